Background: an optimization exercise with open tools, aiming at small area. Do not read the settings as production practice.
At most, simulation tests tie the RTL to the original design; equivalence was not proved.
Order is by start time. A run may have started before the one above it ended, and the first run may already hold edits.
Not every run is shown, and edits may drop behaviour that the tests do not exercise.
For runs 5 to 10 and 19, only the layout was checked, not whether the RTL still works.
Power figures rest on the tool's default switching activity, not on a simulated workload.

[design/flow/config.mk]
export PLATFORM = sky130hd
export DESIGN_NAME = sap1_top
export DESIGN_NICKNAME = sap1_top
export VERILOG_FILES = /design/flow/design.v
export SDC_FILE = /design/flow/constraint.sdc
export NUM_CORES = 4
export LEC_CHECK = 0
export CAP_MARGIN = 20
export CORE_MARGIN = 2
export CORE_UTILIZATION = 40
export SLEW_MARGIN = 20
[design/flow/constraint.sdc]
create_clock -name core_clock -period 15.0 [get_ports {clk}]
set_input_delay 3.0000 -clock core_clock [delete_from_list [all_inputs] [get_ports {clk}]]
set_output_delay 3.0000 -clock core_clock [all_outputs]
set_load 0.01 [all_outputs]
[design/flow/design.v]
`timescale 1ns / 10ps
module sap1_top (
    input wire clk,   
    input wire btnC,   
    input wire btnR,   
    input wire btnL,   
    input wire [15:0] sw,   
    output wire sclk,   
    output wire mosi,   
    output wire cs_n,   
    output wire [6:0] seg,   
    output wire [3:0] an,   
    output wire [15:0] led   
);
  wire sap1_clk;
  wire [15:0] sw_stable;
  wire sys_reset;
  wire [3:0] opcode;
  wire halt;
  wire [7:0] bus;
  wire [3:0] pc_out, mar_out, operand;
  wire [7:0] ir_out, a_out, b_out;
  wire [15:0] acc_out, acc_reg_out;
  wire hlt, pc_inc, pc_en, mar_load, mem_en, ir_load, ir_en;
  wire a_load, a_en, b_load, alu_sub, alu_en, acc_load, acc_reg_load, acc_reg_en, sng_en;
  wire [2:0] state;
  wire overflow, underflow;
  wire [7:0] pc_bus_out, ir_bus_out, a_bus_out, alu_bus_out, ram_bus_out;
  assign halt = hlt;
  wire bus_conflict = (pc_en + ir_en + a_en + alu_en + mem_en + acc_reg_en) > 1;
  reg [9:0] reset_sync;
  always @(posedge clk) begin
    reset_sync <= {reset_sync[8:0], btnC};
  end
  assign sys_reset = |reset_sync;
  reg sap1_clk_d;
  always @(posedge clk) begin
    if (sys_reset) sap1_clk_d <= 0;
    else sap1_clk_d <= sap1_clk;
  end
  wire sap1_pe = sap1_clk & ~sap1_clk_d;
  wire sap1_ne = ~sap1_clk & sap1_clk_d;
  localparam [2:0] IDLE = 3'd0, SELECT_PROG = 3'd1, INPUT_A = 3'd2, INPUT_B = 3'd3, WRITE_RAM = 3'd4, EXECUTE = 3'd5, WRITE_WAIT = 3'd6;
  reg [2:0] input_state;
  reg [2:0] selected_prog;
  reg [7:0] input_A, input_B;
  reg [3:0] write_addr;
  reg write_en;
  reg [3:0] song_number;
  reg write_done_internal;
  wire write_done = write_done_internal;
  reg [2:0] write_counter;
  reg write_busy;
  reg [15:0] btnR_shift, btnL_shift;
  reg btnR_stable, btnL_stable;
  reg btnR_rising_fast_reg, btnL_rising_fast_reg;
  always @(posedge clk) begin
    if (sys_reset) begin
      btnR_shift <= 16'h0000;
      btnR_stable <= 0;
      btnR_rising_fast_reg <= 0;
      btnL_shift <= 16'h0000;
      btnL_stable <= 0;
      btnL_rising_fast_reg <= 0;
    end else begin
      btnR_shift <= {btnR_shift[14:0], btnR};
      if (btnR_shift == 16'hFFFF) btnR_stable <= 1;
      else if (btnR_shift == 16'h0000) btnR_stable <= 0;
      btnR_rising_fast_reg <= btnR_stable & ~btnR_rising_fast_reg;
      btnL_shift <= {btnL_shift[14:0], btnL};
      if (btnL_shift == 16'hFFFF) btnL_stable <= 1;
      else if (btnL_shift == 16'h0000) btnL_stable <= 0;
      btnL_rising_fast_reg <= btnL_stable & ~btnL_rising_fast_reg;
    end
  end
  wire btnR_rising_fast = btnR_stable & ~btnR_rising_fast_reg;
  wire btnL_rising_fast = btnL_stable & ~btnL_rising_fast_reg;
  reg btnR_latched, btnL_latched;
  reg [1:0] btnR_sync, btnL_sync;
  always @(posedge clk) begin
    if (sys_reset) begin
      btnR_latched <= 0;
      btnL_latched <= 0;
    end else begin
      if (btnR_rising_fast) btnR_latched <= 1;
      else if (btnR_sync[1]) btnR_latched <= 0;
      if (btnL_rising_fast) btnL_latched <= 1;
      else if (btnL_sync[1]) btnL_latched <= 0;
    end
  end
  always @(posedge clk) begin
    if (sys_reset) begin
      btnR_sync <= 2'b00;
      btnL_sync <= 2'b00;
    end else if (sap1_pe) begin
      btnR_sync <= {btnR_sync[0], btnR_latched};
      btnL_sync <= {btnL_sync[0], btnL_latched};
    end
  end
  wire btnR_rising = btnR_sync[1] & ~btnR_sync[0];
  wire btnL_rising = btnL_sync[1] & ~btnL_sync[0];
  always @(posedge clk) begin
    if (sys_reset) begin
      input_state <= IDLE;
      selected_prog <= 0;
      input_A <= 0;
      input_B <= 0;
      write_addr <= 0;
      write_en <= 0;
      song_number <= 0;
      write_done_internal <= 0;
      write_counter <= 0;
      write_busy <= 0;
    end else if (sap1_pe) begin
      case (input_state)
        IDLE: begin
          if (btnR_rising) begin
            input_state <= SELECT_PROG;
          end
        end
        SELECT_PROG: begin
          if (btnR_rising) begin
            if (sw_stable[13]) begin
              selected_prog <= 3'b100;
              song_number <= sw_stable[5:2];
              input_state <= WRITE_RAM;
              write_busy <= 1;
              write_counter <= 0;
              write_en <= 1;
              write_addr <= 0;
            end else begin
              selected_prog <= (sw_stable[15:14] == 2'b10) ? 3'b010 : 3'b001;
              input_state <= INPUT_A;
            end
          end
          if (btnL_rising) input_state <= IDLE;
        end
        INPUT_A: begin
          if (btnR_rising) begin
            input_A <= sw_stable[7:0];
            input_state <= INPUT_B;
          end
          if (btnL_rising) input_state <= SELECT_PROG;
        end
        INPUT_B: begin
          if (btnR_rising) begin
            input_B <= sw_stable[7:0];
            input_state <= WRITE_RAM;
            write_busy <= 1;
            write_counter <= 0;
            write_en <= 1;
            write_addr <= 0;
          end
          if (btnL_rising) input_state <= INPUT_A;
        end
        WRITE_RAM: begin
          if (write_busy) begin
            if (selected_prog == 3'b100) begin  
              if (write_counter == 0) begin
                write_addr <= 0;
                write_en <= 1;
                input_state <= WRITE_WAIT;
                write_counter <= 1;
              end else if (write_counter == 1) begin
                write_addr <= 1;
                write_en <= 1;
                input_state <= WRITE_WAIT;
                write_counter <= 2;
              end else begin
                write_en <= 0;
                write_busy <= 0;
                write_done_internal <= 1;
                input_state <= EXECUTE;
                write_counter <= 0;
              end
            end else begin  
              if (write_counter == 0) begin
                write_addr <= 0;
                write_en <= 1;
                input_state <= WRITE_WAIT;
                write_counter <= 1;
              end else if (write_counter == 1) begin
                write_addr <= 1;
                write_en <= 1;
                input_state <= WRITE_WAIT;
                write_counter <= 2;
              end else if (write_counter == 2) begin
                write_addr <= 2;
                write_en <= 1;
                input_state <= WRITE_WAIT;
                write_counter <= 3;
              end else if (write_counter == 3) begin
                write_addr <= 3;
                write_en <= 1;
                input_state <= WRITE_WAIT;
                write_counter <= 4;
              end else if (write_counter == 4) begin
                write_addr <= 4;
                write_en <= 1;
                input_state <= WRITE_WAIT;
                write_counter <= 5;
              end else if (write_counter == 5) begin
                write_addr <= 14;
                write_en <= 1;
                input_state <= WRITE_WAIT;
                write_counter <= 6;
              end else if (write_counter == 6) begin
                write_addr <= 15;
                write_en <= 1;
                input_state <= WRITE_WAIT;
                write_counter <= 7;
              end else begin
                write_en <= 0;
                write_busy <= 0;
                write_done_internal <= 1;
                input_state <= EXECUTE;
                write_counter <= 0;
              end
            end
          end
        end
        WRITE_WAIT: begin
          write_en <= 0;
          input_state <= WRITE_RAM;
        end
        EXECUTE: begin
          if (halt) begin
          end else if (btnL_rising) begin
            input_state <= IDLE;
            write_done_internal <= 0;
            write_en <= 0;
            write_busy <= 0;
            write_counter <= 0;
          end
        end
        default: begin
          input_state <= IDLE;
          write_done_internal <= 0;
          write_en <= 0;
          write_busy <= 0;
          write_counter <= 0;
        end
      endcase
    end
  end
  reg [2:0] spi_clk_sync;
  reg clk_prev;
  reg [1:0] spi_delay;
  wire spi_sending;
  always @(posedge clk) begin
    if (sys_reset) begin
      spi_clk_sync <= 3'b000;
      clk_prev <= 0;
      spi_delay <= 2'b00;
    end else begin
      spi_clk_sync <= {spi_clk_sync[1:0], sap1_clk};
      clk_prev <= spi_clk_sync[2];
      spi_delay <= {spi_delay[0], spi_clk_sync[2] && !clk_prev};
    end
  end
  wire spi_start = spi_delay[1] && (input_state == EXECUTE) && !halt && !spi_sending;
  reg [39:0] spi_data_latched;
  always @(posedge clk) begin
    if (sys_reset) begin
      spi_data_latched <= 40'b0;
    end else if (spi_delay[1]) begin
      spi_data_latched <= {
        a_out,                            
        b_out,                            
        acc_out[7:0],                     
        sng_en, overflow, underflow, 1'b0, pc_out[3:0],   
        1'b0, operand[3:0], state[2:0]    
      };
    end
  end
  assign bus = mem_en ? ram_bus_out :
               pc_en ? pc_bus_out :
               ir_en ? ir_bus_out :
               a_en ? a_bus_out :
               alu_en ? alu_bus_out : 8'b0;
  assign led = {
    bus_conflict,
    ir_load,
    opcode[1:0],
    write_done,
    btnR_rising,
    acc_load,
    a_load,
    b_load,
    write_en,
    halt,
    sap1_clk,
    input_state[1:0]
  };
  program_counter pc_inst (
      .clk(clk),
      .ce(sap1_pe),
      .reset(sys_reset),
      .hlt(halt),
      .pc_inc(pc_inc),
      .pc_en(pc_en),
      .pc_out(pc_out),
      .pc_bus_out(pc_bus_out)
  );
  mar mar_inst (
      .clk(clk),
      .ce(sap1_pe),
      .reset(sys_reset),
      .mar_load(mar_load),
      .bus(bus[3:0]),
      .mar_out(mar_out)
  );
  ram ram_inst (
      .clk(clk),
      .ce(sap1_pe),
      .reset(sys_reset),
      .write_en(write_en),
      .write_addr(write_addr),
      .selected_prog(selected_prog),
      .input_A(input_A),
      .input_B(input_B),
      .song_number(song_number),
      .addr(mar_out),
      .mem_en(mem_en),
      .ram_bus_out(ram_bus_out)
  );
  instruction_reg ir_inst (
      .clk(clk),
      .ce(sap1_pe),
      .reset(sys_reset),
      .ir_load(ir_load),
      .ir_en(ir_en),
      .bus(bus),
      .opcode(opcode),
      .operand(operand),
      .ir_out(ir_out),
      .ir_bus_out(ir_bus_out)
  );
  controller controller_inst (
      .clk(clk),
      .ce(sap1_ne),
      .rst(sys_reset),
      .opcode(opcode),
      .operand(operand),
      .execute(input_state == EXECUTE),
      .out({
        sng_en,         
        hlt,            
        pc_inc,         
        pc_en,          
        mar_load,       
        mem_en,         
        ir_load,        
        ir_en,          
        a_load,         
        a_en,           
        b_load,         
        alu_sub,        
        alu_en,         
        acc_load,       
        acc_reg_load,   
        acc_reg_en      
      }),
      .state(state)
  );
  reg_a reg_a_inst (
      .clk(clk),
      .ce(sap1_pe),
      .reset(sys_reset),
      .a_load(a_load),
      .a_en(a_en),
      .bus(bus),
      .a_out(a_out),
      .a_bus_out(a_bus_out)
  );
  reg_b reg_b_inst (
      .clk(clk),
      .ce(sap1_pe),
      .reset(sys_reset),
      .b_load(b_load),
      .bus(bus),
      .b_out(b_out)
  );
  ALU alu_inst (
      .clk(clk),
      .ce(sap1_pe),
      .reset(sys_reset),
      .a(a_out),
      .b(b_out),
      .sub(alu_sub),
      .en(alu_en),
      .load(acc_load),
      .acc_out(acc_out),
      .overflow(overflow),
      .underflow(underflow),
      .alu_bus_out(alu_bus_out)
  );
  acc_register acc_reg_inst (
      .clk(clk),
      .ce(sap1_pe),
      .reset(sys_reset),
      .acc_reg_load(acc_reg_load),
      .acc_reg_en(acc_reg_en),
      .acc_in(acc_out),
      .acc_reg_out(acc_reg_out)
  );
  spi_master spi_inst (
      .clk(clk),
      .reset(sys_reset),
      .start(spi_start),
      .data_in(spi_data_latched),
      .sclk(sclk),
      .mosi(mosi),
      .cs_n(cs_n),
      .sending(spi_sending)
  );
  clk_divider clk_div_inst (
      .clk(clk),
      .clk_reset(sys_reset),
      .btnL(btnL_rising),
      .halt(halt),
      .sap1_clk(sap1_clk)
  );
  switch_debouncer sw_debounce_inst (
      .clk(clk),
      .reset(sys_reset),
      .sw(sw),
      .sw_stable(sw_stable)
  );
  seven_segment_display seg_display_inst (
      .clk(clk),
      .reset(sys_reset),
      .halt(halt),
      .opcode(opcode),
      .input_state(input_state),
      .overflow(overflow),
      .underflow(underflow),
      .acc_out(acc_out[15:0]),   
      .seg(seg),
      .an(an)
  );
endmodule
module controller (
    input wire clk,
    input wire ce,
    input wire rst,
    input wire [3:0] opcode,
    input wire [3:0] operand,
    input wire execute,
    output wire [15:0] out,
    output reg [2:0] state
);
    localparam SIG_SNG_EN      = 15;
    localparam SIG_HLT         = 14;
    localparam SIG_PC_INC      = 13;
    localparam SIG_PC_EN       = 12;
    localparam SIG_MEM_LOAD    = 11;
    localparam SIG_MEM_EN      = 10;
    localparam SIG_IR_LOAD     = 9;
    localparam SIG_IR_EN       = 8;
    localparam SIG_A_LOAD      = 7;
    localparam SIG_A_EN        = 6;
    localparam SIG_B_LOAD      = 5;
    localparam SIG_ADDER_SUB   = 4;
    localparam SIG_ADDER_EN    = 3;
    localparam SIG_ACC_LOAD    = 2;
    localparam SIG_ACC_REG_LOAD = 1;
    localparam SIG_ACC_REG_EN   = 0;
    localparam OP_LDA = 4'h0;   
    localparam OP_ADD = 4'h1;   
    localparam OP_SUB = 4'h2;   
    localparam OP_SNG = 4'h3;   
    localparam OP_OUT = 4'hE;   
    localparam OP_HLT = 4'hF;   
    reg [15:0] ctrl_word;
    always @(posedge clk) begin
        if (rst) begin
            state <= 0;
        end else if (ce && execute && !ctrl_word[SIG_HLT]) begin   
            if (state == 5) state <= 0;
            else state <= state + 1;
        end
    end
    always @(*) begin
        ctrl_word = 16'b0;
        if (execute) begin
            case (state)
                0: begin
                    ctrl_word[SIG_PC_EN] = 1;
                    ctrl_word[SIG_MEM_LOAD] = 1;
                end
                1: begin
                    ctrl_word[SIG_PC_INC] = 1;
                end
                2: begin
                    ctrl_word[SIG_MEM_EN] = 1;
                    ctrl_word[SIG_IR_LOAD] = 1;
                end
                3: begin
                    case (opcode)
                        OP_LDA: begin
                            ctrl_word[SIG_IR_EN] = 1;
                            ctrl_word[SIG_MEM_LOAD] = 1;
                        end
                        OP_ADD: begin
                            ctrl_word[SIG_IR_EN] = 1;
                            ctrl_word[SIG_MEM_LOAD] = 1;
                        end
                        OP_SUB: begin
                            ctrl_word[SIG_IR_EN] = 1;
                            ctrl_word[SIG_MEM_LOAD] = 1;
                        end
                        OP_SNG: begin
                            ctrl_word[SIG_SNG_EN] = 1;
                        end
                        OP_OUT: begin
                            ctrl_word[SIG_ADDER_EN] = 1;   
                        end
                        OP_HLT: begin
                            ctrl_word[SIG_HLT] = 1;
                        end
                    endcase
                end
                4: begin
                    case (opcode)
                        OP_LDA: begin
                            ctrl_word[SIG_MEM_EN] = 1;
                            ctrl_word[SIG_A_LOAD] = 1;
                        end
                        OP_ADD: begin
                            ctrl_word[SIG_MEM_EN] = 1;
                            ctrl_word[SIG_B_LOAD] = 1;
                        end
                        OP_SUB: begin
                            ctrl_word[SIG_MEM_EN] = 1;
                            ctrl_word[SIG_B_LOAD] = 1;
                        end
                    endcase
                end
                5: begin
                    case (opcode)
                        OP_ADD: begin
                            ctrl_word[SIG_ADDER_EN] = 1;
                            ctrl_word[SIG_ACC_LOAD] = 1;
                        end
                        OP_SUB: begin
                            ctrl_word[SIG_ADDER_SUB] = 1;
                            ctrl_word[SIG_ADDER_EN] = 1;
                            ctrl_word[SIG_ACC_LOAD] = 1;
                        end
                    endcase
                end
            endcase
        end
    end
    assign out = ctrl_word;
endmodule
module acc_register (
    input wire clk,
    input wire ce,
    input wire reset,
    input wire acc_reg_load,
    input wire acc_reg_en,
    input wire [15:0] acc_in,   
    output reg [15:0] acc_reg_out   
);
    always @(posedge clk) begin
        if (reset) begin
            acc_reg_out <= 16'h0000;
        end else if (ce && acc_reg_load) begin
            acc_reg_out <= acc_in;
        end
    end
endmodule
module clk_divider (
    input wire clk,
    input wire clk_reset,
    input wire btnL,
    input wire halt,
    output reg sap1_clk
);
    reg [3:0] clk_counter;
    reg sap1_clk_raw;
    always @(posedge clk) begin
        if (clk_reset) begin
            clk_counter <= 0;
            sap1_clk_raw <= 0;
            sap1_clk <= 0;
        end else if (!halt) begin
            clk_counter <= clk_counter + 1;
            if (clk_counter == 4'd15) begin
                clk_counter <= 0;
                sap1_clk_raw <= ~sap1_clk_raw;
                sap1_clk <= sap1_clk_raw;
            end
        end
    end
endmodule
module switch_debouncer (
    input wire clk,
    input wire reset,
    input wire [15:0] sw,
    output reg [15:0] sw_stable
);
    reg [4:0] debounce_counter[15:0];
    reg [15:0] sw_sync, sw_prev;
    integer i;
    always @(posedge clk) begin
        if (reset) begin
            for (i = 0; i < 16; i = i + 1) begin
                debounce_counter[i] <= 0;
                sw_sync[i] <= 0;
                sw_prev[i] <= 0;
                sw_stable[i] <= 0;
            end
        end else begin
            for (i = 0; i < 16; i = i + 1) begin
                sw_sync[i] <= sw[i];
                if (sw_sync[i] != sw_prev[i]) begin
                    debounce_counter[i] <= 0;
                end else if (debounce_counter[i] < 5'd20) begin
                    debounce_counter[i] <= debounce_counter[i] + 1;
                end else begin
                    sw_stable[i] <= sw_sync[i];
                end
                sw_prev[i] <= sw_sync[i];
            end
        end
    end
endmodule
module seven_segment_display (
    input wire clk,
    input wire reset,
    input wire halt,
    input wire [3:0] opcode,
    input wire [2:0] input_state,
    input wire overflow,
    input wire underflow,
    input wire [15:0] acc_out,   
    output reg [6:0] seg,
    output reg [3:0] an
);
    localparam [6:0] SEG_0 = 7'b0111111;
    localparam [6:0] SEG_1 = 7'b0000110;
    localparam [6:0] SEG_2 = 7'b1011011;
    localparam [6:0] SEG_3 = 7'b1001111;
    localparam [6:0] SEG_4 = 7'b1100110;
    localparam [6:0] SEG_5 = 7'b1101101;
    localparam [6:0] SEG_6 = 7'b1111101;
    localparam [6:0] SEG_7 = 7'b0000111;
    localparam [6:0] SEG_8 = 7'b1111111;
    localparam [6:0] SEG_9 = 7'b1101111;
    localparam [6:0] SEG_A = 7'b1110111;
    localparam [6:0] SEG_B = 7'b1111100;
    localparam [6:0] SEG_C = 7'b0111001;
    localparam [6:0] SEG_D = 7'b1011110;
    localparam [6:0] SEG_E = 7'b1111001;
    localparam [6:0] SEG_F = 7'b1110001;
    localparam [6:0] SEG_I = 7'b0110000;
    localparam [6:0] SEG_L = 7'b0111000;
    localparam [6:0] SEG_S = 7'b1101101;
    localparam [6:0] SEG_X = 7'b1110110;
    localparam [6:0] SEG_O = 7'b0111111;
    localparam [6:0] SEG_U = 7'b0111110;
    localparam [6:0] SEG_N = 7'b1010100;
    localparam [6:0] SEG_R = 7'b1010000;
    localparam [6:0] SEG_MINUS = 7'b1000000;
    localparam [6:0] SEG_OFF = 7'b0000000;
    localparam [2:0] IDLE = 3'd0, SELECT_PROG = 3'd1, INPUT_A = 3'd2, INPUT_B = 3'd3, EXECUTE = 3'd5;
    reg [3:0] seg_counter;
    reg [1:0] digit_select;
    reg [6:0] digit0, digit1, digit2, digit3;
    always @(posedge clk) begin
        if (reset) begin
            seg_counter <= 0;
            digit_select <= 0;
        end else begin
            seg_counter <= seg_counter + 1;
            if (seg_counter == 0) begin
                digit_select <= digit_select + 1;
            end
        end
    end
    function [6:0] digit_to_7seg;
        input [3:0] digit;
        begin
            case (digit)
                4'h0: digit_to_7seg = SEG_0;
                4'h1: digit_to_7seg = SEG_1;
                4'h2: digit_to_7seg = SEG_2;
                4'h3: digit_to_7seg = SEG_3;
                4'h4: digit_to_7seg = SEG_4;
                4'h5: digit_to_7seg = SEG_5;
                4'h6: digit_to_7seg = SEG_6;
                4'h7: digit_to_7seg = SEG_7;
                4'h8: digit_to_7seg = SEG_8;
                4'h9: digit_to_7seg = SEG_9;
                4'hA: digit_to_7seg = SEG_A;
                4'hB: digit_to_7seg = SEG_B;
                4'hC: digit_to_7seg = SEG_C;
                4'hD: digit_to_7seg = SEG_D;
                4'hE: digit_to_7seg = SEG_E;
                4'hF: digit_to_7seg = SEG_F;
                default: digit_to_7seg = SEG_OFF;
            endcase
        end
    endfunction
    wire [15:0] q_1000 = acc_out / 1000;
    wire [15:0] q_100 = acc_out / 100;
    wire [15:0] q_10 = acc_out / 10;
    wire [15:0] r_100_10 = (acc_out / 100) % 10;
    wire [15:0] r_10_10 = (acc_out / 10) % 10;
    wire [15:0] r_10 = acc_out % 10;
    wire [3:0] dig_1000 = q_1000[3:0];
    wire [3:0] dig_q100 = q_100[3:0];
    wire [3:0] dig_q10 = q_10[3:0];
    wire [3:0] dig_r100 = r_100_10[3:0];
    wire [3:0] dig_r10 = r_10_10[3:0];
    wire [3:0] dig_r1 = r_10[3:0];
    wire [3:0] dig_low = acc_out[3:0];
    always @(*) begin
        if (reset) begin
            digit0 = SEG_OFF;
            digit1 = SEG_OFF;
            digit2 = SEG_OFF;
            digit3 = SEG_OFF;
        end else if (halt && (overflow || underflow)) begin
            if (overflow) begin
                digit3 = SEG_O;       
                digit2 = SEG_F;       
                digit1 = SEG_L;       
                digit0 = SEG_O;       
            end else begin
                digit3 = SEG_MINUS;   
                digit2 = digit_to_7seg(dig_q100);           
                digit1 = digit_to_7seg(dig_r10);     
                digit0 = digit_to_7seg(dig_r1);            
            end
        end else if (halt) begin
            if (acc_out >= 1000) begin
                digit3 = digit_to_7seg(dig_1000);
                digit2 = digit_to_7seg(dig_r100);
                digit1 = digit_to_7seg(dig_r10);
                digit0 = digit_to_7seg(dig_r1);
            end else if (acc_out >= 100) begin
                digit3 = SEG_OFF;
                digit2 = digit_to_7seg(dig_q100);
                digit1 = digit_to_7seg(dig_r10);
                digit0 = digit_to_7seg(dig_r1);
            end else if (acc_out >= 10) begin
                digit3 = SEG_OFF;
                digit2 = SEG_OFF;
                digit1 = digit_to_7seg(dig_q10);
                digit0 = digit_to_7seg(dig_r1);
            end else begin
                digit3 = SEG_OFF;
                digit2 = SEG_OFF;
                digit1 = SEG_OFF;
                digit0 = digit_to_7seg(dig_low);
            end
        end else begin
            case (input_state)
                IDLE: begin
                    digit3 = SEG_I;
                    digit2 = SEG_D;
                    digit1 = SEG_L;
                    digit0 = SEG_E;
                end
                SELECT_PROG: begin
                    digit3 = SEG_S;
                    digit2 = SEG_E;
                    digit1 = SEG_L;
                    digit0 = SEG_OFF;
                end
                INPUT_A: begin
                    digit3 = SEG_OFF;
                    digit2 = SEG_OFF;
                    digit1 = SEG_OFF;
                    digit0 = SEG_A;
                end
                INPUT_B: begin
                    digit3 = SEG_OFF;
                    digit2 = SEG_OFF;
                    digit1 = SEG_OFF;
                    digit0 = SEG_B;
                end
                EXECUTE: begin
                    digit3 = SEG_E;
                    digit2 = SEG_X;
                    digit1 = SEG_E;
                    digit0 = SEG_C;
                end
                default: begin
                    digit0 = SEG_OFF;
                    digit1 = SEG_OFF;
                    digit2 = SEG_OFF;
                    digit3 = SEG_OFF;
                end
            endcase
        end
    end
    always @(posedge clk) begin
        case (digit_select)
            2'b00: begin
                an <= 4'b1110;
                seg <= ~digit0;
            end
            2'b01: begin
                an <= 4'b1101;
                seg <= ~digit1;
            end
            2'b10: begin
                an <= 4'b1011;
                seg <= ~digit2;
            end
            2'b11: begin
                an <= 4'b0111;
                seg <= ~digit3;
            end
            default: begin
                an <= 4'b1111;
                seg <= ~SEG_OFF;
            end
        endcase
    end
endmodule
module program_counter (
    input wire clk,
    input wire ce,
    input wire reset,
    input wire hlt,
    input wire pc_inc,
    input wire pc_en,
    output reg [3:0] pc_out,
    output wire [7:0] pc_bus_out
);
    always @(posedge clk) begin
        if (reset) begin
            pc_out <= 0;
        end else if (ce && !hlt && pc_inc) begin
            pc_out <= pc_out + 1;
            if (pc_out >= 4'd15) begin
                pc_out <= 4'd15;   
            end
        end
    end
    assign pc_bus_out = pc_en ? {4'b0, pc_out} : 8'b0;
endmodule
module mar (
    input wire clk,
    input wire ce,
    input wire reset,
    input wire mar_load,
    input wire [3:0] bus,
    output reg [3:0] mar_out
);
    always @(posedge clk) begin
        if (reset) mar_out <= 0;
        else if (ce && mar_load) mar_out <= bus;
    end
endmodule
module ram (
    input wire clk,
    input wire ce,
    input wire reset,
    input wire write_en,
    input wire [3:0] write_addr,
    input wire [2:0] selected_prog,
    input wire [7:0] input_A,
    input wire [7:0] input_B,
    input wire [3:0] song_number,
    input wire [3:0] addr,
    input wire mem_en,
    output reg [7:0] ram_bus_out
);
    reg [7:0] mem[0:15];
    integer i;
    always @(posedge clk) begin
        if (reset) begin
            for (i = 0; i < 16; i = i + 1) mem[i] <= 8'h00;
        end else if (ce && write_en) begin
            if (selected_prog == 3'b100) begin  
                case (write_addr)
                    0: mem[0] <= {4'h3, song_number};
                    1: mem[1] <= 8'hF0;
                endcase
            end else begin  
                case (write_addr)
                    0: mem[0] <= 8'h0F;  
                    1: mem[1] <= (selected_prog == 3'b001) ? 8'h1E : 8'h2E;  
                    2: mem[2] <= 8'hE0;  
                    3: mem[3] <= 8'h30;  
                    4: mem[4] <= 8'hF0;  
                    14: mem[14] <= input_B;   
                    15: mem[15] <= input_A;   
                endcase
            end
        end
    end
    always @(*) begin
        ram_bus_out = mem_en ? mem[addr] : 8'b0;
    end
endmodule
module instruction_reg (
    input wire clk,
    input wire ce,
    input wire reset,
    input wire ir_load,
    input wire ir_en,
    input wire [7:0] bus,
    output reg [3:0] opcode,
    output reg [3:0] operand,
    output wire [7:0] ir_out,
    output wire [7:0] ir_bus_out
);
    always @(posedge clk) begin
        if (reset) begin
            opcode <= 0;
            operand <= 0;
        end else if (ce && ir_load) begin
            opcode <= bus[7:4];
            operand <= bus[3:0];
        end
    end
    assign ir_out = {opcode, operand};
    assign ir_bus_out = ir_en ? ir_out : 8'b0;
endmodule
module reg_a (
    input wire clk,
    input wire ce,
    input wire reset,
    input wire a_load,
    input wire a_en,
    input wire [7:0] bus,
    output reg [7:0] a_out,
    output wire [7:0] a_bus_out
);
    always @(posedge clk) begin
        if (reset) a_out <= 0;
        else if (ce && a_load) a_out <= bus;
    end
    assign a_bus_out = a_en ? a_out : 8'b0;
endmodule
module reg_b (
    input wire clk,
    input wire ce,
    input wire reset,
    input wire b_load,
    input wire [7:0] bus,
    output reg [7:0] b_out
);
    always @(posedge clk) begin
        if (reset) b_out <= 0;
        else if (ce && b_load) b_out <= bus;
    end
endmodule
module ALU (
    input wire clk,
    input wire ce,
    input wire reset,
    input wire [7:0] a,
    input wire [7:0] b,
    input wire sub,
    input wire en,
    input wire load,
    output reg [15:0] acc_out,   
    output reg overflow,
    output reg underflow,
    output wire [7:0] alu_bus_out
);
    wire [15:0] sum = a + b;   
    wire signed [15:0] signed_diff = $signed({8'b0, a}) - $signed({8'b0, b});
    wire diff_underflow = (sub && signed_diff < 0);
    wire sum_overflow = (sum > 9999);   
    always @(posedge clk) begin
        if (reset) begin
            acc_out <= 0;
            overflow <= 0;
            underflow <= 0;
        end else if (ce && load) begin
            if (sub) begin
                if (diff_underflow) begin
                    acc_out <= (-signed_diff);   
                    underflow <= 1;
                    overflow <= 0;
                end else begin
                    acc_out <= signed_diff;
                    underflow <= 0;
                    overflow <= 0;
                end
            end else begin   
                if (sum_overflow) begin
                    acc_out <= 16'h270F;   
                    overflow <= 1;
                    underflow <= 0;
                end else begin
                    acc_out <= sum;   
                    overflow <= 0;
                    underflow <= 0;
                end
            end
        end
    end
    assign alu_bus_out = en ? acc_out[7:0] : 8'b0;
endmodule
module spi_master (
    input wire clk,
    input wire reset,
    input wire start,
    input wire [39:0] data_in,
    output reg mosi,
    output reg sclk,
    output reg cs_n,
    output reg sending
);
    parameter CLK_DIV = 2;
    reg clk_count;
    reg [39:0] shift_reg;
    reg [5:0] bit_count;
    always @(posedge clk) begin
        if (reset) begin
            mosi <= 0;
            sclk <= 0;
            cs_n <= 1;
            clk_count <= 0;
            shift_reg <= 0;
            bit_count <= 0;
            sending <= 0;
        end else if (!sending) begin
            if (start) begin
                shift_reg <= data_in;
                bit_count <= 6'd40;
                sending <= 1;
                cs_n <= 0;
                clk_count <= 0;
            end
        end else begin
            if (clk_count < CLK_DIV - 1) begin
                clk_count <= clk_count + 1;
            end else begin
                clk_count <= 0;
                sclk <= ~sclk;
                if (!sclk) begin
                    mosi <= shift_reg[39];
                    shift_reg <= {shift_reg[38:0], 1'b0};
                    bit_count <= bit_count - 1;
                    if (bit_count == 0) begin
                        sending <= 0;
                        cs_n <= 1;
                    end
                end
            end
        end
    end
endmodule
[design/flow/run.sh]
#!/bin/bash
# synth_recipe.tcl (not shown) runs the flow's synth.tcl, then flattens the netlist and writes it again
# the make line also repeats each setting of config.mk as NAME=value (left out here)
make -C /OpenROAD-flow-scripts/flow DESIGN_CONFIG=/design/flow/config.mk WORK_HOME=/design/flow/orfs CLKGATE_MAP_FILE= SYNTH_SCRIPT=/design/flow/synth_recipe.tcl finish
==> results of run 1 <==
## cell families after synthesis
| family | count (synthesis) | share of synthesized area |
|---|---|---|
| AND/OR/NAND/NOR | 1073 | 0.2249 |
| AO/OA/AOI/OAI | 750 | 0.2241 |
| flip-flops | 375 | 0.3243 |
| buffers and inverters | 280 | 0.05216 |
| multiplexers | 180 | 0.08065 |
| adder cells (fa/ha/maj) | 110 | 0.06027 |
| XOR/XNOR | 87 | 0.03351 |
| other | 1 | 0.0001620 |
## layer usage
metal	vias up	share of wire	GRT usage
met4	0	0.027	0.06564
met3	100	0.050	0.02853
met5	-	0	0
li1	10150	-	-
met2	542	0.46	0.3324
met1	9797	0.46	0.2659
## through the flow
| step | instance area [sq um] | worst slack, ps | utilization |
|---|---|---|---|
| 6_report | 25180 | 4928 | 0.4382 |
| 3_3_place_gp | 23890 | 5324 | 0.4156 |
| 3_5_place_dp | 23890 | 5113 | 0.4156 |
| 5_1_grt | 25180 | 4330 | 0.4382 |
| 4_1_cts | 25180 | 5087 | 0.4382 |
| 2_1_floorplan | 23150 | 6673 | - |
## worst max path at each step
stage | startpoint | to | cells after the start
CTS | alu_inst.acc_out[14]$_SDFFE_PN0P_ | seg_display_inst.seg[0]$_DFF_P_ | 30
global placement | alu_inst.acc_out[14]$_SDFFE_PN0P_ | seg_display_inst.seg[0]$_DFF_P_ | 30
detailed placement | alu_inst.acc_out[14]$_SDFFE_PN0P_ | seg_display_inst.seg[0]$_DFF_P_ | 30
finish | alu_inst.acc_out[14]$_SDFFE_PN0P_ | seg_display_inst.seg[0]$_DFF_P_ | 30
global route | alu_inst.acc_out[14]$_SDFFE_PN0P_ | seg_display_inst.seg[0]$_DFF_P_ | 30
floorplan | alu_inst.acc_out[14]$_SDFFE_PN0P_ | seg_display_inst.seg[0]$_DFF_P_ | 36
## cell type report
class / count / area [sq um]
fillers: 5711 / 32290
clock inverters: 13 / 158.9
inverters: 101 / 381.6
multi-input cells: 2202 / 14450
clock buffers: 58 / 1139
well taps: 765 / 957.2
flip-flops and latches: 375 / 7511
repair buffers: 63 / 590.6
## cells in the final DEF, fill, tap and decap left out, drive strengths merged, types with 13 or more instances in the layout
master	synthesis	routed
xnor2	61	61
a211oi	102	102
o211ai	30	30
nor2b	31	31
inv	100	103
mux2	14	14
nand2b	25	25
o21a	17	17
a311oi	20	20
xor2	25	25
o31ai	21	21
nor4	29	29
nand2	197	197
nand3	75	75
nor2	426	426
o22ai	14	14
buf	56	21
clkbuf	123	58
nand4	39	39
and2	86	86
and3	28	28
mux2i	165	165
o21ai	145	145
a21o	13	13
or3	15	15
dfxtp	375	375
a31oi	50	50
clkdlybuf4s50	0	42
a21oi	185	185
ha	105	105
nor3	59	59
==> flow_summary.yaml, run 1 <==
critical_path:
  cp_common_cell: "ha_1"
  worst-path-max-fanout: 74
  reg2reg_depth: 30
  end_kind: "register"
  cp.arrival_ps: 10520
  r2r_start: "alu_inst.acc_out[14]$_SDFFE_PN0P_"
  ff2ff_setup_slack_ps: 4930
  cp_top_family: "compound AO/OA/AOI/OAI gates"
  cpPeakStageDelay_ps: 570
  path_class: "register to register"
  crit_buf_inv: 4
  required_ps: 15450
  worst_path_max_delay_cell: "buf_4"
  r2r-end: "seg_display_inst.seg[0]$_DFF_P_"
  start_kind: "register"
detailed_routing:
  drc: 0
  via_per_inst: 5.756
  first_pass_iters: 5
  wire_per_inst_um: 17.09
  ant_nets: 0
  vias: 20590
  first_iter_violations: 1446
  drt_wl_total_um: 61120
yosys:
  synth.top_cells.by_area: "dfxtp_1, mux2i_1, nor2_1, ha_1, a21oi_1"
  yosys.area.top_type: "dfxtp_1"
  synthArstFlopShare: 0
  yosysMostFrequentCell: "nor2_1"
  avgSynthCellArea_sq_um: 8.105
  yosysSeqAreaShare: 0.3243
  ys.flop_type: "dfxtp_1"
  netlist_instances: 2856
  syn-cell-area_sq_um: 23150
  ys_types: 123
  synth_seq_cells: 375
  synthTopCellsByCount: "nor2_1, dfxtp_1, nand2_1, a21oi_1, mux2i_1"
  synth_edf_count: 0
  yosys_warnings: 16
  synth_top_area_share: 0.3243
sta:
  clock_skew_ps: 24.47
  hold_violations: 0
  max-slew-margin-rel: 0.3541
  setup_tns_ps: 0
  period_needed_ps: 10070
  post-route-period-util: 0.6715
  maxSlewViolCount: 0
  fmax_mhz: 99.28
  rsz0062_at_grt: "false"
  holdWs_ps: 353.4
  tightest_slew_ps: 968.8
  setup_viol: 0
clock_network:
  clockRootBuffer: "clkbuf_16"
  ctsResizeCount: 0
  clock_latency_ps: 570
  hold_buffers: 0
  cts_setup_buffers: 0
  cts.sinks: 375
  cts_buffers: 40
  tritoncts: "yes"
  cts_buffer_depth: 3
  htree_num_levels: 2
  cts.clk_slew.worst_paths_ps: 60
layout:
  final_nets: 2911
  drive_gt1_frac: 0.06508
  layout.cells.non_filler: 3577
  largest_register_ff_count: 55
  syn2layout_area_growth_pct: 8.800
  diodes: 0
status:
  status: "complete, no violations"
grt:
  grt_max_degree: 196
  antenna_found_initial: 0
  grt_pass1_wl_um: 100400
  grt_pass1_vias: 19600
  grt_usage: 0.2000
  grt_overflow: 0
placed_design:
  portBuffers: 42
  post-place-cells: 3506
  dp_hpwl_um: 43780
  place_congestion: 0.8980
die:
  top_level_ports: 50
  die_y_um: 244.6
  start_util: 0.4027
  die_x_um: 244.6
  core_region_area_sq_um: 57480
  rows: 88
  dieArea_sq_um: 59810
hold_path:
  holdPathEnd: "reset_sync[9]$_DFF_P_"
  worstHoldStart: "reset_sync[8]$_DFF_P_"
  hold_depth: 0
  min_path_type: "register to register"
job:
  drv_cap: 0
Power of run 1 is not shown: the default activity estimate is doubtful for this run.
==> inputs of run 2 (changes only) <==
==> design/flow/design.v (replaced) <==
`timescale 1ns / 10ps
module sap1_top (
    input  wire        clk,
    input  wire        btnC,
    input  wire        btnR,
    input  wire        btnL,
    input  wire [15:0] sw,
    output wire        sclk,
    output wire        mosi,
    output wire        cs_n,
    output reg  [6:0]  seg,
    output wire [3:0]  an,
    output wire [15:0] led
);
  localparam [2:0] IDLE = 3'd0, SELECT_PROG = 3'd1, INPUT_A = 3'd2, INPUT_B = 3'd3,
                   WRITE_RAM = 3'd4, EXECUTE = 3'd5, WRITE_WAIT = 3'd6;
  reg [3:0] rcnt;
  always @(posedge clk)
    if (btnC) rcnt <= 4'd10;
    else if (rcnt != 4'd0) rcnt <= rcnt - 4'd1;
  wire rst = (rcnt != 4'd0);
  reg [5:0] q;
  reg       run;
  always @(posedge clk)
    if (rst) begin
      q   <= 6'd0;
      run <= 1'b0;
    end else begin
      q <= q + 6'd1;
      if (q[4:0] == 5'd31) run <= 1'b1;
    end
  wire       halt;
  wire       tick     = run & ~halt;
  wire       pe       = tick & (q[4:0] == 5'd0);
  wire       ne       = tick & (q[4:0] == 5'd16);
  wire       spi_evt  = tick & (q[4:0] == 5'd5);
  wire       sap1_clk = tick & ~q[4];
  reg       rl, ll;
  reg [3:0] rr, lr;
  reg       rs, ls, rf, lf, rlat, llat;
  reg [1:0] rsy, lsy;
  always @(posedge clk)
    if (rst) begin
      rl <= 1'b0; rr <= 4'd15; rs <= 1'b0; rf <= 1'b0; rlat <= 1'b0; rsy <= 2'b00;
      ll <= 1'b0; lr <= 4'd15; ls <= 1'b0; lf <= 1'b0; llat <= 1'b0; lsy <= 2'b00;
    end else begin
      rl <= btnR;
      rr <= (btnR != rl) ? 4'd0 : ((rr == 4'd15) ? 4'd15 : rr + 4'd1);
      if (rr == 4'd15) rs <= rl;
      rf <= rs & ~rf;
      if (rs & ~rf) rlat <= 1'b1;
      else if (rsy[1]) rlat <= 1'b0;
      if (pe) rsy <= {rsy[0], rlat};
      ll <= btnL;
      lr <= (btnL != ll) ? 4'd0 : ((lr == 4'd15) ? 4'd15 : lr + 4'd1);
      if (lr == 4'd15) ls <= ll;
      lf <= ls & ~lf;
      if (ls & ~lf) llat <= 1'b1;
      else if (lsy[1]) llat <= 1'b0;
      if (pe) lsy <= {lsy[0], llat};
    end
  wire bR = rsy[1] & ~rsy[0];
  wire bL = lsy[1] & ~lsy[0];
  wire [15:0] sst;
  genvar gi;
  generate
    for (gi = 0; gi < 16; gi = gi + 1) begin : g_sw
      if (gi < 8 || gi > 12) begin : g_used
        reg       sy, st;
        reg [4:0] c;
        always @(posedge clk)
          if (rst) begin
            sy <= 1'b0;
            c  <= 5'd1;
            st <= 1'b0;
          end else begin
            sy <= sw[gi];
            c  <= (sw[gi] != sy) ? 5'd0 : ((c == 5'd21) ? 5'd21 : c + 5'd1);
            if (c == 5'd21) st <= sy;
          end
        assign sst[gi] = st;
      end else begin : g_unused
        assign sst[gi] = 1'b0;
      end
    end
  endgenerate
  reg [2:0] ist;
  reg [2:0] wc;
  reg       wen;
  reg       psng, psub;
  reg [3:0] song;
  reg [7:0] inA, inB, m15;
  wire      ex = (ist == EXECUTE);
  always @(posedge clk)
    if (rst) begin
      ist <= IDLE; wc <= 3'd0; wen <= 1'b0; psng <= 1'b0; psub <= 1'b0;
      song <= 4'd0; inA <= 8'd0; inB <= 8'd0; m15 <= 8'd0;
    end else if (pe) begin
      case (ist)
        IDLE: if (bR) ist <= SELECT_PROG;
        SELECT_PROG: begin
          if (bR) begin
            if (sst[13]) begin
              psng <= 1'b1;
              song <= sst[5:2];
              ist  <= WRITE_RAM;
              wen  <= 1'b1;
              wc   <= 3'd0;
            end else begin
              psng <= 1'b0;
              psub <= (sst[15:14] == 2'b10);
              ist  <= INPUT_A;
            end
          end
          if (bL) ist <= IDLE;
        end
        INPUT_A: begin
          if (bR) begin
            inA <= sst[7:0];
            ist <= INPUT_B;
          end
          if (bL) ist <= SELECT_PROG;
        end
        INPUT_B: begin
          if (bR) begin
            ist <= WRITE_RAM;
            wen <= 1'b1;
            wc  <= 3'd0;
            if (!bL) begin
              inB <= sst[7:0];
              m15 <= inA;
            end
          end
          if (bL) ist <= INPUT_A;
        end
        WRITE_RAM: begin
          if (wc == (psng ? 3'd2 : 3'd7)) begin
            wen <= 1'b0;
            ist <= EXECUTE;
            wc  <= 3'd0;
          end else begin
            wen <= 1'b1;
            ist <= WRITE_WAIT;
            wc  <= wc + 3'd1;
          end
        end
        WRITE_WAIT: begin
          wen <= 1'b0;
          ist <= WRITE_RAM;
        end
        EXECUTE: begin
          if (!halt && bL) begin
            ist <= IDLE;
            wen <= 1'b0;
            wc  <= 3'd0;
          end
        end
        default: begin
          ist <= IDLE;
          wen <= 1'b0;
          wc  <= 3'd0;
        end
      endcase
    end
  reg [2:0] cst;    
  reg [2:0] pc;
  reg [2:0] opc;    
  reg [3:0] opr;
  reg [7:0] ra, rb;
  reg [8:0] acc;
  reg       udf;
  wire op_lda = ~opc[2] & (opc[1:0] == 2'd0);
  wire op_add = ~opc[2] & (opc[1:0] == 2'd1);
  wire op_sub = ~opc[2] & (opc[1:0] == 2'd2);
  wire op_sng = ~opc[2] & (opc[1:0] == 2'd3);
  wire op_hlt =  opc[2] & (opc[1:0] == 2'd3);
  wire op_as  = op_add | op_sub;
  assign halt = ex & (cst == 3'd3) & op_hlt;
  wire ir_load  = ex & (cst == 3'd2);
  wire a_load   = ex & (cst == 3'd4) & op_lda;
  wire b_load   = ex & (cst == 3'd4) & op_as;
  wire acc_load = ex & (cst == 3'd5) & op_as;
  wire sng_en   = ex & (cst == 3'd3) & op_sng;
  reg [7:0] ins;
  always @(*) begin
    case (pc)
      3'd1:    ins = psng ? {4'h3, song} : 8'h0F;
      3'd2:    ins = psng ? 8'hF0 : (psub ? 8'h2E : 8'h1E);
      3'd3:    ins = 8'hE0;
      3'd4:    ins = 8'h30;
      default: ins = 8'hF0;
    endcase
  end
  wire [8:0] sum = {1'b0, ra} + {1'b0, rb};
  wire [8:0] dif = {1'b0, ra} - {1'b0, rb};
  wire [7:0] mag = dif[8] ? (~dif[7:0] + 8'd1) : dif[7:0];
  always @(posedge clk)
    if (rst) cst <= 3'd0;
    else if (ne && ex) cst <= (cst == 3'd5) ? 3'd0 : cst + 3'd1;
  always @(posedge clk)
    if (rst) begin
      pc <= 3'd0; opc <= 3'd0; opr <= 4'd0; ra <= 8'd0; rb <= 8'd0;
      acc <= 9'd0; udf <= 1'b0;
    end else if (pe && ex) begin
      case (cst)
        3'd1: pc <= pc + 3'd1;
        3'd2: begin
          opc <= {ins[7], ins[5:4]};
          opr <= ins[3:0];
        end
        3'd4: begin
          if (op_lda) ra <= m15;
          if (op_as) rb <= inB;
        end
        3'd5: begin
          if (op_as) begin
            if (op_sub) begin
              acc <= {1'b0, mag};
              udf <= dif[8];
            end else begin
              acc <= sum;
              udf <= 1'b0;
            end
          end
        end
        default: ;
      endcase
    end
  reg [5:0]  bc;     
  reg        sck;
  reg [35:0] snap;
  wire       sending = ~&bc;
  wire [39:0] word = {snap[35:20], snap[19:12], snap[11], 1'b0, snap[10], 1'b0,
                      1'b0, snap[9:7], 1'b0, snap[6:0]};
  always @(posedge clk)
    if (rst) begin
      bc   <= 6'd63;
      sck  <= 1'b0;
      snap <= 36'd0;
    end else begin
      if (!sending) begin
        if (spi_evt && ex) bc <= 6'd40;
        if (q[4:2] == 3'b011)
          snap <= {ra, rb, acc[7:0], sng_en, udf, pc, opr, cst};
      end else if (q[0]) begin
        sck <= ~sck;
        if (!sck) bc <= bc - 6'd1;
      end
    end
  assign sclk = sck;
  assign cs_n = ~sending;
  assign mosi = (bc < 6'd40) ? word[bc] : 1'b0;
  localparam [6:0] SEG_I = 7'b0110000, SEG_D = 7'b1011110, SEG_L = 7'b0111000,
                   SEG_E = 7'b1111001, SEG_S = 7'b1101101, SEG_A = 7'b1110111,
                   SEG_B = 7'b1111100, SEG_X = 7'b1110110, SEG_C = 7'b0111001,
                   SEG_MINUS = 7'b1000000, SEG_OFF = 7'b0000000;
  function [6:0] seg7;
    input [3:0] d;
    begin
      case (d)
        4'h0: seg7 = 7'b0111111;
        4'h1: seg7 = 7'b0000110;
        4'h2: seg7 = 7'b1011011;
        4'h3: seg7 = 7'b1001111;
        4'h4: seg7 = 7'b1100110;
        4'h5: seg7 = 7'b1101101;
        4'h6: seg7 = 7'b1111101;
        4'h7: seg7 = 7'b0000111;
        4'h8: seg7 = 7'b1111111;
        default: seg7 = 7'b1101111;
      endcase
    end
  endfunction
  function [10:0] bcd9;
    input [8:0] b;
    reg [19:0] s;
    integer i;
    begin
      s = {11'd0, b};
      for (i = 0; i < 9; i = i + 1) begin
        if (s[12:9] >= 4'd5) s[12:9] = s[12:9] + 4'd3;
        if (s[16:13] >= 4'd5) s[16:13] = s[16:13] + 4'd3;
        s = s << 1;
      end
      bcd9 = s[19:9];
    end
  endfunction
  wire [10:0] bcd = bcd9(acc);
  wire [3:0]  d_h = {1'b0, bcd[10:8]};
  wire [3:0]  d_t = bcd[7:4];
  wire [3:0]  d_u = bcd[3:0];
  wire        ge100 = (d_h != 4'd0);
  wire        ge10  = ge100 | (d_t != 4'd0);
  wire [1:0] ds = q[5:4] + {1'b0, |q[3:0]};
  reg  [1:0] dsp;
  reg  [6:0] dig;
  always @(*) begin
    if (rst) dig = SEG_OFF;
    else if (halt) begin
      case (ds)
        2'd0: dig = seg7(d_u);
        2'd1: dig = (udf | ge10) ? seg7(d_t) : SEG_OFF;
        2'd2: dig = (udf | ge100) ? seg7(d_h) : SEG_OFF;
        default: dig = udf ? SEG_MINUS : SEG_OFF;
      endcase
    end else begin
      case (ist)
        IDLE:        dig = (ds == 2'd3) ? SEG_I : (ds == 2'd2) ? SEG_D : (ds == 2'd1) ? SEG_L : SEG_E;
        SELECT_PROG: dig = (ds == 2'd3) ? SEG_S : (ds == 2'd2) ? SEG_E : (ds == 2'd1) ? SEG_L : SEG_OFF;
        INPUT_A:     dig = (ds == 2'd0) ? SEG_A : SEG_OFF;
        INPUT_B:     dig = (ds == 2'd0) ? SEG_B : SEG_OFF;
        EXECUTE:     dig = (ds == 2'd3) ? SEG_E : (ds == 2'd2) ? SEG_X : (ds == 2'd1) ? SEG_E : SEG_C;
        default:     dig = SEG_OFF;
      endcase
    end
  end
  always @(posedge clk) begin
    dsp <= ds;
    seg <= ~dig;
  end
  assign an = ~(4'b0001 << dsp);
  assign led = {2'b00, 1'b0, ir_load, opc[1:0], ex, bR, acc_load, a_load, b_load,
                wen, halt, sap1_clk, ist[1:0]};
endmodule
==> run 2 against run 1 <==
Still clean on timing, DRC and antenna. Non-clock buffer count decreased by 12. Die area fell by 43%. Global-route usage shrank 4.2 points. Final cell count is 45% lower. Wire length is 56% lower. Worst setup slack improved by 2100 ps. Sequential cell count decreased by 139. Fmax increased by 26%. Clock skew decreased by 15 ps. Critical path type unchanged. Largest cell class unchanged.
==> flow_summary.yaml, run 2 <==
die:
  top_level_ports: 50
  rows: 66
  dieArea_sq_um: 33990
  die_y_um: 184.4
  core_region_area_sq_um: 32290
  die_x_um: 184.4
  start_util: 0.4030
sta:
  rsz0062_at_grt: "false"
  hold_violations: 0
  holdWs_ps: 450.3
  tightest_slew_ps: 832.7
  setup_tns_ps: 0
  setup_viol: 0
  setup_ws_ps: 7025
  max-slew-margin-rel: 0.4406
  post-route-period-util: 0.5317
  fmax_mhz: 125.4
  maxSlewViolCount: 0
  period_needed_ps: 7975
  clock_skew_ps: 9.941
clock_network:
  tritoncts: "yes"
  clockRootBuffer: "clkbuf_16"
  cts_setup_buffers: 0
  ctsResizeCount: 0
  cts.sinks: 236
  htree_num_levels: 1
  cts_buffers: 26
  cts.clk_slew.worst_paths_ps: 60
  clock_latency_ps: 520
  cts_buffer_depth: 3
  hold_buffers: 0
critical_path:
  path_class: "register to register"
  cp_common_cell: "ha_1"
  worst_path_max_delay_cell: "dfxtp_1"
  cpPeakStageDelay_ps: 580
  worst-path-max-fanout: 11
  required_ps: 15410
  end_kind: "register"
  r2r_start: "acc[7]$_SDFFE_PP0P_"
  cp-startpoint: "acc[7]$_SDFFE_PP0P_"
  cp.arrival_ps: 8390
  start_kind: "register"
layout:
  regMostFlops: "g_sw.g_used.c"
  layout_commonest_cell: "dfxtp_1"
  n_fill_cell: 3165
  largest_register_ff_count: 55
  layout_common_cells: "dfxtp_1, nand2_1, nor2_1, a21oi_1, ha_1"
  final_nets: 1636
  final_area_sq_um: 14530
  syn2layout_area_growth_pct: 11.66
  drive_gt1_frac: 0.07393
  diodes: 0
  fin_util: 0.4501
detailed_routing:
  vias: 10120
  first_pass_iters: 5
  ant_nets: 0
  drc: 0
  via_per_inst: 5.100
  first_iter_violations: 553
  drt_wl_total_um: 27190
  wire_per_inst_um: 13.71
placed_design:
  dp_slack_ps: 7109
  place_congestion: 0.8353
  place_area_sq_um: 13660
  dp_hpwl_um: 19260
  portBuffers: 41
yosys:
  synthTopCellsByCount: "dfxtp_1, nand2_1, nor2_1, a21oi_1, ha_1"
  yosys.area.top_type: "dfxtp_1"
  synthArstFlopShare: 0
  synth_edf_count: 0
  avgSynthCellArea_sq_um: 8.500
  synth.top_cells.by_area: "dfxtp_1, ha_1, nand2_1, nor2_1, mux2i_1"
  synth_seq_cells: 236
  synth_top_area_share: 0.3630
  netlist_instances: 1531
  yosysMostFrequentCell: "dfxtp_1"
  yosys_warnings: 1
  ys.flop_type: "dfxtp_1"
  ys_types: 101
  syn-cell-area_sq_um: 13010
  yosysSeqAreaShare: 0.3630
job:
  drv_cap: 0
grt:
  grt_max_degree: 63
  grt_pass1_wl_um: 45340
  grt_pass1_vias: 9386
  antenna_found_initial: 0
  grt_usage: 0.1583
  grt_overflow: 0
pwr:
  power_density_nw_per_um2: 91.56
  peakVddDrop_uv: 85.86
  power_leakage_nw: 5.402
hold_path:
  worstHoldStart: "snap[26]$_SDFFE_PP0P_"
  min_path_type: "register to register"
status:
  status: "complete, no violations"
[run 2: cell type report]
| cell class | instances | area [sq um] | area share |
|---|---|---|---|
| multi-input combinational | 1135 | 7612 | 0.5239 |
| timing repair buffer | 51 | 485.5 | 0.03341 |
| sequential | 236 | 4725 | 0.3251 |
| clock inverter | 7 | 97.59 | 0.006716 |
| clock buffer | 37 | 773.2 | 0.05321 |
| tap | 442 | 553.0 | 0.03806 |
| inverter | 76 | 285.3 | 0.01963 |
[run 2: cell families after synthesis]
| group | synth area share |
|---|---|
| buffers and inverters | 0.05394 |
| AO/OA/AOI/OAI | 0.1647 |
| AND/OR/NAND/NOR | 0.2022 |
| multiplexers | 0.06970 |
| other | 0.0002882 |
| flip-flops | 0.3630 |
| XOR/XNOR | 0.05846 |
| adder cells (fa/ha/maj) | 0.08768 |
[run 2: worst paths after layout]
path	endpoint	slack (ps)	cells past startpoint
setup / recovery	seg[0]$_DFF_P_	7020	34
hold / removal	snap[26]$_SDFFE_PP0P_	450	2
setup reg to reg	seg[0]$_DFF_P_	7020	34
hold reg to reg	snap[26]$_SDFFE_PP0P_	450	2
[run 2: report_power, final]
group          leakage, nW  total [mW]  switching [mW]  internal [mW]
combinational         3.07      0.0488          0.0290         0.0198
sequential            1.90       0.639         0.00526          0.634
clock                0.427       0.643           0.251          0.391
total                 5.40        1.33           0.286           1.05
[run 2: metal layers]
| layer | part of all wire | GRT usage |
|---|---|---|
| met5 | 0 | 0 |
| met4 | 0.013 | 0.03264 |
| met3 | 0.034 | 0.02292 |
| met2 | 0.47 | 0.2740 |
| met1 | 0.49 | 0.2092 |
[run 2: worst max-delay path: cells and delay by family, from the launching register on]
| family | cells | cell delay (ps) |
|---|---|---|
| flip-flops | 1 | 580 |
| XOR/XNOR | 3 | 820 |
| AO/OA/AOI/OAI | 12 | 2920 |
| adder cells (fa/ha/maj) | 6 | 1740 |
| AND/OR/NAND/NOR | 9 | 1400 |
| buffers and inverters | 4 | 400 |
[run 2: per-stage QoR]
step / power, mW / cells
3_5_place_dp: 0.7024 / 1940
3_3_place_gp: 0.7010 / 1940
6_report: 1.331 / 1984
2_1_floorplan: 0.6834 / 1533
4_1_cts: 1.347 / 1984
5_1_grt: 1.378 / 1984
==> inputs of run 3 (changes only) <==
--- a/design/flow/config.mk
+++ b/design/flow/config.mk
@@ -5,7 +5,11 @@
 export SDC_FILE = /design/flow/constraint.sdc
 export NUM_CORES = 4
 export LEC_CHECK = 0
+export ABC_AREA = 1
 export CAP_MARGIN = 20
 export CORE_MARGIN = 2
 export CORE_UTILIZATION = 40
+export CTS_BUF_LIST = sky130_fd_sc_hd__clkbuf_2 sky130_fd_sc_hd__clkbuf_4
+export CTS_CLUSTER_SIZE = 30
+export GPL_TIMING_DRIVEN = 0
 export SLEW_MARGIN = 20
==> run 3 against run 2 <==
Still clean on timing, DRC and antenna. Combinational power rose by 35%. Clock power fell by 19%. Critical path depth decreased by 24. Worst setup slack improved by 910 ps. Utilization is 1.2 points higher. Wire length rose by 12%. First-iteration DRC count up 7.4%. Global-route usage increased by 2.7 points. Synthesized area decreased by 3.1%. Design area fell by 2.1%. Total power decreased by 7.5%. Via count increased by 11%. Critical endpoint is now led[3].
==> flow_summary.yaml, run 3 <==
detailed_routing:
  via_per_inst: 4.990
  first_pass_iters: 5
  first_iter_violations: 594
  drt_wl_total_um: 30480
  wire_per_inst_um: 13.49
  vias: 11280
  ant_nets: 0
  drc: 0
critical_path:
  start_kind: "register"
  crit_chain: "clkbuf_1 -> inv_1 -> nor2_1 -> inv_1 -> nor2_1 -> inv_1 -> nor4_1 -> buf_2 -> buf_4 -> clkdlybuf4s50_1"
  crit_buf_inv: 7
  cp_common_cell: "inv_1"
  cp_top_family: "buffers and inverters"
  cp.arrival_ps: 4060
  end_kind: "primary output"
  worst-path-max-fanout: 10
  cpPeakStageDelay_ps: 650
  path_class: "register to primary output"
  required_ps: 12000
  worst_path_max_delay_cell: "nor4_1"
sta:
  max-slew-margin-rel: 0.3755
  tightest_slew_ps: 929.6
  maxSlewViolCount: 0
  clock_skew_ps: 43.85
  fmax_mhz: 141.6
  period_needed_ps: 7061
  setup_tns_ps: 0
  setup_viol: 0
  hold_violations: 0
  rsz0062_at_grt: "false"
  post-route-period-util: 0.4707
layout:
  largest_register_ff_count: 55
  fin_util: 0.4616
  layout_commonest_cell: "inv_1"
  drive_gt1_frac: 0.1014
  regArea_sq_um: 4725
  n_fill_cell: 3124
  final_nets: 1938
  syn2layout_area_growth_pct: 12.89
  layout_common_cells: "inv_1, dfxtp_1, nand2_1, nor2_1, o21ai_0"
  regMostFlops: "g_sw.g_used.c"
  multiInputGateArea_sq_um: 6650
yosys:
  ys.flop_type: "dfxtp_1"
  synth_seq_cells: 236
  synthTopCellsByCount: "inv_1, dfxtp_1, nand2_1, nor2_1, o21ai_0"
  yosysMostFrequentCell: "inv_1"
  yosys_warnings: 1
  syn-cell-area_sq_um: 12600
  yosys.area.top_type: "dfxtp_1"
  netlist_instances: 1723
  ys_types: 54
  avgSynthCellArea_sq_um: 7.315
  synth.top_cells.by_area: "dfxtp_1, ha_1, inv_1, nand2_1, o21ai_0"
  yosysSeqAreaShare: 0.3748
  synthArstFlopShare: 0
  synth_top_area_share: 0.3748
  synth_edf_count: 0
die:
  dieArea_sq_um: 32950
  start_util: 0.4088
  rows: 64
  core_region_area_sq_um: 30830
  top_level_ports: 50
  die_y_um: 181.5
  die_x_um: 181.5
grt:
  grt_pass1_vias: 10560
  grt_pass1_wl_um: 50550
  grt_max_degree: 17
  grt_usage: 0.1855
  grt_overflow: 0
  antenna_found_initial: 1
clock_network:
  hold_buffers: 0
  tritoncts: "yes"
  cts.sinks: 236
  cts_buffers: 60
  clock_latency_ps: 720
  htree_num_levels: 2
  clockRootBuffer: "clkbuf_4"
  ctsResizeCount: 0
  cts_buffer_depth: 3
  cts_setup_buffers: 0
  cts.clk_slew.worst_paths_ps: 70
placed_design:
  dp_hpwl_um: 22870
  place_congestion: 0.8847
  portBuffers: 41
pwr:
  power_leakage_nw: 6.405
  fin_total_pwr_mw: 1.231
  peakVddDrop_uv: 55.63
  power_density_nw_per_um2: 86.51
status:
  status: "complete, no violations"
job:
  drv_cap: 0
hold_path:
  min_path_type: "register to register"
run 3: cell count changes after synthesis, sizes merged, moves of 18 or more:
| cell | previous run | this run |
|---|---|---|
| mux2i | 65 | 0 |
| nor2 | 171 | 222 |
| nand2 | 181 | 266 |
| and3 | 23 | 2 |
| nand2b | 29 | 0 |
| clkbuf | 59 | 41 |
| xnor2 | 37 | 6 |
| inv | 75 | 248 |
| nand3 | 58 | 96 |
| o21ai | 56 | 178 |
| a21o | 27 | 0 |
run 3: metal layers:
metal  wire length [um]  vias to the layer above  track usage
met5                  0                        -            0
met1              14400                     5171       0.2395
met2              14090                      231       0.3171
met4                463                        0      0.04976
met3               1522                       42      0.03510
li1                   -                     5834            -
run 3: kinds of logic after synthesis:
kind of cell               Yosys count  share of synthesized area
and+or+nand+nor                    665                     0.2376
buffers and inverters              313                    0.09817
other                                1                  0.0002975
adders and majority gates           90                    0.09053
AOI/OAI and AO/OA                  374                     0.1669
DFF                                236                     0.3748
xor gates and xnor gates            44                    0.03167
run 3: area by class of cell:
type | instances | share of cell area
Tap cell | 396 | 0.03482
Clock buffer | 90 | 0.04748
Buffer | 62 | 0.02075
Clock inverter | 7 | 0.002374
Inverter | 251 | 0.06621
Antenna cell | 1 | 0.0001759
Timing Repair Buffer | 41 | 0.02884
Sequential cell | 236 | 0.3320
Multi-Input combinational cell | 1176 | 0.4673
run 3: where the power goes:
group          leakage, nW  switching (mW)  total, mW  internal (mW)
sequential            1.90         0.00692      0.643          0.636
clock                0.422           0.254      0.522          0.269
combinational         4.08          0.0415     0.0659         0.0244
total                 6.40           0.302       1.23          0.929
run 3: worst paths after layout:
check	startpoint	to	slack, ps	depth (start not counted)
min	rf$_SDFF_PP0_	rf$_SDFF_PP0_	420	1
max	ist[0]$_SDFFE_PP0P_	led[3]	7940	10
min reg2reg	rf$_SDFF_PP0_	rf$_SDFF_PP0_	420	1
max reg2reg	acc[7]$_SDFFE_PP0P_	seg[4]$_DFF_P_	9260	44
run 3: stage by stage:
step                      hold WS (ps)  setup slack [ps]  cells  cell area (sq um)
after CTS                        420.4              7904   2259              14230
after global routing             445.0              7538   2260              14230
after global placement           399.1              8572   2162              13520
after floorplan                  384.1             10030   1725              12610
after detailed placement         409.8              8711   2162              13520
final                            417.5              7939   2260              14230
==> inputs of run 4 (changes only) <==
--- a/design/flow/config.mk
+++ b/design/flow/config.mk
@@ -9,7 +9,5 @@
 export CAP_MARGIN = 20
 export CORE_MARGIN = 2
 export CORE_UTILIZATION = 40
-export CTS_BUF_LIST = sky130_fd_sc_hd__clkbuf_2 sky130_fd_sc_hd__clkbuf_4
-export CTS_CLUSTER_SIZE = 30
-export GPL_TIMING_DRIVEN = 0
+export CTS_BUF_LIST = sky130_fd_sc_hd__clkbuf_4
 export SLEW_MARGIN = 20
==> run 4 against run 3 <==
Via count shrank 3.4%. Largest power group unchanged. Synthesized cell count is the same. Clock power grew 3%. Register-to-register slack gained 180 ps. Die area is the same. Critical endpoint is now mosi. Clock skew grew 17 ps. Still clean. Worst setup slack gained 210 ps. Sequential share of layout area grew 0.41 points. Utilization shrank 0.57 points. Synthesized area is the same. Global-route usage shrank 1.5 points.
==> flow_summary.yaml, run 4 <==
layout:
  regMostFlops: "g_sw.g_used.c"
  final_nets: 1892
  largest_register_ff_count: 55
  layout_common_cells: "inv_1, dfxtp_1, nand2_1, nor2_1, o21ai_0"
  layout_commonest_cell: "inv_1"
  drive_gt1_frac: 0.1019
  fin_util: 0.4559
  n_fill_cell: 3116
  syn2layout_area_growth_pct: 11.50
grt:
  grt_pass1_wl_um: 47290
  grt_overflow: 0
  antenna_found_initial: 1
  grt_usage: 0.1700
  grt_pass1_vias: 10440
  grt_max_degree: 77
critical_path:
  cp-startpoint: "bc[0]$_SDFFE_PP1P_"
  reg2reg_depth: 47
  worst-path-max-fanout: 21
  path_class: "register to primary output"
  cp.arrival_ps: 3850
  required_ps: 12000
  start_kind: "register"
  end_kind: "primary output"
  r2r_start: "acc[7]$_SDFFE_PP0P_"
detailed_routing:
  via_per_inst: 4.921
  drt_wl_total_um: 27640
  wire_per_inst_um: 12.49
  drc: 0
  first_pass_iters: 6
  first_iter_violations: 523
  ant_nets: 0
  vias: 10890
pwr:
  power_leakage_nw: 6.314
  power_density_nw_per_um2: 88.11
  peakVddDrop_uv: 70.41
clock_network:
  cts_setup_buffers: 0
  cts_buffers: 68
  clockRootBuffer: "clkbuf_4"
  clock_latency_ps: 660
  cts_buffer_depth: 3
  cts.sinks: 236
  htree_num_levels: 3
  cts.clk_slew.worst_paths_ps: 60
  ctsResizeCount: 0
  hold_buffers: 0
  tritoncts: "yes"
yosys:
  synthArstFlopShare: 0
  ys_types: 54
  synth.top_cells.by_area: "dfxtp_1, ha_1, inv_1, nand2_1, o21ai_0"
  synth_top_area_share: 0.3748
  avgSynthCellArea_sq_um: 7.315
  yosysMostFrequentCell: "inv_1"
  yosysSeqAreaShare: 0.3748
  yosys_warnings: 1
  synth_edf_count: 0
  synthTopCellsByCount: "inv_1, dfxtp_1, nand2_1, nor2_1, o21ai_0"
  yosys.area.top_type: "dfxtp_1"
  netlist_instances: 1723
  synth_seq_cells: 236
  ys.flop_type: "dfxtp_1"
  syn-cell-area_sq_um: 12600
sta:
  setup_ws_ps: 8150
  maxSlewViolCount: 0
  setup_tns_ps: 0
  clock_skew_ps: 60.62
  hold_violations: 0
  holdWs_ps: 411.5
  setup_viol: 0
  fmax_mhz: 146.0
  post-route-period-util: 0.4566
  max-slew-margin-rel: 0.3702
  rsz0062_at_grt: "false"
  tightest_slew_ps: 942.4
  period_needed_ps: 6850
die:
  top_level_ports: 50
  core_region_area_sq_um: 30830
  rows: 64
  start_util: 0.4088
  dieArea_sq_um: 32950
  die_y_um: 181.5
  die_x_um: 181.5
job:
  drv_cap: 0
hold_path:
  min_path_type: "register to register"
  hold_depth: 1
  worstHoldStart: "lf$_SDFF_PP0_"
status:
  status: "complete, no violations"
placed_design:
  portBuffers: 41
  dp_hpwl_um: 19670
  place_congestion: 0.8428
  dp_slack_ps: 8854
## run 4: path summary, 6_finish.rpt
kind,to,slack (ps)
max,mosi,8150
min,lf$_SDFF_PP0_,410
max reg2reg,seg[4]$_DFF_P_,9440
min reg2reg,lf$_SDFF_PP0_,410
## run 4: critical path: stages (launching register included)
cell	delay, ps
dfxtp_1	780
clkinv_1	650
a21oi_1	270
o21ai_0	110
a221oi_1	280
a211o_1	150
nand2_1	50
a22oi_1	280
clkdlybuf4s50_1	610
## run 4: report_power, final
group / switching, mW / internal (mW) / leakage, nW
Clock: 0.269 / 0.267 / 0.434
Sequential: 0.00720 / 0.636 / 1.90
Combinational: 0.0357 / 0.0232 / 3.98
Total: 0.312 / 0.927 / 6.31
## run 4: final cells by class
class / count / area (sq um) / area share
clock inverter: 18 / 90.09 / 0.006410
inverter: 251 / 942.2 / 0.06703
sequential: 236 / 4725 / 0.3362
multi-input combinational: 1176 / 6684 / 0.4756
tap: 396 / 495.5 / 0.03525
clock buffer: 86 / 645.6 / 0.04594
timing repair buffer: 49 / 470.5 / 0.03347
antenna: 1 / 2.502 / 0.0001780
## run 4: through the flow
stage | cell area, sq um | instances | total power [mW]
3_3_place_gp | 13310 | 2108 | 0.7153
4_1_cts | 14050 | 2212 | 1.264
6_report | 14050 | 2213 | 1.238
3_5_place_dp | 13320 | 2108 | 0.7166
2_1_floorplan | 12610 | 1725 | 0.6970
5_1_grt | 14050 | 2213 | 1.305
## run 4: metal layers
metal  share of wire  global-route usage  routed length, um
met1            0.48              0.2146              13190
met2            0.46              0.2841              12640
met3           0.041             0.03510               1136
met4           0.024             0.06797                669
met5               0                   0                  0
## run 4: logic make-up after synthesis
group | after synthesis | synth area share
AO/OA/AOI/OAI | 374 | 0.1669
other | 1 | 0.0002975
buffers and inverters | 313 | 0.09817
AND/OR/NAND/NOR | 665 | 0.2376
XOR/XNOR | 44 | 0.03167
flip-flops | 236 | 0.3748
adder cells (fa/ha/maj) | 90 | 0.09053
==> inputs of run 5 (changes only) <==
--- a/design/flow/design.v
+++ b/design/flow/design.v
@@ -16,8 +16,8 @@
                    WRITE_RAM = 3'd4, EXECUTE = 3'd5, WRITE_WAIT = 3'd6;
   reg [3:0] rcnt;
   always @(posedge clk)
-    if (btnC) rcnt <= 4'd10;
-    else if (rcnt != 4'd0) rcnt <= rcnt - 4'd1;
+    if (btnC) rcnt <= 4'b0111;
+    else rcnt <= {rcnt[2:0], rcnt[3] & rcnt[2]};
   wire rst = (rcnt != 4'd0);
   reg [5:0] q;
   reg       run;
@@ -68,15 +68,16 @@
       if (gi < 8 || gi > 12) begin : g_used
         reg       sy, st;
         reg [4:0] c;
+        wire      fb = (c[0] + c[2] + c[4]) == 2'd2;
         always @(posedge clk)
           if (rst) begin
             sy <= 1'b0;
-            c  <= 5'd1;
+            c  <= 5'b10110;
             st <= 1'b0;
           end else begin
             sy <= sw[gi];
-            c  <= (sw[gi] != sy) ? 5'd0 : ((c == 5'd21) ? 5'd21 : c + 5'd1);
-            if (c == 5'd21) st <= sy;
+            c  <= (sw[gi] != sy) ? 5'b01011 : {c[3:0], fb};
+            if (c == 5'd0) st <= sy;
           end
         assign sst[gi] = st;
       end else begin : g_unused
@@ -91,57 +92,43 @@
   reg [3:0] song;
   reg [7:0] inA, inB, m15;
   wire      ex = (ist == EXECUTE);
+  wire      wr_last = (wc == (psng ? 3'd2 : 3'd7));
   always @(posedge clk)
     if (rst) begin
-      ist <= IDLE; wc <= 3'd0; wen <= 1'b0; psng <= 1'b0; psub <= 1'b0;
-      song <= 4'd0; inA <= 8'd0; inB <= 8'd0; m15 <= 8'd0;
+      ist <= IDLE;
+      wen <= 1'b0;
     end else if (pe) begin
       case (ist)
         IDLE: if (bR) ist <= SELECT_PROG;
         SELECT_PROG: begin
           if (bR) begin
             if (sst[13]) begin
-              psng <= 1'b1;
-              song <= sst[5:2];
               ist  <= WRITE_RAM;
               wen  <= 1'b1;
-              wc   <= 3'd0;
             end else begin
-              psng <= 1'b0;
-              psub <= (sst[15:14] == 2'b10);
               ist  <= INPUT_A;
             end
           end
           if (bL) ist <= IDLE;
         end
         INPUT_A: begin
-          if (bR) begin
-            inA <= sst[7:0];
-            ist <= INPUT_B;
-          end
+          if (bR) ist <= INPUT_B;
           if (bL) ist <= SELECT_PROG;
         end
         INPUT_B: begin
           if (bR) begin
             ist <= WRITE_RAM;
             wen <= 1'b1;
-            wc  <= 3'd0;
-            if (!bL) begin
-              inB <= sst[7:0];
-              m15 <= inA;
-            end
           end
           if (bL) ist <= INPUT_A;
         end
         WRITE_RAM: begin
-          if (wc == (psng ? 3'd2 : 3'd7)) begin
+          if (wr_last) begin
             wen <= 1'b0;
             ist <= EXECUTE;
-            wc  <= 3'd0;
           end else begin
             wen <= 1'b1;
             ist <= WRITE_WAIT;
-            wc  <= wc + 3'd1;
           end
         end
         WRITE_WAIT: begin
@@ -152,16 +139,29 @@
           if (!halt && bL) begin
             ist <= IDLE;
             wen <= 1'b0;
-            wc  <= 3'd0;
           end
         end
         default: begin
           ist <= IDLE;
           wen <= 1'b0;
-          wc  <= 3'd0;
         end
       endcase
     end
+  always @(posedge clk)
+    if (pe) begin
+      if (ist == SELECT_PROG && bR) begin
+        psng <= sst[13];
+        if (sst[13]) song <= sst[5:2];
+        else psub <= (sst[15:14] == 2'b10);
+      end
+      if (ist == INPUT_A && bR) inA <= sst[7:0];
+      if (ist == INPUT_B && bR && !bL) begin
+        inB <= sst[7:0];
+        m15 <= inA;
+      end
+      if (ist == WRITE_RAM) wc <= wc + 3'd1;
+      else if (ist != WRITE_WAIT) wc <= 3'd0;
+    end
   reg [2:0] cst;    
   reg [2:0] pc;
   reg [2:0] opc;    
@@ -191,9 +191,10 @@
       default: ins = 8'hF0;
     endcase
   end
-  wire [8:0] sum = {1'b0, ra} + {1'b0, rb};
-  wire [8:0] dif = {1'b0, ra} - {1'b0, rb};
-  wire [7:0] mag = dif[8] ? (~dif[7:0] + 8'd1) : dif[7:0];
+  wire [7:0] bx  = rb ^ {8{op_sub}};
+  wire [8:0] sum = {1'b0, ra} + {1'b0, bx} + {8'd0, op_sub};
+  wire       neg = op_sub & ~sum[8];
+  wire [7:0] mag = neg ? (~sum[7:0] + 8'd1) : sum[7:0];
   always @(posedge clk)
     if (rst) cst <= 3'd0;
     else if (ne && ex) cst <= (cst == 3'd5) ? 3'd0 : cst + 3'd1;
@@ -214,13 +215,8 @@
         end
         3'd5: begin
           if (op_as) begin
-            if (op_sub) begin
-              acc <= {1'b0, mag};
-              udf <= dif[8];
-            end else begin
-              acc <= sum;
-              udf <= 1'b0;
-            end
+            acc <= {~op_sub & sum[8], mag};
+            udf <= neg;
           end
         end
         default: ;
@@ -233,15 +229,15 @@
   wire [39:0] word = {snap[35:20], snap[19:12], snap[11], 1'b0, snap[10], 1'b0,
                       1'b0, snap[9:7], 1'b0, snap[6:0]};
   always @(posedge clk)
+    if (!sending && q[4:2] == 3'b011)
+      snap <= {ra, rb, acc[7:0], sng_en, udf, pc, opr, cst};
+  always @(posedge clk)
     if (rst) begin
       bc   <= 6'd63;
       sck  <= 1'b0;
-      snap <= 36'd0;
     end else begin
       if (!sending) begin
         if (spi_evt && ex) bc <= 6'd40;
-        if (q[4:2] == 3'b011)
-          snap <= {ra, rb, acc[7:0], sng_en, udf, pc, opr, cst};
       end else if (q[0]) begin
         sck <= ~sck;
         if (!sck) bc <= bc - 6'd1;
@@ -271,6 +267,19 @@
       endcase
     end
   endfunction
+  function [3:0] add3;
+    input [3:0] d;
+    begin
+      case (d)
+        4'd5: add3 = 4'd8;
+        4'd6: add3 = 4'd9;
+        4'd7: add3 = 4'd10;
+        4'd8: add3 = 4'd11;
+        4'd9: add3 = 4'd12;
+        default: add3 = d;
+      endcase
+    end
+  endfunction
   function [10:0] bcd9;
     input [8:0] b;
     reg [19:0] s;
@@ -278,42 +287,36 @@
     begin
       s = {11'd0, b};
       for (i = 0; i < 9; i = i + 1) begin
-        if (s[12:9] >= 4'd5) s[12:9] = s[12:9] + 4'd3;
-        if (s[16:13] >= 4'd5) s[16:13] = s[16:13] + 4'd3;
+        s[12:9] = add3(s[12:9]);
+        s[16:13] = add3(s[16:13]);
         s = s << 1;
       end
       bcd9 = s[19:9];
     end
   endfunction
   wire [10:0] bcd = bcd9(acc);
-  wire [3:0]  d_h = {1'b0, bcd[10:8]};
-  wire [3:0]  d_t = bcd[7:4];
-  wire [3:0]  d_u = bcd[3:0];
-  wire        ge100 = (d_h != 4'd0);
-  wire        ge10  = ge100 | (d_t != 4'd0);
+  wire        ge100 = (bcd[10:8] != 3'd0);
+  wire        ge10  = ge100 | (bcd[7:4] != 4'd0);
   wire [1:0] ds = q[5:4] + {1'b0, |q[3:0]};
   reg  [1:0] dsp;
-  reg  [6:0] dig;
+  wire [3:0] nib = ds[1] ? {1'b0, bcd[10:8]} : ds[0] ? bcd[7:4] : bcd[3:0];
+  wire [6:0] num = seg7(nib);
+  wire       shown = (ds == 2'd0) | ((ds == 2'd1) & (udf | ge10)) | ((ds == 2'd2) & (udf | ge100));
+  reg  [6:0] txt;
   always @(*) begin
-    if (rst) dig = SEG_OFF;
-    else if (halt) begin
-      case (ds)
-        2'd0: dig = seg7(d_u);
-        2'd1: dig = (udf | ge10) ? seg7(d_t) : SEG_OFF;
-        2'd2: dig = (udf | ge100) ? seg7(d_h) : SEG_OFF;
-        default: dig = udf ? SEG_MINUS : SEG_OFF;
-      endcase
-    end else begin
-      case (ist)
-        IDLE:        dig = (ds == 2'd3) ? SEG_I : (ds == 2'd2) ? SEG_D : (ds == 2'd1) ? SEG_L : SEG_E;
-        SELECT_PROG: dig = (ds == 2'd3) ? SEG_S : (ds == 2'd2) ? SEG_E : (ds == 2'd1) ? SEG_L : SEG_OFF;
-        INPUT_A:     dig = (ds == 2'd0) ? SEG_A : SEG_OFF;
-        INPUT_B:     dig = (ds == 2'd0) ? SEG_B : SEG_OFF;
-        EXECUTE:     dig = (ds == 2'd3) ? SEG_E : (ds == 2'd2) ? SEG_X : (ds == 2'd1) ? SEG_E : SEG_C;
-        default:     dig = SEG_OFF;
-      endcase
-    end
+    case (ist)
+      IDLE:        txt = (ds == 2'd3) ? SEG_I : (ds == 2'd2) ? SEG_D : (ds == 2'd1) ? SEG_L : SEG_E;
+      SELECT_PROG: txt = (ds == 2'd3) ? SEG_S : (ds == 2'd2) ? SEG_E : (ds == 2'd1) ? SEG_L : SEG_OFF;
+      INPUT_A:     txt = (ds == 2'd0) ? SEG_A : SEG_OFF;
+      INPUT_B:     txt = (ds == 2'd0) ? SEG_B : SEG_OFF;
+      EXECUTE:     txt = (ds == 2'd3) ? SEG_E : (ds == 2'd2) ? SEG_X : (ds == 2'd1) ? SEG_E : SEG_C;
+      default:     txt = SEG_OFF;
+    endcase
   end
+  wire [6:0] dig = rst ? SEG_OFF :
+                   ~halt ? txt :
+                   shown ? num :
+                   ((ds == 2'd3) & udf) ? SEG_MINUS : SEG_OFF;
   always @(posedge clk) begin
     dsp <= ds;
     seg <= ~dig;
--- a/design/flow/config.mk
+++ b/design/flow/config.mk
@@ -9,5 +9,7 @@
 export CAP_MARGIN = 20
 export CORE_MARGIN = 2
 export CORE_UTILIZATION = 40
-export CTS_BUF_LIST = sky130_fd_sc_hd__clkbuf_4
+export CTS_BUF_LIST = sky130_fd_sc_hd__clkbuf_8
+export CTS_CLUSTER_DIAMETER = 60
+export CTS_CLUSTER_SIZE = 12
 export SLEW_MARGIN = 20
==> run 5 against run 4 <==
Largest cell class is now registers. Worst setup slack improved by 150 ps. Clock skew decreased by 33 ps. Fmax increased by 2.2%. Synthesized cell count decreased by 24%. Via count decreased by 25%. Design area decreased by 14%.
==> flow_summary.yaml, run 5 <==
clock_network:
  htree_num_levels: 1
  cts_setup_buffers: 0
  hold_buffers: 0
  ctsResizeCount: 0
  cts.sinks: 236
  cts.clk_slew.worst_paths_ps: 80
  clockRootBuffer: "clkbuf_8"
  cts_buffer_depth: 3
  cts_buffers: 24
  clock_latency_ps: 550
  tritoncts: "yes"
die:
  core_region_area_sq_um: 26880
  dieArea_sq_um: 28700
  die_x_um: 169.4
  die_y_um: 169.4
  top_level_ports: 50
  start_util: 0.4072
  rows: 60
sta:
  fmax_mhz: 149.2
  hold_violations: 0
  period_needed_ps: 6703
  maxSlewViolCount: 0
  rsz0062_at_grt: "false"
  setup_tns_ps: 0
  post-route-period-util: 0.4469
  setup_viol: 0
  max-slew-margin-rel: 0.3410
  tightest_slew_ps: 980.9
  clock_skew_ps: 27.20
detailed_routing:
  drt_wl_total_um: 21740
  wire_per_inst_um: 12.79
  vias: 8184
  ant_nets: 0
  via_per_inst: 4.814
  drc: 0
  first_pass_iters: 6
  first_iter_violations: 528
critical_path:
  ff2ff_setup_slack_ps: 11550
  path_class: "register to primary output"
  start_kind: "register"
  r2r_start: "opc[1]$_SDFFE_PP0P_"
  required_ps: 12000
  worst-path-max-fanout: 21
  reg2reg_depth: 17
  cp.arrival_ps: 3700
  r2r-end: "acc[3]$_SDFFE_PP0P_"
  end_kind: "primary output"
yosys:
  yosysSeqAreaShare: 0.4948
  ys.flop_type: "dfxtp_1"
  avgSynthCellArea_sq_um: 8.323
  syn-cell-area_sq_um: 10940
  yosysMostFrequentCell: "nand2_1"
  yosys.area.top_type: "dfxtp_1"
  synthTopCellsByCount: "nand2_1, dfxtp_1, nor2_1, inv_1, o21ai_0"
  yosys_warnings: 1
  synth.top_cells.by_area: "dfxtp_1, edfxtp_1, nand2_1, nor2_1, inv_1"
  ys_types: 54
  synthArstFlopShare: 0
  synth_edf_count: 69
  netlist_instances: 1315
  synth_seq_cells: 236
  synth_top_area_share: 0.3055
hold_path:
  min_path_type: "register to register"
  holdPathEnd: "m15[4]$_DFFE_PP_"
  hold_depth: 0
  worstHoldStart: "inA[4]$_DFFE_PP_"
layout:
  final_nets: 1411
  syn2layout_area_growth_pct: 9.946
  largest_register_ff_count: 55
  drive_gt1_frac: 0.07358
  regMostFlops: "g_sw.g_used.c"
  diodes: 0
  layout_common_cells: "nand2_1, inv_1, dfxtp_1, nor2_1, o21ai_0"
  layout_commonest_cell: "nand2_1"
  final_area_sq_um: 12030
placed_design:
  portBuffers: 41
  dp_hpwl_um: 15250
  place_congestion: 0.8407
  place_area_sq_um: 11600
job:
  drv_cap: 0
status:
  status: "complete, no violations"
grt:
  grt_overflow: 0
  grt_usage: 0.1571
  antenna_found_initial: 0
  grt_max_degree: 91
  grt_pass1_wl_um: 37470
  grt_pass1_vias: 7800
==> run 5: cell types whose count changed after synthesis, sizes merged, moves of 18 or more <==
cell	previous run	this run
inv	248	170
o21ai	178	106
dfxtp	236	167
edfxtp	0	69
nor2	222	170
ha	88	37
a21oi	120	76
nand3	96	53
xor2	37	15
clkbuf	41	23
==> run 5: area by class of cell <==
cell class	count	area, sq um
Multi-Input combinational cell	863	4669
Tap cell	341	426.7
Inverter	171	641.9
Timing Repair Buffer	46	447.9
Clock buffer	26	357.8
Clock inverter	17	73.82
Fill cell	2699	14840
Sequential cell	236	5415
==> run 5: cells by family (layout without fill, tap and decap cells) <==
family	Yosys count	in the layout	share of synthesized area
AND/OR/NAND/NOR	556	556	0.2210
buffers and inverters	218	260	0.08151
XOR/XNOR	25	25	0.02001
AO/OA/AOI/OAI	230	230	0.1181
flip-flops	236	236	0.4948
adder cells (fa/ha/maj)	49	49	0.06425
other	1	3	0.0003426
==> run 5: worst max-delay path by stage <==
stage / startpoint / to / slack (ps) / cells after the start
6_report: bc[0]$_SDFFE_PP1P_ / mosi / 8300 / 9
3_3_place_gp: bc[0]$_SDFFE_PP1P_ / mosi / 8960 / 9
2_1_floorplan: bc[2]$_SDFFE_PP1P_ / snap[0]$_DFFE_PP_ / 9880 / 6
4_1_cts: bc[0]$_SDFFE_PP1P_ / mosi / 8310 / 9
5_1_grt: bc[0]$_SDFFE_PP1P_ / mosi / 7960 / 9
3_5_place_dp: bc[0]$_SDFFE_PP1P_ / mosi / 8910 / 9
==> run 5: per-layer routing <==
layer / track usage / vias up / part of all wire
met5: 0 / - / 0
met4: 0.04496 / 0 / 0.022
met3: 0.01982 / 32 / 0.032
met2: 0.2625 / 99 / 0.46
met1: 0.2146 / 3722 / 0.49
li1: - / 4331 / -
==> run 5: stage by stage <==
stage                     worst slack (ps)  instances  hold slack (ps)    util
after global placement                8962       1657            401.2  0.4317
after global routing                  7960       1700            430.2  0.4477
after CTS                             8312       1700            419.7  0.4477
after floorplan                       9884       1317            400.3       -
final                                 8297       1700            409.6  0.4477
after detailed placement              8906       1657            404.5  0.4317
==> run 5: critical path, cell delays in order, from the launching register on <==
cell             delay [ps]
dfxtp_1                 800
clkinv_1                660
nor2_1                  240
o21ai_0                 100
a221oi_1                300
o21ai_0                 120
nand2_1                  70
nor2_1                   40
a21oi_1                 240
clkdlybuf4s50_1         600
Power of run 5 is not shown: the default activity estimate is doubtful for this run.
==> inputs of run 6 (changes only) <==
--- a/design/flow/config.mk
+++ b/design/flow/config.mk
@@ -9,7 +9,7 @@
 export CAP_MARGIN = 20
 export CORE_MARGIN = 2
 export CORE_UTILIZATION = 40
-export CTS_BUF_LIST = sky130_fd_sc_hd__clkbuf_8
-export CTS_CLUSTER_DIAMETER = 60
-export CTS_CLUSTER_SIZE = 12
+export CTS_BUF_LIST = sky130_fd_sc_hd__clkbuf_16
+export CTS_CLUSTER_DIAMETER = 80
+export CTS_CLUSTER_SIZE = 20
 export SLEW_MARGIN = 20
==> run 6 against run 5 <==
Critical endpoint unchanged. Die area is the same. Global-route usage is 0.065 points lower. Non-clock buffer count unchanged. First-iteration DRC count rose by 3.6%. Via count decreased by 0.44%. Final cell count is 0.94% lower. Wire length decreased by 0.40%. Utilization rose by 0.18 points. Still clean on timing, DRC and antenna. Synthesized cell count unchanged.
==> flow_summary.yaml, run 6 <==
status:
  status: "complete, no violations"
die:
  rows: 60
  die_x_um: 169.4
  die_y_um: 169.4
  core_region_area_sq_um: 26880
  start_util: 0.4072
  dieArea_sq_um: 28700
  top_level_ports: 50
yosys:
  yosys_warnings: 1
  synthArstFlopShare: 0
  yosysMostFrequentCell: "nand2_1"
  yosysSeqAreaShare: 0.4948
  ys_types: 54
  synthTopCellsByCount: "nand2_1, dfxtp_1, nor2_1, inv_1, o21ai_0"
  synth_seq_cells: 236
  synth.top_cells.by_area: "dfxtp_1, edfxtp_1, nand2_1, nor2_1, inv_1"
  synth_edf_count: 69
  ys.flop_type: "dfxtp_1"
  avgSynthCellArea_sq_um: 8.323
  yosys.area.top_type: "dfxtp_1"
  synth_top_area_share: 0.3055
  syn-cell-area_sq_um: 10940
  netlist_instances: 1315
critical_path:
  crit_buf_inv: 2
  reg2reg_depth: 17
  cpPeakStageDelay_ps: 800
  cp.arrival_ps: 3680
  end_kind: "primary output"
  path_class: "register to primary output"
  r2r_start: "opc[1]$_SDFFE_PP0P_"
  r2r-end: "acc[3]$_SDFFE_PP0P_"
  worst-path-max-fanout: 21
  crit_chain: "clkinv_1 -> nor2_1 -> o21ai_0 -> a221oi_1 -> o21ai_0 -> nand2_1 -> nor2_1 -> a21oi_1 -> clkdlybuf4s50_1"
  cp_top_family: "buffers and inverters"
  required_ps: 12000
  ff2ff_setup_slack_ps: 11490
  worst_path_max_delay_cell: "dfxtp_1"
  start_kind: "register"
sta:
  holdWs_ps: 420.8
  max-slew-margin-rel: 0.3216
  rsz0062_at_grt: "false"
  fmax_mhz: 149.7
  setup_tns_ps: 0
  maxSlewViolCount: 0
  clock_skew_ps: 25.42
  period_needed_ps: 6681
  tightest_slew_ps: 1010
  post-route-period-util: 0.4454
  setup_viol: 0
  setup_ws_ps: 8319
  hold_violations: 0
hold_path:
  worstHoldStart: "inA[3]$_DFFE_PP_"
  hold_depth: 0
  min_path_type: "register to register"
  holdPathEnd: "m15[3]$_DFFE_PP_"
layout:
  layout_commonest_cell: "nand2_1"
  syn2layout_area_growth_pct: 10.39
  layout_common_cells: "nand2_1, dfxtp_1, inv_1, nor2_1, o21ai_0"
  largest_register_ff_count: 55
  final_nets: 1403
  n_fill_cell: 2674
  regMostFlops: "g_sw.g_used.c"
  layout.cells.non_filler: 1684
  diodes: 0
  drive_gt1_frac: 0.06850
clock_network:
  ctsResizeCount: 0
  cts_setup_buffers: 0
  cts.sinks: 236
  cts_buffer_depth: 3
  tritoncts: "yes"
  clockRootBuffer: "clkbuf_16"
  clock_latency_ps: 500
  htree_num_levels: 1
  cts.clk_slew.worst_paths_ps: 90
  hold_buffers: 0
  cts_buffers: 16
placed_design:
  post-place-cells: 1657
  dp_slack_ps: 8906
  portBuffers: 41
  place_congestion: 0.8407
  dp_hpwl_um: 15250
detailed_routing:
  wl_met1_um: 10680
  drt_wl_total_um: 21650
  wire_per_inst_um: 12.86
  ant_nets: 0
  via_per_inst: 4.838
  wl_met2_um: 9918
  first_pass_iters: 5
  drc: 0
  vias: 8148
  first_iter_violations: 547
  route.met3.wl_um: 656
  routed.top_layer: "met4"
grt:
  grt_pass1_wl_um: 37310
  grt_max_degree: 91
  grt_pass1_vias: 7702
  antenna_found_initial: 0
  grt_overflow: 0
  grt_usage: 0.1565
job:
  drv_cap: 0
[run 6: cell counts after synthesis]
No cell type changed its count.
[run 6: how the worst max path moves through the flow]
stage	depth (start not counted)	to	startpoint
final	9	mosi	bc[0]$_SDFFE_PP1P_
after global routing	9	mosi	bc[0]$_SDFFE_PP1P_
after CTS	9	mosi	bc[0]$_SDFFE_PP1P_
after detailed placement	9	mosi	bc[0]$_SDFFE_PP1P_
after global placement	9	mosi	bc[0]$_SDFFE_PP1P_
after floorplan	6	snap[0]$_DFFE_PP_	bc[2]$_SDFFE_PP1P_
[run 6: cells by family (layout without fill, tap and decap cells)]
kind of cell / after synthesis / in the layout / share of synthesized area
AND/OR/NAND/NOR: 556 / 556 / 0.2210
flip-flops: 236 / 236 / 0.4948
AO/OA/AOI/OAI: 230 / 230 / 0.1181
buffers and inverters: 218 / 244 / 0.08151
adder cells (fa/ha/maj): 49 / 49 / 0.06425
XOR/XNOR: 25 / 25 / 0.02001
other: 1 / 3 / 0.0003426
[run 6: final cells by class]
type                    instances  area (sq um)  area share
inverters                     171         641.9     0.05313
repair buffers                 46         447.9     0.03708
well taps                     341         426.7     0.03531
flip-flops and latches        236          5415      0.4482
multi-input cells             863          4669      0.3865
clock buffers                  17         425.4     0.03521
clock inverters                10         55.05    0.004557
[run 6: stage by stage]
| step | util | area (sq um) |
|---|---|---|
| 6_report | 0.4495 | 12080 |
| 3_3_place_gp | 0.4317 | 11600 |
| 4_1_cts | 0.4495 | 12080 |
| 2_1_floorplan | - | 10950 |
| 5_1_grt | 0.4495 | 12080 |
| 3_5_place_dp | 0.4317 | 11600 |
[run 6: metal layers]
metal	up-vias	track usage
met3	28	0.02192
li1	4305	-
met1	3718	0.2162
met2	97	0.2602
met5	-	0
met4	0	0.03753
Power of run 6 is not shown: the default activity estimate is doubtful for this run.
==> inputs of run 7 (changes only) <==
--- a/design/flow/design.v
+++ b/design/flow/design.v
@@ -35,6 +35,7 @@
   wire       ne       = tick & (q[4:0] == 5'd16);
   wire       spi_evt  = tick & (q[4:0] == 5'd5);
   wire       sap1_clk = tick & ~q[4];
+  localparam [15:0] BT_FB = 16'd61583;
   reg       rl, ll;
   reg [3:0] rr, lr;
   reg       rs, ls, rf, lf, rlat, llat;
@@ -45,14 +46,14 @@
       ll <= 1'b0; lr <= 4'd15; ls <= 1'b0; lf <= 1'b0; llat <= 1'b0; lsy <= 2'b00;
     end else begin
       rl <= btnR;
-      rr <= (btnR != rl) ? 4'd0 : ((rr == 4'd15) ? 4'd15 : rr + 4'd1);
+      rr <= (btnR != rl) ? 4'b1110 : {rr[2:0], BT_FB[rr]};
       if (rr == 4'd15) rs <= rl;
       rf <= rs & ~rf;
       if (rs & ~rf) rlat <= 1'b1;
       else if (rsy[1]) rlat <= 1'b0;
       if (pe) rsy <= {rsy[0], rlat};
       ll <= btnL;
-      lr <= (btnL != ll) ? 4'd0 : ((lr == 4'd15) ? 4'd15 : lr + 4'd1);
+      lr <= (btnL != ll) ? 4'b1110 : {lr[2:0], BT_FB[lr]};
       if (lr == 4'd15) ls <= ll;
       lf <= ls & ~lf;
       if (ls & ~lf) llat <= 1'b1;
@@ -61,6 +62,7 @@
     end
   wire bR = rsy[1] & ~rsy[0];
   wire bL = lsy[1] & ~lsy[0];
+  localparam [15:0] SW_FB = 16'd35059;
   wire [15:0] sst;
   genvar gi;
   generate
@@ -68,16 +70,16 @@
       if (gi < 8 || gi > 12) begin : g_used
         reg       sy, st;
         reg [4:0] c;
-        wire      fb = (c[0] + c[2] + c[4]) == 2'd2;
+        wire      fb = SW_FB[{c[4], c[3], c[2], c[0]}];
         always @(posedge clk)
           if (rst) begin
             sy <= 1'b0;
-            c  <= 5'b10110;
+            c  <= 5'b00001;
             st <= 1'b0;
           end else begin
             sy <= sw[gi];
-            c  <= (sw[gi] != sy) ? 5'b01011 : {c[3:0], fb};
-            if (c == 5'd0) st <= sy;
+            c  <= (sw[gi] != sy) ? 5'b00000 : {c[3:0], fb};
+            if (&c) st <= sy;
           end
         assign sst[gi] = st;
       end else begin : g_unused
@@ -148,7 +150,10 @@
       endcase
     end
   always @(posedge clk)
-    if (pe) begin
+    if (cv) begin
+      inB      <= {cv_t[2:0], cv_u[3], cv_u[2:0], acc[8]};
+      m15[2:0] <= {cv_h[1:0], cv_t[3]};
+    end else if (pe) begin
       if (ist == SELECT_PROG && bR) begin
         psng <= sst[13];
         if (sst[13]) song <= sst[5:2];
@@ -195,6 +200,12 @@
   wire [8:0] sum = {1'b0, ra} + {1'b0, bx} + {8'd0, op_sub};
   wire       neg = op_sub & ~sum[8];
   wire [7:0] mag = neg ? (~sum[7:0] + 8'd1) : sum[7:0];
+  wire       pre_halt = ex & (cst == 3'd2) & op_hlt;
+  wire       cv  = pre_halt & ~q[4] & (q[3:0] != 4'd0) & (q[3:0] <= 4'd9);
+  wire       cv0 = (q[3:0] == 4'd1);
+  wire [3:0] cv_u = cv0 ? 4'd0 : add3(inB[3:0]);
+  wire [3:0] cv_t = cv0 ? 4'd0 : add3(inB[7:4]);
+  wire [2:0] cv_h = cv0 ? 3'd0 : m15[2:0];
   always @(posedge clk)
     if (rst) cst <= 3'd0;
     else if (ne && ex) cst <= (cst == 3'd5) ? 3'd0 : cst + 3'd1;
@@ -221,7 +232,7 @@
         end
         default: ;
       endcase
-    end
+    end else if (cv) acc <= {acc[7:0], 1'b0};
   reg [5:0]  bc;     
   reg        sck;
   reg [35:0] snap;
@@ -280,21 +291,7 @@
       endcase
     end
   endfunction
-  function [10:0] bcd9;
-    input [8:0] b;
-    reg [19:0] s;
-    integer i;
-    begin
-      s = {11'd0, b};
-      for (i = 0; i < 9; i = i + 1) begin
-        s[12:9] = add3(s[12:9]);
-        s[16:13] = add3(s[16:13]);
-        s = s << 1;
-      end
-      bcd9 = s[19:9];
-    end
-  endfunction
-  wire [10:0] bcd = bcd9(acc);
+  wire [10:0] bcd = {m15[2:0], inB};
   wire        ge100 = (bcd[10:8] != 3'd0);
   wire        ge10  = ge100 | (bcd[7:4] != 4'd0);
   wire [1:0] ds = q[5:4] + {1'b0, |q[3:0]};
--- a/design/flow/config.mk
+++ b/design/flow/config.mk
@@ -9,7 +9,7 @@
 export CAP_MARGIN = 20
 export CORE_MARGIN = 2
 export CORE_UTILIZATION = 40
-export CTS_BUF_LIST = sky130_fd_sc_hd__clkbuf_16
-export CTS_CLUSTER_DIAMETER = 80
-export CTS_CLUSTER_SIZE = 20
+export CTS_BUF_LIST = sky130_fd_sc_hd__clkbuf_8
+export CTS_CLUSTER_DIAMETER = 60
+export CTS_CLUSTER_SIZE = 12
 export SLEW_MARGIN = 20
==> run 7 against run 6 <==
Fmax grew 7.4%. Utilization shrank 0.28 points. Still clean. Critical path type unchanged. Count of clock-buffer cells in the layout is 11 higher. Via count down 3.7%. Wire length is 1.2% higher. Synthesized area down 4.0%. Global-route usage grew 0.16 points. Sequential share of layout area rose by 2.0 points.
==> flow_summary.yaml, run 7 <==
yosys:
  ys_types: 55
  synth.top_cells.by_area: "dfxtp_1, edfxtp_1, nand2_1, nor2_1, inv_1"
  ys.flop_type: "dfxtp_1"
  netlist_instances: 1233
  avgSynthCellArea_sq_um: 8.521
  synth_seq_cells: 236
  synth-compound-area-share: 0.1380
  synth_top_family_by_area: "simple AND/OR/NAND/NOR gates"
  syn-cell-area_sq_um: 10510
  synth-simple-area-share: 0.1919
  synth_edf_count: 69
  synthArstFlopShare: 0
  synthAdderAreaFrac: 0.04478
  synthMuxAreaShare: 0
  synthTopCellsByCount: "nand2_1, nor2_1, dfxtp_1, inv_1, o21ai_0"
  yosys.area.top_type: "dfxtp_1"
  yosysMostFrequentCell: "nand2_1"
  yosys_warnings: 1
  synth_top_area_share: 0.3182
  yosysSeqAreaShare: 0.5154
  synthXorXnorAreaFrac: 0.02251
layout:
  drive_gt1_frac: 0.05560
  final_area_sq_um: 11580
  layout_commonest_cell: "nand2_1"
  multiInputGateArea_sq_um: 4197
  diodes: 0
  largest_register_ff_count: 55
  n_fill_cell: 2579
  syn2layout_area_growth_pct: 10.18
  layout_common_cells: "nand2_1, inv_1, nor2_1, dfxtp_1, o21ai_0"
  final_nets: 1321
  regMostFlops: "g_sw.g_used.c"
  regArea_sq_um: 5415
  layout.cells.non_filler: 1612
sta:
  post-route-period-util: 0.4148
  fmax_mhz: 160.7
  max-slew-margin-rel: 0.3161
  setup_ws_ps: 8779
  setup_viol: 0
  hold_violations: 0
  maxSlewViolCount: 0
  rsz0062_at_grt: "false"
  period_needed_ps: 6221
  clock_skew_ps: 15.59
  setup_tns_ps: 0
  tightest_slew_ps: 1016
critical_path:
  r2r_start: "q[0]$_SDFF_PP0_"
  path_class: "register to primary output"
  cp.arrival_ps: 3220
  worst-path-max-fanout: 23
  end_kind: "primary output"
  cp-startpoint: "bc[0]$_SDFFE_PP1P_"
  required_ps: 12000
  start_kind: "register"
grt:
  grt_pass1_vias: 7410
  grt_pass1_wl_um: 36410
  grt_usage: 0.1580
  grt_max_degree: 43
  grt_overflow: 0
  antenna_found_initial: 0
detailed_routing:
  wire_per_inst_um: 13.59
  vias: 7850
  drt_wl_total_um: 21910
  first_iter_violations: 620
  ant_nets: 0
  drc: 0
  first_pass_iters: 5
  via_per_inst: 4.870
status:
  status: "complete, no violations"
clock_network:
  cts.clk_slew.worst_paths_ps: 90
  clock_latency_ps: 540
  hold_buffers: 0
  clockRootBuffer: "clkbuf_8"
  cts_buffer_depth: 3
  cts_setup_buffers: 0
  htree_num_levels: 1
  tritoncts: "yes"
  cts.sinks: 236
  ctsResizeCount: 0
  cts_buffers: 24
die:
  dieArea_sq_um: 27580
  die_x_um: 166.1
  die_y_um: 166.1
  rows: 59
  top_level_ports: 50
  core_region_area_sq_um: 25910
  start_util: 0.4055
placed_design:
  place_congestion: 0.8768
  place_area_sq_um: 11140
  portBuffers: 41
  post-place-cells: 1573
  dp_hpwl_um: 15740
  dp_slack_ps: 9397
hold_path:
  worstHoldStart: "inA[4]$_DFFE_PP_"
  min_path_type: "register to register"
job:
  drv_cap: 0
run 7: path summary, 6_finish.rpt:
kind                       to  slack (ps)  depth (start not counted)
max                      mosi        8780                          9
min          m15[4]$_DFFE_PP_         420                          0
max reg2reg    seg[5]$_DFF_P_       11380                         13
min reg2reg  m15[4]$_DFFE_PP_         420                          0
run 7: cell type report:
class	instances	area share
Tap cell	335	0.03621
Multi-Input combinational cell	782	0.3625
Sequential cell	236	0.4678
Clock buffer	28	0.03329
Clock inverter	11	0.004215
Timing Repair Buffer	46	0.03869
Inverter	174	0.05728
run 7: worst max-delay path, stage by stage (launching register included):
cell	delay, ps
dfxtp_1	740
inv_1	530
nor3_1	270
o21ai_0	100
o21ai_0	110
nand2_1	70
nand4_1	70
nand3_1	60
o21ai_0	130
clkdlybuf4s50_1	590
run 7: routing by layer:
| layer | up-vias | part of all wire | track usage |
|---|---|---|---|
| li1 | 4117 | - | - |
| met5 | - | 0 | 0 |
| met2 | 139 | 0.45 | 0.2576 |
| met1 | 3569 | 0.48 | 0.2192 |
| met4 | 0 | 0.020 | 0.04121 |
| met3 | 25 | 0.048 | 0.02598 |
run 7: per-stage QoR:
stage | utilization | hold slack, ps
floorplan | - | 400.3
global placement | 0.4300 | 403.5
detailed placement | 0.4300 | 404.5
CTS | 0.4468 | 425.9
global route | 0.4468 | 429.7
finish | 0.4468 | 424.5
run 7: logic make-up (layout without fill, tap and decap cells):
| family | Yosys count | after routing |
|---|---|---|
| other | 1 | 3 |
| AND/OR/NAND/NOR | 462 | 462 |
| flip-flops | 236 | 236 |
| XOR/XNOR | 27 | 27 |
| AO/OA/AOI/OAI | 253 | 253 |
| adder cells (fa/ha/maj) | 37 | 37 |
| buffers and inverters | 217 | 259 |
Power of run 7 is not shown: the default activity estimate is doubtful for this run.
==> inputs of run 8 (changes only) <==
--- a/design/flow/config.mk
+++ b/design/flow/config.mk
@@ -5,7 +5,7 @@
 export SDC_FILE = /design/flow/constraint.sdc
 export NUM_CORES = 4
 export LEC_CHECK = 0
-export ABC_AREA = 1
+export ABC_AREA = 0
 export CAP_MARGIN = 20
 export CORE_MARGIN = 2
 export CORE_UTILIZATION = 40
==> run 8 against run 7 <==
Still clean on timing, DRC and antenna. First-iteration DRC count decreased by 35%. Synthesized cell count fell by 14%. Critical path depth is 5 lower. Wire length is 1.3% higher. Worst setup slack worse by 120 ps. Via count fell by 5.4%. Hold slack got worse by 2.8 ps. Register-to-register slack lost 170 ps. Clock skew is 17 ps higher. Critical path type unchanged.
==> flow_summary.yaml, run 8 <==
detailed_routing:
  first_iter_violations: 403
  drt_wl_total_um: 22190
  first_pass_iters: 7
  ant_nets: 0
  vias: 7426
  wire_per_inst_um: 15.71
  drc: 0
  via_per_inst: 5.255
clock_network:
  clockRootBuffer: "clkbuf_8"
  ctsResizeCount: 0
  cts_setup_buffers: 0
  clock_latency_ps: 560
  cts_buffers: 24
  hold_buffers: 0
  cts.clk_slew.worst_paths_ps: 80
  cts_buffer_depth: 3
  htree_num_levels: 1
  cts.sinks: 236
  tritoncts: "yes"
yosys:
  yosysMostFrequentCell: "dfxtp_1"
  avgSynthCellArea_sq_um: 10.04
  ys_types: 72
  netlist_instances: 1057
  synthArstFlopShare: 0
  yosysSeqAreaShare: 0.5104
  yosys.area.top_type: "dfxtp_1"
  synth_edf_count: 69
  synth.top_cells.by_area: "dfxtp_1, edfxtp_1, ha_1, nor2_1, mux2i_1"
  yosys_warnings: 1
  ys.flop_type: "dfxtp_1"
  synth_top_area_share: 0.3151
  synth_seq_cells: 236
  synthTopCellsByCount: "dfxtp_1, nor2_1, edfxtp_1, o21ai_0"
  syn-cell-area_sq_um: 10610
layout:
  fin_util: 0.4447
  layout_common_cells: "dfxtp_1, nor2_1, edfxtp_1, o21ai_0"
  layout.cells.non_filler: 1413
  syn2layout_area_growth_pct: 9.210
  diodes: 0
  drive_gt1_frac: 0.06308
  n_fill_cell: 2529
  largest_register_ff_count: 55
  regMostFlops: "g_sw.g_used.c"
  layout_commonest_cell: "dfxtp_1"
  final_nets: 1123
job:
  drv_cap: 0
sta:
  maxSlewViolCount: 0
  hold_violations: 0
  clock_skew_ps: 32.26
  tightest_slew_ps: 1086
  rsz0062_at_grt: "false"
  period_needed_ps: 6342
  setup_viol: 0
  fmax_mhz: 157.7
  max-slew-margin-rel: 0.2760
  post-route-period-util: 0.4228
  setup_ws_ps: 8658
  setup_tns_ps: 0
critical_path:
  start_kind: "register"
  crit_chain: "nand3b_4 -> or4_4 -> nor3b_1 -> clkdlybuf4s50_1"
  cpPeakStageDelay_ps: 880
  required_ps: 12000
  worst-path-max-fanout: 26
  cp.arrival_ps: 3340
  end_kind: "primary output"
  cp_top_family: "simple AND/OR/NAND/NOR gates"
  path_class: "register to primary output"
  crit_buf_inv: 1
  worst_path_max_delay_cell: "dfxtp_1"
grt:
  grt_usage: 0.1603
  grt_pass1_vias: 7146
  grt_max_degree: 55
  antenna_found_initial: 0
  grt_pass1_wl_um: 36990
  grt_overflow: 0
die:
  top_level_ports: 50
  dieArea_sq_um: 27840
  rows: 59
  die_x_um: 166.9
  die_y_um: 166.9
  start_util: 0.4072
  core_region_area_sq_um: 26060
placed_design:
  dp_slack_ps: 9282
  post-place-cells: 1375
  place_congestion: 0.8231
  portBuffers: 41
  dp_hpwl_um: 15760
status:
  status: "complete, no violations"
hold_path:
  min_path_type: "register to register"
==> run 8: cell count changes after synthesis, moves of 19 or more <==
cell      delta
xor2_1      +20
nand3_1     -20
nand2_1    -124
inv_1      -126
o21ai_0     -50
clkbuf_1    +19
and2_1      +50
mux2i_1     +44
nor2_1      -54
==> run 8: per-layer routing <==
layer | GRT usage | vias up | share of wire
li1 | - | 3739 | -
met1 | 0.2205 | 3481 | 0.47
met2 | 0.2662 | 167 | 0.46
met3 | 0.02258 | 39 | 0.046
met4 | 0.04123 | 0 | 0.026
met5 | 0 | - | 0
==> run 8: through the flow <==
stage | hold WS, ps | instance area, sq um
after detailed placement | 404.5 | 11170
final | 421.7 | 11590
after floorplan | 400.3 | 10620
after CTS | 417.8 | 11590
after global routing | 425.7 | 11590
after global placement | 402.6 | 11170
==> run 8: cell families after synthesis <==
family                   after synthesis  share of synthesized area
flip-flops                           236                     0.5104
AO/OA/AOI/OAI                        204                     0.1218
other                                  1                  0.0003534
adder cells (fa/ha/maj)               37                    0.04434
XOR/XNOR                              40                    0.03302
multiplexers                          56                    0.06274
buffers and inverters                107                    0.04587
AND/OR/NAND/NOR                      376                     0.1815
==> run 8: cell type report <==
cell class                 count  area, sq um  area share
clock inverter                14        91.34    0.007882
multi-input combinational    716         4726      0.4078
inverter                      42        157.7     0.01361
sequential                   236         5415      0.4673
clock buffer                  24        330.3     0.02851
tap                          335        419.2     0.03617
timing repair buffer          46        447.9     0.03866
==> run 8: path summary, 6_finish.rpt <==
| check | start | end | slack (ps) | depth (start not counted) |
|---|---|---|---|---|
| max | ist[2]$_SDFFE_PP0P_ | led[5] | 8660 | 4 |
| max reg2reg | q[0]$_SDFF_PP0_ | seg[0]$_DFF_P_ | 11210 | 13 |
| min | inA[7]$_DFFE_PP_ | m15[7]$_DFFE_PP_ | 420 | 0 |
| min reg2reg | inA[7]$_DFFE_PP_ | m15[7]$_DFFE_PP_ | 420 | 0 |
==> run 8: worst reg2reg max path: stages (launching register included) <==
cell and delay, ps:
dfxtp_1 410, inv_1 180, ha_1 170, nand2_1 70, ha_1 190, xnor2_1 600, inv_1 340, o21ai_0 590
inv_1 200, ha_1 280, mux2i_1 130, nor2_1 50, o21ai_0 360, nand2_1 100
Power of run 8 is not shown: the default activity estimate is doubtful for this run.
==> inputs of run 9 (changes only) <==
--- a/design/flow/design.v
+++ b/design/flow/design.v
@@ -23,18 +23,18 @@
   reg       run;
   always @(posedge clk)
     if (rst) begin
-      q   <= 6'd0;
+      q   <= 6'd15;
       run <= 1'b0;
     end else begin
       q <= q + 6'd1;
-      if (q[4:0] == 5'd31) run <= 1'b1;
+      if (q[4:0] == 5'd14) run <= 1'b1;
     end
   wire       halt;
   wire       tick     = run & ~halt;
-  wire       pe       = tick & (q[4:0] == 5'd0);
-  wire       ne       = tick & (q[4:0] == 5'd16);
-  wire       spi_evt  = tick & (q[4:0] == 5'd5);
-  wire       sap1_clk = tick & ~q[4];
+  wire       pe       = tick & (q[4:0] == 5'd15);
+  wire       ne       = tick & (q[4:0] == 5'd31);
+  wire       spi_evt  = tick & (q[4:0] == 5'd20);
+  wire       sap1_clk = tick & (q[4] ^ (q[3:0] == 4'd15));
   localparam [15:0] BT_FB = 16'd61583;
   reg       rl, ll;
   reg [3:0] rr, lr;
@@ -201,8 +201,8 @@
   wire       neg = op_sub & ~sum[8];
   wire [7:0] mag = neg ? (~sum[7:0] + 8'd1) : sum[7:0];
   wire       pre_halt = ex & (cst == 3'd2) & op_hlt;
-  wire       cv  = pre_halt & ~q[4] & (q[3:0] != 4'd0) & (q[3:0] <= 4'd9);
-  wire       cv0 = (q[3:0] == 4'd1);
+  wire       cv  = pre_halt & q[4] & (~q[3] | (q[2:0] == 3'd0));
+  wire       cv0 = (q[3:0] == 4'd0);
   wire [3:0] cv_u = cv0 ? 4'd0 : add3(inB[3:0]);
   wire [3:0] cv_t = cv0 ? 4'd0 : add3(inB[7:4]);
   wire [2:0] cv_h = cv0 ? 3'd0 : m15[2:0];
@@ -240,7 +240,7 @@
   wire [39:0] word = {snap[35:20], snap[19:12], snap[11], 1'b0, snap[10], 1'b0,
                       1'b0, snap[9:7], 1'b0, snap[6:0]};
   always @(posedge clk)
-    if (!sending && q[4:2] == 3'b011)
+    if (!sending && q[4:2] == 3'b110)
       snap <= {ra, rb, acc[7:0], sng_en, udf, pc, opr, cst};
   always @(posedge clk)
     if (rst) begin
@@ -249,7 +249,7 @@
     end else begin
       if (!sending) begin
         if (spi_evt && ex) bc <= 6'd40;
-      end else if (q[0]) begin
+      end else if (!q[0]) begin
         sck <= ~sck;
         if (!sck) bc <= bc - 6'd1;
       end
@@ -294,7 +294,7 @@
   wire [10:0] bcd = {m15[2:0], inB};
   wire        ge100 = (bcd[10:8] != 3'd0);
   wire        ge10  = ge100 | (bcd[7:4] != 4'd0);
-  wire [1:0] ds = q[5:4] + {1'b0, |q[3:0]};
+  wire [1:0] ds = q[5:4];
   reg  [1:0] dsp;
   wire [3:0] nib = ds[1] ? {1'b0, bcd[10:8]} : ds[0] ? bcd[7:4] : bcd[3:0];
   wire [6:0] num = seg7(nib);
==> run 9 against run 8 <==
Sequential cell count unchanged. Utilization is 0.22 points higher. Synthesized cell count down 0.57%. Global-route usage is 0.45 points lower. Still clean on timing, DRC and antenna. Wire length shrank 2.5%. Critical endpoint is now mosi.
==> flow_summary.yaml, run 9 <==
status:
  status: "complete, no violations"
sta:
  max-slew-margin-rel: 0.3372
  hold_violations: 0
  setup_tns_ps: 0
  setup_ws_ps: 8623
  tightest_slew_ps: 994.2
  clock_skew_ps: 14.95
  setup_viol: 0
  period_needed_ps: 6377
  maxSlewViolCount: 0
  post-route-period-util: 0.4251
  rsz0062_at_grt: "false"
  fmax_mhz: 156.8
die:
  rows: 59
  start_util: 0.4057
  dieArea_sq_um: 27590
  die_y_um: 166.1
  core_region_area_sq_um: 25910
  top_level_ports: 50
  die_x_um: 166.1
detailed_routing:
  ant_nets: 0
  drt_wl_total_um: 21640
  via_per_inst: 5.146
  vias: 7308
  wire_per_inst_um: 15.24
  first_pass_iters: 5
  first_iter_violations: 303
  drc: 0
grt:
  grt_usage: 0.1559
  grt_pass1_wl_um: 35690
  antenna_found_initial: 0
  grt_max_degree: 88
  grt_pass1_vias: 6895
  grt_overflow: 0
layout:
  diodes: 0
  regMostFlops: "g_sw.g_used.c"
  syn2layout_area_growth_pct: 10.15
  final_nets: 1125
  layout_commonest_cell: "dfxtp_1"
  fin_util: 0.4469
  layout_common_cells: "dfxtp_1, nor2_1, nand2_1, edfxtp_1, o21ai_0"
  drive_gt1_frac: 0.07742
  largest_register_ff_count: 55
  final_area_sq_um: 11580
critical_path:
  start_kind: "register"
  cp-endpoint: "mosi"
  cp-startpoint: "bc[0]$_SDFFE_PP1P_"
  path_class: "register to primary output"
  ff2ff_setup_slack_ps: 11320
  cp.arrival_ps: 3380
  worst-path-max-fanout: 13
  r2r_start: "opc[1]$_SDFFE_PP0P_"
  r2r-end: "acc[6]$_SDFFE_PP0P_"
  end_kind: "primary output"
  required_ps: 12000
  reg2reg_depth: 10
placed_design:
  place_congestion: 0.8533
  dp_hpwl_um: 15370
  dp_slack_ps: 9153
  place_area_sq_um: 11090
  portBuffers: 41
clock_network:
  clock_latency_ps: 550
  cts_buffer_depth: 3
  ctsResizeCount: 0
  cts_buffers: 26
  cts.clk_slew.worst_paths_ps: 80
  cts_setup_buffers: 0
  hold_buffers: 0
  clockRootBuffer: "clkbuf_8"
  cts.sinks: 236
  htree_num_levels: 1
  tritoncts: "yes"
yosys:
  synthArstFlopShare: 0
  netlist_instances: 1051
  yosys_warnings: 1
  ys_types: 82
  synth.top_cells.by_area: "dfxtp_1, edfxtp_1, nor2_1, ha_1, mux2i_1"
  synth_edf_count: 69
  synthTopCellsByCount: "dfxtp_1, nor2_1, nand2_1, edfxtp_1, o21ai_0"
  avgSynthCellArea_sq_um: 10.00
  synth_seq_cells: 236
  yosys.area.top_type: "dfxtp_1"
  synth_top_area_share: 0.3180
  yosysMostFrequentCell: "dfxtp_1"
  yosysSeqAreaShare: 0.5151
  ys.flop_type: "dfxtp_1"
  syn-cell-area_sq_um: 10510
job:
  drv_cap: 0
hold_path:
  min_path_type: "register to register"
## run 9: cell count changes in the layout (fill, tap and decap cells not counted), moves of 4 or more
cell and delta:
nor3_1 -4, mux2i_1 -7, o31ai_1 -4, a22o_1 -7, nand2_1 +21, a311oi_1 -4, o21ai_0 +4
## run 9: how the worst min path moves through the flow
stage	to	start	cells past startpoint
floorplan	dsp[1]$_DFF_P_	q[5]$_SDFF_PP0_	0
global placement	m15[5]$_DFFE_PP_	inA[5]$_DFFE_PP_	0
global route	m15[5]$_DFFE_PP_	inA[5]$_DFFE_PP_	0
CTS	m15[3]$_DFFE_PP_	inA[3]$_DFFE_PP_	0
finish	m15[3]$_DFFE_PP_	inA[3]$_DFFE_PP_	0
detailed placement	m15[4]$_DFFE_PP_	inA[4]$_DFFE_PP_	0
## run 9: metal layers
metal	track usage	wire, um
met1	0.2186	10400
met2	0.2443	9638
met3	0.02836	982
met4	0.05104	624
met5	0	0
## run 9: worst max-delay path: stages (launching register included)
cell and delay [ps]:
dfxtp_1 770, mux4_2 580, nor2b_1 140, a311oi_1 270, nor3_1 90, a22oi_1 180
a2bb2oi_1 220, o21ai_0 100, clkdlybuf4s50_1 480
## run 9: cell families (layout without fill, tap and decap cells)
group,after synthesis,count (layout),share of synthesized area
AO/OA/AOI/OAI,199,199,0.1212
XOR/XNOR,41,41,0.03416
adder cells (fa/ha/maj),35,35,0.04237
buffers and inverters,99,131,0.04439
flip-flops,236,236,0.5151
multiplexers,48,48,0.05451
other,1,3,0.0003567
AND/OR/NAND/NOR,392,392,0.1879
## run 9: area by class of cell
type | instances | area, sq um
fill | 2452 | 14330
sequential | 236 | 5415
multi-input combinational | 718 | 4657
timing repair buffer | 44 | 432.9
tap | 335 | 419.2
clock buffer | 27 | 371.6
inverter | 44 | 167.7
clock inverter | 16 | 116.4
## run 9: per-stage QoR
stage,hold WS (ps),instances
6_report,416.8,1420
5_1_grt,428.0,1420
4_1_cts,420.3,1420
3_5_place_dp,410.7,1377
3_3_place_gp,408.7,1377
2_1_floorplan,384.5,1053
Power of run 9 is not shown: the default activity estimate is doubtful for this run.
==> inputs of run 10 (changes only) <==
--- a/design/flow/config.mk
+++ b/design/flow/config.mk
@@ -5,7 +5,7 @@
 export SDC_FILE = /design/flow/constraint.sdc
 export NUM_CORES = 4
 export LEC_CHECK = 0
-export ABC_AREA = 0
+export ABC_AREA = 1
 export CAP_MARGIN = 20
 export CORE_MARGIN = 2
 export CORE_UTILIZATION = 40
==> run 10 against run 9 <==
Design area up 0.46%. Synthesized cell count grew 18%. First-iteration DRC count is 50% higher. Critical path depth grew 4. Clock skew rose by 0.91 ps. Sequential share of layout area is 0.22 points lower. Highest routed layer unchanged.
==> flow_summary.yaml, run 10 <==
die:
  dieArea_sq_um: 27800
  die_y_um: 166.7
  top_level_ports: 50
  start_util: 0.4065
  core_region_area_sq_um: 26060
  rows: 59
  die_x_um: 166.7
clock_network:
  cts_buffer_depth: 3
  htree_num_levels: 1
  cts.sinks: 236
  clockRootBuffer: "clkbuf_8"
  tritoncts: "yes"
  cts.clk_slew.worst_paths_ps: 80
  cts_buffers: 24
  cts_setup_buffers: 0
  clock_latency_ps: 550
  hold_buffers: 0
  ctsResizeCount: 0
layout:
  layout_common_cells: "nand2_1, inv_1, nor2_1, dfxtp_1, o21ai_0"
  layout_commonest_cell: "nand2_1"
  regMostFlops: "g_sw.g_used.c"
  drive_gt1_frac: 0.06075
  final_nets: 1325
  n_fill_cell: 2558
  multiInputGateArea_sq_um: 4245
  layout.cells.non_filler: 1619
  largest_register_ff_count: 55
  regArea_sq_um: 5415
  syn2layout_area_growth_pct: 9.815
  fin_util: 0.4464
  diodes: 0
placed_design:
  dp_hpwl_um: 16350
  portBuffers: 41
  post-place-cells: 1579
  place_congestion: 0.8585
sta:
  clock_skew_ps: 15.86
  hold_violations: 0
  rsz0062_at_grt: "false"
  period_needed_ps: 6181
  holdWs_ps: 422.6
  setup_viol: 0
  post-route-period-util: 0.4121
  setup_tns_ps: 0
  maxSlewViolCount: 0
  max-slew-margin-rel: 0.4213
  tightest_slew_ps: 862.8
  fmax_mhz: 161.8
hold_path:
  holdPathEnd: "g_sw[13].g_used.c[2]$_SDFF_PP0_"
  hold_depth: 2
  worstHoldStart: "g_sw[13].g_used.c[1]$_SDFF_PP0_"
  min_path_type: "register to register"
detailed_routing:
  drc: 0
  first_iter_violations: 454
  vias: 8051
  wire_per_inst_um: 13.99
  drt_wl_total_um: 22650
  first_pass_iters: 5
  ant_nets: 0
  via_per_inst: 4.973
critical_path:
  path_class: "register to primary output"
  worst-path-max-fanout: 20
  start_kind: "register"
  r2r_start: "opc[1]$_SDFFE_PP0P_"
  cp.arrival_ps: 3180
  end_kind: "primary output"
  reg2reg_depth: 12
  required_ps: 12000
  r2r-end: "acc[4]$_SDFFE_PP0P_"
  ff2ff_setup_slack_ps: 11760
grt:
  grt_overflow: 0
  grt_usage: 0.1611
  antenna_found_initial: 0
  grt_pass1_vias: 7480
  grt_max_degree: 76
  grt_pass1_wl_um: 37030
yosys:
  synthTopCellsByCount: "nand2_1, inv_1, nor2_1, dfxtp_1, o21ai_0"
  ys.flop_type: "dfxtp_1"
  syn-cell-area_sq_um: 10590
  yosys.area.top_type: "dfxtp_1"
  yosys_warnings: 1
  synthArstFlopShare: 0
  synth.top_cells.by_area: "dfxtp_1, edfxtp_1, nand2_1, inv_1, nor2_1"
  yosysMostFrequentCell: "nand2_1"
  netlist_instances: 1241
  synth_edf_count: 69
  synth_seq_cells: 236
  avgSynthCellArea_sq_um: 8.537
  ys_types: 58
  yosysSeqAreaShare: 0.5112
  synth_top_area_share: 0.3156
status:
  status: "complete, no violations"
job:
  drv_cap: 0
## run 10: changes by cell type in the layout (fill, tap and decap cells not counted), moves of 20 or more
| cell | change |
|---|---|
| mux2i_1 | -37 |
| and2_1 | -50 |
| inv_1 | +136 |
| nor2_1 | +52 |
| nand2_1 | +110 |
| xor2_1 | -20 |
| o21ai_0 | +34 |
## run 10: how the worst max path moves through the flow
stage / start / end / cells past startpoint
floorplan: bc[0]$_SDFFE_PP1P_ / mosi / 10
global placement: bc[0]$_SDFFE_PP1P_ / mosi / 12
detailed placement: bc[0]$_SDFFE_PP1P_ / mosi / 12
CTS: bc[0]$_SDFFE_PP1P_ / mosi / 12
global route: bc[0]$_SDFFE_PP1P_ / mosi / 12
finish: bc[0]$_SDFFE_PP1P_ / mosi / 12
## run 10: cell type report
cell class | count | area share
Tap cell | 335 | 0.03603
Sequential cell | 236 | 0.4655
Inverter | 184 | 0.06044
Clock buffer | 26 | 0.03076
Multi-Input combinational cell | 780 | 0.3649
Clock inverter | 14 | 0.005162
Timing Repair Buffer | 44 | 0.03721
## run 10: cell families (layout without fill, tap and decap cells)
family,Yosys count,in the layout,share of synthesized area
AOI/OAI and AO/OA,248,248,0.1404
buffers and inverters,227,268,0.08988
and+or+nand+nor,468,468,0.1946
xor gates and xnor gates,26,26,0.02150
other,1,3,0.0003540
adders and majority gates,35,35,0.04205
DFF,236,236,0.5112
## run 10: through the flow
stage          setup slack (ps)  area [sq um]
2_1_floorplan             10570         10600
3_3_place_gp               9442         11220
3_5_place_dp               9404         11220
4_1_cts                    8794         11630
5_1_grt                    8551         11630
6_report                   8819         11630
## run 10: layer usage
metal / routed length, um / part of all wire / GRT usage / vias to the layer above
met5: 0 / 0 / 0 / -
met4: 537 / 0.024 / 0.04423 / 0
met3: 1067 / 0.047 / 0.02662 / 41
met2: 10040 / 0.44 / 0.2648 / 181
met1: 11000 / 0.49 / 0.2203 / 3693
li1: - / - / - / 4136
## run 10: critical path, cell delays in order (launching register included)
cell,delay [ps]
dfxtp_1,730
inv_1,470
o21ai_0,270
nand2_1,70
o21ai_0,70
nand2_1,70
nand3_1,60
o311ai_0,170
nand2_1,100
nand2_1,50
nand2_1,50
nand2_1,40
clkdlybuf4s50_1,470
Power of run 10 is not shown: the default activity estimate is doubtful for this run.
==> inputs of run 11 (changes only) <==
--- a/design/flow/design.v
+++ b/design/flow/design.v
@@ -94,6 +94,7 @@
   reg [3:0] song;
   reg [7:0] inA, inB, m15;
   wire      ex = (ist == EXECUTE);
+  wire      snap_ld;
   wire      wr_last = (wc == (psng ? 3'd2 : 3'd7));
   always @(posedge clk)
     if (rst) begin
@@ -153,17 +154,20 @@
     if (cv) begin
       inB      <= {cv_t[2:0], cv_u[3], cv_u[2:0], acc[8]};
       m15[2:0] <= {cv_h[1:0], cv_t[3]};
-    end else if (pe) begin
+    end else if (pe && ist == INPUT_B && bR && !bL) begin
+      inB <= sst[7:0];
+      m15 <= inA;
+    end
+  always @(posedge clk)
+    if (snap_ld) inA <= ra;
+    else if (pe && ist == INPUT_A && bR) inA <= sst[7:0];
+  always @(posedge clk)
+    if (pe) begin
       if (ist == SELECT_PROG && bR) begin
         psng <= sst[13];
         if (sst[13]) song <= sst[5:2];
         else psub <= (sst[15:14] == 2'b10);
       end
-      if (ist == INPUT_A && bR) inA <= sst[7:0];
-      if (ist == INPUT_B && bR && !bL) begin
-        inB <= sst[7:0];
-        m15 <= inA;
-      end
       if (ist == WRITE_RAM) wc <= wc + 3'd1;
       else if (ist != WRITE_WAIT) wc <= 3'd0;
     end
@@ -235,13 +239,14 @@
     end else if (cv) acc <= {acc[7:0], 1'b0};
   reg [5:0]  bc;     
   reg        sck;
-  reg [35:0] snap;
+  reg [27:0] snap;
   wire       sending = ~&bc;
-  wire [39:0] word = {snap[35:20], snap[19:12], snap[11], 1'b0, snap[10], 1'b0,
+  assign snap_ld = ~sending & (q[4:2] == 3'b110) & (ist != INPUT_B);
+  wire [39:0] word = {inA, snap[27:12], snap[11], 1'b0, snap[10], 1'b0,
                       1'b0, snap[9:7], 1'b0, snap[6:0]};
   always @(posedge clk)
-    if (!sending && q[4:2] == 3'b110)
-      snap <= {ra, rb, acc[7:0], sng_en, udf, pc, opr, cst};
+    if (snap_ld)
+      snap <= {rb, acc[7:0], sng_en, udf, pc, opr, cst};
   always @(posedge clk)
     if (rst) begin
       bc   <= 6'd63;
--- a/design/flow/config.mk
+++ b/design/flow/config.mk
@@ -5,7 +5,6 @@
 export SDC_FILE = /design/flow/constraint.sdc
 export NUM_CORES = 4
 export LEC_CHECK = 0
-export ABC_AREA = 1
 export CAP_MARGIN = 20
 export CORE_MARGIN = 2
 export CORE_UTILIZATION = 40
==> run 11 against run 10 <==
Critical path type unchanged. Fmax decreased by 10%. Critical path depth decreased by 7. Wire length decreased by 3.2%. Sequential share of layout area decreased by 0.75 points. Largest cell class unchanged. Synthesized cell count decreased by 14%. Clock skew increased by 2.6 ps. Die area decreased by 3.3%. Still clean on timing, DRC and antenna. Register-to-register slack got worse by 250 ps. Design area decreased by 2.9%.
==> flow_summary.yaml, run 11 <==
grt:
  grt_max_degree: 67
  antenna_found_initial: 0
  grt_overflow: 0
  grt_usage: 0.1680
  grt_pass1_vias: 7004
  grt_pass1_wl_um: 36260
yosys:
  synth_top_area_share: 0.3265
  synthAdderAreaFrac: 0.04350
  yosysSeqAreaShare: 0.5054
  syn-cell-area_sq_um: 10240
  ys_types: 69
  yosysMostFrequentCell: "dfxtp_1"
  synthXorXnorAreaFrac: 0.03397
  synth_seq_cells: 228
  synthMuxAreaShare: 0.05340
  yosys_warnings: 1
  ys.flop_type: "dfxtp_1"
  synth.top_cells.by_area: "dfxtp_1, edfxtp_1, ha_1, nand2_1, a21oi_1"
  synth_edf_count: 61
  synth_top_family_by_area: "simple AND/OR/NAND/NOR gates"
  yosys.area.top_type: "dfxtp_1"
  synthArstFlopShare: 0
  synth-simple-area-share: 0.2006
  synth-compound-area-share: 0.1180
  synthTopCellsByCount: "dfxtp_1, nand2_1, nor2_1, a21oi_1, o21ai_0"
  avgSynthCellArea_sq_um: 9.561
  netlist_instances: 1071
clock_network:
  cts_buffer_depth: 3
  clock_latency_ps: 550
  cts_buffers: 24
  cts.sinks: 228
  cts_setup_buffers: 0
  ctsResizeCount: 0
  cts.clk_slew.worst_paths_ps: 90
  clockRootBuffer: "clkbuf_8"
  hold_buffers: 0
  tritoncts: "yes"
  htree_num_levels: 1
detailed_routing:
  drc: 0
  wire_per_inst_um: 15.31
  vias: 7373
  first_pass_iters: 5
  drt_wl_total_um: 21920
  first_iter_violations: 484
  ant_nets: 0
  via_per_inst: 5.149
die:
  dieArea_sq_um: 26900
  die_y_um: 164
  die_x_um: 164
  core_region_area_sq_um: 25180
  start_util: 0.4066
  rows: 58
  top_level_ports: 50
layout:
  drive_gt1_frac: 0.06624
  syn2layout_area_growth_pct: 10.35
  final_nets: 1143
  regMostFlops: "g_sw.g_used.c"
  diodes: 0
  layout_commonest_cell: "dfxtp_1"
  fin_util: 0.4487
  layout_common_cells: "dfxtp_1, nand2_1, nor2_1, a21oi_1, o21ai_0"
  largest_register_ff_count: 55
sta:
  tightest_slew_ps: 844.1
  setup_tns_ps: 0
  clock_skew_ps: 18.42
  post-route-period-util: 0.4578
  holdWs_ps: 450.4
  max-slew-margin-rel: 0.4294
  setup_viol: 0
  maxSlewViolCount: 0
  fmax_mhz: 145.6
  period_needed_ps: 6867
  rsz0062_at_grt: "false"
  hold_violations: 0
job:
  drv_cap: 0
critical_path:
  worst-path-max-fanout: 26
  cp.arrival_ps: 3870
  r2r_start: "opc[1]$_SDFFE_PP0P_"
  required_ps: 12000
  end_kind: "primary output"
  path_class: "register to primary output"
  cp-endpoint: "led[5]"
  r2r-end: "acc[6]$_SDFFE_PP0P_"
  start_kind: "register"
  ff2ff_setup_slack_ps: 11510
  cp-startpoint: "ist[2]$_SDFFE_PP0P_"
  reg2reg_depth: 10
status:
  status: "complete, no violations"
hold_path:
  worstHoldStart: "opr[3]$_SDFFE_PP0P_"
  min_path_type: "register to register"
placed_design:
  dp_hpwl_um: 15710
  portBuffers: 41
  place_congestion: 0.8829
-- run 11: cell count changes in the layout (fill, tap and decap cells not counted), moves of 15 or more --
cell,before,now
nand2_1,188,110
inv_1,186,50
mux2i_1,0,31
and3_1,0,15
xor2_1,5,24
and2_1,0,50
o21ai_0,98,72
nor3_1,13,34
nor2_1,170,94
nand2b_1,0,18
-- run 11: stage by stage --
stage | worst slack, ps | cell area [sq um] | cells
floorplan | 10130 | 10250 | 1073
global placement | 8815 | 10840 | 1392
detailed placement | 8797 | 10840 | 1392
CTS | 8166 | 11300 | 1432
global route | 7875 | 11300 | 1432
finish | 8133 | 11300 | 1432
-- run 11: area by class of cell --
class	count	area, sq um
clock inverters	13	90.09
multi-input cells	743	4622
inverters	42	157.7
well taps	330	412.9
fillers	2443	13880
clock buffers	27	371.6
repair buffers	49	470.5
flip-flops and latches	228	5175
-- run 11: logic make-up after synthesis --
group                      after synthesis
other                                    1
buffers and inverters                  102
muxes                                   44
DFF                                    228
and+or+nand+nor                        417
AOI/OAI and AO/OA                      206
adders and majority gates               35
xor gates and xnor gates                38
-- run 11: worst min path at each step --
stage	end	slack, ps	depth (start not counted)
finish	snap[6]$_DFFE_PP_	450	0
global route	snap[6]$_DFFE_PP_	460	0
CTS	snap[6]$_DFFE_PP_	450	0
detailed placement	snap[6]$_DFFE_PP_	420	0
global placement	snap[6]$_DFFE_PP_	420	0
floorplan	dsp[0]$_DFF_P_	390	0
-- run 11: critical path, cell delays in order, from the launching register on --
cell	delay (ps)
dfxtp_1	810
nand3b_1	540
inv_1	400
nand3_1	200
nor3_2	690
clkdlybuf4s50_1	670
-- run 11: routing by layer --
| layer | global-route usage | wire length (um) | vias to the layer above |
|---|---|---|---|
| met4 | 0.04585 | 452 | 0 |
| met2 | 0.2786 | 9936 | 149 |
| met1 | 0.2270 | 10400 | 3440 |
| met5 | 0 | 0 | - |
| li1 | - | - | 3742 |
| met3 | 0.02879 | 1138 | 42 |
Power of run 11 is not shown: the default activity estimate is doubtful for this run.
==> inputs of run 12 (changes only) <==
==> design/flow/flow/run.sh (new file) <==
#!/bin/bash
# Standard layout, with the smallest buffer on the ports.
set -euo pipefail
bash standard.sh BUFFER_PORTS_ARGS="-buffer_cell sky130_fd_sc_hd__buf_1" finish > make_flow.log 2>&1
==> design/flow/standard.sh (new file) <==
#!/bin/bash
# synth_recipe.tcl (not shown) runs the flow's synth.tcl, then flattens the netlist and writes it again
# the make line also repeats each setting of config.mk as NAME=value (left out here)
make -C /OpenROAD-flow-scripts/flow DESIGN_CONFIG=/design/flow/config.mk WORK_HOME=/design/flow/orfs CLKGATE_MAP_FILE= SYNTH_SCRIPT=/design/flow/synth_recipe.tcl "${@:-finish}"
removed: design/flow/run.sh
==> run 12 against run 11 <==
Still clean on timing, DRC and antenna. Critical endpoint unchanged. Utilization fell by 1.1 points. Largest cell class unchanged. Design area shrank 2.6%. Non-clock buffer count stayed put.
==> flow_summary.yaml, run 12 <==
status:
  status: "complete, no violations"
placed_design:
  portBuffers: 41
  dp_slack_ps: 9224
  place_area_sq_um: 10580
  place_congestion: 0.8945
  dp_hpwl_um: 15790
clock_network:
  ctsResizeCount: 0
  clockRootBuffer: "clkbuf_8"
  hold_buffers: 0
  tritoncts: "yes"
  cts_buffers: 25
  cts_setup_buffers: 0
  cts.sinks: 228
  clock_latency_ps: 570
  htree_num_levels: 1
  cts_buffer_depth: 3
  cts.clk_slew.worst_paths_ps: 80
critical_path:
  cp-startpoint: "ist[2]$_SDFFE_PP0P_"
  end_kind: "primary output"
  worst-path-max-fanout: 26
  cp.arrival_ps: 3450
  path_class: "register to primary output"
  r2r_start: "opc[1]$_SDFFE_PP0P_"
  start_kind: "register"
  required_ps: 12000
grt:
  grt_pass1_vias: 6936
  grt_max_degree: 46
  grt_overflow: 0
  grt_usage: 0.1660
  grt_pass1_wl_um: 35650
  antenna_found_initial: 1
die:
  start_util: 0.4066
  core_region_area_sq_um: 25180
  die_y_um: 164
  dieArea_sq_um: 26900
  top_level_ports: 50
  rows: 58
  die_x_um: 164
yosys:
  synthArstFlopShare: 0
  synth.top_cells.by_area: "dfxtp_1, edfxtp_1, ha_1, nand2_1, a21oi_1"
  ys_types: 69
  yosys.area.top_type: "dfxtp_1"
  synthTopCellsByCount: "dfxtp_1, nand2_1, nor2_1, a21oi_1, o21ai_0"
  yosysMostFrequentCell: "dfxtp_1"
  netlist_instances: 1071
  yosys_warnings: 1
  synth_top_area_share: 0.3265
  synth_seq_cells: 228
  avgSynthCellArea_sq_um: 9.561
  syn-cell-area_sq_um: 10240
  synth_edf_count: 61
  ys.flop_type: "dfxtp_1"
  yosysSeqAreaShare: 0.5054
sta:
  fmax_mhz: 154.9
  setup_tns_ps: 0
  maxSlewViolCount: 0
  post-route-period-util: 0.4303
  setup_ws_ps: 8546
  max-slew-margin-rel: 0.3635
  clock_skew_ps: 16.09
  setup_viol: 0
  hold_violations: 0
  period_needed_ps: 6454
  rsz0062_at_grt: "false"
  tightest_slew_ps: 954.7
layout:
  layout_commonest_cell: "dfxtp_1"
  layout_common_cells: "dfxtp_1, nand2_1, nor2_1, a21oi_1, o21ai_0"
  diodes: 0
  n_fill_cell: 2477
  regMostFlops: "g_sw.g_used.c"
  final_nets: 1144
  fin_util: 0.4372
  syn2layout_area_growth_pct: 7.527
  largest_register_ff_count: 55
  drive_gt1_frac: 0.06890
  final_area_sq_um: 11010
detailed_routing:
  drt_wl_total_um: 22050
  wire_per_inst_um: 15.39
  drc: 0
  first_pass_iters: 4
  first_iter_violations: 392
  ant_nets: 0
  via_per_inst: 5.190
  vias: 7437
job:
  drv_cap: 0
hold_path:
  worstHoldStart: "opr[3]$_SDFFE_PP0P_"
  min_path_type: "register to register"
-- run 12: cell counts after synthesis --
No cell type changed its count.
-- run 12: path summary, 6_finish.rpt --
check / end / slack, ps / cells past startpoint
worst max-delay path: led[5] / 8550 / 5
worst min-delay path: snap[6]$_DFFE_PP_ / 440 / 0
worst max register to register: acc[6]$_SDFFE_PP0P_ / 11450 / 10
worst min register to register: snap[6]$_DFFE_PP_ / 440 / 0
-- run 12: cell type report --
class                      instances  area, sq um  share of cell area
timing repair buffer              49        214.0             0.01943
inverter                          42        157.7             0.01432
clock inverter                    16        85.08            0.007727
tap                              330        412.9             0.03750
clock buffer                      25        344.1             0.03125
multi-input combinational        743         4622              0.4198
sequential                       228         5175              0.4700
-- run 12: through the flow --
step,hold WS [ps],cells
after floorplan,386.1,1073
after global placement,420.3,1392
after detailed placement,423.1,1392
after global routing,453.3,1433
after CTS,439.5,1433
final,436.9,1433
-- run 12: cell families after synthesis --
group                    after synthesis  share of synthesized area
other                                  1                  0.0003662
buffers and inverters                102                    0.04472
XOR/XNOR                              38                    0.03397
adder cells (fa/ha/maj)               35                    0.04350
AO/OA/AOI/OAI                        206                     0.1180
multiplexers                          44                    0.05340
flip-flops                           228                     0.5054
AND/OR/NAND/NOR                      417                     0.2006
-- run 12: worst max-delay path, stage by stage, from the launching register on --
cell and delay, ps:
dfxtp_1 830, nand3b_1 560, inv_1 410, nand3_1 200, nor3_2 620, buf_1 250
-- run 12: layer usage --
| layer | vias up | share of wire | global-route usage |
|---|---|---|---|
| met5 | - | 0.00059 | 0 |
| met4 | 2 | 0.020 | 0.04545 |
| met3 | 33 | 0.053 | 0.03106 |
| met2 | 157 | 0.45 | 0.2701 |
| met1 | 3508 | 0.47 | 0.2271 |
| li1 | 3737 | - | - |
Power of run 12 is not shown: the default activity estimate is doubtful for this run.
==> inputs of run 13 (changes only) <==
==> design/flow/flow/run.sh (replaced) <==
#!/bin/bash
# Standard layout, with the smallest buffer on the ports and without the
# half/full adder extraction step of synthesis (abc maps the adders).
set -euo pipefail
bash standard.sh BUFFER_PORTS_ARGS="-buffer_cell sky130_fd_sc_hd__buf_1" ADDER_MAP_FILE= finish > make_flow.log 2>&1
==> run 13 against run 12 <==
Sequential cell count unchanged. Sequential share of layout area down 0.82 points. Critical endpoint is now led[2]. Clock skew up 4.5 ps. Worst setup slack better by 240 ps. Count of clock-buffer cells in the layout up 1. Highest routed layer is now met4. Still clean on timing, DRC and antenna. Critical path depth up 2.
==> flow_summary.yaml, run 13 <==
status:
  status: "complete, no violations"
die:
  die_x_um: 165.6
  die_y_um: 165.6
  start_util: 0.4042
  dieArea_sq_um: 27420
  rows: 59
  top_level_ports: 50
  core_region_area_sq_um: 25840
critical_path:
  crit_chain: "nor2b_1 -> nand2_1 -> inv_1 -> nand4_1 -> nand2_1 -> nor2_1 -> buf_1"
  r2r_start: "ist[1]$_SDFFE_PP0P_"
  cpPeakStageDelay_ps: 680
  start_kind: "register"
  reg2reg_depth: 11
  r2r-end: "acc[1]$_SDFFE_PP0P_"
  required_ps: 12000
  worst_path_max_delay_cell: "dfxtp_1"
  worst-path-max-fanout: 17
  end_kind: "primary output"
  cp.arrival_ps: 3210
  cp_common_cell: "nand2_1"
  path_class: "register to primary output"
  ff2ff_setup_slack_ps: 10540
yosys:
  synth.top_cells.by_area: "dfxtp_1, edfxtp_1, nor2_1, mux2i_1, a21oi_1"
  ys_types: 76
  yosysSeqAreaShare: 0.4955
  synth_top_area_share: 0.3201
  syn-cell-area_sq_um: 10440
  ys.flop_type: "dfxtp_1"
  yosys_warnings: 1
  netlist_instances: 1096
  yosysMostFrequentCell: "dfxtp_1"
  synth_seq_cells: 228
  synthArstFlopShare: 0
  yosys.area.top_type: "dfxtp_1"
  avgSynthCellArea_sq_um: 9.529
  synth_edf_count: 61
  synthTopCellsByCount: "dfxtp_1, nor2_1, nand2_1, a21oi_1, edfxtp_1"
detailed_routing:
  wire_per_inst_um: 15.98
  drt_wl_total_um: 23070
  vias: 7699
  drc: 0
  via_per_inst: 5.335
  ant_nets: 0
  first_pass_iters: 5
  first_iter_violations: 447
layout:
  layout_common_cells: "dfxtp_1, nor2_1, nand2_1, a21oi_1, edfxtp_1"
  layout_commonest_cell: "dfxtp_1"
  diodes: 0
  drive_gt1_frac: 0.07491
  final_nets: 1114
  largest_register_ff_count: 55
  syn2layout_area_growth_pct: 7.296
  fin_util: 0.4337
  regMostFlops: "g_sw.g_used.c"
grt:
  grt_overflow: 0
  grt_max_degree: 58
  antenna_found_initial: 0
  grt_usage: 0.1715
  grt_pass1_vias: 7244
  grt_pass1_wl_um: 37440
clock_network:
  htree_num_levels: 1
  cts_buffer_depth: 3
  cts.sinks: 228
  cts.clk_slew.worst_paths_ps: 80
  clock_latency_ps: 540
  clockRootBuffer: "clkbuf_8"
  cts_buffers: 24
  hold_buffers: 0
  tritoncts: "yes"
  ctsResizeCount: 0
  cts_setup_buffers: 0
sta:
  setup_tns_ps: 0
  rsz0062_at_grt: "false"
  clock_skew_ps: 20.58
  maxSlewViolCount: 0
  fmax_mhz: 161.0
  post-route-period-util: 0.4140
  hold_violations: 0
  period_needed_ps: 6210
  holdWs_ps: 437.7
  tightest_slew_ps: 1066
  setup_viol: 0
  max-slew-margin-rel: 0.2864
hold_path:
  min_path_type: "register to register"
  worstHoldStart: "opr[3]$_SDFFE_PP0P_"
  hold_depth: 0
  holdPathEnd: "snap[6]$_DFFE_PP_"
placed_design:
  portBuffers: 41
  place_congestion: 0.8069
  dp_hpwl_um: 16120
job:
  drv_cap: 0
## run 13: cell types whose count changed after synthesis, sizes merged, moves of 13 or more
| cell | previous run | this run |
|---|---|---|
| nor2 | 95 | 132 |
| nand2 | 110 | 75 |
| ha | 34 | 0 |
| xnor2 | 13 | 35 |
| o21ai | 74 | 59 |
| clkbuf | 33 | 46 |
## run 13: worst max-delay path by stage
stage | from | end | slack, ps | cells after the start
2_1_floorplan | bc[0]$_SDFFE_PP1P_ | mosi | 9980 | 5
3_3_place_gp | ist[0]$_SDFFE_PP0P_ | led[2] | 9450 | 7
3_5_place_dp | ist[0]$_SDFFE_PP0P_ | led[2] | 9380 | 7
4_1_cts | ist[0]$_SDFFE_PP0P_ | led[2] | 8800 | 7
5_1_grt | ist[0]$_SDFFE_PP0P_ | led[2] | 8500 | 7
6_report | ist[0]$_SDFFE_PP0P_ | led[2] | 8790 | 7
## run 13: layout make-up
| cell class | instances | area, sq um |
|---|---|---|
| Clock buffer | 26 | 357.8 |
| Clock inverter | 14 | 117.6 |
| Fill cell | 2579 | 14630 |
| Inverter | 32 | 120.1 |
| Multi-Input combinational cell | 761 | 4817 |
| Sequential cell | 228 | 5175 |
| Tap cell | 335 | 419.2 |
| Timing Repair Buffer | 47 | 198.9 |
## run 13: critical path, delay by kind of cell (launching register included)
| family | cells | cell delay (ps) |
|---|---|---|
| simple gates | 5 | 1530 |
| flops | 1 | 680 |
| buf+inv | 2 | 460 |
## run 13: metal layers
metal / global-route usage / routed length [um] / up-vias
met5: 0 / 0 / -
met4: 0.05329 / 565 / 0
met3: 0.02522 / 1125 / 34
met2: 0.2867 / 10890 / 156
met1: 0.2296 / 10480 / 3676
li1: - / - / 3833
## run 13: cell families after synthesis
group,after synthesis,synth area share
adders and majority gates,3,0.002875
DFF,228,0.4955
AOI/OAI and AO/OA,219,0.1349
xor gates and xnor gates,60,0.05355
buffers and inverters,109,0.04744
muxes,58,0.06637
other,1,0.0003591
and+or+nand+nor,418,0.1990
## run 13: through the flow
stage | worst slack (ps) | area [sq um] | std cells
floorplan | 9976 | 10450 | 1098
global placement | 9447 | 10730 | 1403
detailed placement | 9379 | 10730 | 1403
CTS | 8804 | 11210 | 1443
global route | 8498 | 11210 | 1443
finish | 8790 | 11210 | 1443
Power of run 13 is not shown: the default activity estimate is doubtful for this run.
==> inputs of run 14 (changes only) <==
--- a/design/flow/design.v
+++ b/design/flow/design.v
@@ -200,10 +200,20 @@
       default: ins = 8'hF0;
     endcase
   end
-  wire [7:0] bx  = rb ^ {8{op_sub}};
-  wire [8:0] sum = {1'b0, ra} + {1'b0, bx} + {8'd0, op_sub};
-  wire       neg = op_sub & ~sum[8];
-  wire [7:0] mag = neg ? (~sum[7:0] + 8'd1) : sum[7:0];
+  reg        cy;
+  wire       alu_w = q[4] & ~q[3];
+  wire       a_i   = ra[q[2:0]];
+  wire       b_i   = rb[q[2:0]];
+  wire       x_i   = udf ? b_i : a_i;
+  wire       y_i   = (udf ? a_i : b_i) ^ op_sub;
+  wire       s_i   = x_i ^ y_i ^ cy;
+  wire       c_o   = (x_i & y_i) | (x_i & cy) | (y_i & cy);
+  wire       lt_i  = (~a_i & b_i) | (~(a_i ^ b_i) & cy & (q[2:0] != 3'd0));
+  wire       alu_s = alu_w & (cst == 3'd5) & op_as;
+  always @(posedge clk)
+    if (pe && cst == 3'd5) cy <= op_sub;
+    else if (alu_w && cst == 3'd4) cy <= lt_i;
+    else if (alu_s) cy <= c_o;
   wire       pre_halt = ex & (cst == 3'd2) & op_hlt;
   wire       cv  = pre_halt & q[4] & (~q[3] | (q[2:0] == 3'd0));
   wire       cv0 = (q[3:0] == 4'd0);
@@ -228,15 +238,11 @@
           if (op_lda) ra <= m15;
           if (op_as) rb <= inB;
         end
-        3'd5: begin
-          if (op_as) begin
-            acc <= {~op_sub & sum[8], mag};
-            udf <= neg;
-          end
-        end
+        3'd5: if (op_as) udf <= op_sub & cy;
         default: ;
       endcase
-    end else if (cv) acc <= {acc[7:0], 1'b0};
+    end else if (alu_s) acc <= {~op_sub & c_o, s_i, acc[7:1]};
+    else if (cv) acc <= {acc[7:0], 1'b0};
   reg [5:0]  bc;     
   reg        sck;
   reg [27:0] snap;
==> design/flow/flow/run.sh (replaced) <==
#!/bin/bash
# Standard layout, with the smallest buffer on the ports.
set -euo pipefail
bash standard.sh BUFFER_PORTS_ARGS="-buffer_cell sky130_fd_sc_hd__buf_1" finish > make_flow.log 2>&1
==> run 14 against run 13 <==
Still clean on timing, DRC and antenna. Clock skew is essentially flat. Utilization is essentially flat. Critical endpoint unchanged. Critical path depth unchanged. Count of clock-buffer cells in the layout grew 1. Synthesized cell count is 7.5% lower. Synthesized area shrank 2.3%. Wire length shrank 7.0%. Sequential cell count up 1. Critical path type unchanged. Die area is 2.2% lower.
==> flow_summary.yaml, run 14 <==
clock_network:
  htree_num_levels: 1
  clock_latency_ps: 550
  clockRootBuffer: "clkbuf_8"
  cts_setup_buffers: 0
  cts_buffers: 26
  hold_buffers: 0
  cts_buffer_depth: 3
  cts.clk_slew.worst_paths_ps: 90
  cts.sinks: 229
  tritoncts: "yes"
  ctsResizeCount: 0
status:
  status: "complete, no violations"
placed_design:
  portBuffers: 41
  dp_hpwl_um: 14850
  place_congestion: 0.7998
detailed_routing:
  vias: 7097
  drt_wl_total_um: 21440
  ant_nets: 0
  first_pass_iters: 5
  via_per_inst: 5.184
  wire_per_inst_um: 15.66
  first_iter_violations: 492
  drc: 0
sta:
  maxSlewViolCount: 0
  setup_tns_ps: 0
  fmax_mhz: 165.4
  tightest_slew_ps: 822.7
  post-route-period-util: 0.4030
  clock_skew_ps: 20.97
  period_needed_ps: 6045
  setup_viol: 0
  max-slew-margin-rel: 0.4508
  hold_violations: 0
  rsz0062_at_grt: "false"
die:
  start_util: 0.4065
  core_region_area_sq_um: 25110
  rows: 58
  die_x_um: 163.7
  dieArea_sq_um: 26810
  top_level_ports: 50
  die_y_um: 163.7
yosys:
  avgSynthCellArea_sq_um: 10.07
  yosysSeqAreaShare: 0.5100
  ys_types: 69
  synthTopCellsByCount: "dfxtp_1, nor2_1, o21ai_0, nand2_1, a21oi_1"
  synth_seq_cells: 229
  syn-cell-area_sq_um: 10210
  synth_top_area_share: 0.3276
  netlist_instances: 1014
  ys.flop_type: "dfxtp_1"
  synth_edf_count: 62
  synth.top_cells.by_area: "dfxtp_1, edfxtp_1, mux2i_1, nor2_1, o21ai_0"
  yosys.area.top_type: "dfxtp_1"
  yosys_warnings: 1
  yosysMostFrequentCell: "dfxtp_1"
  synthArstFlopShare: 0
critical_path:
  worst-path-max-fanout: 12
  required_ps: 12000
  cp.arrival_ps: 3050
  path_class: "register to primary output"
  r2r_start: "ist[2]$_SDFFE_PP0P_"
  ff2ff_setup_slack_ps: 11620
  reg2reg_depth: 6
  end_kind: "primary output"
  cp-startpoint: "cst[0]$_SDFFE_PP0P_"
  start_kind: "register"
hold_path:
  min_path_type: "register to register"
  worstHoldStart: "llat$_SDFFE_PP0P_"
  hold_depth: 2
grt:
  grt_pass1_wl_um: 35010
  grt_max_degree: 61
  antenna_found_initial: 0
  grt_usage: 0.1627
  grt_use_met1: 0.2230
  grt_pass1_vias: 6806
  grt_use_met3: 0.02778
  grt_overflow: 0
  grt.busiest_layer: "met2"
  met2_usage: 0.2628
job:
  drv_cap: 0
layout:
  syn2layout_area_growth_pct: 6.645
  drive_gt1_frac: 0.08662
  final_nets: 1071
  layout_common_cells: "dfxtp_1, nor2_1, o21ai_0, nand2_1, a21oi_1"
  diodes: 0
  largest_register_ff_count: 55
  layout_commonest_cell: "dfxtp_1"
  regMostFlops: "g_sw.g_used.c"
[run 14: layer usage]
metal  wire length [um]  up-vias
met5                  0        -
met4                499        0
li1                   -     3582
met1              10130     3332
met3               1085       36
met2               9728      147
[run 14: cell families after synthesis]
group           count (synthesis)  share of synthesized area
simple gates                  343                     0.1689
flops                         229                     0.5100
compound gates                209                     0.1280
buf+inv                       115                    0.05811
mux                            66                    0.07981
fa+ha+maj                      28                    0.03506
xor+xnor                       23                    0.01974
other cells                     1                  0.0003674
[run 14: through the flow]
step	util	cell area, sq um	hold WS, ps	cells	worst slack [ps]
2_1_floorplan	-	10210	384.5	1016	10320
3_3_place_gp	0.4149	10420	410.7	1325	9535
3_5_place_dp	0.4149	10420	419.6	1325	9504
4_1_cts	0.4335	10880	437.2	1369	8895
5_1_grt	0.4335	10880	447.6	1369	8701
6_report	0.4335	10880	437.6	1369	8955
[run 14: final timing paths]
kind	to
max	led[2]
max reg2reg	pc[2]$_SDFFE_PP0P_
min	lsy[0]$_SDFFE_PP0P_
min reg2reg	lsy[0]$_SDFFE_PP0P_
[run 14: worst max-delay path: stages, from the launching register on]
cell     delay, ps
dfxtp_1        510
inv_1          190
nor2_1         140
ha_1           180
nand4_1        550
nor2_2         620
nor3b_1        160
buf_1          160
[run 14: layout make-up]
type	instances	area [sq um]
sequential	229	5205
fill	2454	14220
inverter	47	176.4
tap	330	412.9
clock inverter	17	93.84
timing repair buffer	47	198.9
clock buffer	27	371.6
multi-input combinational	672	4425
Power of run 14 is not shown: the default activity estimate is doubtful for this run.
==> inputs of run 15 (changes only) <==
==> design/flow/flow/run.sh (replaced) <==
#!/bin/bash
# Standard layout with two changes: synthesis maps the logic with an
# area-oriented abc script (flow/area.abc; registers are untouched), and the
# ports are buffered with the smallest buffer.
set -euo pipefail
export MY_ABC_SCRIPT="$PWD/flow/area.abc"
bash standard.sh SYNTH_SCRIPT="$PWD/flow/synth.tcl" \
  BUFFER_PORTS_ARGS="-buffer_cell sky130_fd_sc_hd__buf_1" finish > make_flow.log 2>&1
==> design/flow/flow/area.abc (new file) <==
&get -n
&st
&syn3
&dch -f
&put
amap
topo
dnsize -c
==> design/flow/flow/synth.tcl (new file) <==
proc synth {args} { yosys synth -nofsm -noshare {*}$args }
proc abc {args} {
  if {[info exists ::env(MY_ABC_SCRIPT)]} {
    set i [lsearch -exact $args -script]
    if {$i >= 0} { lset args [expr {$i + 1}] $::env(MY_ABC_SCRIPT) }
  }
  yosys abc {*}$args
}
source $::env(SCRIPTS_DIR)/synth.tcl
# left out here: clear keep_hierarchy, flatten, clean up, hide names made inside functions, write 1_2_yosys.v
==> run 15 against run 14 <==
Wire length shrank 0.30%. Hold slack lost 39 ps. Critical endpoint is now mosi. Final cell count grew 1.6%.
==> flow_summary.yaml, run 15 <==
critical_path:
  r2r_start: "ist[2]$_SDFFE_PP0P_"
  required_ps: 12000
  cp-startpoint: "bc[1]$_SDFFE_PP1P_"
  cp.arrival_ps: 3410
  end_kind: "primary output"
  worst_path_max_delay_cell: "dfxtp_1"
  reg2reg_depth: 10
  path_class: "register to primary output"
  crit_chain: "clkinv_1 -> o22ai_1 -> nor2_1 -> a311oi_1 -> a31oi_1 -> o32ai_1 -> a222oi_1 -> buf_1"
  cpPeakStageDelay_ps: 840
  ff2ff_setup_slack_ps: 10440
  r2r-end: "inB[1]$_DFFE_PP_"
  worst-path-max-fanout: 21
  start_kind: "register"
layout:
  layout_common_cells: "nor2_1, dfxtp_1, clkinv_1, a21oi_1, edfxtp_1"
  largest_register_ff_count: 55
  diodes: 0
  syn2layout_area_growth_pct: 9.888
  drive_gt1_frac: 0.03451
  regMostFlops: "g_sw.g_used.c"
  final_nets: 1107
  final_area_sq_um: 10340
  n_fill_cell: 2321
hold_path:
  worstHoldStart: "rf$_SDFF_PP0_"
  min_path_type: "register to register"
  holdPathEnd: "rf$_SDFF_PP0_"
  hold_depth: 1
sta:
  tightest_slew_ps: 1040
  rsz0062_at_grt: "false"
  maxSlewViolCount: 0
  fmax_mhz: 156.1
  max-slew-margin-rel: 0.3010
  period_needed_ps: 6407
  post-route-period-util: 0.4271
  setup_tns_ps: 0
  setup_viol: 0
  hold_violations: 0
  clock_skew_ps: 18.51
yosys:
  yosys.area.top_type: "dfxtp_1"
  yosys_warnings: 1
  synth_edf_count: 62
  synthTopCellsByCount: "dfxtp_1, nor2_1, clkinv_1, a21oi_1, edfxtp_1"
  ys.flop_type: "dfxtp_1"
  synthArstFlopShare: 0
  avgSynthCellArea_sq_um: 9.414
  synth_seq_cells: 229
  ys_types: 44
  syn-cell-area_sq_um: 9414
  netlist_instances: 1000
  yosysSeqAreaShare: 0.5529
  synth_top_area_share: 0.3551
  synth.top_cells.by_area: "dfxtp_1, edfxtp_1, nor2_1, clkinv_1, a21oi_1"
clock_network:
  tritoncts: "yes"
  clock_latency_ps: 530
  htree_num_levels: 1
  hold_buffers: 0
  cts_setup_buffers: 0
  cts.sinks: 229
  clockRootBuffer: "clkbuf_8"
  ctsResizeCount: 0
  cts.clk_slew.worst_paths_ps: 80
  cts_buffers: 23
  cts_buffer_depth: 3
placed_design:
  portBuffers: 41
  dp_hpwl_um: 14760
  place_area_sq_um: 9926
  place_congestion: 0.8831
grt:
  grt_max_degree: 67
  grt_pass1_wl_um: 35070
  grt_usage: 0.1751
  grt_pass1_vias: 6882
  antenna_found_initial: 0
  grt_overflow: 0
status:
  status: "complete, no violations"
detailed_routing:
  first_iter_violations: 495
  drc: 0
  vias: 7265
  wire_per_inst_um: 15.37
  via_per_inst: 5.223
  first_pass_iters: 5
  drt_wl_total_um: 21380
  ant_nets: 0
die:
  start_util: 0.4047
  die_y_um: 157.4
  dieArea_sq_um: 24780
  top_level_ports: 50
  die_x_um: 157.4
  core_region_area_sq_um: 23260
  rows: 56
job:
  drv_cap: 0
## run 15: cell count changes after synthesis, moves of 14 or more
cell	previous run	this run
o22ai_1	0	27
nand2_1	69	55
clkinv_1	0	112
o221ai_1	2	19
xor2_1	16	0
and2_1	48	0
nor2b_1	9	37
mux2i_1	42	0
clkbuf_1	30	0
a22oi_1	1	23
nor2_1	99	167
inv_1	47	0
## run 15: layer usage
metal	share of wire	GRT usage	vias to the layer above
met3	0.042	0.02478	38
met2	0.46	0.2855	163
li1	-	-	3688
met1	0.48	0.2449	3376
met4	0.024	0.04502	0
met5	0	0	-
## run 15: cell type report
cell class	count	area, sq um	share of cell area
sequential	229	5205	0.5031
inverter	112	420.4	0.04064
timing repair buffer	48	206.4	0.01996
multi-input combinational	645	3695	0.3572
clock inverter	13	75.07	0.007257
tap	319	399.1	0.03858
clock buffer	25	344.1	0.03326
## run 15: worst max-delay path by stage
stage	end	cells after the start
detailed placement	mosi	7
floorplan	llat$_SDFFE_PP0P_	4
global route	mosi	8
global placement	mosi	8
CTS	mosi	7
finish	mosi	8
## run 15: kinds of logic (layout without fill, tap and decap cells)
group	Yosys count	count (layout)	share of synthesized area
AND/OR/NAND/NOR	337	337	0.1602
AO/OA/AOI/OAI	277	277	0.1911
flip-flops	229	229	0.5529
buffers and inverters	128	198	0.05742
adder cells (fa/ha/maj)	28	28	0.03801
other	1	3	0.0003983
## run 15: critical path, delay by kind of cell, from the launching register on
kind / cells / cell delay, ps
DFF: 1 / 840
and+or+nand+nor: 1 / 60
buffers and inverters: 2 / 950
AOI/OAI and AO/OA: 5 / 1030
## run 15: per-stage QoR
step	setup slack, ps	std cells	utilization	hold WS [ps]
2_1_floorplan	8014	1002	-	378.6
3_3_place_gp	9214	1353	0.4267	389.5
3_5_place_dp	9247	1353	0.4267	389.4
4_1_cts	8615	1391	0.4447	401.1
5_1_grt	8295	1391	0.4447	417.7
6_report	8593	1391	0.4447	398.5
Power of run 15 is not shown: the default activity estimate is doubtful for this run.
==> inputs of run 16 (changes only) <==
==> design/flow/flow/run.sh (replaced) <==
#!/bin/bash
# Standard layout with three changes: synthesis maps the logic with an
# area-oriented abc script (flow/area.abc; registers are untouched), the
# ports are buffered with the smallest buffer, and the clock tree uses no
# dummy loads.
set -euo pipefail
export MY_ABC_SCRIPT="$PWD/flow/area.abc"
bash standard.sh SYNTH_SCRIPT="$PWD/flow/synth.tcl" \
  BUFFER_PORTS_ARGS="-buffer_cell sky130_fd_sc_hd__buf_1" \
  CTS_ARGS="-sink_clustering_enable -repair_clock_nets -buf_list sky130_fd_sc_hd__clkbuf_8 -sink_clustering_size 12 -sink_clustering_max_diameter 60 -dont_use_dummy_load" \
  finish > make_flow.log 2>&1
==> run 16 against run 15 <==
Worst setup slack gained 53 ps. Non-clock buffer count stayed put. Synthesized area stayed put. Count of clock-buffer cells in the layout down 2. Clock skew decreased by 4.9 ps. Synthesized cell count is the same. Highest routed layer unchanged.
==> flow_summary.yaml, run 16 <==
die:
  top_level_ports: 50
  dieArea_sq_um: 24780
  start_util: 0.4047
  core_region_area_sq_um: 23260
  die_y_um: 157.4
  rows: 56
  die_x_um: 157.4
grt:
  grt_max_degree: 67
  grt_overflow: 0
  grt_usage: 0.1750
  antenna_found_initial: 0
  grt_pass1_vias: 6848
  grt_pass1_wl_um: 34980
yosys:
  yosysSeqAreaShare: 0.5529
  synth_edf_count: 62
  synthTopCellsByCount: "dfxtp_1, nor2_1, clkinv_1, a21oi_1, edfxtp_1"
  synth_seq_cells: 229
  synthAdderAreaFrac: 0.03801
  yosys_warnings: 1
  synth_top_family_by_area: "compound AO/OA/AOI/OAI gates"
  synth-simple-area-share: 0.1602
  synth-compound-area-share: 0.1911
  ys.flop_type: "dfxtp_1"
  yosys.area.top_type: "dfxtp_1"
  synth.top_cells.by_area: "dfxtp_1, edfxtp_1, nor2_1, clkinv_1, a21oi_1"
  synthArstFlopShare: 0
  avgSynthCellArea_sq_um: 9.414
  syn-cell-area_sq_um: 9414
  ys_types: 44
  synth_top_area_share: 0.3551
  synthMuxAreaShare: 0
  synthXorXnorAreaFrac: 0
  netlist_instances: 1000
critical_path:
  worst_path_max_delay_cell: "nor2_1"
  crit_chain: "clkinv_1 -> nor2_1 -> clkinv_1 -> nor2_1 -> nand2_1 -> nor2_1 -> clkinv_1 -> nand2_1 -> nor2_1 -> buf_1"
  required_ps: 12000
  cp.arrival_ps: 3350
  path_class: "register to primary output"
  worst-path-max-fanout: 9
  cpPeakStageDelay_ps: 460
  crit_buf_inv: 4
  end_kind: "primary output"
  cp_top_family: "simple AND/OR/NAND/NOR gates"
  cp_common_cell: "nor2_1"
  start_kind: "register"
detailed_routing:
  first_pass_iters: 5
  vias: 7201
  wire_per_inst_um: 15.52
  drc: 0
  first_iter_violations: 519
  ant_nets: 0
  drt_wl_total_um: 21350
  via_per_inst: 5.233
sta:
  setup_tns_ps: 0
  rsz0062_at_grt: "false"
  maxSlewViolCount: 0
  hold_violations: 0
  period_needed_ps: 6354
  post-route-period-util: 0.4236
  clock_skew_ps: 13.64
  setup_ws_ps: 8646
  max-slew-margin-rel: 0.3313
  setup_viol: 0
  fmax_mhz: 157.4
  tightest_slew_ps: 994.8
  holdWs_ps: 397.3
status:
  status: "complete, no violations"
clock_network:
  cts_buffer_depth: 3
  cts_setup_buffers: 0
  ctsResizeCount: 0
  cts.sinks: 229
  tritoncts: "yes"
  cts.clk_slew.worst_paths_ps: 70
  clockRootBuffer: "clkbuf_8"
  clock_latency_ps: 530
  cts_buffers: 23
  htree_num_levels: 1
  hold_buffers: 0
layout:
  layout_common_cells: "nor2_1, dfxtp_1, clkinv_1, a21oi_1, edfxtp_1"
  layout.cells.non_filler: 1376
  syn2layout_area_growth_pct: 8.798
  largest_register_ff_count: 55
  final_nets: 1107
  drive_gt1_frac: 0.03217
  regMostFlops: "g_sw.g_used.c"
  diodes: 0
placed_design:
  dp_hpwl_um: 14760
  post-place-cells: 1353
  dp_slack_ps: 9247
  place_congestion: 0.8831
  portBuffers: 41
hold_path:
  min_path_type: "register to register"
job:
  drv_cap: 0
[run 16: cell counts after synthesis]
No cell type changed its count.
[run 16: cells by family after synthesis]
| family | Yosys count |
|---|---|
| buffers and inverters | 128 |
| other | 1 |
| AND/OR/NAND/NOR | 337 |
| adder cells (fa/ha/maj) | 28 |
| flip-flops | 229 |
| AO/OA/AOI/OAI | 277 |
[run 16: path summary, 6_finish.rpt]
path                            start          endpoint  slack, ps  cells past startpoint
setup reg to reg  ist[0]$_SDFFE_PP0P_  inB[1]$_DFFE_PP_      10390                     12
setup / recovery  ist[0]$_SDFFE_PP0P_            led[2]       8650                     10
hold reg to reg         rf$_SDFF_PP0_     rf$_SDFF_PP0_        400                      1
hold / removal          rf$_SDFF_PP0_     rf$_SDFF_PP0_        400                      1
[run 16: worst register-to-register path, stage by stage (launching register included)]
cell      delay, ps
dfxtp_1         450
clkinv_1        270
nor2_1          220
clkinv_1        160
nor2_1          360
nand2_1         150
nor2_1          460
clkinv_1        380
nand3_1         480
clkinv_1        380
nand2_1         250
nor4_2          140
or2_0           550
[run 16: final cells by class]
class / instances / area (sq um)
Sequential cell: 229 / 5205
Fill cell: 2322 / 13020
Multi-Input combinational cell: 645 / 3695
Timing Repair Buffer: 48 / 206.4
Tap cell: 319 / 399.1
Clock buffer: 23 / 316.6
Inverter: 112 / 420.4
[run 16: stage by stage]
step / instance area, sq um / util
after floorplan: 9422 / -
after detailed placement: 9926 / 0.4267
final: 10240 / 0.4403
after global placement: 9926 / 0.4267
after CTS: 10240 / 0.4403
after global routing: 10240 / 0.4403
[run 16: metal layers]
metal | vias to the layer above | routed length, um | track usage
met4 | 0 | 471 | 0.04156
met1 | 3319 | 10140 | 0.2441
met2 | 177 | 9746 | 0.2868
li1 | 3671 | - | -
met5 | - | 0 | 0
met3 | 34 | 996 | 0.02616
Power of run 16 is not shown: the default activity estimate is doubtful for this run.
==> inputs of run 17 (changes only) <==
--- a/design/flow/design.v
+++ b/design/flow/design.v
@@ -8,7 +8,7 @@
     output wire        sclk,
     output wire        mosi,
     output wire        cs_n,
-    output reg  [6:0]  seg,
+    output wire [6:0]  seg,
     output wire [3:0]  an,
     output wire [15:0] led
 );
@@ -305,30 +305,28 @@
   wire [10:0] bcd = {m15[2:0], inB};
   wire        ge100 = (bcd[10:8] != 3'd0);
   wire        ge10  = ge100 | (bcd[7:4] != 4'd0);
-  wire [1:0] ds = q[5:4];
   reg  [1:0] dsp;
-  wire [3:0] nib = ds[1] ? {1'b0, bcd[10:8]} : ds[0] ? bcd[7:4] : bcd[3:0];
+  reg  [2:0] mode;
+  always @(posedge clk) begin
+    dsp  <= q[5:4];
+    mode <= rst ? 3'd4 : halt ? 3'd7 : ist;
+  end
+  wire [3:0] nib = dsp[1] ? {1'b0, bcd[10:8]} : dsp[0] ? bcd[7:4] : bcd[3:0];
   wire [6:0] num = seg7(nib);
-  wire       shown = (ds == 2'd0) | ((ds == 2'd1) & (udf | ge10)) | ((ds == 2'd2) & (udf | ge100));
-  reg  [6:0] txt;
+  wire       shown = (dsp == 2'd0) | ((dsp == 2'd1) & (udf | ge10)) | ((dsp == 2'd2) & (udf | ge100));
+  reg  [6:0] dig;
   always @(*) begin
-    case (ist)
-      IDLE:        txt = (ds == 2'd3) ? SEG_I : (ds == 2'd2) ? SEG_D : (ds == 2'd1) ? SEG_L : SEG_E;
-      SELECT_PROG: txt = (ds == 2'd3) ? SEG_S : (ds == 2'd2) ? SEG_E : (ds == 2'd1) ? SEG_L : SEG_OFF;
-      INPUT_A:     txt = (ds == 2'd0) ? SEG_A : SEG_OFF;
-      INPUT_B:     txt = (ds == 2'd0) ? SEG_B : SEG_OFF;
-      EXECUTE:     txt = (ds == 2'd3) ? SEG_E : (ds == 2'd2) ? SEG_X : (ds == 2'd1) ? SEG_E : SEG_C;
-      default:     txt = SEG_OFF;
+    case (mode)
+      IDLE:        dig = (dsp == 2'd3) ? SEG_I : (dsp == 2'd2) ? SEG_D : (dsp == 2'd1) ? SEG_L : SEG_E;
+      SELECT_PROG: dig = (dsp == 2'd3) ? SEG_S : (dsp == 2'd2) ? SEG_E : (dsp == 2'd1) ? SEG_L : SEG_OFF;
+      INPUT_A:     dig = (dsp == 2'd0) ? SEG_A : SEG_OFF;
+      INPUT_B:     dig = (dsp == 2'd0) ? SEG_B : SEG_OFF;
+      EXECUTE:     dig = (dsp == 2'd3) ? SEG_E : (dsp == 2'd2) ? SEG_X : (dsp == 2'd1) ? SEG_E : SEG_C;
+      3'd7:        dig = shown ? num : ((dsp == 2'd3) & udf) ? SEG_MINUS : SEG_OFF;
+      default:     dig = SEG_OFF;
     endcase
   end
-  wire [6:0] dig = rst ? SEG_OFF :
-                   ~halt ? txt :
-                   shown ? num :
-                   ((ds == 2'd3) & udf) ? SEG_MINUS : SEG_OFF;
-  always @(posedge clk) begin
-    dsp <= ds;
-    seg <= ~dig;
-  end
+  assign seg = ~dig;
   assign an = ~(4'b0001 << dsp);
   assign led = {2'b00, 1'b0, ir_load, opc[1:0], ex, bR, acc_load, a_load, b_load,
                 wen, halt, sap1_clk, ist[1:0]};
==> design/flow/flow/run.sh (replaced) <==
#!/bin/bash
# Standard layout with these changes: synthesis maps the logic with an
# area-oriented abc script (flow/area.abc; registers are untouched), the
# ports are buffered with the smallest buffer, and the clock tree is built
# from mid-size buffers without dummy loads.
set -euo pipefail
export MY_ABC_SCRIPT="$PWD/flow/area.abc"
bash standard.sh SYNTH_SCRIPT="$PWD/flow/synth.tcl" \
  BUFFER_PORTS_ARGS="-buffer_cell sky130_fd_sc_hd__buf_1" \
  CTS_ARGS="-sink_clustering_enable -repair_clock_nets -buf_list sky130_fd_sc_hd__clkbuf_8 -sink_clustering_size 18 -sink_clustering_max_diameter 80 -dont_use_dummy_load" \
  finish > make_flow.log 2>&1
==> run 17 against run 16 <==
Final cell count down 1.3%. Sequential share of layout area hardly changed. Still clean. Synthesized cell count decreased by 0.30%. Die area fell by 0.62%. Critical path type unchanged.
==> flow_summary.yaml, run 17 <==
die:
  dieArea_sq_um: 24620
  die_x_um: 156.9
  die_y_um: 156.9
  core_region_area_sq_um: 22780
  start_util: 0.4107
  rows: 55
  top_level_ports: 50
sta:
  hold_violations: 0
  clock_skew_ps: 43.97
  maxSlewViolCount: 0
  tightest_slew_ps: 887.2
  fmax_mhz: 153.3
  period_needed_ps: 6525
  post-route-period-util: 0.4350
  setup_viol: 0
  setup_tns_ps: 0
  rsz0062_at_grt: "false"
  max-slew-margin-rel: 0.4040
  holdWs_ps: 408.3
clock_network:
  hold_buffers: 0
  tritoncts: "yes"
  clock_latency_ps: 530
  cts_buffer_depth: 3
  cts.clk_slew.worst_paths_ps: 110
  ctsResizeCount: 0
  cts_setup_buffers: 0
  clockRootBuffer: "clkbuf_8"
  cts.sinks: 225
  htree_num_levels: 1
  cts_buffers: 16
detailed_routing:
  ant_nets: 0
  vias: 7083
  wire_per_inst_um: 15.08
  routed.top_layer: "met4"
  via_per_inst: 5.216
  drc: 0
  wl_met1_um: 9997
  wl_met2_um: 9276
  first_pass_iters: 5
  first_iter_violations: 477
  drt_wl_total_um: 20480
  route.met3.wl_um: 852
grt:
  grt_overflow: 0
  grt_usage: 0.1683
  grt_pass1_vias: 6549
  grt_pass1_wl_um: 33440
  grt_max_degree: 56
  antenna_found_initial: 0
yosys:
  synthAdderAreaFrac: 0.03692
  ys_types: 49
  synth.top_cells.by_area: "dfxtp_1, edfxtp_1, nor2_1, clkinv_1, a21oi_1"
  ys.flop_type: "dfxtp_1"
  synth_seq_cells: 225
  yosysSeqAreaShare: 0.5479
  synthXorXnorAreaFrac: 0
  synth_top_area_share: 0.3488
  synth-simple-area-share: 0.1688
  synthArstFlopShare: 0
  avgSynthCellArea_sq_um: 9.382
  netlist_instances: 997
  syn-cell-area_sq_um: 9354
  synth_edf_count: 62
  yosys.area.top_type: "dfxtp_1"
  yosysMostFrequentCell: "nor2_1"
  synthTopCellsByCount: "nor2_1, dfxtp_1, clkinv_1, a21oi_1, edfxtp_1"
  synth-compound-area-share: 0.1882
  yosys_warnings: 1
  synth_top_family_by_area: "compound AO/OA/AOI/OAI gates"
  synthMuxAreaShare: 0
critical_path:
  worst-path-max-fanout: 21
  end_kind: "primary output"
  required_ps: 12000
  worst_path_max_delay_cell: "dfxtp_1"
  cp_common_cell: "o22ai_1"
  reg2reg_depth: 7
  start_kind: "register"
  crit_chain: "clkinv_1 -> o22ai_1 -> nor2_1 -> o32ai_1 -> o22ai_1 -> o21ai_0 -> o22ai_1 -> buf_1"
  cp.arrival_ps: 3530
  path_class: "register to primary output"
  cpPeakStageDelay_ps: 870
hold_path:
  min_path_type: "register to register"
  hold_depth: 1
layout:
  diodes: 0
  layout_common_cells: "nor2_1, dfxtp_1, clkinv_1, a21oi_1, edfxtp_1"
  layout_commonest_cell: "nor2_1"
  syn2layout_area_growth_pct: 7.718
  drive_gt1_frac: 0.02392
  layout.cells.non_filler: 1358
  final_area_sq_um: 10080
  final_nets: 1094
  largest_register_ff_count: 55
  regMostFlops: "g_sw.g_used.c"
placed_design:
  post-place-cells: 1342
  place_congestion: 0.8719
  dp_hpwl_um: 14380
  place_area_sq_um: 9844
  portBuffers: 41
job:
  drv_cap: 0
status:
  status: "complete, no violations"
## run 17: changes by cell type after synthesis, sizes merged, moves of 5 or more
| cell | before | now |
|---|---|---|
| a21oi | 68 | 77 |
| nor3 | 17 | 25 |
| o21ai | 61 | 50 |
| o221ai | 19 | 14 |
| o22ai | 27 | 17 |
## run 17: worst paths after layout
path                                           from               end  slack [ps]
worst min-delay path                  rf$_SDFF_PP0_     rf$_SDFF_PP0_         410
worst max-delay path             bc[1]$_SDFFE_PP1P_              mosi        8480
worst min register to register        rf$_SDFF_PP0_     rf$_SDFF_PP0_         410
worst max register to register  ist[0]$_SDFFE_PP0P_  inB[6]$_DFFE_PP_       10750
## run 17: final cells by class
class                   count  area [sq um]
fillers                  2268         12700
flip-flops and latches    225          5125
multi-input cells         646          3727
inverters                 112         420.4
well taps                 313         391.6
clock buffers              16         220.2
repair buffers             46         191.4
## run 17: cell families (layout without fill, tap and decap cells)
| family | count (synthesis) | in the layout |
|---|---|---|
| AOI/OAI and AO/OA | 268 | 268 |
| adders and majority gates | 27 | 27 |
| buffers and inverters | 128 | 174 |
| DFF | 225 | 225 |
| other | 1 | 3 |
| and+or+nand+nor | 348 | 348 |
## run 17: metal layers
metal  global-route usage  up-vias
met5                    0        -
met3              0.02285       25
li1                     -     3635
met2               0.2723      122
met4              0.04238        0
met1               0.2385     3301
## run 17: critical path: cells and delay by family, from the launching register on
kind | cells | cell delay, ps
simple gates | 1 | 80
buf+inv | 2 | 970
compound gates | 5 | 1120
flops | 1 | 870
## run 17: per-stage QoR
step                  util  worst slack [ps]
CTS                 0.4419              8453
finish              0.4424              8475
floorplan                -              8209
global placement    0.4322              9045
global route        0.4424              8167
detailed placement  0.4322              8988
Power of run 17 is not shown: the default activity estimate is doubtful for this run.
==> inputs of run 18 (changes only) <==
--- a/design/flow/flow/run.sh
+++ b/design/flow/flow/run.sh
@@ -7,5 +7,5 @@
 export MY_ABC_SCRIPT="$PWD/flow/area.abc"
 bash standard.sh SYNTH_SCRIPT="$PWD/flow/synth.tcl" \
   BUFFER_PORTS_ARGS="-buffer_cell sky130_fd_sc_hd__buf_1" \
-  CTS_ARGS="-sink_clustering_enable -repair_clock_nets -buf_list sky130_fd_sc_hd__clkbuf_8 -sink_clustering_size 18 -sink_clustering_max_diameter 80 -dont_use_dummy_load" \
+  CTS_ARGS="-sink_clustering_enable -repair_clock_nets -buf_list sky130_fd_sc_hd__clkbuf_8 -sink_clustering_size 12 -sink_clustering_max_diameter 60 -dont_use_dummy_load" ADDER_MAP_FILE= \
   finish > make_flow.log 2>&1
==> run 18 against run 17 <==
Still clean on timing, DRC and antenna. Non-clock buffer count rose by 2. First-iteration DRC count is 5.0% higher. Fmax grew 1.3%. Die area is 3.0% lower. Sequential cell count stayed put. Synthesized area is 3.1% lower. Via count is 0.34% lower.
==> flow_summary.yaml, run 18 <==
die:
  dieArea_sq_um: 23890
  core_region_area_sq_um: 22430
  die_x_um: 154.6
  start_util: 0.4042
  top_level_ports: 50
  die_y_um: 154.6
  rows: 55
clock_network:
  hold_buffers: 0
  tritoncts: "yes"
  cts.clk_slew.worst_paths_ps: 80
  cts.sinks: 225
  clock_latency_ps: 540
  clockRootBuffer: "clkbuf_8"
  cts_buffers: 23
  ctsResizeCount: 0
  cts_buffer_depth: 3
  htree_num_levels: 1
  cts_setup_buffers: 0
critical_path:
  path_class: "register to primary output"
  r2r-end: "m15[1]$_DFFE_PP_"
  cp_top_family: "buffers and inverters"
  worst_path_max_delay_cell: "dfxtp_1"
  end_kind: "primary output"
  cp.arrival_ps: 3440
  worst-path-max-fanout: 14
  cp.depth: 7
  cp-endpoint: "mosi"
  crit_chain: "clkinv_1 -> nand2_1 -> nor2_1 -> o41ai_1 -> o32ai_1 -> o32ai_1 -> buf_1"
  required_ps: 12000
  cpPeakStageDelay_ps: 730
  ff2ff_setup_slack_ps: 10690
  crit_buf_inv: 2
  reg2reg_depth: 8
  cp_common_cell: "o32ai_1"
  cp-startpoint: "bc[1]$_SDFFE_PP1P_"
  r2r_start: "ist[0]$_SDFFE_PP0P_"
  start_kind: "register"
yosys:
  synthTopCellsByCount: "nor2_1, dfxtp_1, clkinv_1, edfxtp_1, a21oi_1"
  synth.top_cells.by_area: "dfxtp_1, edfxtp_1, nor2_1, clkinv_1, a21oi_1"
  yosys_warnings: 1
  synth_edf_count: 62
  yosysSeqAreaShare: 0.5652
  yosys.area.top_type: "dfxtp_1"
  synth_top_area_share: 0.3599
  synth_seq_cells: 225
  yosysMostFrequentCell: "nor2_1"
  ys.flop_type: "dfxtp_1"
  avgSynthCellArea_sq_um: 9.077
  ys_types: 40
  syn-cell-area_sq_um: 9067
  netlist_instances: 999
  synthArstFlopShare: 0
layout:
  largest_register_ff_count: 55
  final_nets: 1078
  layout_commonest_cell: "nor2_1"
  layout.cells.non_filler: 1341
  n_fill_cell: 2235
  syn2layout_area_growth_pct: 8.528
  diodes: 0
  drive_gt1_frac: 0.03030
  layout_common_cells: "nor2_1, dfxtp_1, clkinv_1, edfxtp_1, a21oi_1"
  regMostFlops: "g_sw.g_used.c"
  fin_util: 0.4387
detailed_routing:
  first_pass_iters: 5
  first_iter_violations: 501
  wire_per_inst_um: 15.46
  drc: 0
  vias: 7059
  drt_wl_total_um: 20730
  ant_nets: 0
  via_per_inst: 5.264
placed_design:
  place_congestion: 0.8561
  portBuffers: 41
  dp_hpwl_um: 14660
  dp_slack_ps: 9023
  post-place-cells: 1318
grt:
  antenna_found_initial: 0
  grt_usage: 0.1751
  grt_max_degree: 64
  grt_pass1_vias: 6521
  grt_overflow: 0
  grt_pass1_wl_um: 33930
sta:
  maxSlewViolCount: 0
  rsz0062_at_grt: "false"
  setup_viol: 0
  period_needed_ps: 6444
  hold_violations: 0
  max-slew-margin-rel: 0.2932
  setup_ws_ps: 8556
  clock_skew_ps: 50.40
  tightest_slew_ps: 1054
  setup_tns_ps: 0
  post-route-period-util: 0.4296
  fmax_mhz: 155.2
hold_path:
  min_path_type: "register to register"
status:
  status: "complete, no violations"
job:
  drv_cap: 0
run 18: changes by cell type after synthesis, moves of 6 or more:
cell and change:
a211oi_1 +7, a21oi_1 -18, clkinv_1 +6, ha_1 -26, nand2_1 +6, nor2_1 +28
o221ai_1 -7, o22ai_1 +14
run 18: kinds of logic after synthesis:
| logic type | count (synthesis) | share of synthesized area |
|---|---|---|
| buf+inv | 134 | 0.06209 |
| other cells | 1 | 0.0004136 |
| flops | 225 | 0.5652 |
| simple gates | 377 | 0.1837 |
| compound gates | 262 | 0.1886 |
run 18: per-stage QoR:
step / hold slack [ps] / cell area, sq um
floorplan: 352.2 / 9075
global placement: 395.0 / 9524
detailed placement: 396.6 / 9524
CTS: 410.7 / 9841
global route: 421.3 / 9841
finish: 407.7 / 9841
run 18: how the worst min path moves through the flow:
stage | startpoint | endpoint | slack (ps) | cells after the start
floorplan | q[5]$_SDFF_PP0_ | dsp[1]$_DFF_P_ | 350 | 0
global placement | rf$_SDFF_PP0_ | rf$_SDFF_PP0_ | 390 | 1
detailed placement | q[5]$_SDFF_PP0_ | dsp[1]$_DFF_P_ | 400 | 0
CTS | lf$_SDFF_PP0_ | lf$_SDFF_PP0_ | 410 | 1
global route | q[5]$_SDFF_PP0_ | dsp[1]$_DFF_P_ | 420 | 0
finish | rf$_SDFF_PP0_ | rf$_SDFF_PP0_ | 410 | 1
run 18: area by class of cell:
cell class	count	area [sq um]	area share
flip-flops and latches	225	5125	0.5208
multi-input cells	642	3393	0.3448
inverters	118	442.9	0.04501
well taps	285	356.6	0.03624
clock buffers	23	316.6	0.03217
repair buffers	48	206.4	0.02098
run 18: per-layer routing:
layer / routed length [um] / GRT usage / vias to the layer above / share of wire
met5: 0 / 0 / - / 0
met4: 472 / 0.04497 / 0 / 0.023
met3: 1008 / 0.02914 / 39 / 0.049
met2: 9089 / 0.2749 / 167 / 0.44
met1: 10160 / 0.2519 / 3223 / 0.49
li1: - / - / 3630 / -
run 18: worst reg2reg max path: stages, from the launching register on:
cell      delay [ps]
dfxtp_1          470
clkinv_1         260
nor3_1           530
clkinv_1         380
nor3_1           640
o21ai_0          220
nor4_1           470
buf_4            270
or2_0            670
Power of run 18 is not shown: the default activity estimate is doubtful for this run.
==> inputs of run 19 (changes only) <==
--- a/design/flow/design.v
+++ b/design/flow/design.v
@@ -90,8 +90,8 @@
   reg [2:0] ist;
   reg [2:0] wc;
   reg       wen;
-  reg       psng, psub;
-  reg [3:0] song;
+  reg       psng;
+  reg [3:0] song;    
   reg [7:0] inA, inB, m15;
   wire      ex = (ist == EXECUTE);
   wire      snap_ld;
@@ -166,23 +166,25 @@
       if (ist == SELECT_PROG && bR) begin
         psng <= sst[13];
         if (sst[13]) song <= sst[5:2];
-        else psub <= (sst[15:14] == 2'b10);
+        else song[0] <= (sst[15:14] == 2'b10);
       end
       if (ist == WRITE_RAM) wc <= wc + 3'd1;
       else if (ist != WRITE_WAIT) wc <= 3'd0;
     end
   reg [2:0] cst;    
   reg [2:0] pc;
-  reg [2:0] opc;    
-  reg [3:0] opr;
+  reg       irk;
+  reg [3:0] irn;
+  wire [1:0] opc = irk ? 2'b11 : irn[1:0];                  
+  wire [3:0] opr = irk ? irn : {irn[3], irn[3], irn[3], irn[2]};   
   reg [7:0] ra, rb;
   reg [8:0] acc;
   reg       udf;
-  wire op_lda = ~opc[2] & (opc[1:0] == 2'd0);
-  wire op_add = ~opc[2] & (opc[1:0] == 2'd1);
-  wire op_sub = ~opc[2] & (opc[1:0] == 2'd2);
-  wire op_sng = ~opc[2] & (opc[1:0] == 2'd3);
-  wire op_hlt =  opc[2] & (opc[1:0] == 2'd3);
+  wire op_lda = ~irk & (irn[1:0] == 2'd0);
+  wire op_add = ~irk & (irn[1:0] == 2'd1);
+  wire op_sub = ~irk & (irn[1:0] == 2'd2) & irn[3];
+  wire op_sng = irk;
+  wire op_hlt = ~irk & (irn[1:0] == 2'd3);
   wire op_as  = op_add | op_sub;
   assign halt = ex & (cst == 3'd3) & op_hlt;
   wire ir_load  = ex & (cst == 3'd2);
@@ -190,14 +192,14 @@
   wire b_load   = ex & (cst == 3'd4) & op_as;
   wire acc_load = ex & (cst == 3'd5) & op_as;
   wire sng_en   = ex & (cst == 3'd3) & op_sng;
-  reg [7:0] ins;
+  reg [4:0] ins;
   always @(*) begin
     case (pc)
-      3'd1:    ins = psng ? {4'h3, song} : 8'h0F;
-      3'd2:    ins = psng ? 8'hF0 : (psub ? 8'h2E : 8'h1E);
-      3'd3:    ins = 8'hE0;
-      3'd4:    ins = 8'h30;
-      default: ins = 8'hF0;
+      3'd1:    ins = psng ? {1'b1, song} : 5'b01100;
+      3'd2:    ins = psng ? 5'b00011 : (song[0] ? 5'b01010 : 5'b01001);
+      3'd3:    ins = 5'b00010;
+      3'd4:    ins = 5'b10000;
+      default: ins = 5'b00011;
     endcase
   end
   reg        cy;
@@ -225,14 +227,14 @@
     else if (ne && ex) cst <= (cst == 3'd5) ? 3'd0 : cst + 3'd1;
   always @(posedge clk)
     if (rst) begin
-      pc <= 3'd0; opc <= 3'd0; opr <= 4'd0; ra <= 8'd0; rb <= 8'd0;
+      pc <= 3'd0; irk <= 1'b0; irn <= 4'd0; ra <= 8'd0; rb <= 8'd0;
       acc <= 9'd0; udf <= 1'b0;
     end else if (pe && ex) begin
       case (cst)
         3'd1: pc <= pc + 3'd1;
         3'd2: begin
-          opc <= {ins[7], ins[5:4]};
-          opr <= ins[3:0];
+          irk <= ins[4];
+          irn <= ins[3:0];
         end
         3'd4: begin
           if (op_lda) ra <= m15;
==> design/flow/flow/run.sh (replaced) <==
#!/bin/bash
# Standard layout with these changes: synthesis maps the logic with an
# area-oriented abc script (flow/area.abc) and without the adder-cell step
# (registers are untouched), the ports are buffered with the smallest
# buffer, and the clock tree is built from mid-size buffers without dummy
# loads.
set -euo pipefail
export MY_ABC_SCRIPT="$PWD/flow/area.abc"
bash standard.sh SYNTH_SCRIPT="$PWD/flow/synth.tcl" ADDER_MAP_FILE= \
  BUFFER_PORTS_ARGS="-buffer_cell sky130_fd_sc_hd__buf_1" \
  CTS_ARGS="-sink_clustering_enable -repair_clock_nets -buf_list sky130_fd_sc_hd__clkbuf_8 -sink_clustering_size 12 -sink_clustering_max_diameter 60 -dont_use_dummy_load" \
  finish > make_flow.log 2>&1
==> run 19 against run 18 <==
Worst setup slack better by 160 ps. Via count grew 1.0%. Critical endpoint unchanged. Critical path depth rose by 1. Largest cell class unchanged.
==> flow_summary.yaml, run 19 <==
status:
  status: "complete, no violations"
sta:
  max-slew-margin-rel: 0.4164
  maxSlewViolCount: 0
  setup_tns_ps: 0
  setup_viol: 0
  period_needed_ps: 6287
  clock_skew_ps: 47.79
  tightest_slew_ps: 875.4
  rsz0062_at_grt: "false"
  post-route-period-util: 0.4192
  hold_violations: 0
  holdWs_ps: 380.1
  fmax_mhz: 159.0
yosys:
  yosys.area.top_type: "dfxtp_1"
  synth.top_cells.by_area: "dfxtp_1, edfxtp_1, nor2_1, clkinv_1, a21oi_1"
  avgSynthCellArea_sq_um: 9.047
  synth-simple-area-share: 0.1802
  synth-compound-area-share: 0.1964
  synth_top_family_by_area: "compound AO/OA/AOI/OAI gates"
  yosysSeqAreaShare: 0.5599
  synthArstFlopShare: 0
  synth_top_area_share: 0.3570
  synthTopCellsByCount: "nor2_1, dfxtp_1, clkinv_1, a21oi_1, edfxtp_1"
  ys_types: 41
  synthXorXnorAreaFrac: 0
  synthMuxAreaShare: 0
  yosys_warnings: 1
  netlist_instances: 998
  synth_seq_cells: 222
  syn-cell-area_sq_um: 9029
  yosysMostFrequentCell: "nor2_1"
  ys.flop_type: "dfxtp_1"
  synthAdderAreaFrac: 0
  synth_edf_count: 61
clock_network:
  hold_buffers: 0
  tritoncts: "yes"
  clock_latency_ps: 540
  cts.clk_slew.worst_paths_ps: 90
  cts.sinks: 222
  clockRootBuffer: "clkbuf_8"
  ctsResizeCount: 0
  cts_setup_buffers: 0
  cts_buffers: 22
  htree_num_levels: 1
  cts_buffer_depth: 3
die:
  top_level_ports: 50
  die_y_um: 154.2
  rows: 54
  core_region_area_sq_um: 21960
  start_util: 0.4112
  dieArea_sq_um: 23790
  die_x_um: 154.2
critical_path:
  cp.arrival_ps: 3290
  worst_path_max_delay_cell: "dfxtp_1"
  cp.depth: 8
  cp_top_family: "compound AO/OA/AOI/OAI gates"
  end_kind: "primary output"
  worst-path-max-fanout: 15
  crit_chain: "clkinv_1 -> nand2_1 -> nor2_1 -> o41ai_1 -> o22ai_1 -> o22a_1 -> o21ai_0 -> buf_1"
  reg2reg_depth: 12
  crit_buf_inv: 2
  start_kind: "register"
  cpPeakStageDelay_ps: 710
  path_class: "register to primary output"
  required_ps: 12000
grt:
  grt_pass1_wl_um: 32950
  grt_max_degree: 75
  grt_overflow: 0
  antenna_found_initial: 0
  grt_pass1_vias: 6570
  grt_usage: 0.1680
layout:
  regMostFlops: "g_sw.g_used.c"
  layout_commonest_cell: "nor2_1"
  largest_register_ff_count: 55
  drive_gt1_frac: 0.02941
  final_nets: 1076
  syn2layout_area_growth_pct: 8.550
  diodes: 0
  layout_common_cells: "nor2_1, dfxtp_1, clkinv_1, a21oi_1, edfxtp_1"
  final_area_sq_um: 9801
placed_design:
  dp_hpwl_um: 14270
  place_area_sq_um: 9498
  place_congestion: 0.8212
  portBuffers: 41
detailed_routing:
  via_per_inst: 5.345
  vias: 7130
  drt_wl_total_um: 20160
  ant_nets: 0
  wire_per_inst_um: 15.11
  drc: 0
  first_pass_iters: 5
  first_iter_violations: 460
hold_path:
  hold_depth: 0
  min_path_type: "register to register"
job:
  drv_cap: 0
==> run 19: layer usage <==
metal / share of wire / GRT usage / vias to the layer above
met2: 0.45 / 0.2697 / 139
met4: 0.022 / 0.04361 / 0
met1: 0.49 / 0.2387 / 3322
li1: - / - / 3639
met3: 0.046 / 0.02466 / 30
met5: 0 / 0 / -
==> run 19: cell families (layout without fill, tap and decap cells) <==
kind of cell | count (synthesis) | after routing
and+or+nand+nor | 368 | 368
AOI/OAI and AO/OA | 269 | 269
DFF | 222 | 222
buffers and inverters | 138 | 192
other | 1 | 3
==> run 19: worst paths after layout <==
check	startpoint	end	slack, ps
max	bc[1]$_SDFFE_PP1P_	mosi	8710
min	q[5]$_SDFF_PP0_	dsp[1]$_DFF_P_	380
max reg2reg	ist[1]$_SDFFE_PP0P_	inB[1]$_DFFE_PP_	10800
min reg2reg	q[5]$_SDFF_PP0_	dsp[1]$_DFF_P_	380
==> run 19: layout make-up <==
cell class	count	area, sq um
fill	2128	12160
sequential	222	5055
multi-input combinational	640	3436
inverter	124	465.4
tap	280	350.3
clock buffer	22	302.8
timing repair buffer	46	191.4
==> run 19: per-stage QoR <==
step	std cells	util	worst slack [ps]
detailed placement	1312	0.4325	9227
global route	1334	0.4463	8464
finish	1334	0.4463	8713
global placement	1312	0.4325	9224
CTS	1334	0.4463	8652
floorplan	1000	-	8846
Power of run 19 is not shown: the default activity estimate is doubtful for this run.
==> inputs of run 20 (changes only) <==
--- a/design/flow/design.v
+++ b/design/flow/design.v
@@ -152,15 +152,14 @@
     end
   always @(posedge clk)
     if (cv) begin
-      inB      <= {cv_t[2:0], cv_u[3], cv_u[2:0], acc[8]};
+      inB      <= {cv_t[2:0], cv_u[3], cv_u[2:0], cv_b};
       m15[2:0] <= {cv_h[1:0], cv_t[3]};
     end else if (pe && ist == INPUT_B && bR && !bL) begin
       inB <= sst[7:0];
       m15 <= inA;
     end
   always @(posedge clk)
-    if (snap_ld) inA <= ra;
-    else if (pe && ist == INPUT_A && bR) inA <= sst[7:0];
+    if (pe && ist == INPUT_A && bR) inA <= sst[7:0];
   always @(posedge clk)
     if (pe) begin
       if (ist == SELECT_PROG && bR) begin
@@ -222,6 +221,8 @@
   wire [3:0] cv_u = cv0 ? 4'd0 : add3(inB[3:0]);
   wire [3:0] cv_t = cv0 ? 4'd0 : add3(inB[7:4]);
   wire [2:0] cv_h = cv0 ? 3'd0 : m15[2:0];
+  wire [7:0] acc_r = {acc[1], acc[2], acc[3], acc[4], acc[5], acc[6], acc[7], acc[8]};
+  wire       cv_b = q[3] ? acc[0] : acc_r[q[2:0]];
   always @(posedge clk)
     if (rst) cst <= 3'd0;
     else if (ne && ex) cst <= (cst == 3'd5) ? 3'd0 : cst + 3'd1;
@@ -243,18 +244,28 @@
         3'd5: if (op_as) udf <= op_sub & cy;
         default: ;
       endcase
-    end else if (alu_s) acc <= {~op_sub & c_o, s_i, acc[7:1]};
-    else if (cv) acc <= {acc[7:0], 1'b0};
+    end else if (alu_s) begin
+      acc[q[2:0]] <= s_i;
+      if (q[2:0] == 3'd7) acc[8] <= ~op_sub & c_o;
+    end
   reg [5:0]  bc;     
   reg        sck;
-  reg [27:0] snap;
+  reg [10:0] snap;
+  reg        fa, fb, fc;
   wire       sending = ~&bc;
-  assign snap_ld = ~sending & (q[4:2] == 3'b110) & (ist != INPUT_B);
-  wire [39:0] word = {inA, snap[27:12], snap[11], 1'b0, snap[10], 1'b0,
+  assign snap_ld = ~sending & (q[4:2] == 3'b110);
+  wire [39:0] word = {ra & {8{fa}}, rb & {8{fb}}, acc[7:0] & {8{fc}},
+                      snap[10], 1'b0, udf & fc, 1'b0,
                       1'b0, snap[9:7], 1'b0, snap[6:0]};
   always @(posedge clk)
     if (snap_ld)
-      snap <= {rb, acc[7:0], sng_en, udf, pc, opr, cst};
+      snap <= {sng_en, pc, opr, cst};
+  always @(posedge clk)
+    if (snap_ld) begin
+      fa <= |ra;
+      fb <= |rb;
+      fc <= |acc;
+    end
   always @(posedge clk)
     if (rst) begin
       bc   <= 6'd63;
==> run 20 against run 19 <==
Clock skew is 19 ps lower. Global-route usage is 0.80 points higher. Critical path depth is 2 lower. Hold slack worse by 4.1 ps. Critical endpoint is now led[6].
==> flow_summary.yaml, run 20 <==
detailed_routing:
  ant_nets: 0
  first_iter_violations: 434
  routed.top_layer: "met4"
  wire_per_inst_um: 15.09
  drc: 0
  wl_met2_um: 9112
  vias: 7093
  drt_wl_total_um: 19890
  via_per_inst: 5.382
  route.met3.wl_um: 1000
  wl_met1_um: 9498
  first_pass_iters: 5
critical_path:
  worst-path-max-fanout: 8
  crit_chain: "clkinv_1 -> nor3_1 -> clkinv_1 -> or3_1 -> nor3_1 -> buf_1"
  cp.arrival_ps: 3430
  cpPeakStageDelay_ps: 680
  r2r-end: "inB[7]$_DFFE_PP_"
  ff2ff_setup_slack_ps: 9670
  required_ps: 12000
  r2r_start: "q[0]$_SDFF_PP1_"
  reg2reg_depth: 13
  end_kind: "primary output"
  worst_path_max_delay_cell: "nor3_1"
  cp-startpoint: "ist[0]$_SDFFE_PP0P_"
  start_kind: "register"
  path_class: "register to primary output"
sta:
  rsz0062_at_grt: "false"
  hold_violations: 0
  clock_skew_ps: 28.86
  tightest_slew_ps: 828.2
  setup_viol: 0
  fmax_mhz: 155.4
  maxSlewViolCount: 0
  post-route-period-util: 0.4289
  setup_tns_ps: 0
  period_needed_ps: 6433
  max-slew-margin-rel: 0.4479
yosys:
  yosys.area.top_type: "dfxtp_1"
  netlist_instances: 986
  avgSynthCellArea_sq_um: 8.737
  syn-cell-area_sq_um: 8615
  synthArstFlopShare: 0
  ys.flop_type: "dfxtp_1"
  synth_edf_count: 47
  synth_top_area_share: 0.3741
  ys_types: 42
  synthMuxAreaShare: 0
  synth_top_family_by_area: "compound AO/OA/AOI/OAI gates"
  yosys_warnings: 1
  yosysMostFrequentCell: "nor2_1"
  synthXorXnorAreaFrac: 0
  synth_seq_cells: 208
  yosysSeqAreaShare: 0.5380
  synth.top_cells.by_area: "dfxtp_1, edfxtp_1, nor2_1, clkinv_1, a21oi_1"
  synthTopCellsByCount: "nor2_1, dfxtp_1, clkinv_1, a21oi_1, nand2_1"
  synthAdderAreaFrac: 0
  synth-compound-area-share: 0.2071
  synth-simple-area-share: 0.1856
layout:
  diodes: 0
  drive_gt1_frac: 0.02972
  syn2layout_area_growth_pct: 8.816
  regMostFlops: "g_sw.g_used.c"
  layout_common_cells: "nor2_1, dfxtp_1, clkinv_1, nand2_1, a21oi_1"
  final_nets: 1065
  layout_commonest_cell: "nor2_1"
  layout.cells.non_filler: 1318
  largest_register_ff_count: 55
clock_network:
  tritoncts: "yes"
  clock_latency_ps: 520
  cts.sinks: 208
  ctsResizeCount: 0
  cts_setup_buffers: 0
  cts_buffer_depth: 3
  cts.clk_slew.worst_paths_ps: 80
  htree_num_levels: 1
  cts_buffers: 22
  clockRootBuffer: "clkbuf_8"
  hold_buffers: 0
hold_path:
  worstHoldStart: "q[5]$_SDFF_PP0_"
  min_path_type: "register to register"
  holdPathEnd: "dsp[1]$_DFF_P_"
  hold_depth: 0
die:
  dieArea_sq_um: 22730
  die_y_um: 150.8
  die_x_um: 150.8
  core_region_area_sq_um: 21090
  start_util: 0.4085
  top_level_ports: 50
  rows: 53
grt:
  grt_max_degree: 58
  grt_usage: 0.1759
  grt_pass1_wl_um: 32210
  antenna_found_initial: 0
  grt_pass1_vias: 6427
  grt_overflow: 0
placed_design:
  post-place-cells: 1295
  portBuffers: 41
  place_congestion: 0.8855
  dp_hpwl_um: 14260
job:
  drv_cap: 0
status:
  status: "complete, no violations"
[run 20: metrics by stage]
step / utilization / hold WS (ps) / worst slack, ps / area [sq um]
after floorplan: - / 352.2 / 8053 / 8622
after global placement: 0.4299 / 365.2 / 9201 / 9066
after detailed placement: 0.4299 / 363.8 / 9202 / 9066
after CTS: 0.4443 / 377.8 / 8617 / 9369
after global routing: 0.4445 / 383.9 / 8340 / 9374
final: 0.4445 / 376.0 / 8567 / 9374
[run 20: critical path, delay by kind of cell, from the launching register on]
family        cells  cell delay, ps
buf+inv           3             920
simple gates      3            1520
flops             1             470
[run 20: kinds of logic after synthesis]
family,Yosys count
DFF,208
AOI/OAI and AO/OA,274
other,1
buffers and inverters,144
and+or+nand+nor,359
[run 20: worst max path at each step]
stage / end
3_5_place_dp: led[6]
6_report: led[6]
2_1_floorplan: ist[2]$_SDFFE_PP0P_
4_1_cts: led[6]
3_3_place_gp: led[2]
5_1_grt: led[6]
[run 20: area by class of cell]
| cell class | count | area, sq um |
|---|---|---|
| well taps | 275 | 344.1 |
| repair buffers | 47 | 196.4 |
| inverters | 130 | 488.0 |
| fillers | 2146 | 11710 |
| flip-flops and latches | 208 | 4634 |
| clock buffers | 22 | 302.8 |
| multi-input cells | 636 | 3408 |
[run 20: per-layer routing]
metal / up-vias / global-route usage
met1: 3289 / 0.2430
met5: - / 0
met2: 166 / 0.2877
li1: 3613 / -
met4: 0 / 0.04252
met3: 25 / 0.03091
Power of run 20 is not shown: the default activity estimate is doubtful for this run.
==> inputs of run 21 (changes only) <==
--- a/design/flow/flow/run.sh
+++ b/design/flow/flow/run.sh
@@ -8,5 +8,5 @@
 export MY_ABC_SCRIPT="$PWD/flow/area.abc"
 bash standard.sh SYNTH_SCRIPT="$PWD/flow/synth.tcl" ADDER_MAP_FILE= \
   BUFFER_PORTS_ARGS="-buffer_cell sky130_fd_sc_hd__buf_1" \
-  CTS_ARGS="-sink_clustering_enable -repair_clock_nets -buf_list sky130_fd_sc_hd__clkbuf_8 -sink_clustering_size 12 -sink_clustering_max_diameter 60 -dont_use_dummy_load" \
+  CTS_ARGS="-sink_clustering_enable -repair_clock_nets -buf_list sky130_fd_sc_hd__clkbuf_16 -sink_clustering_size 24 -sink_clustering_max_diameter 70 -dont_use_dummy_load" \
   finish > make_flow.log 2>&1
==> run 21 against run 20 <==
Still clean. Hold slack better by 1.5 ps. Non-clock buffer count unchanged. Sequential share of layout area down 0.25 points. Worst setup slack better by 98 ps. Clock skew up 7.4 ps. Sequential cell count unchanged. Global-route usage down 0.17 points. Synthesized cell count unchanged. Critical path depth unchanged. Synthesized area unchanged. Die area unchanged. Critical endpoint unchanged.
==> flow_summary.yaml, run 21 <==
status:
  status: "complete, no violations"
sta:
  max-slew-margin-rel: 0.4643
  clock_skew_ps: 36.26
  setup_viol: 0
  rsz0062_at_grt: "false"
  hold_violations: 0
  fmax_mhz: 157.9
  setup_tns_ps: 0
  post-route-period-util: 0.4223
  period_needed_ps: 6335
  maxSlewViolCount: 0
  tightest_slew_ps: 803.6
detailed_routing:
  drt_wl_total_um: 19750
  first_pass_iters: 6
  first_iter_violations: 366
  wire_per_inst_um: 15.08
  via_per_inst: 5.395
  ant_nets: 0
  vias: 7068
  drc: 0
yosys:
  synthXorXnorAreaFrac: 0
  ys.flop_type: "dfxtp_1"
  synth-compound-area-share: 0.2071
  yosys_warnings: 1
  synth-simple-area-share: 0.1856
  synth_edf_count: 47
  synthArstFlopShare: 0
  synth_top_area_share: 0.3741
  yosysSeqAreaShare: 0.5380
  synth_seq_cells: 208
  synthAdderAreaFrac: 0
  ys_types: 42
  syn-cell-area_sq_um: 8615
  yosysMostFrequentCell: "nor2_1"
  avgSynthCellArea_sq_um: 8.737
  synth.top_cells.by_area: "dfxtp_1, edfxtp_1, nor2_1, clkinv_1, a21oi_1"
  yosys.area.top_type: "dfxtp_1"
  synthMuxAreaShare: 0
  synthTopCellsByCount: "nor2_1, dfxtp_1, clkinv_1, a21oi_1, nand2_1"
  synth_top_family_by_area: "compound AO/OA/AOI/OAI gates"
  netlist_instances: 986
hold_path:
  min_path_type: "register to register"
  holdPathEnd: "dsp[1]$_DFF_P_"
  hold_depth: 0
  worstHoldStart: "q[5]$_SDFF_PP0_"
clock_network:
  cts_setup_buffers: 0
  htree_num_levels: 1
  cts.sinks: 208
  clock_latency_ps: 480
  cts_buffers: 14
  cts.clk_slew.worst_paths_ps: 80
  ctsResizeCount: 0
  cts_buffer_depth: 3
  hold_buffers: 0
  tritoncts: "yes"
  clockRootBuffer: "clkbuf_16"
die:
  top_level_ports: 50
  start_util: 0.4085
  die_x_um: 150.8
  dieArea_sq_um: 22730
  die_y_um: 150.8
  rows: 53
  core_region_area_sq_um: 21090
grt:
  grt_use_met3: 0.02606
  antenna_found_initial: 0
  grt_pass1_wl_um: 32000
  grt.busiest_layer: "met2"
  grt_usage: 0.1742
  grt_pass1_vias: 6320
  grt_max_degree: 58
  grt_overflow: 0
  met2_usage: 0.2855
  grt_use_met1: 0.2436
critical_path:
  path_class: "register to primary output"
  reg2reg_depth: 13
  cp.arrival_ps: 3340
  ff2ff_setup_slack_ps: 9660
  start_kind: "register"
  end_kind: "primary output"
  required_ps: 12000
  worst-path-max-fanout: 8
  r2r_start: "q[0]$_SDFF_PP1_"
  r2r-end: "inB[6]$_DFFE_PP_"
layout:
  drive_gt1_frac: 0.02222
  regMostFlops: "g_sw.g_used.c"
  largest_register_ff_count: 55
  final_nets: 1057
  n_fill_cell: 2143
  layout_commonest_cell: "nor2_1"
  syn2layout_area_growth_pct: 9.368
  diodes: 0
  layout_common_cells: "nor2_1, dfxtp_1, clkinv_1, nand2_1, a21oi_1"
placed_design:
  dp_hpwl_um: 14260
  portBuffers: 41
  place_congestion: 0.8855
job:
  drv_cap: 0
==> run 21: cell counts after synthesis <==
Identical to the previous run, type by type.
==> run 21: worst max-delay path by stage <==
stage                         from                   to  cells after the start
6_report       ist[0]$_SDFFE_PP0P_               led[6]                      6
5_1_grt        ist[0]$_SDFFE_PP0P_               led[6]                      6
4_1_cts        ist[0]$_SDFFE_PP0P_               led[6]                      6
3_5_place_dp   ist[0]$_SDFFE_PP0P_               led[6]                      6
3_3_place_gp       q[0]$_SDFF_PP1_               led[2]                     10
2_1_floorplan   rcnt[0]$_SDFF_PP1_  ist[2]$_SDFFE_PP0P_                      4
==> run 21: cells by family after synthesis <==
kind of cell,Yosys count
buf+inv,144
compound gates,274
flops,208
simple gates,359
other cells,1
==> run 21: per-stage QoR <==
step                hold slack [ps]  utilization  setup WS (ps)  area, sq um  cells
floorplan                     352.2            -           8053         8622    988
global placement              365.2       0.4299           9201         9066   1295
detailed placement            363.8       0.4299           9202         9066   1295
CTS                           375.2       0.4465           8664         9417   1309
global route                  381.3       0.4468           8396         9422   1310
finish                        377.5       0.4468           8665         9422   1310
==> run 21: cell type report <==
type / count / area [sq um] / area share
flip-flops and latches: 208 / 4634 / 0.4919
multi-input cells: 636 / 3408 / 0.3618
inverters: 130 / 488.0 / 0.05179
clock buffers: 14 / 350.3 / 0.03718
well taps: 275 / 344.1 / 0.03652
repair buffers: 47 / 196.4 / 0.02085
==> run 21: critical path, stage by stage, from the launching register on <==
cell	delay (ps)
dfxtp_1	470
clkinv_1	270
nor3_1	650
clkinv_1	430
or3_1	420
nor3_1	410
buf_1	210
==> run 21: metal layers <==
metal,vias to the layer above,share of wire
li1,3598,-
met1,3263,0.47
met2,175,0.45
met3,32,0.055
met4,0,0.020
met5,-,0
Power of run 21 is not shown: the default activity estimate is doubtful for this run.
==> inputs of run 22 (changes only) <==
--- a/design/flow/design.v
+++ b/design/flow/design.v
@@ -92,7 +92,7 @@
   reg       wen;
   reg       psng;
   reg [3:0] song;    
-  reg [7:0] inA, inB, m15;
+  reg [7:0] inA;
   wire      ex = (ist == EXECUTE);
   wire      snap_ld;
   wire      wr_last = (wc == (psng ? 3'd2 : 3'd7));
@@ -151,22 +151,19 @@
       endcase
     end
   always @(posedge clk)
-    if (cv) begin
-      inB      <= {cv_t[2:0], cv_u[3], cv_u[2:0], cv_b};
-      m15[2:0] <= {cv_h[1:0], cv_t[3]};
-    end else if (pe && ist == INPUT_B && bR && !bL) begin
-      inB <= sst[7:0];
-      m15 <= inA;
-    end
-  always @(posedge clk)
-    if (pe && ist == INPUT_A && bR) inA <= sst[7:0];
+    if (cv) inA <= {cv_t[2:0], cv_u[3], cv_u[2:0], cv_b};
+    else if (pe && ist == INPUT_A && bR) inA <= sst[7:0];
   always @(posedge clk)
-    if (pe) begin
+    if (cv) song[2:0] <= {cv_h[1:0], cv_t[3]};
+    else if (pe) begin
       if (ist == SELECT_PROG && bR) begin
         psng <= sst[13];
         if (sst[13]) song <= sst[5:2];
         else song[0] <= (sst[15:14] == 2'b10);
       end
+    end
+  always @(posedge clk)
+    if (pe) begin
       if (ist == WRITE_RAM) wc <= wc + 3'd1;
       else if (ist != WRITE_WAIT) wc <= 3'd0;
     end
@@ -218,9 +215,9 @@
   wire       pre_halt = ex & (cst == 3'd2) & op_hlt;
   wire       cv  = pre_halt & q[4] & (~q[3] | (q[2:0] == 3'd0));
   wire       cv0 = (q[3:0] == 4'd0);
-  wire [3:0] cv_u = cv0 ? 4'd0 : add3(inB[3:0]);
-  wire [3:0] cv_t = cv0 ? 4'd0 : add3(inB[7:4]);
-  wire [2:0] cv_h = cv0 ? 3'd0 : m15[2:0];
+  wire [3:0] cv_u = cv0 ? 4'd0 : add3(inA[3:0]);
+  wire [3:0] cv_t = cv0 ? 4'd0 : add3(inA[7:4]);
+  wire [2:0] cv_h = cv0 ? 3'd0 : song[2:0];
   wire [7:0] acc_r = {acc[1], acc[2], acc[3], acc[4], acc[5], acc[6], acc[7], acc[8]};
   wire       cv_b = q[3] ? acc[0] : acc_r[q[2:0]];
   always @(posedge clk)
@@ -228,7 +225,7 @@
     else if (ne && ex) cst <= (cst == 3'd5) ? 3'd0 : cst + 3'd1;
   always @(posedge clk)
     if (rst) begin
-      pc <= 3'd0; irk <= 1'b0; irn <= 4'd0; ra <= 8'd0; rb <= 8'd0;
+      pc <= 3'd0; irk <= 1'b0; irn <= 4'd0;
       acc <= 9'd0; udf <= 1'b0;
     end else if (pe && ex) begin
       case (cst)
@@ -237,10 +234,6 @@
           irk <= ins[4];
           irn <= ins[3:0];
         end
-        3'd4: begin
-          if (op_lda) ra <= m15;
-          if (op_as) rb <= inB;
-        end
         3'd5: if (op_as) udf <= op_sub & cy;
         default: ;
       endcase
@@ -248,25 +241,35 @@
       acc[q[2:0]] <= s_i;
       if (q[2:0] == 3'd7) acc[8] <= ~op_sub & c_o;
     end
+  wire a_pend = (pc == 3'd0) |
+                ((pc == 3'd1) & ((cst == 3'd1) | (((cst == 3'd2) | (cst == 3'd3)) & op_lda)));
+  wire b_pend = (pc[2:1] == 2'd0) |
+                ((pc == 3'd2) & ((cst == 3'd1) | (((cst == 3'd2) | (cst == 3'd3)) & op_as)));
+  wire commit_ab = pe & (ist == INPUT_B) & bR & ~bL;
+  wire fetch_w = pe & ex & (cst == 3'd2);
+  always @(posedge clk)
+    if (commit_ab && a_pend) ra <= inA;
+    else if (fetch_w && pc == 3'd1 && psng) ra <= 8'd0;
+  always @(posedge clk)
+    if (commit_ab && b_pend) rb <= sst[7:0];
+    else if (fetch_w && pc == 3'd2 && psng) rb <= 8'd0;
   reg [5:0]  bc;     
   reg        sck;
   reg [10:0] snap;
-  reg        fa, fb, fc;
+  wire [2:0] s_pc  = snap[9:7];
+  wire [2:0] s_cst = snap[2:0];
+  wire       s_a   = (s_pc >= 3'd2) | ((s_pc == 3'd1) & ((s_cst == 3'd0) | (s_cst >= 3'd4)));
+  wire       s_b   = (s_pc >= 3'd3) | ((s_pc == 3'd2) & ((s_cst == 3'd0) | (s_cst >= 3'd4)));
+  wire       s_c   = (s_pc >= 3'd3) | ((s_pc == 3'd2) & ((s_cst == 3'd0) | (s_cst == 3'd5)));
   wire       sending = ~&bc;
   assign snap_ld = ~sending & (q[4:2] == 3'b110);
-  wire [39:0] word = {ra & {8{fa}}, rb & {8{fb}}, acc[7:0] & {8{fc}},
-                      snap[10], 1'b0, udf & fc, 1'b0,
+  wire [39:0] word = {ra & {8{s_a}}, rb & {8{s_b}}, acc[7:0] & {8{s_c}},
+                      snap[10], 1'b0, udf & s_c, 1'b0,
                       1'b0, snap[9:7], 1'b0, snap[6:0]};
   always @(posedge clk)
     if (snap_ld)
       snap <= {sng_en, pc, opr, cst};
   always @(posedge clk)
-    if (snap_ld) begin
-      fa <= |ra;
-      fb <= |rb;
-      fc <= |acc;
-    end
-  always @(posedge clk)
     if (rst) begin
       bc   <= 6'd63;
       sck  <= 1'b0;
@@ -315,7 +318,7 @@
       endcase
     end
   endfunction
-  wire [10:0] bcd = {m15[2:0], inB};
+  wire [10:0] bcd = {song[2:0], inA};
   wire        ge100 = (bcd[10:8] != 3'd0);
   wire        ge10  = ge100 | (bcd[7:4] != 4'd0);
   reg  [1:0] dsp;
--- a/design/flow/flow/run.sh
+++ b/design/flow/flow/run.sh
@@ -8,5 +8,5 @@
 export MY_ABC_SCRIPT="$PWD/flow/area.abc"
 bash standard.sh SYNTH_SCRIPT="$PWD/flow/synth.tcl" ADDER_MAP_FILE= \
   BUFFER_PORTS_ARGS="-buffer_cell sky130_fd_sc_hd__buf_1" \
-  CTS_ARGS="-sink_clustering_enable -repair_clock_nets -buf_list sky130_fd_sc_hd__clkbuf_16 -sink_clustering_size 24 -sink_clustering_max_diameter 70 -dont_use_dummy_load" \
+  CTS_ARGS="-sink_clustering_enable -repair_clock_nets -buf_list sky130_fd_sc_hd__clkbuf_8 -sink_clustering_size 12 -sink_clustering_max_diameter 60 -dont_use_dummy_load" \
   finish > make_flow.log 2>&1
==> run 22 against run 21 <==
Still clean. Sequential share of layout area shrank 1.3 points. Worst setup slack gained 200 ps. Critical endpoint is now mosi. Utilization shrank 0.77 points. Synthesized area shrank 5.7%. Sequential cell count shrank 19. Fmax grew 3.3%. Global-route usage grew 0.58 points.
==> flow_summary.yaml, run 22 <==
clock_network:
  tritoncts: "yes"
  cts_buffer_depth: 2
  cts.sinks: 189
  cts_setup_buffers: 0
  htree_num_levels: 4
  cts_buffers: 17
  cts.clk_slew.worst_paths_ps: 70
  clockRootBuffer: "clkbuf_8"
  clock_latency_ps: 470
  ctsResizeCount: 0
  hold_buffers: 0
sta:
  hold_violations: 0
  setup_viol: 0
  post-route-period-util: 0.4089
  setup_tns_ps: 0
  setup_ws_ps: 8866
  clock_skew_ps: 34.85
  rsz0062_at_grt: "false"
  maxSlewViolCount: 0
  tightest_slew_ps: 914.0
  fmax_mhz: 163.0
  period_needed_ps: 6134
  max-slew-margin-rel: 0.3843
placed_design:
  place_congestion: 0.8767
  portBuffers: 41
  post-place-cells: 1262
  place_area_sq_um: 8584
  dp_hpwl_um: 13710
  dp_slack_ps: 9385
grt:
  grt_pass1_wl_um: 31240
  grt_overflow: 0
  grt_pass1_vias: 6304
  antenna_found_initial: 0
  grt_usage: 0.1800
  grt_max_degree: 50
layout:
  final_nets: 1031
  layout_common_cells: "nor2_1, dfxtp_1, clkinv_1, o21ai_0, nand2_1"
  regMostFlops: "g_sw.g_used.c"
  layout_commonest_cell: "nor2_1"
  drive_gt1_frac: 0.02676
  multiInputGateArea_sq_um: 3388
  diodes: 0
  regArea_sq_um: 4224
  layout.cells.non_filler: 1279
  syn2layout_area_growth_pct: 8.622
  n_fill_cell: 2033
  final_area_sq_um: 8827
  largest_register_ff_count: 55
critical_path:
  start_kind: "register"
  cp_top_family: "simple AND/OR/NAND/NOR gates"
  required_ps: 12000
  end_kind: "primary output"
  crit_buf_inv: 2
  ff2ff_setup_slack_ps: 10910
  worst_path_max_delay_cell: "dfxtp_1"
  cp.arrival_ps: 3130
  worst-path-max-fanout: 14
  cp_common_cell: "nor2_1"
  crit_chain: "clkinv_1 -> nand2_1 -> nor2_1 -> or4_1 -> o21ai_0 -> o221ai_1 -> o41a_1 -> nor2_1 -> or2_0 -> buf_1"
  cpPeakStageDelay_ps: 520
  path_class: "register to primary output"
detailed_routing:
  drt_wl_total_um: 18720
  first_pass_iters: 5
  first_iter_violations: 372
  via_per_inst: 5.238
  drc: 0
  vias: 6700
  ant_nets: 0
  wire_per_inst_um: 14.63
yosys:
  netlist_instances: 956
  synthArstFlopShare: 0
  ys_types: 43
  synth_seq_cells: 189
  syn-cell-area_sq_um: 8127
  yosys_warnings: 1
  synth.top_cells.by_area: "dfxtp_1, edfxtp_1, nor2_1, clkinv_1, o21ai_0"
  synthTopCellsByCount: "nor2_1, dfxtp_1, clkinv_1, o21ai_0, nand2_1"
  synth_edf_count: 44
  yosysMostFrequentCell: "nor2_1"
  yosys.area.top_type: "dfxtp_1"
  yosysSeqAreaShare: 0.5198
  ys.flop_type: "dfxtp_1"
  avgSynthCellArea_sq_um: 8.501
  synth_top_area_share: 0.3572
die:
  rows: 52
  start_util: 0.4042
  die_x_um: 146.5
  dieArea_sq_um: 21470
  core_region_area_sq_um: 20100
  top_level_ports: 50
  die_y_um: 146.5
hold_path:
  min_path_type: "register to register"
status:
  status: "complete, no violations"
job:
  drv_cap: 0
run 22: cell families (layout without fill, tap and decap cells):
logic type,count (synthesis),after routing,synth area share
other,1,3,0.0004615
DFF,189,189,0.5198
AOI/OAI and AO/OA,263,263,0.2105
buffers and inverters,131,182,0.06697
and+or+nand+nor,372,372,0.2023
run 22: final timing paths:
check,end,depth (start not counted),start
worst max register to register,ra[7]$_SDFFCE_PN0P_,13,q[0]$_SDFF_PP1_
worst min-delay path,dsp[1]$_DFF_P_,0,q[5]$_SDFF_PP0_
worst max-delay path,mosi,10,bc[1]$_SDFFE_PP1P_
worst min register to register,dsp[1]$_DFF_P_,0,q[5]$_SDFF_PP0_
run 22: layout make-up:
class	instances	share of cell area
flip-flops and latches	189	0.4785
multi-input cells	638	0.3838
repair buffers	48	0.02310
well taps	270	0.03827
inverters	117	0.04975
clock buffers	17	0.02651
run 22: stage by stage:
stage | util | hold WS (ps)
finish | 0.4391 | 373.9
global placement | 0.4267 | 358.6
CTS | 0.4386 | 372.6
detailed placement | 0.4270 | 366.6
floorplan | - | 352.2
global route | 0.4391 | 398.4
run 22: metal layers:
layer,share of wire,global-route usage,vias up
met5,0,0,-
met4,0.021,0.06408,0
met3,0.047,0.04219,26
met2,0.45,0.2922,145
met1,0.48,0.2360,3066
li1,-,-,3463
Power of run 22 is not shown: the default activity estimate is doubtful for this run.
==> inputs of run 23 (changes only) <==
--- a/design/flow/design.v
+++ b/design/flow/design.v
@@ -88,14 +88,13 @@
     end
   endgenerate
   reg [2:0] ist;
-  reg [2:0] wc;
   reg       wen;
   reg       psng;
   reg [3:0] song;    
   reg [7:0] inA;
   wire      ex = (ist == EXECUTE);
   wire      snap_ld;
-  wire      wr_last = (wc == (psng ? 3'd2 : 3'd7));
+  wire      wr_last;
   always @(posedge clk)
     if (rst) begin
       ist <= IDLE;
@@ -152,7 +151,12 @@
     end
   always @(posedge clk)
     if (cv) inA <= {cv_t[2:0], cv_u[3], cv_u[2:0], cv_b};
-    else if (pe && ist == INPUT_A && bR) inA <= sst[7:0];
+    else if (pe) begin
+      if (ist == INPUT_A && bR) inA <= sst[7:0];
+      if ((ist == SELECT_PROG && bR && sst[13]) || (ist == INPUT_B && bR)) inA[2:0] <= 3'd0;
+      if (ist == WRITE_RAM) inA[2:0] <= inA[2:0] + 3'd1;
+    end
+  assign wr_last = (inA[2:0] == (psng ? 3'd2 : 3'd7));
   always @(posedge clk)
     if (cv) song[2:0] <= {cv_h[1:0], cv_t[3]};
     else if (pe) begin
@@ -162,11 +166,6 @@
         else song[0] <= (sst[15:14] == 2'b10);
       end
     end
-  always @(posedge clk)
-    if (pe) begin
-      if (ist == WRITE_RAM) wc <= wc + 3'd1;
-      else if (ist != WRITE_WAIT) wc <= 3'd0;
-    end
   reg [2:0] cst;    
   reg [2:0] pc;
   reg       irk;
@@ -283,7 +282,18 @@
     end
   assign sclk = sck;
   assign cs_n = ~sending;
-  assign mosi = (bc < 6'd40) ? word[bc] : 1'b0;
+  reg mo;
+  always @(*) begin
+    case (bc[5:3])
+      3'd4: mo = s_a & ra[bc[2:0]];
+      3'd3: mo = s_b & rb[bc[2:0]];
+      3'd2: mo = s_c & acc[bc[2:0]];
+      3'd1: mo = word[{3'd1, bc[2:0]}];
+      3'd0: mo = word[{3'd0, bc[2:0]}];
+      default: mo = 1'b0;
+    endcase
+  end
+  assign mosi = mo;
   localparam [6:0] SEG_I = 7'b0110000, SEG_D = 7'b1011110, SEG_L = 7'b0111000,
                    SEG_E = 7'b1111001, SEG_S = 7'b1101101, SEG_A = 7'b1110111,
                    SEG_B = 7'b1111100, SEG_X = 7'b1110110, SEG_C = 7'b0111001,
==> design/flow/flow/area.abc (replaced) <==
&get -n
&st
&syn2
&dch -f
&put
amap
strash
&get -n
&st
&syn2
&dch -f
&put
amap
topo
dnsize -c
==> run 23 against run 22 <==
Hold slack gained 11 ps. Via count grew 1.0%. Sequential cell count shrank 3. First-iteration DRC count grew 20%. Still clean on timing, DRC and antenna. Wire length grew 1.1%. Synthesized cell count grew 0.31%. Critical path depth grew 1. Sequential share of layout area shrank 0.56 points. Worst setup slack lost 230 ps. Clock skew grew 9.2 ps. Global-route usage shrank 0.17 points.
==> flow_summary.yaml, run 23 <==
layout:
  diodes: 0
  layout_common_cells: "nor2_1, dfxtp_1, clkinv_1, o21ai_0, a21oi_1"
  drive_gt1_frac: 0.02863
  multiInputGateArea_sq_um: 3362
  n_fill_cell: 1999
  largest_register_ff_count: 55
  regArea_sq_um: 4134
  syn2layout_area_growth_pct: 8.662
  regMostFlops: "g_sw.g_used.c"
  layout_commonest_cell: "nor2_1"
  final_nets: 1035
yosys:
  synthTopCellsByCount: "nor2_1, dfxtp_1, clkinv_1, o21ai_0, a21oi_1"
  avgSynthCellArea_sq_um: 8.389
  netlist_instances: 959
  yosys.area.top_type: "dfxtp_1"
  synth.top_cells.by_area: "dfxtp_1, edfxtp_1, nor2_1, clkinv_1, o21ai_0"
  synth_edf_count: 41
  yosys_warnings: 1
  ys_types: 42
  ys.flop_type: "dfxtp_1"
  synthArstFlopShare: 0
  synth_seq_cells: 186
  syn-cell-area_sq_um: 8045
  yosysSeqAreaShare: 0.5138
  synth_top_area_share: 0.3608
  yosysMostFrequentCell: "nor2_1"
die:
  rows: 51
  core_region_area_sq_um: 19590
  die_y_um: 145.8
  start_util: 0.4107
  die_x_um: 145.8
  top_level_ports: 50
  dieArea_sq_um: 21260
detailed_routing:
  ant_nets: 0
  vias: 6770
  drt_wl_total_um: 18910
  first_pass_iters: 5
  drc: 0
  first_iter_violations: 447
  via_per_inst: 5.297
  wire_per_inst_um: 14.80
grt:
  grt_usage: 0.1783
  grt_overflow: 0
  antenna_found_initial: 0
  grt_max_degree: 52
  grt_pass1_wl_um: 30900
  grt_pass1_vias: 6303
critical_path:
  crit_chain: "clkinv_1 -> nor2_1 -> clkinv_1 -> o22ai_1 -> a21oi_1 -> o32a_1 -> a22oi_1 -> nor3_1 -> nor2_1 -> o41ai_1 -> buf_1"
  cp_top_family: "buffers and inverters"
  crit_buf_inv: 3
  cpPeakStageDelay_ps: 680
  end_kind: "primary output"
  reg2reg_depth: 15
  cp.arrival_ps: 3360
  worst_path_max_delay_cell: "dfxtp_1"
  worst-path-max-fanout: 13
  start_kind: "register"
  r2r_start: "q[0]$_SDFF_PP1_"
  ff2ff_setup_slack_ps: 10920
  r2r-end: "ra[4]$_SDFFCE_PN0P_"
  path_class: "register to primary output"
  required_ps: 12000
hold_path:
  min_path_type: "register to register"
  hold_depth: 0
  worstHoldStart: "q[5]$_SDFF_PP0_"
  holdPathEnd: "dsp[1]$_DFF_P_"
clock_network:
  clock_latency_ps: 470
  hold_buffers: 0
  cts_buffer_depth: 2
  cts.clk_slew.worst_paths_ps: 70
  cts_setup_buffers: 0
  cts_buffers: 17
  cts.sinks: 186
  ctsResizeCount: 0
  tritoncts: "yes"
  htree_num_levels: 4
  clockRootBuffer: "clkbuf_8"
sta:
  fmax_mhz: 157.2
  post-route-period-util: 0.4241
  hold_violations: 0
  clock_skew_ps: 44.05
  setup_viol: 0
  period_needed_ps: 6362
  maxSlewViolCount: 0
  setup_tns_ps: 0
  rsz0062_at_grt: "false"
  tightest_slew_ps: 1085
  max-slew-margin-rel: 0.2703
job:
  drv_cap: 0
placed_design:
  place_congestion: 0.8633
  portBuffers: 41
  dp_hpwl_um: 13740
status:
  status: "complete, no violations"
==> run 23: cell types whose count changed in the layout (fill, tap and decap cells not counted), moves of 4 or more <==
| cell | previous run | this run |
|---|---|---|
| nor4_1 | 3 | 9 |
| a21oi_1 | 38 | 49 |
| o21ai_0 | 76 | 64 |
| clkinv_1 | 116 | 124 |
| nand3_1 | 29 | 25 |
| nor3_1 | 19 | 40 |
| o21a_1 | 13 | 5 |
| nand2_1 | 60 | 47 |
==> run 23: cell families (layout without fill, tap and decap cells) <==
kind of cell           count (synthesis)  count (layout)  share of synthesized area
other                                  1               3                  0.0004661
AOI/OAI and AO/OA                    249             249                     0.2002
DFF                                  186             186                     0.5138
and+or+nand+nor                      384             384                     0.2142
buffers and inverters                139             191                    0.07138
==> run 23: worst max path at each step <==
stage                        from  slack, ps  cells after the start               end
2_1_floorplan  rcnt[0]$_SDFF_PP1_       8620                      3  udf$_SDFFE_PP0P_
3_3_place_gp   bc[1]$_SDFFE_PP1P_       9290                     11              mosi
3_5_place_dp   bc[1]$_SDFFE_PP1P_       9290                     11              mosi
4_1_cts        bc[1]$_SDFFE_PP1P_       8750                     11              mosi
5_1_grt        bc[1]$_SDFFE_PP1P_       8400                     11              mosi
6_report       bc[1]$_SDFFE_PP1P_       8640                     11              mosi
==> run 23: through the flow <==
step	util	cells	instance area, sq um	setup slack, ps	hold slack, ps
global placement	0.4338	1260	8498	9293	382.1
finish	0.4463	1278	8742	8638	385.1
CTS	0.4460	1278	8737	8754	384.8
detailed placement	0.4341	1261	8503	9291	369.8
floorplan	-	961	8053	8625	352.2
global route	0.4463	1278	8742	8398	393.5
==> run 23: area by class of cell <==
class | instances | share of cell area
Timing Repair Buffer | 49 | 0.02419
Clock buffer | 17 | 0.02676
Multi-Input combinational cell | 636 | 0.3846
Tap cell | 265 | 0.03793
Sequential cell | 186 | 0.4729
Inverter | 125 | 0.05367
==> run 23: metal layers <==
layer	routed length, um	vias up	track usage
met3	1084	32	0.04232
met5	0	-	0
li1	-	3482	-
met1	8887	3065	0.2339
met4	426	0	0.06127
met2	8516	191	0.2892
Power of run 23 is not shown: the default activity estimate is doubtful for this run.
==> inputs of run 24 (changes only) <==
==> design/flow/flow/area.abc (replaced) <==
&get -n
&st
&syn3
&dch -f
&put
amap
strash
&get -n
&st
&syn3
&dch -f
&put
amap
topo
dnsize -c
==> run 24 against run 23 <==
Global-route usage increased by 0.36 points. Critical endpoint is now led[2]. Final cell count decreased by 1.0%. Critical path depth decreased by 4. Design area decreased by 0.60%. Highest routed layer unchanged. Clock skew decreased by 3.7 ps. Critical path type unchanged. Synthesized cell count decreased by 1.1%.
==> flow_summary.yaml, run 24 <==
status:
  status: "complete, no violations"
critical_path:
  path_class: "register to primary output"
  crit_chain: "clkinv_1 -> nor3_1 -> nand3_1 -> nor4_1 -> nand2b_1 -> nor2_1 -> buf_1"
  start_kind: "register"
  cp.arrival_ps: 3380
  cpPeakStageDelay_ps: 940
  worst_path_max_delay_cell: "nor4_1"
  cp_top_family: "simple AND/OR/NAND/NOR gates"
  required_ps: 12000
  crit_buf_inv: 2
  worst-path-max-fanout: 9
  end_kind: "primary output"
die:
  die_y_um: 145.5
  top_level_ports: 50
  core_region_area_sq_um: 19530
  die_x_um: 145.5
  start_util: 0.4100
  dieArea_sq_um: 21160
  rows: 51
clock_network:
  cts_buffer_depth: 2
  ctsResizeCount: 0
  cts.sinks: 186
  clockRootBuffer: "clkbuf_8"
  cts_buffers: 17
  tritoncts: "yes"
  clock_latency_ps: 490
  hold_buffers: 0
  cts_setup_buffers: 0
  cts.clk_slew.worst_paths_ps: 70
  htree_num_levels: 4
yosys:
  syn-cell-area_sq_um: 8005
  synthArstFlopShare: 0
  yosysSeqAreaShare: 0.5164
  synth_edf_count: 41
  synthTopCellsByCount: "nor2_1, dfxtp_1, clkinv_1, a21oi_1, o21ai_0"
  synth_top_area_share: 0.3626
  yosys_warnings: 1
  ys_types: 45
  ys.flop_type: "dfxtp_1"
  yosys.area.top_type: "dfxtp_1"
  netlist_instances: 948
  yosysMostFrequentCell: "nor2_1"
  avgSynthCellArea_sq_um: 8.444
  synth.top_cells.by_area: "dfxtp_1, edfxtp_1, nor2_1, clkinv_1, a21oi_1"
  synth_seq_cells: 186
grt:
  antenna_found_initial: 0
  grt_overflow: 0
  grt_pass1_wl_um: 31140
  grt_pass1_vias: 6204
  grt_max_degree: 55
  grt_usage: 0.1819
detailed_routing:
  first_pass_iters: 5
  first_iter_violations: 415
  drt_wl_total_um: 18760
  ant_nets: 0
  drc: 0
  vias: 6665
  via_per_inst: 5.269
  wire_per_inst_um: 14.83
layout:
  syn2layout_area_growth_pct: 8.549
  diodes: 0
  layout_common_cells: "nor2_1, dfxtp_1, clkinv_1, a21oi_1, o21ai_0"
  final_nets: 1022
  layout_commonest_cell: "nor2_1"
  largest_register_ff_count: 55
  regMostFlops: "g_sw.g_used.c"
  drive_gt1_frac: 0.02700
placed_design:
  place_congestion: 0.8731
  portBuffers: 41
  dp_hpwl_um: 13520
sta:
  period_needed_ps: 6384
  maxSlewViolCount: 0
  hold_violations: 0
  fmax_mhz: 156.6
  setup_tns_ps: 0
  setup_viol: 0
  max-slew-margin-rel: 0.1950
  tightest_slew_ps: 1196
  post-route-period-util: 0.4256
  clock_skew_ps: 40.30
  rsz0062_at_grt: "false"
job:
  drv_cap: 0
hold_path:
  min_path_type: "register to register"
[run 24: cells by family (layout without fill, tap and decap cells)]
| kind of cell | after synthesis | in the layout | synth area share |
|---|---|---|---|
| buffers and inverters | 125 | 175 | 0.06518 |
| and+or+nand+nor | 375 | 375 | 0.2098 |
| other | 1 | 3 | 0.0004684 |
| AOI/OAI and AO/OA | 261 | 261 | 0.2082 |
| DFF | 186 | 186 | 0.5164 |
[run 24: stage by stage]
step | setup WS [ps] | util | instance area (sq um) | cells | hold WS, ps
final | 8616 | 0.4450 | 8690 | 1265 | 371.0
after global routing | 8334 | 0.4450 | 8690 | 1265 | 388.6
after CTS | 8637 | 0.4448 | 8685 | 1265 | 372.1
after detailed placement | 9138 | 0.4328 | 8451 | 1248 | 359.2
after global placement | 9136 | 0.4328 | 8451 | 1248 | 368.0
after floorplan | 8459 | - | 8013 | 950 | 352.2
[run 24: worst reg2reg max path: cells and delay by family, from the launching register on]
kind                   cells  cell delay [ps]
AO/OA/AOI/OAI              2              700
AND/OR/NAND/NOR            7             2290
buffers and inverters      2              420
flip-flops                 1              510
[run 24: layout make-up]
| class | count | area, sq um |
|---|---|---|
| inverter | 111 | 416.7 |
| clock buffer | 17 | 234.0 |
| tap | 265 | 331.6 |
| timing repair buffer | 47 | 198.9 |
| multi-input combinational | 639 | 3374 |
| fill | 1995 | 10840 |
| sequential | 186 | 4134 |
[run 24: layer usage]
layer | part of all wire | vias up | wire, um | GRT usage
li1 | - | 3435 | - | -
met5 | 0 | - | 0 | 0
met4 | 0.017 | 0 | 311 | 0.06373
met3 | 0.042 | 18 | 781 | 0.03730
met2 | 0.47 | 132 | 8808 | 0.2972
met1 | 0.47 | 3080 | 8856 | 0.2406
[run 24: path summary, 6_finish.rpt]
check,cells after the start,from,end,slack [ps]
max reg2reg,11,ist[0]$_SDFFE_PP0P_,rb[1]$_SDFFCE_PN0P_,10780
max,7,ist[0]$_SDFFE_PP0P_,led[2],8620
min,0,q[5]$_SDFF_PP0_,dsp[1]$_DFF_P_,370
min reg2reg,0,q[5]$_SDFF_PP0_,dsp[1]$_DFF_P_,370
Power of run 24 is not shown: the default activity estimate is doubtful for this run.
==> inputs of run 25 (changes only) <==
==> design/flow/flow/area.abc (replaced) <==
&get -n
&st
&syn3
&dch -f
&put
amap
topo
dnsize -c
==> run 25 against run 24 <==
Critical path type unchanged. Design area decreased by 0.17%. Global-route usage fell by 0.14 points. Utilization fell by 0.077 points. Via count is 0.17% higher.
==> flow_summary.yaml, run 25 <==
layout:
  regMostFlops: "g_sw.g_used.c"
  diodes: 0
  largest_register_ff_count: 55
  drive_gt1_frac: 0.02518
  syn2layout_area_growth_pct: 8.583
  final_nets: 1015
  layout_common_cells: "nor2_1, dfxtp_1, clkinv_1, o21ai_0, nand2_1"
  layout_commonest_cell: "nor2_1"
  n_fill_cell: 1995
critical_path:
  cp.arrival_ps: 3320
  crit_buf_inv: 4
  cpPeakStageDelay_ps: 500
  crit_chain: "clkinv_1 -> nor2_1 -> clkinv_1 -> o22ai_1 -> a21oi_1 -> clkinv_1 -> nor2_1 -> o41ai_1 -> o21ai_0 -> a221oi_1 -> nor2_1 -> o21ai_0 -> buf_1"
  end_kind: "primary output"
  cp_top_family: "compound AO/OA/AOI/OAI gates"
  start_kind: "register"
  worst_path_max_delay_cell: "dfxtp_1"
  ff2ff_setup_slack_ps: 10670
  path_class: "register to primary output"
  worst-path-max-fanout: 9
  required_ps: 12000
yosys:
  yosys_warnings: 1
  avgSynthCellArea_sq_um: 8.490
  syn-cell-area_sq_um: 7989
  synthTopCellsByCount: "nor2_1, dfxtp_1, clkinv_1, o21ai_0, nand2_1"
  synth_top_area_share: 0.3634
  synth_edf_count: 41
  synthArstFlopShare: 0
  netlist_instances: 941
  synth.top_cells.by_area: "dfxtp_1, edfxtp_1, nor2_1, clkinv_1, o21ai_0"
  yosysSeqAreaShare: 0.5175
  synth_seq_cells: 186
  ys_types: 47
  ys.flop_type: "dfxtp_1"
  yosys.area.top_type: "dfxtp_1"
  yosysMostFrequentCell: "nor2_1"
clock_network:
  clockRootBuffer: "clkbuf_8"
  htree_num_levels: 4
  cts_buffers: 17
  cts_setup_buffers: 0
  hold_buffers: 0
  cts.clk_slew.worst_paths_ps: 70
  tritoncts: "yes"
  clock_latency_ps: 450
  ctsResizeCount: 0
  cts.sinks: 186
  cts_buffer_depth: 2
detailed_routing:
  vias: 6676
  drt_wl_total_um: 18450
  first_iter_violations: 540
  ant_nets: 0
  wire_per_inst_um: 14.67
  first_pass_iters: 6
  via_per_inst: 5.307
  drc: 0
die:
  dieArea_sq_um: 21120
  die_y_um: 145.3
  start_util: 0.4091
  core_region_area_sq_um: 19530
  rows: 51
  die_x_um: 145.3
  top_level_ports: 50
sta:
  setup_tns_ps: 0
  clock_skew_ps: 28.05
  hold_violations: 0
  fmax_mhz: 158.2
  period_needed_ps: 6322
  tightest_slew_ps: 1069
  setup_viol: 0
  post-route-period-util: 0.4215
  maxSlewViolCount: 0
  max-slew-margin-rel: 0.2805
  rsz0062_at_grt: "false"
placed_design:
  portBuffers: 41
  dp_hpwl_um: 13370
  place_congestion: 0.8887
grt:
  grt_overflow: 0
  grt_usage: 0.1805
  grt_pass1_vias: 6293
  grt_pass1_wl_um: 31180
  antenna_found_initial: 0
  grt_max_degree: 50
job:
  drv_cap: 0
status:
  status: "complete, no violations"
hold_path:
  min_path_type: "register to register"
==> run 25: cell count changes after synthesis, moves of 5 or more <==
cell / before / now
or2_0: 13 / 8
o21a_1: 4 / 9
nor3_1: 26 / 19
a21oi_1: 64 / 55
o21ai_0: 63 / 78
nor2_1: 191 / 183
==> run 25: worst paths after layout <==
| check | from | end | cells after the start |
|---|---|---|---|
| setup / recovery | dsp[0]$_DFF_P_ | seg[6] | 13 |
| hold / removal | q[5]$_SDFF_PP0_ | dsp[1]$_DFF_P_ | 0 |
| setup reg to reg | ist[0]$_SDFFE_PP0P_ | rb[4]$_SDFFCE_PN0P_ | 12 |
| hold reg to reg | q[5]$_SDFF_PP0_ | dsp[1]$_DFF_P_ | 0 |
==> run 25: metal layers <==
layer,GRT usage,up-vias,share of wire
met4,0.06863,0,0.026
li1,-,3447,-
met2,0.2794,187,0.44
met1,0.2442,3006,0.47
met5,0,-,0
met3,0.04528,36,0.060
==> run 25: logic make-up after synthesis <==
family / Yosys count / share of synthesized area
AO/OA/AOI/OAI: 276 / 0.2210
AND/OR/NAND/NOR: 353 / 0.1958
buffers and inverters: 125 / 0.06531
flip-flops: 186 / 0.5175
other: 1 / 0.0004694
==> run 25: layout make-up <==
type	instances	area, sq um	area share
Sequential cell	186	4134	0.4766
Timing Repair Buffer	47	196.4	0.02265
Tap cell	265	331.6	0.03822
Clock buffer	17	234.0	0.02697
Multi-Input combinational cell	632	3362	0.3876
Inverter	111	416.7	0.04803
==> run 25: worst register-to-register path: cells and delay by family, from the launching register on <==
family	cells	cell delay, ps
AO/OA/AOI/OAI	2	730
buffers and inverters	3	680
flip-flops	1	450
AND/OR/NAND/NOR	7	2200
==> run 25: metrics by stage <==
stage / hold WS (ps) / setup slack (ps) / cells / utilization / instance area, sq um
2_1_floorplan: 352.2 / 8336 / 943 / - / 7996
3_3_place_gp: 367.2 / 9160 / 1240 / 0.4316 / 8427
3_5_place_dp: 364.8 / 9195 / 1240 / 0.4316 / 8427
4_1_cts: 378.1 / 8679 / 1257 / 0.4435 / 8661
5_1_grt: 393.6 / 8257 / 1258 / 0.4443 / 8675
6_report: 383.4 / 8678 / 1258 / 0.4443 / 8675
Power of run 25 is not shown: the default activity estimate is doubtful for this run.
==> inputs of run 26 (changes only) <==
--- a/design/flow/flow/run.sh
+++ b/design/flow/flow/run.sh
@@ -8,5 +8,5 @@
 export MY_ABC_SCRIPT="$PWD/flow/area.abc"
 bash standard.sh SYNTH_SCRIPT="$PWD/flow/synth.tcl" ADDER_MAP_FILE= \
   BUFFER_PORTS_ARGS="-buffer_cell sky130_fd_sc_hd__buf_1" \
-  CTS_ARGS="-sink_clustering_enable -repair_clock_nets -buf_list sky130_fd_sc_hd__clkbuf_8 -sink_clustering_size 12 -sink_clustering_max_diameter 60 -dont_use_dummy_load" \
+  CTS_ARGS="-sink_clustering_enable -repair_clock_nets -buf_list sky130_fd_sc_hd__clkbuf_8 -sink_clustering_size 16 -sink_clustering_max_diameter 60 -dont_use_dummy_load" \
   finish > make_flow.log 2>&1
==> run 26 against run 25 <==
Sequential share of layout area unchanged. Highest routed layer unchanged. Design area is the same. Via count unchanged. Critical path depth is the same. Critical endpoint unchanged. Die area is the same. Count of clock-buffer cells in the layout unchanged. Non-clock buffer count unchanged. Clock skew unchanged.
==> flow_summary.yaml, run 26 <==
clock_network:
  htree_num_levels: 4
  hold_buffers: 0
  cts_buffer_depth: 2
  clock_latency_ps: 450
  tritoncts: "yes"
  cts_buffers: 17
  ctsResizeCount: 0
  clockRootBuffer: "clkbuf_8"
  cts_setup_buffers: 0
  cts.clk_slew.worst_paths_ps: 70
  cts.sinks: 186
critical_path:
  worst-path-max-fanout: 9
  ff2ff_setup_slack_ps: 10670
  r2r-end: "rb[4]$_SDFFCE_PN0P_"
  path_class: "register to primary output"
  cp.arrival_ps: 3320
  reg2reg_depth: 12
  r2r_start: "ist[0]$_SDFFE_PP0P_"
  end_kind: "primary output"
  start_kind: "register"
  crit_chain: "clkinv_1 -> nor2_1 -> clkinv_1 -> o22ai_1 -> a21oi_1 -> clkinv_1 -> nor2_1 -> o41ai_1 -> o21ai_0 -> a221oi_1 -> nor2_1 -> o21ai_0 -> buf_1"
  required_ps: 12000
  worst_path_max_delay_cell: "dfxtp_1"
  cpPeakStageDelay_ps: 500
yosys:
  synth_edf_count: 41
  synthTopCellsByCount: "nor2_1, dfxtp_1, clkinv_1, o21ai_0, nand2_1"
  synth.top_cells.by_area: "dfxtp_1, edfxtp_1, nor2_1, clkinv_1, o21ai_0"
  synthMuxAreaShare: 0
  synth_seq_cells: 186
  netlist_instances: 941
  avgSynthCellArea_sq_um: 8.490
  yosysSeqAreaShare: 0.5175
  yosys.area.top_type: "dfxtp_1"
  yosysMostFrequentCell: "nor2_1"
  synth-simple-area-share: 0.1958
  synthXorXnorAreaFrac: 0
  synth_top_family_by_area: "compound AO/OA/AOI/OAI gates"
  synthAdderAreaFrac: 0
  synthArstFlopShare: 0
  syn-cell-area_sq_um: 7989
  ys.flop_type: "dfxtp_1"
  synth-compound-area-share: 0.2210
  synth_top_area_share: 0.3634
  ys_types: 47
  yosys_warnings: 1
sta:
  post-route-period-util: 0.4215
  setup_tns_ps: 0
  setup_viol: 0
  rsz0062_at_grt: "false"
  hold_violations: 0
  max-slew-margin-rel: 0.2805
  maxSlewViolCount: 0
  clock_skew_ps: 28.05
  tightest_slew_ps: 1069
  fmax_mhz: 158.2
  period_needed_ps: 6322
detailed_routing:
  drt_wl_total_um: 18450
  vias: 6676
  first_iter_violations: 540
  drc: 0
  wire_per_inst_um: 14.67
  first_pass_iters: 6
  via_per_inst: 5.307
  ant_nets: 0
layout:
  largest_register_ff_count: 55
  layout_commonest_cell: "nor2_1"
  regMostFlops: "g_sw.g_used.c"
  drive_gt1_frac: 0.02518
  final_nets: 1015
  diodes: 0
  syn2layout_area_growth_pct: 8.583
  fin_util: 0.4443
  layout_common_cells: "nor2_1, dfxtp_1, clkinv_1, o21ai_0, nand2_1"
placed_design:
  dp_hpwl_um: 13370
  place_congestion: 0.8887
  portBuffers: 41
hold_path:
  holdPathEnd: "dsp[1]$_DFF_P_"
  hold_depth: 0
  worstHoldStart: "q[5]$_SDFF_PP0_"
  min_path_type: "register to register"
status:
  status: "complete, no violations"
die:
  die_y_um: 145.3
  start_util: 0.4091
  rows: 51
  die_x_um: 145.3
  core_region_area_sq_um: 19530
  dieArea_sq_um: 21120
  top_level_ports: 50
grt:
  grt_max_degree: 50
  grt_pass1_wl_um: 31180
  grt_pass1_vias: 6293
  grt_overflow: 0
  antenna_found_initial: 0
  grt_usage: 0.1805
job:
  drv_cap: 0
run 26: critical path, delay by kind of cell, from the launching register on:
| family | cells | cell delay (ps) |
|---|---|---|
| AOI/OAI and AO/OA | 6 | 1300 |
| buffers and inverters | 4 | 690 |
| DFF | 1 | 500 |
| and+or+nand+nor | 3 | 400 |
run 26: worst max path at each step:
stage                  startpoint                   to  slack [ps]  cells after the start
2_1_floorplan  rcnt[0]$_SDFF_PP1_  ist[2]$_SDFFE_PP0P_        8340                      4
3_3_place_gp       dsp[1]$_DFF_P_               seg[6]        9160                      9
3_5_place_dp       dsp[0]$_DFF_P_               seg[6]        9190                     13
4_1_cts            dsp[0]$_DFF_P_               seg[6]        8680                     13
5_1_grt            dsp[0]$_DFF_P_               seg[6]        8260                     13
6_report           dsp[0]$_DFF_P_               seg[6]        8680                     13
run 26: final cells by class:
class                      count  area (sq um)
clock buffer                  17         234.0
fill                        1995         10850
inverter                     111         416.7
multi-input combinational    632          3362
sequential                   186          4134
tap                          265         331.6
timing repair buffer          47         196.4
run 26: metrics by stage:
stage	hold WS (ps)	setup slack (ps)	area, sq um	cells
6_report	383.4	8678	8675	1258
5_1_grt	393.6	8257	8675	1258
4_1_cts	378.1	8679	8661	1257
3_5_place_dp	364.8	9195	8427	1240
3_3_place_gp	367.2	9160	8427	1240
2_1_floorplan	352.2	8336	7996	943
run 26: logic make-up (layout without fill, tap and decap cells):
kind of cell / count (synthesis) / after routing
AOI/OAI and AO/OA: 276 / 276
buffers and inverters: 125 / 175
DFF: 186 / 186
other: 1 / 3
and+or+nand+nor: 353 / 353
run 26: routing by layer:
metal	vias to the layer above	share of wire	GRT usage
li1	3447	-	-
met1	3006	0.47	0.2442
met2	187	0.44	0.2794
met3	36	0.060	0.04528
met4	0	0.026	0.06863
met5	-	0	0
Power of run 26 is not shown: the default activity estimate is doubtful for this run.
==> inputs of run 27 (changes only) <==
--- a/design/flow/flow/run.sh
+++ b/design/flow/flow/run.sh
@@ -8,5 +8,5 @@
 export MY_ABC_SCRIPT="$PWD/flow/area.abc"
 bash standard.sh SYNTH_SCRIPT="$PWD/flow/synth.tcl" ADDER_MAP_FILE= \
   BUFFER_PORTS_ARGS="-buffer_cell sky130_fd_sc_hd__buf_1" \
-  CTS_ARGS="-sink_clustering_enable -repair_clock_nets -buf_list sky130_fd_sc_hd__clkbuf_8 -sink_clustering_size 16 -sink_clustering_max_diameter 60 -dont_use_dummy_load" \
+  CTS_ARGS="-sink_clustering_enable -repair_clock_nets -buf_list \"sky130_fd_sc_hd__clkbuf_4 sky130_fd_sc_hd__clkbuf_8\" -dont_use_dummy_load" \
   finish > make_flow.log 2>&1
==> run 27 against run 26 <==
The run now fails in clock tree synthesis. Synthesized area stayed put. Synthesized cell count stayed put.
==> flow_summary.yaml, run 27 <==
status:
  status: "aborted with a tool error"
  stop_stage: "clock tree synthesis"
  error: "[ERROR STA-0564] clock_tree_synthesis positional arguments not supported."
yosys:
  synth_top_area_share: 0.3634
  ys.flop_type: "dfxtp_1"
  yosys.area.top_type: "dfxtp_1"
  synth.top_cells.by_area: "dfxtp_1, edfxtp_1, nor2_1, clkinv_1, o21ai_0"
  yosysSeqAreaShare: 0.5175
  syn-cell-area_sq_um: 7989
  synthTopCellsByCount: "nor2_1, dfxtp_1, clkinv_1, o21ai_0, nand2_1"
  netlist_instances: 941
  yosys_warnings: 1
  synth_edf_count: 41
  ys_types: 47
  synth_seq_cells: 186
  synthArstFlopShare: 0
  avgSynthCellArea_sq_um: 8.490
  yosysMostFrequentCell: "nor2_1"
placed_design:
  dp_hpwl_um: 13370
  dp_slack_ps: 9195
  place_congestion: 0.8887
  place_area_sq_um: 8427
  post-place-cells: 1240
  portBuffers: 41
die:
  top_level_ports: 50
  die_x_um: 145.3
  die_y_um: 145.3
  start_util: 0.4091
  rows: 51
==> run 27: how the worst min path moves through the flow <==
stage	start	slack (ps)	depth (start not counted)	end
floorplan	q[5]$_SDFF_PP0_	350	0	dsp[1]$_DFF_P_
global placement	q[5]$_SDFF_PP0_	370	0	dsp[1]$_DFF_P_
detailed placement	q[5]$_SDFF_PP0_	360	0	dsp[1]$_DFF_P_
==> run 27: power groups by stage <==
stage	Clock [mW]	Sequential, mW	Combinational, mW
floorplan	0	0.521	0.00328
global placement	0	0.521	0.00472
detailed placement	0	0.521	0.00477
==> run 27: cell families after synthesis <==
| kind of cell | after synthesis | synth area share |
|---|---|---|
| AOI/OAI and AO/OA | 276 | 0.2210 |
| buffers and inverters | 125 | 0.06531 |
| DFF | 186 | 0.5175 |
| other | 1 | 0.0004694 |
| and+or+nand+nor | 353 | 0.1958 |
==> run 27: through the flow <==
step | hold slack (ps) | power (mW)
detailed placement | 364.8 | 0.5261
floorplan | 352.2 | 0.5244
global placement | 367.2 | 0.5261
==> inputs of run 28 (changes only) <==
--- a/design/flow/flow/run.sh
+++ b/design/flow/flow/run.sh
@@ -8,5 +8,5 @@
 export MY_ABC_SCRIPT="$PWD/flow/area.abc"
 bash standard.sh SYNTH_SCRIPT="$PWD/flow/synth.tcl" ADDER_MAP_FILE= \
   BUFFER_PORTS_ARGS="-buffer_cell sky130_fd_sc_hd__buf_1" \
-  CTS_ARGS="-sink_clustering_enable -repair_clock_nets -buf_list \"sky130_fd_sc_hd__clkbuf_4 sky130_fd_sc_hd__clkbuf_8\" -dont_use_dummy_load" \
+  CTS_ARGS="-sink_clustering_enable -repair_clock_nets -buf_list sky130_fd_sc_hd__clkbuf_8 -sink_clustering_size 12 -sink_clustering_max_diameter 60 -dont_use_dummy_load" \
   finish > make_flow.log 2>&1
--- a/design/flow/config.mk
+++ b/design/flow/config.mk
@@ -7,8 +7,9 @@
 export LEC_CHECK = 0
 export CAP_MARGIN = 20
 export CORE_MARGIN = 2
-export CORE_UTILIZATION = 40
+export CORE_UTILIZATION = 65
 export CTS_BUF_LIST = sky130_fd_sc_hd__clkbuf_8
 export CTS_CLUSTER_DIAMETER = 60
 export CTS_CLUSTER_SIZE = 12
+export PLACE_DENSITY = 0.75
 export SLEW_MARGIN = 20
==> run 28 against run 27 <==
Now clean on timing, DRC and antenna. Synthesized cell count unchanged. Synthesized area unchanged.
==> flow_summary.yaml, run 28 <==
status:
  status: "complete, no violations"
detailed_routing:
  routed.top_layer: "met4"
  wl_met1_um: 7490
  vias: 7011
  first_iter_violations: 608
  drc: 0
  drt_wl_total_um: 18170
  ant_nets: 0
  via_per_inst: 6.161
  wl_met2_um: 8948
  first_pass_iters: 5
  wire_per_inst_um: 15.96
  route.met3.wl_um: 1126
clock_network:
  cts_buffers: 17
  cts.clk_slew.worst_paths_ps: 70
  cts_setup_buffers: 0
  tritoncts: "yes"
  cts.sinks: 186
  clock_latency_ps: 470
  clockRootBuffer: "clkbuf_8"
  hold_buffers: 0
  cts_buffer_depth: 2
  htree_num_levels: 4
  ctsResizeCount: 0
hold_path:
  hold_depth: 0
  worstHoldStart: "q[5]$_SDFF_PP0_"
  holdPathEnd: "dsp[1]$_DFF_P_"
  min_path_type: "register to register"
critical_path:
  r2r-end: "rb[6]$_SDFFCE_PN0P_"
  start_kind: "register"
  required_ps: 12000
  worst-path-max-fanout: 12
  r2r_start: "ist[0]$_SDFFE_PP0P_"
  reg2reg_depth: 11
  path_class: "register to primary output"
  ff2ff_setup_slack_ps: 10590
  cp.arrival_ps: 3490
  end_kind: "primary output"
sta:
  max-slew-margin-rel: 0.3017
  hold_violations: 0
  period_needed_ps: 6486
  maxSlewViolCount: 0
  clock_skew_ps: 33.66
  tightest_slew_ps: 1037
  fmax_mhz: 154.2
  setup_viol: 0
  rsz0062_at_grt: "false"
  setup_tns_ps: 0
  post-route-period-util: 0.4324
die:
  dieArea_sq_um: 13190
  start_util: 0.6651
  core_region_area_sq_um: 12010
  top_level_ports: 50
  die_y_um: 114.9
  die_x_um: 114.9
  rows: 40
yosys:
  syn-cell-area_sq_um: 7989
  synth.top_cells.by_area: "dfxtp_1, edfxtp_1, nor2_1, clkinv_1, o21ai_0"
  synth_seq_cells: 186
  synth_edf_count: 41
  yosysSeqAreaShare: 0.5175
  ys_types: 47
  synthTopCellsByCount: "nor2_1, dfxtp_1, clkinv_1, o21ai_0, nand2_1"
  yosys_warnings: 1
  netlist_instances: 941
  avgSynthCellArea_sq_um: 8.490
  ys.flop_type: "dfxtp_1"
  synthArstFlopShare: 0
  yosys.area.top_type: "dfxtp_1"
  yosysMostFrequentCell: "nor2_1"
  synth_top_area_share: 0.3634
layout:
  layout_common_cells: "nor2_1, dfxtp_1, clkinv_1, o21ai_0, nand2_1"
  layout_commonest_cell: "nor2_1"
  n_fill_cell: 955
  final_nets: 1013
  syn2layout_area_growth_pct: 6.578
  regMostFlops: "g_sw.g_used.c"
  largest_register_ff_count: 55
  diodes: 0
  drive_gt1_frac: 0.02321
placed_design:
  place_congestion: 0.9737
  dp_hpwl_um: 13300
  portBuffers: 41
grt:
  grt_pass1_wl_um: 29540
  antenna_found_initial: 0
  grt_overflow: 0
  grt_max_degree: 55
  grt_pass1_vias: 6372
  grt_usage: 0.2832
job:
  drv_cap: 0
[run 28: worst max-delay path by stage]
stage	from	to	slack, ps	cells past startpoint
2_1_floorplan	rcnt[0]$_SDFF_PP1_	ist[2]$_SDFFE_PP0P_	8340	4
3_3_place_gp	dsp[0]$_DFF_P_	seg[6]	9220	13
3_5_place_dp	dsp[0]$_DFF_P_	seg[6]	9140	13
4_1_cts	dsp[0]$_DFF_P_	seg[6]	8630	13
5_1_grt	dsp[0]$_DFF_P_	seg[6]	8190	13
6_report	dsp[1]$_DFF_P_	seg[6]	8510	9
[run 28: through the flow]
| step | area [sq um] | setup WS, ps | util | instances | hold slack (ps) |
|---|---|---|---|---|---|
| 6_report | 8514 | 8514 | 0.7089 | 1138 | 374.6 |
| 5_1_grt | 8514 | 8189 | 0.7089 | 1138 | 380.8 |
| 4_1_cts | 8506 | 8630 | 0.7081 | 1138 | 374.6 |
| 3_5_place_dp | 8272 | 9141 | 0.6886 | 1121 | 362.9 |
| 3_3_place_gp | 8272 | 9225 | 0.6886 | 1121 | 361.5 |
| 2_1_floorplan | 7996 | 8336 | - | 943 | 352.2 |
[run 28: cell families after synthesis]
logic type             count (synthesis)  synth area share
other                                  1         0.0004694
DFF                                  186            0.5175
buffers and inverters                125           0.06531
AOI/OAI and AO/OA                    276            0.2210
and+or+nand+nor                      353            0.1958
[run 28: worst max-delay path: stages, from the launching register on]
cell,delay (ps)
dfxtp_1,600
nor2_1,230
a222oi_1,560
nor2_1,180
o41ai_1,530
o21ai_0,260
a221oi_1,370
nor2_1,60
o21ai_0,80
buf_1,170
[run 28: area by class of cell]
cell class | instances | area (sq um) | area share
sequential | 186 | 4134 | 0.4855
tap | 147 | 183.9 | 0.02160
clock buffer | 17 | 234.0 | 0.02748
inverter | 111 | 416.7 | 0.04893
timing repair buffer | 45 | 183.9 | 0.02160
multi-input combinational | 632 | 3362 | 0.3949
[run 28: metal layers]
metal,GRT usage,up-vias
li1,-,3440
met3,0.05851,57
met1,0.3374,3247
met5,0,-
met2,0.4875,267
met4,0.1414,0
Power of run 28 is not shown: the default activity estimate is doubtful for this run.
==> inputs of run 29 (changes only) <==
--- a/design/flow/design.v
+++ b/design/flow/design.v
@@ -149,23 +149,6 @@
         end
       endcase
     end
-  always @(posedge clk)
-    if (cv) inA <= {cv_t[2:0], cv_u[3], cv_u[2:0], cv_b};
-    else if (pe) begin
-      if (ist == INPUT_A && bR) inA <= sst[7:0];
-      if ((ist == SELECT_PROG && bR && sst[13]) || (ist == INPUT_B && bR)) inA[2:0] <= 3'd0;
-      if (ist == WRITE_RAM) inA[2:0] <= inA[2:0] + 3'd1;
-    end
-  assign wr_last = (inA[2:0] == (psng ? 3'd2 : 3'd7));
-  always @(posedge clk)
-    if (cv) song[2:0] <= {cv_h[1:0], cv_t[3]};
-    else if (pe) begin
-      if (ist == SELECT_PROG && bR) begin
-        psng <= sst[13];
-        if (sst[13]) song <= sst[5:2];
-        else song[0] <= (sst[15:14] == 2'b10);
-      end
-    end
   reg [2:0] cst;    
   reg [2:0] pc;
   reg       irk;
@@ -220,6 +203,23 @@
   wire [7:0] acc_r = {acc[1], acc[2], acc[3], acc[4], acc[5], acc[6], acc[7], acc[8]};
   wire       cv_b = q[3] ? acc[0] : acc_r[q[2:0]];
   always @(posedge clk)
+    if (cv) inA <= {cv_t[2:0], cv_u[3], cv_u[2:0], cv_b};
+    else if (pe) begin
+      if (ist == INPUT_A && bR) inA <= sst[7:0];
+      if ((ist == SELECT_PROG && bR && sst[13]) || (ist == INPUT_B && bR)) inA[2:0] <= 3'd0;
+      if (ist == WRITE_RAM) inA[2:0] <= inA[2:0] + 3'd1;
+    end
+  assign wr_last = (inA[2:0] == (psng ? 3'd2 : 3'd7));
+  always @(posedge clk)
+    if (cv) song[2:0] <= {cv_h[1:0], cv_t[3]};
+    else if (pe) begin
+      if (ist == SELECT_PROG && bR) begin
+        psng <= sst[13];
+        if (sst[13]) song <= sst[5:2];
+        else song[0] <= (sst[15:14] == 2'b10);
+      end
+    end
+  always @(posedge clk)
     if (rst) cst <= 3'd0;
     else if (ne && ex) cst <= (cst == 3'd5) ? 3'd0 : cst + 3'd1;
   always @(posedge clk)
==> run 29 against run 28 <==
Sequential share of layout area about the same. Register-to-register slack improved by 20 ps. Die area about the same. Critical endpoint unchanged. Fmax increased by 0.88%. Synthesized area about the same. Via count increased by 2.2%. Count of clock-buffer cells in the layout unchanged.
==> flow_summary.yaml, run 29 <==
status:
  status: "complete, no violations"
clock_network:
  cts_buffers: 17
  cts_buffer_depth: 2
  cts.clk_slew.worst_paths_ps: 70
  clock_latency_ps: 470
  clockRootBuffer: "clkbuf_8"
  tritoncts: "yes"
  hold_buffers: 0
  htree_num_levels: 4
  cts.sinks: 186
  ctsResizeCount: 0
  cts_setup_buffers: 0
yosys:
  avgSynthCellArea_sq_um: 8.408
  ys_types: 43
  yosys.area.top_type: "dfxtp_1"
  synth_edf_count: 41
  yosys_warnings: 1
  ys.flop_type: "dfxtp_1"
  synth_seq_cells: 186
  synthTopCellsByCount: "nor2_1, dfxtp_1, clkinv_1, o21ai_0, nand2_1"
  syn-cell-area_sq_um: 7996
  synth.top_cells.by_area: "dfxtp_1, edfxtp_1, nor2_1, clkinv_1, o21ai_0"
  synthArstFlopShare: 0
  yosysMostFrequentCell: "nor2_1"
  yosysSeqAreaShare: 0.5170
  netlist_instances: 951
  synth_top_area_share: 0.3630
grt:
  grt_pass1_wl_um: 30680
  antenna_found_initial: 0
  grt_usage: 0.2969
  grt_overflow: 0
  grt_pass1_vias: 6540
  grt_max_degree: 58
placed_design:
  place_congestion: 0.9900
  portBuffers: 41
  dp_hpwl_um: 13840
sta:
  hold_violations: 0
  rsz0062_at_grt: "false"
  fmax_mhz: 155.5
  max-slew-margin-rel: 0.3195
  tightest_slew_ps: 1010
  period_needed_ps: 6430
  setup_tns_ps: 0
  setup_viol: 0
  post-route-period-util: 0.4286
  maxSlewViolCount: 0
  clock_skew_ps: 31.88
layout:
  diodes: 0
  largest_register_ff_count: 55
  syn2layout_area_growth_pct: 6.572
  layout_commonest_cell: "nor2_1"
  regMostFlops: "g_sw.g_used.c"
  drive_gt1_frac: 0.02298
  n_fill_cell: 974
  final_nets: 1023
  layout_common_cells: "nor2_1, dfxtp_1, clkinv_1, o21ai_0, nand2_1"
critical_path:
  required_ps: 12000
  worst-path-max-fanout: 11
  r2r_start: "ist[0]$_SDFFE_PP0P_"
  r2r-end: "rb[5]$_SDFFCE_PN0P_"
  path_class: "register to primary output"
  start_kind: "register"
  end_kind: "primary output"
  cp.arrival_ps: 3430
  reg2reg_depth: 11
  cp-startpoint: "dsp[0]$_DFF_P_"
  ff2ff_setup_slack_ps: 10610
  cp-endpoint: "seg[6]"
hold_path:
  min_path_type: "register to register"
die:
  die_x_um: 114.9
  die_y_um: 114.9
  dieArea_sq_um: 13210
  rows: 40
  start_util: 0.6657
  core_region_area_sq_um: 12010
  top_level_ports: 50
detailed_routing:
  first_iter_violations: 791
  via_per_inst: 6.240
  wire_per_inst_um: 16.49
  drc: 0
  ant_nets: 0
  drt_wl_total_um: 18930
  vias: 7163
  first_pass_iters: 7
job:
  drv_cap: 0
[run 29: cell count changes in the layout (fill, tap and decap cells not counted), sizes merged, moves of 3 or more]
cell | before | now
o22a | 4 | 0
nor2 | 183 | 193
nand3 | 18 | 23
o21ai | 78 | 75
o221ai | 11 | 14
or2 | 8 | 11
o22ai | 29 | 26
nor3 | 19 | 25
[run 29: logic make-up (layout without fill, tap and decap cells)]
kind of cell / count (synthesis) / in the layout / synth area share
other cells: 1 / 3 / 0.0004690
compound gates: 263 / 263 / 0.2086
flops: 186 / 186 / 0.5170
simple gates: 378 / 378 / 0.2097
buf+inv: 123 / 171 / 0.06431
[run 29: metrics by stage]
step / utilization / hold WS, ps / setup WS [ps] / cells / cell area (sq um)
4_1_cts: 0.7088 / 374.2 / 8676 / 1148 / 8513
6_report: 0.7095 / 369.8 / 8570 / 1148 / 8522
2_1_floorplan: - / 352.2 / 8319 / 953 / 8004
5_1_grt: 0.7095 / 386.5 / 8248 / 1148 / 8522
3_5_place_dp: 0.6893 / 364.9 / 9174 / 1131 / 8279
3_3_place_gp: 0.6893 / 359.9 / 9253 / 1131 / 8279
[run 29: worst min-delay path by stage]
stage	from	end	slack (ps)	depth (start not counted)
floorplan	q[5]$_SDFF_PP0_	dsp[1]$_DFF_P_	350	0
global placement	q[5]$_SDFF_PP0_	dsp[1]$_DFF_P_	360	0
detailed placement	q[5]$_SDFF_PP0_	dsp[1]$_DFF_P_	360	0
CTS	q[5]$_SDFF_PP0_	dsp[1]$_DFF_P_	370	0
global route	q[5]$_SDFF_PP0_	dsp[1]$_DFF_P_	390	0
finish	q[5]$_SDFF_PP0_	dsp[1]$_DFF_P_	370	0
[run 29: cell type report]
type | instances | area (sq um) | area share
Multi-Input combinational cell | 644 | 3377 | 0.3963
Clock buffer | 17 | 234.0 | 0.02746
Sequential cell | 186 | 4134 | 0.4851
Timing Repair Buffer | 45 | 183.9 | 0.02158
Inverter | 109 | 409.1 | 0.04801
Tap cell | 147 | 183.9 | 0.02158
[run 29: critical path: stages (launching register included)]
cell	delay (ps)
dfxtp_1	540
clkinv_1	260
nor2_1	270
clkinv_1	120
o22ai_1	120
a21oi_1	110
clkinv_1	100
nor2_1	60
o41ai_1	500
o21ai_0	230
a221oi_1	320
nor2_1	70
o21ai_0	90
buf_1	180
[run 29: layer usage]
metal  GRT usage  part of all wire  vias to the layer above
li1            -                 -                     3461
met1      0.3641              0.41                     3299
met2      0.5000              0.48                      346
met3     0.07433             0.079                       57
met4      0.1269             0.032                        0
met5           0                 0                        -
Power of run 29 is not shown: the default activity estimate is doubtful for this run.
==> inputs of run 30 (changes only) <==
--- a/design/flow/flow/run.sh
+++ b/design/flow/flow/run.sh
@@ -8,5 +8,5 @@
 export MY_ABC_SCRIPT="$PWD/flow/area.abc"
 bash standard.sh SYNTH_SCRIPT="$PWD/flow/synth.tcl" ADDER_MAP_FILE= \
   BUFFER_PORTS_ARGS="-buffer_cell sky130_fd_sc_hd__buf_1" \
-  CTS_ARGS="-sink_clustering_enable -repair_clock_nets -buf_list sky130_fd_sc_hd__clkbuf_8 -sink_clustering_size 12 -sink_clustering_max_diameter 60 -dont_use_dummy_load" \
+  CTS_ARGS="-sink_clustering_enable -repair_clock_nets -buf_list sky130_fd_sc_hd__clkbuf_8 -sink_clustering_size 15 -sink_clustering_max_diameter 70 -dont_use_dummy_load" \
   finish > make_flow.log 2>&1
==> run 30 against run 29 <==
Clock skew did not move. Synthesized area stayed put. Register-to-register slack barely moved. Wire length unchanged. Hold slack stayed put. Critical endpoint unchanged. Non-clock buffer count did not move. Critical path type unchanged.
==> flow_summary.yaml, run 30 <==
yosys:
  yosys_warnings: 1
  netlist_instances: 951
  synthXorXnorAreaFrac: 0
  yosys.area.top_type: "dfxtp_1"
  ys.flop_type: "dfxtp_1"
  synth-simple-area-share: 0.2097
  synthMuxAreaShare: 0
  synth-compound-area-share: 0.2086
  ys_types: 43
  syn-cell-area_sq_um: 7996
  synth.top_cells.by_area: "dfxtp_1, edfxtp_1, nor2_1, clkinv_1, o21ai_0"
  synth_edf_count: 41
  synthTopCellsByCount: "nor2_1, dfxtp_1, clkinv_1, o21ai_0, nand2_1"
  yosysMostFrequentCell: "nor2_1"
  yosysSeqAreaShare: 0.5170
  synth_top_family_by_area: "simple AND/OR/NAND/NOR gates"
  synth_top_area_share: 0.3630
  avgSynthCellArea_sq_um: 8.408
  synthArstFlopShare: 0
  synth_seq_cells: 186
  synthAdderAreaFrac: 0
clock_network:
  tritoncts: "yes"
  clockRootBuffer: "clkbuf_8"
  cts_setup_buffers: 0
  ctsResizeCount: 0
  cts_buffers: 17
  cts.clk_slew.worst_paths_ps: 70
  cts_buffer_depth: 2
  clock_latency_ps: 470
  cts.sinks: 186
  htree_num_levels: 4
  hold_buffers: 0
grt:
  grt_pass1_vias: 6540
  antenna_found_initial: 0
  grt_pass1_wl_um: 30680
  grt_max_degree: 58
  grt_usage: 0.2969
  grt_overflow: 0
critical_path:
  reg2reg_depth: 11
  cp-endpoint: "seg[6]"
  cp.arrival_ps: 3430
  cp-startpoint: "dsp[0]$_DFF_P_"
  start_kind: "register"
  r2r_start: "ist[0]$_SDFFE_PP0P_"
  ff2ff_setup_slack_ps: 10610
  required_ps: 12000
  r2r-end: "rb[5]$_SDFFCE_PN0P_"
  path_class: "register to primary output"
  end_kind: "primary output"
  worst-path-max-fanout: 11
sta:
  rsz0062_at_grt: "false"
  tightest_slew_ps: 1010
  maxSlewViolCount: 0
  clock_skew_ps: 31.88
  setup_ws_ps: 8570
  post-route-period-util: 0.4286
  setup_viol: 0
  hold_violations: 0
  period_needed_ps: 6430
  setup_tns_ps: 0
  max-slew-margin-rel: 0.3195
  fmax_mhz: 155.5
detailed_routing:
  ant_nets: 0
  first_iter_violations: 791
  via_per_inst: 6.240
  wire_per_inst_um: 16.49
  first_pass_iters: 7
  drc: 0
  vias: 7163
  drt_wl_total_um: 18930
placed_design:
  dp_hpwl_um: 13840
  place_congestion: 0.9900
  portBuffers: 41
  dp_slack_ps: 9174
layout:
  layout_commonest_cell: "nor2_1"
  fin_util: 0.7095
  n_fill_cell: 974
  final_nets: 1023
  largest_register_ff_count: 55
  layout_common_cells: "nor2_1, dfxtp_1, clkinv_1, o21ai_0, nand2_1"
  syn2layout_area_growth_pct: 6.572
  regMostFlops: "g_sw.g_used.c"
  drive_gt1_frac: 0.02298
  diodes: 0
die:
  rows: 40
  top_level_ports: 50
  core_region_area_sq_um: 12010
  die_x_um: 114.9
  dieArea_sq_um: 13210
  die_y_um: 114.9
  start_util: 0.6657
status:
  status: "complete, no violations"
job:
  drv_cap: 0
hold_path:
  min_path_type: "register to register"
run 30: cell counts in the layout (fill, tap and decap cells not counted):
Identical to the previous run, type by type.
run 30: cell families after synthesis:
kind of cell | count (synthesis)
AND/OR/NAND/NOR | 378
other | 1
buffers and inverters | 123
AO/OA/AOI/OAI | 263
flip-flops | 186
run 30: layout make-up:
cell class                 instances  area (sq um)  area share
sequential                       186          4134      0.4851
multi-input combinational        644          3377      0.3963
inverter                         109         409.1     0.04801
clock buffer                      17         234.0     0.02746
timing repair buffer              45         183.9     0.02158
tap                              147         183.9     0.02158
run 30: critical path: stages, from the launching register on:
cell and delay [ps]:
dfxtp_1 540, clkinv_1 260, nor2_1 270, clkinv_1 120, o22ai_1 120, a21oi_1 110, clkinv_1 100, nor2_1 60
o41ai_1 500, o21ai_0 230, a221oi_1 320, nor2_1 70, o21ai_0 90, buf_1 180
run 30: worst min-delay path by stage:
stage	to	start	slack [ps]	cells past startpoint
after global routing	dsp[1]$_DFF_P_	q[5]$_SDFF_PP0_	390	0
after floorplan	dsp[1]$_DFF_P_	q[5]$_SDFF_PP0_	350	0
after CTS	dsp[1]$_DFF_P_	q[5]$_SDFF_PP0_	370	0
after global placement	dsp[1]$_DFF_P_	q[5]$_SDFF_PP0_	360	0
after detailed placement	dsp[1]$_DFF_P_	q[5]$_SDFF_PP0_	360	0
final	dsp[1]$_DFF_P_	q[5]$_SDFF_PP0_	370	0
run 30: metrics by stage:
step                      area (sq um)  instances  hold slack [ps]
after floorplan                   8004        953            352.2
after global placement            8279       1131            359.9
after detailed placement          8279       1131            364.9
after CTS                         8513       1148            374.2
after global routing              8522       1148            386.5
final                             8522       1148            369.8
run 30: layer usage:
layer | vias to the layer above | global-route usage | part of all wire
met4 | 0 | 0.1269 | 0.032
met1 | 3299 | 0.3641 | 0.41
met2 | 346 | 0.5000 | 0.48
met3 | 57 | 0.07433 | 0.079
met5 | - | 0 | 0
li1 | 3461 | - | -
Power of run 30 is not shown: the default activity estimate is doubtful for this run.
==> inputs of run 31 (changes only) <==
--- a/design/flow/design.v
+++ b/design/flow/design.v
@@ -251,7 +251,6 @@
     else if (fetch_w && pc == 3'd1 && psng) ra <= 8'd0;
   always @(posedge clk)
     if (commit_ab && b_pend) rb <= sst[7:0];
-    else if (fetch_w && pc == 3'd2 && psng) rb <= 8'd0;
   reg [5:0]  bc;     
   reg        sck;
   reg [10:0] snap;
--- a/design/flow/flow/run.sh
+++ b/design/flow/flow/run.sh
@@ -8,5 +8,5 @@
 export MY_ABC_SCRIPT="$PWD/flow/area.abc"
 bash standard.sh SYNTH_SCRIPT="$PWD/flow/synth.tcl" ADDER_MAP_FILE= \
   BUFFER_PORTS_ARGS="-buffer_cell sky130_fd_sc_hd__buf_1" \
-  CTS_ARGS="-sink_clustering_enable -repair_clock_nets -buf_list sky130_fd_sc_hd__clkbuf_8 -sink_clustering_size 15 -sink_clustering_max_diameter 70 -dont_use_dummy_load" \
+  CTS_ARGS="-sink_clustering_enable -repair_clock_nets -buf_list sky130_fd_sc_hd__clkbuf_8 -sink_clustering_size 12 -sink_clustering_max_diameter 60 -dont_use_dummy_load" \
   finish > make_flow.log 2>&1
==> run 31 against run 30 <==
Critical path type unchanged. Design area barely moved. Utilization barely moved. Wire length fell by 1.8%. Critical endpoint unchanged. Highest routed layer unchanged. Register-to-register slack got worse by 500 ps. Largest cell class unchanged.
==> flow_summary.yaml, run 31 <==
clock_network:
  hold_buffers: 0
  clock_latency_ps: 460
  ctsResizeCount: 0
  htree_num_levels: 4
  tritoncts: "yes"
  clockRootBuffer: "clkbuf_8"
  cts.clk_slew.worst_paths_ps: 80
  cts.sinks: 186
  cts_setup_buffers: 0
  cts_buffers: 17
  cts_buffer_depth: 2
sta:
  max-slew-margin-rel: 0.4630
  hold_violations: 0
  setup_viol: 0
  setup_tns_ps: 0
  tightest_slew_ps: 799.3
  rsz0062_at_grt: "false"
  maxSlewViolCount: 0
  period_needed_ps: 6444
  post-route-period-util: 0.4296
  clock_skew_ps: 34.36
  fmax_mhz: 155.2
detailed_routing:
  first_pass_iters: 6
  ant_nets: 0
  wire_per_inst_um: 16.41
  via_per_inst: 6.148
  vias: 6966
  drt_wl_total_um: 18590
  drc: 0
  first_iter_violations: 691
critical_path:
  r2r_start: "q[0]$_SDFF_PP1_"
  reg2reg_depth: 14
  crit_chain: "nor2_1 -> a222oi_1 -> nor2_1 -> o41ai_1 -> o21ai_0 -> a221oi_1 -> nor2_1 -> o21ai_0 -> buf_1"
  worst-path-max-fanout: 12
  required_ps: 12000
  cp_common_cell: "nor2_1"
  start_kind: "register"
  cpPeakStageDelay_ps: 680
  cp.arrival_ps: 3440
  r2r-end: "ra[4]$_SDFFCE_PN0P_"
  worst_path_max_delay_cell: "a222oi_1"
  end_kind: "primary output"
  ff2ff_setup_slack_ps: 10110
  path_class: "register to primary output"
yosys:
  yosysSeqAreaShare: 0.5183
  avgSynthCellArea_sq_um: 8.558
  yosysMostFrequentCell: "nor2_1"
  synth_seq_cells: 186
  ys_types: 46
  netlist_instances: 932
  synthArstFlopShare: 0
  synth.top_cells.by_area: "dfxtp_1, edfxtp_1, nor2_1, clkinv_1, o21ai_0"
  yosys.area.top_type: "dfxtp_1"
  synth_edf_count: 41
  synth_top_area_share: 0.3639
  ys.flop_type: "dfxtp_1"
  synthTopCellsByCount: "nor2_1, dfxtp_1, clkinv_1, o21ai_0, a21oi_1"
  yosys_warnings: 1
  syn-cell-area_sq_um: 7976
grt:
  grt_overflow: 0
  grt_max_degree: 58
  grt_usage: 0.2929
  grt_pass1_wl_um: 30300
  antenna_found_initial: 0
  grt_pass1_vias: 6406
die:
  die_x_um: 114.8
  core_region_area_sq_um: 12010
  die_y_um: 114.8
  dieArea_sq_um: 13170
  top_level_ports: 50
  rows: 40
  start_util: 0.6641
hold_path:
  holdPathEnd: "dsp[1]$_DFF_P_"
  worstHoldStart: "q[5]$_SDFF_PP0_"
  min_path_type: "register to register"
  hold_depth: 0
layout:
  syn2layout_area_growth_pct: 6.855
  n_fill_cell: 972
  largest_register_ff_count: 55
  final_nets: 1008
  regMostFlops: "g_sw.g_used.c"
  drive_gt1_frac: 0.02738
  layout_common_cells: "nor2_1, dfxtp_1, clkinv_1, o21ai_0, a21oi_1"
  layout_commonest_cell: "nor2_1"
  diodes: 0
job:
  drv_cap: 0
placed_design:
  place_congestion: 0.9090
  dp_hpwl_um: 13580
  portBuffers: 41
status:
  status: "complete, no violations"
-- run 31: changes by cell type after synthesis, moves of 4 or more --
cell / delta
nor3_1: -4
o22a_1: +4
o221ai_1: +5
o21ai_0: -8
clkinv_1: +10
o22ai_1: -5
nor2_1: -23
-- run 31: worst max-delay path by stage --
stage,start,to,slack (ps)
floorplan,rcnt[2]$_SDFF_PP1_,q[1]$_SDFF_PP1_,8240
global placement,bc[1]$_SDFFE_PP1P_,mosi,9200
detailed placement,bc[1]$_SDFFE_PP1P_,mosi,9130
CTS,dsp[1]$_DFF_P_,seg[6],8650
global route,dsp[1]$_DFF_P_,seg[6],8220
finish,dsp[1]$_DFF_P_,seg[6],8560
-- run 31: kinds of logic after synthesis --
logic type	count (synthesis)	share of synthesized area
simple gates	347	0.1945
compound gates	265	0.2176
flops	186	0.5183
buf+inv	133	0.06918
other cells	1	0.0004701
-- run 31: worst max-delay path, delay by kind of cell (launching register included) --
kind	cells	cell delay, ps
AND/OR/NAND/NOR	3	450
buffers and inverters	1	170
AO/OA/AOI/OAI	5	1790
flip-flops	1	590
-- run 31: layer usage --
layer  share of wire  routed length [um]  track usage
met5               0                   0            0
met4           0.020                 380       0.1052
met3           0.069                1282      0.07064
met2            0.48                8909       0.4817
met1            0.43                8016       0.3810
-- run 31: final cells by class --
type / instances / area [sq um] / share of cell area
timing repair buffer: 49 / 214.0 / 0.02510
clock buffer: 17 / 234.0 / 0.02745
multi-input combinational: 615 / 3311 / 0.3884
tap: 147 / 183.9 / 0.02158
inverter: 119 / 446.7 / 0.05241
sequential: 186 / 4134 / 0.4850
-- run 31: through the flow --
| stage | area, sq um | setup slack (ps) | std cells | hold WS [ps] | utilization |
|---|---|---|---|---|---|
| floorplan | 7984 | 8243 | 934 | 352.2 | - |
| global placement | 8289 | 9198 | 1116 | 360.9 | 0.6901 |
| detailed placement | 8289 | 9133 | 1116 | 366.2 | 0.6901 |
| CTS | 8523 | 8651 | 1133 | 387.1 | 0.7096 |
| global route | 8523 | 8218 | 1133 | 406.6 | 0.7096 |
| finish | 8523 | 8556 | 1133 | 393.4 | 0.7096 |
Power of run 31 is not shown: the default activity estimate is doubtful for this run.
==> inputs of run 32 (changes only) <==
--- a/design/flow/config.mk
+++ b/design/flow/config.mk
@@ -11,5 +11,7 @@
 export CTS_BUF_LIST = sky130_fd_sc_hd__clkbuf_8
 export CTS_CLUSTER_DIAMETER = 60
 export CTS_CLUSTER_SIZE = 12
+export GPL_ROUTABILITY_DRIVEN = 0
+export GPL_TIMING_DRIVEN = 0
 export PLACE_DENSITY = 0.75
 export SLEW_MARGIN = 20
==> run 32 against run 31 <==
Sequential share of layout area down 0.76 points. Synthesized area unchanged. Die area unchanged. Design area up 1.6%. Clock skew down 4.2 ps. First-iteration DRC count up 5.4%. Via count up 2.4%. Fmax down 1.5%. Worst setup slack worse by 100 ps. Global-route usage up 1.1 points. Sequential cell count unchanged. Critical path type unchanged. Critical endpoint unchanged.
==> flow_summary.yaml, run 32 <==
status:
  status: "complete, no violations"
clock_network:
  cts.sinks: 186
  hold_buffers: 0
  clock_latency_ps: 460
  tritoncts: "yes"
  htree_num_levels: 4
  ctsResizeCount: 0
  clockRootBuffer: "clkbuf_8"
  cts.clk_slew.worst_paths_ps: 60
  cts_buffers: 17
  cts_buffer_depth: 2
  cts_setup_buffers: 0
yosys:
  avgSynthCellArea_sq_um: 8.558
  yosysSeqAreaShare: 0.5183
  synth.top_cells.by_area: "dfxtp_1, edfxtp_1, nor2_1, clkinv_1, o21ai_0"
  synthAdderAreaFrac: 0
  yosysMostFrequentCell: "nor2_1"
  synthArstFlopShare: 0
  synth_edf_count: 41
  syn-cell-area_sq_um: 7976
  yosys.area.top_type: "dfxtp_1"
  synthTopCellsByCount: "nor2_1, dfxtp_1, clkinv_1, o21ai_0, a21oi_1"
  synth-simple-area-share: 0.1945
  ys_types: 46
  synthMuxAreaShare: 0
  yosys_warnings: 1
  ys.flop_type: "dfxtp_1"
  synthXorXnorAreaFrac: 0
  synth_seq_cells: 186
  synth_top_family_by_area: "compound AO/OA/AOI/OAI gates"
  synth_top_area_share: 0.3639
  synth-compound-area-share: 0.2176
  netlist_instances: 932
die:
  core_region_area_sq_um: 12010
  top_level_ports: 50
  dieArea_sq_um: 13170
  start_util: 0.6641
  rows: 40
  die_y_um: 114.8
  die_x_um: 114.8
critical_path:
  path_class: "register to primary output"
  ff2ff_setup_slack_ps: 9480
  required_ps: 12000
  cp.arrival_ps: 3540
  cpPeakStageDelay_ps: 770
  start_kind: "register"
  r2r-end: "ra[4]$_SDFFCE_PN0P_"
  worst-path-max-fanout: 12
  r2r_start: "q[1]$_SDFF_PP1_"
  reg2reg_depth: 13
  end_kind: "primary output"
  crit_chain: "nor2_1 -> a222oi_1 -> nor2_1 -> o41ai_1 -> o21ai_0 -> a221oi_1 -> nor2_1 -> o21ai_0 -> buf_1"
  cp_common_cell: "nor2_1"
  worst_path_max_delay_cell: "a222oi_1"
hold_path:
  min_path_type: "register to register"
  hold_depth: 0
  holdPathEnd: "dsp[1]$_DFF_P_"
  worstHoldStart: "q[5]$_SDFF_PP0_"
sta:
  maxSlewViolCount: 0
  max-slew-margin-rel: 0.3463
  rsz0062_at_grt: "false"
  setup_viol: 0
  tightest_slew_ps: 973.0
  period_needed_ps: 6545
  fmax_mhz: 152.8
  clock_skew_ps: 30.16
  post-route-period-util: 0.4363
  hold_violations: 0
  setup_ws_ps: 8455
  setup_tns_ps: 0
layout:
  layout.cells.non_filler: 1149
  layout_common_cells: "nor2_1, dfxtp_1, clkinv_1, o21ai_0, a21oi_1"
  largest_register_ff_count: 55
  regMostFlops: "g_sw.g_used.c"
  diodes: 0
  final_nets: 1024
  drive_gt1_frac: 0.04591
  syn2layout_area_growth_pct: 8.549
  layout_commonest_cell: "nor2_1"
detailed_routing:
  drc: 0
  drt_wl_total_um: 19000
  first_iter_violations: 728
  vias: 7136
  ant_nets: 0
  first_pass_iters: 5
  wire_per_inst_um: 16.53
  via_per_inst: 6.211
job:
  drv_cap: 0
placed_design:
  post-place-cells: 1132
  dp_slack_ps: 9057
  portBuffers: 41
  dp_hpwl_um: 14320
grt:
  grt_pass1_wl_um: 31570
  antenna_found_initial: 0
  grt_overflow: 0
  grt_pass1_vias: 6676
  grt_max_degree: 26
  grt_usage: 0.3042
[run 32: final cells by class]
| cell class | instances | area, sq um |
|---|---|---|
| Timing Repair Buffer | 51 | 231.5 |
| Buffer | 14 | 105.1 |
| Multi-Input combinational cell | 615 | 3322 |
| Fill cell | 932 | 3353 |
| Sequential cell | 186 | 4134 |
| Inverter | 119 | 447.9 |
| Tap cell | 147 | 183.9 |
| Clock buffer | 17 | 234.0 |
[run 32: kinds of logic after synthesis]
kind of cell    Yosys count
buf+inv                 133
other cells               1
flops                   186
compound gates          265
simple gates            347
[run 32: worst max path at each step]
stage,start,end,slack [ps]
2_1_floorplan,rcnt[2]$_SDFF_PP1_,q[1]$_SDFF_PP1_,8240
3_3_place_gp,rcnt[2]$_SDFF_PP1_,q[1]$_SDFF_PP1_,2950
3_5_place_dp,bc[1]$_SDFFE_PP1P_,mosi,9060
4_1_cts,bc[1]$_SDFFE_PP1P_,mosi,8570
5_1_grt,dsp[1]$_DFF_P_,seg[6],8120
6_report,dsp[1]$_DFF_P_,seg[6],8460
[run 32: critical path, delay by kind of cell (launching register included)]
family	cells	cell delay [ps]
simple gates	3	460
buf+inv	1	170
compound gates	5	1890
flops	1	590
[run 32: per-stage QoR]
| stage | hold WS (ps) | utilization | cell area [sq um] |
|---|---|---|---|
| 3_5_place_dp | 364.9 | 0.7008 | 8418 |
| 3_3_place_gp | 361.1 | 0.6928 | 8322 |
| 6_report | 373.2 | 0.7208 | 8658 |
| 5_1_grt | 393.0 | 0.7208 | 8658 |
| 2_1_floorplan | 352.2 | - | 7984 |
| 4_1_cts | 373.5 | 0.7203 | 8652 |
[run 32: layer usage]
| layer | vias up | wire (um) | global-route usage |
|---|---|---|---|
| met5 | - | 0 | 0 |
| met4 | 0 | 553 | 0.1253 |
| met3 | 48 | 1406 | 0.07327 |
| met2 | 331 | 9334 | 0.5176 |
| met1 | 3309 | 7702 | 0.3738 |
| li1 | 3448 | - | - |
Power of run 32 is not shown: the default activity estimate is doubtful for this run.
==> inputs of run 33 (changes only) <==
==> design/flow/config.mk (replaced) <==
export PLATFORM = sky130hd
export DESIGN_NAME = sap1_top
export DESIGN_NICKNAME = sap1_top
export VERILOG_FILES = /design/flow/design.v
export SDC_FILE = /design/flow/constraint.sdc
export NUM_CORES = 4
export LEC_CHECK = 0
export CAP_MARGIN = 20
export CORE_MARGIN = 2
export CORE_UTILIZATION = 75
export CTS_BUF_LIST = sky130_fd_sc_hd__clkbuf_8
export CTS_CLUSTER_DIAMETER = 60
export CTS_CLUSTER_SIZE = 12
export PLACE_DENSITY = 0.85
export SLEW_MARGIN = 20
==> run 33 against run 32 <==
Still clean on timing, DRC and antenna. First-iteration DRC count increased by 39%. Worst setup slack better by 26 ps. Utilization grew 10 points. Register-to-register slack improved by 590 ps. Critical path type unchanged. Highest routed layer unchanged.
==> flow_summary.yaml, run 33 <==
grt:
  grt_overflow: 0
  grt_pass1_vias: 6831
  grt_pass1_wl_um: 31410
  grt_max_degree: 58
  grt_usage: 0.3459
  antenna_found_initial: 0
clock_network:
  tritoncts: "yes"
  ctsResizeCount: 0
  htree_num_levels: 4
  cts_setup_buffers: 0
  cts.clk_slew.worst_paths_ps: 70
  clock_latency_ps: 460
  cts_buffer_depth: 2
  cts.sinks: 186
  hold_buffers: 0
  cts_buffers: 17
  clockRootBuffer: "clkbuf_8"
layout:
  layout_commonest_cell: "nor2_1"
  diodes: 0
  final_nets: 1008
  regMostFlops: "g_sw.g_used.c"
  n_fill_cell: 652
  layout_common_cells: "nor2_1, dfxtp_1, clkinv_1, o21ai_0, a21oi_1"
  drive_gt1_frac: 0.02738
  syn2layout_area_growth_pct: 6.682
  largest_register_ff_count: 55
detailed_routing:
  ant_nets: 0
  vias: 7240
  drc: 0
  drt_wl_total_um: 19010
  routed.top_layer: "met4"
  first_iter_violations: 1012
  wire_per_inst_um: 16.94
  route.met3.wl_um: 1819
  wl_met2_um: 8791
  wl_met1_um: 7685
  first_pass_iters: 6
  via_per_inst: 6.453
placed_design:
  dp_hpwl_um: 13610
  portBuffers: 41
  place_congestion: 0.9888
  dp_slack_ps: 9114
sta:
  clock_skew_ps: 26.40
  rsz0062_at_grt: "false"
  post-route-period-util: 0.4346
  max-slew-margin-rel: 0.2619
  tightest_slew_ps: 1096
  maxSlewViolCount: 0
  setup_viol: 0
  setup_ws_ps: 8481
  hold_violations: 0
  period_needed_ps: 6519
  fmax_mhz: 153.4
  setup_tns_ps: 0
die:
  rows: 37
  die_y_um: 107.1
  start_util: 0.7726
  dieArea_sq_um: 11480
  core_region_area_sq_um: 10320
  top_level_ports: 50
  die_x_um: 107.1
yosys:
  synth.top_cells.by_area: "dfxtp_1, edfxtp_1, nor2_1, clkinv_1, o21ai_0"
  synth_top_area_share: 0.3639
  ys_types: 46
  synthTopCellsByCount: "nor2_1, dfxtp_1, clkinv_1, o21ai_0, a21oi_1"
  syn-cell-area_sq_um: 7976
  yosys_warnings: 1
  netlist_instances: 932
  synthArstFlopShare: 0
  yosys.area.top_type: "dfxtp_1"
  ys.flop_type: "dfxtp_1"
  yosysSeqAreaShare: 0.5183
  synth_seq_cells: 186
  avgSynthCellArea_sq_um: 8.558
  synth_edf_count: 41
  yosysMostFrequentCell: "nor2_1"
critical_path:
  r2r-end: "ra[5]$_SDFFCE_PN0P_"
  worst-path-max-fanout: 12
  cp-endpoint: "seg[6]"
  cp.arrival_ps: 3520
  r2r_start: "q[1]$_SDFF_PP1_"
  cp-startpoint: "dsp[1]$_DFF_P_"
  end_kind: "primary output"
  ff2ff_setup_slack_ps: 10070
  reg2reg_depth: 14
  start_kind: "register"
  path_class: "register to primary output"
  required_ps: 12000
hold_path:
  min_path_type: "register to register"
status:
  status: "complete, no violations"
job:
  drv_cap: 0
run 33: worst min path at each step:
stage	from	end	slack (ps)	depth (start not counted)
6_report	q[5]$_SDFF_PP0_	dsp[1]$_DFF_P_	370	0
5_1_grt	q[5]$_SDFF_PP0_	dsp[1]$_DFF_P_	380	0
4_1_cts	q[5]$_SDFF_PP0_	dsp[1]$_DFF_P_	370	0
3_5_place_dp	q[5]$_SDFF_PP0_	dsp[1]$_DFF_P_	370	0
3_3_place_gp	q[5]$_SDFF_PP0_	dsp[1]$_DFF_P_	360	0
2_1_floorplan	q[5]$_SDFF_PP0_	dsp[1]$_DFF_P_	350	0
run 33: layout make-up:
cell class | count | area, sq um | area share
inverter | 119 | 446.7 | 0.05249
tap | 136 | 170.2 | 0.02000
timing repair buffer | 49 | 214.0 | 0.02514
multi-input combinational | 615 | 3311 | 0.3891
sequential | 186 | 4134 | 0.4858
clock buffer | 17 | 234.0 | 0.02750
run 33: cell families after synthesis:
kind of cell | count (synthesis) | share of synthesized area
flip-flops | 186 | 0.5183
buffers and inverters | 133 | 0.06918
other | 1 | 0.0004701
AND/OR/NAND/NOR | 347 | 0.1945
AO/OA/AOI/OAI | 265 | 0.2176
run 33: layer usage:
layer,track usage,up-vias
met2,0.5506,442
met4,0.1633,0
met3,0.08571,74
met5,0,-
li1,-,3423
met1,0.4442,3301
run 33: metrics by stage:
stage / cell area, sq um / cells / hold WS, ps / util
floorplan: 7984 / 934 / 352.2 / -
global placement: 8275 / 1105 / 361.6 / 0.8016
detailed placement: 8275 / 1105 / 372.6 / 0.8016
CTS: 8509 / 1122 / 373.1 / 0.8243
global route: 8509 / 1122 / 376.0 / 0.8243
finish: 8509 / 1122 / 375.0 / 0.8243
run 33: worst max-delay path: stages (launching register included):
cell and delay, ps:
dfxtp_1 620, nor2_1 260, a222oi_1 630, nor2_1 150, o41ai_1 520, o21ai_0 220
a221oi_1 330, nor2_1 90, o21ai_0 80, buf_1 170
Power of run 33 is not shown: the default activity estimate is doubtful for this run.
==> inputs of run 34 (changes only) <==
--- a/design/flow/design.v
+++ b/design/flow/design.v
@@ -91,7 +91,7 @@
   reg       wen;
   reg       psng;
   reg [3:0] song;    
-  reg [7:0] inA;
+  reg [2:0] wc;      
   wire      ex = (ist == EXECUTE);
   wire      snap_ld;
   wire      wr_last;
@@ -197,22 +197,23 @@
   wire       pre_halt = ex & (cst == 3'd2) & op_hlt;
   wire       cv  = pre_halt & q[4] & (~q[3] | (q[2:0] == 3'd0));
   wire       cv0 = (q[3:0] == 4'd0);
-  wire [3:0] cv_u = cv0 ? 4'd0 : add3(inA[3:0]);
-  wire [3:0] cv_t = cv0 ? 4'd0 : add3(inA[7:4]);
-  wire [2:0] cv_h = cv0 ? 3'd0 : song[2:0];
+  wire [3:0] cv_u = cv0 ? 4'd0 : add3(song);
+  wire [3:0] cv_t = cv0 ? 4'd0 : add3({wc, psng});
+  wire [2:0] cv_h = cv0 ? 3'd0 : pc;
   wire [7:0] acc_r = {acc[1], acc[2], acc[3], acc[4], acc[5], acc[6], acc[7], acc[8]};
   wire       cv_b = q[3] ? acc[0] : acc_r[q[2:0]];
   always @(posedge clk)
-    if (cv) inA <= {cv_t[2:0], cv_u[3], cv_u[2:0], cv_b};
+    if (cv) wc <= cv_t[2:0];
     else if (pe) begin
-      if (ist == INPUT_A && bR) inA <= sst[7:0];
-      if ((ist == SELECT_PROG && bR && sst[13]) || (ist == INPUT_B && bR)) inA[2:0] <= 3'd0;
-      if (ist == WRITE_RAM) inA[2:0] <= inA[2:0] + 3'd1;
+      if ((ist == SELECT_PROG && bR && sst[13]) || (ist == INPUT_B && bR)) wc <= 3'd0;
+      if (ist == WRITE_RAM) wc <= wc + 3'd1;
     end
-  assign wr_last = (inA[2:0] == (psng ? 3'd2 : 3'd7));
+  assign wr_last = (wc == (psng ? 3'd2 : 3'd7));
   always @(posedge clk)
-    if (cv) song[2:0] <= {cv_h[1:0], cv_t[3]};
-    else if (pe) begin
+    if (cv) begin
+      song <= {cv_u[2:0], cv_b};
+      psng <= cv_u[3];
+    end else if (pe) begin
       if (ist == SELECT_PROG && bR) begin
         psng <= sst[13];
         if (sst[13]) song <= sst[5:2];
@@ -226,6 +227,8 @@
     if (rst) begin
       pc <= 3'd0; irk <= 1'b0; irn <= 4'd0;
       acc <= 9'd0; udf <= 1'b0;
+    end else if (cv) begin
+      pc <= {cv_h[1:0], cv_t[3]};
     end else if (pe && ex) begin
       case (cst)
         3'd1: pc <= pc + 3'd1;
@@ -247,10 +250,10 @@
   wire commit_ab = pe & (ist == INPUT_B) & bR & ~bL;
   wire fetch_w = pe & ex & (cst == 3'd2);
   always @(posedge clk)
-    if (commit_ab && a_pend) ra <= inA;
+    if (commit_ab && a_pend) ra <= rb;
     else if (fetch_w && pc == 3'd1 && psng) ra <= 8'd0;
   always @(posedge clk)
-    if (commit_ab && b_pend) rb <= sst[7:0];
+    if ((commit_ab && b_pend) || (pe && ist == INPUT_A && bR && a_pend)) rb <= sst[7:0];
   reg [5:0]  bc;     
   reg        sck;
   reg [10:0] snap;
@@ -327,7 +330,7 @@
       endcase
     end
   endfunction
-  wire [10:0] bcd = {song[2:0], inA};
+  wire [10:0] bcd = {pc, wc, psng, song};
   wire        ge100 = (bcd[10:8] != 3'd0);
   wire        ge10  = ge100 | (bcd[7:4] != 4'd0);
   reg  [1:0] dsp;
--- a/design/flow/config.mk
+++ b/design/flow/config.mk
@@ -7,9 +7,9 @@
 export LEC_CHECK = 0
 export CAP_MARGIN = 20
 export CORE_MARGIN = 2
-export CORE_UTILIZATION = 75
+export CORE_UTILIZATION = 65
 export CTS_BUF_LIST = sky130_fd_sc_hd__clkbuf_8
 export CTS_CLUSTER_DIAMETER = 60
 export CTS_CLUSTER_SIZE = 12
-export PLACE_DENSITY = 0.85
+export PLACE_DENSITY = 0.75
 export SLEW_MARGIN = 20
==> run 34 against run 33 <==
First-iteration DRC count shrank 33%. Count of clock-buffer cells in the layout is the same. Die area grew 13%. Highest routed layer unchanged. Still clean on timing, DRC and antenna. Largest cell class unchanged.
==> flow_summary.yaml, run 34 <==
status:
  status: "complete, no violations"
yosys:
  synthArstFlopShare: 0
  synth_seq_cells: 181
  synth_top_area_share: 0.3711
  ys_types: 43
  synthTopCellsByCount: "nor2_1, dfxtp_1, clkinv_1, o21ai_0, nand2_1"
  synth-compound-area-share: 0.2097
  synth_top_family_by_area: "simple AND/OR/NAND/NOR gates"
  avgSynthCellArea_sq_um: 8.374
  syn-cell-area_sq_um: 7821
  synthXorXnorAreaFrac: 0
  synthAdderAreaFrac: 0
  yosysMostFrequentCell: "nor2_1"
  netlist_instances: 934
  ys.flop_type: "dfxtp_1"
  synth_edf_count: 36
  yosys.area.top_type: "dfxtp_1"
  synth-simple-area-share: 0.2099
  yosysSeqAreaShare: 0.5094
  synthMuxAreaShare: 0
  yosys_warnings: 1
  synth.top_cells.by_area: "dfxtp_1, edfxtp_1, nor2_1, clkinv_1, o21ai_0"
critical_path:
  required_ps: 12000
  start_kind: "register"
  cp_top_family: "compound AO/OA/AOI/OAI gates"
  cp.depth: 11
  worst-path-max-fanout: 8
  cp.arrival_ps: 3370
  crit_chain: "clkinv_1 -> a222oi_1 -> clkinv_1 -> nor2_1 -> o41ai_1 -> o21ai_0 -> nor2_1 -> nor3_1 -> a21oi_1 -> or4_1 -> buf_1"
  reg2reg_depth: 14
  end_kind: "primary output"
  crit_buf_inv: 3
  path_class: "register to primary output"
  cpPeakStageDelay_ps: 630
  worst_path_max_delay_cell: "a222oi_1"
hold_path:
  min_path_type: "register to register"
  hold_depth: 0
sta:
  setup_tns_ps: 0
  post-route-period-util: 0.4245
  setup_ws_ps: 8633
  clock_skew_ps: 36.85
  max-slew-margin-rel: 0.2697
  rsz0062_at_grt: "false"
  maxSlewViolCount: 0
  setup_viol: 0
  period_needed_ps: 6367
  hold_violations: 0
  fmax_mhz: 157.1
  holdWs_ps: 376.0
  tightest_slew_ps: 1084
die:
  core_region_area_sq_um: 11860
  rows: 40
  dieArea_sq_um: 12930
  start_util: 0.6594
  die_x_um: 113.7
  die_y_um: 113.7
  top_level_ports: 50
grt:
  grt_overflow: 0
  grt_usage: 0.2885
  grt_max_degree: 59
  grt_pass1_vias: 6429
  grt_pass1_wl_um: 29690
  antenna_found_initial: 0
clock_network:
  ctsResizeCount: 0
  cts.sinks: 181
  cts.clk_slew.worst_paths_ps: 80
  cts_buffers: 17
  cts_setup_buffers: 0
  htree_num_levels: 4
  clockRootBuffer: "clkbuf_8"
  clock_latency_ps: 460
  hold_buffers: 0
  cts_buffer_depth: 2
  tritoncts: "yes"
layout:
  drive_gt1_frac: 0.02437
  final_nets: 1007
  layout_common_cells: "nor2_1, dfxtp_1, clkinv_1, o21ai_0, nand2_1"
  layout_commonest_cell: "nor2_1"
  largest_register_ff_count: 55
  regMostFlops: "g_sw.g_used.c"
  fin_util: 0.7043
  diodes: 0
  syn2layout_area_growth_pct: 6.815
placed_design:
  dp_slack_ps: 9144
  portBuffers: 41
  place_congestion: 0.9319
  dp_hpwl_um: 12950
detailed_routing:
  ant_nets: 0
  vias: 6937
  wire_per_inst_um: 15.88
  drc: 0
  drt_wl_total_um: 17980
  first_pass_iters: 8
  via_per_inst: 6.128
  first_iter_violations: 680
job:
  drv_cap: 0
## run 34: cell count changes after synthesis, moves of 5 or more
cell	delta
edfxtp_1	-5
nor3_1	+5
nor2_1	+7
a211oi_1	+8
o221ai_1	-6
nor2b_1	+7
a221oi_1	-7
## run 34: layout make-up
class / instances / area, sq um
fill: 977 / 3507
clock buffer: 17 / 234.0
sequential: 181 / 3984
timing repair buffer: 46 / 191.4
multi-input combinational: 622 / 3314
tap: 147 / 183.9
inverter: 119 / 446.7
## run 34: per-stage QoR
stage                     instances  instance area, sq um
after floorplan                 936                  7829
after global placement         1115                  8112
after detailed placement       1115                  8112
after CTS                      1132                  8346
after global routing           1132                  8354
final                          1132                  8354
## run 34: worst paths after layout
path / start / to / slack, ps
worst max register to register: q[0]$_SDFF_PP1_ / ra[0]$_SDFFCE_PN0P_ / 10320
worst min-delay path: q[5]$_SDFF_PP0_ / dsp[1]$_DFF_P_ / 380
worst min register to register: q[5]$_SDFF_PP0_ / dsp[1]$_DFF_P_ / 380
worst max-delay path: pc[1]$_SDFFE_PP0P_ / seg[6] / 8630
## run 34: layer usage
layer / up-vias / wire (um) / share of wire / GRT usage
met5: - / 0 / 0 / 0
met3: 46 / 1305 / 0.073 / 0.07120
met1: 3194 / 7672 / 0.43 / 0.3611
met4: 0 / 518 / 0.029 / 0.1309
li1: 3396 / - / - / -
met2: 301 / 8479 / 0.47 / 0.4750
## run 34: worst register-to-register path, delay by kind of cell (launching register included)
family,cells,cell delay [ps]
AND/OR/NAND/NOR,7,2290
flip-flops,1,470
AO/OA/AOI/OAI,1,130
buffers and inverters,6,1480
## run 34: logic make-up (layout without fill, tap and decap cells)
group	after synthesis	count (layout)
simple gates	366	366
compound gates	253	253
flops	181	181
buf+inv	133	182
other cells	1	3
Power of run 34 is not shown: the default activity estimate is doubtful for this run.
==> inputs of run 35 (changes only) <==
==> design/flow/flow/area.abc (replaced) <==
&get -n
&st
&syn3
&dch -f
&put
amap
strash
&get -n
&st
&syn3
&dch -f
&put
amap
topo
dnsize -c
==> run 35 against run 34 <==
Register-to-register slack better by 530 ps. Critical endpoint unchanged. Still clean on timing, DRC and antenna. Design area barely moved. Hold slack lost 1.3 ps. Count of clock-buffer cells in the layout stayed put. Sequential share of layout area is essentially flat. Worst setup slack got worse by 330 ps. Critical path depth stayed put. Critical path type unchanged. Fmax decreased by 5.0%. Global-route usage is 0.95 points lower.
==> flow_summary.yaml, run 35 <==
status:
  status: "complete, no violations"
layout:
  final_nets: 1007
  layout_commonest_cell: "nor2_1"
  drive_gt1_frac: 0.02538
  regArea_sq_um: 3984
  diodes: 0
  n_fill_cell: 979
  regMostFlops: "g_sw.g_used.c"
  layout_common_cells: "nor2_1, dfxtp_1, clkinv_1, o21ai_0, a21oi_1"
  multiInputGateArea_sq_um: 3317
  largest_register_ff_count: 55
  layout.cells.non_filler: 1132
  syn2layout_area_growth_pct: 6.912
grt:
  grt_use_met1: 0.3707
  grt_usage: 0.2790
  met2_usage: 0.4583
  grt_pass1_wl_um: 29010
  grt_max_degree: 58
  grt_overflow: 0
  grt_pass1_vias: 6276
  antenna_found_initial: 0
  grt.busiest_layer: "met2"
  grt_use_met3: 0.05313
die:
  core_region_area_sq_um: 11860
  top_level_ports: 50
  die_y_um: 113.7
  die_x_um: 113.7
  dieArea_sq_um: 12920
  start_util: 0.6593
  rows: 40
sta:
  setup_tns_ps: 0
  setup_ws_ps: 8300
  rsz0062_at_grt: "false"
  fmax_mhz: 149.2
  maxSlewViolCount: 0
  tightest_slew_ps: 868.3
  clock_skew_ps: 26.92
  period_needed_ps: 6700
  setup_viol: 0
  max-slew-margin-rel: 0.4211
  post-route-period-util: 0.4467
  hold_violations: 0
yosys:
  synth-compound-area-share: 0.2163
  synthAdderAreaFrac: 0
  synth.top_cells.by_area: "dfxtp_1, edfxtp_1, nor2_1, clkinv_1, o21ai_0"
  synth_top_family_by_area: "compound AO/OA/AOI/OAI gates"
  yosys_warnings: 1
  synth_seq_cells: 181
  synth-simple-area-share: 0.2037
  syn-cell-area_sq_um: 7820
  ys.flop_type: "dfxtp_1"
  synthMuxAreaShare: 0
  netlist_instances: 933
  synth_edf_count: 36
  synthXorXnorAreaFrac: 0
  synthTopCellsByCount: "nor2_1, dfxtp_1, clkinv_1, o21ai_0, a21oi_1"
  synth_top_area_share: 0.3712
  avgSynthCellArea_sq_um: 8.382
  yosysSeqAreaShare: 0.5094
  yosysMostFrequentCell: "nor2_1"
  yosys.area.top_type: "dfxtp_1"
  synthArstFlopShare: 0
  ys_types: 47
critical_path:
  cp.depth: 11
  cp-endpoint: "seg[6]"
  cp_common_cell: "o21ai_0"
  cp.arrival_ps: 3700
  r2r_start: "ist[0]$_SDFFE_PP0P_"
  required_ps: 12000
  cp_top_family: "compound AO/OA/AOI/OAI gates"
  path_class: "register to primary output"
  r2r-end: "wc[2]$_DFFE_PP_"
  ff2ff_setup_slack_ps: 10850
  end_kind: "primary output"
  crit_buf_inv: 3
  start_kind: "register"
  cp-startpoint: "pc[2]$_SDFFE_PP0P_"
  reg2reg_depth: 13
  cpPeakStageDelay_ps: 750
  worst_path_max_delay_cell: "a222oi_1"
  crit_chain: "clkinv_1 -> a222oi_1 -> clkinv_1 -> o21ai_0 -> o21ai_0 -> o21ai_0 -> nor2_1 -> nor3_1 -> a21oi_1 -> or4_1 -> buf_1"
  worst-path-max-fanout: 7
detailed_routing:
  via_per_inst: 6.058
  drc: 0
  vias: 6858
  drt_wl_total_um: 17650
  first_iter_violations: 750
  first_pass_iters: 8
  ant_nets: 0
  wire_per_inst_um: 15.59
clock_network:
  cts_buffers: 17
  cts_setup_buffers: 0
  hold_buffers: 0
  ctsResizeCount: 0
  htree_num_levels: 4
  clock_latency_ps: 460
  clockRootBuffer: "clkbuf_8"
  cts_buffer_depth: 2
  cts.clk_slew.worst_paths_ps: 80
  cts.sinks: 181
  tritoncts: "yes"
hold_path:
  worstHoldStart: "q[5]$_SDFF_PP0_"
  min_path_type: "register to register"
placed_design:
  dp_hpwl_um: 12770
  place_congestion: 0.9475
  dp_slack_ps: 8910
  portBuffers: 41
  post-place-cells: 1115
job:
  drv_cap: 0
[run 35: cell count changes in the layout (fill, tap and decap cells not counted), moves of 4 or more]
cell	before	now
nand2_1	58	49
nor2_1	177	173
a211oi_1	24	16
o21ai_0	64	78
nand3_1	26	18
nor4_1	5	1
o221ai_1	13	5
nor3_1	26	37
[run 35: cell families after synthesis]
kind of cell	count (synthesis)
AO/OA/AOI/OAI	265
buffers and inverters	132
AND/OR/NAND/NOR	354
flip-flops	181
other	1
[run 35: cell type report]
cell class | count | share of cell area
repair buffers | 47 | 0.02380
inverters | 118 | 0.05298
clock buffers | 17 | 0.02799
flip-flops and latches | 181 | 0.4765
well taps | 147 | 0.02200
multi-input cells | 622 | 0.3967
[run 35: worst min-delay path by stage]
| stage | end | slack [ps] | cells past startpoint |
|---|---|---|---|
| floorplan | dsp[1]$_DFF_P_ | 350 | 0 |
| global placement | dsp[1]$_DFF_P_ | 360 | 0 |
| detailed placement | dsp[1]$_DFF_P_ | 360 | 0 |
| CTS | dsp[1]$_DFF_P_ | 380 | 0 |
| global route | dsp[1]$_DFF_P_ | 390 | 0 |
| finish | dsp[1]$_DFF_P_ | 370 | 0 |
[run 35: worst register-to-register path: cells and delay by family, from the launching register on]
family / cells / cell delay (ps)
buffers and inverters: 6 / 1590
AND/OR/NAND/NOR: 3 / 1190
flip-flops: 1 / 480
AO/OA/AOI/OAI: 4 / 720
[run 35: through the flow]
step           utilization  cell area (sq um)  hold WS, ps
3_3_place_gp        0.6844               8118        362.3
5_1_grt             0.7049               8361        390.5
4_1_cts             0.7041               8352        375.0
6_report            0.7049               8361        374.8
3_5_place_dp        0.6844               8118        362.4
2_1_floorplan            -               7828        352.2
[run 35: layer usage]
layer	wire length, um	share of wire	up-vias
met4	399	0.023	0
met3	1150	0.065	41
met5	0	0	-
met2	8355	0.47	288
li1	-	-	3404
met1	7748	0.44	3125
Power of run 35 is not shown: the default activity estimate is doubtful for this run.
==> inputs of run 36 (changes only) <==
==> design/flow/flow/area.abc (replaced) <==
&get -n
&st
&syn3
&syn3
&dch -f
&put
amap
topo
dnsize -c
==> run 36 against run 35 <==
Fmax is 1.4% higher. Final cell count hardly changed. Global-route usage is 0.75 points higher. First-iteration DRC count is 9.7% lower. Non-clock buffer count stayed put. Count of clock-buffer cells in the layout stayed put. Critical path depth stayed put. Synthesized area is 0.21% lower. Sequential share of layout area is 0.093 points higher. Hold slack better by 1.4 ps. Still clean on timing, DRC and antenna. Critical path type unchanged.
==> flow_summary.yaml, run 36 <==
grt:
  grt_overflow: 0
  antenna_found_initial: 0
  grt_pass1_vias: 6402
  grt_pass1_wl_um: 29770
  grt_usage: 0.2865
  grt_max_degree: 59
layout:
  n_fill_cell: 976
  syn2layout_area_growth_pct: 6.926
  largest_register_ff_count: 55
  diodes: 0
  final_nets: 1008
  layout_commonest_cell: "nor2_1"
  drive_gt1_frac: 0.02535
  regMostFlops: "g_sw.g_used.c"
  layout_common_cells: "nor2_1, dfxtp_1, clkinv_1, o21ai_0, a21oi_1"
sta:
  maxSlewViolCount: 0
  tightest_slew_ps: 924.3
  rsz0062_at_grt: "false"
  hold_violations: 0
  clock_skew_ps: 32.02
  fmax_mhz: 151.4
  max-slew-margin-rel: 0.3791
  post-route-period-util: 0.4403
  setup_viol: 0
  setup_tns_ps: 0
  period_needed_ps: 6605
clock_network:
  cts_setup_buffers: 0
  clockRootBuffer: "clkbuf_8"
  cts.sinks: 181
  tritoncts: "yes"
  cts_buffer_depth: 2
  hold_buffers: 0
  cts.clk_slew.worst_paths_ps: 70
  clock_latency_ps: 460
  cts_buffers: 17
  ctsResizeCount: 0
  htree_num_levels: 4
job:
  drv_cap: 0
yosys:
  synth_edf_count: 36
  ys.flop_type: "dfxtp_1"
  synth_top_area_share: 0.3720
  yosysSeqAreaShare: 0.5105
  yosys_warnings: 1
  synth_seq_cells: 181
  yosysMostFrequentCell: "nor2_1"
  ys_types: 48
  synthTopCellsByCount: "nor2_1, dfxtp_1, clkinv_1, o21ai_0, a21oi_1"
  syn-cell-area_sq_um: 7804
  synthArstFlopShare: 0
  synth.top_cells.by_area: "dfxtp_1, edfxtp_1, nor2_1, clkinv_1, o21ai_0"
  netlist_instances: 934
  avgSynthCellArea_sq_um: 8.355
  yosys.area.top_type: "dfxtp_1"
detailed_routing:
  wire_per_inst_um: 15.80
  ant_nets: 0
  vias: 6976
  drt_wl_total_um: 17900
  first_pass_iters: 5
  drc: 0
  via_per_inst: 6.157
  first_iter_violations: 677
critical_path:
  required_ps: 12000
  worst-path-max-fanout: 10
  start_kind: "register"
  reg2reg_depth: 10
  end_kind: "primary output"
  cp-endpoint: "seg[6]"
  r2r_start: "q[0]$_SDFF_PP1_"
  path_class: "register to primary output"
  ff2ff_setup_slack_ps: 10790
  cp.arrival_ps: 3610
  r2r-end: "ra[0]$_SDFFCE_PN0P_"
  cp-startpoint: "dsp[1]$_DFF_P_"
die:
  dieArea_sq_um: 12900
  core_region_area_sq_um: 11860
  top_level_ports: 50
  start_util: 0.6579
  rows: 40
  die_y_um: 113.6
  die_x_um: 113.6
placed_design:
  portBuffers: 41
  place_congestion: 0.9173
  dp_hpwl_um: 13040
status:
  status: "complete, no violations"
hold_path:
  worstHoldStart: "q[5]$_SDFF_PP0_"
  min_path_type: "register to register"
[run 36: cell families after synthesis]
group | count (synthesis) | share of synthesized area
compound gates | 257 | 0.2112
buf+inv | 128 | 0.06830
flops | 181 | 0.5105
other cells | 1 | 0.0004805
simple gates | 367 | 0.2096
[run 36: routing by layer]
layer,GRT usage,wire [um],up-vias
met5,0,0,-
met4,0.1260,446,0
met3,0.06004,1240,40
met2,0.4603,8368,305
met1,0.3772,7847,3231
li1,-,-,3400
[run 36: area by class of cell]
cell class              instances  area (sq um)  share of cell area
inverters                     114         427.9             0.05128
clock buffers                  17         234.0             0.02804
multi-input cells             627          3316              0.3974
well taps                     147         183.9             0.02204
flip-flops and latches        181          3984              0.4774
repair buffers                 47         198.9             0.02384
[run 36: how the worst min path moves through the flow]
stage | end | slack, ps | depth (start not counted)
2_1_floorplan | dsp[1]$_DFF_P_ | 350 | 0
3_3_place_gp | dsp[1]$_DFF_P_ | 360 | 0
3_5_place_dp | dsp[1]$_DFF_P_ | 370 | 0
4_1_cts | dsp[1]$_DFF_P_ | 380 | 0
5_1_grt | dsp[1]$_DFF_P_ | 400 | 0
6_report | dsp[1]$_DFF_P_ | 380 | 0
[run 36: per-stage QoR]
step | instance area [sq um] | hold slack [ps] | instances | setup slack, ps | utilization
floorplan | 7811 | 352.2 | 936 | 8296 | -
finish | 8344 | 376.2 | 1133 | 8395 | 0.7035
detailed placement | 8102 | 367.5 | 1116 | 8924 | 0.6830
global route | 8344 | 398.0 | 1133 | 8000 | 0.7035
global placement | 8102 | 364.4 | 1116 | 9108 | 0.6830
CTS | 8335 | 379.1 | 1133 | 8433 | 0.7027
[run 36: critical path, stage by stage (launching register included)]
cell and delay, ps:
dfxtp_1 530, nor2_1 180, a222oi_1 720, clkinv_1 290
o21ai_0 310, o21ai_0 120, o21ai_0 160, nor2_1 70
nor3_1 180, a21oi_1 50, or4_1 400, buf_1 140
Power of run 36 is not shown: the default activity estimate is doubtful for this run.

## afterwards: timing with drivers on the ports
Ports are ideal in the flow. The routed layouts listed here were re-timed in OpenROAD.
Step 1, drivers: a clkbuf_16 drives clk and a buf_2 each remaining input, both assumed.
Step 2 moves the port delays by t, midway between the first and last clock arrival at a register: inputs arrive t later, outputs are due t later. That takes back most of the time a late clock gives input paths.
Slacks: no drivers / after step 1 / after step 2; pairs: no drivers / after step 1.
run | t, ns | slack for setup (ns) | latest minus earliest clock arrival (ns) | pins driven straight from the clock port
run 1 | 0.615 | 4.928 / 4.928 / 4.928 | 0.024 / 0.025 | 1
run 2 | 0.569 | 7.025 / 7.025 / 7.025 | 0.010 / 0.010 | 1
run 3 | 0.739 | 7.939 / 7.898 / 8.637 | 0.045 / 0.044 | 1
run 4 | 0.666 | 8.150 / 8.111 / 8.778 | 0.061 / 0.061 | 1
run 5 | 0.578 | 8.297 / 8.255 / 8.832 | 0.031 / 0.031 | 1
run 6 | 0.530 | 8.319 / 8.274 / 8.804 | 0.027 / 0.028 | 1
run 7 | 0.578 | 8.779 / 8.736 / 9.314 | 0.018 / 0.018 | 1
run 8 | 0.584 | 8.658 / 8.619 / 9.203 | 0.034 / 0.034 | 1
run 9 | 0.587 | 8.623 / 8.579 / 9.167 | 0.016 / 0.015 | 1
run 10 | 0.583 | 8.819 / 8.778 / 9.361 | 0.021 / 0.020 | 1
run 11 | 0.588 | 8.133 / 8.090 / 8.678 | 0.018 / 0.018 | 1
run 12 | 0.607 | 8.546 / 8.504 / 9.111 | 0.016 / 0.016 | 1
run 13 | 0.571 | 8.790 / 8.749 / 9.320 | 0.023 / 0.023 | 1
run 14 | 0.583 | 8.955 / 8.916 / 9.499 | 0.021 / 0.021 | 1
run 15 | 0.560 | 8.593 / 8.555 / 9.116 | 0.019 / 0.019 | 1
run 16 | 0.557 | 8.646 / 8.608 / 9.165 | 0.019 / 0.018 | 1
run 17 | 0.544 | 8.475 / 8.435 / 8.979 | 0.044 / 0.044 | 1
run 18 | 0.553 | 8.556 / 8.518 / 9.071 | 0.050 / 0.050 | 1
run 19 | 0.553 | 8.713 / 8.674 / 9.228 | 0.048 / 0.047 | 1
run 20 | 0.542 | 8.567 / 8.529 / 9.072 | 0.029 / 0.029 | 1
run 21 | 0.499 | 8.665 / 8.623 / 9.122 | 0.036 / 0.036 | 1
run 22 | 0.488 | 8.866 / 8.827 / 9.315 | 0.035 / 0.035 | 1
run 23 | 0.490 | 8.638 / 8.599 / 9.089 | 0.046 / 0.045 | 1
run 24 | 0.510 | 8.616 / 8.575 / 9.086 | 0.048 / 0.047 | 1
run 25 | 0.483 | 8.678 / 8.636 / 9.119 | 0.034 / 0.034 | 1
run 26 | 0.483 | 8.678 / 8.636 / 9.119 | 0.034 / 0.034 | 1
run 28 | 0.490 | 8.514 / 8.478 / 8.968 | 0.034 / 0.033 | 1
run 29 | 0.496 | 8.570 / 8.530 / 9.026 | 0.034 / 0.034 | 1
run 30 | 0.496 | 8.570 / 8.530 / 9.026 | 0.034 / 0.034 | 1
run 31 | 0.480 | 8.556 / 8.518 / 8.998 | 0.034 / 0.034 | 1
run 32 | 0.486 | 8.455 / 8.416 / 8.902 | 0.032 / 0.032 | 1
run 33 | 0.485 | 8.481 / 8.445 / 8.931 | 0.029 / 0.029 | 1
run 34 | 0.477 | 8.633 / 8.596 / 9.073 | 0.038 / 0.037 | 1
run 35 | 0.482 | 8.300 / 8.263 / 8.746 | 0.027 / 0.027 | 1
run 36 | 0.485 | 8.395 / 8.359 / 8.844 | 0.032 / 0.032 | 1
After both steps every run listed still meets setup and hold.
